Context: an optimization exercise on an open-source flow, tuned for small area and a short achievable clock period. The choices shown serve that exercise and are no tape-out recipe.
Where RTL was checked, it was by simulation tests only, not by an equivalence proof against the original.
The runs stand in the order in which they began. Some may have run side by side, so a run need not build on the results above it, and the first need not be the original design.
Not every run is shown, and edits may drop behaviour that the tests do not exercise.
Function not checked in runs 4 to 11, 18, 24 and 26 to 29: the RTL went through the layout flow alone.
No activity file was given, so power comes from the tool's default toggle rates.

===== design/flow/run.sh =====
#!/bin/bash
# synth_recipe.tcl (not shown) runs the flow's synth.tcl, then flattens the netlist and writes it again
# the make line also repeats each setting of config.mk as NAME=value (left out here)
make -C /OpenROAD-flow-scripts/flow DESIGN_CONFIG=/design/flow/config.mk WORK_HOME=/design/flow/orfs CLKGATE_MAP_FILE= SYNTH_SCRIPT=/design/flow/synth_recipe.tcl finish

===== design/flow/design.v =====
module alu #(
    parameter DATA_WIDTH = 32,
    parameter INST_WIDTH = 4
)(
    input                   i_clk,
    input                   i_rst_n,
    input  [DATA_WIDTH-1:0] i_data_a,
    input  [DATA_WIDTH-1:0] i_data_b,
    input  [INST_WIDTH-1:0] i_inst,
    input                   i_valid,
    output [DATA_WIDTH-1:0] o_data,
    output                  o_overflow,
    output                  o_valid
);
reg [DATA_WIDTH-1:0] o_data_w, o_data_r;
reg                  o_overflow_w, o_overflow_r;
reg                  o_valid_w, o_valid_r;
integer i;
wire signed [DATA_WIDTH-1:0] signed_data_a_w, signed_data_a_r;
wire signed [DATA_WIDTH-1:0] signed_data_b_w, signed_data_b_r;
reg signed [DATA_WIDTH-1:0] data_ext;
assign o_data = o_data_r;
assign o_overflow = o_overflow_r;
assign o_valid = o_valid_r;
assign signed_data_a_w = i_data_a;
assign signed_data_b_w = i_data_b;
always @(*) begin
    data_ext = 0;
    i = 0;
    if (i_valid) begin
        case(i_inst) 
            4'd0: begin
                o_data_w = signed_data_a_w + signed_data_b_w;
                if (signed_data_a_w[DATA_WIDTH-1] == 0 && signed_data_b_w[DATA_WIDTH-1] == 0 && o_data_w[DATA_WIDTH-1] == 1)
                    o_overflow_w = 1;
                else if(signed_data_a_w[DATA_WIDTH-1] == 1 && signed_data_b_w[DATA_WIDTH-1] == 1 && o_data_w[DATA_WIDTH-1] == 0)
                    o_overflow_w = 1;
                else
                    o_overflow_w = 0;
                o_valid_w = 1;
            end
            4'd1: begin
                o_data_w = signed_data_a_w - signed_data_b_w;
                if (signed_data_a_w[DATA_WIDTH-1] == 0 && signed_data_b_w[DATA_WIDTH-1] == 1 && o_data_w[DATA_WIDTH-1] == 1)
                    o_overflow_w = 1;
                else if(signed_data_a_w[DATA_WIDTH-1] == 1 && signed_data_b_w[DATA_WIDTH-1] == 0 && o_data_w[DATA_WIDTH-1] == 0)
                    o_overflow_w = 1;
                else
                    o_overflow_w = 0;
                o_valid_w = 1;
            end
            4'd2: begin
                {data_ext, o_data_w} = signed_data_a_w * signed_data_b_w;
                o_overflow_w = {data_ext, o_data_w[DATA_WIDTH-1]} == 0? 0: data_ext == -1? 0:1;
                o_valid_w = 1;
            end
            4'd3: begin
                o_overflow_w = 0;
                o_data_w = signed_data_a_w > signed_data_b_w? signed_data_a_w : signed_data_b_w;
                o_valid_w = 1;
            end
            4'd4: begin
                o_overflow_w = 0;
                o_data_w = signed_data_a_w < signed_data_b_w? signed_data_a_w : signed_data_b_w;
                o_valid_w = 1;
            end
            4'd5: begin 
                {o_overflow_w, o_data_w} = i_data_a + i_data_b;
                o_valid_w = 1;
            end
            4'd6: begin
                {o_overflow_w, o_data_w} = i_data_a - i_data_b;
                o_valid_w = 1;
            end
            4'd7: begin
                {data_ext, o_data_w} = i_data_a * i_data_b;
                o_overflow_w = data_ext == 0? 0 : 1;
                o_valid_w = 1;
            end
            4'd8: begin
                o_overflow_w = 0;
                o_data_w = i_data_a > i_data_b? i_data_a:i_data_b;
                o_valid_w = 1;
            end
            4'd9: begin
                o_overflow_w = 0;
                o_data_w = i_data_a < i_data_b? i_data_a:i_data_b;
                o_valid_w = 1;
            end
            4'd10: begin
                o_overflow_w = 0;
                o_data_w = i_data_a & i_data_b;
                o_valid_w = 1;
            end
            4'd11: begin
                o_overflow_w = 0;
                o_data_w = i_data_a | i_data_b;
                o_valid_w = 1;
            end
            4'd12: begin
                o_overflow_w = 0;
                o_data_w = i_data_a ^ i_data_b;
                o_valid_w = 1;
            end
            4'd13: begin
                o_overflow_w = 0;
                o_data_w = ~i_data_a;
                o_valid_w = 1;
            end
            4'd14: begin
                o_overflow_w = 0;
                for(i = 0; i < DATA_WIDTH; i = i + 1) begin
                    o_data_w[i] = i_data_a[DATA_WIDTH-1-i];
                end
                o_valid_w = 1;
            end
        default: begin
            o_valid_w = 1;
            o_data_w = 0;
            o_overflow_w = 0;
        end
    endcase
    end else begin
        o_valid_w = 0;
        o_data_w = 0;
        o_overflow_w = 0;
    end
end
always @(posedge i_clk or negedge i_rst_n) begin
    if (~i_rst_n) begin
        o_data_r <= 0;
        o_overflow_r <= 0;
        o_valid_r <= 0;
    end else begin
        o_data_r <= o_data_w;
        o_overflow_r <= o_overflow_w;
        o_valid_r <= o_valid_w;
    end
end
endmodule

===== design/flow/constraint.sdc =====
create_clock -name core_clock -period 13.0 [get_ports {i_clk}]
set_input_delay 2.6000 -clock core_clock [delete_from_list [all_inputs] [get_ports {i_clk}]]
set_output_delay 2.6000 -clock core_clock [all_outputs]
set_load 0.01 [all_outputs]

===== design/flow/config.mk =====
export PLATFORM = sky130hd
export DESIGN_NAME = alu
export DESIGN_NICKNAME = alu
export VERILOG_FILES = /design/flow/design.v
export SDC_FILE = /design/flow/constraint.sdc
export NUM_CORES = 4
export LEC_CHECK = 0
export CAP_MARGIN = 20
export CORE_MARGIN = 2
export CORE_UTILIZATION = 45
export PLACE_DENSITY = 0.6
export SLEW_MARGIN = 20

==> flow_metrics.tcl, run 1 <==
set metrics [dict create \
    status "complete, no violations" \
    rsz0062_at_grt "no" \
    htree_levels 2 \
    synth_area_per_cell_um2 8.73 \
    async_flop_share_pct 100 \
    nets 8679 \
    grt_usage_pct 36.8 \
    fin_crit_sh_pct 97.9 \
    drt-vias-per-instance 5.81 \
    critPathRequiredTime_ps 13210 \
    cts_made_buffers 5 \
    slowest_stage "a2111oi_4" \
    row_count 131 \
    synthDistinctLibCells 88 \
    gr-total-overflow 0 \
    synth_seq_area_share_pct 1.47 \
    wl_met2_um 105000 \
    post-route-cell-area_um2 61700 \
    first_pass_iters 6 \
    grt_pass1_vias 52100 \
    startpoint_type "input pin" \
    wl_met3_um 19100 \
    yosysMostFrequentCell "inv_1" \
    dpl_cell_area_um2 61400 \
    antenna_found_initial 5 \
    tightest_slew_ps 1210 \
    portBuffers 104 \
    synthesis.instances 6613 \
    drt-initial-drc-count 4860 \
    cts.hold.buffers_added 0 \
    crit_path_end_kind "flip-flop" \
    wl_met1_um 85000 \
    setup_viol 0 \
    yosysWarnings 1 \
    hold_ws_ps 2420 \
    dr_total_vias 48300 \
    fin_crit_ps 12730 \
    syn_nets 8642 \
    max_cap_violations 0 \
    yosysTopAreaCell "fa_1" \
    cts-root-buf "clkbuf_16" \
    die_w_um 362 \
    slew_headroom_pct 18.3 \
    cts_buffer_depth 2 \
    path_clk_slew_ps 80 \
    synth_seq_cells 34 \
    crit_type "input pin to flip-flop" \
    synth_area_um2 57700 \
    crit_arrival_ps 12940 \
    ant_nets 0 \
    cp_max_fo 18 \
    instances_no_fill 8316 \
    hold_viol_final 0 \
    placed_cells 8302 \
    synthFlopType "dfrtp_1" \
    wl_per_cell_um 28.2 \
    drc 0 \
    fp.dieArea_um2 131000 \
    max_freq_ghz 0.0786 \
    finalMaxSlewViolations 0 \
    ioPinCount 105 \
    critical_path_cell_count 33 \
    yosys-top-cells-area "fa_1 (51%), ha_1 (10%), inv_1 (10%)" \
    post-synth-top-area-fraction_pct 51.1 \
    gp_congestion 1.10 \
    start_util_pct 45.3 \
    clock_sinks 34 \
    drive_gt1_share_pct 4.63 \
    routed.top_layer "met5" \
    synth_common_cells "inv_1 (1611), fa_1 (1474), nand2_1 (739)" \
    grt_max_degree 47 \
    area_growth_syn_to_layout_pct 6.88 \
    synth_edf_count 0 \
    fin_util_pct 48.4 \
    totalWireLength_um 234000 \
    path_delay_family "adder cells" \
    cp_num_buf_inv 11 \
    hold_class "input pin to asynchronous set/reset pin" \
    cts_tree "yes" \
    cpPeakStageDelay_ps 740 \
    dieHeight_um 362 \
    dpl.hpwl_um 198000 \
    core_area_um2 127000 \
    grt_pass1_wl_um 348000 \
]
==> cells by family after synthesis <==
family	count (synthesis)	share of synthesized area, %
XOR/XNOR	132	2.00
AO/OA/AOI/OAI	862	9.98
multiplexers	14	0.247
AND/OR/NAND/NOR	1669	12.0
flip-flops	34	1.47
buffers and inverters	1944	12.7
adder cells (fa/ha/maj)	1958	61.6
==> through the flow <==
stage	setup TNS [ps]	setup WS, ps
after global placement	-111	-111
after detailed placement	-170	-170
after global routing	0	58.6
after CTS	0	141
final	0	270
after floorplan	0	1850
==> layout make-up <==
cell class              count  area [um^2]
flip-flops and latches     34          851
multi-input cells        4635        49600
clock inverters             3         68.8
clock buffers               5          125
diodes                      3         7.51
repair buffers            340         2860
fillers                 12500        65700
well taps                1662         2080
inverters                1634         6140
==> worst paths after layout <==
check	from	endpoint	slack (ps)
hold / removal	i_rst_n	o_data_r[23]	2420
max in group asynchronous	i_rst_n	o_data_r[20]	9960
min in group core_clock	i_valid	o_valid_r	2810
setup / recovery	i_data_a[8]	o_overflow_r	270
==> layout by cell type, fill, tap and decap left out, types with 22 or more instances in the layout <==
master,n
a221oi_1,27
xnor2_1,79
nand4_1,43
nand2_1,738
o21ai_0,158
nand3_1,45
o211ai_1,27
xor2_1,53
o21bai_1,30
a221o_1,51
a31oi_1,22
nor2_1,653
inv_1,1610
a21oi_1,259
nor3_1,42
clkdlybuf4s50_1,99
nor2b_1,25
nand2b_1,23
buf_4,230
ha_1,484
a211oi_1,22
fa_1,1474
o31ai_1,22
dfrtp_1,34
a21o_1,57
o22ai_1,38
==> repair_timing <==
item	4_1_cts	5_1_grt
setup endpoints to repair	0	1
resized for setup	0	2
setup buffers	0	3
hold endpoints to repair	0	0
==> metal layers <==
layer	vias to the layer above	GRT usage (%)
li1	20100	-
met1	24900	44.5
met2	2575	58.2
met3	742	6.00
met4	6	30.4
met5	-	0
==> flip-flops by register name, indices dropped and copies added (netlist names) <==
| signal | flops |
|---|---|
| o_overflow_r | 1 |
| o_valid_r | 1 |
| o_data_r | 32 |
Power of run 1 is left out: the tool's default activity adds up to more than one toggle a clock period on the data nets, which glitch-free logic cannot reach.
==> run 2, diff against run 1 <==
==> design/flow/design.v (replaced) <==
module alu #(
    parameter DATA_WIDTH = 32,
    parameter INST_WIDTH = 4
)(
    input                   i_clk,
    input                   i_rst_n,
    input  [DATA_WIDTH-1:0] i_data_a,
    input  [DATA_WIDTH-1:0] i_data_b,
    input  [INST_WIDTH-1:0] i_inst,
    input                   i_valid,
    output [DATA_WIDTH-1:0] o_data,
    output                  o_overflow,
    output                  o_valid
);
reg [31:0] o_data_r;
reg        o_overflow_r;
reg        o_valid_r;
assign o_data     = o_data_r;
assign o_overflow = o_overflow_r;
assign o_valid    = o_valid_r;
wire [31:0] a = i_data_a;
wire [31:0] b = i_data_b;
wire [3:0]  op = i_inst;
wire sub = (op == 4'd1) | (op == 4'd3) | (op == 4'd4) | (op == 4'd6) |
           (op == 4'd8) | (op == 4'd9);
wire [31:0] bx = b ^ {32{sub}};
wire [32:0] s = {1'b0, a} + {1'b0, bx} + {32'd0, sub};
wire c32 = s[32];
wire c31 = a[31] ^ bx[31] ^ s[31];
wire v_add = c31 ^ c32;
wire lt_u = ~c32;
wire lt_s = a[31] ^ b[31] ^ lt_u;
wire [32:0] p = {1'b0, a} * {1'b0, b};
wire sgn = ~op[2];                        
wire [31:0] xa = a ^ {32{sgn & a[31]}};
wire [31:0] xb = b ^ {32{sgn & b[31]}};
reg  [31:0] ta, tb;                       
integer i;
always @(*) begin
    ta[31] = xa[31];
    tb[31] = xb[31];
    for (i = 30; i >= 0; i = i - 1) begin
        ta[i] = ta[i+1] | xa[i];
        tb[i] = tb[i+1] | xb[i];
    end
end
reg ge32, ge31;                           
always @(*) begin
    ge32 = 1'b0;
    ge31 = 1'b0;
    for (i = 1; i <= 31; i = i + 1) begin
        ge32 = ge32 | (ta[i] & tb[32-i]);
        ge31 = ge31 | (ta[i] & tb[31-i]);
    end
    ge31 = ge31 | (ta[0] & tb[31]);
end
wire ps32 = p[32] ^ (a[31] & b[0]) ^ (b[31] & a[0]);
wire e31 = ge31 & ~ge32;
wire sneg = a[31] ^ b[31];
wire ov_smul = ge32 | (~sneg & (e31 | p[31] | ps32)) | (sneg & e31 & ~ps32);
wire ov_umul = ge32 | p[32];
reg [31:0] d_w;
reg        ov_w;
always @(*) begin
    d_w = 32'd0;
    ov_w = 1'b0;
    case (op)
        4'd0: begin d_w = s[31:0]; ov_w = v_add; end
        4'd1: begin d_w = s[31:0]; ov_w = v_add; end
        4'd2: begin d_w = p[31:0]; ov_w = ov_smul; end
        4'd3: d_w = lt_s ? b : a;
        4'd4: d_w = lt_s ? a : b;
        4'd5: begin d_w = s[31:0]; ov_w = c32; end
        4'd6: begin d_w = s[31:0]; ov_w = lt_u; end
        4'd7: begin d_w = p[31:0]; ov_w = ov_umul; end
        4'd8: d_w = lt_u ? b : a;
        4'd9: d_w = lt_u ? a : b;
        4'd10: d_w = a & b;
        4'd11: d_w = a | b;
        4'd12: d_w = a ^ b;
        4'd13: d_w = ~a;
        4'd14: for (i = 0; i < 32; i = i + 1) d_w[i] = a[31-i];
        default: ;
    endcase
    if (!i_valid) begin
        d_w = 32'd0;
        ov_w = 1'b0;
    end
end
always @(posedge i_clk or negedge i_rst_n) begin
    if (~i_rst_n) begin
        o_data_r     <= 32'd0;
        o_overflow_r <= 1'b0;
        o_valid_r    <= 1'b0;
    end else begin
        o_data_r     <= d_w;
        o_overflow_r <= ov_w;
        o_valid_r    <= i_valid;
    end
end
endmodule
==> run 2 against run 1 <==
Compared with the run above:
- still clean on timing, DRC and antenna
- die area is 58% lower
- worst hold slack worse by 120 ps
- design area down 58%
- critical path depth decreased by 5
==> flow_metrics.tcl, run 2 <==
set metrics [dict create \
    cts_tree "yes" \
    cts.hold.buffers_added 0 \
    synth_area_per_cell_um2 7.92 \
    synth_common_cells "inv_1 (619), nand2_1 (489), fa_1 (439)" \
    fin_crit_sh_pct 86.3 \
    reg_top3 "o_data_r x32, o_overflow_r x1, o_valid_r x1" \
    synthDistinctLibCells 79 \
    slew_headroom_pct 23.5 \
    status "complete, no violations" \
    grtUsageMet3_pct 8.66 \
    first_pass_iters 5 \
    cp_max_fo 17 \
    drive_gt1_share_pct 4.66 \
    final_common_cell "inv_1" \
    synthesis.instances 3017 \
    dpl.hpwl_um 81600 \
    yosysTopAreaCell "fa_1" \
    yosysMostFrequentCell "inv_1" \
    grt_usage_pct 38.4 \
    htree_levels 2 \
    dr_total_vias 22500 \
    synth_area_um2 23900 \
    path_clk_slew_ps 70 \
    max_cap_violations 0 \
    setup_viol 0 \
    antenna_found_initial 3 \
    max_freq_ghz 0.0891 \
    drt-vias-per-instance 6.03 \
    drc 0 \
    startpoint_type "input pin" \
    synth_seq_area_share_pct 3.56 \
    final_cell_mix "inv_1 (619), nand2_1 (489), fa_1 (439), nor2_1 (230), ha_1 (219)" \
    synthFlopType "dfrtp_1" \
    yosysWarnings 1 \
    crit_arrival_ps 11390 \
    grt_pass1_wl_um 152000 \
    cts_setup_buffers 0 \
    grt_busiest_layer "met2" \
    async_flop_share_pct 100 \
    use_met1_pct 51.6 \
    start_util_pct 45.5 \
    crit_type "input pin to flip-flop" \
    hold_viol_final 0 \
    post-synth-top-area-fraction_pct 36.8 \
    yosys-top-cells-area "fa_1 (37%), ha_1 (11%), inv_1 (9.7%)" \
    nets 3777 \
    critPathRequiredTime_ps 13170 \
    crit_path_end_kind "flip-flop" \
    clock_sinks 34 \
    die_w_um 234 \
    dieHeight_um 234 \
    core_area_um2 52600 \
    grt_max_degree 35 \
    ioPinCount 105 \
    gp_congestion 1.03 \
    ant_nets 0 \
    cts.repair.resized 0 \
    fp.dieArea_um2 55000 \
    finalMaxSlewViolations 0 \
    regMostFlops "o_data_r" \
    fin_crit_ps 11220 \
    portBuffers 104 \
    hold_class "input pin to asynchronous set/reset pin" \
    cts_buffer_depth 2 \
    largest_reg_flops 32 \
    synth_edf_count 0 \
    row_count 84 \
    met2_usage_pct 57.4 \
    tns_ps 0 \
    wl_per_cell_um 27.8 \
    tightest_slew_ps 1140 \
    totalWireLength_um 104000 \
    cts-root-buf "clkbuf_16" \
    cts_made_buffers 5 \
    drt-initial-drc-count 2655 \
    syn_nets 3746 \
    rsz0062_at_grt "no" \
    grt_pass1_vias 22600 \
    synth_seq_cells 34 \
    gr-total-overflow 0 \
    area_growth_syn_to_layout_pct 8.83 \
]
## run 2: cell types whose count changed in the layout (fill, tap and decap cells not counted), moves of 29 or more
cell	previous run	this run
fa_1	1474	439
nand2_1	738	489
nand4_1	43	6
inv_1	1610	619
nor2_1	653	230
a221o_1	51	6
ha_1	484	219
a22oi_1	7	36
xnor2_1	79	130
o21ai_0	158	72
a21oi_1	259	90
buf_4	230	96
## run 2: metrics by stage
step | hold WS [ps] | setup WS (ps) | instance area [um^2] | utilization (%) | instances
after floorplan | 2300 | 2900 | 23900 | - | 3017
after global placement | 2820 | 1550 | 25900 | 49.2 | 3728
after detailed placement | 2820 | 1540 | 25800 | 49.2 | 3728
after CTS | 2490 | 1870 | 26000 | 49.5 | 3736
after global routing | 2330 | 1510 | 26000 | 49.5 | 3737
final | 2310 | 1780 | 26000 | 49.5 | 3739
## run 2: metal layers
layer	vias up	part of all wire (%)
li1	9472	-
met1	11300	40
met2	1455	42
met3	338	11
met4	2	7.1
met5	-	0.0067
## run 2: critical path, stage by stage
cell	delay (ps)
clkdlybuf4s50_1	1220
buf_4	370
nand2_1	110
fa_1	580
inv_1	50
fa_1	390
fa_1	460
fa_1	500
inv_1	50
fa_1	490
inv_1	50
fa_1	450
fa_1	510
inv_1	50
fa_1	480
inv_1	40
ha_1	360
a21oi_1	300
o21ai_0	160
o211ai_1	210
o211ai_1	110
a31oi_1	760
nand2b_1	250
o21ai_0	130
xnor2_1	280
o21ai_0	160
nor2_1	150
a31oi_1	90
## run 2: worst paths after layout
| path | end | slack, ps | depth (start not counted) | start |
|---|---|---|---|---|
| setup / recovery | o_data_r[31] | 1780 | 28 | i_data_a[9] |
| hold / removal | o_overflow_r | 2310 | 1 | i_rst_n |
| max in group asynchronous | o_data_r[17] | 10270 | 1 | i_rst_n |
| min in group core_clock | o_valid_r | 2900 | 1 | i_valid |
## run 2: final cells by class
class                      instances  area, um^2
tap                              688         861
clock inverter                     2        12.5
inverter                         632        2370
antenna                            2        5.00
sequential                        34         851
multi-input combinational       2175       20000
fill                            5274       26500
clock buffer                       6         139
timing repair buffer             200        1750
## run 2: cells by family after synthesis
group                    count (synthesis)  synth area share [%]
AO/OA/AOI/OAI                          444                  12.8
XOR/XNOR                               162                  5.94
adder cells (fa/ha/maj)                658                  48.2
buffers and inverters                  808                  12.8
flip-flops                              34                  3.56
multiplexers                            20                 0.906
AND/OR/NAND/NOR                        891                  15.8
Power of run 2 is left out for the same reason.
==> run 3, diff against run 2 <==
==> design/flow/design.v (replaced) <==
module alu #(
    parameter DATA_WIDTH = 32,
    parameter INST_WIDTH = 4
)(
    input                   i_clk,
    input                   i_rst_n,
    input  [DATA_WIDTH-1:0] i_data_a,
    input  [DATA_WIDTH-1:0] i_data_b,
    input  [INST_WIDTH-1:0] i_inst,
    input                   i_valid,
    output [DATA_WIDTH-1:0] o_data,
    output                  o_overflow,
    output                  o_valid
);
reg [31:0] o_data_r;
reg        o_overflow_r;
reg        o_valid_r;
assign o_data     = o_data_r;
assign o_overflow = o_overflow_r;
assign o_valid    = o_valid_r;
wire [31:0] a  = i_data_a;
wire [31:0] b  = i_data_b;
wire [3:0]  op = i_inst;
wire is_mul = i_valid & ((op == 4'd2) | (op == 4'd7));
wire addop  = i_valid & ((op == 4'd0) | (op == 4'd1) | (op == 4'd5) | (op == 4'd6));
wire sub    = i_valid & ((op == 4'd1) | (op == 4'd6));
wire [31:0] bm = b & {32{is_mul}};
wire [32:0] bx = {bm, 1'b0};
wire [15:0] bt_one, bt_two, bt_neg;
genvar gi;
generate
    for (gi = 0; gi < 16; gi = gi + 1) begin : g_enc
        assign bt_one[gi] = bx[2*gi+1] ^ bx[2*gi];
        assign bt_two[gi] = (bx[2*gi+2] & ~bx[2*gi+1] & ~bx[2*gi]) |
                            (~bx[2*gi+2] & bx[2*gi+1] & bx[2*gi]);
        assign bt_neg[gi] = bx[2*gi+2] & ~(bx[2*gi+1] & bx[2*gi]);
    end
endgenerate
wire pp0_0 = ((bt_one[0] & a[0])) ^ bt_neg[0];
wire pp0_1 = ((bt_one[0] & a[1]) | (bt_two[0] & a[0])) ^ bt_neg[0];
wire pp0_2 = ((bt_one[0] & a[2]) | (bt_two[0] & a[1])) ^ bt_neg[0];
wire pp0_3 = ((bt_one[0] & a[3]) | (bt_two[0] & a[2])) ^ bt_neg[0];
wire pp0_4 = ((bt_one[0] & a[4]) | (bt_two[0] & a[3])) ^ bt_neg[0];
wire pp0_5 = ((bt_one[0] & a[5]) | (bt_two[0] & a[4])) ^ bt_neg[0];
wire pp0_6 = ((bt_one[0] & a[6]) | (bt_two[0] & a[5])) ^ bt_neg[0];
wire pp0_7 = ((bt_one[0] & a[7]) | (bt_two[0] & a[6])) ^ bt_neg[0];
wire pp0_8 = ((bt_one[0] & a[8]) | (bt_two[0] & a[7])) ^ bt_neg[0];
wire pp0_9 = ((bt_one[0] & a[9]) | (bt_two[0] & a[8])) ^ bt_neg[0];
wire pp0_10 = ((bt_one[0] & a[10]) | (bt_two[0] & a[9])) ^ bt_neg[0];
wire pp0_11 = ((bt_one[0] & a[11]) | (bt_two[0] & a[10])) ^ bt_neg[0];
wire pp0_12 = ((bt_one[0] & a[12]) | (bt_two[0] & a[11])) ^ bt_neg[0];
wire pp0_13 = ((bt_one[0] & a[13]) | (bt_two[0] & a[12])) ^ bt_neg[0];
wire pp0_14 = ((bt_one[0] & a[14]) | (bt_two[0] & a[13])) ^ bt_neg[0];
wire pp0_15 = ((bt_one[0] & a[15]) | (bt_two[0] & a[14])) ^ bt_neg[0];
wire pp0_16 = ((bt_one[0] & a[16]) | (bt_two[0] & a[15])) ^ bt_neg[0];
wire pp0_17 = ((bt_one[0] & a[17]) | (bt_two[0] & a[16])) ^ bt_neg[0];
wire pp0_18 = ((bt_one[0] & a[18]) | (bt_two[0] & a[17])) ^ bt_neg[0];
wire pp0_19 = ((bt_one[0] & a[19]) | (bt_two[0] & a[18])) ^ bt_neg[0];
wire pp0_20 = ((bt_one[0] & a[20]) | (bt_two[0] & a[19])) ^ bt_neg[0];
wire pp0_21 = ((bt_one[0] & a[21]) | (bt_two[0] & a[20])) ^ bt_neg[0];
wire pp0_22 = ((bt_one[0] & a[22]) | (bt_two[0] & a[21])) ^ bt_neg[0];
wire pp0_23 = ((bt_one[0] & a[23]) | (bt_two[0] & a[22])) ^ bt_neg[0];
wire pp0_24 = ((bt_one[0] & a[24]) | (bt_two[0] & a[23])) ^ bt_neg[0];
wire pp0_25 = ((bt_one[0] & a[25]) | (bt_two[0] & a[24])) ^ bt_neg[0];
wire pp0_26 = ((bt_one[0] & a[26]) | (bt_two[0] & a[25])) ^ bt_neg[0];
wire pp0_27 = ((bt_one[0] & a[27]) | (bt_two[0] & a[26])) ^ bt_neg[0];
wire pp0_28 = ((bt_one[0] & a[28]) | (bt_two[0] & a[27])) ^ bt_neg[0];
wire pp0_29 = ((bt_one[0] & a[29]) | (bt_two[0] & a[28])) ^ bt_neg[0];
wire pp0_30 = ((bt_one[0] & a[30]) | (bt_two[0] & a[29])) ^ bt_neg[0];
wire pp0_31 = ((bt_one[0] & a[31]) | (bt_two[0] & a[30])) ^ bt_neg[0];
wire pp0_32 = ((bt_two[0] & a[31])) ^ bt_neg[0];
wire pp1_0 = ((bt_one[1] & a[0])) ^ bt_neg[1];
wire pp1_1 = ((bt_one[1] & a[1]) | (bt_two[1] & a[0])) ^ bt_neg[1];
wire pp1_2 = ((bt_one[1] & a[2]) | (bt_two[1] & a[1])) ^ bt_neg[1];
wire pp1_3 = ((bt_one[1] & a[3]) | (bt_two[1] & a[2])) ^ bt_neg[1];
wire pp1_4 = ((bt_one[1] & a[4]) | (bt_two[1] & a[3])) ^ bt_neg[1];
wire pp1_5 = ((bt_one[1] & a[5]) | (bt_two[1] & a[4])) ^ bt_neg[1];
wire pp1_6 = ((bt_one[1] & a[6]) | (bt_two[1] & a[5])) ^ bt_neg[1];
wire pp1_7 = ((bt_one[1] & a[7]) | (bt_two[1] & a[6])) ^ bt_neg[1];
wire pp1_8 = ((bt_one[1] & a[8]) | (bt_two[1] & a[7])) ^ bt_neg[1];
wire pp1_9 = ((bt_one[1] & a[9]) | (bt_two[1] & a[8])) ^ bt_neg[1];
wire pp1_10 = ((bt_one[1] & a[10]) | (bt_two[1] & a[9])) ^ bt_neg[1];
wire pp1_11 = ((bt_one[1] & a[11]) | (bt_two[1] & a[10])) ^ bt_neg[1];
wire pp1_12 = ((bt_one[1] & a[12]) | (bt_two[1] & a[11])) ^ bt_neg[1];
wire pp1_13 = ((bt_one[1] & a[13]) | (bt_two[1] & a[12])) ^ bt_neg[1];
wire pp1_14 = ((bt_one[1] & a[14]) | (bt_two[1] & a[13])) ^ bt_neg[1];
wire pp1_15 = ((bt_one[1] & a[15]) | (bt_two[1] & a[14])) ^ bt_neg[1];
wire pp1_16 = ((bt_one[1] & a[16]) | (bt_two[1] & a[15])) ^ bt_neg[1];
wire pp1_17 = ((bt_one[1] & a[17]) | (bt_two[1] & a[16])) ^ bt_neg[1];
wire pp1_18 = ((bt_one[1] & a[18]) | (bt_two[1] & a[17])) ^ bt_neg[1];
wire pp1_19 = ((bt_one[1] & a[19]) | (bt_two[1] & a[18])) ^ bt_neg[1];
wire pp1_20 = ((bt_one[1] & a[20]) | (bt_two[1] & a[19])) ^ bt_neg[1];
wire pp1_21 = ((bt_one[1] & a[21]) | (bt_two[1] & a[20])) ^ bt_neg[1];
wire pp1_22 = ((bt_one[1] & a[22]) | (bt_two[1] & a[21])) ^ bt_neg[1];
wire pp1_23 = ((bt_one[1] & a[23]) | (bt_two[1] & a[22])) ^ bt_neg[1];
wire pp1_24 = ((bt_one[1] & a[24]) | (bt_two[1] & a[23])) ^ bt_neg[1];
wire pp1_25 = ((bt_one[1] & a[25]) | (bt_two[1] & a[24])) ^ bt_neg[1];
wire pp1_26 = ((bt_one[1] & a[26]) | (bt_two[1] & a[25])) ^ bt_neg[1];
wire pp1_27 = ((bt_one[1] & a[27]) | (bt_two[1] & a[26])) ^ bt_neg[1];
wire pp1_28 = ((bt_one[1] & a[28]) | (bt_two[1] & a[27])) ^ bt_neg[1];
wire pp1_29 = ((bt_one[1] & a[29]) | (bt_two[1] & a[28])) ^ bt_neg[1];
wire pp1_30 = ((bt_one[1] & a[30]) | (bt_two[1] & a[29])) ^ bt_neg[1];
wire pp2_0 = ((bt_one[2] & a[0])) ^ bt_neg[2];
wire pp2_1 = ((bt_one[2] & a[1]) | (bt_two[2] & a[0])) ^ bt_neg[2];
wire pp2_2 = ((bt_one[2] & a[2]) | (bt_two[2] & a[1])) ^ bt_neg[2];
wire pp2_3 = ((bt_one[2] & a[3]) | (bt_two[2] & a[2])) ^ bt_neg[2];
wire pp2_4 = ((bt_one[2] & a[4]) | (bt_two[2] & a[3])) ^ bt_neg[2];
wire pp2_5 = ((bt_one[2] & a[5]) | (bt_two[2] & a[4])) ^ bt_neg[2];
wire pp2_6 = ((bt_one[2] & a[6]) | (bt_two[2] & a[5])) ^ bt_neg[2];
wire pp2_7 = ((bt_one[2] & a[7]) | (bt_two[2] & a[6])) ^ bt_neg[2];
wire pp2_8 = ((bt_one[2] & a[8]) | (bt_two[2] & a[7])) ^ bt_neg[2];
wire pp2_9 = ((bt_one[2] & a[9]) | (bt_two[2] & a[8])) ^ bt_neg[2];
wire pp2_10 = ((bt_one[2] & a[10]) | (bt_two[2] & a[9])) ^ bt_neg[2];
wire pp2_11 = ((bt_one[2] & a[11]) | (bt_two[2] & a[10])) ^ bt_neg[2];
wire pp2_12 = ((bt_one[2] & a[12]) | (bt_two[2] & a[11])) ^ bt_neg[2];
wire pp2_13 = ((bt_one[2] & a[13]) | (bt_two[2] & a[12])) ^ bt_neg[2];
wire pp2_14 = ((bt_one[2] & a[14]) | (bt_two[2] & a[13])) ^ bt_neg[2];
wire pp2_15 = ((bt_one[2] & a[15]) | (bt_two[2] & a[14])) ^ bt_neg[2];
wire pp2_16 = ((bt_one[2] & a[16]) | (bt_two[2] & a[15])) ^ bt_neg[2];
wire pp2_17 = ((bt_one[2] & a[17]) | (bt_two[2] & a[16])) ^ bt_neg[2];
wire pp2_18 = ((bt_one[2] & a[18]) | (bt_two[2] & a[17])) ^ bt_neg[2];
wire pp2_19 = ((bt_one[2] & a[19]) | (bt_two[2] & a[18])) ^ bt_neg[2];
wire pp2_20 = ((bt_one[2] & a[20]) | (bt_two[2] & a[19])) ^ bt_neg[2];
wire pp2_21 = ((bt_one[2] & a[21]) | (bt_two[2] & a[20])) ^ bt_neg[2];
wire pp2_22 = ((bt_one[2] & a[22]) | (bt_two[2] & a[21])) ^ bt_neg[2];
wire pp2_23 = ((bt_one[2] & a[23]) | (bt_two[2] & a[22])) ^ bt_neg[2];
wire pp2_24 = ((bt_one[2] & a[24]) | (bt_two[2] & a[23])) ^ bt_neg[2];
wire pp2_25 = ((bt_one[2] & a[25]) | (bt_two[2] & a[24])) ^ bt_neg[2];
wire pp2_26 = ((bt_one[2] & a[26]) | (bt_two[2] & a[25])) ^ bt_neg[2];
wire pp2_27 = ((bt_one[2] & a[27]) | (bt_two[2] & a[26])) ^ bt_neg[2];
wire pp2_28 = ((bt_one[2] & a[28]) | (bt_two[2] & a[27])) ^ bt_neg[2];
wire pp3_0 = ((bt_one[3] & a[0])) ^ bt_neg[3];
wire pp3_1 = ((bt_one[3] & a[1]) | (bt_two[3] & a[0])) ^ bt_neg[3];
wire pp3_2 = ((bt_one[3] & a[2]) | (bt_two[3] & a[1])) ^ bt_neg[3];
wire pp3_3 = ((bt_one[3] & a[3]) | (bt_two[3] & a[2])) ^ bt_neg[3];
wire pp3_4 = ((bt_one[3] & a[4]) | (bt_two[3] & a[3])) ^ bt_neg[3];
wire pp3_5 = ((bt_one[3] & a[5]) | (bt_two[3] & a[4])) ^ bt_neg[3];
wire pp3_6 = ((bt_one[3] & a[6]) | (bt_two[3] & a[5])) ^ bt_neg[3];
wire pp3_7 = ((bt_one[3] & a[7]) | (bt_two[3] & a[6])) ^ bt_neg[3];
wire pp3_8 = ((bt_one[3] & a[8]) | (bt_two[3] & a[7])) ^ bt_neg[3];
wire pp3_9 = ((bt_one[3] & a[9]) | (bt_two[3] & a[8])) ^ bt_neg[3];
wire pp3_10 = ((bt_one[3] & a[10]) | (bt_two[3] & a[9])) ^ bt_neg[3];
wire pp3_11 = ((bt_one[3] & a[11]) | (bt_two[3] & a[10])) ^ bt_neg[3];
wire pp3_12 = ((bt_one[3] & a[12]) | (bt_two[3] & a[11])) ^ bt_neg[3];
wire pp3_13 = ((bt_one[3] & a[13]) | (bt_two[3] & a[12])) ^ bt_neg[3];
wire pp3_14 = ((bt_one[3] & a[14]) | (bt_two[3] & a[13])) ^ bt_neg[3];
wire pp3_15 = ((bt_one[3] & a[15]) | (bt_two[3] & a[14])) ^ bt_neg[3];
wire pp3_16 = ((bt_one[3] & a[16]) | (bt_two[3] & a[15])) ^ bt_neg[3];
wire pp3_17 = ((bt_one[3] & a[17]) | (bt_two[3] & a[16])) ^ bt_neg[3];
wire pp3_18 = ((bt_one[3] & a[18]) | (bt_two[3] & a[17])) ^ bt_neg[3];
wire pp3_19 = ((bt_one[3] & a[19]) | (bt_two[3] & a[18])) ^ bt_neg[3];
wire pp3_20 = ((bt_one[3] & a[20]) | (bt_two[3] & a[19])) ^ bt_neg[3];
wire pp3_21 = ((bt_one[3] & a[21]) | (bt_two[3] & a[20])) ^ bt_neg[3];
wire pp3_22 = ((bt_one[3] & a[22]) | (bt_two[3] & a[21])) ^ bt_neg[3];
wire pp3_23 = ((bt_one[3] & a[23]) | (bt_two[3] & a[22])) ^ bt_neg[3];
wire pp3_24 = ((bt_one[3] & a[24]) | (bt_two[3] & a[23])) ^ bt_neg[3];
wire pp3_25 = ((bt_one[3] & a[25]) | (bt_two[3] & a[24])) ^ bt_neg[3];
wire pp3_26 = ((bt_one[3] & a[26]) | (bt_two[3] & a[25])) ^ bt_neg[3];
wire pp4_0 = ((bt_one[4] & a[0])) ^ bt_neg[4];
wire pp4_1 = ((bt_one[4] & a[1]) | (bt_two[4] & a[0])) ^ bt_neg[4];
wire pp4_2 = ((bt_one[4] & a[2]) | (bt_two[4] & a[1])) ^ bt_neg[4];
wire pp4_3 = ((bt_one[4] & a[3]) | (bt_two[4] & a[2])) ^ bt_neg[4];
wire pp4_4 = ((bt_one[4] & a[4]) | (bt_two[4] & a[3])) ^ bt_neg[4];
wire pp4_5 = ((bt_one[4] & a[5]) | (bt_two[4] & a[4])) ^ bt_neg[4];
wire pp4_6 = ((bt_one[4] & a[6]) | (bt_two[4] & a[5])) ^ bt_neg[4];
wire pp4_7 = ((bt_one[4] & a[7]) | (bt_two[4] & a[6])) ^ bt_neg[4];
wire pp4_8 = ((bt_one[4] & a[8]) | (bt_two[4] & a[7])) ^ bt_neg[4];
wire pp4_9 = ((bt_one[4] & a[9]) | (bt_two[4] & a[8])) ^ bt_neg[4];
wire pp4_10 = ((bt_one[4] & a[10]) | (bt_two[4] & a[9])) ^ bt_neg[4];
wire pp4_11 = ((bt_one[4] & a[11]) | (bt_two[4] & a[10])) ^ bt_neg[4];
wire pp4_12 = ((bt_one[4] & a[12]) | (bt_two[4] & a[11])) ^ bt_neg[4];
wire pp4_13 = ((bt_one[4] & a[13]) | (bt_two[4] & a[12])) ^ bt_neg[4];
wire pp4_14 = ((bt_one[4] & a[14]) | (bt_two[4] & a[13])) ^ bt_neg[4];
wire pp4_15 = ((bt_one[4] & a[15]) | (bt_two[4] & a[14])) ^ bt_neg[4];
wire pp4_16 = ((bt_one[4] & a[16]) | (bt_two[4] & a[15])) ^ bt_neg[4];
wire pp4_17 = ((bt_one[4] & a[17]) | (bt_two[4] & a[16])) ^ bt_neg[4];
wire pp4_18 = ((bt_one[4] & a[18]) | (bt_two[4] & a[17])) ^ bt_neg[4];
wire pp4_19 = ((bt_one[4] & a[19]) | (bt_two[4] & a[18])) ^ bt_neg[4];
wire pp4_20 = ((bt_one[4] & a[20]) | (bt_two[4] & a[19])) ^ bt_neg[4];
wire pp4_21 = ((bt_one[4] & a[21]) | (bt_two[4] & a[20])) ^ bt_neg[4];
wire pp4_22 = ((bt_one[4] & a[22]) | (bt_two[4] & a[21])) ^ bt_neg[4];
wire pp4_23 = ((bt_one[4] & a[23]) | (bt_two[4] & a[22])) ^ bt_neg[4];
wire pp4_24 = ((bt_one[4] & a[24]) | (bt_two[4] & a[23])) ^ bt_neg[4];
wire pp5_0 = ((bt_one[5] & a[0])) ^ bt_neg[5];
wire pp5_1 = ((bt_one[5] & a[1]) | (bt_two[5] & a[0])) ^ bt_neg[5];
wire pp5_2 = ((bt_one[5] & a[2]) | (bt_two[5] & a[1])) ^ bt_neg[5];
wire pp5_3 = ((bt_one[5] & a[3]) | (bt_two[5] & a[2])) ^ bt_neg[5];
wire pp5_4 = ((bt_one[5] & a[4]) | (bt_two[5] & a[3])) ^ bt_neg[5];
wire pp5_5 = ((bt_one[5] & a[5]) | (bt_two[5] & a[4])) ^ bt_neg[5];
wire pp5_6 = ((bt_one[5] & a[6]) | (bt_two[5] & a[5])) ^ bt_neg[5];
wire pp5_7 = ((bt_one[5] & a[7]) | (bt_two[5] & a[6])) ^ bt_neg[5];
wire pp5_8 = ((bt_one[5] & a[8]) | (bt_two[5] & a[7])) ^ bt_neg[5];
wire pp5_9 = ((bt_one[5] & a[9]) | (bt_two[5] & a[8])) ^ bt_neg[5];
wire pp5_10 = ((bt_one[5] & a[10]) | (bt_two[5] & a[9])) ^ bt_neg[5];
wire pp5_11 = ((bt_one[5] & a[11]) | (bt_two[5] & a[10])) ^ bt_neg[5];
wire pp5_12 = ((bt_one[5] & a[12]) | (bt_two[5] & a[11])) ^ bt_neg[5];
wire pp5_13 = ((bt_one[5] & a[13]) | (bt_two[5] & a[12])) ^ bt_neg[5];
wire pp5_14 = ((bt_one[5] & a[14]) | (bt_two[5] & a[13])) ^ bt_neg[5];
wire pp5_15 = ((bt_one[5] & a[15]) | (bt_two[5] & a[14])) ^ bt_neg[5];
wire pp5_16 = ((bt_one[5] & a[16]) | (bt_two[5] & a[15])) ^ bt_neg[5];
wire pp5_17 = ((bt_one[5] & a[17]) | (bt_two[5] & a[16])) ^ bt_neg[5];
wire pp5_18 = ((bt_one[5] & a[18]) | (bt_two[5] & a[17])) ^ bt_neg[5];
wire pp5_19 = ((bt_one[5] & a[19]) | (bt_two[5] & a[18])) ^ bt_neg[5];
wire pp5_20 = ((bt_one[5] & a[20]) | (bt_two[5] & a[19])) ^ bt_neg[5];
wire pp5_21 = ((bt_one[5] & a[21]) | (bt_two[5] & a[20])) ^ bt_neg[5];
wire pp5_22 = ((bt_one[5] & a[22]) | (bt_two[5] & a[21])) ^ bt_neg[5];
wire pp6_0 = ((bt_one[6] & a[0])) ^ bt_neg[6];
wire pp6_1 = ((bt_one[6] & a[1]) | (bt_two[6] & a[0])) ^ bt_neg[6];
wire pp6_2 = ((bt_one[6] & a[2]) | (bt_two[6] & a[1])) ^ bt_neg[6];
wire pp6_3 = ((bt_one[6] & a[3]) | (bt_two[6] & a[2])) ^ bt_neg[6];
wire pp6_4 = ((bt_one[6] & a[4]) | (bt_two[6] & a[3])) ^ bt_neg[6];
wire pp6_5 = ((bt_one[6] & a[5]) | (bt_two[6] & a[4])) ^ bt_neg[6];
wire pp6_6 = ((bt_one[6] & a[6]) | (bt_two[6] & a[5])) ^ bt_neg[6];
wire pp6_7 = ((bt_one[6] & a[7]) | (bt_two[6] & a[6])) ^ bt_neg[6];
wire pp6_8 = ((bt_one[6] & a[8]) | (bt_two[6] & a[7])) ^ bt_neg[6];
wire pp6_9 = ((bt_one[6] & a[9]) | (bt_two[6] & a[8])) ^ bt_neg[6];
wire pp6_10 = ((bt_one[6] & a[10]) | (bt_two[6] & a[9])) ^ bt_neg[6];
wire pp6_11 = ((bt_one[6] & a[11]) | (bt_two[6] & a[10])) ^ bt_neg[6];
wire pp6_12 = ((bt_one[6] & a[12]) | (bt_two[6] & a[11])) ^ bt_neg[6];
wire pp6_13 = ((bt_one[6] & a[13]) | (bt_two[6] & a[12])) ^ bt_neg[6];
wire pp6_14 = ((bt_one[6] & a[14]) | (bt_two[6] & a[13])) ^ bt_neg[6];
wire pp6_15 = ((bt_one[6] & a[15]) | (bt_two[6] & a[14])) ^ bt_neg[6];
wire pp6_16 = ((bt_one[6] & a[16]) | (bt_two[6] & a[15])) ^ bt_neg[6];
wire pp6_17 = ((bt_one[6] & a[17]) | (bt_two[6] & a[16])) ^ bt_neg[6];
wire pp6_18 = ((bt_one[6] & a[18]) | (bt_two[6] & a[17])) ^ bt_neg[6];
wire pp6_19 = ((bt_one[6] & a[19]) | (bt_two[6] & a[18])) ^ bt_neg[6];
wire pp6_20 = ((bt_one[6] & a[20]) | (bt_two[6] & a[19])) ^ bt_neg[6];
wire pp7_0 = ((bt_one[7] & a[0])) ^ bt_neg[7];
wire pp7_1 = ((bt_one[7] & a[1]) | (bt_two[7] & a[0])) ^ bt_neg[7];
wire pp7_2 = ((bt_one[7] & a[2]) | (bt_two[7] & a[1])) ^ bt_neg[7];
wire pp7_3 = ((bt_one[7] & a[3]) | (bt_two[7] & a[2])) ^ bt_neg[7];
wire pp7_4 = ((bt_one[7] & a[4]) | (bt_two[7] & a[3])) ^ bt_neg[7];
wire pp7_5 = ((bt_one[7] & a[5]) | (bt_two[7] & a[4])) ^ bt_neg[7];
wire pp7_6 = ((bt_one[7] & a[6]) | (bt_two[7] & a[5])) ^ bt_neg[7];
wire pp7_7 = ((bt_one[7] & a[7]) | (bt_two[7] & a[6])) ^ bt_neg[7];
wire pp7_8 = ((bt_one[7] & a[8]) | (bt_two[7] & a[7])) ^ bt_neg[7];
wire pp7_9 = ((bt_one[7] & a[9]) | (bt_two[7] & a[8])) ^ bt_neg[7];
wire pp7_10 = ((bt_one[7] & a[10]) | (bt_two[7] & a[9])) ^ bt_neg[7];
wire pp7_11 = ((bt_one[7] & a[11]) | (bt_two[7] & a[10])) ^ bt_neg[7];
wire pp7_12 = ((bt_one[7] & a[12]) | (bt_two[7] & a[11])) ^ bt_neg[7];
wire pp7_13 = ((bt_one[7] & a[13]) | (bt_two[7] & a[12])) ^ bt_neg[7];
wire pp7_14 = ((bt_one[7] & a[14]) | (bt_two[7] & a[13])) ^ bt_neg[7];
wire pp7_15 = ((bt_one[7] & a[15]) | (bt_two[7] & a[14])) ^ bt_neg[7];
wire pp7_16 = ((bt_one[7] & a[16]) | (bt_two[7] & a[15])) ^ bt_neg[7];
wire pp7_17 = ((bt_one[7] & a[17]) | (bt_two[7] & a[16])) ^ bt_neg[7];
wire pp7_18 = ((bt_one[7] & a[18]) | (bt_two[7] & a[17])) ^ bt_neg[7];
wire pp8_0 = ((bt_one[8] & a[0])) ^ bt_neg[8];
wire pp8_1 = ((bt_one[8] & a[1]) | (bt_two[8] & a[0])) ^ bt_neg[8];
wire pp8_2 = ((bt_one[8] & a[2]) | (bt_two[8] & a[1])) ^ bt_neg[8];
wire pp8_3 = ((bt_one[8] & a[3]) | (bt_two[8] & a[2])) ^ bt_neg[8];
wire pp8_4 = ((bt_one[8] & a[4]) | (bt_two[8] & a[3])) ^ bt_neg[8];
wire pp8_5 = ((bt_one[8] & a[5]) | (bt_two[8] & a[4])) ^ bt_neg[8];
wire pp8_6 = ((bt_one[8] & a[6]) | (bt_two[8] & a[5])) ^ bt_neg[8];
wire pp8_7 = ((bt_one[8] & a[7]) | (bt_two[8] & a[6])) ^ bt_neg[8];
wire pp8_8 = ((bt_one[8] & a[8]) | (bt_two[8] & a[7])) ^ bt_neg[8];
wire pp8_9 = ((bt_one[8] & a[9]) | (bt_two[8] & a[8])) ^ bt_neg[8];
wire pp8_10 = ((bt_one[8] & a[10]) | (bt_two[8] & a[9])) ^ bt_neg[8];
wire pp8_11 = ((bt_one[8] & a[11]) | (bt_two[8] & a[10])) ^ bt_neg[8];
wire pp8_12 = ((bt_one[8] & a[12]) | (bt_two[8] & a[11])) ^ bt_neg[8];
wire pp8_13 = ((bt_one[8] & a[13]) | (bt_two[8] & a[12])) ^ bt_neg[8];
wire pp8_14 = ((bt_one[8] & a[14]) | (bt_two[8] & a[13])) ^ bt_neg[8];
wire pp8_15 = ((bt_one[8] & a[15]) | (bt_two[8] & a[14])) ^ bt_neg[8];
wire pp8_16 = ((bt_one[8] & a[16]) | (bt_two[8] & a[15])) ^ bt_neg[8];
wire pp9_0 = ((bt_one[9] & a[0])) ^ bt_neg[9];
wire pp9_1 = ((bt_one[9] & a[1]) | (bt_two[9] & a[0])) ^ bt_neg[9];
wire pp9_2 = ((bt_one[9] & a[2]) | (bt_two[9] & a[1])) ^ bt_neg[9];
wire pp9_3 = ((bt_one[9] & a[3]) | (bt_two[9] & a[2])) ^ bt_neg[9];
wire pp9_4 = ((bt_one[9] & a[4]) | (bt_two[9] & a[3])) ^ bt_neg[9];
wire pp9_5 = ((bt_one[9] & a[5]) | (bt_two[9] & a[4])) ^ bt_neg[9];
wire pp9_6 = ((bt_one[9] & a[6]) | (bt_two[9] & a[5])) ^ bt_neg[9];
wire pp9_7 = ((bt_one[9] & a[7]) | (bt_two[9] & a[6])) ^ bt_neg[9];
wire pp9_8 = ((bt_one[9] & a[8]) | (bt_two[9] & a[7])) ^ bt_neg[9];
wire pp9_9 = ((bt_one[9] & a[9]) | (bt_two[9] & a[8])) ^ bt_neg[9];
wire pp9_10 = ((bt_one[9] & a[10]) | (bt_two[9] & a[9])) ^ bt_neg[9];
wire pp9_11 = ((bt_one[9] & a[11]) | (bt_two[9] & a[10])) ^ bt_neg[9];
wire pp9_12 = ((bt_one[9] & a[12]) | (bt_two[9] & a[11])) ^ bt_neg[9];
wire pp9_13 = ((bt_one[9] & a[13]) | (bt_two[9] & a[12])) ^ bt_neg[9];
wire pp9_14 = ((bt_one[9] & a[14]) | (bt_two[9] & a[13])) ^ bt_neg[9];
wire pp10_0 = ((bt_one[10] & a[0])) ^ bt_neg[10];
wire pp10_1 = ((bt_one[10] & a[1]) | (bt_two[10] & a[0])) ^ bt_neg[10];
wire pp10_2 = ((bt_one[10] & a[2]) | (bt_two[10] & a[1])) ^ bt_neg[10];
wire pp10_3 = ((bt_one[10] & a[3]) | (bt_two[10] & a[2])) ^ bt_neg[10];
wire pp10_4 = ((bt_one[10] & a[4]) | (bt_two[10] & a[3])) ^ bt_neg[10];
wire pp10_5 = ((bt_one[10] & a[5]) | (bt_two[10] & a[4])) ^ bt_neg[10];
wire pp10_6 = ((bt_one[10] & a[6]) | (bt_two[10] & a[5])) ^ bt_neg[10];
wire pp10_7 = ((bt_one[10] & a[7]) | (bt_two[10] & a[6])) ^ bt_neg[10];
wire pp10_8 = ((bt_one[10] & a[8]) | (bt_two[10] & a[7])) ^ bt_neg[10];
wire pp10_9 = ((bt_one[10] & a[9]) | (bt_two[10] & a[8])) ^ bt_neg[10];
wire pp10_10 = ((bt_one[10] & a[10]) | (bt_two[10] & a[9])) ^ bt_neg[10];
wire pp10_11 = ((bt_one[10] & a[11]) | (bt_two[10] & a[10])) ^ bt_neg[10];
wire pp10_12 = ((bt_one[10] & a[12]) | (bt_two[10] & a[11])) ^ bt_neg[10];
wire pp11_0 = ((bt_one[11] & a[0])) ^ bt_neg[11];
wire pp11_1 = ((bt_one[11] & a[1]) | (bt_two[11] & a[0])) ^ bt_neg[11];
wire pp11_2 = ((bt_one[11] & a[2]) | (bt_two[11] & a[1])) ^ bt_neg[11];
wire pp11_3 = ((bt_one[11] & a[3]) | (bt_two[11] & a[2])) ^ bt_neg[11];
wire pp11_4 = ((bt_one[11] & a[4]) | (bt_two[11] & a[3])) ^ bt_neg[11];
wire pp11_5 = ((bt_one[11] & a[5]) | (bt_two[11] & a[4])) ^ bt_neg[11];
wire pp11_6 = ((bt_one[11] & a[6]) | (bt_two[11] & a[5])) ^ bt_neg[11];
wire pp11_7 = ((bt_one[11] & a[7]) | (bt_two[11] & a[6])) ^ bt_neg[11];
wire pp11_8 = ((bt_one[11] & a[8]) | (bt_two[11] & a[7])) ^ bt_neg[11];
wire pp11_9 = ((bt_one[11] & a[9]) | (bt_two[11] & a[8])) ^ bt_neg[11];
wire pp11_10 = ((bt_one[11] & a[10]) | (bt_two[11] & a[9])) ^ bt_neg[11];
wire pp12_0 = ((bt_one[12] & a[0])) ^ bt_neg[12];
wire pp12_1 = ((bt_one[12] & a[1]) | (bt_two[12] & a[0])) ^ bt_neg[12];
wire pp12_2 = ((bt_one[12] & a[2]) | (bt_two[12] & a[1])) ^ bt_neg[12];
wire pp12_3 = ((bt_one[12] & a[3]) | (bt_two[12] & a[2])) ^ bt_neg[12];
wire pp12_4 = ((bt_one[12] & a[4]) | (bt_two[12] & a[3])) ^ bt_neg[12];
wire pp12_5 = ((bt_one[12] & a[5]) | (bt_two[12] & a[4])) ^ bt_neg[12];
wire pp12_6 = ((bt_one[12] & a[6]) | (bt_two[12] & a[5])) ^ bt_neg[12];
wire pp12_7 = ((bt_one[12] & a[7]) | (bt_two[12] & a[6])) ^ bt_neg[12];
wire pp12_8 = ((bt_one[12] & a[8]) | (bt_two[12] & a[7])) ^ bt_neg[12];
wire pp13_0 = ((bt_one[13] & a[0])) ^ bt_neg[13];
wire pp13_1 = ((bt_one[13] & a[1]) | (bt_two[13] & a[0])) ^ bt_neg[13];
wire pp13_2 = ((bt_one[13] & a[2]) | (bt_two[13] & a[1])) ^ bt_neg[13];
wire pp13_3 = ((bt_one[13] & a[3]) | (bt_two[13] & a[2])) ^ bt_neg[13];
wire pp13_4 = ((bt_one[13] & a[4]) | (bt_two[13] & a[3])) ^ bt_neg[13];
wire pp13_5 = ((bt_one[13] & a[5]) | (bt_two[13] & a[4])) ^ bt_neg[13];
wire pp13_6 = ((bt_one[13] & a[6]) | (bt_two[13] & a[5])) ^ bt_neg[13];
wire pp14_0 = ((bt_one[14] & a[0])) ^ bt_neg[14];
wire pp14_1 = ((bt_one[14] & a[1]) | (bt_two[14] & a[0])) ^ bt_neg[14];
wire pp14_2 = ((bt_one[14] & a[2]) | (bt_two[14] & a[1])) ^ bt_neg[14];
wire pp14_3 = ((bt_one[14] & a[3]) | (bt_two[14] & a[2])) ^ bt_neg[14];
wire pp14_4 = ((bt_one[14] & a[4]) | (bt_two[14] & a[3])) ^ bt_neg[14];
wire pp15_0 = ((bt_one[15] & a[0])) ^ bt_neg[15];
wire pp15_1 = ((bt_one[15] & a[1]) | (bt_two[15] & a[0])) ^ bt_neg[15];
wire pp15_2 = ((bt_one[15] & a[2]) | (bt_two[15] & a[1])) ^ bt_neg[15];
wire pp16_0 = bm[31] & a[0];
wire fs1, fc1;
ha u_ha1 (.x(bt_neg[1]), .y(pp0_2), .s(fs1), .c(fc1));
wire fs2, fc2;
ha u_ha2 (.x(pp0_3), .y(pp1_1), .s(fs2), .c(fc2));
wire fs3, fc3;
fa u_fa3 (.x(bt_neg[2]), .y(pp0_4), .z(pp1_2), .s(fs3), .c(fc3));
wire fs4, fc4;
ha u_ha4 (.x(pp2_0), .y(fc2), .s(fs4), .c(fc4));
wire fs5, fc5;
fa u_fa5 (.x(pp0_5), .y(pp1_3), .z(pp2_1), .s(fs5), .c(fc5));
wire fs6, fc6;
ha u_ha6 (.x(fc3), .y(fs5), .s(fs6), .c(fc6));
wire fs7, fc7;
fa u_fa7 (.x(bt_neg[3]), .y(pp0_6), .z(pp1_4), .s(fs7), .c(fc7));
wire fs8, fc8;
fa u_fa8 (.x(pp2_2), .y(pp3_0), .z(fc5), .s(fs8), .c(fc8));
wire fs9, fc9;
ha u_ha9 (.x(fs7), .y(fc6), .s(fs9), .c(fc9));
wire fs10, fc10;
fa u_fa10 (.x(pp0_7), .y(pp1_5), .z(pp2_3), .s(fs10), .c(fc10));
wire fs11, fc11;
fa u_fa11 (.x(pp3_1), .y(fc7), .z(fs10), .s(fs11), .c(fc11));
wire fs12, fc12;
ha u_ha12 (.x(fc8), .y(fs11), .s(fs12), .c(fc12));
wire fs13, fc13;
fa u_fa13 (.x(bt_neg[4]), .y(pp0_8), .z(pp1_6), .s(fs13), .c(fc13));
wire fs14, fc14;
fa u_fa14 (.x(pp2_4), .y(pp3_2), .z(pp4_0), .s(fs14), .c(fc14));
wire fs15, fc15;
fa u_fa15 (.x(fc10), .y(fs13), .z(fs14), .s(fs15), .c(fc15));
wire fs16, fc16;
ha u_ha16 (.x(fc11), .y(fs15), .s(fs16), .c(fc16));
wire fs17, fc17;
fa u_fa17 (.x(pp0_9), .y(pp1_7), .z(pp2_5), .s(fs17), .c(fc17));
wire fs18, fc18;
fa u_fa18 (.x(pp3_3), .y(pp4_1), .z(fc13), .s(fs18), .c(fc18));
wire fs19, fc19;
fa u_fa19 (.x(fc14), .y(fs17), .z(fc15), .s(fs19), .c(fc19));
wire fs20, fc20;
ha u_ha20 (.x(fs18), .y(fc16), .s(fs20), .c(fc20));
wire fs21, fc21;
fa u_fa21 (.x(bt_neg[5]), .y(pp0_10), .z(pp1_8), .s(fs21), .c(fc21));
wire fs22, fc22;
fa u_fa22 (.x(pp2_6), .y(pp3_4), .z(pp4_2), .s(fs22), .c(fc22));
wire fs23, fc23;
fa u_fa23 (.x(pp5_0), .y(fc17), .z(fs21), .s(fs23), .c(fc23));
wire fs24, fc24;
fa u_fa24 (.x(fs22), .y(fc18), .z(fs23), .s(fs24), .c(fc24));
wire fs25, fc25;
ha u_ha25 (.x(fc19), .y(fs24), .s(fs25), .c(fc25));
wire fs26, fc26;
fa u_fa26 (.x(pp0_11), .y(pp1_9), .z(pp2_7), .s(fs26), .c(fc26));
wire fs27, fc27;
fa u_fa27 (.x(pp3_5), .y(pp4_3), .z(pp5_1), .s(fs27), .c(fc27));
wire fs28, fc28;
fa u_fa28 (.x(fc21), .y(fc22), .z(fs26), .s(fs28), .c(fc28));
wire fs29, fc29;
fa u_fa29 (.x(fs27), .y(fc23), .z(fs28), .s(fs29), .c(fc29));
wire fs30, fc30;
ha u_ha30 (.x(fc24), .y(fs29), .s(fs30), .c(fc30));
wire fs31, fc31;
fa u_fa31 (.x(bt_neg[6]), .y(pp0_12), .z(pp1_10), .s(fs31), .c(fc31));
wire fs32, fc32;
fa u_fa32 (.x(pp2_8), .y(pp3_6), .z(pp4_4), .s(fs32), .c(fc32));
wire fs33, fc33;
fa u_fa33 (.x(pp5_2), .y(pp6_0), .z(fc26), .s(fs33), .c(fc33));
wire fs34, fc34;
fa u_fa34 (.x(fc27), .y(fs31), .z(fs32), .s(fs34), .c(fc34));
wire fs35, fc35;
fa u_fa35 (.x(fc28), .y(fs33), .z(fs34), .s(fs35), .c(fc35));
wire fs36, fc36;
ha u_ha36 (.x(fc29), .y(fs35), .s(fs36), .c(fc36));
wire fs37, fc37;
fa u_fa37 (.x(pp0_13), .y(pp1_11), .z(pp2_9), .s(fs37), .c(fc37));
wire fs38, fc38;
fa u_fa38 (.x(pp3_7), .y(pp4_5), .z(pp5_3), .s(fs38), .c(fc38));
wire fs39, fc39;
fa u_fa39 (.x(pp6_1), .y(fc31), .z(fc32), .s(fs39), .c(fc39));
wire fs40, fc40;
fa u_fa40 (.x(fs37), .y(fs38), .z(fc33), .s(fs40), .c(fc40));
wire fs41, fc41;
fa u_fa41 (.x(fc34), .y(fs39), .z(fs40), .s(fs41), .c(fc41));
wire fs42, fc42;
ha u_ha42 (.x(fc35), .y(fc36), .s(fs42), .c(fc42));
wire fs43, fc43;
fa u_fa43 (.x(bt_neg[7]), .y(pp0_14), .z(pp1_12), .s(fs43), .c(fc43));
wire fs44, fc44;
fa u_fa44 (.x(pp2_10), .y(pp3_8), .z(pp4_6), .s(fs44), .c(fc44));
wire fs45, fc45;
fa u_fa45 (.x(pp5_4), .y(pp6_2), .z(pp7_0), .s(fs45), .c(fc45));
wire fs46, fc46;
fa u_fa46 (.x(fc37), .y(fc38), .z(fs43), .s(fs46), .c(fc46));
wire fs47, fc47;
fa u_fa47 (.x(fs44), .y(fs45), .z(fc39), .s(fs47), .c(fc47));
wire fs48, fc48;
fa u_fa48 (.x(fs46), .y(fc40), .z(fs47), .s(fs48), .c(fc48));
wire fs49, fc49;
ha u_ha49 (.x(fc41), .y(fs48), .s(fs49), .c(fc49));
wire fs50, fc50;
fa u_fa50 (.x(pp0_15), .y(pp1_13), .z(pp2_11), .s(fs50), .c(fc50));
wire fs51, fc51;
fa u_fa51 (.x(pp3_9), .y(pp4_7), .z(pp5_5), .s(fs51), .c(fc51));
wire fs52, fc52;
fa u_fa52 (.x(pp6_3), .y(pp7_1), .z(fc43), .s(fs52), .c(fc52));
wire fs53, fc53;
fa u_fa53 (.x(fc44), .y(fc45), .z(fs50), .s(fs53), .c(fc53));
wire fs54, fc54;
fa u_fa54 (.x(fs51), .y(fc46), .z(fs52), .s(fs54), .c(fc54));
wire fs55, fc55;
fa u_fa55 (.x(fs53), .y(fc47), .z(fs54), .s(fs55), .c(fc55));
wire fs56, fc56;
ha u_ha56 (.x(fc48), .y(fs55), .s(fs56), .c(fc56));
wire fs57, fc57;
fa u_fa57 (.x(bt_neg[8]), .y(pp0_16), .z(pp1_14), .s(fs57), .c(fc57));
wire fs58, fc58;
fa u_fa58 (.x(pp2_12), .y(pp3_10), .z(pp4_8), .s(fs58), .c(fc58));
wire fs59, fc59;
fa u_fa59 (.x(pp5_6), .y(pp6_4), .z(pp7_2), .s(fs59), .c(fc59));
wire fs60, fc60;
fa u_fa60 (.x(pp8_0), .y(fc50), .z(fc51), .s(fs60), .c(fc60));
wire fs61, fc61;
fa u_fa61 (.x(fs57), .y(fs58), .z(fs59), .s(fs61), .c(fc61));
wire fs62, fc62;
fa u_fa62 (.x(fc52), .y(fc53), .z(fs60), .s(fs62), .c(fc62));
wire fs63, fc63;
fa u_fa63 (.x(fs61), .y(fc54), .z(fs62), .s(fs63), .c(fc63));
wire fs64, fc64;
ha u_ha64 (.x(fc55), .y(fs63), .s(fs64), .c(fc64));
wire fs65, fc65;
fa u_fa65 (.x(pp0_17), .y(pp1_15), .z(pp2_13), .s(fs65), .c(fc65));
wire fs66, fc66;
fa u_fa66 (.x(pp3_11), .y(pp4_9), .z(pp5_7), .s(fs66), .c(fc66));
wire fs67, fc67;
fa u_fa67 (.x(pp6_5), .y(pp7_3), .z(pp8_1), .s(fs67), .c(fc67));
wire fs68, fc68;
fa u_fa68 (.x(fc57), .y(fc58), .z(fc59), .s(fs68), .c(fc68));
wire fs69, fc69;
fa u_fa69 (.x(fs65), .y(fs66), .z(fs67), .s(fs69), .c(fc69));
wire fs70, fc70;
fa u_fa70 (.x(fc60), .y(fc61), .z(fs68), .s(fs70), .c(fc70));
wire fs71, fc71;
fa u_fa71 (.x(fs69), .y(fc62), .z(fs70), .s(fs71), .c(fc71));
wire fs72, fc72;
ha u_ha72 (.x(fc63), .y(fs71), .s(fs72), .c(fc72));
wire fs73, fc73;
fa u_fa73 (.x(bt_neg[9]), .y(pp0_18), .z(pp1_16), .s(fs73), .c(fc73));
wire fs74, fc74;
fa u_fa74 (.x(pp2_14), .y(pp3_12), .z(pp4_10), .s(fs74), .c(fc74));
wire fs75, fc75;
fa u_fa75 (.x(pp5_8), .y(pp6_6), .z(pp7_4), .s(fs75), .c(fc75));
wire fs76, fc76;
fa u_fa76 (.x(pp8_2), .y(pp9_0), .z(fc65), .s(fs76), .c(fc76));
wire fs77, fc77;
fa u_fa77 (.x(fc66), .y(fc67), .z(fs73), .s(fs77), .c(fc77));
wire fs78, fc78;
fa u_fa78 (.x(fs74), .y(fs75), .z(fc68), .s(fs78), .c(fc78));
wire fs79, fc79;
fa u_fa79 (.x(fc69), .y(fs76), .z(fs77), .s(fs79), .c(fc79));
wire fs80, fc80;
fa u_fa80 (.x(fc70), .y(fs78), .z(fs79), .s(fs80), .c(fc80));
wire fs81, fc81;
ha u_ha81 (.x(fc71), .y(fs80), .s(fs81), .c(fc81));
wire fs82, fc82;
fa u_fa82 (.x(pp0_19), .y(pp1_17), .z(pp2_15), .s(fs82), .c(fc82));
wire fs83, fc83;
fa u_fa83 (.x(pp3_13), .y(pp4_11), .z(pp5_9), .s(fs83), .c(fc83));
wire fs84, fc84;
fa u_fa84 (.x(pp6_7), .y(pp7_5), .z(pp8_3), .s(fs84), .c(fc84));
wire fs85, fc85;
fa u_fa85 (.x(pp9_1), .y(fc73), .z(fc74), .s(fs85), .c(fc85));
wire fs86, fc86;
fa u_fa86 (.x(fc75), .y(fs82), .z(fs83), .s(fs86), .c(fc86));
wire fs87, fc87;
fa u_fa87 (.x(fs84), .y(fc76), .z(fc77), .s(fs87), .c(fc87));
wire fs88, fc88;
fa u_fa88 (.x(fs85), .y(fs86), .z(fc78), .s(fs88), .c(fc88));
wire fs89, fc89;
fa u_fa89 (.x(fc79), .y(fs87), .z(fs88), .s(fs89), .c(fc89));
wire fs90, fc90;
ha u_ha90 (.x(fc80), .y(fc81), .s(fs90), .c(fc90));
wire fs91, fc91;
fa u_fa91 (.x(bt_neg[10]), .y(pp0_20), .z(pp1_18), .s(fs91), .c(fc91));
wire fs92, fc92;
fa u_fa92 (.x(pp2_16), .y(pp3_14), .z(pp4_12), .s(fs92), .c(fc92));
wire fs93, fc93;
fa u_fa93 (.x(pp5_10), .y(pp6_8), .z(pp7_6), .s(fs93), .c(fc93));
wire fs94, fc94;
fa u_fa94 (.x(pp8_4), .y(pp9_2), .z(pp10_0), .s(fs94), .c(fc94));
wire fs95, fc95;
fa u_fa95 (.x(fc82), .y(fc83), .z(fc84), .s(fs95), .c(fc95));
wire fs96, fc96;
fa u_fa96 (.x(fs91), .y(fs92), .z(fs93), .s(fs96), .c(fc96));
wire fs97, fc97;
fa u_fa97 (.x(fs94), .y(fc85), .z(fc86), .s(fs97), .c(fc97));
wire fs98, fc98;
fa u_fa98 (.x(fs95), .y(fs96), .z(fc87), .s(fs98), .c(fc98));
wire fs99, fc99;
fa u_fa99 (.x(fs97), .y(fc88), .z(fs98), .s(fs99), .c(fc99));
wire fs100, fc100;
ha u_ha100 (.x(fc89), .y(fs99), .s(fs100), .c(fc100));
wire fs101, fc101;
fa u_fa101 (.x(pp0_21), .y(pp1_19), .z(pp2_17), .s(fs101), .c(fc101));
wire fs102, fc102;
fa u_fa102 (.x(pp3_15), .y(pp4_13), .z(pp5_11), .s(fs102), .c(fc102));
wire fs103, fc103;
fa u_fa103 (.x(pp6_9), .y(pp7_7), .z(pp8_5), .s(fs103), .c(fc103));
wire fs104, fc104;
fa u_fa104 (.x(pp9_3), .y(pp10_1), .z(fc91), .s(fs104), .c(fc104));
wire fs105, fc105;
fa u_fa105 (.x(fc92), .y(fc93), .z(fc94), .s(fs105), .c(fc105));
wire fs106, fc106;
fa u_fa106 (.x(fs101), .y(fs102), .z(fs103), .s(fs106), .c(fc106));
wire fs107, fc107;
fa u_fa107 (.x(fc95), .y(fc96), .z(fs104), .s(fs107), .c(fc107));
wire fs108, fc108;
fa u_fa108 (.x(fs105), .y(fs106), .z(fc97), .s(fs108), .c(fc108));
wire fs109, fc109;
fa u_fa109 (.x(fs107), .y(fc98), .z(fs108), .s(fs109), .c(fc109));
wire fs110, fc110;
ha u_ha110 (.x(fc99), .y(fs109), .s(fs110), .c(fc110));
wire fs111, fc111;
fa u_fa111 (.x(bt_neg[11]), .y(pp0_22), .z(pp1_20), .s(fs111), .c(fc111));
wire fs112, fc112;
fa u_fa112 (.x(pp2_18), .y(pp3_16), .z(pp4_14), .s(fs112), .c(fc112));
wire fs113, fc113;
fa u_fa113 (.x(pp5_12), .y(pp6_10), .z(pp7_8), .s(fs113), .c(fc113));
wire fs114, fc114;
fa u_fa114 (.x(pp8_6), .y(pp9_4), .z(pp10_2), .s(fs114), .c(fc114));
wire fs115, fc115;
fa u_fa115 (.x(pp11_0), .y(fc101), .z(fc102), .s(fs115), .c(fc115));
wire fs116, fc116;
fa u_fa116 (.x(fc103), .y(fs111), .z(fs112), .s(fs116), .c(fc116));
wire fs117, fc117;
fa u_fa117 (.x(fs113), .y(fs114), .z(fc104), .s(fs117), .c(fc117));
wire fs118, fc118;
fa u_fa118 (.x(fc105), .y(fc106), .z(fs115), .s(fs118), .c(fc118));
wire fs119, fc119;
fa u_fa119 (.x(fs116), .y(fc107), .z(fs117), .s(fs119), .c(fc119));
wire fs120, fc120;
fa u_fa120 (.x(fs118), .y(fc108), .z(fs119), .s(fs120), .c(fc120));
wire fs121, fc121;
ha u_ha121 (.x(fc109), .y(fs120), .s(fs121), .c(fc121));
wire fs122, fc122;
fa u_fa122 (.x(pp0_23), .y(pp1_21), .z(pp2_19), .s(fs122), .c(fc122));
wire fs123, fc123;
fa u_fa123 (.x(pp3_17), .y(pp4_15), .z(pp5_13), .s(fs123), .c(fc123));
wire fs124, fc124;
fa u_fa124 (.x(pp6_11), .y(pp7_9), .z(pp8_7), .s(fs124), .c(fc124));
wire fs125, fc125;
fa u_fa125 (.x(pp9_5), .y(pp10_3), .z(pp11_1), .s(fs125), .c(fc125));
wire fs126, fc126;
fa u_fa126 (.x(fc111), .y(fc112), .z(fc113), .s(fs126), .c(fc126));
wire fs127, fc127;
fa u_fa127 (.x(fc114), .y(fs122), .z(fs123), .s(fs127), .c(fc127));
wire fs128, fc128;
fa u_fa128 (.x(fs124), .y(fs125), .z(fc115), .s(fs128), .c(fc128));
wire fs129, fc129;
fa u_fa129 (.x(fc116), .y(fs126), .z(fs127), .s(fs129), .c(fc129));
wire fs130, fc130;
fa u_fa130 (.x(fc117), .y(fc118), .z(fs128), .s(fs130), .c(fc130));
wire fs131, fc131;
fa u_fa131 (.x(fs129), .y(fc119), .z(fs130), .s(fs131), .c(fc131));
wire fs132, fc132;
ha u_ha132 (.x(fc120), .y(fs131), .s(fs132), .c(fc132));
wire fs133, fc133;
fa u_fa133 (.x(bt_neg[12]), .y(pp0_24), .z(pp1_22), .s(fs133), .c(fc133));
wire fs134, fc134;
fa u_fa134 (.x(pp2_20), .y(pp3_18), .z(pp4_16), .s(fs134), .c(fc134));
wire fs135, fc135;
fa u_fa135 (.x(pp5_14), .y(pp6_12), .z(pp7_10), .s(fs135), .c(fc135));
wire fs136, fc136;
fa u_fa136 (.x(pp8_8), .y(pp9_6), .z(pp10_4), .s(fs136), .c(fc136));
wire fs137, fc137;
fa u_fa137 (.x(pp11_2), .y(pp12_0), .z(fc122), .s(fs137), .c(fc137));
wire fs138, fc138;
fa u_fa138 (.x(fc123), .y(fc124), .z(fc125), .s(fs138), .c(fc138));
wire fs139, fc139;
fa u_fa139 (.x(fs133), .y(fs134), .z(fs135), .s(fs139), .c(fc139));
wire fs140, fc140;
fa u_fa140 (.x(fs136), .y(fc126), .z(fc127), .s(fs140), .c(fc140));
wire fs141, fc141;
fa u_fa141 (.x(fs137), .y(fs138), .z(fs139), .s(fs141), .c(fc141));
wire fs142, fc142;
fa u_fa142 (.x(fc128), .y(fc129), .z(fs140), .s(fs142), .c(fc142));
wire fs143, fc143;
fa u_fa143 (.x(fs141), .y(fc130), .z(fs142), .s(fs143), .c(fc143));
wire fs144, fc144;
ha u_ha144 (.x(fc131), .y(fs143), .s(fs144), .c(fc144));
wire fs145, fc145;
fa u_fa145 (.x(pp0_25), .y(pp1_23), .z(pp2_21), .s(fs145), .c(fc145));
wire fs146, fc146;
fa u_fa146 (.x(pp3_19), .y(pp4_17), .z(pp5_15), .s(fs146), .c(fc146));
wire fs147, fc147;
fa u_fa147 (.x(pp6_13), .y(pp7_11), .z(pp8_9), .s(fs147), .c(fc147));
wire fs148, fc148;
fa u_fa148 (.x(pp9_7), .y(pp10_5), .z(pp11_3), .s(fs148), .c(fc148));
wire fs149, fc149;
fa u_fa149 (.x(pp12_1), .y(fc133), .z(fc134), .s(fs149), .c(fc149));
wire fs150, fc150;
fa u_fa150 (.x(fc135), .y(fc136), .z(fs145), .s(fs150), .c(fc150));
wire fs151, fc151;
fa u_fa151 (.x(fs146), .y(fs147), .z(fs148), .s(fs151), .c(fc151));
wire fs152, fc152;
fa u_fa152 (.x(fc137), .y(fc138), .z(fc139), .s(fs152), .c(fc152));
wire fs153, fc153;
fa u_fa153 (.x(fs149), .y(fs150), .z(fs151), .s(fs153), .c(fc153));
wire fs154, fc154;
fa u_fa154 (.x(fc140), .y(fc141), .z(fs152), .s(fs154), .c(fc154));
wire fs155, fc155;
fa u_fa155 (.x(fs153), .y(fc142), .z(fs154), .s(fs155), .c(fc155));
wire fs156, fc156;
ha u_ha156 (.x(fc143), .y(fs155), .s(fs156), .c(fc156));
wire fs157, fc157;
fa u_fa157 (.x(bt_neg[13]), .y(pp0_26), .z(pp1_24), .s(fs157), .c(fc157));
wire fs158, fc158;
fa u_fa158 (.x(pp2_22), .y(pp3_20), .z(pp4_18), .s(fs158), .c(fc158));
wire fs159, fc159;
fa u_fa159 (.x(pp5_16), .y(pp6_14), .z(pp7_12), .s(fs159), .c(fc159));
wire fs160, fc160;
fa u_fa160 (.x(pp8_10), .y(pp9_8), .z(pp10_6), .s(fs160), .c(fc160));
wire fs161, fc161;
fa u_fa161 (.x(pp11_4), .y(pp12_2), .z(pp13_0), .s(fs161), .c(fc161));
wire fs162, fc162;
fa u_fa162 (.x(fc145), .y(fc146), .z(fc147), .s(fs162), .c(fc162));
wire fs163, fc163;
fa u_fa163 (.x(fc148), .y(fs157), .z(fs158), .s(fs163), .c(fc163));
wire fs164, fc164;
fa u_fa164 (.x(fs159), .y(fs160), .z(fs161), .s(fs164), .c(fc164));
wire fs165, fc165;
fa u_fa165 (.x(fc149), .y(fc150), .z(fc151), .s(fs165), .c(fc165));
wire fs166, fc166;
fa u_fa166 (.x(fs162), .y(fs163), .z(fs164), .s(fs166), .c(fc166));
wire fs167, fc167;
fa u_fa167 (.x(fc152), .y(fc153), .z(fs165), .s(fs167), .c(fc167));
wire fs168, fc168;
fa u_fa168 (.x(fs166), .y(fc154), .z(fs167), .s(fs168), .c(fc168));
wire fs169, fc169;
ha u_ha169 (.x(fc155), .y(fs168), .s(fs169), .c(fc169));
wire fs170, fc170;
fa u_fa170 (.x(pp0_27), .y(pp1_25), .z(pp2_23), .s(fs170), .c(fc170));
wire fs171, fc171;
fa u_fa171 (.x(pp3_21), .y(pp4_19), .z(pp5_17), .s(fs171), .c(fc171));
wire fs172, fc172;
fa u_fa172 (.x(pp6_15), .y(pp7_13), .z(pp8_11), .s(fs172), .c(fc172));
wire fs173, fc173;
fa u_fa173 (.x(pp9_9), .y(pp10_7), .z(pp11_5), .s(fs173), .c(fc173));
wire fs174, fc174;
fa u_fa174 (.x(pp12_3), .y(pp13_1), .z(fc157), .s(fs174), .c(fc174));
wire fs175, fc175;
fa u_fa175 (.x(fc158), .y(fc159), .z(fc160), .s(fs175), .c(fc175));
wire fs176, fc176;
fa u_fa176 (.x(fc161), .y(fs170), .z(fs171), .s(fs176), .c(fc176));
wire fs177, fc177;
fa u_fa177 (.x(fs172), .y(fs173), .z(fc162), .s(fs177), .c(fc177));
wire fs178, fc178;
fa u_fa178 (.x(fc163), .y(fc164), .z(fs174), .s(fs178), .c(fc178));
wire fs179, fc179;
fa u_fa179 (.x(fs175), .y(fs176), .z(fc165), .s(fs179), .c(fc179));
wire fs180, fc180;
fa u_fa180 (.x(fs177), .y(fc166), .z(fs178), .s(fs180), .c(fc180));
wire fs181, fc181;
fa u_fa181 (.x(fs179), .y(fc167), .z(fs180), .s(fs181), .c(fc181));
wire fs182, fc182;
ha u_ha182 (.x(fc168), .y(fs181), .s(fs182), .c(fc182));
wire fs183, fc183;
fa u_fa183 (.x(bt_neg[14]), .y(pp0_28), .z(pp1_26), .s(fs183), .c(fc183));
wire fs184, fc184;
fa u_fa184 (.x(pp2_24), .y(pp3_22), .z(pp4_20), .s(fs184), .c(fc184));
wire fs185, fc185;
fa u_fa185 (.x(pp5_18), .y(pp6_16), .z(pp7_14), .s(fs185), .c(fc185));
wire fs186, fc186;
fa u_fa186 (.x(pp8_12), .y(pp9_10), .z(pp10_8), .s(fs186), .c(fc186));
wire fs187, fc187;
fa u_fa187 (.x(pp11_6), .y(pp12_4), .z(pp13_2), .s(fs187), .c(fc187));
wire fs188, fc188;
fa u_fa188 (.x(pp14_0), .y(fc170), .z(fc171), .s(fs188), .c(fc188));
wire fs189, fc189;
fa u_fa189 (.x(fc172), .y(fc173), .z(fs183), .s(fs189), .c(fc189));
wire fs190, fc190;
fa u_fa190 (.x(fs184), .y(fs185), .z(fs186), .s(fs190), .c(fc190));
wire fs191, fc191;
fa u_fa191 (.x(fs187), .y(fc174), .z(fc175), .s(fs191), .c(fc191));
wire fs192, fc192;
fa u_fa192 (.x(fc176), .y(fs188), .z(fs189), .s(fs192), .c(fc192));
wire fs193, fc193;
fa u_fa193 (.x(fs190), .y(fc177), .z(fc178), .s(fs193), .c(fc193));
wire fs194, fc194;
fa u_fa194 (.x(fs191), .y(fs192), .z(fc179), .s(fs194), .c(fc194));
wire fs195, fc195;
fa u_fa195 (.x(fs193), .y(fc180), .z(fs194), .s(fs195), .c(fc195));
wire fs196, fc196;
ha u_ha196 (.x(fc181), .y(fc182), .s(fs196), .c(fc196));
wire fs197, fc197;
fa u_fa197 (.x(pp0_29), .y(pp1_27), .z(pp2_25), .s(fs197), .c(fc197));
wire fs198, fc198;
fa u_fa198 (.x(pp3_23), .y(pp4_21), .z(pp5_19), .s(fs198), .c(fc198));
wire fs199, fc199;
fa u_fa199 (.x(pp6_17), .y(pp7_15), .z(pp8_13), .s(fs199), .c(fc199));
wire fs200, fc200;
fa u_fa200 (.x(pp9_11), .y(pp10_9), .z(pp11_7), .s(fs200), .c(fc200));
wire fs201, fc201;
fa u_fa201 (.x(pp12_5), .y(pp13_3), .z(pp14_1), .s(fs201), .c(fc201));
wire fs202, fc202;
fa u_fa202 (.x(fc183), .y(fc184), .z(fc185), .s(fs202), .c(fc202));
wire fs203, fc203;
fa u_fa203 (.x(fc186), .y(fc187), .z(fs197), .s(fs203), .c(fc203));
wire fs204, fc204;
fa u_fa204 (.x(fs198), .y(fs199), .z(fs200), .s(fs204), .c(fc204));
wire fs205, fc205;
fa u_fa205 (.x(fs201), .y(fc188), .z(fc189), .s(fs205), .c(fc205));
wire fs206, fc206;
fa u_fa206 (.x(fc190), .y(fs202), .z(fs203), .s(fs206), .c(fc206));
wire fs207, fc207;
fa u_fa207 (.x(fs204), .y(fc191), .z(fc192), .s(fs207), .c(fc207));
wire fs208, fc208;
fa u_fa208 (.x(fs205), .y(fs206), .z(fc193), .s(fs208), .c(fc208));
wire fs209, fc209;
fa u_fa209 (.x(fs207), .y(fc194), .z(fs208), .s(fs209), .c(fc209));
wire fs210, fc210;
ha u_ha210 (.x(fc195), .y(fs209), .s(fs210), .c(fc210));
wire fs211, fc211;
fa u_fa211 (.x(bt_neg[15]), .y(pp0_30), .z(pp1_28), .s(fs211), .c(fc211));
wire fs212, fc212;
fa u_fa212 (.x(pp2_26), .y(pp3_24), .z(pp4_22), .s(fs212), .c(fc212));
wire fs213, fc213;
fa u_fa213 (.x(pp5_20), .y(pp6_18), .z(pp7_16), .s(fs213), .c(fc213));
wire fs214, fc214;
fa u_fa214 (.x(pp8_14), .y(pp9_12), .z(pp10_10), .s(fs214), .c(fc214));
wire fs215, fc215;
fa u_fa215 (.x(pp11_8), .y(pp12_6), .z(pp13_4), .s(fs215), .c(fc215));
wire fs216, fc216;
fa u_fa216 (.x(pp14_2), .y(pp15_0), .z(fc197), .s(fs216), .c(fc216));
wire fs217, fc217;
fa u_fa217 (.x(fc198), .y(fc199), .z(fc200), .s(fs217), .c(fc217));
wire fs218, fc218;
fa u_fa218 (.x(fc201), .y(fs211), .z(fs212), .s(fs218), .c(fc218));
wire fs219, fc219;
fa u_fa219 (.x(fs213), .y(fs214), .z(fs215), .s(fs219), .c(fc219));
wire fs220, fc220;
fa u_fa220 (.x(fc202), .y(fc203), .z(fc204), .s(fs220), .c(fc220));
wire fs221, fc221;
fa u_fa221 (.x(fs216), .y(fs217), .z(fs218), .s(fs221), .c(fc221));
wire fs222, fc222;
fa u_fa222 (.x(fs219), .y(fc205), .z(fc206), .s(fs222), .c(fc222));
wire fs223, fc223;
fa u_fa223 (.x(fs220), .y(fs221), .z(fc207), .s(fs223), .c(fc223));
wire fs224, fc224;
fa u_fa224 (.x(fs222), .y(fc208), .z(fs223), .s(fs224), .c(fc224));
wire fs225, fc225;
ha u_ha225 (.x(fc209), .y(fs224), .s(fs225), .c(fc225));
wire fs226, fc226;
fa u_fa226 (.x(pp0_31), .y(pp1_29), .z(pp2_27), .s(fs226), .c(fc226));
wire fs227, fc227;
fa u_fa227 (.x(pp3_25), .y(pp4_23), .z(pp5_21), .s(fs227), .c(fc227));
wire fs228, fc228;
fa u_fa228 (.x(pp6_19), .y(pp7_17), .z(pp8_15), .s(fs228), .c(fc228));
wire fs229, fc229;
fa u_fa229 (.x(pp9_13), .y(pp10_11), .z(pp11_9), .s(fs229), .c(fc229));
wire fs230, fc230;
fa u_fa230 (.x(pp12_7), .y(pp13_5), .z(pp14_3), .s(fs230), .c(fc230));
wire fs231, fc231;
fa u_fa231 (.x(pp15_1), .y(fc211), .z(fc212), .s(fs231), .c(fc231));
wire fs232, fc232;
fa u_fa232 (.x(fc213), .y(fc214), .z(fc215), .s(fs232), .c(fc232));
wire fs233, fc233;
fa u_fa233 (.x(fs226), .y(fs227), .z(fs228), .s(fs233), .c(fc233));
wire fs234, fc234;
fa u_fa234 (.x(fs229), .y(fs230), .z(fc216), .s(fs234), .c(fc234));
wire fs235, fc235;
fa u_fa235 (.x(fc217), .y(fc218), .z(fc219), .s(fs235), .c(fc235));
wire fs236, fc236;
fa u_fa236 (.x(fs231), .y(fs232), .z(fs233), .s(fs236), .c(fc236));
wire fs237, fc237;
fa u_fa237 (.x(fc220), .y(fs234), .z(fc221), .s(fs237), .c(fc237));
wire fs238, fc238;
fa u_fa238 (.x(fs235), .y(fs236), .z(fc222), .s(fs238), .c(fc238));
wire fs239, fc239;
fa u_fa239 (.x(fs237), .y(fc223), .z(fs238), .s(fs239), .c(fc239));
wire fs240, fc240;
ha u_ha240 (.x(fc224), .y(fs239), .s(fs240), .c(fc240));
wire fs241, fc241;
fa u_fa241 (.x(pp16_0), .y(pp0_32), .z(pp1_30), .s(fs241), .c(fc241));
wire fs242, fc242;
fa u_fa242 (.x(pp2_28), .y(pp3_26), .z(pp4_24), .s(fs242), .c(fc242));
wire fs243, fc243;
fa u_fa243 (.x(pp5_22), .y(pp6_20), .z(pp7_18), .s(fs243), .c(fc243));
wire fs244, fc244;
fa u_fa244 (.x(pp8_16), .y(pp9_14), .z(pp10_12), .s(fs244), .c(fc244));
wire fs245, fc245;
fa u_fa245 (.x(pp11_10), .y(pp12_8), .z(pp13_6), .s(fs245), .c(fc245));
wire fs246, fc246;
fa u_fa246 (.x(pp14_4), .y(pp15_2), .z(fc226), .s(fs246), .c(fc246));
wire fs247, fc247;
fa u_fa247 (.x(fc227), .y(fc228), .z(fc229), .s(fs247), .c(fc247));
wire fs248, fc248;
fa u_fa248 (.x(fc230), .y(fs241), .z(fs242), .s(fs248), .c(fc248));
wire fs249, fc249;
fa u_fa249 (.x(fs243), .y(fs244), .z(fs245), .s(fs249), .c(fc249));
wire fs250, fc250;
fa u_fa250 (.x(fc231), .y(fc232), .z(fc233), .s(fs250), .c(fc250));
wire fs251, fc251;
fa u_fa251 (.x(fs246), .y(fs247), .z(fs248), .s(fs251), .c(fc251));
wire fs252, fc252;
fa u_fa252 (.x(fs249), .y(fc234), .z(fc235), .s(fs252), .c(fc252));
wire fs253, fc253;
fa u_fa253 (.x(fc236), .y(fs250), .z(fs251), .s(fs253), .c(fc253));
wire fs254, fc254;
fa u_fa254 (.x(fs252), .y(fc237), .z(fs253), .s(fs254), .c(fc254));
wire fs255, fc255;
fa u_fa255 (.x(fc238), .y(fs254), .z(fc239), .s(fs255), .c(fc255));
wire [32:0] tr0 = {fc240, fc225, fc210, fc196, fs195, fc169, fc156, fc144, fc132, fc121, fc110, fc100, fc90, fs89, fc72, fc64, fc56, fc49, fc42, fs41, fc30, fc25, fc20, fs19, fc12, fc9, fs8, fc4, fs3, fc1, pp1_0, pp0_1, bt_neg[0]};
wire [32:0] tr1 = {fs255, fs240, fs225, fs210, fs196, fs182, fs169, fs156, fs144, fs132, fs121, fs110, fs100, fs90, fs81, fs72, fs64, fs56, fs49, fs42, fs36, fs30, fs25, fs20, fs16, fs12, fs9, fs6, fs4, fs2, fs1, 1'b0, pp0_0};
wire [31:0] aa = a & {32{addop}};
wire [31:0] bb = (b ^ {32{sub}}) & {32{addop}};
wire [32:0] ax = tr0 | {1'b0, aa};
wire [32:0] bxx = tr1 | {1'b0, bb};
wire [33:0] s2 = {ax, 1'b1} + {bxx, sub};
wire [32:0] s = s2[33:1];
wire c32 = s[32];
wire c31 = ax[31] ^ bxx[31] ^ s[31];
wire v_add = c31 ^ c32;
wire lt_u = a < b;
wire lt_s = a[31] ^ b[31] ^ lt_u;
wire sgn = ~op[2];                        
wire [31:0] xa = a ^ {32{sgn & a[31]}};
wire [31:0] xb = b ^ {32{sgn & b[31]}};
reg  [31:0] tb;                           
reg ge32, ge31;                           
integer i;
always @(*) begin
    tb[31] = xb[31];
    for (i = 30; i >= 0; i = i - 1)
        tb[i] = tb[i+1] | xb[i];
    ge32 = 1'b0;
    ge31 = xa[0] & tb[31];
    for (i = 1; i <= 31; i = i + 1) begin
        ge32 = ge32 | (xa[i] & tb[32-i]);
        ge31 = ge31 | (xa[i] & tb[31-i]);
    end
end
wire ps32 = s[32] ^ (a[31] & b[0]) ^ (b[31] & a[0]);
wire e31 = ge31 & ~ge32;
wire sneg = a[31] ^ b[31];
wire ov_smul = ge32 | (~sneg & (e31 | s[31] | ps32)) | (sneg & e31 & ~ps32);
wire ov_umul = ge32 | s[32];
wire lt = op[3] ? lt_u : lt_s;           
wire mx = (op == 4'd3) | (op == 4'd8);
wire mn = (op == 4'd4) | (op == 4'd9);
wire sel_a = (mx & ~lt) | (mn & lt);
wire sel_b = (mx & lt) | (mn & ~lt);
wire e11 = i_valid & (sel_a | sel_b | (op == 4'd10) | (op == 4'd11));
wire e10 = i_valid & (sel_a | (op == 4'd11) | (op == 4'd12));
wire e01 = i_valid & (sel_b | (op == 4'd11) | (op == 4'd12) | (op == 4'd13));
wire e00 = i_valid & (op == 4'd13);
wire erev = i_valid & (op == 4'd14);
wire [31:0] d_w;
genvar gk;
generate
    for (gk = 0; gk < 32; gk = gk + 1) begin : g_out
        wire f = (a[gk] & b[gk] & e11) | (a[gk] & ~b[gk] & e10) |
                 (~a[gk] & b[gk] & e01) | (~a[gk] & ~b[gk] & e00);
        assign d_w[gk] = s[gk] | f | (a[31-gk] & erev);
    end
endgenerate
wire ov_w = i_valid & ((((op == 4'd0) | (op == 4'd1)) & v_add) |
                       ((op == 4'd2) & ov_smul) | ((op == 4'd5) & c32) |
                       ((op == 4'd6) & ~c32) | ((op == 4'd7) & ov_umul));
always @(posedge i_clk or negedge i_rst_n) begin
    if (~i_rst_n) begin
        o_data_r     <= 32'd0;
        o_overflow_r <= 1'b0;
        o_valid_r    <= 1'b0;
    end else begin
        o_data_r     <= d_w;
        o_overflow_r <= ov_w;
        o_valid_r    <= i_valid;
    end
end
endmodule
module fa (input x, input y, input z, output s, output c);
assign s = x ^ y ^ z;
assign c = (x & y) | (x & z) | (y & z);
endmodule
module ha (input x, input y, output s, output c);
assign s = x ^ y;
assign c = x & y;
endmodule
--- a/design/flow/config.mk
+++ b/design/flow/config.mk
@@ -11,2 +11,4 @@
 export PLACE_DENSITY = 0.6
 export SLEW_MARGIN = 20
+export SYNTH_HIERARCHICAL = 1
+export SYNTH_MINIMUM_KEEP_SIZE = 0
==> run 3 against run 2 <==
Compared with the run above:
- critical path type unchanged
- core utilization rose by 0.28 points
- synthesized cell count fell by 21%
- sequential cell count did not move
- still clean
==> flow_metrics.tcl, run 3 <==
set metrics [dict create \
    status "complete, no violations" \
    die_w_um 216 \
    dpl_cell_area_um2 21900 \
    cts_tree "yes" \
    max_freq_ghz 0.0853 \
    insertedDiodeCount 0 \
    totalWireLength_um 90500 \
    synth_top_family_by_area "adder cells" \
    cts_setup_buffers 0 \
    path_delay_family "adder cells" \
    post-synth-top-area-fraction_pct 22.3 \
    cp_max_fo 92 \
    startpoint_type "input pin" \
    fin_total_pwr_mw 2.13 \
    fin_crit_ps 11720 \
    drive_gt1_share_pct 7.05 \
    first_pass_iters 9 \
    max_cap_violations 0 \
    drt-initial-drc-count 3198 \
    row_count 77 \
    gr-total-overflow 0 \
    async_flop_share_pct 100 \
    crit_type "input pin to flip-flop" \
    final_common_cell "xnor2_1" \
    fp.dieArea_um2 46700 \
    htree_levels 2 \
    slowest_stage "ha_1" \
    max-vdd-ir-drop_mv 0.0715 \
    instances_no_fill 2946 \
    slew_headroom_pct 22.3 \
    ant_nets 0 \
    area_growth_syn_to_layout_pct 8.91 \
    fillers 4328 \
    critPathRequiredTime_ps 13180 \
    syn_nets 2894 \
    tns_ps 0 \
    regMostFlops "o_data_r" \
    drt-vias-per-instance 6.93 \
    power_density_nw_per_um2 96.5 \
    dr_total_vias 20400 \
    cp_num_buf_inv 2 \
    cts.hold.buffers_added 0 \
    largest_reg_flops 32 \
    cts_made_buffers 5 \
    yosysWarnings 7 \
    synth_area_per_cell_um2 8.45 \
    antenna_found_initial 5 \
    synth_mux_area_share_pct 0.772 \
    synth_seq_cells 34 \
    synthFlopType "dfrtp_1" \
    synth_seq_area_share_pct 4.20 \
    cts-root-buf "clkbuf_16" \
    synth-compound-area-share_pct 27.1 \
    reg_top3 "o_data_r x32, o_overflow_r x1, o_valid_r x1" \
    hold_class "input pin to asynchronous set/reset pin" \
    post-route-cell-area_um2 22100 \
    synth_edf_count 0 \
    hold_ws_ps 2420 \
    yosys-top-cells-area "fa_1 (22%), xnor2_1 (14%), ha_1 (12%)" \
    dpl.hpwl_um 66100 \
    grt_usage_pct 37.9 \
    portBuffers 104 \
    grt_pass1_wl_um 134000 \
    hold_viol_final 0 \
    synth_area_um2 20300 \
    synth_simple_gate_area_share_pct 12.3 \
    synth_common_cells "xnor2_1 (317), a22oi_1 (249), fa_1 (226)" \
    crit_arrival_ps 11900 \
    setup_viol 0 \
    ioPinCount 105 \
    synthDistinctLibCells 78 \
    cts_buffer_depth 2 \
    rsz0062_at_grt "no" \
    yosysMostFrequentCell "xnor2_1" \
    start_util_pct 45.7 \
    finalMaxSlewViolations 0 \
    final_cell_mix "xnor2_1 (317), a22oi_1 (249), fa_1 (226), ha_1 (201), nor2_1 (138)" \
    dieHeight_um 216 \
    core_area_um2 44300 \
    synthAdderAreaFrac_pct 34.8 \
    crit_path_end_kind "flip-flop" \
    leakage_nw 9.62 \
    cpMostUsedCell "fa_1" \
    nets 2853 \
    grt_pass1_vias 19900 \
    clock_sinks 34 \
    placed_cells 2939 \
    path_clk_slew_ps 70 \
    cpPeakStageDelay_ps 1030 \
    grt_max_degree 93 \
    cts.repair.resized 0 \
    synthesis.instances 2396 \
    yosysTopAreaCell "fa_1" \
    fin_crit_sh_pct 90.2 \
    drc 0 \
    synth_xor_xnor_area_share_pct 14.4 \
    tightest_slew_ps 1160 \
    wl_per_cell_um 30.7 \
    gp_congestion 1.00 \
]
[run 3: cell count changes in the layout (fill, tap and decap cells not counted), sizes merged, moves of 22 or more]
cell / previous run / this run
a21o: 38 / 74
fa: 439 / 226
o211a: 0 / 31
a222oi: 3 / 28
nor2: 231 / 142
xnor2: 130 / 317
nand2: 489 / 131
a22oi: 36 / 249
a221o: 6 / 32
nand3: 28 / 59
o21ai: 76 / 54
a221oi: 44 / 13
inv: 621 / 75
[run 3: report_power, final]
| part | total, mW | leakage (nW) | switching, mW | internal (mW) |
|---|---|---|---|---|
| registers | 0.169 | 0.397 | 0.0145 | 0.155 |
| clock network | 0.128 | 0.0688 | 0.0534 | 0.0743 |
| logic | 1.83 | 9.15 | 1.10 | 0.732 |
| total | 2.13 | 9.62 | 1.17 | 0.961 |
[run 3: metrics by stage]
stage	setup WS, ps	utilization, %
after floorplan	1780	-
after global placement	1150	49.4
after detailed placement	1100	49.4
after CTS	1390	49.7
after global routing	895	49.8
final	1280	49.8
[run 3: area by class of cell]
class | count | area [um^2] | share of cell area, %
clock buffers | 6 | 139 | 0.630
inverters | 88 | 330 | 1.50
multi-input cells | 2022 | 18200 | 82.6
flip-flops and latches | 34 | 851 | 3.86
well taps | 592 | 741 | 3.36
repair buffers | 204 | 1780 | 8.09
[run 3: final timing paths]
| path | to | start | cells past startpoint | slack (ps) |
|---|---|---|---|---|
| min in group core_clock | o_overflow_r | i_inst[2] | 5 | 2980 |
| max | o_overflow_r | i_inst[0] | 26 | 1280 |
| min | o_data_r[1] | i_rst_n | 1 | 2420 |
| max in group asynchronous | o_data_r[14] | i_rst_n | 1 | 9970 |
[run 3: modules after synthesis (local to each module, per instance)]
module  times used  flops+latches  area, um^2  cells
alu              1             34       15400   2141
fa             225              0        20.0      1
ha              30              0        12.5      1
[run 3: kinds of logic after synthesis]
kind of cell,after synthesis
flip-flops,34
AO/OA/AOI/OAI,736
XOR/XNOR,331
AND/OR/NAND/NOR,513
multiplexers,15
adder cells (fa/ha/maj),427
buffers and inverters,340
[run 3: metal layers]
layer | track usage, % | part of all wire [%] | vias to the layer above
li1 | - | - | 8576
met1 | 52.3 | 40 | 10200
met2 | 58.6 | 44 | 1412
met3 | 6.68 | 11 | 258
met4 | 15.7 | 4.5 | 8
met5 | 0 | 0.055 | -
## Run 4: large edit since run 3, in outline
design/flow/design.v: 914 -> 1074 lines; modules unchanged: 2
  alu: edited, 906 -> 873 lines, shown in part
  cpa: new, 131 lines
  ltu: new, 3 lines
  ovf: new, 42 lines
  omux: new, 3 lines
  outsel: new, 14 lines
==> module alu, changes in run 4, first 42 of 812 lines <==
@@ -25,6 +25,5 @@
 wire addop  = i_valid & ((op == 4'd0) | (op == 4'd1) | (op == 4'd5) | (op == 4'd6));
 wire sub    = i_valid & ((op == 4'd1) | (op == 4'd6));
-wire [31:0] bm = b & {32{is_mul}};
-wire [32:0] bx = {bm, 1'b0};
+wire [32:0] bx = {b, 1'b0};
 wire [15:0] bt_one, bt_two, bt_neg;
 genvar gi;
@@ -325,5 +324,5 @@
 wire pp15_1 = ((bt_one[15] & a[1]) | (bt_two[15] & a[0])) ^ bt_neg[15];
 wire pp15_2 = ((bt_one[15] & a[2]) | (bt_two[15] & a[1])) ^ bt_neg[15];
-wire pp16_0 = bm[31] & a[0];
+wire pp16_0 = b[31] & a[0];
 wire fs1, fc1;
 ha u_ha1 (.x(bt_neg[1]), .y(pp0_2), .s(fs1), .c(fc1));
@@ -331,544 +330,521 @@
 ha u_ha2 (.x(pp0_3), .y(pp1_1), .s(fs2), .c(fc2));
 wire fs3, fc3;
-fa u_fa3 (.x(bt_neg[2]), .y(pp0_4), .z(pp1_2), .s(fs3), .c(fc3));
+fa u_fa3 (.x(pp1_2), .y(bt_neg[2]), .z(pp0_4), .s(fs3), .c(fc3));
 wire fs4, fc4;
 ha u_ha4 (.x(pp2_0), .y(fc2), .s(fs4), .c(fc4));
 wire fs5, fc5;
-fa u_fa5 (.x(pp0_5), .y(pp1_3), .z(pp2_1), .s(fs5), .c(fc5));
+fa u_fa5 (.x(pp2_1), .y(pp0_5), .z(pp1_3), .s(fs5), .c(fc5));
 wire fs6, fc6;
 ha u_ha6 (.x(fc3), .y(fs5), .s(fs6), .c(fc6));
 wire fs7, fc7;
-fa u_fa7 (.x(bt_neg[3]), .y(pp0_6), .z(pp1_4), .s(fs7), .c(fc7));
+fa u_fa7 (.x(pp1_4), .y(bt_neg[3]), .z(pp0_6), .s(fs7), .c(fc7));
 wire fs8, fc8;
-fa u_fa8 (.x(pp2_2), .y(pp3_0), .z(fc5), .s(fs8), .c(fc8));
+fa u_fa8 (.x(fc5), .y(pp2_2), .z(pp3_0), .s(fs8), .c(fc8));
 wire fs9, fc9;
 ha u_ha9 (.x(fs7), .y(fc6), .s(fs9), .c(fc9));
 wire fs10, fc10;
-fa u_fa10 (.x(pp0_7), .y(pp1_5), .z(pp2_3), .s(fs10), .c(fc10));
+fa u_fa10 (.x(pp2_3), .y(pp0_7), .z(pp1_5), .s(fs10), .c(fc10));
 wire fs11, fc11;
-fa u_fa11 (.x(pp3_1), .y(fc7), .z(fs10), .s(fs11), .c(fc11));
+fa u_fa11 (.x(fs10), .y(pp3_1), .z(fc7), .s(fs11), .c(fc11));
 wire fs12, fc12;
==> module cpa as of run 4 <==
module cpa (
    input  [32:0] t0, t1,
    input  [31:0] a, b,
    input         mul, addop, sub,
    output [32:0] s
);
wire [32:0] x = (t0 & {33{mul}}) | {1'b0, a & {32{addop}}};
wire [32:0] y = (t1 & {33{mul}}) | {1'b0, (b ^ {32{sub}}) & {32{addop}}};
wire [32:0] p0 = x ^ y;
wire [32:0] g0 = x & y;
wire gg1 = g0[32] | (p0[32] & g0[31]);
wire pp1 = p0[32] & p0[31];
wire gg2 = g0[30] | (p0[30] & g0[29]);
wire pp2 = p0[30] & p0[29];
wire gg3 = g0[28] | (p0[28] & g0[27]);
wire pp3 = p0[28] & p0[27];
wire gg4 = g0[26] | (p0[26] & g0[25]);
wire pp4 = p0[26] & p0[25];
wire gg5 = g0[24] | (p0[24] & g0[23]);
wire pp5 = p0[24] & p0[23];
wire gg6 = g0[22] | (p0[22] & g0[21]);
wire pp6 = p0[22] & p0[21];
wire gg7 = g0[20] | (p0[20] & g0[19]);
wire pp7 = p0[20] & p0[19];
wire gg8 = g0[18] | (p0[18] & g0[17]);
wire pp8 = p0[18] & p0[17];
wire gg9 = g0[16] | (p0[16] & g0[15]);
wire pp9 = p0[16] & p0[15];
wire gg10 = g0[14] | (p0[14] & g0[13]);
wire pp10 = p0[14] & p0[13];
wire gg11 = g0[12] | (p0[12] & g0[11]);
wire pp11 = p0[12] & p0[11];
wire gg12 = g0[10] | (p0[10] & g0[9]);
wire pp12 = p0[10] & p0[9];
wire gg13 = g0[8] | (p0[8] & g0[7]);
wire pp13 = p0[8] & p0[7];
wire gg14 = g0[6] | (p0[6] & g0[5]);
wire pp14 = p0[6] & p0[5];
wire gg15 = g0[4] | (p0[4] & g0[3]);
wire pp15 = p0[4] & p0[3];
wire gg16 = g0[2] | (p0[2] & g0[1]);
wire pp16 = p0[2] & p0[1];
wire gg17 = g0[0] | (p0[0] & sub);
wire gg18 = gg2 | (pp2 & gg3);
wire pp18 = pp2 & pp3;
wire gg19 = gg4 | (pp4 & gg5);
wire pp19 = pp4 & pp5;
wire gg20 = gg6 | (pp6 & gg7);
wire pp20 = pp6 & pp7;
wire gg21 = gg8 | (pp8 & gg9);
wire pp21 = pp8 & pp9;
wire gg22 = gg10 | (pp10 & gg11);
wire pp22 = pp10 & pp11;
wire gg23 = gg12 | (pp12 & gg13);
wire pp23 = pp12 & pp13;
wire gg24 = gg14 | (pp14 & gg15);
wire pp24 = pp14 & pp15;
wire gg25 = gg16 | (pp16 & gg17);
wire gg26 = gg18 | (pp18 & gg19);
wire pp26 = pp18 & pp19;
wire gg27 = gg20 | (pp20 & gg21);
wire pp27 = pp20 & pp21;
wire gg28 = gg22 | (pp22 & gg23);
wire pp28 = pp22 & pp23;
wire gg29 = gg24 | (pp24 & gg25);
wire gg30 = gg26 | (pp26 & gg27);
wire pp30 = pp26 & pp27;
wire gg31 = gg28 | (pp28 & gg29);
wire gg32 = gg30 | (pp30 & gg31);
wire gg33 = gg27 | (pp27 & gg31);
wire gg34 = gg19 | (pp19 & gg33);
wire gg35 = gg21 | (pp21 & gg31);
wire gg36 = gg23 | (pp23 & gg29);
wire gg37 = gg1 | (pp1 & gg32);
wire gg38 = gg3 | (pp3 & gg34);
wire gg39 = gg5 | (pp5 & gg33);
wire gg40 = gg7 | (pp7 & gg35);
wire gg41 = gg9 | (pp9 & gg31);
wire gg42 = gg11 | (pp11 & gg36);
wire gg43 = gg13 | (pp13 & gg29);
wire gg44 = gg15 | (pp15 & gg25);
wire gg45 = g0[31] | (p0[31] & gg32);
wire gg46 = g0[29] | (p0[29] & gg38);
wire gg47 = g0[27] | (p0[27] & gg34);
wire gg48 = g0[25] | (p0[25] & gg39);
wire gg49 = g0[23] | (p0[23] & gg33);
wire gg50 = g0[21] | (p0[21] & gg40);
wire gg51 = g0[19] | (p0[19] & gg35);
wire gg52 = g0[17] | (p0[17] & gg41);
wire gg53 = g0[15] | (p0[15] & gg31);
wire gg54 = g0[13] | (p0[13] & gg42);
wire gg55 = g0[11] | (p0[11] & gg36);
wire gg56 = g0[9] | (p0[9] & gg43);
wire gg57 = g0[7] | (p0[7] & gg29);
wire gg58 = g0[5] | (p0[5] & gg44);
wire gg59 = g0[3] | (p0[3] & gg25);
wire gg60 = g0[1] | (p0[1] & gg17);
assign s[0] = p0[0] ^ sub;
assign s[1] = p0[1] ^ gg17;
assign s[2] = p0[2] ^ gg60;
assign s[3] = p0[3] ^ gg25;
assign s[4] = p0[4] ^ gg59;
assign s[5] = p0[5] ^ gg44;
assign s[6] = p0[6] ^ gg58;
assign s[7] = p0[7] ^ gg29;
assign s[8] = p0[8] ^ gg57;
assign s[9] = p0[9] ^ gg43;
assign s[10] = p0[10] ^ gg56;
assign s[11] = p0[11] ^ gg36;
assign s[12] = p0[12] ^ gg55;
assign s[13] = p0[13] ^ gg42;
assign s[14] = p0[14] ^ gg54;
assign s[15] = p0[15] ^ gg31;
assign s[16] = p0[16] ^ gg53;
assign s[17] = p0[17] ^ gg41;
assign s[18] = p0[18] ^ gg52;
assign s[19] = p0[19] ^ gg35;
assign s[20] = p0[20] ^ gg51;
assign s[21] = p0[21] ^ gg40;
assign s[22] = p0[22] ^ gg50;
assign s[23] = p0[23] ^ gg33;
assign s[24] = p0[24] ^ gg49;
assign s[25] = p0[25] ^ gg39;
assign s[26] = p0[26] ^ gg48;
assign s[27] = p0[27] ^ gg34;
assign s[28] = p0[28] ^ gg47;
assign s[29] = p0[29] ^ gg38;
assign s[30] = p0[30] ^ gg46;
assign s[31] = p0[31] ^ gg32;
assign s[32] = p0[32] ^ gg45;
endmodule
==> module ltu as of run 4 <==
module ltu (input [31:0] a, input [31:0] b, output lt);
assign lt = a < b;
endmodule
==> module ovf as of run 4 <==
module ovf (
    input  [31:0] a, b,
    input  [3:0]  op,
    input         valid, sub,
    output reg [3:0] ovt
);
wire sgn = ~op[2];                        
wire [31:0] xa = a ^ {32{sgn & a[31]}};
wire [31:0] xb = b ^ {32{sgn & b[31]}};
reg  [31:0] tb;                           
reg ge32, ge31;
integer i;
always @(*) begin
    tb[31] = xb[31];
    for (i = 30; i >= 0; i = i - 1)
        tb[i] = tb[i+1] | xb[i];
    ge32 = 1'b0;
    ge31 = xa[0] & tb[31];
    for (i = 1; i <= 31; i = i + 1) begin
        ge32 = ge32 | (xa[i] & tb[32-i]);
        ge31 = ge31 | (xa[i] & tb[31-i]);
    end
end
wire e31 = ge31 & ~ge32;
wire sneg = a[31] ^ b[31];
wire k32 = (a[31] & b[0]) ^ (b[31] & a[0]);    
wire x31 = a[31] ^ b[31] ^ sub;                
always @(*) begin
    case (op)
        4'd0, 4'd1: ovt = {x31, ~x31, ~x31, x31};            
        4'd2: ovt = {ge32 | ~sneg | (sneg & e31 & k32),
                     ge32 | ~sneg | (sneg & e31 & ~k32),
                     ge32 | (~sneg & (e31 | ~k32)) | (sneg & e31 & k32),
                     ge32 | (~sneg & (e31 | k32)) | (sneg & e31 & ~k32)};
        4'd5: ovt = 4'b1010;                                 
        4'd6: ovt = 4'b0101;                                 
        4'd7: ovt = {1'b1, ge32, 1'b1, ge32};
        default: ovt = 4'b0000;
    endcase
    if (!valid) ovt = 4'b0000;
end
endmodule
==> module omux as of run 4 <==
module omux (input [3:0] t, input s31, input s32, output y);
assign y = t[{s31, s32}];
endmodule
==> module outsel as of run 4 <==
module outsel (
    input  [31:0] a, b, s,
    input         e11, e10, e01, e00, erev,
    output [31:0] d
);
genvar k;
generate
    for (k = 0; k < 32; k = k + 1) begin : g
        wire f = (a[k] & b[k] & e11) | (a[k] & ~b[k] & e10) |
                 (~a[k] & b[k] & e01) | (~a[k] & ~b[k] & e00);
        assign d[k] = s[k] | f | (a[31-k] & erev);
    end
endgenerate
endmodule
--- a/design/flow/config.mk
+++ b/design/flow/config.mk
@@ -10,4 +10,5 @@
 export CORE_UTILIZATION = 45
 export PLACE_DENSITY = 0.6
+export SETUP_SLACK_MARGIN = 4
 export SLEW_MARGIN = 20
 export SYNTH_HIERARCHICAL = 1
==> run 4 against run 3 <==
Compared with the run above:
- highest routed layer is now met4
- largest power group unchanged
- sequential cell count is the same
- still clean on timing, DRC and antenna
- clock-buffer cell count fell by 1
- global-route usage decreased by 1.2 points
- area after synthesis fell by 7.0%
- critical path type unchanged
- sequential share of layout area about the same
- die area fell by 6.9%
- setup slack improved by 2600 ps
- first-iteration DRC count down 21%
- clock power grew 27%
==> flow_metrics.tcl, run 4 <==
set metrics [dict create \
    status "complete, no violations" \
    max-vdd-ir-drop_mv 0.655 \
    synth-compound-area-share_pct 24.4 \
    dieHeight_um 209 \
    synthFlopType "dfrtp_1" \
    synth_seq_cells 34 \
    drc 0 \
    tightest_slew_ps 1140 \
    wl_per_cell_um 30.4 \
    synth_mux_area_share_pct 4.40 \
    ioPinCount 105 \
    cts.hold.buffers_added 0 \
    slew_headroom_pct 24.0 \
    fin_ws_ps 3930 \
    synthDistinctLibCells 102 \
    synth_common_cells "xnor2_1 (269), a22oi_1 (243), fa_1 (242)" \
    synth_area_per_cell_um2 9.09 \
    crit_arrival_ps 9240 \
    synth_xor_xnor_area_share_pct 15.6 \
    fillers 3746 \
    die_w_um 209 \
    final_common_cell "xnor2_1" \
    leakage_nw 8.79 \
    drt-vias-per-instance 6.98 \
    grt_pass1_wl_um 120000 \
    fin_crit_sh_pct 69.8 \
    gr-total-overflow 0 \
    cts_buffer_depth 2 \
    setup_viol 0 \
    post-synth-top-area-fraction_pct 25.7 \
    ant_nets 0 \
    synthAdderAreaFrac_pct 32.8 \
    dpl.hpwl_um 53900 \
    instances_no_fill 2664 \
    yosysTopAreaCell "fa_1" \
    post-route-cell-area_um2 22000 \
    yosysWarnings 8 \
    finalMaxSlewViolations 0 \
    max_cap_violations 0 \
    htree_levels 2 \
    start_util_pct 45.8 \
    totalWireLength_um 81000 \
    critPathRequiredTime_ps 13160 \
    rsz0062_at_grt "yes" \
    drive_gt1_share_pct 16.8 \
    regArea_um2 851 \
    synth_simple_gate_area_share_pct 11.2 \
    crit_path_end_kind "flip-flop" \
    multi_input_area_um2 17200 \
    largest_reg_flops 32 \
    synth_edf_count 0 \
    core_area_um2 41100 \
    reg_top3 "o_data_r x32, o_overflow_r x1, o_valid_r x1" \
    hold_viol_final 0 \
    max_freq_ghz 0.110 \
    fp.dieArea_um2 43500 \
    grt_pass1_vias 18600 \
    power_density_nw_per_um2 187 \
    synthesis.instances 2071 \
    yosysMostFrequentCell "xnor2_1" \
    synth_area_um2 18800 \
    startpoint_type "input pin" \
    synth_top_family_by_area "adder cells" \
    yosys-top-cells-area "fa_1 (26%), xnor2_1 (13%), a22oi_1 (9.7%)" \
    pre_cts_ws_ps 1860 \
    dr_total_vias 18600 \
    regMostFlops "o_data_r" \
    grt_max_degree 75 \
    hold_ws_ps 2400 \
    drt-initial-drc-count 2523 \
    final_cell_mix "xnor2_1 (263), a22oi_1 (235), fa_1 (206), nand2_1 (133), buf_4 (108)" \
    hold_class "input pin to asynchronous set/reset pin" \
    row_count 74 \
    nets 2550 \
    cts_made_buffers 5 \
    portBuffers 104 \
    insertedDiodeCount 0 \
    first_pass_iters 7 \
    tns_ps 0 \
    syn_nets 2490 \
    dpl_cell_area_um2 20100 \
    cp_max_fo 17 \
    placed_cells 2574 \
    synth_seq_area_share_pct 4.52 \
    async_flop_share_pct 100 \
    fin_crit_ps 9070 \
    antenna_found_initial 1 \
    cts-root-buf "clkbuf_16" \
    gp_congestion 0.946 \
    area_growth_syn_to_layout_pct 16.7 \
    path_clk_slew_ps 60 \
    crit_type "input pin to flip-flop" \
    cts_tree "yes" \
    grt_usage_pct 36.7 \
    clock_sinks 34 \
]
-- run 4: per-module statistics from Yosys, one instance, submodules excluded --
| module | times used | cells | flops+latches | cell area, um^2 |
|---|---|---|---|---|
| ovf | 1 | 427 | 0 | 2730 |
| cpa | 1 | 275 | 0 | 2310 |
| fa | 225 | 1 | 0 | 20.0 |
| ha | 30 | 1 | 0 | 12.5 |
| ltu | 1 | 108 | 0 | 777 |
| outsel | 1 | 79 | 0 | 1150 |
| omux | 1 | 1 | 0 | 22.5 |
| alu | 1 | 926 | 34 | 6960 |
-- run 4: metrics by stage --
stage / utilization, % / power [mW]
after CTS: 52.7 / 4.05
after global placement: 48.9 / 3.70
after detailed placement: 48.9 / 3.73
final: 53.5 / 4.10
after global routing: 53.5 / 4.49
after floorplan: - / 2.57
-- run 4: layout make-up --
type                       count  area share [%]
inverter                      87            1.88
sequential                    34            3.87
timing repair inverter         3           0.114
multi-input combinational   1740            78.3
tap                          532            3.03
clock inverter                 3           0.313
clock buffer                   5           0.569
timing repair buffer         260            11.9
-- run 4: worst max-delay path by stage --
stage | startpoint | to | slack, ps | cells past startpoint
after global routing | i_data_b[15] | o_overflow_r | 3740 | 25
final | i_data_a[17] | o_overflow_r | 3930 | 21
after global placement | i_data_b[2] | o_overflow_r | 2000 | 22
after detailed placement | i_data_b[2] | o_overflow_r | 1860 | 22
after floorplan | i_data_b[5] | o_overflow_r | 4090 | 22
after CTS | i_data_b[5] | o_overflow_r | 4000 | 25
-- run 4: logic make-up after synthesis --
kind of cell | Yosys count
and+or+nand+nor | 404
buffers and inverters | 298
DFF | 34
AOI/OAI and AO/OA | 616
adders and majority gates | 348
xor gates and xnor gates | 333
other | 1
muxes | 37
-- run 4: per-layer routing --
layer,vias to the layer above,share of wire [%],global-route usage (%)
met2,1309,45,57.3
met1,9323,37,47.2
met4,0,6.3,18.7
met3,334,12,9.30
met5,-,0,0
li1,7622,-,-
-- run 4: timing repair --
item | in CTS | in global routing
setup endpoints to repair | 22 | 10
pin swaps | 52 | 31
buffers inserted | 54 | 17
resized for setup | 206 | 51
gates cloned | 10 | 1
-- run 4: report_power, final --
group | internal [mW] | switching [mW]
combinational | 1.73 | 2.05
sequential | 0.145 | 0.0133
clock | 0.110 | 0.0523
total | 1.99 | 2.11
-- run 4: critical path: stages --
cell and delay [ps]:
dlygate4sd2_1 950, a22oi_2 240, xnor2_2 220, fa_1 600, fa_2 460, fa_2 350
fa_1 520, fa_1 410, ha_1 310, a22o_1 270, ha_4 260, a21o_1 170
a21o_1 190, a21oi_2 130, o21ai_1 90, a21oi_2 120, buf_6 140, o21ai_1 90
fa_2 360, xnor2_2 210, mux4_2 520
==> run 5, diff against run 4 <==
--- a/design/flow/config.mk
+++ b/design/flow/config.mk
@@ -10,5 +10,5 @@
 export CORE_UTILIZATION = 45
 export PLACE_DENSITY = 0.6
-export SETUP_SLACK_MARGIN = 4
+export SETUP_SLACK_MARGIN = 0
 export SLEW_MARGIN = 20
 export SYNTH_HIERARCHICAL = 1
==> run 5 against run 4 <==
Compared with the run above:
- cell count shrank 3.0%
- core utilization fell by 4.0 points
- clock-buffer cell count is the same
- maximum frequency is 17% lower
- global-route usage down 1.8 points
- largest cell class unchanged
==> flow_metrics.tcl, run 5 <==
set metrics [dict create \
    fin_util_pct 49.4 \
    power_frac_comb_pct 91.8 \
    ant_nets 0 \
    post-synth-top-area-fraction_pct 25.7 \
    max_cap_violations 0 \
    crit_type "input pin to flip-flop" \
    fin_crit_sh_pct 84.6 \
    cts_made_buffers 5 \
    finalMaxSlewViolations 0 \
    wl_met1_um 29800 \
    critPathRequiredTime_ps 13170 \
    yosysWarnings 8 \
    hold_viol_final 0 \
    synthAdderAreaFrac_pct 32.8 \
    cpMostUsedCell "fa_1" \
    grt_usage_pct 34.9 \
    totalWireLength_um 76500 \
    p_switching_mw 2.05 \
    synth_area_per_cell_um2 9.09 \
    nets 2468 \
    synth-compound-area-share_pct 24.4 \
    cts_setup_buffers 0 \
    p_int_mw 1.87 \
    slowest_stage "clkdlybuf4s50_1" \
    yosysTopAreaCell "fa_1" \
    grt_max_degree 75 \
    synth_xor_xnor_area_share_pct 15.6 \
    startpoint_type "input pin" \
    cts_tree "yes" \
    antenna_found_initial 1 \
    rsz0062_at_grt "no" \
    tns_ps 0 \
    slew_headroom_pct 15.9 \
    drt-initial-drc-count 2238 \
    synth_seq_area_share_pct 4.52 \
    cts_buffer_depth 2 \
    crit_arrival_ps 11160 \
    die_w_um 209 \
    dpl_cell_area_um2 20100 \
    cts.hold.buffers_added 0 \
    wl_per_cell_um 29.6 \
    fin_crit_ps 10990 \
    cp_max_fo 19 \
    drc 0 \
    synth_simple_gate_area_share_pct 11.2 \
    gp_congestion 0.946 \
    tightest_slew_ps 1260 \
    synth_edf_count 0 \
    swShare_pct 52.3 \
    post-route-cell-area_um2 20300 \
    largest_reg_flops 32 \
    path_clk_slew_ps 70 \
    cts-root-buf "clkbuf_16" \
    cp_cell_sequence "clkdlybuf4s50_1 > ha_1 > nand2b_1 > clkinv_1 > buf_4 > xnor2_1 > fa_1 > fa_1 > fa_1 > fa_1 > ha_1 > a22o_1 > ha_1 > a21oi_1 > o21ai_0 > a221oi_1 > o21ai_0 > a21oi_2 > o21ai_1 > fa_1 > xnor2_1 > mux4_2" \
    fin_total_pwr_mw 3.93 \
    async_flop_share_pct 100 \
    wl_met2_um 34300 \
    hold_class "input pin to asynchronous set/reset pin" \
    path_delay_family "adder cells" \
    synth_top_family_by_area "adder cells" \
    dieHeight_um 209 \
    wl_met3_um 8300 \
    routed.top_layer "met4" \
    synthFlopType "dfrtp_1" \
    synth_mux_area_share_pct 4.40 \
    cpPeakStageDelay_ps 960 \
    reg_top3 "o_data_r x32, o_overflow_r x1, o_valid_r x1" \
    synth_common_cells "xnor2_1 (269), a22oi_1 (243), fa_1 (242)" \
    drt-vias-per-instance 6.94 \
    power_density_nw_per_um2 193 \
    yosys-top-cells-area "fa_1 (26%), xnor2_1 (13%), a22oi_1 (9.7%)" \
    fp.dieArea_um2 43500 \
    synthDistinctLibCells 102 \
    setup_viol 0 \
    cts.repair.resized 0 \
    max_freq_ghz 0.0910 \
    crit_path_end_kind "flip-flop" \
    max-vdd-ir-drop_mv 0.650 \
    first_pass_iters 8 \
    leakage_nw 8.13 \
    gr-total-overflow 0 \
    yosysMostFrequentCell "xnor2_1" \
    cp_num_buf_inv 3 \
    regMostFlops "o_data_r" \
    dr_total_vias 17900 \
    grt_pass1_wl_um 114000 \
    final_common_cell "xnor2_1" \
    status "complete, no violations" \
    ioPinCount 105 \
    start_util_pct 45.8 \
    syn_nets 2490 \
    synth_seq_cells 34 \
    drive_gt1_share_pct 8.59 \
    pwr-share-seq_pct 4.0 \
    grt_pass1_vias 17900 \
    dpl.hpwl_um 53900 \
    synthesis.instances 2071 \
    synth_area_um2 18800 \
    row_count 74 \
    core_area_um2 41100 \
    area_growth_syn_to_layout_pct 7.91 \
    clkPwrFrac_pct 4.2 \
    htree_levels 2 \
    portBuffers 104 \
    final_cell_mix "xnor2_1 (269), a22oi_1 (243), fa_1 (242), nand2_1 (133), ha_1 (106)" \
    clock_sinks 34 \
]
==> run 5: changes by cell type in the layout (fill, tap and decap cells not counted), moves of 13 or more <==
cell,previous run,this run
buf_6,14,0
buf_12,22,0
ha_1,91,106
clkdlybuf4s50_1,72,95
buf_4,108,78
ha_4,13,0
fa_2,36,0
fa_1,206,242
==> run 5: logic make-up (layout without fill, tap and decap cells) <==
kind of cell | after synthesis | after routing
AO/OA/AOI/OAI | 616 | 616
AND/OR/NAND/NOR | 404 | 404
adder cells (fa/ha/maj) | 348 | 348
XOR/XNOR | 333 | 333
buffers and inverters | 298 | 277
multiplexers | 37 | 37
flip-flops | 34 | 34
other | 1 | 2
==> run 5: power by group through the flow <==
stage                     registers, mW  clock network, mW  logic, mW
after floorplan                   0.176                  0       2.40
after detailed placement          0.161                  0       3.57
after global placement            0.159                  0       3.54
after global routing              0.161              0.168       3.99
after CTS                         0.159              0.163       3.60
final                             0.159              0.163       3.60
==> run 5: through the flow <==
stage          hold WS (ps)  instances  setup slack (ps)
3_5_place_dp           2730       2574              1860
3_3_place_gp           2710       2574              2000
2_1_floorplan          2300       2071              4090
4_1_cts                2420       2582              2140
5_1_grt                2470       2582              1750
6_report               2400       2583              2010
==> run 5: layout make-up <==
type                            count  area, um^2
Fill cell                        3906       20800
Multi-Input combinational cell   1739       16700
Timing Repair Buffer              182        1580
Sequential cell                    34         851
Tap cell                          532         666
Inverter                           87         327
Clock buffer                        5         125
Clock inverter                      3        68.8
Antenna cell                        1        2.50
==> run 5: layer usage <==
metal | GRT usage, % | vias to the layer above
li1 | - | 7444
met1 | 46.4 | 9010
met2 | 55.1 | 1228
met3 | 6.94 | 256
met4 | 15.5 | 0
met5 | 0 | -
==> run 5: worst max path at each step <==
stage / startpoint / endpoint / cells past startpoint
after floorplan: i_data_b[5] / o_overflow_r / 22
after global placement: i_data_b[2] / o_overflow_r / 22
after detailed placement: i_data_b[2] / o_overflow_r / 22
after CTS: i_data_b[2] / o_overflow_r / 22
after global routing: i_data_b[2] / o_overflow_r / 22
final: i_data_b[2] / o_overflow_r / 22
==> run 5: modules after synthesis (local to each module, per instance), excerpt <==
module	copies in the design	flops+latches	cell area (um^2)
fa	225	0	20.0
ltu	1	0	777
outsel	1	0	1150
ovf	1	0	2730
omux	1	0	22.5
cpa	1	0	2310
alu	1	34	6960
==> run 6, diff against run 5 <==
--- a/design/flow/design.v
+++ b/design/flow/design.v
@@ -1015,18 +1015,33 @@
 wire [31:0] xa = a ^ {32{sgn & a[31]}};
 wire [31:0] xb = b ^ {32{sgn & b[31]}};
-reg  [31:0] tb;                           
-reg ge32, ge31;
-integer i;
-always @(*) begin
-    tb[31] = xb[31];
-    for (i = 30; i >= 0; i = i - 1)
-        tb[i] = tb[i+1] | xb[i];
-    ge32 = 1'b0;
-    ge31 = xa[0] & tb[31];
-    for (i = 1; i <= 31; i = i + 1) begin
-        ge32 = ge32 | (xa[i] & tb[32-i]);
-        ge31 = ge31 | (xa[i] & tb[31-i]);
+wire [32:0] tb;                           
+wire [31:0] lb;                           
+wire [8:0]  hb;                           
+assign tb[32] = 1'b0;
+assign hb[8] = 1'b0;
+genvar g;
+generate
+    for (g = 0; g < 8; g = g + 1) begin : g_sfx
+        sfx4 u (.x(xb[4*g+3:4*g]), .t(lb[4*g+3:4*g]));
+        assign hb[g] = hb[g+1] | lb[4*g];
+        assign tb[4*g+3:4*g] = lb[4*g+3:4*g] | {4{hb[g+1]}};
     end
-end
+endgenerate
+wire [31:0] q32, q31;
+generate
+    for (g = 0; g < 32; g = g + 1) begin : g_q
+        assign q32[g] = (g == 0) ? 1'b0 : tb[32-g];
+        assign q31[g] = tb[31-g];
+    end
+endgenerate
+wire [3:0] h32, h31;
+generate
+    for (g = 0; g < 4; g = g + 1) begin : g_h
+        ao8 u32 (.p(xa[8*g+7:8*g]), .q(q32[8*g+7:8*g]), .y(h32[g]));
+        ao8 u31 (.p(xa[8*g+7:8*g]), .q(q31[8*g+7:8*g]), .y(h31[g]));
+    end
+endgenerate
+wire ge32 = |h32;
+wire ge31 = |h31;
 wire e31 = ge31 & ~ge32;
 wire sneg = a[31] ^ b[31];
@@ -1048,4 +1063,13 @@
 end
 endmodule
+module sfx4 (input [3:0] x, output [3:0] t);
+assign t[3] = x[3];
+assign t[2] = t[3] | x[2];
+assign t[1] = t[2] | x[1];
+assign t[0] = t[1] | x[0];
+endmodule
+module ao8 (input [7:0] p, input [7:0] q, output y);
+assign y = |(p & q);
+endmodule
 module omux (input [3:0] t, input s31, input s32, output y);
 assign y = t[{s31, s32}];
--- a/design/flow/config.mk
+++ b/design/flow/config.mk
@@ -10,5 +10,5 @@
 export CORE_UTILIZATION = 45
 export PLACE_DENSITY = 0.6
-export SETUP_SLACK_MARGIN = 0
+export SETUP_SLACK_MARGIN = 4
 export SLEW_MARGIN = 20
 export SYNTH_HIERARCHICAL = 1
==> run 6 against run 5 <==
Compared with the run above:
- still clean
- die area shrank 5.9%
- clock-buffer cell count grew 1
- synthesized cell count shrank 9.9%
- cell count shrank 5.2%
- global-route usage shrank 2.8 points
- setup slack gained 2000 ps
- combinational power grew 7.2%
- sequential power shrank 3%
- design area grew 2.9%
- critical path depth grew 1
- area after synthesis shrank 6.0%
- critical endpoint unchanged
- highest routed layer unchanged
==> flow_metrics.tcl, run 6 <==
set metrics [dict create \
    synthDistinctLibCells 70 \
    regMostFlops "o_data_r" \
    grt_pass1_wl_um 99900 \
    setup_viol 0 \
    yosys-top-cells-area "fa_1 (27%), xnor2_1 (16%), a22oi_1 (12%)" \
    largest_reg_flops 32 \
    startpoint_type "input pin" \
    clock_sinks 34 \
    rsz0062_at_grt "no" \
    synth_area_um2 17700 \
    max_freq_ghz 0.112 \
    gp_congestion 0.936 \
    nets 2349 \
    dr_total_vias 16400 \
    max-vdd-ir-drop_mv 0.433 \
    drc 0 \
    synth_seq_cells 34 \
    drive_gt1_share_pct 17.8 \
    cp_num_buf_inv 3 \
    synth_common_cells "xnor2_1 (314), a22oi_1 (273), fa_1 (242)" \
    fin_crit_ps 8950 \
    core_area_um2 38700 \
    slew_headroom_pct 34.1 \
    async_flop_share_pct 100 \
    totalWireLength_um 69100 \
    cts_buffer_depth 2 \
    die_w_um 202 \
    critical_path_cell_count 23 \
    grt_pass1_vias 15800 \
    crit_arrival_ps 9120 \
    drt-initial-drc-count 2012 \
    cts.hold.buffers_added 0 \
    cts-root-buf "clkbuf_16" \
    power_density_nw_per_um2 198 \
    area_growth_syn_to_layout_pct 18.1 \
    synth_area_per_cell_um2 9.49 \
    row_count 72 \
    synth_seq_area_share_pct 4.81 \
    fin_crit_sh_pct 68.8 \
    path_clk_slew_ps 60 \
    cp-endpoint "o_overflow_r" \
    dieHeight_um 202 \
    htree_levels 2 \
    leakage_nw 8.38 \
    cts_tree "yes" \
    status "complete, no violations" \
    insertedDiodeCount 0 \
    slowest_stage "fa_1" \
    antenna_found_initial 1 \
    finalMaxSlewViolations 0 \
    crit_path_start "i_data_b[12]" \
    hold_viol_final 0 \
    reg_top3 "o_data_r x32, o_overflow_r x1, o_valid_r x1" \
    final_cell_mix "xnor2_1 (307), a22oi_1 (264), fa_1 (208), nand2_1 (99), ha_1 (87)" \
    yosysTopAreaCell "fa_1" \
    synthesis.instances 1865 \
    tns_ps 0 \
    grt_max_degree 66 \
    fin_util_pct 54.0 \
    crit_path_end_kind "flip-flop" \
    cts_made_buffers 5 \
    critPathRequiredTime_ps 13170 \
    final_common_cell "xnor2_1" \
    first_pass_iters 8 \
    max_cap_violations 0 \
    yosysMostFrequentCell "xnor2_1" \
    yosysWarnings 8 \
    post-synth-top-area-fraction_pct 27.4 \
    syn_nets 2284 \
    gr-total-overflow 0 \
    portBuffers 104 \
    crit_type "input pin to flip-flop" \
    grt_usage_pct 32.1 \
    tightest_slew_ps 989 \
    ioPinCount 105 \
    cpMostUsedCell "fa_2" \
    synth_edf_count 0 \
    drt-vias-per-instance 6.68 \
    cp_max_fo 10 \
    path_delay_family "adder cells" \
    start_util_pct 45.7 \
    cpPeakStageDelay_ps 530 \
    hold_class "input pin to asynchronous set/reset pin" \
    cp_cell_sequence "clkbuf_2 > nand2b_4 > o21ai_4 > buf_2 > a22oi_1 > xnor2_1 > fa_2 > fa_2 > fa_2 > fa_1 > fa_1 > ha_1 > a22o_1 > ha_1 > a21o_1 > a21oi_2 > o21ai_1 > a21oi_2 > buf_6 > o21ai_2 > fa_2 > xnor2_2 > mux4_2" \
    wl_per_cell_um 28.2 \
    dpl.hpwl_um 45200 \
    fp.dieArea_um2 40900 \
    ant_nets 0 \
    synthFlopType "dfrtp_1" \
]
==> run 6: power breakdown <==
group          switching (mW)  internal [mW]
Sequential            0.00937          0.145
Clock                  0.0532         0.0760
Combinational            2.07           1.79
Total                    2.13           2.01
==> run 6: final cells by class <==
class | count | area, um^2
clock buffer | 6 | 139
clock inverter | 2 | 12.5
fill | 3500 | 17800
inverter | 82 | 409
multi-input combinational | 1565 | 16300
sequential | 34 | 851
tap | 518 | 648
timing repair buffer | 239 | 2480
timing repair inverter | 3 | 26.3
==> run 6: how the worst min path moves through the flow <==
stage	from	to	slack, ps	depth (start not counted)
floorplan	i_rst_n	o_data_r[0]	2300	0
global placement	i_rst_n	o_valid_r	2740	1
detailed placement	i_rst_n	o_valid_r	2740	1
CTS	i_rst_n	o_valid_r	2420	1
global route	i_rst_n	o_valid_r	2460	1
finish	i_rst_n	o_valid_r	2390	1
==> run 6: what timing repair did <==
action	in CTS	in global routing
setup buffers	29	41
pin swaps	23	44
cloned	1	10
endpoints found under the hold margin	0	0
setup endpoints to repair	16	9
gates resized for setup	176	190
==> run 6: modules after synthesis, one instance, submodules excluded, a selection <==
module / flip-flops and latches / area [um^2]
ovf: 0 / 1090
outsel: 0 / 1150
sfx4: 0 / 27.5
ltu: 0 / 777
ha: 0 / 12.5
ao8: 0 / 36.3
fa: 0 / 20.0
cpa: 0 / 2310
==> run 6: layer usage <==
| layer | global-route usage [%] | vias up | share of wire (%) |
|---|---|---|---|
| met1 | 43.1 | 8301 | 39 |
| li1 | - | 6760 | - |
| met4 | 11.8 | 0 | 3.7 |
| met5 | 0 | - | 0 |
| met3 | 6.47 | 196 | 12 |
| met2 | 51.3 | 1100 | 46 |
==> run 6: logic make-up after synthesis <==
group / after synthesis / share of synthesized area (%)
AND/OR/NAND/NOR: 298 / 8.99
multiplexers: 35 / 4.57
AO/OA/AOI/OAI: 510 / 21.5
adder cells (fa/ha/maj): 348 / 34.9
flip-flops: 34 / 4.81
buffers and inverters: 266 / 6.57
other: 2 / 0.0424
XOR/XNOR: 372 / 18.6
==> run 6: metrics by stage <==
step,setup slack (ps),power [mW],instances,area (um^2),hold slack [ps]
after floorplan,4090,2.56,1865,17700,2300
after global placement,2230,3.68,2360,19000,2740
after detailed placement,2170,3.75,2360,19000,2740
after CTS,4000,4.01,2398,19900,2420
after global routing,3980,4.56,2449,20900,2460
final,4050,4.14,2449,20900,2390
==> run 7, diff against run 6 <==
--- a/design/flow/config.mk
+++ b/design/flow/config.mk
@@ -10,5 +10,5 @@
 export CORE_UTILIZATION = 45
 export PLACE_DENSITY = 0.6
-export SETUP_SLACK_MARGIN = 4
+export SETUP_SLACK_MARGIN = 5
 export SLEW_MARGIN = 20
 export SYNTH_HIERARCHICAL = 1
==> run 7 against run 6 <==
Compared with the run above:
- still clean
- clock-buffer cell count up 1
- total power up 18%
- maximum frequency up 1.5%
- critical path type unchanged
- highest routed layer is now met5
==> flow_metrics.tcl, run 7 <==
set metrics [dict create \
    drt-initial-drc-count 2770 \
    grt_pass1_wl_um 122000 \
    max-vdd-ir-drop_mv 0.291 \
    drt-vias-per-instance 7.03 \
    synth_area_um2 17700 \
    totalWireLength_um 87100 \
    final_common_cell "xnor2_1" \
    cts-root-buf "clkbuf_16" \
    cp_max_fo 9 \
    fin_crit_sh_pct 67.8 \
    synth_edf_count 0 \
    row_count 72 \
    swShare_pct 50.8 \
    antenna_found_initial 2 \
    cts_tree "yes" \
    max_cap_violations 0 \
    die_w_um 202 \
    status "complete, no violations" \
    start_util_pct 45.7 \
    portBuffers 104 \
    reg_top3 "o_data_r x32, o_overflow_r x1, o_valid_r x1" \
    yosysWarnings 8 \
    synth_common_cells "xnor2_1 (314), a22oi_1 (273), fa_1 (242)" \
    ant_nets 0 \
    crit_path_end_kind "flip-flop" \
    insertedDiodeCount 0 \
    synth_area_per_cell_um2 9.49 \
    ioPinCount 105 \
    cts_made_buffers 5 \
    syn_nets 2284 \
    final_cell_mix "xnor2_1 (288), a22oi_1 (217), buf_4 (196), fa_1 (154), nand2_1 (96)" \
    setup_viol 0 \
    yosysMostFrequentCell "xnor2_1" \
    cts.hold.buffers_added 0 \
    synth_seq_area_share_pct 4.81 \
    tns_ps 0 \
    wl_per_cell_um 32.9 \
    grt_usage_pct 40.3 \
    area_growth_syn_to_layout_pct 39.4 \
    hold_class "input pin to asynchronous set/reset pin" \
    regMostFlops "o_data_r" \
    power_frac_comb_pct 94.2 \
    fin_crit_ps 8820 \
    drive_gt1_share_pct 33.2 \
    core_area_um2 38700 \
    drc 0 \
    fin_util_pct 63.7 \
    crit_arrival_ps 8990 \
    rsz0062_at_grt "yes" \
    fp.dieArea_um2 40900 \
    synthesis.instances 1865 \
    tightest_slew_ps 975 \
    hold_viol_final 0 \
    pwr-share-seq_pct 3.2 \
    post-route-cell-area_um2 24700 \
    crit_type "input pin to flip-flop" \
    fin_ws_ps 4180 \
    first_pass_iters 7 \
    dr_total_vias 18600 \
    cts_buffer_depth 2 \
    clock_sinks 34 \
    clkPwrFrac_pct 2.6 \
    slew_headroom_pct 35.0 \
    gr-total-overflow 0 \
    yosys-top-cells-area "fa_1 (27%), xnor2_1 (16%), a22oi_1 (12%)" \
    dpl_cell_area_um2 19300 \
    largest_reg_flops 32 \
    dieHeight_um 202 \
    nets 2551 \
    max_freq_ghz 0.113 \
    grt_pass1_vias 18600 \
    synth_seq_cells 34 \
    async_flop_share_pct 100 \
    finalMaxSlewViolations 0 \
    synthFlopType "dfrtp_1" \
    power_density_nw_per_um2 199 \
    p_int_mw 2.41 \
    post-synth-top-area-fraction_pct 27.4 \
    gp_congestion 0.900 \
    pre_cts_ws_ps 2610 \
    grt_max_degree 66 \
    path_clk_slew_ps 60 \
    critPathRequiredTime_ps 13170 \
    hold_ws_ps 2400 \
    dpl.hpwl_um 44800 \
    p_switching_mw 2.49 \
    leakage_nw 10.1 \
    htree_levels 2 \
    synthDistinctLibCells 70 \
    startpoint_type "input pin" \
    yosysTopAreaCell "fa_1" \
]
-- run 7: cell counts after synthesis --
Identical to the previous run, type by type.
-- run 7: cell families after synthesis --
kind of cell	count (synthesis)	share of synthesized area [%]
compound gates	510	21.5
buf+inv	266	6.57
mux	35	4.57
xor+xnor	372	18.6
fa+ha+maj	348	34.9
simple gates	298	8.99
other cells	2	0.0424
flops	34	4.81
-- run 7: path summary, 6_finish.rpt --
path	to	startpoint	depth (start not counted)
worst max-delay path	o_overflow_r	i_data_b[5]	24
max in group asynchronous	o_data_r[20]	i_rst_n	1
min in group core_clock	o_data_r[31]	i_data_a[0]	2
worst min-delay path	o_data_r[0]	i_rst_n	1
-- run 7: Yosys stat by module (local to each module, per instance) --
module,area [um^2],cells,times used,flops+latches
ha,12.5,1,30,0
omux,22.5,1,1,0
outsel,1150,79,1,0
alu,6960,926,1,34
cpa,2310,275,1,0
ovf,1090,149,1,0
ltu,777,108,1,0
fa,20.0,1,225,0
ao8,36.3,5,8,0
sfx4,27.5,4,8,0
-- run 7: final cells by class --
class / instances / area (um^2)
multi-input combinational: 1568 / 17300
fill: 2904 / 14100
timing repair buffer: 439 / 5240
sequential: 34 / 851
tap: 518 / 648
inverter: 82 / 420
clock buffer: 7 / 143
timing repair inverter: 2 / 17.5
clock inverter: 1 / 5.00
-- run 7: worst max-delay path, stage by stage --
cell and delay, ps:
buf_12 120, buf_8 130, ha_4 280, buf_12 160, a22oi_2 340, xnor2_1 170, fa_2 420, fa_2 370
fa_1 510, fa_1 580, fa_1 450, ha_1 310, a22o_1 290, ha_2 210, a21o_1 170, a21o_1 170
a21oi_2 220, o21ai_2 100, a21oi_2 130, buf_6 150, o21ai_4 60, fa_2 350, xnor2_2 170, mux4_2 520
-- run 7: power groups by stage --
stage                     combinational (mW)  clock [mW]  sequential [mW]
after floorplan                         2.46           0            0.176
after global placement                  3.54           0            0.157
after detailed placement                3.62           0            0.157
after CTS                               4.03       0.130            0.155
after global routing                    4.84       0.133            0.158
final                                   4.62       0.127            0.155
-- run 7: per-layer routing --
metal / track usage, % / vias up / share of wire [%]
li1: - / 7189 / -
met4: 24.2 / 4 / 8.2
met2: 57.8 / 1856 / 41
met1: 50.2 / 9007 / 34
met3: 16.8 / 575 / 17
met5: 0 / - / 0.057
-- run 7: through the flow --
stage	power, mW	cells
2_1_floorplan	2.64	1865
3_3_place_gp	3.69	2354
4_1_cts	4.31	2576
5_1_grt	5.13	2651
6_report	4.90	2651
3_5_place_dp	3.78	2354
-- run 7: timing repair --
action	CTS	global route
gates cloned	31	3
pin swaps	153	152
gates resized for setup	507	136
buffers inserted	183	72
setup endpoints to repair	24	20
==> run 8, diff against run 7 <==
==> design/flow/flow/run.sh (new file) <==
#!/bin/bash
# The standard ORFS layout (standard synthesis included), except that the
# port buffers are plain buffers (buf_4) rather than the delay cell that
# buffer_ports picks on its own; every port still gets its buffer.
set -uo pipefail
export BUFFER_PORTS_ARGS="-buffer_cell sky130_fd_sc_hd__buf_4"
bash standard.sh finish > flow_make.log 2>&1
status=$?
cp -r orfs/logs flow_logs 2>/dev/null || true
exit $status
==> design/flow/standard.sh (new file) <==
#!/bin/bash
# synth_recipe.tcl (not shown) runs the flow's synth.tcl, then flattens the netlist and writes it again
# the make line also repeats each setting of config.mk as NAME=value (left out here)
make -C /OpenROAD-flow-scripts/flow DESIGN_CONFIG=/design/flow/config.mk WORK_HOME=/design/flow/orfs CLKGATE_MAP_FILE= SYNTH_SCRIPT=/design/flow/synth_recipe.tcl "${@:-finish}"
--- a/design/flow/config.mk
+++ b/design/flow/config.mk
@@ -10,5 +10,5 @@
 export CORE_UTILIZATION = 45
 export PLACE_DENSITY = 0.6
-export SETUP_SLACK_MARGIN = 5
+export SETUP_SLACK_MARGIN = 4
 export SLEW_MARGIN = 20
 export SYNTH_HIERARCHICAL = 1
removed: design/flow/run.sh
==> run 8 against run 7 <==
Compared with the run above:
- sequential share of layout area grew 0.87 points
- critical path depth shrank 1
- combinational power shrank 21%
- clock-buffer cell count is the same
- die area is the same
- worst hold slack lost 140 ps
- design area shrank 20%
- setup slack lost 130 ps
- core utilization shrank 13 points
- sequential cell count is the same
- via count shrank 14%
- critical endpoint unchanged
- largest cell class unchanged
- highest routed layer is now met4
==> flow_metrics.tcl, run 8 <==
set metrics [dict create \
    path_delay_family "adder cells" \
    power_density_nw_per_um2 201 \
    cpPeakStageDelay_ps 540 \
    synth_area_um2 17700 \
    crit_type "input pin to flip-flop" \
    hold_viol_final 0 \
    critPathRequiredTime_ps 13160 \
    placed_cells 2328 \
    yosysMostFrequentCell "xnor2_1" \
    synth_seq_area_share_pct 4.81 \
    synth_common_cells "xnor2_1 (314), a22oi_1 (273), fa_1 (242)" \
    grt_max_degree 66 \
    grt_pass1_wl_um 101000 \
    portBuffers 104 \
    synthesis.instances 1865 \
    max-vdd-ir-drop_mv 0.337 \
    slew_headroom_pct 30.3 \
    yosysWarnings 8 \
    finalMaxSlewViolations 0 \
    drc 0 \
    fp.dieArea_um2 40900 \
    crit_arrival_ps 9110 \
    fin_crit_sh_pct 68.8 \
    tightest_slew_ps 1050 \
    rsz0062_at_grt "no" \
    die_w_um 202 \
    fin_crit_ps 8950 \
    final_cell_mix "xnor2_1 (307), a22oi_1 (269), fa_1 (236), buf_4 (144), nand2_1 (99)" \
    synth_area_per_cell_um2 9.49 \
    async_flop_share_pct 100 \
    first_pass_iters 6 \
    antenna_found_initial 0 \
    slowest_stage "fa_1" \
    start_util_pct 45.7 \
    startpoint_type "input pin" \
    totalWireLength_um 68000 \
    max_cap_violations 0 \
    drt-initial-drc-count 1812 \
    wl_per_cell_um 28.5 \
    post-synth-top-area-fraction_pct 27.4 \
    regMostFlops "o_data_r" \
    synthFlopType "dfrtp_1" \
    setup_viol 0 \
    cts-root-buf "clkbuf_16" \
    clock_sinks 34 \
    status "complete, no violations" \
    synth_seq_cells 34 \
    syn_nets 2284 \
    nets 2283 \
    gp_congestion 0.932 \
    htree_levels 2 \
    synth_edf_count 0 \
    dr_total_vias 15900 \
    cts_made_buffers 5 \
    cpMostUsedCell "fa_1" \
    drt-vias-per-instance 6.69 \
    ioPinCount 105 \
    final_common_cell "xnor2_1" \
    grt_pass1_vias 16000 \
    reg_top3 "o_data_r x32, o_overflow_r x1, o_valid_r x1" \
    ant_nets 0 \
    instances_no_fill 2383 \
    synthDistinctLibCells 70 \
    core_area_um2 38700 \
    hold_class "input pin to asynchronous set/reset pin" \
    dpl.hpwl_um 45100 \
    insertedDiodeCount 0 \
    max_freq_ghz 0.112 \
    grt_usage_pct 32.5 \
    cp_num_buf_inv 3 \
    dieHeight_um 202 \
    gr-total-overflow 0 \
    area_growth_syn_to_layout_pct 11.4 \
    crit_path_end_kind "flip-flop" \
    yosysTopAreaCell "fa_1" \
    cts_buffer_depth 2 \
    path_clk_slew_ps 60 \
    cp_cell_sequence "buf_4 > nand2b_1 > o21ai_4 > buf_4 > buf_4 > a22oi_1 > xnor2_1 > fa_1 > fa_1 > fa_1 > fa_1 > ha_1 > a22o_1 > ha_1 > a21oi_1 > o21ai_0 > a221oi_2 > o21ai_1 > a21oi_2 > o21ai_1 > fa_2 > xnor2_2 > mux4_2" \
    leakage_nw 8.01 \
    yosys-top-cells-area "fa_1 (27%), xnor2_1 (16%), a22oi_1 (12%)" \
    largest_reg_flops 32 \
    drive_gt1_share_pct 15.7 \
    cp_max_fo 11 \
    tns_ps 0 \
    row_count 72 \
    cts.hold.buffers_added 0 \
    cts_tree "yes" \
]
==> run 8: per-module statistics from Yosys, one instance, submodules excluded, excerpt <==
module / area [um^2] / times used / cells inside
ao8: 36.3 / 8 / 5
sfx4: 27.5 / 8 / 4
outsel: 1150 / 1 / 79
omux: 22.5 / 1 / 1
alu: 6960 / 1 / 926
ha: 12.5 / 30 / 1
ltu: 777 / 1 / 108
==> run 8: routing by layer <==
metal	up-vias	global-route usage, %	share of wire [%]
met5	-	0	0
met4	0	13.5	4.2
met3	196	6.26	11
met2	1101	51.8	46
met1	8004	43.3	39
li1	6632	-	-
==> run 8: power breakdown <==
| part | total (mW) | internal (mW) | switching (mW) | leakage [nW] |
|---|---|---|---|---|
| Sequential | 0.155 | 0.145 | 0.0101 | 0.433 |
| Combinational | 3.67 | 1.67 | 2.00 | 7.50 |
| Clock | 0.126 | 0.0761 | 0.0499 | 0.0739 |
==> run 8: area by class of cell <==
type / count / area [um^2]
inverters: 82 / 368
flip-flops and latches: 34 / 851
fillers: 3628 / 19000
clock inverters: 1 / 5.00
repair buffers: 175 / 1620
well taps: 518 / 648
clock buffers: 7 / 143
multi-input cells: 1566 / 16100
==> run 8: path summary, 6_finish.rpt <==
kind	start	endpoint	cells after the start
max in group asynchronous	i_rst_n	o_data_r[11]	1
setup / recovery	i_data_b[10]	o_overflow_r	23
min in group core_clock	i_valid	o_valid_r	1
hold / removal	i_rst_n	o_valid_r	1
==> run 8: kinds of logic after synthesis <==
| kind of cell | after synthesis | share of synthesized area, % |
|---|---|---|
| other | 2 | 0.0424 |
| adder cells (fa/ha/maj) | 348 | 34.9 |
| AO/OA/AOI/OAI | 510 | 21.5 |
| flip-flops | 34 | 4.81 |
| multiplexers | 35 | 4.57 |
| AND/OR/NAND/NOR | 298 | 8.99 |
| buffers and inverters | 266 | 6.57 |
| XOR/XNOR | 372 | 18.6 |
==> run 8: through the flow <==
stage / hold WS (ps) / worst slack, ps / area, um^2 / power (mW) / util [%]
after floorplan: 2300 / 4090 / 17700 / 2.56 / -
after global placement: 2580 / 2760 / 18500 / 3.64 / 47.8
after detailed placement: 2590 / 2740 / 18500 / 3.70 / 47.8
after CTS: 2280 / 4010 / 19300 / 3.90 / 49.7
after global routing: 2300 / 3930 / 19700 / 4.39 / 50.9
final: 2260 / 4050 / 19700 / 3.95 / 50.9
==> run 8: timing repair <==
action | in CTS | in global routing
pin swaps | 8 | 18
gates resized for setup | 68 | 57
cloned | 2 | 3
endpoints found under the setup margin | 16 | 4
setup buffers | 26 | 16
==> run 9, diff against run 8 <==
==> design/flow/run.sh (new file) <==
#!/bin/bash
# synth_recipe.tcl (not shown) runs the flow's synth.tcl, then flattens the netlist and writes it again
# the make line also repeats each setting of config.mk as NAME=value (left out here)
make -C /OpenROAD-flow-scripts/flow DESIGN_CONFIG=/design/flow/config.mk WORK_HOME=/design/flow/orfs CLKGATE_MAP_FILE= SYNTH_SCRIPT=/design/flow/synth_recipe.tcl finish
--- a/design/flow/config.mk
+++ b/design/flow/config.mk
@@ -10,5 +10,5 @@
 export CORE_UTILIZATION = 45
 export PLACE_DENSITY = 0.6
-export SETUP_SLACK_MARGIN = 4
+export SETUP_SLACK_MARGIN = 3
 export SLEW_MARGIN = 20
 export SYNTH_HIERARCHICAL = 1
removed: design/flow/flow/run.sh
removed: design/flow/standard.sh
==> run 9 against run 8 <==
Compared with the run above:
- maximum frequency down 9.0%
- highest routed layer unchanged
- worst hold slack better by 130 ps
- combinational power about the same
- sequential power about the same
- area after synthesis unchanged
- routed wire length down 4.7%
- total power about the same
- cell count down 0.25%
- clock power about the same
- still clean
- synthesized cell count unchanged
==> flow_metrics.tcl, run 9 <==
set metrics [dict create \
    status "complete, no violations" \
    fillers 3632 \
    final_common_cell "xnor2_1" \
    synth_seq_area_share_pct 4.81 \
    synthDistinctLibCells 70 \
    yosys-top-cells-area "fa_1 (27%), xnor2_1 (16%), a22oi_1 (12%)" \
    fin_total_pwr_mw 3.96 \
    fp.dieArea_um2 40900 \
    syn_nets 2284 \
    wl_per_cell_um 27.3 \
    grt_pass1_vias 15600 \
    yosysWarnings 8 \
    placed_cells 2360 \
    yosysMostFrequentCell "xnor2_1" \
    ant_nets 0 \
    regMostFlops "o_data_r" \
    synth_area_per_cell_um2 9.49 \
    fin_crit_ps 9830 \
    hold_ws_ps 2390 \
    multi_input_area_um2 15800 \
    totalWireLength_um 64800 \
    regArea_um2 851 \
    cts_made_buffers 5 \
    instances_no_fill 2377 \
    grt_pass1_wl_um 98400 \
    setup_viol 0 \
    ioPinCount 105 \
    largest_reg_flops 32 \
    dpl.hpwl_um 45200 \
    final_cell_mix "xnor2_1 (313), a22oi_1 (273), fa_1 (242), nand2_1 (99), ha_1 (99)" \
    gr-total-overflow 0 \
    portBuffers 104 \
    reg_top3 "o_data_r x32, o_overflow_r x1, o_valid_r x1" \
    fin_crit_sh_pct 75.6 \
    gp_congestion 0.936 \
    grt_usage_pct 31.5 \
    insertedDiodeCount 0 \
    async_flop_share_pct 100 \
    die_w_um 202 \
    drive_gt1_share_pct 8.55 \
    dr_total_vias 15700 \
    start_util_pct 45.7 \
    leakage_nw 7.82 \
    crit_path_end_kind "flip-flop" \
    critPathRequiredTime_ps 13170 \
    cts_tree "yes" \
    row_count 72 \
    tns_ps 0 \
    max_cap_violations 0 \
    pre_cts_ws_ps 2170 \
    synthFlopType "dfrtp_1" \
    post-synth-top-area-fraction_pct 27.4 \
    cts.hold.buffers_added 0 \
    fin_ws_ps 3170 \
    synth_seq_cells 34 \
    path_clk_slew_ps 60 \
    first_pass_iters 7 \
    drc 0 \
    synth_edf_count 0 \
    crit_type "input pin to flip-flop" \
    drt-vias-per-instance 6.58 \
    synthesis.instances 1865 \
    slew_headroom_pct 29.0 \
    synth_common_cells "xnor2_1 (314), a22oi_1 (273), fa_1 (242)" \
    finalMaxSlewViolations 0 \
    core_area_um2 38700 \
    htree_levels 2 \
    tightest_slew_ps 1060 \
    yosysTopAreaCell "fa_1" \
    clock_sinks 34 \
    cp_max_fo 17 \
    cts_buffer_depth 2 \
    max-vdd-ir-drop_mv 0.443 \
    area_growth_syn_to_layout_pct 9.77 \
    power_density_nw_per_um2 204 \
    hold_class "input pin to asynchronous set/reset pin" \
    hold_viol_final 0 \
    startpoint_type "input pin" \
    drt-initial-drc-count 1712 \
    dieHeight_um 202 \
    antenna_found_initial 2 \
    synth_area_um2 17700 \
    crit_arrival_ps 10000 \
    nets 2277 \
    rsz0062_at_grt "no" \
    cts-root-buf "clkbuf_16" \
    max_freq_ghz 0.102 \
    grt_max_degree 66 \
]
==> run 9: report_power, final <==
part / internal, mW / switching, mW
sequential: 0.145 / 0.00931
clock: 0.0760 / 0.0523
combinational: 1.67 / 2.01
total: 1.89 / 2.07
==> run 9: per-layer routing <==
layer  up-vias  share of wire, %  track usage [%]
met5         -                 0                0
met4         0               3.1             10.6
met3       158                10             6.29
met2       990                47             50.7
met1      7896                40             42.5
li1       6606                 -                -
==> run 9: kinds of logic (layout without fill, tap and decap cells) <==
kind of cell / Yosys count / in the layout / share of synthesized area (%)
compound gates: 510 / 510 / 21.5
xor+xnor: 372 / 372 / 18.6
fa+ha+maj: 348 / 348 / 34.9
simple gates: 298 / 298 / 8.99
buf+inv: 266 / 260 / 6.57
mux: 35 / 35 / 4.57
flops: 34 / 34 / 4.81
other cells: 2 / 2 / 0.0424
==> run 9: modules after synthesis (local to each module, per instance), excerpt <==
module | copies in the design | cells
omux | 1 | 1
cpa | 1 | 275
ovf | 1 | 149
outsel | 1 | 79
ha | 30 | 1
sfx4 | 8 | 4
ao8 | 8 | 5
fa | 225 | 1
==> run 9: path summary, 6_finish.rpt <==
check                      slack (ps)          from      endpoint
worst max-delay path             3170  i_data_a[11]  o_overflow_r
max in group asynchronous       10080       i_rst_n  o_data_r[18]
worst min-delay path             2390       i_rst_n     o_valid_r
min in group core_clock          2950   i_data_b[1]   o_data_r[1]
==> run 9: final cells by class <==
| cell class | instances | area share (%) |
|---|---|---|
| sequential | 34 | 4.38 |
| tap | 518 | 3.34 |
| timing repair buffer | 170 | 8.19 |
| multi-input combinational | 1565 | 81.6 |
| clock inverter | 2 | 0.0644 |
| clock buffer | 6 | 0.715 |
| inverter | 82 | 1.75 |
==> run 9: stage by stage <==
stage          area [um^2]  utilization [%]
2_1_floorplan        17700                -
3_3_place_gp         19000             49.0
3_5_place_dp         19000             49.0
4_1_cts              19300             49.9
5_1_grt              19400             50.2
6_report             19400             50.2
==> run 9: worst max-delay path: stages <==
cell and delay, ps:
clkdlybuf4s50_1 950, buf_4 380, a22oi_1 120, xnor2_1 170, fa_1 540, fa_1 500, fa_1 430, fa_1 530
fa_1 410, ha_1 310, a22o_1 230, ha_1 350, a21o_1 180, a21o_1 170, a21oi_1 250, o21ai_0 160
a21oi_2 290, o21ai_1 150, fa_1 470, xnor2_2 240, mux4_2 530
==> run 9: repair_timing <==
action                                  4_1_cts  5_1_grt
setup buffers                                 9        0
resized for setup                            31       26
cloned                                        0        0
pin swaps                                     2        0
endpoints found under the setup margin        6        1
==> run 10, diff against run 9 <==
--- a/design/flow/design.v
+++ b/design/flow/design.v
@@ -837,7 +837,8 @@
 wire [32:0] tr0 = {fc240, fc225, fc210, fc196, fs195, fc169, fc156, fc144, fc132, fc121, fc110, fc100, fc90, fs89, fc72, fc64, fc56, fc49, fc42, fs41, fc30, fc25, fc20, fs19, fc12, fc9, fs8, fc4, fs3, fc1, pp1_0, pp0_1, bt_neg[0]};
 wire [32:0] tr1 = {fs255, fs240, fs225, fs210, fs196, fs182, fs169, fs156, fs144, fs132, fs121, fs110, fs100, fs90, fs81, fs72, fs64, fs56, fs49, fs42, fs36, fs30, fs25, fs20, fs16, fs12, fs9, fs6, fs4, fs2, fs1, 1'b0, pp0_0};
-wire [32:0] s;
+wire [31:0] s;
+wire c31, p31, g31, q32;
 cpa u_cpa (.t0(tr0), .t1(tr1), .a(a), .b(b), .mul(is_mul), .addop(addop),
-           .sub(sub), .s(s));
+           .sub(sub), .s(s), .c31(c31), .p31(p31), .g31(g31), .q32(q32));
 wire lt_u;
 ltu u_ltu (.a(a), .b(b), .lt(lt_u));
@@ -846,5 +847,5 @@
 ovf u_ovf (.a(a), .b(b), .op(op), .valid(i_valid), .sub(sub), .ovt(ovt));
 wire ov_w;
-omux u_omux (.t(ovt), .s31(s[31]), .s32(s[32]), .y(ov_w));
+ovsel u_ovsel (.t(ovt), .p31(p31), .g31(g31), .q32(q32), .c31(c31), .y(ov_w));
 wire lt = op[3] ? lt_u : lt_s;           
 wire mx = (op == 4'd3) | (op == 4'd8);
@@ -858,5 +859,5 @@
 wire erev = i_valid & (op == 4'd14);
 wire [31:0] d_w;
-outsel u_out (.a(a), .b(b), .s(s[31:0]), .e11(e11), .e10(e10), .e01(e01),
+outsel u_out (.a(a), .b(b), .s(s), .e11(e11), .e10(e10), .e01(e01),
               .e00(e00), .erev(erev), .d(d_w));
 always @(posedge i_clk or negedge i_rst_n) begin
@@ -876,10 +877,17 @@
     input  [31:0] a, b,
     input         mul, addop, sub,
-    output [32:0] s
-);
+    output [31:0] s,
+    output        c31, p31, g31, q32    
+);                                      
+wire addp = addop & ~sub;
 wire [32:0] x = (t0 & {33{mul}}) | {1'b0, a & {32{addop}}};
-wire [32:0] y = (t1 & {33{mul}}) | {1'b0, (b ^ {32{sub}}) & {32{addop}}};
-wire [32:0] p0 = x ^ y;
-wire [32:0] g0 = x & y;
+wire [32:0] y = (t1 & {33{mul}}) | {1'b0, (b & {32{addp}}) | (~b & {32{sub}})};
+wire [32:0] p0, g0;
+genvar k;
+generate
+    for (k = 0; k < 33; k = k + 1) begin : g_pg
+        ha u_pg (.x(x[k]), .y(y[k]), .s(p0[k]), .c(g0[k]));
+    end
+endgenerate
 wire gg1 = g0[32] | (p0[32] & g0[31]);
 wire pp1 = p0[32] & p0[31];
@@ -1001,5 +1009,8 @@
 assign s[30] = p0[30] ^ gg46;
 assign s[31] = p0[31] ^ gg32;
-assign s[32] = p0[32] ^ gg45;
+assign c31 = gg32;
+assign p31 = p0[31];
+assign g31 = g0[31];
+assign q32 = p0[32];
 endmodule
 module ltu (input [31:0] a, input [31:0] b, output lt);
@@ -1072,4 +1083,13 @@
 assign y = |(p & q);
 endmodule
+module ovsel (input [3:0] t, input p31, input g31, input q32, input c31, output y);
+wire y0, y1;
+omux u0 (.t(t), .s31(p31), .s32(q32 ^ g31), .y(y0));
+omux u1 (.t(t), .s31(~p31), .s32(q32 ^ (g31 | p31)), .y(y1));
+mx2 u2 (.a(y0), .b(y1), .s(c31), .y(y));
+endmodule
+module mx2 (input a, input b, input s, output y);
+assign y = s ? b : a;
+endmodule
 module omux (input [3:0] t, input s31, input s32, output y);
 assign y = t[{s31, s32}];
==> design/flow/flow/run.sh (new file) <==
#!/bin/bash
# The standard ORFS layout (standard synthesis included), except that the
# port buffers are plain buffers (buf_4) rather than the delay cell that
# buffer_ports picks on its own; every port still gets its buffer.
set -uo pipefail
export BUFFER_PORTS_ARGS="-buffer_cell sky130_fd_sc_hd__buf_4"
bash standard.sh finish > flow_make.log 2>&1
status=$?
cp -r orfs/logs flow_logs 2>/dev/null || true
exit $status
==> design/flow/standard.sh (new file) <==
#!/bin/bash
# synth_recipe.tcl (not shown) runs the flow's synth.tcl, then flattens the netlist and writes it again
# the make line also repeats each setting of config.mk as NAME=value (left out here)
make -C /OpenROAD-flow-scripts/flow DESIGN_CONFIG=/design/flow/config.mk WORK_HOME=/design/flow/orfs CLKGATE_MAP_FILE= SYNTH_SCRIPT=/design/flow/synth_recipe.tcl "${@:-finish}"
--- a/design/flow/config.mk
+++ b/design/flow/config.mk
@@ -10,5 +10,5 @@
 export CORE_UTILIZATION = 45
 export PLACE_DENSITY = 0.6
-export SETUP_SLACK_MARGIN = 3
+export SETUP_SLACK_MARGIN = 4.5
 export SLEW_MARGIN = 20
 export SYNTH_HIERARCHICAL = 1
removed: design/flow/run.sh
==> run 10 against run 9 <==
Compared with the run above:
- sequential cell count is the same
- global-route usage grew 1.5 points
- routed wire length grew 11%
- first-iteration DRC count grew 17%
- clock-buffer cell count grew 1
- design area grew 5.0%
- critical path type unchanged
- largest power group unchanged
==> flow_metrics.tcl, run 10 <==
set metrics [dict create \
    status "complete, no violations" \
    synth_seq_cells 34 \
    dieHeight_um 202 \
    gr-total-overflow 0 \
    instances_no_fill 2410 \
    core_area_um2 38600 \
    tightest_slew_ps 986 \
    critPathRequiredTime_ps 13190 \
    yosysTopAreaCell "fa_1" \
    start_util_pct 45.6 \
    slew_headroom_pct 34.2 \
    grt_pass1_wl_um 102000 \
    power_frac_comb_pct 93.1 \
    drive_gt1_share_pct 19.8 \
    synthDistinctLibCells 79 \
    max_cap_violations 0 \
    fin_crit_sh_pct 64.8 \
    rsz0062_at_grt "yes" \
    yosysMostFrequentCell "xnor2_1" \
    swShare_pct 50.7 \
    cp_max_fo 14 \
    finalMaxSlewViolations 0 \
    synth_area_per_cell_um2 9.43 \
    final_cell_mix "xnor2_1 (310), a22oi_1 (261), fa_1 (194), buf_4 (148), ha_1 (103)" \
    synth_edf_count 0 \
    p_switching_mw 2.16 \
    drc 0 \
    p_int_mw 2.10 \
    crit_path_start "i_data_b[4]" \
    dpl_cell_area_um2 18500 \
    pwr-share-seq_pct 3.9 \
    regMostFlops "o_data_r" \
    hold_viol_final 0 \
    fp.dieArea_um2 40800 \
    final_common_cell "xnor2_1" \
    htree_levels 2 \
    post-synth-top-area-fraction_pct 25.5 \
    antenna_found_initial 0 \
    cts-root-buf "clkbuf_16" \
    clock_sinks 34 \
    dr_total_vias 16500 \
    pre_cts_ws_ps 3620 \
    grt_usage_pct 33.0 \
    cts_made_buffers 5 \
    dpl.hpwl_um 44800 \
    synthesis.instances 1871 \
    synth_area_um2 17600 \
    yosysWarnings 8 \
    crit_arrival_ps 8600 \
    max_freq_ghz 0.119 \
    crit_path_end_kind "flip-flop" \
    clkPwrFrac_pct 3.1 \
    synth_common_cells "xnor2_1 (320), a22oi_1 (273), fa_1 (225)" \
    cts_buffer_depth 2 \
    path_clk_slew_ps 60 \
    synthFlopType "dfrtp_1" \
    fin_util_pct 52.8 \
    setup_viol 0 \
    grt_max_degree 67 \
    wl_per_cell_um 29.9 \
    synth_seq_area_share_pct 4.82 \
    async_flop_share_pct 100 \
    yosys-top-cells-area "fa_1 (26%), xnor2_1 (16%), a22oi_1 (12%)" \
    power_density_nw_per_um2 209 \
    crit_type "input pin to flip-flop" \
    nets 2312 \
    hold_class "input pin to asynchronous set/reset pin" \
    max-vdd-ir-drop_mv 0.233 \
    post-route-cell-area_um2 20400 \
    insertedDiodeCount 0 \
    grt_pass1_vias 16300 \
    portBuffers 104 \
    drt-initial-drc-count 2000 \
    cts_tree "yes" \
    reg_top3 "o_data_r x32, o_overflow_r x1, o_valid_r x1" \
    drt-vias-per-instance 6.85 \
    totalWireLength_um 72100 \
    fin_ws_ps 4580 \
    ioPinCount 105 \
    largest_reg_flops 32 \
    fin_crit_ps 8420 \
    die_w_um 202 \
    cts.hold.buffers_added 0 \
    startpoint_type "input pin" \
    gp_congestion 0.897 \
    first_pass_iters 6 \
    placed_cells 2338 \
    ant_nets 0 \
    area_growth_syn_to_layout_pct 15.6 \
    row_count 72 \
    tns_ps 0 \
    leakage_nw 8.07 \
    syn_nets 2292 \
]
[run 10: cell count changes after synthesis, moves of 3 or more]
cell,before,now
clkbuf_1,87,96
a22o_1,65,33
fa_1,242,225
nor2b_1,6,39
xor2_1,55,17
buf_2,50,47
xnor2_1,314,320
buf_1,26,20
a221o_1,0,33
ha_1,106,125
nand3_1,34,37
nor2_1,16,36
inv_1,70,44
[run 10: area by class of cell]
type	instances	area, um^2
clock buffers	7	143
clock inverters	1	5.00
fillers	3478	18300
inverters	56	294
multi-input cells	1597	16400
flip-flops and latches	34	851
well taps	518	648
repair buffers	195	2050
repair inverters	2	17.5
[run 10: timing repair]
item / CTS / global route
gates cloned: 1 / 15
endpoints found under the setup margin: 16 / 15
buffers inserted: 11 / 37
gates resized for setup: 68 / 146
pin swaps: 2 / 63
[run 10: worst max-delay path: stages]
cell,delay [ps]
buf_4,160
nand2b_1,200
o21ai_4,220
buf_4,170
clkbuf_16,190
a22oi_1,100
xnor2_1,290
fa_1,490
fa_1,460
fa_1,430
fa_2,580
fa_1,430
ha_1,310
a221o_1,360
ha_2,360
nand2_1,130
nor2_2,200
o21ai_4,90
a21oi_1,210
ha_1,190
nor2_1,50
xnor2_1,110
a211o_1,260
[run 10: metrics by stage]
stage	hold WS (ps)	power (mW)
4_1_cts	2290	3.91
6_report	2260	4.26
3_5_place_dp	2600	3.71
2_1_floorplan	2300	2.53
5_1_grt	2300	4.66
3_3_place_gp	2590	3.68
[run 10: power by group through the flow]
stage          sequential (mW)  clock [mW]  combinational, mW
5_1_grt                  0.166       0.134               4.35
3_5_place_dp             0.166           0               3.55
6_report                 0.164       0.130               3.97
4_1_cts                  0.164       0.131               3.61
3_3_place_gp             0.165           0               3.51
2_1_floorplan            0.177           0               2.35
[run 10: cells by family (layout without fill, tap and decap cells)]
family                     after synthesis  count (layout)  share of synthesized area, %
AOI/OAI and AO/OA                      509             509                          21.8
adders and majority gates              350             350                          34.4
muxes                                   38              38                          4.85
and+or+nand+nor                        358             358                          10.9
other                                    2               2                        0.0426
xor gates and xnor gates               340             340                          17.1
buffers and inverters                  240             261                          6.02
DFF                                     34              34                          4.82
[run 10: routing by layer]
layer,global-route usage [%],wire length (um),up-vias
met4,11.9,3170,0
li1,-,-,6778
met1,44.6,27700,8264
met3,6.92,9100,238
met5,0,0,-
met2,52.3,32200,1237
[run 10: path summary, 6_finish.rpt]
kind,to,slack [ps]
setup / recovery,o_data_r[30],4580
hold / removal,o_data_r[0],2260
max in group asynchronous,o_data_r[15],10370
min in group core_clock,o_valid_r,2470
[run 10: Yosys stat by module (local to each module, per instance), a selection]
| module | flip-flops and latches | cells inside | times used | cell area [um^2] |
|---|---|---|---|---|
| fa | 0 | 1 | 225 | 20.0 |
| mx2 | 0 | 1 | 1 | 15.0 |
| outsel | 0 | 79 | 1 | 1150 |
| cpa | 0 | 242 | 1 | 1770 |
| alu | 34 | 926 | 1 | 6960 |
| sfx4 | 0 | 4 | 8 | 27.5 |
| ovf | 0 | 149 | 1 | 1090 |
| omux | 0 | 1 | 2 | 22.5 |
| ao8 | 0 | 5 | 8 | 36.3 |
| ltu | 0 | 108 | 1 | 777 |
==> run 11, diff against run 10 <==
--- a/design/flow/config.mk
+++ b/design/flow/config.mk
@@ -10,5 +10,5 @@
 export CORE_UTILIZATION = 45
 export PLACE_DENSITY = 0.6
-export SETUP_SLACK_MARGIN = 4.5
+export SETUP_SLACK_MARGIN = 4
 export SLEW_MARGIN = 20
 export SYNTH_HIERARCHICAL = 1
==> run 11 against run 10 <==
Compared with the run above:
- cell count is 2.5% lower
- synthesized cell count stayed put
- routed wire length is 5.8% lower
- global-route usage hardly changed
- die area stayed put
- setup slack worse by 390 ps
- sequential share of layout area is 0.35 points higher
- largest cell class unchanged
- area after synthesis stayed put
- worst hold slack better by 23 ps
- clock power hardly changed
- highest routed layer unchanged
- non-clock buffer count is 62 lower
==> flow_metrics.tcl, run 11 <==
set metrics [dict create \
    status "complete, no violations" \
    finalMaxSlewViolations 0 \
    gp_congestion 0.857 \
    first_pass_iters 7 \
    yosysWarnings 8 \
    crit_arrival_ps 9000 \
    synth_common_cells "xnor2_1 (320), a22oi_1 (273), fa_1 (225)" \
    drt-vias-per-instance 6.79 \
    synthesis.instances 1871 \
    cp_max_fo 13 \
    crit_path_end_kind "flip-flop" \
    max_freq_ghz 0.114 \
    cpPeakStageDelay_ps 520 \
    synth_area_per_cell_um2 9.43 \
    synthFlopType "dfrtp_1" \
    htree_levels 2 \
    grt_usage_pct 33.0 \
    antenna_found_initial 0 \
    die_w_um 202 \
    cp_cell_sequence "buf_4 > ha_1 > nand2b_1 > clkinvlp_4 > xnor2_1 > fa_1 > fa_1 > fa_1 > fa_1 > fa_1 > fa_1 > ha_1 > a221o_1 > ha_1 > nor2_2 > xnor2_1 > mux4_2 > mux2_4" \
    cpMostUsedCell "fa_1" \
    core_area_um2 38600 \
    leakage_nw 7.51 \
    tns_ps 0 \
    synthDistinctLibCells 79 \
    path_delay_family "adder cells" \
    wl_per_cell_um 28.9 \
    syn_nets 2292 \
    dieHeight_um 202 \
    largest_reg_flops 32 \
    startpoint_type "input pin" \
    yosys-top-cells-area "fa_1 (26%), xnor2_1 (16%), a22oi_1 (12%)" \
    max-vdd-ir-drop_mv 0.285 \
    synth_seq_area_share_pct 4.82 \
    final_cell_mix "xnor2_1 (320), a22oi_1 (273), fa_1 (225), buf_4 (126), ha_1 (120)" \
    max_cap_violations 0 \
    tightest_slew_ps 1060 \
    clock_sinks 34 \
    grt_pass1_vias 16000 \
    grt_max_degree 74 \
    fin_crit_ps 8810 \
    cts.hold.buffers_added 0 \
    slowest_stage "mux4_2" \
    yosysTopAreaCell "fa_1" \
    yosysMostFrequentCell "xnor2_1" \
    setup_viol 0 \
    crit_type "input pin to flip-flop" \
    critPathRequiredTime_ps 13190 \
    totalWireLength_um 67900 \
    ioPinCount 105 \
    portBuffers 104 \
    ant_nets 0 \
    drt-initial-drc-count 1800 \
    regArea_um2 851 \
    fillers 3609 \
    fp.dieArea_um2 40800 \
    start_util_pct 45.6 \
    cp_num_buf_inv 2 \
    area_growth_syn_to_layout_pct 6.62 \
    gr-total-overflow 0 \
    dpl_cell_area_um2 18400 \
    async_flop_share_pct 100 \
    nets 2250 \
    slew_headroom_pct 29.3 \
    cts_buffer_depth 2 \
    fin_crit_sh_pct 67.8 \
    regMostFlops "o_data_r" \
    post-route-cell-area_um2 18800 \
    hold_viol_final 0 \
    drc 0 \
    synth_edf_count 0 \
    synth_seq_cells 34 \
    dr_total_vias 15900 \
    multi_input_area_um2 15900 \
    synth_area_um2 17600 \
    drive_gt1_share_pct 12.2 \
    cts_made_buffers 5 \
    cts-root-buf "clkbuf_16" \
    cts_tree "yes" \
    final_common_cell "xnor2_1" \
    rsz0062_at_grt "no" \
    reg_top3 "o_data_r x32, o_overflow_r x1, o_valid_r x1" \
    row_count 72 \
    post-synth-top-area-fraction_pct 25.5 \
    dpl.hpwl_um 45100 \
    power_density_nw_per_um2 208 \
    hold_class "input pin to asynchronous set/reset pin" \
    path_clk_slew_ps 60 \
    grt_pass1_wl_um 102000 \
]
run 11: power breakdown:
| part | leakage [nW] | switching (mW) | internal, mW |
|---|---|---|---|
| sequential | 0.431 | 0.0211 | 0.145 |
| combinational | 7.00 | 1.96 | 1.66 |
| clock | 0.0739 | 0.0534 | 0.0762 |
| total | 7.51 | 2.03 | 1.89 |
run 11: stage by stage:
step	worst slack (ps)	total power, mW	hold slack (ps)	utilization, %	instances
5_1_grt	4000	4.33	2310	48.7	2348
6_report	4190	3.92	2290	48.7	2349
4_1_cts	4040	3.90	2290	48.2	2343
3_3_place_gp	3320	3.68	2600	47.7	2332
2_1_floorplan	4480	2.53	2300	-	1871
3_5_place_dp	3180	3.72	2610	47.7	2332
run 11: path summary, 6_finish.rpt:
path	from	endpoint	slack, ps	depth (start not counted)
max	i_data_b[19]	o_overflow_r	4190	18
min	i_rst_n	o_valid_r	2290	1
max in group asynchronous	i_rst_n	o_data_r[13]	10320	1
min in group core_clock	i_valid	o_valid_r	2470	1
run 11: kinds of logic (layout without fill, tap and decap cells):
| kind of cell | count (synthesis) | after routing | synth area share [%] |
|---|---|---|---|
| buffers and inverters | 240 | 197 | 6.02 |
| other | 2 | 3 | 0.0426 |
| adders and majority gates | 350 | 350 | 34.4 |
| xor gates and xnor gates | 340 | 340 | 17.1 |
| muxes | 38 | 38 | 4.85 |
| AOI/OAI and AO/OA | 509 | 511 | 21.8 |
| DFF | 34 | 34 | 4.82 |
| and+or+nand+nor | 358 | 358 | 10.9 |
run 11: layer usage:
metal / track usage [%] / vias to the layer above / wire length, um
met2: 51.1 / 1060 / 30400
met3: 7.97 / 183 / 8030
li1: - / 6649 / -
met5: 0 / - / 0
met1: 44.0 / 8055 / 26700
met4: 14.3 / 0 / 2800
run 11: repair_timing:
item	4_1_cts	5_1_grt
cloned	2	0
setup buffers	1	5
endpoints found under the setup margin	10	13
pin swaps	2	2
gates resized for setup	8	22
run 11: layout make-up:
class / instances / share of cell area [%]
Antenna cell: 1 / 0.0133
Clock buffer: 7 / 0.759
Clock inverter: 1 / 0.0266
Inverter: 56 / 1.21
Multi-Input combinational cell: 1599 / 84.4
Sequential cell: 34 / 4.52
Tap cell: 518 / 3.45
Timing Repair Buffer: 133 / 5.63
run 11: Yosys stat by module (local to each module, per instance), a selection:
module,cells,area (um^2),times used
alu,926,6960,1
ovf,149,1090,1
ltu,108,777,1
ao8,5,36.3,8
ovsel,4,27.5,1
sfx4,4,27.5,8
omux,1,22.5,2
fa,1,20.0,225
ha,1,12.5,63
==> run 12, diff against run 11 <==
--- a/design/flow/design.v
+++ b/design/flow/design.v
@@ -326,515 +326,515 @@
 wire pp16_0 = b[31] & a[0];
 wire fs1, fc1;
-ha u_ha1 (.x(bt_neg[1]), .y(pp0_2), .s(fs1), .c(fc1));
+ha u_ha1 (.x(bt_neg[12]), .y(pp0_24), .s(fs1), .c(fc1));
 wire fs2, fc2;
-ha u_ha2 (.x(pp0_3), .y(pp1_1), .s(fs2), .c(fc2));
+ha u_ha2 (.x(pp0_25), .y(pp1_23), .s(fs2), .c(fc2));
 wire fs3, fc3;
-fa u_fa3 (.x(pp1_2), .y(bt_neg[2]), .z(pp0_4), .s(fs3), .c(fc3));
+fa u_fa3 (.x(pp1_24), .y(bt_neg[13]), .z(pp0_26), .s(fs3), .c(fc3));
 wire fs4, fc4;
-ha u_ha4 (.x(pp2_0), .y(fc2), .s(fs4), .c(fc4));
+ha u_ha4 (.x(pp2_22), .y(pp3_20), .s(fs4), .c(fc4));
 wire fs5, fc5;
-fa u_fa5 (.x(pp2_1), .y(pp0_5), .z(pp1_3), .s(fs5), .c(fc5));
+fa u_fa5 (.x(pp2_23), .y(pp0_27), .z(pp1_25), .s(fs5), .c(fc5));
 wire fs6, fc6;
-ha u_ha6 (.x(fc3), .y(fs5), .s(fs6), .c(fc6));
+ha u_ha6 (.x(pp3_21), .y(pp4_19), .s(fs6), .c(fc6));
 wire fs7, fc7;
-fa u_fa7 (.x(pp1_4), .y(bt_neg[3]), .z(pp0_6), .s(fs7), .c(fc7));
+fa u_fa7 (.x(pp1_26), .y(bt_neg[14]), .z(pp0_28), .s(fs7), .c(fc7));
 wire fs8, fc8;
-fa u_fa8 (.x(fc5), .y(pp2_2), .z(pp3_0), .s(fs8), .c(fc8));
+fa u_fa8 (.x(pp4_20), .y(pp2_24), .z(pp3_22), .s(fs8), .c(fc8));
 wire fs9, fc9;
-ha u_ha9 (.x(fs7), .y(fc6), .s(fs9), .c(fc9));
+ha u_ha9 (.x(pp5_18), .y(pp6_16), .s(fs9), .c(fc9));
 wire fs10, fc10;
-fa u_fa10 (.x(pp2_3), .y(pp0_7), .z(pp1_5), .s(fs10), .c(fc10));
+fa u_fa10 (.x(pp2_25), .y(pp0_29), .z(pp1_27), .s(fs10), .c(fc10));
 wire fs11, fc11;
-fa u_fa11 (.x(fs10), .y(pp3_1), .z(fc7), .s(fs11), .c(fc11));
+fa u_fa11 (.x(pp5_19), .y(pp3_23), .z(pp4_21), .s(fs11), .c(fc11));
 wire fs12, fc12;
-ha u_ha12 (.x(fc8), .y(fs11), .s(fs12), .c(fc12));
+ha u_ha12 (.x(pp6_17), .y(pp7_15), .s(fs12), .c(fc12));
 wire fs13, fc13;
-fa u_fa13 (.x(pp1_6), .y(bt_neg[4]), .z(pp0_8), .s(fs13), .c(fc13));
+fa u_fa13 (.x(pp1_28), .y(bt_neg[15]), .z(pp0_30), .s(fs13), .c(fc13));
 wire fs14, fc14;
-fa u_fa14 (.x(pp4_0), .y(pp2_4), .z(pp3_2), .s(fs14), .c(fc14));
+fa u_fa14 (.x(pp4_22), .y(pp2_26), .z(pp3_24), .s(fs14), .c(fc14));
 wire fs15, fc15;
-fa u_fa15 (.x(fs14), .y(fc10), .z(fs13), .s(fs15), .c(fc15));
+fa u_fa15 (.x(pp7_16), .y(pp5_20), .z(pp6_18), .s(fs15), .c(fc15));
 wire fs16, fc16;
-ha u_ha16 (.x(fc11), .y(fs15), .s(fs16), .c(fc16));
+ha u_ha16 (.x(pp8_14), .y(pp9_12), .s(fs16), .c(fc16));
 wire fs17, fc17;
-fa u_fa17 (.x(pp2_5), .y(pp0_9), .z(pp1_7), .s(fs17), .c(fc17));
+fa u_fa17 (.x(pp2_27), .y(pp0_31), .z(pp1_29), .s(fs17), .c(fc17));
 wire fs18, fc18;
-fa u_fa18 (.x(fc13), .y(pp3_3), .z(pp4_1), .s(fs18), .c(fc18));
+fa u_fa18 (.x(pp5_21), .y(pp3_25), .z(pp4_23), .s(fs18), .c(fc18));
 wire fs19, fc19;
-fa u_fa19 (.x(fc15), .y(fc14), .z(fs17), .s(fs19), .c(fc19));
+fa u_fa19 (.x(pp8_15), .y(pp6_19), .z(pp7_17), .s(fs19), .c(fc19));
 wire fs20, fc20;
-ha u_ha20 (.x(fs18), .y(fc16), .s(fs20), .c(fc20));
+ha u_ha20 (.x(pp9_13), .y(pp10_11), .s(fs20), .c(fc20));
 wire fs21, fc21;
-fa u_fa21 (.x(pp1_8), .y(bt_neg[5]), .z(pp0_10), .s(fs21), .c(fc21));
+fa u_fa21 (.x(pp1_30), .y(pp16_0), .z(pp0_32), .s(fs21), .c(fc21));
 wire fs22, fc22;
-fa u_fa22 (.x(pp4_2), .y(pp2_6), .z(pp3_4), .s(fs22), .c(fc22));
+fa u_fa22 (.x(pp4_24), .y(pp2_28), .z(pp3_26), .s(fs22), .c(fc22));
 wire fs23, fc23;
-fa u_fa23 (.x(fs21), .y(pp5_0), .z(fc17), .s(fs23), .c(fc23));
+fa u_fa23 (.x(pp7_18), .y(pp5_22), .z(pp6_20), .s(fs23), .c(fc23));
 wire fs24, fc24;
-fa u_fa24 (.x(fs23), .y(fs22), .z(fc18), .s(fs24), .c(fc24));
+fa u_fa24 (.x(pp10_12), .y(pp8_16), .z(pp9_14), .s(fs24), .c(fc24));
 wire fs25, fc25;
-ha u_ha25 (.x(fc19), .y(fs24), .s(fs25), .c(fc25));
+ha u_ha25 (.x(bt_neg[8]), .y(pp0_16), .s(fs25), .c(fc25));
 wire fs26, fc26;
-fa u_fa26 (.x(pp2_7), .y(pp0_11), .z(pp1_9), .s(fs26), .c(fc26));
+ha u_ha26 (.x(pp0_17), .y(pp1_15), .s(fs26), .c(fc26));
 wire fs27, fc27;
-fa u_fa27 (.x(pp5_1), .y(pp3_5), .z(pp4_3), .s(fs27), .c(fc27));
+fa u_fa27 (.x(pp1_16), .y(bt_neg[9]), .z(pp0_18), .s(fs27), .c(fc27));
 wire fs28, fc28;
-fa u_fa28 (.x(fs26), .y(fc21), .z(fc22), .s(fs28), .c(fc28));
+ha u_ha28 (.x(pp2_14), .y(pp3_12), .s(fs28), .c(fc28));
 wire fs29, fc29;
-fa u_fa29 (.x(fs28), .y(fs27), .z(fc23), .s(fs29), .c(fc29));
+fa u_fa29 (.x(pp2_15), .y(pp0_19), .z(pp1_17), .s(fs29), .c(fc29));
 wire fs30, fc30;
-ha u_ha30 (.x(fc24), .y(fs29), .s(fs30), .c(fc30));
+ha u_ha30 (.x(pp3_13), .y(pp4_11), .s(fs30), .c(fc30));
 wire fs31, fc31;
-fa u_fa31 (.x(pp1_10), .y(bt_neg[6]), .z(pp0_12), .s(fs31), .c(fc31));
+fa u_fa31 (.x(pp1_18), .y(bt_neg[10]), .z(pp0_20), .s(fs31), .c(fc31));
 wire fs32, fc32;
-fa u_fa32 (.x(pp4_4), .y(pp2_8), .z(pp3_6), .s(fs32), .c(fc32));
+fa u_fa32 (.x(pp4_12), .y(pp2_16), .z(pp3_14), .s(fs32), .c(fc32));
 wire fs33, fc33;
-fa u_fa33 (.x(fc26), .y(pp5_2), .z(pp6_0), .s(fs33), .c(fc33));
+ha u_ha33 (.x(pp5_10), .y(pp6_8), .s(fs33), .c(fc33));
 wire fs34, fc34;
-fa u_fa34 (.x(fs32), .y(fc27), .z(fs31), .s(fs34), .c(fc34));
+fa u_fa34 (.x(pp2_17), .y(pp0_21), .z(pp1_19), .s(fs34), .c(fc34));
 wire fs35, fc35;
-fa u_fa35 (.x(fs34), .y(fc28), .z(fs33), .s(fs35), .c(fc35));
+fa u_fa35 (.x(pp5_11), .y(pp3_15), .z(pp4_13), .s(fs35), .c(fc35));
 wire fs36, fc36;
-ha u_ha36 (.x(fc29), .y(fs35), .s(fs36), .c(fc36));
+ha u_ha36 (.x(pp6_9), .y(pp7_7), .s(fs36), .c(fc36));
 wire fs37, fc37;
-fa u_fa37 (.x(pp2_9), .y(pp0_13), .z(pp1_11), .s(fs37), .c(fc37));
+fa u_fa37 (.x(pp1_20), .y(bt_neg[11]), .z(pp0_22), .s(fs37), .c(fc37));
 wire fs38, fc38;
-fa u_fa38 (.x(pp5_3), .y(pp3_7), .z(pp4_5), .s(fs38), .c(fc38));
+fa u_fa38 (.x(pp4_14), .y(pp2_18), .z(pp3_16), .s(fs38), .c(fc38));
 wire fs39, fc39;
-fa u_fa39 (.x(fc32), .y(pp6_1), .z(fc31), .s(fs39), .c(fc39));
+fa u_fa39 (.x(pp7_8), .y(pp5_12), .z(pp6_10), .s(fs39), .c(fc39));
 wire fs40, fc40;
-fa u_fa40 (.x(fc33), .y(fs37), .z(fs38), .s(fs40), .c(fc40));
+ha u_ha40 (.x(pp8_6), .y(pp9_4), .s(fs40), .c(fc40));
 wire fs41, fc41;
-fa u_fa41 (.x(fs40), .y(fc34), .z(fs39), .s(fs41), .c(fc41));
+fa u_fa41 (.x(pp2_19), .y(pp0_23), .z(pp1_21), .s(fs41), .c(fc41));
 wire fs42, fc42;
-ha u_ha42 (.x(fc35), .y(fc36), .s(fs42), .c(fc42));
+fa u_fa42 (.x(pp5_13), .y(pp3_17), .z(pp4_15), .s(fs42), .c(fc42));
 wire fs43, fc43;
-fa u_fa43 (.x(pp1_12), .y(bt_neg[7]), .z(pp0_14), .s(fs43), .c(fc43));
+fa u_fa43 (.x(pp8_7), .y(pp6_11), .z(pp7_9), .s(fs43), .c(fc43));
 wire fs44, fc44;
-fa u_fa44 (.x(pp4_6), .y(pp2_10), .z(pp3_8), .s(fs44), .c(fc44));
+ha u_ha44 (.x(pp9_5), .y(pp10_3), .s(fs44), .c(fc44));
 wire fs45, fc45;
-fa u_fa45 (.x(pp7_0), .y(pp5_4), .z(pp6_2), .s(fs45), .c(fc45));
+fa u_fa45 (.x(pp3_18), .y(pp1_22), .z(pp2_20), .s(fs45), .c(fc45));
 wire fs46, fc46;
-fa u_fa46 (.x(fs43), .y(fc37), .z(fc38), .s(fs46), .c(fc46));
+fa u_fa46 (.x(pp6_12), .y(pp4_16), .z(pp5_14), .s(fs46), .c(fc46));
 wire fs47, fc47;
-fa u_fa47 (.x(fc39), .y(fs44), .z(fs45), .s(fs47), .c(fc47));
+fa u_fa47 (.x(pp9_6), .y(pp7_10), .z(pp8_8), .s(fs47), .c(fc47));
 wire fs48, fc48;
-fa u_fa48 (.x(fs47), .y(fs46), .z(fc40), .s(fs48), .c(fc48));
+fa u_fa48 (.x(pp12_0), .y(pp10_4), .z(pp11_2), .s(fs48), .c(fc48));
 wire fs49, fc49;
-ha u_ha49 (.x(fc41), .y(fs48), .s(fs49), .c(fc49));
+fa u_fa49 (.x(pp4_17), .y(pp2_21), .z(pp3_19), .s(fs49), .c(fc49));
 wire fs50, fc50;
-fa u_fa50 (.x(pp2_11), .y(pp0_15), .z(pp1_13), .s(fs50), .c(fc50));
+fa u_fa50 (.x(pp7_11), .y(pp5_15), .z(pp6_13), .s(fs50), .c(fc50));
 wire fs51, fc51;
-fa u_fa51 (.x(pp5_5), .y(pp3_9), .z(pp4_7), .s(fs51), .c(fc51));
+fa u_fa51 (.x(pp10_5), .y(pp8_9), .z(pp9_7), .s(fs51), .c(fc51));
 wire fs52, fc52;
-fa u_fa52 (.x(fc43), .y(pp6_3), .z(pp7_1), .s(fs52), .c(fc52));
+fa u_fa52 (.x(fc1), .y(pp11_3), .z(pp12_1), .s(fs52), .c(fc52));
 wire fs53, fc53;
-fa u_fa53 (.x(fs50), .y(fc44), .z(fc45), .s(fs53), .c(fc53));
+fa u_fa53 (.x(pp6_14), .y(pp4_18), .z(pp5_16), .s(fs53), .c(fc53));
 wire fs54, fc54;
-fa u_fa54 (.x(fs52), .y(fs51), .z(fc46), .s(fs54), .c(fc54));
+fa u_fa54 (.x(pp9_8), .y(pp7_12), .z(pp8_10), .s(fs54), .c(fc54));
 wire fs55, fc55;
-fa u_fa55 (.x(fs54), .y(fs53), .z(fc47), .s(fs55), .c(fc55));
+fa u_fa55 (.x(pp12_2), .y(pp10_6), .z(pp11_4), .s(fs55), .c(fc55));
 wire fs56, fc56;
-ha u_ha56 (.x(fc48), .y(fs55), .s(fs56), .c(fc56));
+fa u_fa56 (.x(fs4), .y(pp13_0), .z(fc2), .s(fs56), .c(fc56));
 wire fs57, fc57;
-fa u_fa57 (.x(pp1_14), .y(bt_neg[8]), .z(pp0_16), .s(fs57), .c(fc57));
+fa u_fa57 (.x(pp7_13), .y(pp5_17), .z(pp6_15), .s(fs57), .c(fc57));
 wire fs58, fc58;
-fa u_fa58 (.x(pp4_8), .y(pp2_12), .z(pp3_10), .s(fs58), .c(fc58));
+fa u_fa58 (.x(pp10_7), .y(pp8_11), .z(pp9_9), .s(fs58), .c(fc58));
 wire fs59, fc59;
-fa u_fa59 (.x(pp7_2), .y(pp5_6), .z(pp6_4), .s(fs59), .c(fc59));
+fa u_fa59 (.x(pp13_1), .y(pp11_5), .z(pp12_3), .s(fs59), .c(fc59));
 wire fs60, fc60;
-fa u_fa60 (.x(fc51), .y(pp8_0), .z(fc50), .s(fs60), .c(fc60));
+fa u_fa60 (.x(fc3), .y(fc4), .z(fs6), .s(fs60), .c(fc60));
 wire fs61, fc61;
-fa u_fa61 (.x(fs59), .y(fs57), .z(fs58), .s(fs61), .c(fc61));
+fa u_fa61 (.x(pp9_10), .y(pp7_14), .z(pp8_12), .s(fs61), .c(fc61));
 wire fs62, fc62;
-fa u_fa62 (.x(fs60), .y(fc52), .z(fc53), .s(fs62), .c(fc62));
+fa u_fa62 (.x(pp12_4), .y(pp10_8), .z(pp11_6), .s(fs62), .c(fc62));
 wire fs63, fc63;
-fa u_fa63 (.x(fs62), .y(fs61), .z(fc54), .s(fs63), .c(fc63));
+fa u_fa63 (.x(fc6), .y(pp13_2), .z(pp14_0), .s(fs63), .c(fc63));
 wire fs64, fc64;
-ha u_ha64 (.x(fc55), .y(fs63), .s(fs64), .c(fc64));
+fa u_fa64 (.x(fs7), .y(fs9), .z(fc5), .s(fs64), .c(fc64));
 wire fs65, fc65;
-fa u_fa65 (.x(pp2_13), .y(pp0_17), .z(pp1_15), .s(fs65), .c(fc65));
+fa u_fa65 (.x(pp10_9), .y(pp8_13), .z(pp9_11), .s(fs65), .c(fc65));
 wire fs66, fc66;
-fa u_fa66 (.x(pp5_7), .y(pp3_11), .z(pp4_9), .s(fs66), .c(fc66));
+fa u_fa66 (.x(pp13_3), .y(pp11_7), .z(pp12_5), .s(fs66), .c(fc66));
 wire fs67, fc67;
-fa u_fa67 (.x(pp8_1), .y(pp6_5), .z(pp7_3), .s(fs67), .c(fc67));
+fa u_fa67 (.x(fs12), .y(pp14_1), .z(fc9), .s(fs67), .c(fc67));
 wire fs68, fc68;
-fa u_fa68 (.x(fc59), .y(fc57), .z(fc58), .s(fs68), .c(fc68));
+fa u_fa68 (.x(fs10), .y(fc7), .z(fc8), .s(fs68), .c(fc68));
 wire fs69, fc69;
-fa u_fa69 (.x(fs67), .y(fs65), .z(fs66), .s(fs69), .c(fc69));
+fa u_fa69 (.x(pp12_6), .y(pp10_10), .z(pp11_8), .s(fs69), .c(fc69));
 wire fs70, fc70;
-fa u_fa70 (.x(fs68), .y(fc60), .z(fc61), .s(fs70), .c(fc70));
+fa u_fa70 (.x(pp15_0), .y(pp13_4), .z(pp14_2), .s(fs70), .c(fc70));
 wire fs71, fc71;
-fa u_fa71 (.x(fs70), .y(fs69), .z(fc62), .s(fs71), .c(fc71));
+fa u_fa71 (.x(fc10), .y(fc12), .z(fs16), .s(fs71), .c(fc71));
 wire fs72, fc72;
-ha u_ha72 (.x(fc63), .y(fs71), .s(fs72), .c(fc72));
+fa u_fa72 (.x(fs14), .y(fc11), .z(fs13), .s(fs72), .c(fc72));
 wire fs73, fc73;
-fa u_fa73 (.x(pp1_16), .y(bt_neg[9]), .z(pp0_18), .s(fs73), .c(fc73));
+fa u_fa73 (.x(pp13_5), .y(pp11_9), .z(pp12_7), .s(fs73), .c(fc73));
 wire fs74, fc74;
-fa u_fa74 (.x(pp4_10), .y(pp2_14), .z(pp3_12), .s(fs74), .c(fc74));
+fa u_fa74 (.x(fc16), .y(pp14_3), .z(pp15_1), .s(fs74), .c(fc74));
 wire fs75, fc75;
-fa u_fa75 (.x(pp7_4), .y(pp5_8), .z(pp6_6), .s(fs75), .c(fc75));
+fa u_fa75 (.x(fc14), .y(fs20), .z(fc13), .s(fs75), .c(fc75));
 wire fs76, fc76;
-fa u_fa76 (.x(fc65), .y(pp8_2), .z(pp9_0), .s(fs76), .c(fc76));
+fa u_fa76 (.x(fs18), .y(fc15), .z(fs17), .s(fs76), .c(fc76));
 wire fs77, fc77;
-fa u_fa77 (.x(fs73), .y(fc66), .z(fc67), .s(fs77), .c(fc77));
+fa u_fa77 (.x(pp13_6), .y(pp11_10), .z(pp12_8), .s(fs77), .c(fc77));
 wire fs78, fc78;
-fa u_fa78 (.x(fc68), .y(fs74), .z(fs75), .s(fs78), .c(fc78));
+fa u_fa78 (.x(fc20), .y(pp14_4), .z(pp15_2), .s(fs78), .c(fc78));
 wire fs79, fc79;
-fa u_fa79 (.x(fs77), .y(fc69), .z(fs76), .s(fs79), .c(fc79));
+fa u_fa79 (.x(fc19), .y(fc17), .z(fc18), .s(fs79), .c(fc79));
 wire fs80, fc80;
-fa u_fa80 (.x(fs79), .y(fc70), .z(fs78), .s(fs80), .c(fc80));
+fa u_fa80 (.x(fs23), .y(fs21), .z(fs22), .s(fs80), .c(fc80));
 wire fs81, fc81;
-ha u_ha81 (.x(fc71), .y(fs80), .s(fs81), .c(fc81));
+ha u_ha81 (.x(bt_neg[5]), .y(pp0_10), .s(fs81), .c(fc81));
 wire fs82, fc82;
-fa u_fa82 (.x(pp2_15), .y(pp0_19), .z(pp1_17), .s(fs82), .c(fc82));
+ha u_ha82 (.x(pp0_11), .y(pp1_9), .s(fs82), .c(fc82));
 wire fs83, fc83;
-fa u_fa83 (.x(pp5_9), .y(pp3_13), .z(pp4_11), .s(fs83), .c(fc83));
+fa u_fa83 (.x(pp1_10), .y(bt_neg[6]), .z(pp0_12), .s(fs83), .c(fc83));
 wire fs84, fc84;
-fa u_fa84 (.x(pp8_3), .y(pp6_7), .z(pp7_5), .s(fs84), .c(fc84));
+ha u_ha84 (.x(pp2_8), .y(pp3_6), .s(fs84), .c(fc84));
 wire fs85, fc85;
-fa u_fa85 (.x(fc74), .y(pp9_1), .z(fc73), .s(fs85), .c(fc85));
+fa u_fa85 (.x(pp2_9), .y(pp0_13), .z(pp1_11), .s(fs85), .c(fc85));
 wire fs86, fc86;
-fa u_fa86 (.x(fs83), .y(fc75), .z(fs82), .s(fs86), .c(fc86));
+ha u_ha86 (.x(pp3_7), .y(pp4_5), .s(fs86), .c(fc86));
 wire fs87, fc87;
-fa u_fa87 (.x(fc77), .y(fs84), .z(fc76), .s(fs87), .c(fc87));
+fa u_fa87 (.x(pp1_12), .y(bt_neg[7]), .z(pp0_14), .s(fs87), .c(fc87));
 wire fs88, fc88;
-fa u_fa88 (.x(fc78), .y(fs85), .z(fs86), .s(fs88), .c(fc88));
+fa u_fa88 (.x(pp4_6), .y(pp2_10), .z(pp3_8), .s(fs88), .c(fc88));
 wire fs89, fc89;
-fa u_fa89 (.x(fs88), .y(fc79), .z(fs87), .s(fs89), .c(fc89));
+ha u_ha89 (.x(pp5_4), .y(pp6_2), .s(fs89), .c(fc89));
 wire fs90, fc90;
-ha u_ha90 (.x(fc80), .y(fc81), .s(fs90), .c(fc90));
+fa u_fa90 (.x(pp2_11), .y(pp0_15), .z(pp1_13), .s(fs90), .c(fc90));
 wire fs91, fc91;
-fa u_fa91 (.x(pp1_18), .y(bt_neg[10]), .z(pp0_20), .s(fs91), .c(fc91));
+fa u_fa91 (.x(pp5_5), .y(pp3_9), .z(pp4_7), .s(fs91), .c(fc91));
 wire fs92, fc92;
-fa u_fa92 (.x(pp4_12), .y(pp2_16), .z(pp3_14), .s(fs92), .c(fc92));
+ha u_ha92 (.x(pp6_3), .y(pp7_1), .s(fs92), .c(fc92));
 wire fs93, fc93;
-fa u_fa93 (.x(pp7_6), .y(pp5_10), .z(pp6_8), .s(fs93), .c(fc93));
+fa u_fa93 (.x(pp3_10), .y(pp1_14), .z(pp2_12), .s(fs93), .c(fc93));
 wire fs94, fc94;
-fa u_fa94 (.x(pp10_0), .y(pp8_4), .z(pp9_2), .s(fs94), .c(fc94));
+fa u_fa94 (.x(pp6_4), .y(pp4_8), .z(pp5_6), .s(fs94), .c(fc94));
 wire fs95, fc95;
-fa u_fa95 (.x(fc84), .y(fc82), .z(fc83), .s(fs95), .c(fc95));
+fa u_fa95 (.x(fs25), .y(pp7_2), .z(pp8_0), .s(fs95), .c(fc95));
 wire fs96, fc96;
-fa u_fa96 (.x(fs93), .y(fs91), .z(fs92), .s(fs96), .c(fc96));
+fa u_fa96 (.x(pp4_9), .y(pp2_13), .z(pp3_11), .s(fs96), .c(fc96));
 wire fs97, fc97;
-fa u_fa97 (.x(fc86), .y(fs94), .z(fc85), .s(fs97), .c(fc97));
+fa u_fa97 (.x(pp7_3), .y(pp5_7), .z(pp6_5), .s(fs97), .c(fc97));
 wire fs98, fc98;
-fa u_fa98 (.x(fc87), .y(fs95), .z(fs96), .s(fs98), .c(fc98));
+fa u_fa98 (.x(fs26), .y(pp8_1), .z(fc25), .s(fs98), .c(fc98));
 wire fs99, fc99;
-fa u_fa99 (.x(fs98), .y(fs97), .z(fc88), .s(fs99), .c(fc99));
+fa u_fa99 (.x(pp6_6), .y(pp4_10), .z(pp5_8), .s(fs99), .c(fc99));
 wire fs100, fc100;
-ha u_ha100 (.x(fc89), .y(fs99), .s(fs100), .c(fc100));
+fa u_fa100 (.x(pp9_0), .y(pp7_4), .z(pp8_2), .s(fs100), .c(fc100));
 wire fs101, fc101;
-fa u_fa101 (.x(pp2_17), .y(pp0_21), .z(pp1_19), .s(fs101), .c(fc101));
+fa u_fa101 (.x(fs27), .y(fc26), .z(fs28), .s(fs101), .c(fc101));
 wire fs102, fc102;
-fa u_fa102 (.x(pp5_11), .y(pp3_15), .z(pp4_13), .s(fs102), .c(fc102));
+fa u_fa102 (.x(pp7_5), .y(pp5_9), .z(pp6_7), .s(fs102), .c(fc102));
 wire fs103, fc103;
-fa u_fa103 (.x(pp8_5), .y(pp6_9), .z(pp7_7), .s(fs103), .c(fc103));
+fa u_fa103 (.x(fc28), .y(pp8_3), .z(pp9_1), .s(fs103), .c(fc103));
 wire fs104, fc104;
-fa u_fa104 (.x(fc91), .y(pp9_3), .z(pp10_1), .s(fs104), .c(fc104));
+fa u_fa104 (.x(fs29), .y(fs30), .z(fc27), .s(fs104), .c(fc104));
 wire fs105, fc105;
-fa u_fa105 (.x(fc94), .y(fc92), .z(fc93), .s(fs105), .c(fc105));
+fa u_fa105 (.x(pp9_2), .y(pp7_6), .z(pp8_4), .s(fs105), .c(fc105));
 wire fs106, fc106;
-fa u_fa106 (.x(fs103), .y(fs101), .z(fs102), .s(fs106), .c(fc106));
+fa u_fa106 (.x(fs33), .y(pp10_0), .z(fc30), .s(fs106), .c(fc106));
 wire fs107, fc107;
-fa u_fa107 (.x(fs104), .y(fc95), .z(fc96), .s(fs107), .c(fc107));
+fa u_fa107 (.x(fs32), .y(fc29), .z(fs31), .s(fs107), .c(fc107));
 wire fs108, fc108;
-fa u_fa108 (.x(fc97), .y(fs105), .z(fs106), .s(fs108), .c(fc108));
+fa u_fa108 (.x(pp10_1), .y(pp8_5), .z(pp9_3), .s(fs108), .c(fc108));
 wire fs109, fc109;
-fa u_fa109 (.x(fs108), .y(fs107), .z(fc98), .s(fs109), .c(fc109));
+fa u_fa109 (.x(fc31), .y(fc33), .z(fs36), .s(fs109), .c(fc109));
 wire fs110, fc110;
-ha u_ha110 (.x(fc99), .y(fs109), .s(fs110), .c(fc110));
+fa u_fa110 (.x(fs35), .y(fc32), .z(fs34), .s(fs110), .c(fc110));
 wire fs111, fc111;
-fa u_fa111 (.x(pp1_20), .y(bt_neg[11]), .z(pp0_22), .s(fs111), .c(fc111));
+fa u_fa111 (.x(fc36), .y(pp10_2), .z(pp11_0), .s(fs111), .c(fc111));
 wire fs112, fc112;
-fa u_fa112 (.x(pp4_14), .y(pp2_18), .z(pp3_16), .s(fs112), .c(fc112));
+fa u_fa112 (.x(fc35), .y(fs40), .z(fc34), .s(fs112), .c(fc112));
 wire fs113, fc113;
-fa u_fa113 (.x(pp7_8), .y(pp5_12), .z(pp6_10), .s(fs113), .c(fc113));
+fa u_fa113 (.x(fs39), .y(fs37), .z(fs38), .s(fs113), .c(fc113));
 wire fs114, fc114;
-fa u_fa114 (.x(pp10_2), .y(pp8_6), .z(pp9_4), .s(fs114), .c(fc114));
+fa u_fa114 (.x(fs44), .y(pp11_1), .z(fc40), .s(fs114), .c(fc114));
 wire fs115, fc115;
-fa u_fa115 (.x(fc102), .y(pp11_0), .z(fc101), .s(fs115), .c(fc115));
+fa u_fa115 (.x(fc39), .y(fc37), .z(fc38), .s(fs115), .c(fc115));
 wire fs116, fc116;
-fa u_fa116 (.x(fs112), .y(fc103), .z(fs111), .s(fs116), .c(fc116));
+fa u_fa116 (.x(fs43), .y(fs41), .z(fs42), .s(fs116), .c(fc116));
 wire fs117, fc117;
-fa u_fa117 (.x(fc104), .y(fs113), .z(fs114), .s(fs117), .c(fc117));
+fa u_fa117 (.x(fc41), .y(fc44), .z(fs1), .s(fs117), .c(fc117));
 wire fs118, fc118;
-fa u_fa118 (.x(fs115), .y(fc105), .z(fc106), .s(fs118), .c(fc118));
+fa u_fa118 (.x(fs45), .y(fc42), .z(fc43), .s(fs118), .c(fc118));
 wire fs119, fc119;
-fa u_fa119 (.x(fs117), .y(fs116), .z(fc107), .s(fs119), .c(fc119));
+fa u_fa119 (.x(fs48), .y(fs46), .z(fs47), .s(fs119), .c(fc119));
 wire fs120, fc120;
-fa u_fa120 (.x(fs119), .y(fs118), .z(fc108), .s(fs120), .c(fc120));
+fa u_fa120 (.x(fc46), .y(fs2), .z(fc45), .s(fs120), .c(fc120));
 wire fs121, fc121;
-ha u_ha121 (.x(fc109), .y(fs120), .s(fs121), .c(fc121));
+fa u_fa121 (.x(fs49), .y(fc47), .z(fc48), .s(fs121), .c(fc121));
 wire fs122, fc122;
-fa u_fa122 (.x(pp2_19), .y(pp0_23), .z(pp1_21), .s(fs122), .c(fc122));
+fa u_fa122 (.x(fs52), .y(fs50), .z(fs51), .s(fs122), .c(fc122));
 wire fs123, fc123;
-fa u_fa123 (.x(pp5_13), .y(pp3_17), .z(pp4_15), .s(fs123), .c(fc123));
+fa u_fa123 (.x(fc51), .y(fc49), .z(fc50), .s(fs123), .c(fc123));
 wire fs124, fc124;
-fa u_fa124 (.x(pp8_7), .y(pp6_11), .z(pp7_9), .s(fs124), .c(fc124));
+fa u_fa124 (.x(fs55), .y(fs53), .z(fs54), .s(fs124), .c(fc124));
 wire fs125, fc125;
-fa u_fa125 (.x(pp11_1), .y(pp9_5), .z(pp10_3), .s(fs125), .c(fc125));
+fa u_fa125 (.x(fs56), .y(fs3), .z(fc52), .s(fs125), .c(fc125));
 wire fs126, fc126;
-fa u_fa126 (.x(fc113), .y(fc111), .z(fc112), .s(fs126), .c(fc126));
+fa u_fa126 (.x(fc55), .y(fc53), .z(fc54), .s(fs126), .c(fc126));
 wire fs127, fc127;
-fa u_fa127 (.x(fs123), .y(fc114), .z(fs122), .s(fs127), .c(fc127));
+fa u_fa127 (.x(fs59), .y(fs57), .z(fs58), .s(fs127), .c(fc127));
 wire fs128, fc128;
-fa u_fa128 (.x(fc115), .y(fs124), .z(fs125), .s(fs128), .c(fc128));
+fa u_fa128 (.x(fs60), .y(fs5), .z(fc56), .s(fs128), .c(fc128));
 wire fs129, fc129;
-fa u_fa129 (.x(fs127), .y(fc116), .z(fs126), .s(fs129), .c(fc129));
+fa u_fa129 (.x(fc59), .y(fc57), .z(fc58), .s(fs129), .c(fc129));
 wire fs130, fc130;
-fa u_fa130 (.x(fs128), .y(fc117), .z(fc118), .s(fs130), .c(fc130));
+fa u_fa130 (.x(fs8), .y(fs61), .z(fs62), .s(fs130), .c(fc130));
 wire fs131, fc131;
-fa u_fa131 (.x(fs130), .y(fs129), .z(fc119), .s(fs131), .c(fc131));
+fa u_fa131 (.x(fs64), .y(fs63), .z(fc60), .s(fs131), .c(fc131));
 wire fs132, fc132;
-ha u_ha132 (.x(fc120), .y(fs131), .s(fs132), .c(fc132));
+fa u_fa132 (.x(fs65), .y(fc61), .z(fc62), .s(fs132), .c(fc132));
 wire fs133, fc133;
-fa u_fa133 (.x(pp1_22), .y(bt_neg[12]), .z(pp0_24), .s(fs133), .c(fc133));
+fa u_fa133 (.x(fc63), .y(fs66), .z(fs11), .s(fs133), .c(fc133));
 wire fs134, fc134;
-fa u_fa134 (.x(pp4_16), .y(pp2_20), .z(pp3_18), .s(fs134), .c(fc134));
+fa u_fa134 (.x(fs68), .y(fs67), .z(fc64), .s(fs134), .c(fc134));
 wire fs135, fc135;
-fa u_fa135 (.x(pp7_10), .y(pp5_14), .z(pp6_12), .s(fs135), .c(fc135));
+fa u_fa135 (.x(fs69), .y(fc65), .z(fc66), .s(fs135), .c(fc135));
 wire fs136, fc136;
-fa u_fa136 (.x(pp10_4), .y(pp8_8), .z(pp9_6), .s(fs136), .c(fc136));
+fa u_fa136 (.x(fc67), .y(fs70), .z(fs15), .s(fs136), .c(fc136));
 wire fs137, fc137;
-fa u_fa137 (.x(fc122), .y(pp11_2), .z(pp12_0), .s(fs137), .c(fc137));
+fa u_fa137 (.x(fs72), .y(fc68), .z(fs71), .s(fs137), .c(fc137));
 wire fs138, fc138;
-fa u_fa138 (.x(fc125), .y(fc123), .z(fc124), .s(fs138), .c(fc138));
+fa u_fa138 (.x(fs73), .y(fc69), .z(fc70), .s(fs138), .c(fc138));
 wire fs139, fc139;
-fa u_fa139 (.x(fs135), .y(fs133), .z(fs134), .s(fs139), .c(fc139));
+fa u_fa139 (.x(fc71), .y(fs19), .z(fs74), .s(fs139), .c(fc139));
 wire fs140, fc140;
-fa u_fa140 (.x(fc127), .y(fs136), .z(fc126), .s(fs140), .c(fc140));
+fa u_fa140 (.x(fs76), .y(fc72), .z(fs75), .s(fs140), .c(fc140));
 wire fs141, fc141;
-fa u_fa141 (.x(fs139), .y(fs137), .z(fs138), .s(fs141), .c(fc141));
+fa u_fa141 (.x(fs24), .y(fc73), .z(fs77), .s(fs141), .c(fc141));
 wire fs142, fc142;
-fa u_fa142 (.x(fs140), .y(fc128), .z(fc129), .s(fs142), .c(fc142));
+fa u_fa142 (.x(fc75), .y(fc74), .z(fs78), .s(fs142), .c(fc142));
 wire fs143, fc143;
-fa u_fa143 (.x(fs142), .y(fs141), .z(fc130), .s(fs143), .c(fc143));
+fa u_fa143 (.x(fs80), .y(fc76), .z(fs79), .s(fs143), .c(fc143));
 wire fs144, fc144;
-ha u_ha144 (.x(fc131), .y(fs143), .s(fs144), .c(fc144));
+ha u_ha144 (.x(bt_neg[3]), .y(pp0_6), .s(fs144), .c(fc144));
 wire fs145, fc145;
-fa u_fa145 (.x(pp2_21), .y(pp0_25), .z(pp1_23), .s(fs145), .c(fc145));
+ha u_ha145 (.x(pp0_7), .y(pp1_5), .s(fs145), .c(fc145));
 wire fs146, fc146;
-fa u_fa146 (.x(pp5_15), .y(pp3_19), .z(pp4_17), .s(fs146), .c(fc146));
+fa u_fa146 (.x(pp1_6), .y(bt_neg[4]), .z(pp0_8), .s(fs146), .c(fc146));
 wire fs147, fc147;
-fa u_fa147 (.x(pp8_9), .y(pp6_13), .z(pp7_11), .s(fs147), .c(fc147));
+ha u_ha147 (.x(pp2_4), .y(pp3_2), .s(fs147), .c(fc147));
 wire fs148, fc148;
-fa u_fa148 (.x(pp11_3), .y(pp9_7), .z(pp10_5), .s(fs148), .c(fc148));
+fa u_fa148 (.x(pp2_5), .y(pp0_9), .z(pp1_7), .s(fs148), .c(fc148));
 wire fs149, fc149;
-fa u_fa149 (.x(fc134), .y(pp12_1), .z(fc133), .s(fs149), .c(fc149));
+ha u_ha149 (.x(pp3_3), .y(pp4_1), .s(fs149), .c(fc149));
 wire fs150, fc150;
-fa u_fa150 (.x(fs145), .y(fc135), .z(fc136), .s(fs150), .c(fc150));
+fa u_fa150 (.x(pp3_4), .y(pp1_8), .z(pp2_6), .s(fs150), .c(fc150));
 wire fs151, fc151;
-fa u_fa151 (.x(fs148), .y(fs146), .z(fs147), .s(fs151), .c(fc151));
+fa u_fa151 (.x(fs81), .y(pp4_2), .z(pp5_0), .s(fs151), .c(fc151));
 wire fs152, fc152;
-fa u_fa152 (.x(fc139), .y(fc137), .z(fc138), .s(fs152), .c(fc152));
+fa u_fa152 (.x(pp4_3), .y(pp2_7), .z(pp3_5), .s(fs152), .c(fc152));
 wire fs153, fc153;
-fa u_fa153 (.x(fs151), .y(fs149), .z(fs150), .s(fs153), .c(fc153));
+fa u_fa153 (.x(fs82), .y(pp5_1), .z(fc81), .s(fs153), .c(fc153));
 wire fs154, fc154;
-fa u_fa154 (.x(fs152), .y(fc140), .z(fc141), .s(fs154), .c(fc154));
+fa u_fa154 (.x(pp6_0), .y(pp4_4), .z(pp5_2), .s(fs154), .c(fc154));
 wire fs155, fc155;
-fa u_fa155 (.x(fs154), .y(fs153), .z(fc142), .s(fs155), .c(fc155));
+fa u_fa155 (.x(fs83), .y(fc82), .z(fs84), .s(fs155), .c(fc155));
 wire fs156, fc156;
-ha u_ha156 (.x(fc143), .y(fs155), .s(fs156), .c(fc156));
+fa u_fa156 (.x(fc84), .y(pp5_3), .z(pp6_1), .s(fs156), .c(fc156));
 wire fs157, fc157;
-fa u_fa157 (.x(pp1_24), .y(bt_neg[13]), .z(pp0_26), .s(fs157), .c(fc157));
+fa u_fa157 (.x(fs85), .y(fs86), .z(fc83), .s(fs157), .c(fc157));
 wire fs158, fc158;
-fa u_fa158 (.x(pp4_18), .y(pp2_22), .z(pp3_20), .s(fs158), .c(fc158));
+fa u_fa158 (.x(fs89), .y(pp7_0), .z(fc86), .s(fs158), .c(fc158));
 wire fs159, fc159;
-fa u_fa159 (.x(pp7_12), .y(pp5_16), .z(pp6_14), .s(fs159), .c(fc159));
+fa u_fa159 (.x(fs88), .y(fc85), .z(fs87), .s(fs159), .c(fc159));
 wire fs160, fc160;
-fa u_fa160 (.x(pp10_6), .y(pp8_10), .z(pp9_8), .s(fs160), .c(fc160));
+fa u_fa160 (.x(fc87), .y(fc89), .z(fs92), .s(fs160), .c(fc160));
 wire fs161, fc161;
-fa u_fa161 (.x(pp13_0), .y(pp11_4), .z(pp12_2), .s(fs161), .c(fc161));
+fa u_fa161 (.x(fs91), .y(fc88), .z(fs90), .s(fs161), .c(fc161));
 wire fs162, fc162;
-fa u_fa162 (.x(fc147), .y(fc145), .z(fc146), .s(fs162), .c(fc162));
+fa u_fa162 (.x(fc91), .y(fc92), .z(fc90), .s(fs162), .c(fc162));
 wire fs163, fc163;
-fa u_fa163 (.x(fs158), .y(fc148), .z(fs157), .s(fs163), .c(fc163));
+fa u_fa163 (.x(fs95), .y(fs93), .z(fs94), .s(fs163), .c(fc163));
 wire fs164, fc164;
-fa u_fa164 (.x(fs161), .y(fs159), .z(fs160), .s(fs164), .c(fc164));
+fa u_fa164 (.x(fs96), .y(fc93), .z(fc94), .s(fs164), .c(fc164));
 wire fs165, fc165;
-fa u_fa165 (.x(fc151), .y(fc149), .z(fc150), .s(fs165), .c(fc165));
+fa u_fa165 (.x(fs98), .y(fs97), .z(fc95), .s(fs165), .c(fc165));
 wire fs166, fc166;
-fa u_fa166 (.x(fs164), .y(fs162), .z(fs163), .s(fs166), .c(fc166));
+fa u_fa166 (.x(fs99), .y(fc96), .z(fc97), .s(fs166), .c(fc166));
 wire fs167, fc167;
-fa u_fa167 (.x(fs165), .y(fc152), .z(fc153), .s(fs167), .c(fc167));
+fa u_fa167 (.x(fs101), .y(fs100), .z(fc98), .s(fs167), .c(fc167));
 wire fs168, fc168;
-fa u_fa168 (.x(fs167), .y(fs166), .z(fc154), .s(fs168), .c(fc168));
+fa u_fa168 (.x(fs102), .y(fc99), .z(fc100), .s(fs168), .c(fc168));
 wire fs169, fc169;
-ha u_ha169 (.x(fc155), .y(fs168), .s(fs169), .c(fc169));
+fa u_fa169 (.x(fs104), .y(fs103), .z(fc101), .s(fs169), .c(fc169));
 wire fs170, fc170;
-fa u_fa170 (.x(pp2_23), .y(pp0_27), .z(pp1_25), .s(fs170), .c(fc170));
+fa u_fa170 (.x(fc103), .y(fc102), .z(fs105), .s(fs170), .c(fc170));
 wire fs171, fc171;
-fa u_fa171 (.x(pp5_17), .y(pp3_21), .z(pp4_19), .s(fs171), .c(fc171));
+fa u_fa171 (.x(fs107), .y(fs106), .z(fc104), .s(fs171), .c(fc171));
 wire fs172, fc172;
-fa u_fa172 (.x(pp8_11), .y(pp6_15), .z(pp7_13), .s(fs172), .c(fc172));
+fa u_fa172 (.x(fc106), .y(fc105), .z(fs108), .s(fs172), .c(fc172));
 wire fs173, fc173;
-fa u_fa173 (.x(pp11_5), .y(pp9_9), .z(pp10_7), .s(fs173), .c(fc173));
+fa u_fa173 (.x(fs110), .y(fc107), .z(fs109), .s(fs173), .c(fc173));
 wire fs174, fc174;
-fa u_fa174 (.x(fc157), .y(pp12_3), .z(pp13_1), .s(fs174), .c(fc174));
+fa u_fa174 (.x(fc109), .y(fc108), .z(fs111), .s(fs174), .c(fc174));
 wire fs175, fc175;
-fa u_fa175 (.x(fc160), .y(fc158), .z(fc159), .s(fs175), .c(fc175));
+fa u_fa175 (.x(fs113), .y(fc110), .z(fs112), .s(fs175), .c(fc175));
 wire fs176, fc176;
-fa u_fa176 (.x(fs171), .y(fc161), .z(fs170), .s(fs176), .c(fc176));
+fa u_fa176 (.x(fc112), .y(fc111), .z(fs114), .s(fs176), .c(fc176));
 wire fs177, fc177;
-fa u_fa177 (.x(fc162), .y(fs172), .z(fs173), .s(fs177), .c(fc177));
+fa u_fa177 (.x(fs116), .y(fc113), .z(fs115), .s(fs177), .c(fc177));
 wire fs178, fc178;
-fa u_fa178 (.x(fs174), .y(fc163), .z(fc164), .s(fs178), .c(fc178));
+fa u_fa178 (.x(fc116), .y(fc114), .z(fc115), .s(fs178), .c(fc178));
 wire fs179, fc179;
-fa u_fa179 (.x(fc165), .y(fs175), .z(fs176), .s(fs179), .c(fc179));
+fa u_fa179 (.x(fs119), .y(fs117), .z(fs118), .s(fs179), .c(fc179));
 wire fs180, fc180;
-fa u_fa180 (.x(fs178), .y(fs177), .z(fc166), .s(fs180), .c(fc180));
+fa u_fa180 (.x(fc119), .y(fc117), .z(fc118), .s(fs180), .c(fc180));
 wire fs181, fc181;
-fa u_fa181 (.x(fs180), .y(fs179), .z(fc167), .s(fs181), .c(fc181));
+fa u_fa181 (.x(fs122), .y(fs120), .z(fs121), .s(fs181), .c(fc181));
 wire fs182, fc182;
-ha u_ha182 (.x(fc168), .y(fs181), .s(fs182), .c(fc182));
+fa u_fa182 (.x(fs123), .y(fc120), .z(fc121), .s(fs182), .c(fc182));
 wire fs183, fc183;
-fa u_fa183 (.x(pp1_26), .y(bt_neg[14]), .z(pp0_28), .s(fs183), .c(fc183));
+fa u_fa183 (.x(fs125), .y(fs124), .z(fc122), .s(fs183), .c(fc183));
 wire fs184, fc184;
-fa u_fa184 (.x(pp4_20), .y(pp2_24), .z(pp3_22), .s(fs184), .c(fc184));
+fa u_fa184 (.x(fs126), .y(fc123), .z(fc124), .s(fs184), .c(fc184));
 wire fs185, fc185;
-fa u_fa185 (.x(pp7_14), .y(pp5_18), .z(pp6_16), .s(fs185), .c(fc185));
+fa u_fa185 (.x(fs128), .y(fs127), .z(fc125), .s(fs185), .c(fc185));
 wire fs186, fc186;
-fa u_fa186 (.x(pp10_8), .y(pp8_12), .z(pp9_10), .s(fs186), .c(fc186));
+fa u_fa186 (.x(fs129), .y(fc126), .z(fc127), .s(fs186), .c(fc186));
 wire fs187, fc187;
-fa u_fa187 (.x(pp13_2), .y(pp11_6), .z(pp12_4), .s(fs187), .c(fc187));
+fa u_fa187 (.x(fs131), .y(fs130), .z(fc128), .s(fs187), .c(fc187));
 wire fs188, fc188;
-fa u_fa188 (.x(fc171), .y(pp14_0), .z(fc170), .s(fs188), .c(fc188));
+fa u_fa188 (.x(fs132), .y(fc129), .z(fc130), .s(fs188), .c(fc188));
 wire fs189, fc189;
-fa u_fa189 (.x(fs183), .y(fc172), .z(fc173), .s(fs189), .c(fc189));
+fa u_fa189 (.x(fs134), .y(fs133), .z(fc131), .s(fs189), .c(fc189));
 wire fs190, fc190;
-fa u_fa190 (.x(fs186), .y(fs184), .z(fs185), .s(fs190), .c(fc190));
+fa u_fa190 (.x(fc133), .y(fc132), .z(fs135), .s(fs190), .c(fc190));
 wire fs191, fc191;
-fa u_fa191 (.x(fc175), .y(fs187), .z(fc174), .s(fs191), .c(fc191));
+fa u_fa191 (.x(fs137), .y(fs136), .z(fc134), .s(fs191), .c(fc191));
 wire fs192, fc192;
-fa u_fa192 (.x(fs189), .y(fc176), .z(fs188), .s(fs192), .c(fc192));
+fa u_fa192 (.x(fc136), .y(fc135), .z(fs138), .s(fs192), .c(fc192));
 wire fs193, fc193;
-fa u_fa193 (.x(fc178), .y(fs190), .z(fc177), .s(fs193), .c(fc193));
+fa u_fa193 (.x(fs140), .y(fs139), .z(fc137), .s(fs193), .c(fc193));
 wire fs194, fc194;
-fa u_fa194 (.x(fc179), .y(fs191), .z(fs192), .s(fs194), .c(fc194));
+fa u_fa194 (.x(fc139), .y(fc138), .z(fs141), .s(fs194), .c(fc194));
 wire fs195, fc195;
-fa u_fa195 (.x(fs194), .y(fs193), .z(fc180), .s(fs195), .c(fc195));
+fa u_fa195 (.x(fs143), .y(fs142), .z(fc140), .s(fs195), .c(fc195));
 wire fs196, fc196;
-ha u_ha196 (.x(fc181), .y(fc182), .s(fs196), .c(fc196));
+ha u_ha196 (.x(bt_neg[2]), .y(pp0_4), .s(fs196), .c(fc196));
 wire fs197, fc197;
-fa u_fa197 (.x(pp2_25), .y(pp0_29), .z(pp1_27), .s(fs197), .c(fc197));
+ha u_ha197 (.x(pp0_5), .y(pp1_3), .s(fs197), .c(fc197));
 wire fs198, fc198;
-fa u_fa198 (.x(pp5_19), .y(pp3_23), .z(pp4_21), .s(fs198), .c(fc198));
+fa u_fa198 (.x(pp3_0), .y(pp1_4), .z(pp2_2), .s(fs198), .c(fc198));
 wire fs199, fc199;
-fa u_fa199 (.x(pp8_13), .y(pp6_17), .z(pp7_15), .s(fs199), .c(fc199));
+fa u_fa199 (.x(fc144), .y(pp2_3), .z(pp3_1), .s(fs199), .c(fc199));
 wire fs200, fc200;
-fa u_fa200 (.x(pp11_7), .y(pp9_11), .z(pp10_9), .s(fs200), .c(fc200));
+fa u_fa200 (.x(fs147), .y(pp4_0), .z(fc145), .s(fs200), .c(fc200));
 wire fs201, fc201;
-fa u_fa201 (.x(pp14_1), .y(pp12_5), .z(pp13_3), .s(fs201), .c(fc201));
+fa u_fa201 (.x(fc146), .y(fc147), .z(fs149), .s(fs201), .c(fc201));
 wire fs202, fc202;
-fa u_fa202 (.x(fc185), .y(fc183), .z(fc184), .s(fs202), .c(fc202));
+fa u_fa202 (.x(fs150), .y(fc149), .z(fc148), .s(fs202), .c(fc202));
 wire fs203, fc203;
-fa u_fa203 (.x(fs197), .y(fc186), .z(fc187), .s(fs203), .c(fc203));
+fa u_fa203 (.x(fc151), .y(fc150), .z(fs152), .s(fs203), .c(fc203));
 wire fs204, fc204;
-fa u_fa204 (.x(fs200), .y(fs198), .z(fs199), .s(fs204), .c(fc204));
+fa u_fa204 (.x(fc153), .y(fc152), .z(fs154), .s(fs204), .c(fc204));
 wire fs205, fc205;
-fa u_fa205 (.x(fc189), .y(fs201), .z(fc188), .s(fs205), .c(fc205));
+fa u_fa205 (.x(fc155), .y(fc154), .z(fs156), .s(fs205), .c(fc205));
 wire fs206, fc206;
-fa u_fa206 (.x(fs203), .y(fc190), .z(fs202), .s(fs206), .c(fc206));
+fa u_fa206 (.x(fc157), .y(fc156), .z(fs158), .s(fs206), .c(fc206));
 wire fs207, fc207;
-fa u_fa207 (.x(fc192), .y(fs204), .z(fc191), .s(fs207), .c(fc207));
+fa u_fa207 (.x(fs160), .y(fc158), .z(fc159), .s(fs207), .c(fc207));
 wire fs208, fc208;
-fa u_fa208 (.x(fc193), .y(fs205), .z(fs206), .s(fs208), .c(fc208));
+fa u_fa208 (.x(fs162), .y(fc160), .z(fc161), .s(fs208), .c(fc208));
 wire fs209, fc209;
-fa u_fa209 (.x(fs208), .y(fs207), .z(fc194), .s(fs209), .c(fc209));
+fa u_fa209 (.x(fc163), .y(fc162), .z(fs164), .s(fs209), .c(fc209));
 wire fs210, fc210;
-ha u_ha210 (.x(fc195), .y(fs209), .s(fs210), .c(fc210));
+fa u_fa210 (.x(fc165), .y(fc164), .z(fs166), .s(fs210), .c(fc210));
 wire fs211, fc211;
-fa u_fa211 (.x(pp1_28), .y(bt_neg[15]), .z(pp0_30), .s(fs211), .c(fc211));
+fa u_fa211 (.x(fc167), .y(fc166), .z(fs168), .s(fs211), .c(fc211));
 wire fs212, fc212;
-fa u_fa212 (.x(pp4_22), .y(pp2_26), .z(pp3_24), .s(fs212), .c(fc212));
+fa u_fa212 (.x(fc169), .y(fc168), .z(fs170), .s(fs212), .c(fc212));
 wire fs213, fc213;
-fa u_fa213 (.x(pp7_16), .y(pp5_20), .z(pp6_18), .s(fs213), .c(fc213));
+fa u_fa213 (.x(fc171), .y(fc170), .z(fs172), .s(fs213), .c(fc213));
 wire fs214, fc214;
-fa u_fa214 (.x(pp10_10), .y(pp8_14), .z(pp9_12), .s(fs214), .c(fc214));
+fa u_fa214 (.x(fc173), .y(fc172), .z(fs174), .s(fs214), .c(fc214));
 wire fs215, fc215;
-fa u_fa215 (.x(pp13_4), .y(pp11_8), .z(pp12_6), .s(fs215), .c(fc215));
+fa u_fa215 (.x(fc175), .y(fc174), .z(fs176), .s(fs215), .c(fc215));
 wire fs216, fc216;
-fa u_fa216 (.x(fc197), .y(pp14_2), .z(pp15_0), .s(fs216), .c(fc216));
+fa u_fa216 (.x(fs178), .y(fc176), .z(fc177), .s(fs216), .c(fc216));
 wire fs217, fc217;
-fa u_fa217 (.x(fc200), .y(fc198), .z(fc199), .s(fs217), .c(fc217));
+fa u_fa217 (.x(fs180), .y(fc178), .z(fc179), .s(fs217), .c(fc217));
 wire fs218, fc218;
-fa u_fa218 (.x(fs212), .y(fc201), .z(fs211), .s(fs218), .c(fc218));
+fa u_fa218 (.x(fc181), .y(fc180), .z(fs182), .s(fs218), .c(fc218));
 wire fs219, fc219;
-fa u_fa219 (.x(fs215), .y(fs213), .z(fs214), .s(fs219), .c(fc219));
+fa u_fa219 (.x(fc183), .y(fc182), .z(fs184), .s(fs219), .c(fc219));
 wire fs220, fc220;
-fa u_fa220 (.x(fc204), .y(fc202), .z(fc203), .s(fs220), .c(fc220));
+fa u_fa220 (.x(fc185), .y(fc184), .z(fs186), .s(fs220), .c(fc220));
 wire fs221, fc221;
-fa u_fa221 (.x(fs218), .y(fs216), .z(fs217), .s(fs221), .c(fc221));
+fa u_fa221 (.x(fc187), .y(fc186), .z(fs188), .s(fs221), .c(fc221));
 wire fs222, fc222;
-fa u_fa222 (.x(fc206), .y(fs219), .z(fc205), .s(fs222), .c(fc222));
+fa u_fa222 (.x(fc189), .y(fc188), .z(fs190), .s(fs222), .c(fc222));
 wire fs223, fc223;
-fa u_fa223 (.x(fc207), .y(fs220), .z(fs221), .s(fs223), .c(fc223));
+fa u_fa223 (.x(fc191), .y(fc190), .z(fs192), .s(fs223), .c(fc223));
 wire fs224, fc224;
-fa u_fa224 (.x(fs223), .y(fs222), .z(fc208), .s(fs224), .c(fc224));
+fa u_fa224 (.x(fc193), .y(fc192), .z(fs194), .s(fs224), .c(fc224));
 wire fs225, fc225;
-ha u_ha225 (.x(fc209), .y(fs224), .s(fs225), .c(fc225));
+ha u_ha225 (.x(bt_neg[1]), .y(pp0_2), .s(fs225), .c(fc225));
 wire fs226, fc226;
-fa u_fa226 (.x(pp2_27), .y(pp0_31), .z(pp1_29), .s(fs226), .c(fc226));
+ha u_ha226 (.x(pp0_3), .y(pp1_1), .s(fs226), .c(fc226));
 wire fs227, fc227;
-fa u_fa227 (.x(pp5_21), .y(pp3_25), .z(pp4_23), .s(fs227), .c(fc227));
+fa u_fa227 (.x(fs196), .y(pp1_2), .z(pp2_0), .s(fs227), .c(fc227));
 wire fs228, fc228;
-fa u_fa228 (.x(pp8_15), .y(pp6_19), .z(pp7_17), .s(fs228), .c(fc228));
+fa u_fa228 (.x(fs197), .y(pp2_1), .z(fc196), .s(fs228), .c(fc228));
 wire fs229, fc229;
-fa u_fa229 (.x(pp11_9), .y(pp9_13), .z(pp10_11), .s(fs229), .c(fc229));
+fa u_fa229 (.x(fs198), .y(fc197), .z(fs144), .s(fs229), .c(fc229));
 wire fs230, fc230;
-fa u_fa230 (.x(pp14_3), .y(pp12_7), .z(pp13_5), .s(fs230), .c(fc230));
+fa u_fa230 (.x(fs199), .y(fs145), .z(fc198), .s(fs230), .c(fc230));
 wire fs231, fc231;
-fa u_fa231 (.x(fc212), .y(pp15_1), .z(fc211), .s(fs231), .c(fc231));
+fa u_fa231 (.x(fs200), .y(fs146), .z(fc199), .s(fs231), .c(fc231));
 wire fs232, fc232;
-fa u_fa232 (.x(fc215), .y(fc213), .z(fc214), .s(fs232), .c(fc232));
+fa u_fa232 (.x(fs201), .y(fs148), .z(fc200), .s(fs232), .c(fc232));
 wire fs233, fc233;
-fa u_fa233 (.x(fs228), .y(fs226), .z(fs227), .s(fs233), .c(fc233));
+fa u_fa233 (.x(fs202), .y(fs151), .z(fc201), .s(fs233), .c(fc233));
 wire fs234, fc234;
-fa u_fa234 (.x(fc216), .y(fs229), .z(fs230), .s(fs234), .c(fc234));
+fa u_fa234 (.x(fs203), .y(fs153), .z(fc202), .s(fs234), .c(fc234));
 wire fs235, fc235;
-fa u_fa235 (.x(fc219), .y(fc217), .z(fc218), .s(fs235), .c(fc235));
+fa u_fa235 (.x(fs204), .y(fs155), .z(fc203), .s(fs235), .c(fc235));
 wire fs236, fc236;
-fa u_fa236 (.x(fs233), .y(fs231), .z(fs232), .s(fs236), .c(fc236));
+fa u_fa236 (.x(fs205), .y(fs157), .z(fc204), .s(fs236), .c(fc236));
 wire fs237, fc237;
-fa u_fa237 (.x(fc221), .y(fc220), .z(fs234), .s(fs237), .c(fc237));
+fa u_fa237 (.x(fs206), .y(fs159), .z(fc205), .s(fs237), .c(fc237));
 wire fs238, fc238;
-fa u_fa238 (.x(fc222), .y(fs235), .z(fs236), .s(fs238), .c(fc238));
+fa u_fa238 (.x(fs207), .y(fs161), .z(fc206), .s(fs238), .c(fc238));
 wire fs239, fc239;
-fa u_fa239 (.x(fs238), .y(fs237), .z(fc223), .s(fs239), .c(fc239));
+fa u_fa239 (.x(fs208), .y(fs163), .z(fc207), .s(fs239), .c(fc239));
 wire fs240, fc240;
-ha u_ha240 (.x(fc224), .y(fs239), .s(fs240), .c(fc240));
+fa u_fa240 (.x(fs209), .y(fs165), .z(fc208), .s(fs240), .c(fc240));
 wire fs241, fc241;
-fa u_fa241 (.x(pp1_30), .y(pp16_0), .z(pp0_32), .s(fs241), .c(fc241));
+fa u_fa241 (.x(fs210), .y(fs167), .z(fc209), .s(fs241), .c(fc241));
 wire fs242, fc242;
-fa u_fa242 (.x(pp4_24), .y(pp2_28), .z(pp3_26), .s(fs242), .c(fc242));
+fa u_fa242 (.x(fs211), .y(fs169), .z(fc210), .s(fs242), .c(fc242));
 wire fs243, fc243;
-fa u_fa243 (.x(pp7_18), .y(pp5_22), .z(pp6_20), .s(fs243), .c(fc243));
+fa u_fa243 (.x(fs212), .y(fs171), .z(fc211), .s(fs243), .c(fc243));
 wire fs244, fc244;
-fa u_fa244 (.x(pp10_12), .y(pp8_16), .z(pp9_14), .s(fs244), .c(fc244));
+fa u_fa244 (.x(fs213), .y(fs173), .z(fc212), .s(fs244), .c(fc244));
 wire fs245, fc245;
-fa u_fa245 (.x(pp13_6), .y(pp11_10), .z(pp12_8), .s(fs245), .c(fc245));
+fa u_fa245 (.x(fs214), .y(fs175), .z(fc213), .s(fs245), .c(fc245));
 wire fs246, fc246;
-fa u_fa246 (.x(fc226), .y(pp14_4), .z(pp15_2), .s(fs246), .c(fc246));
+fa u_fa246 (.x(fs215), .y(fs177), .z(fc214), .s(fs246), .c(fc246));
 wire fs247, fc247;
-fa u_fa247 (.x(fc229), .y(fc227), .z(fc228), .s(fs247), .c(fc247));
+fa u_fa247 (.x(fs216), .y(fs179), .z(fc215), .s(fs247), .c(fc247));
 wire fs248, fc248;
-fa u_fa248 (.x(fs242), .y(fc230), .z(fs241), .s(fs248), .c(fc248));
+fa u_fa248 (.x(fs217), .y(fs181), .z(fc216), .s(fs248), .c(fc248));
 wire fs249, fc249;
-fa u_fa249 (.x(fs245), .y(fs243), .z(fs244), .s(fs249), .c(fc249));
+fa u_fa249 (.x(fs218), .y(fs183), .z(fc217), .s(fs249), .c(fc249));
 wire fs250, fc250;
-fa u_fa250 (.x(fc233), .y(fc231), .z(fc232), .s(fs250), .c(fc250));
+fa u_fa250 (.x(fs219), .y(fs185), .z(fc218), .s(fs250), .c(fc250));
 wire fs251, fc251;
-fa u_fa251 (.x(fs248), .y(fs246), .z(fs247), .s(fs251), .c(fc251));
+fa u_fa251 (.x(fs220), .y(fs187), .z(fc219), .s(fs251), .c(fc251));
 wire fs252, fc252;
-fa u_fa252 (.x(fc235), .y(fs249), .z(fc234), .s(fs252), .c(fc252));
+fa u_fa252 (.x(fs221), .y(fs189), .z(fc220), .s(fs252), .c(fc252));
 wire fs253, fc253;
-fa u_fa253 (.x(fs251), .y(fc236), .z(fs250), .s(fs253), .c(fc253));
+fa u_fa253 (.x(fs222), .y(fs191), .z(fc221), .s(fs253), .c(fc253));
 wire fs254, fc254;
-fa u_fa254 (.x(fs253), .y(fs252), .z(fc237), .s(fs254), .c(fc254));
+fa u_fa254 (.x(fs223), .y(fs193), .z(fc222), .s(fs254), .c(fc254));
 wire fs255, fc255;
-fa u_fa255 (.x(fc239), .y(fc238), .z(fs254), .s(fs255), .c(fc255));
-wire [32:0] tr0 = {fc240, fc225, fc210, fc196, fs195, fc169, fc156, fc144, fc132, fc121, fc110, fc100, fc90, fs89, fc72, fc64, fc56, fc49, fc42, fs41, fc30, fc25, fc20, fs19, fc12, fc9, fs8, fc4, fs3, fc1, pp1_0, pp0_1, bt_neg[0]};
-wire [32:0] tr1 = {fs255, fs240, fs225, fs210, fs196, fs182, fs169, fs156, fs144, fs132, fs121, fs110, fs100, fs90, fs81, fs72, fs64, fs56, fs49, fs42, fs36, fs30, fs25, fs20, fs16, fs12, fs9, fs6, fs4, fs2, fs1, 1'b0, pp0_0};
+fa u_fa255 (.x(fs224), .y(fs195), .z(fc223), .s(fs255), .c(fc255));
+wire [32:0] tr0 = {fc254, fc253, fc252, fc251, fc250, fc249, fc248, fc247, fc246, fc245, fc244, fc243, fc242, fc241, fc240, fc239, fc238, fc237, fc236, fc235, fc234, fc233, fc232, fc231, fc230, fc229, fc228, fc227, fc226, fc225, pp1_0, pp0_1, bt_neg[0]};
+wire [32:0] tr1 = {fs255, fs254, fs253, fs252, fs251, fs250, fs249, fs248, fs247, fs246, fs245, fs244, fs243, fs242, fs241, fs240, fs239, fs238, fs237, fs236, fs235, fs234, fs233, fs232, fs231, fs230, fs229, fs228, fs227, fs226, fs225, 1'b0, pp0_0};
 wire [31:0] s;
 wire c31, p31, g31, q32;
==> run 12 against run 11 <==
Compared with the run above:
- design area down 1.0%
- synthesized cell count unchanged
- combinational power down 14%
- sequential share of layout area about the same
- worst hold slack worse by 11 ps
- total power down 13%
- via count down 1.6%
- clock power about the same
- setup slack better by 45 ps
- routed wire length down 2.5%
- critical endpoint is now o_data_r[31]
- die area unchanged
==> flow_metrics.tcl, run 12 <==
set metrics [dict create \
    tightest_slew_ps 1220 \
    tns_ps 0 \
    cts_tree "yes" \
    core_area_um2 38600 \
    yosysTopAreaCell "fa_1" \
    synth_area_um2 17600 \
    clock_sinks 34 \
    post-route-cell-area_um2 18600 \
    cts-root-buf "clkbuf_16" \
    wl_per_cell_um 28.3 \
    synthFlopType "dfrtp_1" \
    synth_seq_area_share_pct 4.82 \
    hold_viol_final 0 \
    crit_path_end_kind "flip-flop" \
    final_common_cell "xnor2_1" \
    drive_gt1_share_pct 11.7 \
    drt-initial-drc-count 1770 \
    hold_ws_ps 2270 \
    rsz0062_at_grt "no" \
    dr_total_vias 15700 \
    fin_crit_ps 8760 \
    totalWireLength_um 66200 \
    fin_util_pct 48.2 \
    reg_top3 "o_data_r x32, o_overflow_r x1, o_valid_r x1" \
    grt_pass1_vias 16000 \
    fp.dieArea_um2 40800 \
    slowest_stage "o21ai_1" \
    yosysWarnings 8 \
    cts.hold.buffers_added 0 \
    gr-total-overflow 0 \
    synthesis.instances 1871 \
    startpoint_type "input pin" \
    largest_reg_flops 32 \
    dpl_cell_area_um2 18400 \
    cp_max_fo 12 \
    synth_common_cells "xnor2_1 (320), a22oi_1 (273), fa_1 (225)" \
    portBuffers 104 \
    placed_cells 2333 \
    post-synth-top-area-fraction_pct 25.5 \
    synthDistinctLibCells 79 \
    die_w_um 202 \
    cp_cell_sequence "buf_4 > nand2b_1 > o21ai_1 > a22oi_1 > xnor2_1 > fa_1 > fa_1 > fa_1 > fa_1 > fa_1 > a221o_1 > ha_1 > o21ai_0 > o21a_1 > o31ai_2 > mux2i_1 > o311ai_0 > a311oi_1 > a211o_1" \
    cts_buffer_depth 2 \
    max_freq_ghz 0.114 \
    fin_crit_sh_pct 67.4 \
    hold_class "input pin to asynchronous set/reset pin" \
    syn_nets 2292 \
    nets 2243 \
    first_pass_iters 6 \
    antenna_found_initial 0 \
    cpPeakStageDelay_ps 910 \
    synth_area_per_cell_um2 9.43 \
    grt_usage_pct 32.2 \
    cts_made_buffers 5 \
    dpl.hpwl_um 44600 \
    async_flop_share_pct 100 \
    synth_seq_cells 34 \
    crit_arrival_ps 8990 \
    finalMaxSlewViolations 0 \
    cpMostUsedCell "fa_1" \
    htree_levels 2 \
    yosysMostFrequentCell "xnor2_1" \
    row_count 72 \
    fin_total_pwr_mw 3.41 \
    area_growth_syn_to_layout_pct 5.53 \
    fillers 3674 \
    pre_cts_ws_ps 3450 \
    yosys-top-cells-area "fa_1 (26%), xnor2_1 (16%), a22oi_1 (12%)" \
    start_util_pct 45.6 \
    gp_congestion 0.921 \
    crit_type "input pin to flip-flop" \
    drt-vias-per-instance 6.70 \
    slew_headroom_pct 18.4 \
    path_clk_slew_ps 50 \
    insertedDiodeCount 0 \
    regMostFlops "o_data_r" \
    final_cell_mix "xnor2_1 (320), a22oi_1 (273), fa_1 (225), buf_4 (127), ha_1 (123)" \
    fin_ws_ps 4240 \
    drc 0 \
    ant_nets 0 \
    cts_setup_buffers 0 \
    instances_no_fill 2341 \
    path_delay_family "compound AO/OA/AOI/OAI gates" \
    status "complete, no violations" \
    power_density_nw_per_um2 183 \
    grt_pass1_wl_um 100000 \
    grt_max_degree 74 \
    dieHeight_um 202 \
    max-vdd-ir-drop_mv 0.180 \
    ioPinCount 105 \
    cp_num_buf_inv 1 \
    leakage_nw 7.49 \
    synth_edf_count 0 \
    setup_viol 0 \
    max_cap_violations 0 \
    critPathRequiredTime_ps 13230 \
]
run 12: cell count changes in the layout (fill, tap and decap cells not counted), moves of 3 or more:
cell,before,now
o21ai_4,6,0
buf_6,4,0
ha_1,120,123
inv_4,4,1
o21ai_2,3,6
run 12: timing repair:
item	CTS	global route
setup endpoints to repair	10	5
gates resized for setup	2	8
hold endpoints to repair	0	0
run 12: final timing paths:
check	endpoint	startpoint	slack, ps	cells after the start
worst max-delay path	o_data_r[31]	i_data_b[20]	4240	19
worst min-delay path	o_overflow_r	i_rst_n	2270	1
max in group asynchronous	o_data_r[18]	i_rst_n	10350	1
min in group core_clock	o_valid_r	i_valid	2480	1
run 12: area by class of cell:
cell class | count | area [um^2] | area share, %
multi-input cells | 1597 | 15800 | 84.8
repair buffers | 128 | 973 | 5.23
flip-flops and latches | 34 | 851 | 4.57
well taps | 518 | 648 | 3.48
inverters | 56 | 214 | 1.15
clock buffers | 7 | 143 | 0.766
clock inverters | 1 | 5.00 | 0.0269
run 12: power by group:
| group | internal (mW) | switching [mW] | total, mW |
|---|---|---|---|
| Sequential | 0.144 | 0.0179 | 0.162 |
| Clock | 0.0762 | 0.0522 | 0.128 |
| Combinational | 1.41 | 1.71 | 3.12 |
| Total | 1.63 | 1.78 | 3.41 |
run 12: cells by family after synthesis:
family	share of synthesized area, %
AOI/OAI and AO/OA	21.8
xor gates and xnor gates	17.1
adders and majority gates	34.4
buffers and inverters	6.02
DFF	4.82
muxes	4.85
other	0.0426
and+or+nand+nor	10.9
run 12: per-module statistics from Yosys, one instance, submodules excluded:
module,flops+latches,copies in the design
alu,34,1
cpa,0,1
outsel,0,1
ovf,0,1
ltu,0,1
fa,0,225
ao8,0,8
mx2,0,1
sfx4,0,8
ovsel,0,1
omux,0,2
ha,0,63
run 12: per-layer routing:
metal	global-route usage, %	routed length (um)
met5	0	0
met4	13.6	2580
met3	5.51	6750
met2	50.7	30000
met1	43.8	26800
==> run 13, diff against run 12 <==
--- a/design/flow/config.mk
+++ b/design/flow/config.mk
@@ -10,5 +10,5 @@
 export CORE_UTILIZATION = 45
 export PLACE_DENSITY = 0.6
-export SETUP_SLACK_MARGIN = 4
+export SETUP_SLACK_MARGIN = 4.5
 export SLEW_MARGIN = 20
 export SYNTH_HIERARCHICAL = 1
==> run 13 against run 12 <==
Compared with the run above:
- still clean on timing, DRC and antenna
- combinational power hardly changed
- setup slack better by 450 ps
- core utilization is 1.0 points higher
==> flow_metrics.tcl, run 13 <==
set metrics [dict create \
    p_int_mw 1.65 \
    portBuffers 104 \
    cts_made_buffers 5 \
    pre_cts_ws_ps 3450 \
    cp_max_fo 19 \
    synthesis.instances 1871 \
    regArea_um2 851 \
    yosysWarnings 8 \
    crit_type "input pin to flip-flop" \
    final_cell_mix "xnor2_1 (318), a22oi_1 (273), fa_1 (225), buf_4 (119), ha_1 (117)" \
    final_common_cell "xnor2_1" \
    status "complete, no violations" \
    drc 0 \
    dpl.hpwl_um 44600 \
    dpl_cell_area_um2 18400 \
    fin_ws_ps 4680 \
    wl_per_cell_um 28.3 \
    synth_common_cells "xnor2_1 (320), a22oi_1 (273), fa_1 (225)" \
    power_density_nw_per_um2 180 \
    drt-vias-per-instance 6.72 \
    synthDistinctLibCells 79 \
    gr-total-overflow 0 \
    dr_total_vias 15800 \
    slowest_stage "fa_1" \
    grt_pass1_vias 16000 \
    area_growth_syn_to_layout_pct 7.78 \
    nets 2253 \
    gp_congestion 0.921 \
    die_w_um 202 \
    first_pass_iters 6 \
    htree_levels 2 \
    dieHeight_um 202 \
    ioPinCount 105 \
    crit_path_end_kind "flip-flop" \
    post-synth-top-area-fraction_pct 25.5 \
    post-route-cell-area_um2 19000 \
    cts_buffer_depth 2 \
    startpoint_type "input pin" \
    insertedDiodeCount 0 \
    swShare_pct 52.0 \
    regMostFlops "o_data_r" \
    hold_class "input pin to asynchronous set/reset pin" \
    path_clk_slew_ps 60 \
    synth_seq_cells 34 \
    core_area_um2 38600 \
    cts-root-buf "clkbuf_16" \
    instances_no_fill 2351 \
    synth_area_per_cell_um2 9.43 \
    row_count 72 \
    fin_util_pct 49.2 \
    grt_pass1_wl_um 100000 \
    drt-initial-drc-count 1810 \
    antenna_found_initial 0 \
    max_freq_ghz 0.120 \
    syn_nets 2292 \
    placed_cells 2333 \
    crit_arrival_ps 8500 \
    clock_sinks 34 \
    max_cap_violations 0 \
    yosysMostFrequentCell "xnor2_1" \
    leakage_nw 7.61 \
    fin_crit_sh_pct 64.0 \
    clkPwrFrac_pct 3.8 \
    grt_max_degree 74 \
    yosys-top-cells-area "fa_1 (26%), xnor2_1 (16%), a22oi_1 (12%)" \
    drive_gt1_share_pct 13.0 \
    hold_viol_final 0 \
    multi_input_area_um2 15900 \
    max-vdd-ir-drop_mv 0.183 \
    finalMaxSlewViolations 0 \
    cpMostUsedCell "fa_1" \
    fillers 3644 \
    synth_seq_area_share_pct 4.82 \
    pwr-share-seq_pct 4.7 \
    start_util_pct 45.6 \
    reg_top3 "o_data_r x32, o_overflow_r x1, o_valid_r x1" \
    cpPeakStageDelay_ps 510 \
    synth_area_um2 17600 \
    cts_tree "yes" \
    synth_edf_count 0 \
    rsz0062_at_grt "yes" \
    largest_reg_flops 32 \
    tns_ps 0 \
    cp_cell_sequence "buf_4 > ha_4 > buf_6 > a22oi_1 > xnor2_1 > fa_1 > fa_1 > fa_1 > fa_1 > fa_1 > a221o_1 > ha_1 > a21o_1 > a21o_1 > a221o_1 > o21ai_2 > a21oi_1 > ha_1 > nor2_1 > xnor2_1 > a211o_1" \
    setup_viol 0 \
    power_frac_comb_pct 91.5 \
    fin_crit_ps 8320 \
    grt_usage_pct 32.2 \
    ant_nets 0 \
    fp.dieArea_um2 40800 \
    critPathRequiredTime_ps 13180 \
    synthFlopType "dfrtp_1" \
    totalWireLength_um 66600 \
    tightest_slew_ps 1220 \
    p_switching_mw 1.78 \
    yosysTopAreaCell "fa_1" \
    async_flop_share_pct 100 \
    slew_headroom_pct 18.9 \
]
-- run 13: cell counts after synthesis --
No cell type changed its count.
-- run 13: final cells by class --
class / count / area share [%]
multi-input cells: 1597 / 83.6
inverters: 56 / 1.51
clock inverters: 1 / 0.0263
clock buffers: 7 / 0.750
flip-flops and latches: 34 / 4.48
repair buffers: 138 / 6.17
well taps: 518 / 3.41
-- run 13: path summary, 6_finish.rpt --
kind,startpoint,endpoint
hold / removal,i_rst_n,o_data_r[6]
max in group asynchronous,i_rst_n,o_data_r[16]
setup / recovery,i_data_b[3],o_data_r[30]
min in group core_clock,i_valid,o_valid_r
-- run 13: per-layer routing --
layer | global-route usage [%] | part of all wire, %
met2 | 50.9 | 46
met1 | 43.6 | 41
met4 | 13.6 | 3.5
met3 | 5.45 | 9.9
met5 | 0 | 0
-- run 13: power by group through the flow --
| stage | clock network (mW) | registers [mW] | logic, mW |
|---|---|---|---|
| after floorplan | 0 | 0.175 | 1.99 |
| after global placement | 0 | 0.164 | 2.99 |
| after detailed placement | 0 | 0.164 | 3.06 |
| after CTS | 0.130 | 0.162 | 3.07 |
| after global routing | 0.133 | 0.165 | 3.43 |
| final | 0.130 | 0.162 | 3.14 |
-- run 13: critical path: cells and delay by family --
family | cells | cell delay, ps
buffers and inverters | 2 | 420
and+or+nand+nor | 1 | 110
adders and majority gates | 8 | 3180
AOI/OAI and AO/OA | 8 | 1890
xor gates and xnor gates | 2 | 270
-- run 13: kinds of logic after synthesis --
| logic type | after synthesis | synth area share [%] |
|---|---|---|
| mux | 38 | 4.85 |
| fa+ha+maj | 350 | 34.4 |
| buf+inv | 240 | 6.02 |
| compound gates | 509 | 21.8 |
| other cells | 2 | 0.0426 |
| simple gates | 358 | 10.9 |
| flops | 34 | 4.82 |
| xor+xnor | 340 | 17.1 |
-- run 13: what timing repair did --
item / in CTS / in global routing
setup buffers: 0 / 8
gates resized for setup: 19 / 58
gates cloned: 0 / 2
hold buffers: 0 / 0
endpoints found under the setup margin: 16 / 10
pin swaps: 0 / 1
-- run 13: per-stage QoR --
| stage | hold WS, ps | total power [mW] |
|---|---|---|
| floorplan | 2300 | 2.16 |
| global route | 2320 | 3.73 |
| detailed placement | 2620 | 3.22 |
| finish | 2280 | 3.43 |
| CTS | 2300 | 3.36 |
| global placement | 2610 | 3.15 |
-- run 13: modules after synthesis, one instance, submodules excluded, excerpt --
module	flops+latches	cell area (um^2)	times used
alu	34	6960	1
ovf	0	1090	1
ltu	0	777	1
sfx4	0	27.5	8
ovsel	0	27.5	1
omux	0	22.5	2
mx2	0	15.0	1
==> run 14, diff against run 13 <==
--- a/design/flow/config.mk
+++ b/design/flow/config.mk
@@ -10,5 +10,5 @@
 export CORE_UTILIZATION = 45
 export PLACE_DENSITY = 0.6
-export SETUP_SLACK_MARGIN = 4.5
+export SETUP_SLACK_MARGIN = 5
 export SLEW_MARGIN = 20
 export SYNTH_HIERARCHICAL = 1
==> run 14 against run 13 <==
Compared with the run above:
- total power is 5.5% higher
- via count increased by 4.8%
- routed wire length up 7.1%
- sequential power barely moved
- critical endpoint is now o_data_r[31]
==> flow_metrics.tcl, run 14 <==
set metrics [dict create \
    fin_total_pwr_mw 3.62 \
    max_freq_ghz 0.123 \
    critPathRequiredTime_ps 13230 \
    core_area_um2 38600 \
    crit_arrival_ps 8340 \
    slew_headroom_pct 33.5 \
    cts_buffer_depth 2 \
    cpPeakStageDelay_ps 600 \
    start_util_pct 45.6 \
    synth_common_cells "xnor2_1 (320), a22oi_1 (273), fa_1 (225)" \
    fin_crit_sh_pct 62.4 \
    synthAdderAreaFrac_pct 34.4 \
    drt-initial-drc-count 1887 \
    yosysMostFrequentCell "xnor2_1" \
    wl_met3_um 7860 \
    max_cap_violations 0 \
    rsz0062_at_grt "yes" \
    final_common_cell "xnor2_1" \
    reg_top3 "o_data_r x32, o_overflow_r x1, o_valid_r x1" \
    row_count 72 \
    htree_levels 2 \
    synthesis.instances 1871 \
    synth_area_um2 17600 \
    cts_tree "yes" \
    crit_path_end_kind "flip-flop" \
    drc 0 \
    finalMaxSlewViolations 0 \
    synth-compound-area-share_pct 21.8 \
    totalWireLength_um 71300 \
    portBuffers 104 \
    wl_met2_um 32300 \
    synth_area_per_cell_um2 9.43 \
    regArea_um2 851 \
    cts-root-buf "clkbuf_16" \
    synth_top_family_by_area "adder cells" \
    post-synth-top-area-fraction_pct 25.5 \
    routed.top_layer "met5" \
    tns_ps 0 \
    path_delay_family "adder cells" \
    hold_class "input pin to asynchronous set/reset pin" \
    synth_simple_gate_area_share_pct 10.9 \
    synth_xor_xnor_area_share_pct 17.1 \
    grt_max_degree 67 \
    tightest_slew_ps 998 \
    cts_made_buffers 5 \
    cp_num_buf_inv 2 \
    synthFlopType "dfrtp_1" \
    yosys-top-cells-area "fa_1 (26%), xnor2_1 (16%), a22oi_1 (12%)" \
    largest_reg_flops 32 \
    insertedDiodeCount 0 \
    yosysWarnings 8 \
    async_flop_share_pct 100 \
    wl_met1_um 27800 \
    status "complete, no violations" \
    setup_viol 0 \
    grt_usage_pct 33.6 \
    multi_input_area_um2 16600 \
    path_clk_slew_ps 50 \
    grt_pass1_vias 16700 \
    fp.dieArea_um2 40800 \
    leakage_nw 8.30 \
    regMostFlops "o_data_r" \
    fin_util_pct 53.9 \
    area_growth_syn_to_layout_pct 18.1 \
    drt-vias-per-instance 6.78 \
    syn_nets 2292 \
    final_cell_mix "xnor2_1 (310), a22oi_1 (260), fa_1 (197), buf_4 (176), nand2_1 (98)" \
    first_pass_iters 6 \
    dieHeight_um 202 \
    clock_sinks 34 \
    gr-total-overflow 0 \
    ant_nets 0 \
    max-vdd-ir-drop_mv 0.191 \
    synth_mux_area_share_pct 4.85 \
    slowest_stage "fa_1" \
    nets 2346 \
    dr_total_vias 16600 \
    cts.hold.buffers_added 0 \
    fillers 3418 \
    cp_cell_sequence "buf_4 > nand2b_1 > o21ai_2 > buf_6 > a22oi_1 > xnor2_1 > fa_1 > fa_1 > fa_1 > fa_1 > fa_1 > a221o_1 > ha_1 > o21ai_1 > o21a_2 > o31ai_4 > mux2i_1 > o311ai_2 > a311oi_2 > a211o_1" \
    power_density_nw_per_um2 174 \
    fin_crit_ps 8120 \
    wl_per_cell_um 29.2 \
    synthDistinctLibCells 79 \
    dpl.hpwl_um 44800 \
    startpoint_type "input pin" \
    gp_congestion 0.959 \
    cp_max_fo 18 \
    synth_seq_area_share_pct 4.82 \
    antenna_found_initial 1 \
    synth_edf_count 0 \
    crit_type "input pin to flip-flop" \
    ioPinCount 105 \
    die_w_um 202 \
    synth_seq_cells 34 \
    grt_pass1_wl_um 105000 \
    drive_gt1_share_pct 22.3 \
    cpMostUsedCell "fa_1" \
    hold_viol_final 0 \
    yosysTopAreaCell "fa_1" \
]
-- run 14: worst paths after layout --
| check | endpoint | from | slack, ps | cells past startpoint |
|---|---|---|---|---|
| setup / recovery | o_data_r[31] | i_data_b[15] | 4880 | 20 |
| hold / removal | o_data_r[1] | i_rst_n | 2290 | 1 |
| max in group asynchronous | o_data_r[10] | i_rst_n | 10350 | 1 |
| min in group core_clock | o_valid_r | i_valid | 2490 | 1 |
-- run 14: power breakdown --
group          total (mW)  switching (mW)  internal (mW)  leakage [nW]
sequential          0.162          0.0177          0.144         0.429
clock               0.119          0.0483         0.0702        0.0640
combinational        3.34            1.76           1.58          7.81
-- run 14: cell type report --
| cell class | count | area share, % |
|---|---|---|
| repair buffers | 228 | 11.3 |
| well taps | 518 | 3.11 |
| multi-input cells | 1598 | 79.5 |
| inverters | 56 | 1.29 |
| flip-flops and latches | 34 | 4.08 |
| repair inverters | 2 | 0.0841 |
| clock buffers | 7 | 0.637 |
-- run 14: modules after synthesis, one instance, submodules excluded --
module | copies in the design | cells
cpa | 1 | 242
ltu | 1 | 108
mx2 | 1 | 1
fa | 225 | 1
alu | 1 | 926
ha | 63 | 1
sfx4 | 8 | 4
ovsel | 1 | 4
ovf | 1 | 149
omux | 2 | 1
outsel | 1 | 79
ao8 | 8 | 5
-- run 14: cells by family (layout without fill, tap and decap cells) --
logic type               count (synthesis)  count (layout)
AO/OA/AOI/OAI                          509             509
adder cells (fa/ha/maj)                350             350
buffers and inverters                  240             293
other                                    2               2
multiplexers                            38              38
AND/OR/NAND/NOR                        358             359
XOR/XNOR                               340             340
flip-flops                              34              34
-- run 14: what timing repair did --
item / CTS / global route
endpoints found under the setup margin: 18 / 15
setup buffers: 35 / 51
gates cloned: 9 / 8
pin swaps: 48 / 121
hold endpoints to repair: 0 / 0
resized for setup: 133 / 112
-- run 14: stage by stage --
stage                     worst slack, ps  instances  area [um^2]  hold WS [ps]
final                                4880       2443        20800          2290
after floorplan                      5000       1871        17700          2300
after CTS                            4960       2384        19800          2300
after detailed placement             3710       2333        18400          2600
after global routing                 4750       2443        20800          2320
after global placement               3950       2333        18400          2600
-- run 14: per-layer routing --
| layer | global-route usage (%) | vias to the layer above |
|---|---|---|
| met5 | 0 | - |
| met4 | 14.6 | 2 |
| met3 | 5.42 | 229 |
| met2 | 53.3 | 1172 |
| met1 | 45.5 | 8322 |
| li1 | - | 6838 |
==> run 15, diff against run 14 <==
==> design/flow/flow/run.sh (replaced) <==
#!/bin/bash
# The standard ORFS layout (standard synthesis included), except that the
# port buffers are plain buffers (buf_2) rather than the delay cell that
# buffer_ports picks on its own; every port still gets its buffer.
set -uo pipefail
export BUFFER_PORTS_ARGS="-buffer_cell sky130_fd_sc_hd__buf_2"
bash standard.sh finish > flow_make.log 2>&1
status=$?
cp -r orfs/logs flow_logs 2>/dev/null || true
exit $status
--- a/design/flow/config.mk
+++ b/design/flow/config.mk
@@ -10,5 +10,5 @@
 export CORE_UTILIZATION = 45
 export PLACE_DENSITY = 0.6
-export SETUP_SLACK_MARGIN = 5
+export SETUP_SLACK_MARGIN = 4.5
 export SLEW_MARGIN = 20
 export SYNTH_HIERARCHICAL = 1
==> run 15 against run 14 <==
Compared with the run above:
- die area unchanged
- total power is 5.1% lower
- sequential cell count unchanged
- still clean on timing, DRC and antenna
==> flow_metrics.tcl, run 15 <==
set metrics [dict create \
    status "complete, no violations" \
    synthDistinctLibCells 79 \
    yosysWarnings 8 \
    hold_viol_final 0 \
    hold_class "input pin to asynchronous set/reset pin" \
    drive_gt1_share_pct 15.1 \
    synth_area_per_cell_um2 9.43 \
    regArea_um2 851 \
    swShare_pct 51.8 \
    dieHeight_um 202 \
    largest_reg_flops 32 \
    fp.dieArea_um2 40800 \
    rsz0062_at_grt "yes" \
    p_int_mw 1.66 \
    hold_ws_ps 2420 \
    leakage_nw 7.60 \
    grt_usage_pct 31.5 \
    synthAdderAreaFrac_pct 34.4 \
    synth_simple_gate_area_share_pct 10.9 \
    cts.hold.buffers_added 0 \
    crit_path_end_kind "flip-flop" \
    synth-compound-area-share_pct 21.8 \
    synthesis.instances 1871 \
    synth_seq_cells 34 \
    yosysTopAreaCell "fa_1" \
    cts_tree "yes" \
    synth_area_um2 17600 \
    setup_viol 0 \
    yosys-top-cells-area "fa_1 (26%), xnor2_1 (16%), a22oi_1 (12%)" \
    ant_nets 0 \
    clkPwrFrac_pct 3.6 \
    totalWireLength_um 64900 \
    nets 2272 \
    core_area_um2 38600 \
    cts_buffer_depth 2 \
    synth_top_family_by_area "adder cells" \
    slew_headroom_pct 33.0 \
    drt-initial-drc-count 1502 \
    fillers 3626 \
    fin_util_pct 49.2 \
    crit_arrival_ps 8610 \
    first_pass_iters 6 \
    power_density_nw_per_um2 181 \
    multi_input_area_um2 16000 \
    final_cell_mix "xnor2_1 (319), a22oi_1 (273), fa_1 (219), ha_1 (110), buf_2 (102)" \
    startpoint_type "input pin" \
    finalMaxSlewViolations 0 \
    grt_pass1_vias 16000 \
    dr_total_vias 15700 \
    synth_seq_area_share_pct 4.82 \
    gr-total-overflow 0 \
    cp_max_fo 25 \
    path_clk_slew_ps 60 \
    die_w_um 202 \
    tightest_slew_ps 1010 \
    reg_top3 "o_data_r x32, o_overflow_r x1, o_valid_r x1" \
    area_growth_syn_to_layout_pct 7.77 \
    drc 0 \
    cts-root-buf "clkbuf_16" \
    fin_crit_ps 8430 \
    clock_sinks 34 \
    crit_path_start "i_data_b[7]" \
    drt-vias-per-instance 6.61 \
    max-vdd-ir-drop_mv 0.157 \
    max_freq_ghz 0.119 \
    async_flop_share_pct 100 \
    gp_congestion 0.933 \
    row_count 72 \
    synth_mux_area_share_pct 4.85 \
    crit_type "input pin to flip-flop" \
    grt_max_degree 67 \
    ioPinCount 105 \
    post-synth-top-area-fraction_pct 25.5 \
    wl_per_cell_um 27.4 \
    htree_levels 2 \
    antenna_found_initial 0 \
    max_cap_violations 0 \
    syn_nets 2292 \
    synth_common_cells "xnor2_1 (320), a22oi_1 (273), fa_1 (225)" \
    synthFlopType "dfrtp_1" \
    cts_made_buffers 5 \
    insertedDiodeCount 0 \
    synth_edf_count 0 \
    portBuffers 104 \
    critPathRequiredTime_ps 13180 \
    tns_ps 0 \
    power_frac_comb_pct 91.8 \
    p_switching_mw 1.78 \
    yosysMostFrequentCell "xnor2_1" \
    pwr-share-seq_pct 4.6 \
    grt_pass1_wl_um 98800 \
    start_util_pct 45.6 \
    final_common_cell "xnor2_1" \
    dpl.hpwl_um 44300 \
    synth_xor_xnor_area_share_pct 17.1 \
    regMostFlops "o_data_r" \
    fin_crit_sh_pct 64.8 \
]
## run 15: cell count changes in the layout (fill, tap and decap cells not counted), sizes merged, moves of 3 or more
cell | before | now
clkinv | 2 | 6
clkbuf | 12 | 9
inv | 54 | 50
bufbuf | 6 | 2
buf | 217 | 151
## run 15: power by group through the flow
stage	combinational, mW	clock, mW	sequential [mW]
after floorplan	1.99	0	0.175
after global placement	2.95	0	0.161
after detailed placement	3.02	0	0.160
after CTS	3.04	0.126	0.158
after global routing	3.45	0.129	0.161
final	3.15	0.123	0.158
## run 15: cell families (layout without fill, tap and decap cells)
logic type,count (synthesis),after routing
and+or+nand+nor,358,358
buffers and inverters,240,221
other,2,2
xor gates and xnor gates,340,340
muxes,38,38
DFF,34,34
AOI/OAI and AO/OA,509,509
adders and majority gates,350,350
## run 15: cell type report
type | count | share of cell area [%]
clock inverter | 3 | 0.112
multi-input combinational | 1597 | 84.3
tap | 518 | 3.41
clock buffer | 5 | 0.658
inverter | 56 | 1.31
sequential | 34 | 4.48
timing repair buffer | 157 | 5.73
## run 15: repair_timing
item | CTS | global route
pin swaps | 3 | 33
hold endpoints to repair | 0 | 0
setup buffers | 6 | 8
resized for setup | 29 | 56
endpoints found under the setup margin | 13 | 13
gates cloned | 2 | 2
## run 15: Yosys stat by module (local to each module, per instance)
module  cells inside  area, um^2
ao8                5        36.3
fa                 1        20.0
ovf              149        1090
ltu              108         777
omux               1        22.5
sfx4               4        27.5
cpa              242        1770
ovsel              4        27.5
alu              926        6960
mx2                1        15.0
outsel            79        1150
ha                 1        12.5
## run 15: worst max path at each step
stage | endpoint | slack [ps] | cells past startpoint
after global placement | o_data_r[30] | 3890 | 22
after CTS | o_data_r[31] | 4470 | 21
final | o_data_r[31] | 4570 | 21
after floorplan | o_data_r[30] | 4870 | 20
after global routing | o_data_r[31] | 4430 | 20
after detailed placement | o_data_r[30] | 3730 | 22
## run 15: worst max-delay path, stage by stage
cell	delay (ps)
buf_2	210
ha_1	330
buf_4	360
a22oi_1	170
xnor2_1	180
ha_1	330
fa_1	530
fa_1	440
fa_1	410
fa_1	520
fa_1	450
a221o_1	370
ha_1	360
o21a_1	130
nor2_1	200
o31ai_4	110
buf_4	150
buf_4	130
nor4_2	260
a311oi_2	100
a211o_1	260
## run 15: metrics by stage
stage	area, um^2	cells	worst slack (ps)	power (mW)
after floorplan	17600	1871	4870	2.16
after global placement	18300	2344	3890	3.11
after detailed placement	18300	2344	3730	3.18
after CTS	18600	2360	4470	3.32
after global routing	19000	2370	4430	3.74
final	19000	2370	4570	3.43
## run 15: routing by layer
metal	vias to the layer above	global-route usage [%]	wire [um]	share of wire, %
met1	7912	42.1	26700	41
met2	903	51.6	30200	47
met4	0	11.6	2260	3.5
li1	6691	-	-	-
met5	-	0	0	0
met3	150	4.72	5770	8.9
==> run 16, diff against run 15 <==
==> design/flow/flow/run.sh (replaced) <==
#!/bin/bash
# The standard ORFS layout (standard synthesis included), except that the
# port buffers are plain buffers (buf_4) rather than the delay cell that
# buffer_ports picks on its own; every port still gets its buffer.
set -uo pipefail
export BUFFER_PORTS_ARGS="-buffer_cell sky130_fd_sc_hd__buf_4"
bash standard.sh finish > flow_make.log 2>&1
status=$?
cp -r orfs/logs flow_logs 2>/dev/null || true
exit $status
--- a/design/flow/config.mk
+++ b/design/flow/config.mk
@@ -14,2 +14,3 @@
 export SYNTH_HIERARCHICAL = 1
 export SYNTH_MINIMUM_KEEP_SIZE = 0
+export TNS_END_PERCENT = 10
==> run 16 against run 15 <==
Compared with the run above:
- routed wire length is 2.5% higher
- cell count is 0.80% lower
- total power is 0.43% lower
- critical path type unchanged
- highest routed layer unchanged
==> flow_metrics.tcl, run 16 <==
set metrics [dict create \
    hold_viol_final 0 \
    yosys-top-cells-area "fa_1 (26%), xnor2_1 (16%), a22oi_1 (12%)" \
    crit_arrival_ps 8500 \
    yosysWarnings 8 \
    critPathRequiredTime_ps 13180 \
    crit_path_start "i_data_b[3]" \
    gp_congestion 0.921 \
    cts-root-buf "clkbuf_16" \
    cts_tree "yes" \
    synth_area_per_cell_um2 9.43 \
    first_pass_iters 6 \
    power_density_nw_per_um2 180 \
    yosysTopAreaCell "fa_1" \
    synth_seq_area_share_pct 4.82 \
    fin_crit_ps 8320 \
    dr_total_vias 15800 \
    rsz0062_at_grt "yes" \
    insertedDiodeCount 0 \
    grt_pass1_vias 16000 \
    regArea_um2 851 \
    wl_per_cell_um 28.3 \
    leakage_nw 7.61 \
    reg_top3 "o_data_r x32, o_overflow_r x1, o_valid_r x1" \
    gr-total-overflow 0 \
    fp.dieArea_um2 40800 \
    htree_levels 2 \
    finalMaxSlewViolations 0 \
    tns_ps 0 \
    crit_path_end_kind "flip-flop" \
    totalWireLength_um 66500 \
    synth_edf_count 0 \
    ant_nets 0 \
    synth_area_um2 17600 \
    drive_gt1_share_pct 12.9 \
    area_growth_syn_to_layout_pct 7.68 \
    row_count 72 \
    drt-vias-per-instance 6.73 \
    synth_seq_cells 34 \
    startpoint_type "input pin" \
    cp_max_fo 19 \
    final_cell_mix "xnor2_1 (318), a22oi_1 (273), fa_1 (225), buf_4 (119), ha_1 (117)" \
    fin_total_pwr_mw 3.42 \
    path_clk_slew_ps 60 \
    synthesis.instances 1871 \
    start_util_pct 45.6 \
    largest_reg_flops 32 \
    antenna_found_initial 0 \
    die_w_um 202 \
    grt_max_degree 74 \
    grt_usage_pct 32.2 \
    cp-endpoint "o_data_r[30]" \
    final_common_cell "xnor2_1" \
    ioPinCount 105 \
    core_area_um2 38600 \
    yosysMostFrequentCell "xnor2_1" \
    setup_viol 0 \
    post-synth-top-area-fraction_pct 25.5 \
    nets 2253 \
    post-route-cell-area_um2 19000 \
    drt-initial-drc-count 1742 \
    cts_buffer_depth 2 \
    hold_class "input pin to asynchronous set/reset pin" \
    multi_input_area_um2 15900 \
    drc 0 \
    max_freq_ghz 0.120 \
    dieHeight_um 202 \
    synthDistinctLibCells 79 \
    status "complete, no violations" \
    portBuffers 104 \
    dpl.hpwl_um 44600 \
    slew_headroom_pct 19.6 \
    crit_type "input pin to flip-flop" \
    tightest_slew_ps 1210 \
    clock_sinks 34 \
    syn_nets 2292 \
    max-vdd-ir-drop_mv 0.181 \
    fillers 3649 \
    grt_pass1_wl_um 100000 \
    cts_made_buffers 5 \
    synth_common_cells "xnor2_1 (320), a22oi_1 (273), fa_1 (225)" \
    max_cap_violations 0 \
    async_flop_share_pct 100 \
    dpl_cell_area_um2 18400 \
    synthFlopType "dfrtp_1" \
    fin_crit_sh_pct 64.0 \
    regMostFlops "o_data_r" \
]
==> run 16: worst min-delay path by stage <==
| stage | slack, ps | startpoint | to |
|---|---|---|---|
| after CTS | 2300 | i_rst_n | o_overflow_r |
| after detailed placement | 2620 | i_rst_n | o_data_r[0] |
| after global routing | 2320 | i_rst_n | o_data_r[25] |
| final | 2280 | i_rst_n | o_data_r[6] |
| after floorplan | 2300 | i_rst_n | o_data_r[0] |
| after global placement | 2610 | i_rst_n | o_overflow_r |
==> run 16: logic make-up after synthesis <==
family                   count (synthesis)  synth area share (%)
other                                    2                0.0426
multiplexers                            38                  4.85
flip-flops                              34                  4.82
AND/OR/NAND/NOR                        358                  10.9
buffers and inverters                  240                  6.02
AO/OA/AOI/OAI                          509                  21.8
XOR/XNOR                               340                  17.1
adder cells (fa/ha/maj)                350                  34.4
==> run 16: metal layers <==
metal	wire (um)	part of all wire (%)	vias up	track usage (%)
met5	0	0	-	0
met4	2330	3.5	0	13.6
met3	6970	10	151	5.45
met2	30400	46	972	50.9
met1	26800	40	8045	43.6
li1	-	-	6660	-
==> run 16: per-module statistics from Yosys (local to each module, per instance), a selection <==
module,flops+latches,cell area [um^2]
alu,34,6960
ovf,0,1090
fa,0,20.0
cpa,0,1770
ao8,0,36.3
mx2,0,15.0
outsel,0,1150
ovsel,0,27.5
==> run 16: metrics by stage <==
stage                     hold slack [ps]  setup slack (ps)  std cells  utilization, %
after floorplan                      2300              4870       1871               -
after global placement               2610              3610       2333            47.7
after detailed placement             2620              3450       2333            47.7
after CTS                            2300              4480       2341            48.2
after global routing                 2320              4470       2351            49.1
final                                2280              4680       2351            49.1
==> run 16: timing repair <==
item / in CTS / in global routing
hold buffers: 0 / 0
gates cloned: 0 / 2
setup endpoints to repair: 16 / 10
setup buffers: 0 / 8
pin swaps: 0 / 1
resized for setup: 18 / 55
==> run 16: worst max-delay path, stage by stage <==
cell and delay [ps]:
buf_4 180, ha_4 380, buf_6 250, a22oi_1 140, xnor2_1 190, fa_1 470
fa_1 470, fa_1 390, fa_1 500, fa_1 420, a221o_1 360, ha_1 360
a21o_1 220, a21o_1 180, a221o_1 420, o21ai_2 220, a21oi_1 90, ha_1 190
nor2_1 110, xnor2_1 80, a211o_1 270
==> run 16: cell type report <==
type                            count  area share, %
Clock buffer                        7          0.751
Inverter                           56           1.50
Clock inverter                      1         0.0264
Sequential cell                    34           4.48
Timing Repair Buffer              138           6.11
Multi-Input combinational cell   1597           83.7
Tap cell                          518           3.41
==> run 16: power breakdown <==
| group | switching, mW | internal [mW] | total (mW) |
|---|---|---|---|
| sequential | 0.0180 | 0.144 | 0.162 |
| clock | 0.0526 | 0.0762 | 0.129 |
| combinational | 1.70 | 1.42 | 3.13 |
| total | 1.78 | 1.64 | 3.42 |
==> run 17, diff against run 16 <==
--- a/design/flow/config.mk
+++ b/design/flow/config.mk
@@ -8,9 +8,8 @@
 export CAP_MARGIN = 20
 export CORE_MARGIN = 2
-export CORE_UTILIZATION = 45
-export PLACE_DENSITY = 0.6
+export CORE_UTILIZATION = 60
+export PLACE_DENSITY = 0.75
 export SETUP_SLACK_MARGIN = 4.5
 export SLEW_MARGIN = 20
 export SYNTH_HIERARCHICAL = 1
 export SYNTH_MINIMUM_KEEP_SIZE = 0
-export TNS_END_PERCENT = 10
==> run 17 against run 16 <==
Compared with the run above:
- critical path depth is 3 lower
- total power shrank 4.0%
- global-route usage is 7.8 points higher
- worst hold slack worse by 9.0 ps
- non-clock buffer count rose by 7
- combinational power fell by 4%
- routed wire length is 5.7% lower
- cell count shrank 5.4%
- largest cell class unchanged
- largest power group unchanged
- highest routed layer unchanged
==> flow_metrics.tcl, run 17 <==
set metrics [dict create \
    cpMostUsedCell "fa_1" \
    yosysMostFrequentCell "xnor2_1" \
    synthDistinctLibCells 79 \
    hold_class "input pin to asynchronous set/reset pin" \
    die_w_um 175 \
    grt_pass1_vias 16000 \
    slowest_stage "ha_2" \
    yosysTopAreaCell "fa_1" \
    insertedDiodeCount 0 \
    yosys-top-cells-area "fa_1 (26%), xnor2_1 (16%), a22oi_1 (12%)" \
    yosysWarnings 8 \
    final_common_cell "xnor2_1" \
    synthFlopType "dfrtp_1" \
    p_switching_mw 1.69 \
    cts_tree "yes" \
    cp_max_fo 17 \
    finalMaxSlewViolations 0 \
    htree_levels 2 \
    synth_edf_count 0 \
    crit_type "input pin to flip-flop" \
    max-vdd-ir-drop_mv 0.146 \
    power_density_nw_per_um2 174 \
    cts_made_buffers 5 \
    dieHeight_um 175 \
    fin_crit_ps 8360 \
    drt-initial-drc-count 2252 \
    synth_seq_area_share_pct 4.82 \
    p_int_mw 1.59 \
    largest_reg_flops 32 \
    grt_pass1_wl_um 94200 \
    synth_common_cells "xnor2_1 (320), a22oi_1 (273), fa_1 (225)" \
    synth_area_per_cell_um2 9.43 \
    fin_crit_sh_pct 64.3 \
    tns_ps 0 \
    slew_headroom_pct 34.1 \
    rsz0062_at_grt "yes" \
    crit_path_start "i_data_b[15]" \
    setup_viol 0 \
    startpoint_type "input pin" \
    antenna_found_initial 0 \
    drt-vias-per-instance 7.28 \
    instances_no_fill 2223 \
    clkPwrFrac_pct 3.6 \
    synth_seq_cells 34 \
    path_clk_slew_ps 60 \
    portBuffers 104 \
    drive_gt1_share_pct 13.2 \
    max_cap_violations 0 \
    gr-total-overflow 0 \
    start_util_pct 61.1 \
    post-synth-top-area-fraction_pct 25.5 \
    wl_per_cell_um 28.2 \
    syn_nets 2292 \
    nets 2260 \
    fp.dieArea_um2 30800 \
    synth_area_um2 17600 \
    crit_arrival_ps 8590 \
    regMostFlops "o_data_r" \
    ioPinCount 105 \
    placed_cells 2197 \
    swShare_pct 51.5 \
    cts_buffer_depth 2 \
    grt_max_degree 67 \
    hold_viol_final 0 \
    final_cell_mix "xnor2_1 (319), a22oi_1 (272), fa_1 (225), buf_4 (128), ha_1 (120)" \
    crit_path_end_kind "flip-flop" \
    first_pass_iters 7 \
    fin_util_pct 65.3 \
    status "complete, no violations" \
    leakage_nw 7.61 \
    dpl.hpwl_um 41800 \
    tightest_slew_ps 988 \
    critPathRequiredTime_ps 13230 \
    power_frac_comb_pct 91.4 \
    dr_total_vias 16200 \
    ant_nets 0 \
    max_freq_ghz 0.120 \
    cpPeakStageDelay_ps 640 \
    cp_cell_sequence "buf_4 > ha_2 > a22oi_1 > xnor2_1 > fa_1 > fa_1 > fa_1 > fa_1 > fa_1 > a221o_1 > ha_1 > a211oi_1 > o21a_1 > o31ai_4 > mux2i_1 > o311ai_0 > a311oi_1 > a211o_1" \
    async_flop_share_pct 100 \
    hold_ws_ps 2280 \
    reg_top3 "o_data_r x32, o_overflow_r x1, o_valid_r x1" \
    area_growth_syn_to_layout_pct 6.77 \
    clock_sinks 34 \
    cts-root-buf "clkbuf_16" \
    grt_usage_pct 40.0 \
    synthesis.instances 1871 \
    row_count 62 \
    drc 0 \
    pwr-share-seq_pct 5.0 \
    core_area_um2 28900 \
    gp_congestion 1.01 \
    totalWireLength_um 62700 \
]
==> run 17: cell counts after synthesis <==
No cell type changed its count.
==> run 17: worst max-delay path by stage <==
| stage | endpoint | slack, ps | cells past startpoint |
|---|---|---|---|
| floorplan | o_data_r[30] | 4870 | 20 |
| global placement | o_data_r[30] | 4070 | 21 |
| detailed placement | o_data_r[31] | 3940 | 19 |
| CTS | o_data_r[31] | 4420 | 19 |
| global route | o_data_r[31] | 4450 | 19 |
| finish | o_data_r[31] | 4640 | 18 |
==> run 17: critical path, delay by kind of cell <==
family | cells | cell delay [ps]
xor gates and xnor gates | 1 | 240
adders and majority gates | 7 | 3370
buffers and inverters | 1 | 180
muxes | 1 | 160
AOI/OAI and AO/OA | 8 | 2020
==> run 17: per-layer routing <==
metal / routed length (um) / vias to the layer above / share of wire, % / track usage, %
met5: 0 / - / 0 / 0
met4: 2750 / 0 / 4.4 / 17.3
met3: 8440 / 250 / 13 / 9.39
met2: 28300 / 1325 / 45 / 62.4
met1: 23300 / 7946 / 37 / 53.3
li1: - / 6670 / - / -
==> run 17: what timing repair did <==
item,CTS,global route
endpoints found under the setup margin,10,9
resized for setup,15,44
buffers inserted,4,15
pin swaps,0,4
gates cloned,0,0
hold buffers,0,0
==> run 17: per-stage QoR <==
stage | setup slack, ps | cell area [um^2] | total power [mW]
CTS | 4420 | 18500 | 3.20
finish | 4640 | 18800 | 3.28
floorplan | 4870 | 17600 | 2.16
global route | 4450 | 18800 | 3.57
global placement | 4070 | 18200 | 3.00
detailed placement | 3940 | 18200 | 3.07
==> run 17: cell type report <==
class                   count  area [um^2]
well taps                 384          480
fillers                  2384        10000
clock buffers               5          125
inverters                  56          264
clock inverters             2         10.0
multi-input cells        1597        15900
flip-flops and latches     34          851
repair buffers            145         1230
==> run 17: modules after synthesis (local to each module, per instance) <==
module  area, um^2  cells inside  times used  flip-flops and latches
ha            12.5             1          63                       0
fa            20.0             1         225                       0
outsel        1150            79           1                       0
cpa           1770           242           1                       0
omux          22.5             1           2                       0
mx2           15.0             1           1                       0
sfx4          27.5             4           8                       0
ovf           1090           149           1                       0
ovsel         27.5             4           1                       0
ltu            777           108           1                       0
ao8           36.3             5           8                       0
alu           6960           926           1                      34
==> run 17: power by group through the flow <==
stage               Clock [mW]  Sequential (mW)  Combinational, mW
detailed placement           0            0.163               2.91
global placement             0            0.164               2.83
CTS                      0.119            0.161               2.92
finish                   0.119            0.163               3.00
global route             0.123            0.164               3.29
floorplan                    0            0.175               1.99
==> run 17: kinds of logic (layout without fill, tap and decap cells) <==
| logic type | Yosys count | after routing | synth area share, % |
|---|---|---|---|
| AO/OA/AOI/OAI | 509 | 509 | 21.8 |
| AND/OR/NAND/NOR | 358 | 358 | 10.9 |
| adder cells (fa/ha/maj) | 350 | 350 | 34.4 |
| XOR/XNOR | 340 | 340 | 17.1 |
| buffers and inverters | 240 | 208 | 6.02 |
| multiplexers | 38 | 38 | 4.85 |
| flip-flops | 34 | 34 | 4.82 |
| other | 2 | 2 | 0.0426 |
==> run 18, diff against run 17 <==
--- a/design/flow/design.v
+++ b/design/flow/design.v
@@ -13,10 +13,4 @@
     output                  o_valid
 );
-reg [31:0] o_data_r;
-reg        o_overflow_r;
-reg        o_valid_r;
-assign o_data     = o_data_r;
-assign o_overflow = o_overflow_r;
-assign o_valid    = o_valid_r;
 wire [31:0] a  = i_data_a;
 wire [31:0] b  = i_data_b;
@@ -25,4 +19,5 @@
 wire addop  = i_valid & ((op == 4'd0) | (op == 4'd1) | (op == 4'd5) | (op == 4'd6));
 wire sub    = i_valid & ((op == 4'd1) | (op == 4'd6));
+wire addp   = addop & ~sub;
 wire [32:0] bx = {b, 1'b0};
 wire [15:0] bt_one, bt_two, bt_neg;
@@ -837,15 +832,7 @@
 wire [32:0] tr0 = {fc254, fc253, fc252, fc251, fc250, fc249, fc248, fc247, fc246, fc245, fc244, fc243, fc242, fc241, fc240, fc239, fc238, fc237, fc236, fc235, fc234, fc233, fc232, fc231, fc230, fc229, fc228, fc227, fc226, fc225, pp1_0, pp0_1, bt_neg[0]};
 wire [32:0] tr1 = {fs255, fs254, fs253, fs252, fs251, fs250, fs249, fs248, fs247, fs246, fs245, fs244, fs243, fs242, fs241, fs240, fs239, fs238, fs237, fs236, fs235, fs234, fs233, fs232, fs231, fs230, fs229, fs228, fs227, fs226, fs225, 1'b0, pp0_0};
-wire [31:0] s;
-wire c31, p31, g31, q32;
-cpa u_cpa (.t0(tr0), .t1(tr1), .a(a), .b(b), .mul(is_mul), .addop(addop),
-           .sub(sub), .s(s), .c31(c31), .p31(p31), .g31(g31), .q32(q32));
 wire lt_u;
 ltu u_ltu (.a(a), .b(b), .lt(lt_u));
 wire lt_s = a[31] ^ b[31] ^ lt_u;
-wire [3:0] ovt;
-ovf u_ovf (.a(a), .b(b), .op(op), .valid(i_valid), .sub(sub), .ovt(ovt));
-wire ov_w;
-ovsel u_ovsel (.t(ovt), .p31(p31), .g31(g31), .q32(q32), .c31(c31), .y(ov_w));
 wire lt = op[3] ? lt_u : lt_s;           
 wire mx = (op == 4'd3) | (op == 4'd8);
@@ -858,29 +845,48 @@
 wire e00 = i_valid & (op == 4'd13);
 wire erev = i_valid & (op == 4'd14);
-wire [31:0] d_w;
-outsel u_out (.a(a), .b(b), .s(s), .e11(e11), .e10(e10), .e01(e01),
-              .e00(e00), .erev(erev), .d(d_w));
+wire [31:0] lg;
+logic_unit u_lg (.a(a), .b(b), .e11(e11), .e10(e10), .e01(e01), .e00(e00),
+                 .erev(erev), .d(lg));
+wire [31:0] ax = (a & {32{addop}}) | lg;
+wire [31:0] by = (b & {32{addp}}) | (~b & {32{sub}});
+wire [32:0] x_w = (tr0 & {33{is_mul}}) | {1'b0, ax};
+wire [32:0] y_w = (tr1 & {33{is_mul}}) | {1'b0, by};
+wire [3:0] ovt;
+ovf u_ovf (.a(a), .b(b), .op(op), .valid(i_valid), .sub(sub), .ovt(ovt));
+reg [32:0] x_r, y_r;
+reg        sub_r;
+reg [3:0]  ovt_r;
+reg        valid_r;
 always @(posedge i_clk or negedge i_rst_n) begin
     if (~i_rst_n) begin
-        o_data_r     <= 32'd0;
-        o_overflow_r <= 1'b0;
-        o_valid_r    <= 1'b0;
+        x_r     <= 33'd0;
+        y_r     <= 33'd0;
+        sub_r   <= 1'b0;
+        ovt_r   <= 4'd0;
+        valid_r <= 1'b0;
     end else begin
-        o_data_r     <= d_w;
-        o_overflow_r <= ov_w;
-        o_valid_r    <= i_valid;
+        x_r     <= x_w;
+        y_r     <= y_w;
+        sub_r   <= sub;
+        ovt_r   <= ovt;
+        valid_r <= i_valid;
     end
 end
+wire [31:0] s;
+wire c31, p31, g31, q32;
+cpa u_cpa (.x(x_r), .y(y_r), .sub(sub_r), .s(s), .c31(c31), .p31(p31),
+           .g31(g31), .q32(q32));
+wire ov;
+ovsel u_ovsel (.t(ovt_r), .p31(p31), .g31(g31), .q32(q32), .c31(c31), .y(ov));
+assign o_data     = s;
+assign o_overflow = ov;
+assign o_valid    = valid_r;
 endmodule
 module cpa (
-    input  [32:0] t0, t1,
-    input  [31:0] a, b,
-    input         mul, addop, sub,
+    input  [32:0] x, y,
+    input         sub,
     output [31:0] s,
     output        c31, p31, g31, q32    
 );                                      
-wire addp = addop & ~sub;
-wire [32:0] x = (t0 & {33{mul}}) | {1'b0, a & {32{addop}}};
-wire [32:0] y = (t1 & {33{mul}}) | {1'b0, (b & {32{addp}}) | (~b & {32{sub}})};
 wire [32:0] p0, g0;
 genvar k;
@@ -1095,6 +1101,6 @@
 assign y = t[{s31, s32}];
 endmodule
-module outsel (
-    input  [31:0] a, b, s,
+module logic_unit (
+    input  [31:0] a, b,
     input         e11, e10, e01, e00, erev,
     output [31:0] d
@@ -1105,5 +1111,5 @@
         wire f = (a[k] & b[k] & e11) | (a[k] & ~b[k] & e10) |
                  (~a[k] & b[k] & e01) | (~a[k] & ~b[k] & e00);
-        assign d[k] = s[k] | f | (a[31-k] & erev);
+        assign d[k] = f | (a[31-k] & erev);
     end
 endgenerate
--- a/design/flow/config.mk
+++ b/design/flow/config.mk
@@ -8,7 +8,7 @@
 export CAP_MARGIN = 20
 export CORE_MARGIN = 2
-export CORE_UTILIZATION = 60
-export PLACE_DENSITY = 0.75
-export SETUP_SLACK_MARGIN = 4.5
+export CORE_UTILIZATION = 45
+export PLACE_DENSITY = 0.6
+export SETUP_SLACK_MARGIN = 5
 export SLEW_MARGIN = 20
 export SYNTH_HIERARCHICAL = 1
==> run 18 against run 17 <==
Compared with the run above:
- still clean on timing, DRC and antenna
- clock power grew 120%
- global-route usage shrank 8.4 points
- cell count grew 8.5%
- critical endpoint is now y_r[28]
- synthesized cell count grew 2.5%
- clock-buffer cell count grew 7
- non-clock buffer count shrank 11
- sequential power grew 79%
- routed wire length grew 5.2%
- sequential share of layout area grew 4.7 points
==> flow_metrics.tcl, run 18 <==
set metrics [dict create \
    status "complete, no violations" \
    ant_nets 0 \
    post-synth-top-area-fraction_pct 24.5 \
    totalWireLength_um 66000 \
    startpoint_type "input pin" \
    synth_edf_count 0 \
    finalMaxSlewViolations 0 \
    dr_total_vias 15900 \
    max-vdd-ir-drop_mv 0.172 \
    power_frac_comb_pct 83.6 \
    drc 0 \
    synthFlopType "dfrtp_1" \
    final_cell_mix "xnor2_1 (320), a22oi_1 (304), fa_1 (225), buf_4 (134), ha_1 (125)" \
    area_growth_syn_to_layout_pct 6.33 \
    path_clk_slew_ps 60 \
    fillers 3783 \
    synth_seq_area_share_pct 9.80 \
    pwr-share-seq_pct 8.6 \
    final_common_cell "xnor2_1" \
    grt_usage_pct 31.6 \
    synthesis.instances 1918 \
    syn_nets 2339 \
    wl_per_cell_um 27.3 \
    slew_headroom_pct 27.7 \
    hold_viol_final 0 \
    cp_num_buf_inv 3 \
    yosys-top-cells-area "fa_1 (24%), xnor2_1 (15%), a22oi_1 (12%)" \
    critPathRequiredTime_ps 13220 \
    insertedDiodeCount 0 \
    grt_pass1_wl_um 99500 \
    row_count 74 \
    pre_cts_ws_ps 4920 \
    yosysMostFrequentCell "xnor2_1" \
    antenna_found_initial 1 \
    start_util_pct 45.3 \
    crit_type "input pin to flip-flop" \
    cp_max_fo 73 \
    first_pass_iters 8 \
    cts-root-buf "clkbuf_16" \
    power_density_nw_per_um2 172 \
    yosysWarnings 8 \
    crit_path_start "i_data_b[1]" \
    max_freq_ghz 0.130 \
    reg_top3 "x_r x33, y_r x33, ovt_r x4" \
    htree_levels 3 \
    cp_cell_sequence "buf_4 > ha_1 > nand2b_1 > clkinv_1 > buf_4 > xnor2_1 > fa_1 > fa_1 > fa_1 > fa_1 > fa_1 > fa_1 > a22oi_1 > o21ai_0" \
    ioPinCount 105 \
    cpMostUsedCell "fa_1" \
    drive_gt1_share_pct 12.1 \
    cts_buffer_depth 2 \
    synth_area_um2 18400 \
    cts.hold.buffers_added 0 \
    clock_sinks 72 \
    tns_ps 0 \
    synthDistinctLibCells 74 \
    fin_ws_ps 5340 \
    synth_area_per_cell_um2 9.59 \
    leakage_nw 7.96 \
    setup_viol 0 \
    gr-total-overflow 0 \
    dpl.hpwl_um 45000 \
    cts_made_buffers 9 \
    crit_arrival_ps 7890 \
    drt-vias-per-instance 6.58 \
    p_switching_mw 1.66 \
    swShare_pct 49.4 \
    grt_pass1_vias 16300 \
    dieHeight_um 206 \
    fin_crit_sh_pct 59.0 \
    core_area_um2 40600 \
    cts.repair.resized 0 \
    path_delay_family "adder cells" \
    portBuffers 104 \
    async_flop_share_pct 100 \
    drt-initial-drc-count 1871 \
    fp.dieArea_um2 42500 \
    nets 2297 \
    grt_max_degree 74 \
    synth_common_cells "xnor2_1 (320), a22oi_1 (304), fa_1 (225)" \
    die_w_um 206 \
    cts_tree "yes" \
    max_cap_violations 0 \
    rsz0062_at_grt "no" \
    p_int_mw 1.70 \
    yosysTopAreaCell "fa_1" \
    hold_class "input pin to asynchronous set/reset pin" \
    fin_crit_ps 7660 \
    clkPwrFrac_pct 7.7 \
    tightest_slew_ps 1080 \
    gp_congestion 0.960 \
    cts_setup_buffers 0 \
    synth_seq_cells 72 \
    slowest_stage "clkinv_1" \
    cpPeakStageDelay_ps 710 \
    crit_path_end_kind "flip-flop" \
]
run 18: cell count changes after synthesis, moves of 11 or more:
cell / delta
a211o_1: -32
a21o_1: +32
a22o_1: -33
a22oi_1: +31
clkbuf_1: +11
dfrtp_1: +38
mux4_1: -12
mux4_2: +12
nand2_1: +13
nand3b_1: -11
nor2b_1: -34
o21ai_0: +15
o21ai_1: +11
run 18: area by class of cell:
cell class	instances	area, um^2	area share [%]
sequential	72	1800	9.21
inverter	57	214	1.09
clock inverter	4	45.0	0.230
timing repair buffer	134	1010	5.14
clock buffer	12	236	1.21
tap	532	666	3.40
multi-input combinational	1602	15600	79.7
run 18: Yosys stat by module (local to each module, per instance), a selection:
module | flops+latches | times used | cells | area (um^2)
alu | 72 | 1 | 1088 | 8670
ao8 | 0 | 8 | 5 | 36.3
cpa | 0 | 1 | 127 | 913
fa | 0 | 225 | 1 | 20.0
ha | 0 | 63 | 1 | 12.5
ltu | 0 | 1 | 108 | 777
mx2 | 0 | 1 | 1 | 15.0
omux | 0 | 2 | 1 | 22.5
ovf | 0 | 1 | 149 | 1090
ovsel | 0 | 1 | 4 | 27.5
sfx4 | 0 | 8 | 4 | 27.5
run 18: stage by stage:
step                      utilization [%]  total power [mW]  cells  hold slack (ps)  instance area, um^2
after floorplan                         -              2.22   1918             2300                18400
after global placement               47.5              3.08   2397             2530                19300
after detailed placement             47.5              3.12   2397             2530                19300
after CTS                            48.2              3.39   2413             2130                19600
after global routing                 48.2              3.70   2413             2150                19600
final                                48.2              3.37   2413             2130                19600
run 18: worst paths after layout:
| path | to | cells past startpoint |
|---|---|---|
| setup / recovery | y_r[28] | 14 |
| hold / removal | y_r[11] | 1 |
| max in group asynchronous | x_r[24] | 2 |
| min in group core_clock | valid_r | 1 |
run 18: per-layer routing:
| metal | track usage (%) | up-vias | share of wire (%) |
|---|---|---|---|
| met3 | 6.78 | 154 | 9.5 |
| met5 | 1.19 | - | 0.10 |
| li1 | - | 6777 | - |
| met1 | 41.5 | 8057 | 40 |
| met2 | 49.3 | 883 | 45 |
| met4 | 15.6 | 2 | 4.7 |
run 18: cell families after synthesis:
kind of cell    after synthesis  share of synthesized area (%)
other cells                   1                         0.0204
fa+ha+maj                   350                           33.0
buf+inv                     244                           5.67
flops                        72                           9.80
simple gates                333                           9.44
mux                          36                           4.30
xor+xnor                    340                           16.3
compound gates              542                           21.4
run 18: power by group through the flow:
stage	Clock, mW	Combinational, mW	Sequential [mW]
6_report	0.261	2.82	0.291
5_1_grt	0.272	3.14	0.294
4_1_cts	0.265	2.83	0.292
3_5_place_dp	0	2.83	0.295
3_3_place_gp	0	2.78	0.296
2_1_floorplan	0	1.94	0.284
==> run 19, diff against run 18 <==
--- a/design/flow/design.v
+++ b/design/flow/design.v
@@ -31,4 +31,23 @@
     end
 endgenerate
+wire lt_u;
+ltu u_ltu (.a(a), .b(b), .lt(lt_u));
+wire lt_s = a[31] ^ b[31] ^ lt_u;
+wire lt = op[3] ? lt_u : lt_s;           
+wire mx = (op == 4'd3) | (op == 4'd8);
+wire mn = (op == 4'd4) | (op == 4'd9);
+wire sel_a = (mx & ~lt) | (mn & lt);
+wire sel_b = (mx & lt) | (mn & ~lt);
+wire e11 = i_valid & (sel_a | sel_b | (op == 4'd10) | (op == 4'd11));
+wire e10 = i_valid & (sel_a | (op == 4'd11) | (op == 4'd12));
+wire e01 = i_valid & (sel_b | (op == 4'd11) | (op == 4'd12) | (op == 4'd13));
+wire e00 = i_valid & (op == 4'd13);
+wire erev = i_valid & (op == 4'd14);
+wire [31:0] lg;
+logic_unit u_lg (.a(a), .b(b), .e11(e11), .e10(e10), .e01(e01), .e00(e00),
+                 .erev(erev), .d(lg));
+wire [31:0] ax = (a & {32{addop}}) | lg;
+wire [31:0] by = (b & {32{addp}}) | (~b & {32{sub}});
+wire [95:0] cs_w;
 wire pp0_0 = ((bt_one[0] & a[0])) ^ bt_neg[0];
 wire pp0_1 = ((bt_one[0] & a[1]) | (bt_two[0] & a[0])) ^ bt_neg[0];
@@ -768,117 +787,200 @@
 wire fs224, fc224;
 fa u_fa224 (.x(fc193), .y(fc192), .z(fs194), .s(fs224), .c(fc224));
+assign cs_w[0] = (bt_neg[0] & is_mul) | ax[0];
+assign cs_w[1] = (pp0_0 & is_mul) | by[0];
+assign cs_w[2] = (pp0_1 & is_mul) | ax[1];
+assign cs_w[3] = by[1];
+assign cs_w[4] = (bt_neg[1] & is_mul) | ax[2];
+assign cs_w[5] = (pp0_2 & is_mul) | by[2];
+assign cs_w[6] = (pp1_0 & is_mul);
+assign cs_w[7] = (pp0_3 & is_mul) | ax[3];
+assign cs_w[8] = (pp1_1 & is_mul) | by[3];
+assign cs_w[9] = (pp1_2 & is_mul) | ax[4];
+assign cs_w[10] = (pp2_0 & is_mul) | by[4];
+assign cs_w[11] = (fs196 & is_mul);
+assign cs_w[12] = (pp2_1 & is_mul) | ax[5];
+assign cs_w[13] = (fc196 & is_mul) | by[5];
+assign cs_w[14] = (fs197 & is_mul);
+assign cs_w[15] = (fc197 & is_mul) | ax[6];
+assign cs_w[16] = (fs144 & is_mul) | by[6];
+assign cs_w[17] = (fs198 & is_mul);
+assign cs_w[18] = (fs145 & is_mul) | ax[7];
+assign cs_w[19] = (fc198 & is_mul) | by[7];
+assign cs_w[20] = (fs199 & is_mul);
+assign cs_w[21] = (fs146 & is_mul) | ax[8];
+assign cs_w[22] = (fc199 & is_mul) | by[8];
+assign cs_w[23] = (fs200 & is_mul);
+assign cs_w[24] = (fs148 & is_mul) | ax[9];
+assign cs_w[25] = (fc200 & is_mul) | by[9];
+assign cs_w[26] = (fs201 & is_mul);
+assign cs_w[27] = (fs151 & is_mul) | ax[10];
+assign cs_w[28] = (fc201 & is_mul) | by[10];
+assign cs_w[29] = (fs202 & is_mul);
+assign cs_w[30] = (fs153 & is_mul) | ax[11];
+assign cs_w[31] = (fc202 & is_mul) | by[11];
+assign cs_w[32] = (fs203 & is_mul);
+assign cs_w[33] = (fs155 & is_mul) | ax[12];
+assign cs_w[34] = (fc203 & is_mul) | by[12];
+assign cs_w[35] = (fs204 & is_mul);
+assign cs_w[36] = (fs157 & is_mul) | ax[13];
+assign cs_w[37] = (fc204 & is_mul) | by[13];
+assign cs_w[38] = (fs205 & is_mul);
+assign cs_w[39] = (fs159 & is_mul) | ax[14];
+assign cs_w[40] = (fc205 & is_mul) | by[14];
+assign cs_w[41] = (fs206 & is_mul);
+assign cs_w[42] = (fs161 & is_mul) | ax[15];
+assign cs_w[43] = (fc206 & is_mul) | by[15];
+assign cs_w[44] = (fs207 & is_mul);
+assign cs_w[45] = (fs163 & is_mul) | ax[16];
+assign cs_w[46] = (fc207 & is_mul) | by[16];
+assign cs_w[47] = (fs208 & is_mul);
+assign cs_w[48] = (fs165 & is_mul) | ax[17];
+assign cs_w[49] = (fc208 & is_mul) | by[17];
+assign cs_w[50] = (fs209 & is_mul);
+assign cs_w[51] = (fs167 & is_mul) | ax[18];
+assign cs_w[52] = (fc209 & is_mul) | by[18];
+assign cs_w[53] = (fs210 & is_mul);
+assign cs_w[54] = (fs169 & is_mul) | ax[19];
+assign cs_w[55] = (fc210 & is_mul) | by[19];
+assign cs_w[56] = (fs211 & is_mul);
+assign cs_w[57] = (fs171 & is_mul) | ax[20];
+assign cs_w[58] = (fc211 & is_mul) | by[20];
+assign cs_w[59] = (fs212 & is_mul);
+assign cs_w[60] = (fs173 & is_mul) | ax[21];
+assign cs_w[61] = (fc212 & is_mul) | by[21];
+assign cs_w[62] = (fs213 & is_mul);
+assign cs_w[63] = (fs175 & is_mul) | ax[22];
+assign cs_w[64] = (fc213 & is_mul) | by[22];
+assign cs_w[65] = (fs214 & is_mul);
+assign cs_w[66] = (fs177 & is_mul) | ax[23];
+assign cs_w[67] = (fc214 & is_mul) | by[23];
+assign cs_w[68] = (fs215 & is_mul);
+assign cs_w[69] = (fs179 & is_mul) | ax[24];
+assign cs_w[70] = (fc215 & is_mul) | by[24];
+assign cs_w[71] = (fs216 & is_mul);
+assign cs_w[72] = (fs181 & is_mul) | ax[25];
+assign cs_w[73] = (fc216 & is_mul) | by[25];
+assign cs_w[74] = (fs217 & is_mul);
+assign cs_w[75] = (fs183 & is_mul) | ax[26];
+assign cs_w[76] = (fc217 & is_mul) | by[26];
+assign cs_w[77] = (fs218 & is_mul);
+assign cs_w[78] = (fs185 & is_mul) | ax[27];
+assign cs_w[79] = (fc218 & is_mul) | by[27];
+assign cs_w[80] = (fs219 & is_mul);
+assign cs_w[81] = (fs187 & is_mul) | ax[28];
+assign cs_w[82] = (fc219 & is_mul) | by[28];
+assign cs_w[83] = (fs220 & is_mul);
+assign cs_w[84] = (fs189 & is_mul) | ax[29];
+assign cs_w[85] = (fc220 & is_mul) | by[29];
+assign cs_w[86] = (fs221 & is_mul);
+assign cs_w[87] = (fs191 & is_mul) | ax[30];
+assign cs_w[88] = (fc221 & is_mul) | by[30];
+assign cs_w[89] = (fs222 & is_mul);
+assign cs_w[90] = (fs193 & is_mul) | ax[31];
+assign cs_w[91] = (fc222 & is_mul) | by[31];
+assign cs_w[92] = (fs223 & is_mul);
+assign cs_w[93] = (fs195 & is_mul);
+assign cs_w[94] = (fc223 & is_mul);
+assign cs_w[95] = (fs224 & is_mul);
+wire ge32, ge31;
+mulov u_mulov (.a(a), .b(b), .sgn(~op[2]), .ge32(ge32), .ge31(ge31));
+wire [9:0] ovi = {i_valid & (op == 4'd2), i_valid & (op == 4'd7),
+                  i_valid & ((op == 4'd0) | (op == 4'd1)),
+                  i_valid & (op == 4'd5), i_valid & (op == 4'd6),
+                  ge32, ge31,
+                  a[31] ^ b[31],                             
+                  (a[31] & b[0]) ^ (b[31] & a[0]),           
+                  a[31] ^ b[31] ^ sub};                      
+reg [95:0] cs_r;
+reg        sub_r;
+reg [9:0]  ovi_r;
+reg        valid_r;
+always @(posedge i_clk) begin
+    cs_r  <= cs_w;
+    sub_r <= sub;
+    ovi_r <= ovi;
+end
+always @(posedge i_clk or negedge i_rst_n) begin
+    if (~i_rst_n)
+        valid_r <= 1'b0;
+    else
+        valid_r <= i_valid;
+end
 wire fs225, fc225;
-ha u_ha225 (.x(bt_neg[1]), .y(pp0_2), .s(fs225), .c(fc225));
+ha u_ha225 (.x(cs_r[4]), .y(cs_r[5]), .s(fs225), .c(fc225));
 wire fs226, fc226;
-ha u_ha226 (.x(pp0_3), .y(pp1_1), .s(fs226), .c(fc226));
+ha u_ha226 (.x(cs_r[7]), .y(cs_r[8]), .s(fs226), .c(fc226));
 wire fs227, fc227;
-fa u_fa227 (.x(fs196), .y(pp1_2), .z(pp2_0), .s(fs227), .c(fc227));
+fa u_fa227 (.x(cs_r[11]), .y(cs_r[9]), .z(cs_r[10]), .s(fs227), .c(fc227));
 wire fs228, fc228;
-fa u_fa228 (.x(fs197), .y(pp2_1), .z(fc196), .s(fs228), .c(fc228));
+fa u_fa228 (.x(cs_r[14]), .y(cs_r[12]), .z(cs_r[13]), .s(fs228), .c(fc228));
 wire fs229, fc229;
-fa u_fa229 (.x(fs198), .y(fc197), .z(fs144), .s(fs229), .c(fc229));
+fa u_fa229 (.x(cs_r[17]), .y(cs_r[15]), .z(cs_r[16]), .s(fs229), .c(fc229));
 wire fs230, fc230;
-fa u_fa230 (.x(fs199), .y(fs145), .z(fc198), .s(fs230), .c(fc230));
+fa u_fa230 (.x(cs_r[20]), .y(cs_r[18]), .z(cs_r[19]), .s(fs230), .c(fc230));
 wire fs231, fc231;
-fa u_fa231 (.x(fs200), .y(fs146), .z(fc199), .s(fs231), .c(fc231));
+fa u_fa231 (.x(cs_r[23]), .y(cs_r[21]), .z(cs_r[22]), .s(fs231), .c(fc231));
 wire fs232, fc232;
-fa u_fa232 (.x(fs201), .y(fs148), .z(fc200), .s(fs232), .c(fc232));
+fa u_fa232 (.x(cs_r[26]), .y(cs_r[24]), .z(cs_r[25]), .s(fs232), .c(fc232));
 wire fs233, fc233;
-fa u_fa233 (.x(fs202), .y(fs151), .z(fc201), .s(fs233), .c(fc233));
+fa u_fa233 (.x(cs_r[29]), .y(cs_r[27]), .z(cs_r[28]), .s(fs233), .c(fc233));
 wire fs234, fc234;
-fa u_fa234 (.x(fs203), .y(fs153), .z(fc202), .s(fs234), .c(fc234));
+fa u_fa234 (.x(cs_r[32]), .y(cs_r[30]), .z(cs_r[31]), .s(fs234), .c(fc234));
 wire fs235, fc235;
-fa u_fa235 (.x(fs204), .y(fs155), .z(fc203), .s(fs235), .c(fc235));
+fa u_fa235 (.x(cs_r[35]), .y(cs_r[33]), .z(cs_r[34]), .s(fs235), .c(fc235));
 wire fs236, fc236;
-fa u_fa236 (.x(fs205), .y(fs157), .z(fc204), .s(fs236), .c(fc236));
+fa u_fa236 (.x(cs_r[38]), .y(cs_r[36]), .z(cs_r[37]), .s(fs236), .c(fc236));
 wire fs237, fc237;
-fa u_fa237 (.x(fs206), .y(fs159), .z(fc205), .s(fs237), .c(fc237));
+fa u_fa237 (.x(cs_r[41]), .y(cs_r[39]), .z(cs_r[40]), .s(fs237), .c(fc237));
 wire fs238, fc238;
-fa u_fa238 (.x(fs207), .y(fs161), .z(fc206), .s(fs238), .c(fc238));
+fa u_fa238 (.x(cs_r[44]), .y(cs_r[42]), .z(cs_r[43]), .s(fs238), .c(fc238));
 wire fs239, fc239;
-fa u_fa239 (.x(fs208), .y(fs163), .z(fc207), .s(fs239), .c(fc239));
+fa u_fa239 (.x(cs_r[47]), .y(cs_r[45]), .z(cs_r[46]), .s(fs239), .c(fc239));
 wire fs240, fc240;
-fa u_fa240 (.x(fs209), .y(fs165), .z(fc208), .s(fs240), .c(fc240));
+fa u_fa240 (.x(cs_r[50]), .y(cs_r[48]), .z(cs_r[49]), .s(fs240), .c(fc240));
 wire fs241, fc241;
-fa u_fa241 (.x(fs210), .y(fs167), .z(fc209), .s(fs241), .c(fc241));
+fa u_fa241 (.x(cs_r[53]), .y(cs_r[51]), .z(cs_r[52]), .s(fs241), .c(fc241));
 wire fs242, fc242;
-fa u_fa242 (.x(fs211), .y(fs169), .z(fc210), .s(fs242), .c(fc242));
+fa u_fa242 (.x(cs_r[56]), .y(cs_r[54]), .z(cs_r[55]), .s(fs242), .c(fc242));
 wire fs243, fc243;
-fa u_fa243 (.x(fs212), .y(fs171), .z(fc211), .s(fs243), .c(fc243));
+fa u_fa243 (.x(cs_r[59]), .y(cs_r[57]), .z(cs_r[58]), .s(fs243), .c(fc243));
 wire fs244, fc244;
-fa u_fa244 (.x(fs213), .y(fs173), .z(fc212), .s(fs244), .c(fc244));
+fa u_fa244 (.x(cs_r[62]), .y(cs_r[60]), .z(cs_r[61]), .s(fs244), .c(fc244));
 wire fs245, fc245;
-fa u_fa245 (.x(fs214), .y(fs175), .z(fc213), .s(fs245), .c(fc245));
+fa u_fa245 (.x(cs_r[65]), .y(cs_r[63]), .z(cs_r[64]), .s(fs245), .c(fc245));
 wire fs246, fc246;
-fa u_fa246 (.x(fs215), .y(fs177), .z(fc214), .s(fs246), .c(fc246));
+fa u_fa246 (.x(cs_r[68]), .y(cs_r[66]), .z(cs_r[67]), .s(fs246), .c(fc246));
 wire fs247, fc247;
-fa u_fa247 (.x(fs216), .y(fs179), .z(fc215), .s(fs247), .c(fc247));
+fa u_fa247 (.x(cs_r[71]), .y(cs_r[69]), .z(cs_r[70]), .s(fs247), .c(fc247));
 wire fs248, fc248;
-fa u_fa248 (.x(fs217), .y(fs181), .z(fc216), .s(fs248), .c(fc248));
+fa u_fa248 (.x(cs_r[74]), .y(cs_r[72]), .z(cs_r[73]), .s(fs248), .c(fc248));
 wire fs249, fc249;
-fa u_fa249 (.x(fs218), .y(fs183), .z(fc217), .s(fs249), .c(fc249));
+fa u_fa249 (.x(cs_r[77]), .y(cs_r[75]), .z(cs_r[76]), .s(fs249), .c(fc249));
 wire fs250, fc250;
-fa u_fa250 (.x(fs219), .y(fs185), .z(fc218), .s(fs250), .c(fc250));
+fa u_fa250 (.x(cs_r[80]), .y(cs_r[78]), .z(cs_r[79]), .s(fs250), .c(fc250));
 wire fs251, fc251;
-fa u_fa251 (.x(fs220), .y(fs187), .z(fc219), .s(fs251), .c(fc251));
+fa u_fa251 (.x(cs_r[83]), .y(cs_r[81]), .z(cs_r[82]), .s(fs251), .c(fc251));
 wire fs252, fc252;
-fa u_fa252 (.x(fs221), .y(fs189), .z(fc220), .s(fs252), .c(fc252));
+fa u_fa252 (.x(cs_r[86]), .y(cs_r[84]), .z(cs_r[85]), .s(fs252), .c(fc252));
 wire fs253, fc253;
-fa u_fa253 (.x(fs222), .y(fs191), .z(fc221), .s(fs253), .c(fc253));
+fa u_fa253 (.x(cs_r[89]), .y(cs_r[87]), .z(cs_r[88]), .s(fs253), .c(fc253));
 wire fs254, fc254;
-fa u_fa254 (.x(fs223), .y(fs193), .z(fc222), .s(fs254), .c(fc254));
+fa u_fa254 (.x(cs_r[92]), .y(cs_r[90]), .z(cs_r[91]), .s(fs254), .c(fc254));
 wire fs255, fc255;
-fa u_fa255 (.x(fs224), .y(fs195), .z(fc223), .s(fs255), .c(fc255));
-wire [32:0] tr0 = {fc254, fc253, fc252, fc251, fc250, fc249, fc248, fc247, fc246, fc245, fc244, fc243, fc242, fc241, fc240, fc239, fc238, fc237, fc236, fc235, fc234, fc233, fc232, fc231, fc230, fc229, fc228, fc227, fc226, fc225, pp1_0, pp0_1, bt_neg[0]};
-wire [32:0] tr1 = {fs255, fs254, fs253, fs252, fs251, fs250, fs249, fs248, fs247, fs246, fs245, fs244, fs243, fs242, fs241, fs240, fs239, fs238, fs237, fs236, fs235, fs234, fs233, fs232, fs231, fs230, fs229, fs228, fs227, fs226, fs225, 1'b0, pp0_0};
-wire lt_u;
-ltu u_ltu (.a(a), .b(b), .lt(lt_u));
-wire lt_s = a[31] ^ b[31] ^ lt_u;
-wire lt = op[3] ? lt_u : lt_s;           
-wire mx = (op == 4'd3) | (op == 4'd8);
-wire mn = (op == 4'd4) | (op == 4'd9);
-wire sel_a = (mx & ~lt) | (mn & lt);
-wire sel_b = (mx & lt) | (mn & ~lt);
-wire e11 = i_valid & (sel_a | sel_b | (op == 4'd10) | (op == 4'd11));
-wire e10 = i_valid & (sel_a | (op == 4'd11) | (op == 4'd12));
-wire e01 = i_valid & (sel_b | (op == 4'd11) | (op == 4'd12) | (op == 4'd13));
-wire e00 = i_valid & (op == 4'd13);
-wire erev = i_valid & (op == 4'd14);
-wire [31:0] lg;
-logic_unit u_lg (.a(a), .b(b), .e11(e11), .e10(e10), .e01(e01), .e00(e00),
-                 .erev(erev), .d(lg));
-wire [31:0] ax = (a & {32{addop}}) | lg;
-wire [31:0] by = (b & {32{addp}}) | (~b & {32{sub}});
-wire [32:0] x_w = (tr0 & {33{is_mul}}) | {1'b0, ax};
-wire [32:0] y_w = (tr1 & {33{is_mul}}) | {1'b0, by};
-wire [3:0] ovt;
-ovf u_ovf (.a(a), .b(b), .op(op), .valid(i_valid), .sub(sub), .ovt(ovt));
-reg [32:0] x_r, y_r;
-reg        sub_r;
-reg [3:0]  ovt_r;
-reg        valid_r;
-always @(posedge i_clk or negedge i_rst_n) begin
-    if (~i_rst_n) begin
-        x_r     <= 33'd0;
-        y_r     <= 33'd0;
-        sub_r   <= 1'b0;
-        ovt_r   <= 4'd0;
-        valid_r <= 1'b0;
-    end else begin
-        x_r     <= x_w;
-        y_r     <= y_w;
-        sub_r   <= sub;
-        ovt_r   <= ovt;
-        valid_r <= i_valid;
-    end
-end
+fa u_fa255 (.x(cs_r[95]), .y(cs_r[93]), .z(cs_r[94]), .s(fs255), .c(fc255));
+wire [32:0] tr0 = {fc254, fc253, fc252, fc251, fc250, fc249, fc248, fc247, fc246, fc245, fc244, fc243, fc242, fc241, fc240, fc239, fc238, fc237, fc236, fc235, fc234, fc233, fc232, fc231, fc230, fc229, fc228, fc227, fc226, fc225, cs_r[6], cs_r[2], cs_r[0]};
+wire [32:0] tr1 = {fs255, fs254, fs253, fs252, fs251, fs250, fs249, fs248, fs247, fs246, fs245, fs244, fs243, fs242, fs241, fs240, fs239, fs238, fs237, fs236, fs235, fs234, fs233, fs232, fs231, fs230, fs229, fs228, fs227, fs226, fs225, cs_r[3], cs_r[1]};
 wire [31:0] s;
 wire c31, p31, g31, q32;
-cpa u_cpa (.x(x_r), .y(y_r), .sub(sub_r), .s(s), .c31(c31), .p31(p31),
+cpa u_cpa (.x(tr0), .y(tr1), .sub(sub_r), .s(s), .c31(c31), .p31(p31),
            .g31(g31), .q32(q32));
+wire [3:0] ovt;
+ovtab u_ovtab (.mul_s(ovi_r[9]), .mul_u(ovi_r[8]), .add(ovi_r[7]), .cout(ovi_r[6]),
+               .bout(ovi_r[5]), .ge32(ovi_r[4]), .ge31(ovi_r[3]), .sneg(ovi_r[2]),
+               .k32(ovi_r[1]), .x31(ovi_r[0]), .t(ovt));
 wire ov;
-ovsel u_ovsel (.t(ovt_r), .p31(p31), .g31(g31), .q32(q32), .c31(c31), .y(ov));
-assign o_data     = s;
-assign o_overflow = ov;
+ovsel u_ovsel (.t(ovt), .p31(p31), .g31(g31), .q32(q32), .c31(c31), .y(ov));
+assign o_data     = s & {32{valid_r}};
+assign o_overflow = ov & valid_r;
 assign o_valid    = valid_r;
 endmodule
@@ -1023,23 +1125,46 @@
 assign lt = a < b;
 endmodule
-module ovf (
+module mulov (
     input  [31:0] a, b,
-    input  [3:0]  op,
-    input         valid, sub,
-    output reg [3:0] ovt
+    input         sgn,
+    output        ge32, ge31
 );
-wire sgn = ~op[2];                        
 wire [31:0] xa = a ^ {32{sgn & a[31]}};
 wire [31:0] xb = b ^ {32{sgn & b[31]}};
-wire [32:0] tb;                           
 wire [31:0] lb;                           
 wire [8:0]  hb;                           
-assign tb[32] = 1'b0;
-assign hb[8] = 1'b0;
+wire [32:0] tb;                           
 genvar g;
 generate
     for (g = 0; g < 8; g = g + 1) begin : g_sfx
         sfx4 u (.x(xb[4*g+3:4*g]), .t(lb[4*g+3:4*g]));
-        assign hb[g] = hb[g+1] | lb[4*g];
+    end
+endgenerate
+wire [7:0] l1, l2;
+generate
+    for (g = 0; g < 8; g = g + 1) begin : g_hb
+        assign l1[g] = (g % 2 == 0) ? (lb[4*g] | lb[4*g+4]) : lb[4*g];
+    end
+endgenerate
+assign l2[7] = l1[7];
+assign l2[6] = l1[6];
+assign l2[5] = l1[5] | l1[6];
+assign l2[4] = l1[4] | l1[6];
+assign l2[3] = l1[3] | l1[4];
+assign l2[2] = l1[2] | l1[4];
+assign l2[1] = l1[1] | l1[2];
+assign l2[0] = l1[0] | l1[2];
+assign hb[8] = 1'b0;
+assign hb[7] = l2[7];
+assign hb[6] = l2[6];
+assign hb[5] = l2[5];
+assign hb[4] = l2[4];
+assign hb[3] = l2[3] | l2[4];
+assign hb[2] = l2[2] | l2[4];
+assign hb[1] = l2[1] | l2[4];
+assign hb[0] = l2[0] | l2[4];
+assign tb[32] = 1'b0;
+generate
+    for (g = 0; g < 8; g = g + 1) begin : g_tb
         assign tb[4*g+3:4*g] = lb[4*g+3:4*g] | {4{hb[g+1]}};
     end
@@ -1059,23 +1184,23 @@
     end
 endgenerate
-wire ge32 = |h32;
-wire ge31 = |h31;
+assign ge32 = |h32;
+assign ge31 = |h31;
+endmodule
+module ovtab (
+    input            mul_s, mul_u, add, cout, bout,    
+    input            ge32, ge31, sneg, k32, x31,
+    output reg [3:0] t
+);
 wire e31 = ge31 & ~ge32;
-wire sneg = a[31] ^ b[31];
-wire k32 = (a[31] & b[0]) ^ (b[31] & a[0]);    
-wire x31 = a[31] ^ b[31] ^ sub;                
 always @(*) begin
-    case (op)
-        4'd0, 4'd1: ovt = {x31, ~x31, ~x31, x31};            
-        4'd2: ovt = {ge32 | ~sneg | (sneg & e31 & k32),
-                     ge32 | ~sneg | (sneg & e31 & ~k32),
-                     ge32 | (~sneg & (e31 | ~k32)) | (sneg & e31 & k32),
-                     ge32 | (~sneg & (e31 | k32)) | (sneg & e31 & ~k32)};
-        4'd5: ovt = 4'b1010;                                 
-        4'd6: ovt = 4'b0101;                                 
-        4'd7: ovt = {1'b1, ge32, 1'b1, ge32};
-        default: ovt = 4'b0000;
-    endcase
-    if (!valid) ovt = 4'b0000;
+    t = 4'b0000;
+    if (add)   t = {x31, ~x31, ~x31, x31};                
+    if (cout)  t = 4'b1010;                               
+    if (bout)  t = 4'b0101;                               
+    if (mul_u) t = {1'b1, ge32, 1'b1, ge32};
+    if (mul_s) t = {ge32 | ~sneg | (sneg & e31 & k32),
+                    ge32 | ~sneg | (sneg & e31 & ~k32),
+                    ge32 | (~sneg & (e31 | ~k32)) | (sneg & e31 & k32),
+                    ge32 | (~sneg & (e31 | k32)) | (sneg & e31 & ~k32)};
 end
 endmodule
==> design/flow/flow/run.sh (replaced) <==
#!/bin/bash
# The standard ORFS layout (standard synthesis included), with two
# changes to how it is made:
#  - the port buffers are plain buffers (buf_4) rather than the delay cell
#    that buffer_ports picks on its own; every port still gets its buffer;
set -uo pipefail
MARGIN=5
export BUFFER_PORTS_ARGS="-buffer_cell sky130_fd_sc_hd__buf_4"
bash standard.sh SETUP_SLACK_MARGIN=$MARGIN finish > flow_make.log 2>&1
status=$?
cp -r orfs/logs flow_logs 2>/dev/null || true
exit $status
--- a/design/flow/config.mk
+++ b/design/flow/config.mk
@@ -10,5 +10,4 @@
 export CORE_UTILIZATION = 45
 export PLACE_DENSITY = 0.6
-export SETUP_SLACK_MARGIN = 5
 export SLEW_MARGIN = 20
 export SYNTH_HIERARCHICAL = 1
==> run 19 against run 18 <==
Compared with the run above:
- sequential cell count increased by 36
- sequential share of layout area increased by 1.4 points
- routed wire length increased by 5.0%
- clock-buffer cell count decreased by 1
- maximum frequency increased by 12%
- combinational power decreased by 28%
- global-route usage increased by 0.054 points
- core utilization increased by 0.33 points
- sequential power increased by 42%
- via count increased by 4.3%
- highest routed layer unchanged
==> flow_metrics.tcl, run 19 <==
set metrics [dict create \
    status "complete, no violations" \
    drt-vias-per-instance 6.56 \
    max_cap_violations 0 \
    final_cell_mix "xnor2_1 (322), a22oi_1 (271), fa_1 (225), buf_4 (137), ha_1 (125)" \
    leakage_nw 8.27 \
    drc 0 \
    fin_ws_ps 6140 \
    crit_type "flip-flop to output port" \
    totalWireLength_um 69300 \
    synthAdderAreaFrac_pct 31.4 \
    fp.dieArea_um2 44600 \
    synth-compound-area-share_pct 20.0 \
    largest_reg_flops 96 \
    max-vdd-ir-drop_mv 0.0886 \
    critPathRequiredTime_ps 10400 \
    grt_usage_pct 31.7 \
    cts_buffer_depth 2 \
    synthFlopType "dfxtp_1" \
    tns_ps 0 \
    rsz0062_at_grt "no" \
    dpl.hpwl_um 47200 \
    startpoint_type "flip-flop" \
    cpPeakStageDelay_ps 640 \
    grt_pass1_wl_um 105000 \
    synth_mux_area_share_pct 4.15 \
    first_pass_iters 6 \
    crit_path_end_kind "output port" \
    antenna_found_initial 3 \
    drive_gt1_share_pct 12.2 \
    fin_util_pct 48.5 \
    reg_top3 "cs_r x96, ovi_r x10" \
    drt-initial-drc-count 1783 \
    wl_per_cell_um 27.4 \
    grt_busiest_layer "met2" \
    grt_max_degree 75 \
    post-synth-top-area-fraction_pct 23.3 \
    die_w_um 211 \
    yosysTopAreaCell "fa_1" \
    gp_congestion 0.943 \
    finalMaxSlewViolations 0 \
    cts.hold.buffers_added 0 \
    clock_sinks 108 \
    cp_max_fo 7 \
    synth_xor_xnor_area_share_pct 15.3 \
    met2_usage_pct 50.8 \
    syn_nets 2454 \
    synth_area_per_cell_um2 9.50 \
    fin_crit_sh_pct 52.8 \
    fillers 4006 \
    dieHeight_um 211 \
    fin_crit_ps 6860 \
    synth_edf_count 0 \
    cts-root-buf "clkbuf_16" \
    crit_arrival_ps 4260 \
    async_flop_share_pct 0.926 \
    yosysMostFrequentCell "xnor2_1" \
    synthDistinctLibCells 81 \
    pre_cts_ws_ps 6120 \
    row_count 75 \
    final_common_cell "xnor2_1" \
    synth_area_um2 19300 \
    yosysWarnings 8 \
    post-route-cell-area_um2 20500 \
    core_area_um2 42100 \
    multi_input_area_um2 16100 \
    start_util_pct 45.9 \
    hold_viol_final 0 \
    area_growth_syn_to_layout_pct 5.88 \
    synth_top_family_by_area "adder cells" \
    regMostFlops "cs_r" \
    setup_viol 0 \
    hold_class "input pin to asynchronous set/reset pin" \
    cts.repair.resized 0 \
    portBuffers 104 \
    tightest_slew_ps 1030 \
    path_clk_slew_ps 80 \
    synth_seq_area_share_pct 11.2 \
    slowest_stage "o21bai_1" \
    cts_setup_buffers 0 \
    gr-total-overflow 0 \
    synth_seq_cells 108 \
    use_met1_pct 41.4 \
    nets 2404 \
    cts_made_buffers 9 \
    synth_simple_gate_area_share_pct 12.2 \
    synthesis.instances 2033 \
    slew_headroom_pct 31.2 \
    dr_total_vias 16600 \
    power_density_nw_per_um2 134 \
    cts_tree "yes" \
    htree_levels 3 \
    synth_common_cells "xnor2_1 (322), a22oi_1 (271), fa_1 (225)" \
    yosys-top-cells-area "fa_1 (23%), xnor2_1 (15%), dfxtp_1 (11%)" \
    ant_nets 0 \
    grt_pass1_vias 16800 \
    dpl_cell_area_um2 20200 \
    grtUsageMet3_pct 6.47 \
    max_freq_ghz 0.146 \
    regArea_um2 2170 \
    cp_cell_sequence "fa_1 > ha_1 > nand3_1 > a211oi_1 > nor3_2 > o31ai_4 > a31oi_1 > o21bai_1 > mux2_4 > and2_1 > buf_4" \
    ioPinCount 105 \
]
==> run 19: changes by cell type in the layout (fill, tap and decap cells not counted), moves of 29 or more <==
cell     change
nor2_1      +29
dfrtp_1     -71
a221o_1     +30
a22oi_1     -33
and2_1      +59
dfxtp_1    +107
==> run 19: area by class of cell <==
cell class / instances / area share [%]
Antenna cell: 1 / 0.0122
Sequential cell: 108 / 10.6
Tap cell: 539 / 3.30
Clock buffer: 11 / 1.14
Clock inverter: 3 / 0.196
Multi-Input combinational cell: 1673 / 78.7
Timing Repair Buffer: 137 / 5.03
Inverter: 54 / 0.991
==> run 19: critical path: cells and delay by family, from the launching register on <==
| family | cells | cell delay [ps] |
|---|---|---|
| compound gates | 4 | 1810 |
| fa+ha+maj | 2 | 830 |
| buf+inv | 1 | 140 |
| flops | 1 | 320 |
| mux | 1 | 350 |
| simple gates | 3 | 420 |
==> run 19: stage by stage <==
step,hold slack (ps),total power [mW],cells
2_1_floorplan,2300,1.85,2033
3_5_place_dp,2400,2.47,2511
4_1_cts,1980,2.76,2525
3_3_place_gp,2400,2.43,2511
6_report,2000,2.74,2526
5_1_grt,1980,3.02,2525
==> run 19: worst max path at each step <==
stage / from / end / slack, ps / depth (start not counted)
CTS: cs_r[21] / o_overflow / 6160 / 11
global route: cs_r[15] / o_overflow / 5990 / 11
floorplan: i_data_b[1] / cs_r[91] / 6820 / 11
detailed placement: i_inst[2] / ovi_r[3] / 6120 / 10
finish: cs_r[15] / o_overflow / 6140 / 11
global placement: i_inst[2] / ovi_r[3] / 6120 / 10
==> run 19: per-layer routing <==
| metal | routed length [um] | vias to the layer above |
|---|---|---|
| met3 | 6400 | 180 |
| met5 | 24 | - |
| met2 | 32200 | 966 |
| met4 | 2780 | 4 |
| li1 | - | 7124 |
| met1 | 27900 | 8285 |
==> run 19: cell families after synthesis <==
group                      count (synthesis)
xor gates and xnor gates                 336
AOI/OAI and AO/OA                        513
DFF                                      108
other                                      1
adders and majority gates                350
muxes                                     37
and+or+nand+nor                          436
buffers and inverters                    252
==> run 19: power by group <==
group          leakage (nW)  switching (mW)  internal (mW)  total [mW]
logic                  7.24            1.12          0.925        2.04
clock network         0.135           0.130          0.147       0.277
registers             0.889          0.0298          0.385       0.414
total                  8.27            1.28           1.46        2.74
==> run 19: Yosys stat by module (local to each module, per instance), a selection <==
module | times used | flops+latches
logic_unit | 1 | 0
mulov | 1 | 0
ovtab | 1 | 0
alu | 1 | 108
mx2 | 1 | 0
ovsel | 1 | 0
==> run 20, diff against run 19 <==
--- a/design/flow/design.v
+++ b/design/flow/design.v
@@ -896,14 +896,16 @@
 reg [9:0]  ovi_r;
 reg        valid_r;
-always @(posedge i_clk) begin
-    cs_r  <= cs_w;
-    sub_r <= sub;
-    ovi_r <= ovi;
-end
 always @(posedge i_clk or negedge i_rst_n) begin
-    if (~i_rst_n)
+    if (~i_rst_n) begin
+        cs_r    <= 96'd0;
+        sub_r   <= 1'b0;
+        ovi_r   <= 10'd0;
         valid_r <= 1'b0;
-    else
+    end else begin
+        cs_r    <= cs_w;
+        sub_r   <= sub;
+        ovi_r   <= ovi;
         valid_r <= i_valid;
+    end
 end
 wire fs225, fc225;
@@ -981,6 +983,6 @@
 wire ov;
 ovsel u_ovsel (.t(ovt), .p31(p31), .g31(g31), .q32(q32), .c31(c31), .y(ov));
-assign o_data     = s & {32{valid_r}};
-assign o_overflow = ov & valid_r;
+assign o_data     = s;
+assign o_overflow = ov;
 assign o_valid    = valid_r;
 endmodule
==> design/flow/flow/run.sh (replaced) <==
#!/bin/bash
# The standard ORFS layout (standard synthesis included), except that the
# port buffers are plain buffers (buf_4) rather than the delay cell that
# buffer_ports picks on its own; every port still gets its buffer.
set -uo pipefail
export BUFFER_PORTS_ARGS="-buffer_cell sky130_fd_sc_hd__buf_4"
bash standard.sh finish > flow_make.log 2>&1
status=$?
cp -r orfs/logs flow_logs 2>/dev/null || true
exit $status
--- a/design/flow/config.mk
+++ b/design/flow/config.mk
@@ -10,4 +10,5 @@
 export CORE_UTILIZATION = 45
 export PLACE_DENSITY = 0.6
+export SETUP_SLACK_MARGIN = 5
 export SLEW_MARGIN = 20
 export SYNTH_HIERARCHICAL = 1
==> run 20 against run 19 <==
Compared with the run above:
- still clean
- cell count grew 0.28%
- core utilization shrank 0.30 points
- setup slack gained 330 ps
- total power grew 8.0%
- synthesized cell count shrank 2.0%
- sequential power is essentially flat
- worst hold slack gained 240 ps
- non-clock buffer count shrank 5
- critical path type unchanged
- critical endpoint unchanged
- largest power group unchanged
- highest routed layer unchanged
==> flow_metrics.tcl, run 20 <==
set metrics [dict create \
    status "complete, no violations" \
    power_density_nw_per_um2 142 \
    fp.dieArea_um2 45100 \
    cts_made_buffers 9 \
    placed_cells 2516 \
    fin_ws_ps 6470 \
    area_growth_syn_to_layout_pct 6.16 \
    instances_no_fill 2533 \
    post-synth-top-area-fraction_pct 23.1 \
    portBuffers 104 \
    grt_pass1_vias 17200 \
    grt_pass1_wl_um 107000 \
    cpMostUsedCell "buf_4" \
    gp_congestion 0.890 \
    max_cap_violations 0 \
    synthesis.instances 1993 \
    rsz0062_at_grt "no" \
    cp_cell_sequence "fa_1 > ha_1 > a21o_1 > nor3b_1 > nor3_2 > o31ai_4 > buf_4 > a31oi_1 > o21bai_1 > mux2_4 > buf_4" \
    crit_path_end_kind "output port" \
    cpPeakStageDelay_ps 480 \
    synth-compound-area-share_pct 20.0 \
    max_freq_ghz 0.153 \
    tightest_slew_ps 1130 \
    clock_sinks 108 \
    syn_nets 2414 \
    regMostFlops "cs_r" \
    yosysWarnings 8 \
    synth_area_per_cell_um2 9.80 \
    grt_max_degree 96 \
    dpl.hpwl_um 47000 \
    hold_class "input pin to asynchronous set/reset pin" \
    drt-initial-drc-count 1786 \
    dieHeight_um 212 \
    nets 2363 \
    cts_buffer_depth 2 \
    synth_xor_xnor_area_share_pct 15.2 \
    cts_tree "yes" \
    synth_area_um2 19500 \
    synth_simple_gate_area_share_pct 10.2 \
    totalWireLength_um 70500 \
    pre_cts_ws_ps 6120 \
    ioPinCount 105 \
    hold_viol_final 0 \
    cp_max_fo 7 \
    path_clk_slew_ps 70 \
    gr-total-overflow 0 \
    crit_type "flip-flop to output port" \
    final_common_cell "xnor2_1" \
    finalMaxSlewViolations 0 \
    ant_nets 0 \
    wl_per_cell_um 27.8 \
    cp_num_buf_inv 2 \
    fin_crit_sh_pct 50.3 \
    synth_seq_area_share_pct 13.8 \
    yosysMostFrequentCell "xnor2_1" \
    hold_ws_ps 2240 \
    yosysTopAreaCell "fa_1" \
    dr_total_vias 16700 \
    first_pass_iters 9 \
    synthFlopType "dfrtp_1" \
    synth_top_family_by_area "adder cells" \
    drt-vias-per-instance 6.60 \
    synth_edf_count 0 \
    reg_top3 "cs_r x96, ovi_r x10" \
    fin_crit_ps 6530 \
    drive_gt1_share_pct 12.3 \
    startpoint_type "flip-flop" \
    grt_usage_pct 32.2 \
    core_area_um2 43000 \
    path_delay_family "compound AO/OA/AOI/OAI gates" \
    start_util_pct 45.4 \
    synth_mux_area_share_pct 4.16 \
    critPathRequiredTime_ps 10400 \
    slowest_stage "fa_1" \
    tns_ps 0 \
    cts_setup_buffers 0 \
    synthAdderAreaFrac_pct 31.1 \
    synthDistinctLibCells 77 \
    crit_arrival_ps 3930 \
    yosys-top-cells-area "fa_1 (23%), xnor2_1 (14%), dfrtp_1 (14%)" \
    async_flop_share_pct 100 \
    antenna_found_initial 1 \
    max-vdd-ir-drop_mv 0.0934 \
    final_cell_mix "xnor2_1 (322), a22oi_1 (299), fa_1 (225), buf_4 (132), ha_1 (125)" \
    slew_headroom_pct 24.5 \
    largest_reg_flops 96 \
    synth_seq_cells 108 \
    synth_common_cells "xnor2_1 (322), a22oi_1 (299), fa_1 (225)" \
    row_count 76 \
    fin_total_pwr_mw 2.95 \
    cts.repair.resized 0 \
    htree_levels 3 \
    die_w_um 212 \
    drc 0 \
    leakage_nw 8.63 \
    cts-root-buf "clkbuf_16" \
    cts.hold.buffers_added 0 \
    setup_viol 0 \
]
[run 20: cell families after synthesis]
group	after synthesis
compound gates	536
simple gates	372
fa+ha+maj	350
xor+xnor	339
buf+inv	249
flops	108
mux	38
other cells	1
[run 20: power breakdown]
part | total (mW) | leakage, nW | internal (mW) | switching, mW
clock network | 0.296 | 0.143 | 0.143 | 0.153
logic | 2.24 | 7.05 | 0.998 | 1.24
registers | 0.417 | 1.45 | 0.383 | 0.0341
total | 2.95 | 8.63 | 1.52 | 1.43
[run 20: layout make-up]
type	count	area [um^2]
well taps	585	732
flip-flops and latches	108	2700
diodes	1	2.50
multi-input cells	1636	15800
repair buffers	132	991
clock buffers	11	253
clock inverters	5	42.5
fillers	4090	22200
inverters	55	206
[run 20: path summary, 6_finish.rpt]
kind / startpoint / end / cells after the start
worst max-delay path: cs_r[9] / o_overflow / 11
worst min-delay path: i_rst_n / valid_r / 1
max in group asynchronous: i_rst_n / cs_r[52] / 2
min in group core_clock: i_valid / valid_r / 1
[run 20: per-layer routing]
metal | track usage (%) | part of all wire, % | routed length, um
met1 | 41.9 | 39 | 27400
met2 | 50.2 | 45 | 32000
met3 | 6.03 | 9.6 | 6730
met4 | 18.8 | 6.2 | 4370
met5 | 0 | 0.023 | 16
[run 20: per-stage QoR]
step / instance area (um^2) / util [%]
floorplan: 19500 / -
global placement: 20400 / 47.5
detailed placement: 20400 / 47.5
CTS: 20700 / 48.2
global route: 20700 / 48.2
finish: 20700 / 48.2
[run 20: modules after synthesis (local to each module, per instance), a selection]
module | cells inside | times used
alu | 1184 | 1
ao8 | 5 | 8
cpa | 127 | 1
fa | 1 | 225
ha | 1 | 63
logic_unit | 79 | 1
ltu | 108 | 1
mulov | 107 | 1
omux | 1 | 2
ovsel | 4 | 1
ovtab | 21 | 1
sfx4 | 4 | 8
==> run 21, diff against run 20 <==
--- a/design/flow/design.v
+++ b/design/flow/design.v
@@ -896,16 +896,14 @@
 reg [9:0]  ovi_r;
 reg        valid_r;
+always @(posedge i_clk) begin
+    cs_r  <= cs_w;
+    sub_r <= sub;
+    ovi_r <= ovi;
+end
 always @(posedge i_clk or negedge i_rst_n) begin
-    if (~i_rst_n) begin
-        cs_r    <= 96'd0;
-        sub_r   <= 1'b0;
-        ovi_r   <= 10'd0;
+    if (~i_rst_n)
         valid_r <= 1'b0;
-    end else begin
-        cs_r    <= cs_w;
-        sub_r   <= sub;
-        ovi_r   <= ovi;
+    else
         valid_r <= i_valid;
-    end
 end
 wire fs225, fc225;
@@ -983,6 +981,6 @@
 wire ov;
 ovsel u_ovsel (.t(ovt), .p31(p31), .g31(g31), .q32(q32), .c31(c31), .y(ov));
-assign o_data     = s;
-assign o_overflow = ov;
+assign o_data     = s & {32{valid_r}};
+assign o_overflow = ov & valid_r;
 assign o_valid    = valid_r;
 endmodule
==> design/flow/flow/run.sh (replaced) <==
#!/bin/bash
# The standard ORFS layout (standard synthesis included), with two
# changes to how it is made:
#  - the port buffers are plain buffers (buf_4) rather than the delay cell
#    that buffer_ports picks on its own; every port still gets its buffer;
set -uo pipefail
MARGIN=7.5
export BUFFER_PORTS_ARGS="-buffer_cell sky130_fd_sc_hd__buf_4"
bash standard.sh SETUP_SLACK_MARGIN=$MARGIN finish > flow_make.log 2>&1
status=$?
cp -r orfs/logs flow_logs 2>/dev/null || true
exit $status
--- a/design/flow/config.mk
+++ b/design/flow/config.mk
@@ -10,5 +10,4 @@
 export CORE_UTILIZATION = 45
 export PLACE_DENSITY = 0.6
-export SETUP_SLACK_MARGIN = 5
 export SLEW_MARGIN = 20
 export SYNTH_HIERARCHICAL = 1
==> run 21 against run 20 <==
Compared with the run above:
- via count rose by 5.2%
- synthesized cell count up 2.0%
- maximum frequency grew 5.2%
- core utilization rose by 9.1 points
- cell count grew 4.9%
- setup slack improved by 320 ps
- sequential share of layout area shrank 4.0 points
- worst hold slack worse by 250 ps
- non-clock buffer count up 130
- sequential power is essentially flat
- die area decreased by 1.1%
- critical path type unchanged
- critical endpoint unchanged
- largest cell class unchanged
- largest power group unchanged
- highest routed layer is now met4
==> flow_metrics.tcl, run 21 <==
set metrics [dict create \
    status "complete, no violations" \
    crit_type "flip-flop to output port" \
    yosysMostFrequentCell "xnor2_1" \
    drc 0 \
    multi_input_area_um2 17600 \
    htree_levels 3 \
    fin_ws_ps 6790 \
    synth_seq_area_share_pct 11.2 \
    crit_path_start "cs_r[17]" \
    leakage_nw 9.59 \
    regArea_um2 2170 \
    slew_headroom_pct 30.6 \
    p_int_mw 1.68 \
    use_met1_pct 42.5 \
    setup_viol 0 \
    syn_nets 2454 \
    synthesis.instances 2033 \
    drt-vias-per-instance 6.62 \
    synthFlopType "dfxtp_1" \
    swShare_pct 45.4 \
    synth_edf_count 0 \
    portBuffers 104 \
    grtUsageMet3_pct 7.52 \
    rsz0062_at_grt "yes" \
    power_density_nw_per_um2 127 \
    final_common_cell "xnor2_1" \
    max_cap_violations 0 \
    dr_total_vias 17600 \
    start_util_pct 45.9 \
    synth_seq_cells 108 \
    gp_congestion 0.915 \
    tns_ps 0 \
    max-vdd-ir-drop_mv 0.0722 \
    clock_sinks 108 \
    synth_common_cells "xnor2_1 (322), a22oi_1 (271), fa_1 (225)" \
    fin_crit_sh_pct 47.8 \
    fp.dieArea_um2 44600 \
    reg_top3 "cs_r x96, ovi_r x10" \
    grt_max_degree 49 \
    yosysTopAreaCell "fa_1" \
    ioPinCount 105 \
    yosys-top-cells-area "fa_1 (23%), xnor2_1 (15%), dfxtp_1 (11%)" \
    crit_arrival_ps 3610 \
    nets 2534 \
    final_cell_mix "xnor2_1 (294), a22oi_1 (219), fa_1 (165), buf_4 (150), dfxtp_1 (103)" \
    first_pass_iters 8 \
    dieHeight_um 211 \
    cts-root-buf "clkbuf_16" \
    ant_nets 0 \
    synthDistinctLibCells 81 \
    post-synth-top-area-fraction_pct 23.3 \
    async_flop_share_pct 0.926 \
    insertedDiodeCount 0 \
    cp-endpoint "o_overflow" \
    gr-total-overflow 0 \
    cts_tree "yes" \
    die_w_um 211 \
    grt_busiest_layer "met2" \
    clkPwrFrac_pct 9.7 \
    fin_crit_ps 6210 \
    row_count 75 \
    drt-initial-drc-count 1957 \
    regMostFlops "cs_r" \
    wl_per_cell_um 28.2 \
    met2_usage_pct 53.8 \
    pwr-share-seq_pct 13.5 \
    crit_path_end_kind "output port" \
    power_frac_comb_pct 76.8 \
    totalWireLength_um 74900 \
    pre_cts_ws_ps 6060 \
    yosysWarnings 8 \
    max_freq_ghz 0.161 \
    path_clk_slew_ps 80 \
    area_growth_syn_to_layout_pct 25.1 \
    grt_pass1_wl_um 111000 \
    finalMaxSlewViolations 0 \
    p_switching_mw 1.40 \
    fillers 3531 \
    drive_gt1_share_pct 30.0 \
    startpoint_type "flip-flop" \
    hold_class "input pin to asynchronous set/reset pin" \
    grt_usage_pct 33.5 \
    tightest_slew_ps 1040 \
    cp_max_fo 4 \
    antenna_found_initial 0 \
    grt_pass1_vias 17700 \
    hold_viol_final 0 \
    largest_reg_flops 96 \
    cts_buffer_depth 2 \
    synth_area_um2 19300 \
    synth_area_per_cell_um2 9.50 \
    dpl.hpwl_um 47400 \
    cts_made_buffers 9 \
    core_area_um2 42100 \
    critPathRequiredTime_ps 10400 \
]
run 21: cell types whose count changed in the layout (fill, tap and decap cells not counted), sizes merged, moves of 11 or more:
cell,before,now
a221o,34,63
nor2,42,62
o21ai,86,60
dfrtp,108,1
a22oi,299,271
buf,132,250
bufbuf,0,11
and2,35,69
dfxtp,0,107
run 21: Yosys stat by module, one instance, submodules excluded:
module | cells | copies in the design
cpa | 127 | 1
mx2 | 1 | 1
logic_unit | 79 | 1
ha | 1 | 63
sfx4 | 4 | 8
alu | 1224 | 1
mulov | 107 | 1
ltu | 108 | 1
ovsel | 4 | 1
fa | 1 | 225
ovtab | 21 | 1
omux | 1 | 2
ao8 | 5 | 8
run 21: worst max-delay path, cell delays in order (launching register included):
cell	delay [ps]
dfxtp_2	330
fa_1	520
ha_4	320
nand3_4	100
a211oi_2	210
nor3_2	70
buf_4	160
o31ai_4	230
buf_6	170
buf_12	110
a31oi_4	120
o21bai_4	270
mux2_4	330
and2_1	160
buf_4	140
run 21: layout make-up:
class                   instances  area share [%]
repair inverters                3           0.109
clock buffers                   9           0.932
clock inverters                 7           0.326
repair buffers                262            12.5
multi-input cells            1675            73.0
well taps                     539            2.79
inverters                      54            1.40
flip-flops and latches        108            8.98
run 21: worst min-delay path by stage:
stage                     slack (ps)  startpoint  depth (start not counted)  endpoint
after global placement          2370     i_rst_n                          1   valid_r
final                           1980     i_rst_n                          1   valid_r
after global routing            1980     i_rst_n                          1   valid_r
after CTS                       1970     i_rst_n                          1   valid_r
after floorplan                 2300     i_rst_n                          0   valid_r
after detailed placement        2380     i_rst_n                          1   valid_r
run 21: layer usage:
| metal | wire [um] | share of wire [%] |
|---|---|---|
| met4 | 4040 | 5.4 |
| met3 | 7830 | 10 |
| met5 | 0 | 0 |
| met1 | 28300 | 38 |
| met2 | 34700 | 46 |
run 21: stage by stage:
stage | instances | util (%) | cell area, um^2 | power, mW | hold slack, ps
final | 2657 | 57.4 | 24200 | 3.08 | 1980
after global routing | 2657 | 57.4 | 24200 | 3.35 | 1980
after CTS | 2632 | 55.4 | 23400 | 3.00 | 1970
after detailed placement | 2507 | 48.7 | 20500 | 2.53 | 2380
after global placement | 2507 | 48.7 | 20500 | 2.48 | 2370
after floorplan | 2033 | - | 19900 | 1.92 | 2300
run 21: cells by family after synthesis:
logic type / share of synthesized area (%)
adders and majority gates: 31.4
other: 0.0194
AOI/OAI and AO/OA: 20.0
muxes: 4.15
DFF: 11.2
and+or+nand+nor: 12.2
buffers and inverters: 5.69
xor gates and xnor gates: 15.3
run 21: what timing repair did:
item / in CTS / in global routing
resized for setup: 278 / 121
pin swaps: 115 / 107
setup endpoints to repair: 99 / 92
setup buffers: 92 / 24
gates cloned: 17 / 1
hold buffers: 0 / 0
run 21: power by group through the flow:
| stage | registers (mW) | logic [mW] | clock network (mW) |
|---|---|---|---|
| CTS | 0.418 | 2.28 | 0.305 |
| global route | 0.423 | 2.61 | 0.313 |
| detailed placement | 0.425 | 2.10 | 0 |
| floorplan | 0.416 | 1.51 | 0 |
| global placement | 0.424 | 2.06 | 0 |
| finish | 0.417 | 2.37 | 0.298 |
==> run 22, diff against run 21 <==
--- a/design/flow/flow/run.sh
+++ b/design/flow/flow/run.sh
@@ -5,5 +5,5 @@
 #    that buffer_ports picks on its own; every port still gets its buffer;
 set -uo pipefail
-MARGIN=7.5
+MARGIN=7
 export BUFFER_PORTS_ARGS="-buffer_cell sky130_fd_sc_hd__buf_4"
 bash standard.sh SETUP_SLACK_MARGIN=$MARGIN finish > flow_make.log 2>&1
==> run 22 against run 21 <==
Compared with the run above:
- first-iteration DRC count is 8.6% lower
- via count is 4.1% lower
- clock-buffer cell count is 1 higher
- critical path type unchanged
- still clean on timing, DRC and antenna
==> flow_metrics.tcl, run 22 <==
set metrics [dict create \
    status "complete, no violations" \
    regArea_um2 2170 \
    antenna_found_initial 0 \
    core_area_um2 42100 \
    cp_max_fo 4 \
    path_delay_family "adder cells" \
    tns_ps 0 \
    final_cell_mix "xnor2_1 (318), a22oi_1 (265), fa_1 (220), buf_4 (126), dfxtp_1 (105)" \
    swShare_pct 46.4 \
    hold_viol_final 0 \
    dpl.hpwl_um 45800 \
    cts-root-buf "clkbuf_16" \
    row_count 75 \
    synthFlopType "dfxtp_1" \
    tightest_slew_ps 1070 \
    cpMostUsedCell "ha_4" \
    gp_congestion 0.911 \
    synth_area_per_cell_um2 9.50 \
    placed_cells 2507 \
    crit_type "flip-flop to output port" \
    p_switching_mw 1.32 \
    area_growth_syn_to_layout_pct 11.6 \
    synth_seq_area_share_pct 11.2 \
    dr_total_vias 16900 \
    cts_tree "yes" \
    slowest_stage "fa_1" \
    path_clk_slew_ps 80 \
    yosysTopAreaCell "fa_1" \
    synthesis.instances 2033 \
    gr-total-overflow 0 \
    fin_crit_ps 6190 \
    largest_reg_flops 96 \
    fp.dieArea_um2 44600 \
    drt-vias-per-instance 6.59 \
    yosys-top-cells-area "fa_1 (23%), xnor2_1 (15%), dfxtp_1 (11%)" \
    totalWireLength_um 70200 \
    dieHeight_um 211 \
    clock_sinks 108 \
    ant_nets 0 \
    max_freq_ghz 0.162 \
    wl_per_cell_um 27.5 \
    pwr-share-seq_pct 14.6 \
    rsz0062_at_grt "yes" \
    power_frac_comb_pct 74.8 \
    finalMaxSlewViolations 0 \
    reg_top3 "cs_r x96, ovi_r x10" \
    drive_gt1_share_pct 16.9 \
    synth_edf_count 0 \
    cp_num_buf_inv 3 \
    fin_util_pct 51.2 \
    insertedDiodeCount 0 \
    critPathRequiredTime_ps 10400 \
    leakage_nw 8.57 \
    p_int_mw 1.53 \
    crit_path_end_kind "output port" \
    grt_pass1_wl_um 106000 \
    ioPinCount 105 \
    dpl_cell_area_um2 20200 \
    yosysMostFrequentCell "xnor2_1" \
    max_cap_violations 0 \
    synth_common_cells "xnor2_1 (322), a22oi_1 (271), fa_1 (225)" \
    max-vdd-ir-drop_mv 0.0879 \
    fin_crit_sh_pct 47.6 \
    power_density_nw_per_um2 132 \
    final_common_cell "xnor2_1" \
    start_util_pct 45.9 \
    cts_buffer_depth 2 \
    instances_no_fill 2555 \
    yosysWarnings 8 \
    fillers 3868 \
    post-route-cell-area_um2 21600 \
    synth_area_um2 19300 \
    drc 0 \
    slew_headroom_pct 28.4 \
    htree_levels 3 \
    hold_class "input pin to asynchronous set/reset pin" \
    multi_input_area_um2 16600 \
    async_flop_share_pct 0.926 \
    grt_pass1_vias 17200 \
    cts_made_buffers 9 \
    cp_cell_sequence "fa_1 > ha_4 > a21o_1 > nor3b_4 > nor3_2 > buf_4 > o31ai_4 > buf_12 > nand4_1 > a31oi_4 > ha_4 > nor2_1 > xnor2_1 > and2_4 > buf_6" \
    post-synth-top-area-fraction_pct 23.3 \
    first_pass_iters 6 \
    drt-initial-drc-count 1788 \
    cpPeakStageDelay_ps 510 \
    setup_viol 0 \
    die_w_um 211 \
    regMostFlops "cs_r" \
    nets 2432 \
    syn_nets 2454 \
    grt_usage_pct 31.8 \
    clkPwrFrac_pct 10.6 \
    startpoint_type "flip-flop" \
    grt_max_degree 96 \
    synth_seq_cells 108 \
    portBuffers 104 \
    synthDistinctLibCells 81 \
    hold_ws_ps 1970 \
    cts.hold.buffers_added 0 \
    crit_arrival_ps 3590 \
]
## run 22: changes by cell type in the layout (fill, tap and decap cells not counted), moves of 24 or more
cell,before,now
fa_1,165,220
fa_2,60,5
a22oi_1,219,265
a22oi_2,52,6
buf_6,54,17
buf_4,150,126
xnor2_1,294,318
## run 22: kinds of logic (layout without fill, tap and decap cells)
kind of cell / after synthesis / in the layout / share of synthesized area (%)
compound gates: 513 / 513 / 20.0
xor+xnor: 336 / 336 / 15.3
fa+ha+maj: 350 / 350 / 31.4
buf+inv: 252 / 234 / 5.69
flops: 108 / 108 / 11.2
mux: 37 / 37 / 4.15
other cells: 1 / 1 / 0.0194
simple gates: 436 / 437 / 12.2
## run 22: worst paths after layout
| kind | start | to | slack [ps] | cells after the start |
|---|---|---|---|---|
| worst max-delay path | cs_r[11] | o_data[30] | 6810 | 15 |
| max in group asynchronous | i_rst_n | valid_r | 10940 | 1 |
| worst min-delay path | i_rst_n | valid_r | 1970 | 1 |
| min in group core_clock | i_valid | valid_r | 2380 | 1 |
## run 22: routing by layer
metal	global-route usage, %	part of all wire [%]	vias to the layer above
li1	-	-	7195
met5	0	0	-
met4	16.5	4.9	0
met1	41.8	40	8503
met3	5.46	8.7	213
met2	50.3	46	939
## run 22: cell type report
| type | instances | area share [%] |
|---|---|---|
| multi-input combinational | 1674 | 77.0 |
| clock inverter | 6 | 0.325 |
| sequential | 108 | 10.1 |
| timing repair buffer | 164 | 7.12 |
| tap | 539 | 3.13 |
| inverter | 54 | 1.26 |
| clock buffer | 10 | 1.11 |
## run 22: power by group through the flow
stage / sequential [mW] / clock, mW / combinational, mW
6_report: 0.416 / 0.303 / 2.14
5_1_grt: 0.423 / 0.318 / 2.38
3_3_place_gp: 0.424 / 0 / 2.01
3_5_place_dp: 0.425 / 0 / 2.04
4_1_cts: 0.417 / 0.306 / 2.10
2_1_floorplan: 0.416 / 0 / 1.44
## run 22: modules after synthesis (local to each module, per instance), excerpt
module,flip-flops and latches,times used,cells inside,area [um^2]
sfx4,0,8,4,27.5
mx2,0,1,1,15.0
ha,0,63,1,12.5
logic_unit,0,1,79,1050
ao8,0,8,5,36.3
fa,0,225,1,20.0
## run 22: per-stage QoR
step | setup slack (ps) | total power [mW]
2_1_floorplan | 6980 | 1.85
3_3_place_gp | 6040 | 2.43
3_5_place_dp | 5980 | 2.46
4_1_cts | 6830 | 2.83
5_1_grt | 6660 | 3.13
6_report | 6810 | 2.86
## run 22: timing repair
item	in CTS	in global routing
resized for setup	91	58
setup endpoints to repair	82	58
pin swaps	29	18
cloned	0	4
buffers inserted	21	7
==> run 23, diff against run 22 <==
--- a/design/flow/flow/run.sh
+++ b/design/flow/flow/run.sh
@@ -5,5 +5,5 @@
 #    that buffer_ports picks on its own; every port still gets its buffer;
 set -uo pipefail
-MARGIN=7
+MARGIN=6.5
 export BUFFER_PORTS_ARGS="-buffer_cell sky130_fd_sc_hd__buf_4"
 bash standard.sh SETUP_SLACK_MARGIN=$MARGIN finish > flow_make.log 2>&1
==> run 23 against run 22 <==
Compared with the run above:
- cell count fell by 1.0%
- global-route usage fell by 0.078 points
- critical path type is now input pin to flip-flop
- still clean on timing, DRC and antenna
- setup slack got worse by 180 ps
- worst hold slack improved by 31 ps
- via count fell by 1.9%
- combinational power fell by 4%
- die area did not move
==> flow_metrics.tcl, run 23 <==
set metrics [dict create \
    hold_class "input pin to asynchronous set/reset pin" \
    crit_type "input pin to flip-flop" \
    setup_viol 0 \
    power_density_nw_per_um2 133 \
    largest_reg_flops 96 \
    tightest_slew_ps 1030 \
    status "complete, no violations" \
    yosysTopAreaCell "fa_1" \
    grt_usage_pct 31.7 \
    fin_crit_ps 6370 \
    ioPinCount 105 \
    dpl_cell_area_um2 20200 \
    cts_tree "yes" \
    hold_ws_ps 2000 \
    synth_area_um2 19300 \
    hold_viol_final 0 \
    critPathRequiredTime_ps 13280 \
    synth_edf_count 0 \
    first_pass_iters 6 \
    rsz0062_at_grt "yes" \
    cts-root-buf "clkbuf_16" \
    max-vdd-ir-drop_mv 0.0887 \
    cts_made_buffers 9 \
    reg_top3 "cs_r x96, ovi_r x10" \
    gr-total-overflow 0 \
    synthesis.instances 2033 \
    max_cap_violations 0 \
    synth_seq_cells 108 \
    slew_headroom_pct 31.3 \
    yosys-top-cells-area "fa_1 (23%), xnor2_1 (15%), dfxtp_1 (11%)" \
    async_flop_share_pct 0.926 \
    yosysWarnings 8 \
    final_common_cell "xnor2_1" \
    drc 0 \
    totalWireLength_um 69400 \
    max_freq_ghz 0.157 \
    met2_usage_pct 50.9 \
    clock_sinks 108 \
    fp.dieArea_um2 44600 \
    tns_ps 0 \
    crit_arrival_ps 6650 \
    cp_cell_sequence "buf_4 > ha_1 > nand2b_1 > inv_2 > xnor2_1 > fa_1 > fa_1 > fa_1 > fa_1 > fa_1 > and2_1" \
    final_cell_mix "xnor2_1 (322), a22oi_1 (271), fa_1 (225), buf_4 (135), ha_1 (125)" \
    dr_total_vias 16500 \
    finalMaxSlewViolations 0 \
    leakage_nw 8.31 \
    synth_common_cells "xnor2_1 (322), a22oi_1 (271), fa_1 (225)" \
    nets 2407 \
    die_w_um 211 \
    yosysMostFrequentCell "xnor2_1" \
    grt_max_degree 75 \
    htree_levels 3 \
    portBuffers 104 \
    post-route-cell-area_um2 20600 \
    crit_path_end_kind "flip-flop" \
    grtUsageMet3_pct 6.47 \
    regMostFlops "cs_r" \
    startpoint_type "input pin" \
    fillers 3993 \
    antenna_found_initial 3 \
    synth_area_per_cell_um2 9.50 \
    core_area_um2 42100 \
    dpl.hpwl_um 47200 \
    row_count 75 \
    grt_pass1_vias 16800 \
    grt_busiest_layer "met2" \
    cpPeakStageDelay_ps 640 \
    path_clk_slew_ps 80 \
    ant_nets 0 \
    synthDistinctLibCells 81 \
    post-synth-top-area-fraction_pct 23.3 \
    start_util_pct 45.9 \
    syn_nets 2454 \
    grt_pass1_wl_um 105000 \
    drive_gt1_share_pct 12.6 \
    cpMostUsedCell "fa_1" \
    dieHeight_um 211 \
    cts_buffer_depth 2 \
    cp_max_fo 27 \
    drt-initial-drc-count 1732 \
    drt-vias-per-instance 6.54 \
    gp_congestion 0.943 \
    wl_per_cell_um 27.5 \
    slowest_stage "inv_2" \
    synthFlopType "dfxtp_1" \
    use_met1_pct 41.5 \
    area_growth_syn_to_layout_pct 6.44 \
    fin_crit_sh_pct 49.0 \
    synth_seq_area_share_pct 11.2 \
]
run 23: stage by stage:
step                      utilization (%)  setup slack, ps  total power [mW]  std cells
after floorplan                         -             6820              1.85       2033
after global routing                 48.8             6440              3.03       2528
final                                48.8             6630              2.74       2529
after global placement               47.9             6120              2.43       2511
after CTS                            48.6             6450              2.76       2526
after detailed placement             47.9             6120              2.47       2511
run 23: where the power goes:
| part | switching [mW] | internal [mW] |
|---|---|---|
| Combinational | 1.12 | 0.927 |
| Sequential | 0.0299 | 0.385 |
| Clock | 0.129 | 0.147 |
run 23: final cells by class:
class,instances,area [um^2],area share (%)
inverters,54,203,0.986
multi-input cells,1673,16200,78.6
clock inverters,3,40.0,0.195
clock buffers,11,233,1.13
diodes,1,2.50,0.0122
well taps,539,674,3.28
repair buffers,140,1090,5.29
flip-flops and latches,108,2170,10.5
run 23: critical path: cells and delay by family:
| family | cells | cell delay (ps) |
|---|---|---|
| adder cells (fa/ha/maj) | 6 | 2650 |
| buffers and inverters | 2 | 810 |
| AND/OR/NAND/NOR | 2 | 310 |
| XOR/XNOR | 1 | 220 |
run 23: per-layer routing:
| metal | share of wire (%) | vias to the layer above | wire, um |
|---|---|---|---|
| met4 | 4.1 | 4 | 2820 |
| met2 | 46 | 926 | 32200 |
| met1 | 40 | 8281 | 28100 |
| met5 | 0.035 | - | 24 |
| li1 | - | 7136 | - |
| met3 | 9.0 | 186 | 6280 |
run 23: per-module statistics from Yosys, one instance, submodules excluded, excerpt:
| module | cells inside | times used | cell area, um^2 |
|---|---|---|---|
| fa | 1 | 225 | 20.0 |
| logic_unit | 79 | 1 | 1050 |
| omux | 1 | 2 | 22.5 |
| ovtab | 21 | 1 | 136 |
| ha | 1 | 63 | 12.5 |
| alu | 1224 | 1 | 9730 |
| mulov | 107 | 1 | 825 |
| cpa | 127 | 1 | 913 |
| ovsel | 4 | 1 | 27.5 |
| ao8 | 5 | 8 | 36.3 |
| sfx4 | 4 | 8 | 27.5 |
| ltu | 108 | 1 | 777 |
run 23: what timing repair did:
| item | 4_1_cts | 5_1_grt |
|---|---|---|
| hold buffers | 0 | 0 |
| pin swaps | 2 | 2 |
| setup endpoints to repair | 5 | 49 |
| gates resized for setup | 5 | 8 |
| buffers inserted | 1 | 2 |
run 23: worst paths after layout:
check | endpoint | slack (ps) | startpoint
setup / recovery | cs_r[95] | 6630 | i_data_b[5]
hold / removal | valid_r | 2000 | i_rst_n
max in group asynchronous | valid_r | 10890 | i_rst_n
min in group core_clock | valid_r | 2400 | i_valid
run 23: kinds of logic (layout without fill, tap and decap cells):
group           count (synthesis)  after routing  share of synthesized area, %
compound gates                513            513                          20.0
xor+xnor                      336            336                          15.3
fa+ha+maj                     350            350                          31.4
buf+inv                       252            208                          5.69
flops                         108            108                          11.2
mux                            37             37                          4.15
other cells                     1              2                        0.0194
simple gates                  436            436                          12.2
==> run 24, diff against run 23 <==
--- a/design/flow/design.v
+++ b/design/flow/design.v
@@ -39,6 +39,6 @@
 wire sel_a = (mx & ~lt) | (mn & lt);
 wire sel_b = (mx & lt) | (mn & ~lt);
-wire e11 = i_valid & (sel_a | sel_b | (op == 4'd10) | (op == 4'd11));
-wire e10 = i_valid & (sel_a | (op == 4'd11) | (op == 4'd12));
+wire e11 = i_valid & (sel_a | sel_b | (op == 4'd10) | (op == 4'd11)) | addop;
+wire e10 = i_valid & (sel_a | (op == 4'd11) | (op == 4'd12)) | addop;
 wire e01 = i_valid & (sel_b | (op == 4'd11) | (op == 4'd12) | (op == 4'd13));
 wire e00 = i_valid & (op == 4'd13);
@@ -47,5 +47,5 @@
 logic_unit u_lg (.a(a), .b(b), .e11(e11), .e10(e10), .e01(e01), .e00(e00),
                  .erev(erev), .d(lg));
-wire [31:0] ax = (a & {32{addop}}) | lg;
+wire [31:0] ax = lg;
 wire [31:0] by = (b & {32{addp}}) | (~b & {32{sub}});
 wire [95:0] cs_w;
--- a/design/flow/flow/run.sh
+++ b/design/flow/flow/run.sh
@@ -5,5 +5,5 @@
 #    that buffer_ports picks on its own; every port still gets its buffer;
 set -uo pipefail
-MARGIN=6.5
+MARGIN=7
 export BUFFER_PORTS_ARGS="-buffer_cell sky130_fd_sc_hd__buf_4"
 bash standard.sh SETUP_SLACK_MARGIN=$MARGIN finish > flow_make.log 2>&1
==> run 24 against run 23 <==
Compared with the run above:
- routed wire length rose by 1.8%
- still clean on timing, DRC and antenna
- maximum frequency is 5.0% higher
- core utilization rose by 1.7 points
==> flow_metrics.tcl, run 24 <==
set metrics [dict create \
    status "complete, no violations" \
    synth_edf_count 0 \
    drive_gt1_share_pct 16.8 \
    final_cell_mix "xnor2_1 (318), a22oi_1 (295), fa_1 (215), buf_4 (136), ha_1 (107)" \
    first_pass_iters 8 \
    core_area_um2 42000 \
    insertedDiodeCount 0 \
    fin_crit_sh_pct 46.7 \
    fin_crit_ps 6070 \
    path_clk_slew_ps 80 \
    yosysWarnings 8 \
    nets 2440 \
    power_frac_comb_pct 75.8 \
    gr-total-overflow 0 \
    clkPwrFrac_pct 10.0 \
    synth_area_um2 19200 \
    dpl_cell_area_um2 20200 \
    cp_max_fo 5 \
    yosysTopAreaCell "fa_1" \
    max_freq_ghz 0.165 \
    syn_nets 2455 \
    finalMaxSlewViolations 0 \
    ant_nets 0 \
    synth_seq_area_share_pct 11.3 \
    setup_viol 0 \
    pwr-share-seq_pct 14.2 \
    fin_util_pct 50.5 \
    rsz0062_at_grt "yes" \
    synthesis.instances 2034 \
    cts.hold.buffers_added 0 \
    max-vdd-ir-drop_mv 0.0799 \
    clock_sinks 108 \
    synthFlopType "dfxtp_1" \
    largest_reg_flops 96 \
    synthDistinctLibCells 84 \
    grt_pass1_vias 17000 \
    power_density_nw_per_um2 136 \
    regMostFlops "cs_r" \
    tns_ps 0 \
    tightest_slew_ps 1150 \
    row_count 75 \
    hold_class "input pin to asynchronous set/reset pin" \
    grt_usage_pct 32.1 \
    wl_per_cell_um 27.6 \
    totalWireLength_um 70700 \
    swShare_pct 47.4 \
    slew_headroom_pct 23.3 \
    async_flop_share_pct 0.926 \
    synth_common_cells "xnor2_1 (319), a22oi_1 (297), fa_1 (225)" \
    cts_tree "yes" \
    grt_pass1_wl_um 107000 \
    cts_buffer_depth 2 \
    dpl.hpwl_um 47500 \
    p_int_mw 1.52 \
    p_switching_mw 1.37 \
    synth_area_per_cell_um2 9.44 \
    fp.dieArea_um2 44300 \
    crit_path_end_kind "output port" \
    area_growth_syn_to_layout_pct 10.6 \
    ioPinCount 105 \
    startpoint_type "flip-flop" \
    critPathRequiredTime_ps 10400 \
    htree_levels 3 \
    yosys-top-cells-area "fa_1 (23%), xnor2_1 (15%), a22oi_1 (12%)" \
    crit_type "flip-flop to output port" \
    reg_top3 "cs_r x96, ovi_r x10" \
    hold_viol_final 0 \
    yosysMostFrequentCell "xnor2_1" \
    synth_seq_cells 108 \
    drt-vias-per-instance 6.51 \
    cts-root-buf "clkbuf_16" \
    post-synth-top-area-fraction_pct 23.5 \
    gp_congestion 0.981 \
    hold_ws_ps 1970 \
    die_w_um 211 \
    portBuffers 104 \
    dr_total_vias 16700 \
    crit_arrival_ps 3470 \
    cts_made_buffers 9 \
    drt-initial-drc-count 1688 \
    grt_max_degree 76 \
    antenna_found_initial 1 \
    post-route-cell-area_um2 21200 \
    start_util_pct 45.7 \
    max_cap_violations 0 \
    fillers 3884 \
    leakage_nw 8.71 \
    dieHeight_um 211 \
    drc 0 \
    final_common_cell "xnor2_1" \
]
[run 24: layer usage]
| metal | share of wire (%) | track usage, % | vias up |
|---|---|---|---|
| met5 | 0.023 | 0 | - |
| met4 | 4.2 | 13.3 | 2 |
| met3 | 9.0 | 6.11 | 166 |
| met2 | 47 | 52.0 | 941 |
| met1 | 40 | 42.2 | 8400 |
| li1 | - | - | 7172 |
[run 24: per-module statistics from Yosys (local to each module, per instance), a selection]
module / flops+latches / copies in the design / area [um^2] / cells
logic_unit: 0 / 1 / 1050 / 79
ao8: 0 / 8 / 36.3 / 5
fa: 0 / 225 / 20.0 / 1
mulov: 0 / 1 / 825 / 107
cpa: 0 / 1 / 913 / 127
sfx4: 0 / 8 / 27.5 / 4
mx2: 0 / 1 / 15.0 / 1
[run 24: area by class of cell]
class                      count  area (um^2)  area share, %
multi-input combinational   1677        16400           77.1
sequential                   108         2170           10.2
timing repair buffer         167         1510           7.11
tap                          539          674           3.18
clock buffer                  10          239           1.13
inverter                      56          228           1.07
clock inverter                 6         46.3          0.218
[run 24: worst paths after layout]
path	startpoint	to	slack, ps	cells after the start
setup / recovery	cs_r[12]	o_data[22]	6930	15
hold / removal	i_rst_n	valid_r	1970	1
max in group asynchronous	i_rst_n	valid_r	10950	1
min in group core_clock	i_valid	valid_r	2410	1
[run 24: per-stage QoR]
stage                     setup WS [ps]  total power, mW  std cells
after floorplan                    6880             1.84       2034
after global placement             6290             2.50       2523
after detailed placement           6190             2.53       2523
after CTS                          6910             2.87       2557
after global routing               6770             3.15       2563
final                              6930             2.89       2563
[run 24: cell families after synthesis]
logic type	after synthesis	share of synthesized area, %
compound gates	537	20.0
simple gates	415	11.8
fa+ha+maj	350	31.6
xor+xnor	337	15.5
buf+inv	249	5.68
flops	108	11.3
mux	37	4.18
other cells	1	0.0195
[run 24: power groups by stage]
stage | Sequential, mW | Combinational (mW) | Clock [mW]
after floorplan | 0.410 | 1.43 | 0
after global placement | 0.418 | 2.09 | 0
after detailed placement | 0.419 | 2.11 | 0
after CTS | 0.411 | 2.17 | 0.292
after global routing | 0.416 | 2.43 | 0.304
final | 0.410 | 2.19 | 0.289
[run 24: worst max-delay path, stage by stage, from the launching register on]
cell	delay [ps]
dfxtp_2	330
fa_1	520
ha_4	310
nand3_2	60
a211oi_2	230
nor3_2	70
buf_4	160
o31ai_4	180
buf_6	220
a31o_1	200
a31o_1	180
ha_4	130
nor2_2	40
xnor2_1	170
and2_4	170
buf_6	90
[run 24: repair_timing]
item,in CTS,in global routing
endpoints found under the setup margin,76,53
cloned,1,1
resized for setup,56,61
pin swaps,27,13
setup buffers,17,5
==> run 25, diff against run 24 <==
--- a/design/flow/design.v
+++ b/design/flow/design.v
@@ -896,14 +896,16 @@
 reg [9:0]  ovi_r;
 reg        valid_r;
-always @(posedge i_clk) begin
-    cs_r  <= cs_w;
-    sub_r <= sub;
-    ovi_r <= ovi;
-end
 always @(posedge i_clk or negedge i_rst_n) begin
-    if (~i_rst_n)
+    if (~i_rst_n) begin
+        cs_r    <= 96'd0;
+        sub_r   <= 1'b0;
+        ovi_r   <= 10'd0;
         valid_r <= 1'b0;
-    else
+    end else begin
+        cs_r    <= cs_w;
+        sub_r   <= sub;
+        ovi_r   <= ovi;
         valid_r <= i_valid;
+    end
 end
 wire fs225, fc225;
@@ -981,6 +983,6 @@
 wire ov;
 ovsel u_ovsel (.t(ovt), .p31(p31), .g31(g31), .q32(q32), .c31(c31), .y(ov));
-assign o_data     = s & {32{valid_r}};
-assign o_overflow = ov & valid_r;
+assign o_data     = s;
+assign o_overflow = ov;
 assign o_valid    = valid_r;
 endmodule
==> run 25 against run 24 <==
Compared with the run above:
- clock-buffer cell count shrank 1
- global-route usage down 0.72 points
- sequential power is essentially flat
- cell count shrank 1.5%
- design area rose by 1.1%
- sequential cell count did not move
- area after synthesis up 1.1%
- synthesized cell count is 2.5% lower
- clock power decreased by 2%
- largest power group unchanged
- die area up 1.1%
==> flow_metrics.tcl, run 25 <==
set metrics [dict create \
    nets 2395 \
    tns_ps 0 \
    totalWireLength_um 69400 \
    synth_common_cells "a22oi_1 (298), xnor2_1 (294), fa_1 (225)" \
    dieHeight_um 212 \
    cts_tree "yes" \
    grt_usage_pct 31.4 \
    fin_crit_sh_pct 46.1 \
    cts-root-buf "clkbuf_16" \
    drt-vias-per-instance 6.59 \
    rsz0062_at_grt "yes" \
    max_cap_violations 0 \
    max_freq_ghz 0.167 \
    cpPeakStageDelay_ps 580 \
    synthesis.instances 1983 \
    antenna_found_initial 2 \
    critPathRequiredTime_ps 10400 \
    area_growth_syn_to_layout_pct 10.6 \
    slowest_stage "fa_1" \
    synthFlopType "dfrtp_1" \
    fillers 3939 \
    regArea_um2 2700 \
    synth_seq_cells 108 \
    leakage_nw 9.03 \
    drt-initial-drc-count 1836 \
    pre_cts_ws_ps 6130 \
    dr_total_vias 16600 \
    synth_area_per_cell_um2 9.79 \
    cts_made_buffers 9 \
    gp_congestion 0.910 \
    synth_seq_area_share_pct 13.9 \
    yosysTopAreaCell "fa_1" \
    cp_max_fo 5 \
    multi_input_area_um2 16200 \
    post-route-cell-area_um2 21500 \
    insertedDiodeCount 0 \
    wl_per_cell_um 27.5 \
    path_clk_slew_ps 80 \
    hold_ws_ps 2260 \
    fp.dieArea_um2 44800 \
    setup_viol 0 \
    fin_ws_ps 7010 \
    crit_arrival_ps 3390 \
    hold_class "input pin to asynchronous set/reset pin" \
    drc 0 \
    dpl.hpwl_um 46000 \
    fin_crit_ps 5990 \
    largest_reg_flops 96 \
    dpl_cell_area_um2 20400 \
    synth_area_um2 19400 \
    async_flop_share_pct 100 \
    core_area_um2 42800 \
    reg_top3 "cs_r x96, ovi_r x10" \
    crit_path_end_kind "output port" \
    cp_num_buf_inv 3 \
    syn_nets 2404 \
    clock_sinks 108 \
    post-synth-top-area-fraction_pct 23.2 \
    finalMaxSlewViolations 0 \
    max-vdd-ir-drop_mv 0.101 \
    synth_edf_count 0 \
    status "complete, no violations" \
    ioPinCount 105 \
    final_common_cell "a22oi_1" \
    slew_headroom_pct 37.6 \
    hold_viol_final 0 \
    synthDistinctLibCells 83 \
    power_density_nw_per_um2 138 \
    grt_pass1_vias 16700 \
    gr-total-overflow 0 \
    grt_max_degree 76 \
    grt_pass1_wl_um 104000 \
    cp_cell_sequence "fa_1 > ha_4 > a21o_1 > nor3b_2 > nor3_2 > buf_4 > o31ai_4 > buf_6 > a31o_1 > a31o_1 > ha_2 > nor2_2 > xnor2_1 > buf_4" \
    startpoint_type "flip-flop" \
    crit_type "flip-flop to output port" \
    tightest_slew_ps 933 \
    portBuffers 104 \
    yosysMostFrequentCell "a22oi_1" \
    final_cell_mix "a22oi_1 (297), xnor2_1 (294), fa_1 (217), buf_4 (139), dfrtp_1 (108)" \
    path_delay_family "adder cells" \
    regMostFlops "cs_r" \
    first_pass_iters 8 \
    yosys-top-cells-area "fa_1 (23%), dfrtp_1 (14%), xnor2_1 (13%)" \
    ant_nets 0 \
    htree_levels 3 \
    cts_buffer_depth 2 \
    drive_gt1_share_pct 16.7 \
    die_w_um 212 \
    yosysWarnings 8 \
    start_util_pct 45.4 \
    row_count 76 \
]
-- run 25: power by group --
group | internal (mW) | leakage, nW | switching (mW)
clock network | 0.131 | 0.136 | 0.152
registers | 0.383 | 1.44 | 0.0295
logic | 1.03 | 7.45 | 1.23
-- run 25: path summary, 6_finish.rpt --
check	end	slack (ps)	start	cells past startpoint
max	o_data[22]	7010	cs_r[11]	14
min	cs_r[28]	2260	i_rst_n	1
max in group asynchronous	cs_r[73]	9490	i_rst_n	2
min in group core_clock	valid_r	2370	i_valid	1
-- run 25: cells by family (layout without fill, tap and decap cells) --
group	Yosys count	after routing	synth area share [%]
compound gates	535	536	19.6
xor+xnor	336	336	15.2
fa+ha+maj	350	350	31.2
buf+inv	238	232	5.26
flops	108	108	13.9
mux	37	37	4.13
other cells	1	1	0.0193
simple gates	378	379	10.7
-- run 25: stage by stage --
stage                     cells  util, %  total power, mW
after floorplan            1983        -             1.84
after global placement     2478     47.6             2.59
after detailed placement   2478     47.6             2.62
after CTS                  2513     49.2             2.95
after global routing       2525     50.2             3.22
final                      2525     50.2             2.96
-- run 25: Yosys stat by module (local to each module, per instance), a selection --
module / cells inside / flip-flops and latches
ao8: 5 / 0
cpa: 127 / 0
logic_unit: 79 / 0
ltu: 108 / 0
mx2: 1 / 0
ovsel: 4 / 0
ovtab: 21 / 0
sfx4: 4 / 0
-- run 25: final cells by class --
class	count	area share [%]
Inverter	55	1.10
Tap cell	546	3.18
Clock inverter	7	0.227
Timing Repair inverter	1	0.0233
Clock buffer	9	1.05
Sequential cell	108	12.6
Timing Repair Buffer	160	6.44
Multi-Input combinational cell	1639	75.4
-- run 25: per-layer routing --
layer | vias to the layer above | global-route usage [%] | part of all wire [%]
li1 | 7005 | - | -
met1 | 8460 | 40.6 | 39
met2 | 978 | 50.8 | 47
met3 | 201 | 5.83 | 8.9
met4 | 4 | 15.0 | 5.0
met5 | - | 0 | 0.039
-- run 25: what timing repair did --
item,in CTS,in global routing
pin swaps,32,29
hold endpoints to repair,0,0
gates cloned,2,3
setup buffers,17,9
resized for setup,49,55
hold buffers,0,0
endpoints found under the setup margin,72,60
==> run 26, diff against run 25 <==
--- a/design/flow/design.v
+++ b/design/flow/design.v
@@ -31,15 +31,13 @@
     end
 endgenerate
-wire lt_u;
-ltu u_ltu (.a(a), .b(b), .lt(lt_u));
-wire lt_s = a[31] ^ b[31] ^ lt_u;
-wire lt = op[3] ? lt_u : lt_s;           
+wire lt;
+ltcmp u_lt (.a(a), .b(b), .sgn(~op[3]), .lt(lt));
 wire mx = (op == 4'd3) | (op == 4'd8);
 wire mn = (op == 4'd4) | (op == 4'd9);
-wire sel_a = (mx & ~lt) | (mn & lt);
-wire sel_b = (mx & lt) | (mn & ~lt);
-wire e11 = i_valid & (sel_a | sel_b | (op == 4'd10) | (op == 4'd11)) | addop;
-wire e10 = i_valid & (sel_a | (op == 4'd11) | (op == 4'd12)) | addop;
-wire e01 = i_valid & (sel_b | (op == 4'd11) | (op == 4'd12) | (op == 4'd13));
+wire e11 = i_valid & (mx | mn | (op == 4'd10) | (op == 4'd11)) | addop;
+wire k10 = i_valid & ((op == 4'd11) | (op == 4'd12)) | addop;
+wire k01 = i_valid & ((op == 4'd11) | (op == 4'd12) | (op == 4'd13));
+wire e10 = k10 | (i_valid & (lt ? mn : mx));
+wire e01 = k01 | (i_valid & (lt ? mx : mn));
 wire e00 = i_valid & (op == 4'd13);
 wire erev = i_valid & (op == 4'd14);
@@ -1124,6 +1122,34 @@
 assign q32 = p0[32];
 endmodule
-module ltu (input [31:0] a, input [31:0] b, output lt);
-assign lt = a < b;
+module ltcmp (input [31:0] a, input [31:0] b, input sgn, output lt);
+wire [31:0] g0, e0;
+assign g0[30:0] = ~a[30:0] & b[30:0];
+assign e0[30:0] = ~(a[30:0] ^ b[30:0]);
+assign g0[31] = sgn ? (a[31] & ~b[31]) : (~a[31] & b[31]);
+assign e0[31] = ~(a[31] ^ b[31]);
+wire [15:0] g1, e1;
+wire [7:0]  g2, e2;
+wire [3:0]  g3, e3;
+wire [1:0]  g4, e4;
+genvar i;
+generate
+    for (i = 0; i < 16; i = i + 1) begin : l1
+        assign g1[i] = g0[2*i+1] | (e0[2*i+1] & g0[2*i]);
+        assign e1[i] = e0[2*i+1] & e0[2*i];
+    end
+    for (i = 0; i < 8; i = i + 1) begin : l2
+        assign g2[i] = g1[2*i+1] | (e1[2*i+1] & g1[2*i]);
+        assign e2[i] = e1[2*i+1] & e1[2*i];
+    end
+    for (i = 0; i < 4; i = i + 1) begin : l3
+        assign g3[i] = g2[2*i+1] | (e2[2*i+1] & g2[2*i]);
+        assign e3[i] = e2[2*i+1] & e2[2*i];
+    end
+    for (i = 0; i < 2; i = i + 1) begin : l4
+        assign g4[i] = g3[2*i+1] | (e3[2*i+1] & g3[2*i]);
+        assign e4[i] = e3[2*i+1] & e3[2*i];
+    end
+endgenerate
+assign lt = g4[1] | (e4[1] & g4[0]);
 endmodule
 module mulov (
==> run 26 against run 25 <==
Compared with the run above:
- critical endpoint is now o_data[26]
- worst hold slack got worse by 21 ps
- routed wire length increased by 1.7%
- design area increased by 0.55%
- critical path depth grew 2
==> flow_metrics.tcl, run 26 <==
set metrics [dict create \
    gr-total-overflow 0 \
    syn_nets 2403 \
    status "complete, no violations" \
    tns_ps 0 \
    antenna_found_initial 0 \
    synth_common_cells "xnor2_1 (320), a22oi_1 (297), fa_1 (225)" \
    async_flop_share_pct 100 \
    pwr-share-seq_pct 13.8 \
    tightest_slew_ps 920 \
    drt-vias-per-instance 6.43 \
    totalWireLength_um 70600 \
    crit_type "flip-flop to output port" \
    hold_viol_final 0 \
    clkPwrFrac_pct 10.4 \
    synth_xor_xnor_area_share_pct 15.2 \
    cts_made_buffers 9 \
    path_clk_slew_ps 80 \
    slew_headroom_pct 38.5 \
    final_common_cell "xnor2_1" \
    wl_per_cell_um 27.7 \
    p_int_mw 1.58 \
    gp_congestion 0.937 \
    synth_mux_area_share_pct 4.33 \
    first_pass_iters 6 \
    finalMaxSlewViolations 0 \
    placed_cells 2510 \
    fin_crit_sh_pct 47.3 \
    fp.dieArea_um2 44900 \
    dpl.hpwl_um 47800 \
    cp_cell_sequence "fa_1 > ha_4 > buf_6 > nand3_2 > a211oi_2 > nor3_2 > buf_4 > o31ai_4 > buf_12 > buf_4 > a31oi_4 > o21ai_2 > ha_1 > nor2_1 > xnor2_1 > buf_4" \
    fin_util_pct 50.4 \
    fin_ws_ps 6850 \
    synthDistinctLibCells 75 \
    yosysWarnings 8 \
    synthAdderAreaFrac_pct 31.3 \
    dr_total_vias 16400 \
    synthFlopType "dfrtp_1" \
    max_freq_ghz 0.163 \
    cpPeakStageDelay_ps 520 \
    grt_usage_pct 32.0 \
    row_count 76 \
    max_cap_violations 0 \
    dpl_cell_area_um2 20400 \
    leakage_nw 9.16 \
    insertedDiodeCount 0 \
    pre_cts_ws_ps 6150 \
    grt_max_degree 76 \
    fin_total_pwr_mw 3.01 \
    max-vdd-ir-drop_mv 0.0932 \
    power_frac_comb_pct 75.8 \
    drt-initial-drc-count 1656 \
    clock_sinks 108 \
    ioPinCount 105 \
    yosysTopAreaCell "fa_1" \
    cp_max_fo 4 \
    synth_top_family_by_area "adder cells" \
    cts_buffer_depth 2 \
    power_density_nw_per_um2 139 \
    grt_pass1_vias 16900 \
    crit_path_end_kind "output port" \
    htree_levels 3 \
    nets 2387 \
    post-route-cell-area_um2 21600 \
    area_growth_syn_to_layout_pct 11.0 \
    final_cell_mix "xnor2_1 (317), a22oi_1 (293), fa_1 (223), buf_4 (131), dfrtp_1 (108)" \
    reg_top3 "cs_r x96, ovi_r x10" \
    crit_arrival_ps 3550 \
    die_w_um 212 \
    portBuffers 104 \
    post-synth-top-area-fraction_pct 23.2 \
    core_area_um2 42900 \
    setup_viol 0 \
    critPathRequiredTime_ps 10400 \
    p_switching_mw 1.43 \
    ant_nets 0 \
    synth_edf_count 0 \
    hold_ws_ps 2240 \
    grt_pass1_wl_um 106000 \
    synthesis.instances 1981 \
    start_util_pct 45.4 \
    swShare_pct 47.4 \
    dieHeight_um 212 \
    synth_area_um2 19500 \
    regMostFlops "cs_r" \
    synth_seq_cells 108 \
    rsz0062_at_grt "yes" \
    drive_gt1_share_pct 16.7 \
    yosys-top-cells-area "fa_1 (23%), xnor2_1 (14%), dfrtp_1 (14%)" \
    slowest_stage "fa_1" \
    synth_seq_area_share_pct 13.9 \
    cts-root-buf "clkbuf_16" \
    synth_simple_gate_area_share_pct 10.2 \
    drc 0 \
    cpMostUsedCell "buf_4" \
    fin_crit_ps 6150 \
    cts_tree "yes" \
    hold_class "input pin to asynchronous set/reset pin" \
    largest_reg_flops 96 \
    synth_area_per_cell_um2 9.82 \
    startpoint_type "flip-flop" \
    yosysMostFrequentCell "xnor2_1" \
    synth-compound-area-share_pct 19.5 \
    instances_no_fill 2554 \
]
## run 26: cell types whose count changed after synthesis, moves of 3 or more
cell and change:
nor2_1 +3, buf_4 +3, and2_1 -33, a21o_1 -3, o21ai_0 -33, xor2_1 -26
and3_1 +28, buf_2 +5, inv_1 +4, o21ai_2 +5, o21ai_1 +24, xnor2_1 +26
mux2i_1 +4
## run 26: final cells by class
cell class,count,area [um^2]
multi-input combinational,1625,16100
fill,3906,21300
inverter,59,268
clock inverter,4,75.1
tap,585,732
sequential,108,2700
clock buffer,11,233
timing repair buffer,162,1490
## run 26: worst max-delay path by stage
stage | start | cells past startpoint | end
floorplan | i_data_b[6] | 12 | cs_r[91]
global placement | i_data_b[1] | 12 | cs_r[85]
detailed placement | i_data_b[1] | 12 | cs_r[88]
CTS | cs_r[11] | 15 | o_data[22]
global route | cs_r[10] | 15 | o_data[22]
finish | cs_r[10] | 16 | o_data[26]
## run 26: kinds of logic after synthesis
kind of cell	Yosys count
AOI/OAI and AO/OA	527
buffers and inverters	248
adders and majority gates	351
other	1
DFF	108
xor gates and xnor gates	337
and+or+nand+nor	368
muxes	41
## run 26: layer usage
layer / GRT usage (%) / up-vias / wire (um)
met5: 0 / - / 0
met4: 16.0 / 0 / 3640
met3: 7.31 / 174 / 6550
met2: 50.8 / 929 / 32500
met1: 41.1 / 8320 / 27900
li1: - / 6997 / -
## run 26: power by group through the flow
stage          registers, mW  clock network, mW  logic, mW
3_3_place_gp           0.424                  0       2.17
3_5_place_dp           0.424                  0       2.20
4_1_cts                0.418              0.317       2.24
2_1_floorplan          0.411                  0       1.41
5_1_grt                0.422              0.333       2.51
6_report               0.416              0.314       2.28
## run 26: worst max-delay path, delay by kind of cell, from the launching register on
| kind | cells | cell delay (ps) |
|---|---|---|
| adders and majority gates | 3 | 980 |
| xor gates and xnor gates | 1 | 170 |
| and+or+nand+nor | 3 | 190 |
| buffers and inverters | 5 | 700 |
| DFF | 1 | 390 |
| AOI/OAI and AO/OA | 4 | 730 |
## run 26: Yosys stat by module, one instance, submodules excluded, a selection
module	cells inside	copies in the design
fa	1	225
sfx4	4	8
cpa	127	1
ovsel	4	1
omux	1	2
ltcmp	110	1
## run 26: timing repair
action | in CTS | in global routing
setup buffers | 18 | 9
gates resized for setup | 50 | 73
setup endpoints to repair | 48 | 34
endpoints found under the hold margin | 0 | 0
hold buffers | 0 | 0
cloned | 0 | 2
pin swaps | 23 | 20
==> run 27, diff against run 26 <==
--- a/design/flow/design.v
+++ b/design/flow/design.v
@@ -31,13 +31,15 @@
     end
 endgenerate
-wire lt;
-ltcmp u_lt (.a(a), .b(b), .sgn(~op[3]), .lt(lt));
+wire lt_u;
+ltu u_ltu (.a(a), .b(b), .lt(lt_u));
+wire lt_s = a[31] ^ b[31] ^ lt_u;
+wire lt = op[3] ? lt_u : lt_s;           
 wire mx = (op == 4'd3) | (op == 4'd8);
 wire mn = (op == 4'd4) | (op == 4'd9);
-wire e11 = i_valid & (mx | mn | (op == 4'd10) | (op == 4'd11)) | addop;
-wire k10 = i_valid & ((op == 4'd11) | (op == 4'd12)) | addop;
-wire k01 = i_valid & ((op == 4'd11) | (op == 4'd12) | (op == 4'd13));
-wire e10 = k10 | (i_valid & (lt ? mn : mx));
-wire e01 = k01 | (i_valid & (lt ? mx : mn));
+wire sel_a = (mx & ~lt) | (mn & lt);
+wire sel_b = (mx & lt) | (mn & ~lt);
+wire e11 = i_valid & (sel_a | sel_b | (op == 4'd10) | (op == 4'd11)) | addop;
+wire e10 = i_valid & (sel_a | (op == 4'd11) | (op == 4'd12)) | addop;
+wire e01 = i_valid & (sel_b | (op == 4'd11) | (op == 4'd12) | (op == 4'd13));
 wire e00 = i_valid & (op == 4'd13);
 wire erev = i_valid & (op == 4'd14);
@@ -47,5 +49,5 @@
 wire [31:0] ax = lg;
 wire [31:0] by = (b & {32{addp}}) | (~b & {32{sub}});
-wire [95:0] cs_w;
+wire [73:0] cs_w;
 wire pp0_0 = ((bt_one[0] & a[0])) ^ bt_neg[0];
 wire pp0_1 = ((bt_one[0] & a[1]) | (bt_two[0] & a[0])) ^ bt_neg[0];
@@ -785,100 +787,126 @@
 wire fs224, fc224;
 fa u_fa224 (.x(fc193), .y(fc192), .z(fs194), .s(fs224), .c(fc224));
+wire fs225, fc225;
+ha u_ha225 (.x((bt_neg[1] & is_mul) | ax[2]), .y((pp0_2 & is_mul) | by[2]), .s(fs225), .c(fc225));
+wire fs226, fc226;
+ha u_ha226 (.x((pp0_3 & is_mul) | ax[3]), .y((pp1_1 & is_mul) | by[3]), .s(fs226), .c(fc226));
+wire fs227, fc227;
+fa u_fa227 (.x((fs196 & is_mul)), .y((pp1_2 & is_mul) | ax[4]), .z((pp2_0 & is_mul) | by[4]), .s(fs227), .c(fc227));
+wire fs228, fc228;
+fa u_fa228 (.x((fs197 & is_mul)), .y((pp2_1 & is_mul) | ax[5]), .z((fc196 & is_mul) | by[5]), .s(fs228), .c(fc228));
+wire fs229, fc229;
+fa u_fa229 (.x((fs198 & is_mul)), .y((fc197 & is_mul) | ax[6]), .z((fs144 & is_mul) | by[6]), .s(fs229), .c(fc229));
+wire fs230, fc230;
+fa u_fa230 (.x((fs199 & is_mul)), .y((fs145 & is_mul) | ax[7]), .z((fc198 & is_mul) | by[7]), .s(fs230), .c(fc230));
+wire fs231, fc231;
+fa u_fa231 (.x((fs200 & is_mul)), .y((fs146 & is_mul) | ax[8]), .z((fc199 & is_mul) | by[8]), .s(fs231), .c(fc231));
+wire fs232, fc232;
+fa u_fa232 (.x((fs201 & is_mul)), .y((fs148 & is_mul) | ax[9]), .z((fc200 & is_mul) | by[9]), .s(fs232), .c(fc232));
+wire fs233, fc233;
+fa u_fa233 (.x((fs202 & is_mul)), .y((fs151 & is_mul) | ax[10]), .z((fc201 & is_mul) | by[10]), .s(fs233), .c(fc233));
+wire fs234, fc234;
+fa u_fa234 (.x((fs203 & is_mul)), .y((fs153 & is_mul) | ax[11]), .z((fc202 & is_mul) | by[11]), .s(fs234), .c(fc234));
+wire fs235, fc235;
+fa u_fa235 (.x((fs204 & is_mul)), .y((fs155 & is_mul) | ax[12]), .z((fc203 & is_mul) | by[12]), .s(fs235), .c(fc235));
+wire fs236, fc236;
+fa u_fa236 (.x((fs205 & is_mul)), .y((fs157 & is_mul) | ax[13]), .z((fc204 & is_mul) | by[13]), .s(fs236), .c(fc236));
+wire fs237, fc237;
+fa u_fa237 (.x((fs206 & is_mul)), .y((fs159 & is_mul) | ax[14]), .z((fc205 & is_mul) | by[14]), .s(fs237), .c(fc237));
+wire fs238, fc238;
+fa u_fa238 (.x((fs207 & is_mul)), .y((fs161 & is_mul) | ax[15]), .z((fc206 & is_mul) | by[15]), .s(fs238), .c(fc238));
+wire fs239, fc239;
+fa u_fa239 (.x((fs208 & is_mul)), .y((fs163 & is_mul) | ax[16]), .z((fc207 & is_mul) | by[16]), .s(fs239), .c(fc239));
+wire fs240, fc240;
+fa u_fa240 (.x((fs209 & is_mul)), .y((fs165 & is_mul) | ax[17]), .z((fc208 & is_mul) | by[17]), .s(fs240), .c(fc240));
+wire fs241, fc241;
+fa u_fa241 (.x((fs210 & is_mul)), .y((fs167 & is_mul) | ax[18]), .z((fc209 & is_mul) | by[18]), .s(fs241), .c(fc241));
+wire fs242, fc242;
+fa u_fa242 (.x((fs211 & is_mul)), .y((fs169 & is_mul) | ax[19]), .z((fc210 & is_mul) | by[19]), .s(fs242), .c(fc242));
+wire fs243, fc243;
+fa u_fa243 (.x((fs212 & is_mul)), .y((fs171 & is_mul) | ax[20]), .z((fc211 & is_mul) | by[20]), .s(fs243), .c(fc243));
+wire fs244, fc244;
+fa u_fa244 (.x((fs213 & is_mul)), .y((fs173 & is_mul) | ax[21]), .z((fc212 & is_mul) | by[21]), .s(fs244), .c(fc244));
+wire fs245, fc245;
+fa u_fa245 (.x((fs214 & is_mul)), .y((fs175 & is_mul) | ax[22]), .z((fc213 & is_mul) | by[22]), .s(fs245), .c(fc245));
+wire fs246, fc246;
+fa u_fa246 (.x((fs215 & is_mul)), .y((fs177 & is_mul) | ax[23]), .z((fc214 & is_mul) | by[23]), .s(fs246), .c(fc246));
+wire fs247, fc247;
+fa u_fa247 (.x((fs216 & is_mul)), .y((fs179 & is_mul) | ax[24]), .z((fc215 & is_mul) | by[24]), .s(fs247), .c(fc247));
+wire fs248, fc248;
+fa u_fa248 (.x((fs217 & is_mul)), .y((fs181 & is_mul) | ax[25]), .z((fc216 & is_mul) | by[25]), .s(fs248), .c(fc248));
 assign cs_w[0] = (bt_neg[0] & is_mul) | ax[0];
 assign cs_w[1] = (pp0_0 & is_mul) | by[0];
 assign cs_w[2] = (pp0_1 & is_mul) | ax[1];
 assign cs_w[3] = by[1];
-assign cs_w[4] = (bt_neg[1] & is_mul) | ax[2];
-assign cs_w[5] = (pp0_2 & is_mul) | by[2];
-assign cs_w[6] = (pp1_0 & is_mul);
-assign cs_w[7] = (pp0_3 & is_mul) | ax[3];
-assign cs_w[8] = (pp1_1 & is_mul) | by[3];
-assign cs_w[9] = (pp1_2 & is_mul) | ax[4];
-assign cs_w[10] = (pp2_0 & is_mul) | by[4];
-assign cs_w[11] = (fs196 & is_mul);
-assign cs_w[12] = (pp2_1 & is_mul) | ax[5];
-assign cs_w[13] = (fc196 & is_mul) | by[5];
-assign cs_w[14] = (fs197 & is_mul);
-assign cs_w[15] = (fc197 & is_mul) | ax[6];
-assign cs_w[16] = (fs144 & is_mul) | by[6];
-assign cs_w[17] = (fs198 & is_mul);
-assign cs_w[18] = (fs145 & is_mul) | ax[7];
-assign cs_w[19] = (fc198 & is_mul) | by[7];
-assign cs_w[20] = (fs199 & is_mul);
-assign cs_w[21] = (fs146 & is_mul) | ax[8];
-assign cs_w[22] = (fc199 & is_mul) | by[8];
-assign cs_w[23] = (fs200 & is_mul);
-assign cs_w[24] = (fs148 & is_mul) | ax[9];
-assign cs_w[25] = (fc200 & is_mul) | by[9];
-assign cs_w[26] = (fs201 & is_mul);
-assign cs_w[27] = (fs151 & is_mul) | ax[10];
-assign cs_w[28] = (fc201 & is_mul) | by[10];
-assign cs_w[29] = (fs202 & is_mul);
-assign cs_w[30] = (fs153 & is_mul) | ax[11];
-assign cs_w[31] = (fc202 & is_mul) | by[11];
-assign cs_w[32] = (fs203 & is_mul);
-assign cs_w[33] = (fs155 & is_mul) | ax[12];
-assign cs_w[34] = (fc203 & is_mul) | by[12];
-assign cs_w[35] = (fs204 & is_mul);
-assign cs_w[36] = (fs157 & is_mul) | ax[13];
-assign cs_w[37] = (fc204 & is_mul) | by[13];
-assign cs_w[38] = (fs205 & is_mul);
-assign cs_w[39] = (fs159 & is_mul) | ax[14];
-assign cs_w[40] = (fc205 & is_mul) | by[14];
-assign cs_w[41] = (fs206 & is_mul);
-assign cs_w[42] = (fs161 & is_mul) | ax[15];
-assign cs_w[43] = (fc206 & is_mul) | by[15];
-assign cs_w[44] = (fs207 & is_mul);
-assign cs_w[45] = (fs163 & is_mul) | ax[16];
-assign cs_w[46] = (fc207 & is_mul) | by[16];
-assign cs_w[47] = (fs208 & is_mul);
-assign cs_w[48] = (fs165 & is_mul) | ax[17];
-assign cs_w[49] = (fc208 & is_mul) | by[17];
-assign cs_w[50] = (fs209 & is_mul);
-assign cs_w[51] = (fs167 & is_mul) | ax[18];
-assign cs_w[52] = (fc209 & is_mul) | by[18];
-assign cs_w[53] = (fs210 & is_mul);
-assign cs_w[54] = (fs169 & is_mul) | ax[19];
-assign cs_w[55] = (fc210 & is_mul) | by[19];
-assign cs_w[56] = (fs211 & is_mul);
-assign cs_w[57] = (fs171 & is_mul) | ax[20];
-assign cs_w[58] = (fc211 & is_mul) | by[20];
-assign cs_w[59] = (fs212 & is_mul);
-assign cs_w[60] = (fs173 & is_mul) | ax[21];
-assign cs_w[61] = (fc212 & is_mul) | by[21];
-assign cs_w[62] = (fs213 & is_mul);
-assign cs_w[63] = (fs175 & is_mul) | ax[22];
-assign cs_w[64] = (fc213 & is_mul) | by[22];
-assign cs_w[65] = (fs214 & is_mul);
-assign cs_w[66] = (fs177 & is_mul) | ax[23];
-assign cs_w[67] = (fc214 & is_mul) | by[23];
-assign cs_w[68] = (fs215 & is_mul);
-assign cs_w[69] = (fs179 & is_mul) | ax[24];
-assign cs_w[70] = (fc215 & is_mul) | by[24];
-assign cs_w[71] = (fs216 & is_mul);
-assign cs_w[72] = (fs181 & is_mul) | ax[25];
-assign cs_w[73] = (fc216 & is_mul) | by[25];
-assign cs_w[74] = (fs217 & is_mul);
-assign cs_w[75] = (fs183 & is_mul) | ax[26];
-assign cs_w[76] = (fc217 & is_mul) | by[26];
-assign cs_w[77] = (fs218 & is_mul);
-assign cs_w[78] = (fs185 & is_mul) | ax[27];
-assign cs_w[79] = (fc218 & is_mul) | by[27];
-assign cs_w[80] = (fs219 & is_mul);
-assign cs_w[81] = (fs187 & is_mul) | ax[28];
-assign cs_w[82] = (fc219 & is_mul) | by[28];
-assign cs_w[83] = (fs220 & is_mul);
-assign cs_w[84] = (fs189 & is_mul) | ax[29];
-assign cs_w[85] = (fc220 & is_mul) | by[29];
-assign cs_w[86] = (fs221 & is_mul);
-assign cs_w[87] = (fs191 & is_mul) | ax[30];
-assign cs_w[88] = (fc221 & is_mul) | by[30];
-assign cs_w[89] = (fs222 & is_mul);
-assign cs_w[90] = (fs193 & is_mul) | ax[31];
-assign cs_w[91] = (fc222 & is_mul) | by[31];
-assign cs_w[92] = (fs223 & is_mul);
-assign cs_w[93] = (fs195 & is_mul);
-assign cs_w[94] = (fc223 & is_mul);
-assign cs_w[95] = (fs224 & is_mul);
+assign cs_w[4] = fs225;
+assign cs_w[5] = (pp1_0 & is_mul);
+assign cs_w[6] = fc225;
+assign cs_w[7] = fs226;
+assign cs_w[8] = fc226;
+assign cs_w[9] = fs227;
+assign cs_w[10] = fc227;
+assign cs_w[11] = fs228;
+assign cs_w[12] = fc228;
+assign cs_w[13] = fs229;
+assign cs_w[14] = fc229;
+assign cs_w[15] = fs230;
+assign cs_w[16] = fc230;
+assign cs_w[17] = fs231;
+assign cs_w[18] = fc231;
+assign cs_w[19] = fs232;
+assign cs_w[20] = fc232;
+assign cs_w[21] = fs233;
+assign cs_w[22] = fc233;
+assign cs_w[23] = fs234;
+assign cs_w[24] = fc234;
+assign cs_w[25] = fs235;
+assign cs_w[26] = fc235;
+assign cs_w[27] = fs236;
+assign cs_w[28] = fc236;
+assign cs_w[29] = fs237;
+assign cs_w[30] = fc237;
+assign cs_w[31] = fs238;
+assign cs_w[32] = fc238;
+assign cs_w[33] = fs239;
+assign cs_w[34] = fc239;
+assign cs_w[35] = fs240;
+assign cs_w[36] = fc240;
+assign cs_w[37] = fs241;
+assign cs_w[38] = fc241;
+assign cs_w[39] = fs242;
+assign cs_w[40] = fc242;
+assign cs_w[41] = fs243;
+assign cs_w[42] = fc243;
+assign cs_w[43] = fs244;
+assign cs_w[44] = fc244;
+assign cs_w[45] = fs245;
+assign cs_w[46] = fc245;
+assign cs_w[47] = fs246;
+assign cs_w[48] = fc246;
+assign cs_w[49] = fs247;
+assign cs_w[50] = fc247;
+assign cs_w[51] = fs248;
+assign cs_w[52] = (fs183 & is_mul) | ax[26];
+assign cs_w[53] = (fc217 & is_mul) | by[26];
+assign cs_w[54] = (fs218 & is_mul);
+assign cs_w[55] = fc248;
+assign cs_w[56] = (fs185 & is_mul) | ax[27];
+assign cs_w[57] = (fc218 & is_mul) | by[27];
+assign cs_w[58] = (fs219 & is_mul);
+assign cs_w[59] = (fs187 & is_mul) | ax[28];
+assign cs_w[60] = (fc219 & is_mul) | by[28];
+assign cs_w[61] = (fs220 & is_mul);
+assign cs_w[62] = (fs189 & is_mul) | ax[29];
+assign cs_w[63] = (fc220 & is_mul) | by[29];
+assign cs_w[64] = (fs221 & is_mul);
+assign cs_w[65] = (fs191 & is_mul) | ax[30];
+assign cs_w[66] = (fc221 & is_mul) | by[30];
+assign cs_w[67] = (fs222 & is_mul);
+assign cs_w[68] = (fs193 & is_mul) | ax[31];
+assign cs_w[69] = (fc222 & is_mul) | by[31];
+assign cs_w[70] = (fs223 & is_mul);
+assign cs_w[71] = (fs195 & is_mul);
+assign cs_w[72] = (fc223 & is_mul);
+assign cs_w[73] = (fs224 & is_mul);
 wire ge32, ge31;
 mulov u_mulov (.a(a), .b(b), .sgn(~op[2]), .ge32(ge32), .ge31(ge31));
@@ -890,5 +918,5 @@
                   (a[31] & b[0]) ^ (b[31] & a[0]),           
                   a[31] ^ b[31] ^ sub};                      
-reg [95:0] cs_r;
+reg [73:0] cs_r;
 reg        sub_r;
 reg [9:0]  ovi_r;
@@ -896,5 +924,5 @@
 always @(posedge i_clk or negedge i_rst_n) begin
     if (~i_rst_n) begin
-        cs_r    <= 96'd0;
+        cs_r    <= 74'd0;
         sub_r   <= 1'b0;
         ovi_r   <= 10'd0;
@@ -907,68 +935,20 @@
     end
 end
-wire fs225, fc225;
-ha u_ha225 (.x(cs_r[4]), .y(cs_r[5]), .s(fs225), .c(fc225));
-wire fs226, fc226;
-ha u_ha226 (.x(cs_r[7]), .y(cs_r[8]), .s(fs226), .c(fc226));
-wire fs227, fc227;
-fa u_fa227 (.x(cs_r[11]), .y(cs_r[9]), .z(cs_r[10]), .s(fs227), .c(fc227));
-wire fs228, fc228;
-fa u_fa228 (.x(cs_r[14]), .y(cs_r[12]), .z(cs_r[13]), .s(fs228), .c(fc228));
-wire fs229, fc229;
-fa u_fa229 (.x(cs_r[17]), .y(cs_r[15]), .z(cs_r[16]), .s(fs229), .c(fc229));
-wire fs230, fc230;
-fa u_fa230 (.x(cs_r[20]), .y(cs_r[18]), .z(cs_r[19]), .s(fs230), .c(fc230));
-wire fs231, fc231;
-fa u_fa231 (.x(cs_r[23]), .y(cs_r[21]), .z(cs_r[22]), .s(fs231), .c(fc231));
-wire fs232, fc232;
-fa u_fa232 (.x(cs_r[26]), .y(cs_r[24]), .z(cs_r[25]), .s(fs232), .c(fc232));
-wire fs233, fc233;
-fa u_fa233 (.x(cs_r[29]), .y(cs_r[27]), .z(cs_r[28]), .s(fs233), .c(fc233));
-wire fs234, fc234;
-fa u_fa234 (.x(cs_r[32]), .y(cs_r[30]), .z(cs_r[31]), .s(fs234), .c(fc234));
-wire fs235, fc235;
-fa u_fa235 (.x(cs_r[35]), .y(cs_r[33]), .z(cs_r[34]), .s(fs235), .c(fc235));
-wire fs236, fc236;
-fa u_fa236 (.x(cs_r[38]), .y(cs_r[36]), .z(cs_r[37]), .s(fs236), .c(fc236));
-wire fs237, fc237;
-fa u_fa237 (.x(cs_r[41]), .y(cs_r[39]), .z(cs_r[40]), .s(fs237), .c(fc237));
-wire fs238, fc238;
-fa u_fa238 (.x(cs_r[44]), .y(cs_r[42]), .z(cs_r[43]), .s(fs238), .c(fc238));
-wire fs239, fc239;
-fa u_fa239 (.x(cs_r[47]), .y(cs_r[45]), .z(cs_r[46]), .s(fs239), .c(fc239));
-wire fs240, fc240;
-fa u_fa240 (.x(cs_r[50]), .y(cs_r[48]), .z(cs_r[49]), .s(fs240), .c(fc240));
-wire fs241, fc241;
-fa u_fa241 (.x(cs_r[53]), .y(cs_r[51]), .z(cs_r[52]), .s(fs241), .c(fc241));
-wire fs242, fc242;
-fa u_fa242 (.x(cs_r[56]), .y(cs_r[54]), .z(cs_r[55]), .s(fs242), .c(fc242));
-wire fs243, fc243;
-fa u_fa243 (.x(cs_r[59]), .y(cs_r[57]), .z(cs_r[58]), .s(fs243), .c(fc243));
-wire fs244, fc244;
-fa u_fa244 (.x(cs_r[62]), .y(cs_r[60]), .z(cs_r[61]), .s(fs244), .c(fc244));
-wire fs245, fc245;
-fa u_fa245 (.x(cs_r[65]), .y(cs_r[63]), .z(cs_r[64]), .s(fs245), .c(fc245));
-wire fs246, fc246;
-fa u_fa246 (.x(cs_r[68]), .y(cs_r[66]), .z(cs_r[67]), .s(fs246), .c(fc246));
-wire fs247, fc247;
-fa u_fa247 (.x(cs_r[71]), .y(cs_r[69]), .z(cs_r[70]), .s(fs247), .c(fc247));
-wire fs248, fc248;
-fa u_fa248 (.x(cs_r[74]), .y(cs_r[72]), .z(cs_r[73]), .s(fs248), .c(fc248));
 wire fs249, fc249;
-fa u_fa249 (.x(cs_r[77]), .y(cs_r[75]), .z(cs_r[76]), .s(fs249), .c(fc249));
+fa u_fa249 (.x(cs_r[54]), .y(cs_r[52]), .z(cs_r[53]), .s(fs249), .c(fc249));
 wire fs250, fc250;
-fa u_fa250 (.x(cs_r[80]), .y(cs_r[78]), .z(cs_r[79]), .s(fs250), .c(fc250));
+fa u_fa250 (.x(cs_r[58]), .y(cs_r[56]), .z(cs_r[57]), .s(fs250), .c(fc250));
 wire fs251, fc251;
-fa u_fa251 (.x(cs_r[83]), .y(cs_r[81]), .z(cs_r[82]), .s(fs251), .c(fc251));
+fa u_fa251 (.x(cs_r[61]), .y(cs_r[59]), .z(cs_r[60]), .s(fs251), .c(fc251));
 wire fs252, fc252;
-fa u_fa252 (.x(cs_r[86]), .y(cs_r[84]), .z(cs_r[85]), .s(fs252), .c(fc252));
+fa u_fa252 (.x(cs_r[64]), .y(cs_r[62]), .z(cs_r[63]), .s(fs252), .c(fc252));
 wire fs253, fc253;
-fa u_fa253 (.x(cs_r[89]), .y(cs_r[87]), .z(cs_r[88]), .s(fs253), .c(fc253));
+fa u_fa253 (.x(cs_r[67]), .y(cs_r[65]), .z(cs_r[66]), .s(fs253), .c(fc253));
 wire fs254, fc254;
-fa u_fa254 (.x(cs_r[92]), .y(cs_r[90]), .z(cs_r[91]), .s(fs254), .c(fc254));
+fa u_fa254 (.x(cs_r[70]), .y(cs_r[68]), .z(cs_r[69]), .s(fs254), .c(fc254));
 wire fs255, fc255;
-fa u_fa255 (.x(cs_r[95]), .y(cs_r[93]), .z(cs_r[94]), .s(fs255), .c(fc255));
-wire [32:0] tr0 = {fc254, fc253, fc252, fc251, fc250, fc249, fc248, fc247, fc246, fc245, fc244, fc243, fc242, fc241, fc240, fc239, fc238, fc237, fc236, fc235, fc234, fc233, fc232, fc231, fc230, fc229, fc228, fc227, fc226, fc225, cs_r[6], cs_r[2], cs_r[0]};
-wire [32:0] tr1 = {fs255, fs254, fs253, fs252, fs251, fs250, fs249, fs248, fs247, fs246, fs245, fs244, fs243, fs242, fs241, fs240, fs239, fs238, fs237, fs236, fs235, fs234, fs233, fs232, fs231, fs230, fs229, fs228, fs227, fs226, fs225, cs_r[3], cs_r[1]};
+fa u_fa255 (.x(cs_r[73]), .y(cs_r[71]), .z(cs_r[72]), .s(fs255), .c(fc255));
+wire [32:0] tr0 = {fc254, fc253, fc252, fc251, fc250, fc249, cs_r[55], cs_r[50], cs_r[48], cs_r[46], cs_r[44], cs_r[42], cs_r[40], cs_r[38], cs_r[36], cs_r[34], cs_r[32], cs_r[30], cs_r[28], cs_r[26], cs_r[24], cs_r[22], cs_r[20], cs_r[18], cs_r[16], cs_r[14], cs_r[12], cs_r[10], cs_r[8], cs_r[6], cs_r[4], cs_r[2], cs_r[0]};
+wire [32:0] tr1 = {fs255, fs254, fs253, fs252, fs251, fs250, fs249, cs_r[51], cs_r[49], cs_r[47], cs_r[45], cs_r[43], cs_r[41], cs_r[39], cs_r[37], cs_r[35], cs_r[33], cs_r[31], cs_r[29], cs_r[27], cs_r[25], cs_r[23], cs_r[21], cs_r[19], cs_r[17], cs_r[15], cs_r[13], cs_r[11], cs_r[9], cs_r[7], cs_r[5], cs_r[3], cs_r[1]};
 wire [31:0] s;
 wire c31, p31, g31, q32;
@@ -1122,34 +1102,6 @@
 assign q32 = p0[32];
 endmodule
-module ltcmp (input [31:0] a, input [31:0] b, input sgn, output lt);
-wire [31:0] g0, e0;
-assign g0[30:0] = ~a[30:0] & b[30:0];
-assign e0[30:0] = ~(a[30:0] ^ b[30:0]);
-assign g0[31] = sgn ? (a[31] & ~b[31]) : (~a[31] & b[31]);
-assign e0[31] = ~(a[31] ^ b[31]);
-wire [15:0] g1, e1;
-wire [7:0]  g2, e2;
-wire [3:0]  g3, e3;
-wire [1:0]  g4, e4;
-genvar i;
-generate
-    for (i = 0; i < 16; i = i + 1) begin : l1
-        assign g1[i] = g0[2*i+1] | (e0[2*i+1] & g0[2*i]);
-        assign e1[i] = e0[2*i+1] & e0[2*i];
-    end
-    for (i = 0; i < 8; i = i + 1) begin : l2
-        assign g2[i] = g1[2*i+1] | (e1[2*i+1] & g1[2*i]);
-        assign e2[i] = e1[2*i+1] & e1[2*i];
-    end
-    for (i = 0; i < 4; i = i + 1) begin : l3
-        assign g3[i] = g2[2*i+1] | (e2[2*i+1] & g2[2*i]);
-        assign e3[i] = e2[2*i+1] & e2[2*i];
-    end
-    for (i = 0; i < 2; i = i + 1) begin : l4
-        assign g4[i] = g3[2*i+1] | (e3[2*i+1] & g3[2*i]);
-        assign e4[i] = e3[2*i+1] & e3[2*i];
-    end
-endgenerate
-assign lt = g4[1] | (e4[1] & g4[0]);
+module ltu (input [31:0] a, input [31:0] b, output lt);
+assign lt = a < b;
 endmodule
 module mulov (
==> run 27 against run 26 <==
Compared with the run above:
- still clean
- global-route usage up 1.0 points
- area after synthesis down 2.7%
- die area down 2.6%
- sequential power down 17%
- clock power down about 10%
- synthesized cell count down 0.35%
- largest power group unchanged
- clock-buffer cell count down 2
- total power down 2.1%
- core utilization up 2.9 points
- setup slack better by 170 ps
==> flow_metrics.tcl, run 27 <==
set metrics [dict create \
    status "complete, no violations" \
    crit_path_end_kind "flip-flop" \
    cts-root-buf "clkbuf_16" \
    cp_max_fo 21 \
    row_count 75 \
    regMostFlops "cs_r" \
    area_growth_syn_to_layout_pct 17.6 \
    die_w_um 209 \
    portBuffers 104 \
    crit_arrival_ps 6230 \
    synth_common_cells "xnor2_1 (322), a22oi_1 (299), fa_1 (225)" \
    cts_made_buffers 9 \
    yosysMostFrequentCell "xnor2_1" \
    hold_viol_final 0 \
    crit_type "input pin to flip-flop" \
    critPathRequiredTime_ps 13260 \
    synth_area_um2 18900 \
    slew_headroom_pct 46.6 \
    multi_input_area_um2 16500 \
    cpMostUsedCell "fa_1" \
    synthDistinctLibCells 78 \
    dieHeight_um 209 \
    final_cell_mix "xnor2_1 (315), a22oi_1 (284), fa_1 (206), buf_4 (127), ha_1 (109)" \
    max-vdd-ir-drop_mv 0.0789 \
    first_pass_iters 6 \
    cp_cell_sequence "buf_6 > ha_1 > buf_12 > a22oi_2 > xnor2_2 > fa_1 > fa_1 > fa_2 > fa_2 > and3_1 > fa_1" \
    yosys-top-cells-area "fa_1 (24%), xnor2_1 (15%), a22oi_1 (12%)" \
    cts_buffer_depth 2 \
    drt-vias-per-instance 6.75 \
    largest_reg_flops 74 \
    path_clk_slew_ps 70 \
    grt_max_degree 61 \
    grt_pass1_vias 17400 \
    setup_viol 0 \
    nets 2424 \
    antenna_found_initial 1 \
    synth_seq_area_share_pct 11.4 \
    synthesis.instances 1974 \
    fin_util_pct 53.3 \
    slowest_stage "fa_1" \
    rsz0062_at_grt "yes" \
    yosysTopAreaCell "fa_1" \
    cts.hold.buffers_added 0 \
    post-synth-top-area-fraction_pct 23.8 \
    yosysWarnings 8 \
    cpPeakStageDelay_ps 610 \
    grt_usage_pct 33.0 \
    start_util_pct 45.3 \
    finalMaxSlewViolations 0 \
    ant_nets 0 \
    synth_edf_count 0 \
    drive_gt1_share_pct 21.0 \
    synth_seq_cells 86 \
    core_area_um2 41800 \
    grt_pass1_wl_um 108000 \
    final_common_cell "xnor2_1" \
    drt-initial-drc-count 2163 \
    synth_area_per_cell_um2 9.59 \
    fin_crit_sh_pct 45.9 \
    leakage_nw 9.38 \
    totalWireLength_um 75600 \
    syn_nets 2395 \
    fp.dieArea_um2 43700 \
    max_cap_violations 0 \
    drc 0 \
    startpoint_type "input pin" \
    clock_sinks 86 \
    htree_levels 3 \
    dpl.hpwl_um 47100 \
    ioPinCount 105 \
    fillers 3722 \
    hold_class "input pin to asynchronous set/reset pin" \
    tns_ps 0 \
    reg_top3 "cs_r x74, ovi_r x10" \
    gp_congestion 0.968 \
    tightest_slew_ps 801 \
    synthFlopType "dfrtp_1" \
    gr-total-overflow 0 \
    cts_tree "yes" \
    async_flop_share_pct 100 \
    power_density_nw_per_um2 132 \
    dr_total_vias 17200 \
    regArea_um2 2150 \
    wl_per_cell_um 29.6 \
    fin_crit_ps 5970 \
    max_freq_ghz 0.167 \
]
==> run 27: changes by cell type after synthesis, moves of 3 or more <==
cell	delta
o21ai_0	+38
buf_1	-3
dfrtp_1	-22
o211ai_1	+3
o21ai_1	-27
and3_1	+3
buf_6	-3
nor2b_1	+3
buf_4	+3
mux2i_1	-3
clkbuf_1	+5
o21ai_2	-4
nand2_1	+4
==> run 27: what timing repair did <==
| action | in CTS | in global routing |
|---|---|---|
| setup endpoints to repair | 83 | 65 |
| pin swaps | 10 | 69 |
| buffers inserted | 14 | 36 |
| gates resized for setup | 91 | 179 |
| gates cloned | 4 | 17 |
==> run 27: through the flow <==
stage	area (um^2)	total power [mW]	cells	hold WS, ps	setup slack, ps
global placement	19900	2.46	2459	2660	5900
global route	22300	3.18	2547	2270	6940
CTS	20800	2.84	2494	2240	6960
detailed placement	19900	2.50	2460	2660	5770
finish	22300	2.95	2550	2230	7030
floorplan	19000	1.76	1974	2300	6900
==> run 27: modules after synthesis (local to each module, per instance) <==
module      flip-flops and latches  cell area [um^2]  cells  times used
ovsel                            0              27.5      4           1
cpa                              0               913    127           1
ltu                              0               777    108           1
alu                             86              9340   1165           1
omux                             0              22.5      1           2
mulov                            0               825    107           1
ovtab                            0               136     21           1
ao8                              0              36.3      5           8
logic_unit                       0              1050     79           1
mx2                              0              15.0      1           1
fa                               0              20.0      1         225
sfx4                             0              27.5      4           8
ha                               0              12.5      1          63
==> run 27: routing by layer <==
metal | vias up | wire length [um] | global-route usage [%]
met4 | 0 | 4450 | 18.4
met5 | - | 0 | 0
met1 | 8764 | 29500 | 42.4
met2 | 1114 | 34200 | 52.3
met3 | 256 | 7430 | 6.73
li1 | 7091 | - | -
==> run 27: kinds of logic (layout without fill, tap and decap cells) <==
kind of cell / Yosys count / after routing / share of synthesized area [%]
buffers and inverters: 246 / 277 / 5.60
other: 1 / 4 / 0.0198
multiplexers: 38 / 38 / 4.29
XOR/XNOR: 337 / 337 / 15.6
flip-flops: 86 / 86 / 11.4
AND/OR/NAND/NOR: 381 / 381 / 10.9
AO/OA/AOI/OAI: 535 / 538 / 20.1
adder cells (fa/ha/maj): 350 / 350 / 32.1
==> run 27: layout make-up <==
class | instances | share of cell area, %
clock buffer | 9 | 1.01
timing repair inverter | 2 | 0.0787
tap | 539 | 3.03
clock inverter | 7 | 0.326
timing repair buffer | 202 | 10.3
antenna | 3 | 0.0337
inverter | 57 | 1.38
sequential | 86 | 9.67
multi-input combinational | 1645 | 74.2
==> run 27: worst max path at each step <==
| stage | start | slack, ps | cells after the start | end |
|---|---|---|---|---|
| floorplan | i_data_b[15] | 6900 | 11 | cs_r[51] |
| global placement | i_data_b[1] | 5900 | 15 | cs_r[11] |
| detailed placement | i_data_b[1] | 5770 | 15 | cs_r[11] |
| CTS | i_data_b[5] | 6960 | 15 | cs_r[11] |
| global route | i_data_b[11] | 6940 | 11 | cs_r[47] |
| finish | i_data_b[11] | 7030 | 11 | cs_r[47] |
==> run 27: report_power, final <==
| group | internal [mW] | leakage (nW) | total [mW] | switching [mW] |
|---|---|---|---|---|
| sequential | 0.317 | 1.14 | 0.347 | 0.0302 |
| clock | 0.150 | 0.142 | 0.282 | 0.133 |
| combinational | 1.07 | 8.09 | 2.32 | 1.25 |
| total | 1.54 | 9.38 | 2.95 | 1.41 |
==> run 27: critical path: cells and delay by family <==
kind / cells / cell delay, ps
fa+ha+maj: 6 / 2780
compound gates: 1 / 230
simple gates: 1 / 160
xor+xnor: 1 / 120
buf+inv: 2 / 330
==> run 28, diff against run 27 <==
--- a/design/flow/design.v
+++ b/design/flow/design.v
@@ -49,5 +49,5 @@
 wire [31:0] ax = lg;
 wire [31:0] by = (b & {32{addp}}) | (~b & {32{sub}});
-wire [73:0] cs_w;
+wire [82:0] cs_w;
 wire pp0_0 = ((bt_one[0] & a[0])) ^ bt_neg[0];
 wire pp0_1 = ((bt_one[0] & a[1]) | (bt_two[0] & a[0])) ^ bt_neg[0];
@@ -817,22 +817,4 @@
 wire fs239, fc239;
 fa u_fa239 (.x((fs208 & is_mul)), .y((fs163 & is_mul) | ax[16]), .z((fc207 & is_mul) | by[16]), .s(fs239), .c(fc239));
-wire fs240, fc240;
-fa u_fa240 (.x((fs209 & is_mul)), .y((fs165 & is_mul) | ax[17]), .z((fc208 & is_mul) | by[17]), .s(fs240), .c(fc240));
-wire fs241, fc241;
-fa u_fa241 (.x((fs210 & is_mul)), .y((fs167 & is_mul) | ax[18]), .z((fc209 & is_mul) | by[18]), .s(fs241), .c(fc241));
-wire fs242, fc242;
-fa u_fa242 (.x((fs211 & is_mul)), .y((fs169 & is_mul) | ax[19]), .z((fc210 & is_mul) | by[19]), .s(fs242), .c(fc242));
-wire fs243, fc243;
-fa u_fa243 (.x((fs212 & is_mul)), .y((fs171 & is_mul) | ax[20]), .z((fc211 & is_mul) | by[20]), .s(fs243), .c(fc243));
-wire fs244, fc244;
-fa u_fa244 (.x((fs213 & is_mul)), .y((fs173 & is_mul) | ax[21]), .z((fc212 & is_mul) | by[21]), .s(fs244), .c(fc244));
-wire fs245, fc245;
-fa u_fa245 (.x((fs214 & is_mul)), .y((fs175 & is_mul) | ax[22]), .z((fc213 & is_mul) | by[22]), .s(fs245), .c(fc245));
-wire fs246, fc246;
-fa u_fa246 (.x((fs215 & is_mul)), .y((fs177 & is_mul) | ax[23]), .z((fc214 & is_mul) | by[23]), .s(fs246), .c(fc246));
-wire fs247, fc247;
-fa u_fa247 (.x((fs216 & is_mul)), .y((fs179 & is_mul) | ax[24]), .z((fc215 & is_mul) | by[24]), .s(fs247), .c(fc247));
-wire fs248, fc248;
-fa u_fa248 (.x((fs217 & is_mul)), .y((fs181 & is_mul) | ax[25]), .z((fc216 & is_mul) | by[25]), .s(fs248), .c(fc248));
 assign cs_w[0] = (bt_neg[0] & is_mul) | ax[0];
 assign cs_w[1] = (pp0_0 & is_mul) | by[0];
@@ -869,44 +851,53 @@
 assign cs_w[32] = fc238;
 assign cs_w[33] = fs239;
-assign cs_w[34] = fc239;
-assign cs_w[35] = fs240;
-assign cs_w[36] = fc240;
-assign cs_w[37] = fs241;
-assign cs_w[38] = fc241;
-assign cs_w[39] = fs242;
-assign cs_w[40] = fc242;
-assign cs_w[41] = fs243;
-assign cs_w[42] = fc243;
-assign cs_w[43] = fs244;
-assign cs_w[44] = fc244;
-assign cs_w[45] = fs245;
-assign cs_w[46] = fc245;
-assign cs_w[47] = fs246;
-assign cs_w[48] = fc246;
-assign cs_w[49] = fs247;
-assign cs_w[50] = fc247;
-assign cs_w[51] = fs248;
-assign cs_w[52] = (fs183 & is_mul) | ax[26];
-assign cs_w[53] = (fc217 & is_mul) | by[26];
-assign cs_w[54] = (fs218 & is_mul);
-assign cs_w[55] = fc248;
-assign cs_w[56] = (fs185 & is_mul) | ax[27];
-assign cs_w[57] = (fc218 & is_mul) | by[27];
-assign cs_w[58] = (fs219 & is_mul);
-assign cs_w[59] = (fs187 & is_mul) | ax[28];
-assign cs_w[60] = (fc219 & is_mul) | by[28];
-assign cs_w[61] = (fs220 & is_mul);
-assign cs_w[62] = (fs189 & is_mul) | ax[29];
-assign cs_w[63] = (fc220 & is_mul) | by[29];
-assign cs_w[64] = (fs221 & is_mul);
-assign cs_w[65] = (fs191 & is_mul) | ax[30];
-assign cs_w[66] = (fc221 & is_mul) | by[30];
-assign cs_w[67] = (fs222 & is_mul);
-assign cs_w[68] = (fs193 & is_mul) | ax[31];
-assign cs_w[69] = (fc222 & is_mul) | by[31];
-assign cs_w[70] = (fs223 & is_mul);
-assign cs_w[71] = (fs195 & is_mul);
-assign cs_w[72] = (fc223 & is_mul);
-assign cs_w[73] = (fs224 & is_mul);
+assign cs_w[34] = (fs165 & is_mul) | ax[17];
+assign cs_w[35] = (fc208 & is_mul) | by[17];
+assign cs_w[36] = (fs209 & is_mul);
+assign cs_w[37] = fc239;
+assign cs_w[38] = (fs167 & is_mul) | ax[18];
+assign cs_w[39] = (fc209 & is_mul) | by[18];
+assign cs_w[40] = (fs210 & is_mul);
+assign cs_w[41] = (fs169 & is_mul) | ax[19];
+assign cs_w[42] = (fc210 & is_mul) | by[19];
+assign cs_w[43] = (fs211 & is_mul);
+assign cs_w[44] = (fs171 & is_mul) | ax[20];
+assign cs_w[45] = (fc211 & is_mul) | by[20];
+assign cs_w[46] = (fs212 & is_mul);
+assign cs_w[47] = (fs173 & is_mul) | ax[21];
+assign cs_w[48] = (fc212 & is_mul) | by[21];
+assign cs_w[49] = (fs213 & is_mul);
+assign cs_w[50] = (fs175 & is_mul) | ax[22];
+assign cs_w[51] = (fc213 & is_mul) | by[22];
+assign cs_w[52] = (fs214 & is_mul);
+assign cs_w[53] = (fs177 & is_mul) | ax[23];
+assign cs_w[54] = (fc214 & is_mul) | by[23];
+assign cs_w[55] = (fs215 & is_mul);
+assign cs_w[56] = (fs179 & is_mul) | ax[24];
+assign cs_w[57] = (fc215 & is_mul) | by[24];
+assign cs_w[58] = (fs216 & is_mul);
+assign cs_w[59] = (fs181 & is_mul) | ax[25];
+assign cs_w[60] = (fc216 & is_mul) | by[25];
+assign cs_w[61] = (fs217 & is_mul);
+assign cs_w[62] = (fs183 & is_mul) | ax[26];
+assign cs_w[63] = (fc217 & is_mul) | by[26];
+assign cs_w[64] = (fs218 & is_mul);
+assign cs_w[65] = (fs185 & is_mul) | ax[27];
+assign cs_w[66] = (fc218 & is_mul) | by[27];
+assign cs_w[67] = (fs219 & is_mul);
+assign cs_w[68] = (fs187 & is_mul) | ax[28];
+assign cs_w[69] = (fc219 & is_mul) | by[28];
+assign cs_w[70] = (fs220 & is_mul);
+assign cs_w[71] = (fs189 & is_mul) | ax[29];
+assign cs_w[72] = (fc220 & is_mul) | by[29];
+assign cs_w[73] = (fs221 & is_mul);
+assign cs_w[74] = (fs191 & is_mul) | ax[30];
+assign cs_w[75] = (fc221 & is_mul) | by[30];
+assign cs_w[76] = (fs222 & is_mul);
+assign cs_w[77] = (fs193 & is_mul) | ax[31];
+assign cs_w[78] = (fc222 & is_mul) | by[31];
+assign cs_w[79] = (fs223 & is_mul);
+assign cs_w[80] = (fs195 & is_mul);
+assign cs_w[81] = (fc223 & is_mul);
+assign cs_w[82] = (fs224 & is_mul);
 wire ge32, ge31;
 mulov u_mulov (.a(a), .b(b), .sgn(~op[2]), .ge32(ge32), .ge31(ge31));
@@ -918,5 +909,5 @@
                   (a[31] & b[0]) ^ (b[31] & a[0]),           
                   a[31] ^ b[31] ^ sub};                      
-reg [73:0] cs_r;
+reg [82:0] cs_r;
 reg        sub_r;
 reg [9:0]  ovi_r;
@@ -924,5 +915,5 @@
 always @(posedge i_clk or negedge i_rst_n) begin
     if (~i_rst_n) begin
-        cs_r    <= 74'd0;
+        cs_r    <= 83'd0;
         sub_r   <= 1'b0;
         ovi_r   <= 10'd0;
@@ -935,20 +926,38 @@
     end
 end
+wire fs240, fc240;
+fa u_fa240 (.x(cs_r[36]), .y(cs_r[34]), .z(cs_r[35]), .s(fs240), .c(fc240));
+wire fs241, fc241;
+fa u_fa241 (.x(cs_r[40]), .y(cs_r[38]), .z(cs_r[39]), .s(fs241), .c(fc241));
+wire fs242, fc242;
+fa u_fa242 (.x(cs_r[43]), .y(cs_r[41]), .z(cs_r[42]), .s(fs242), .c(fc242));
+wire fs243, fc243;
+fa u_fa243 (.x(cs_r[46]), .y(cs_r[44]), .z(cs_r[45]), .s(fs243), .c(fc243));
+wire fs244, fc244;
+fa u_fa244 (.x(cs_r[49]), .y(cs_r[47]), .z(cs_r[48]), .s(fs244), .c(fc244));
+wire fs245, fc245;
+fa u_fa245 (.x(cs_r[52]), .y(cs_r[50]), .z(cs_r[51]), .s(fs245), .c(fc245));
+wire fs246, fc246;
+fa u_fa246 (.x(cs_r[55]), .y(cs_r[53]), .z(cs_r[54]), .s(fs246), .c(fc246));
+wire fs247, fc247;
+fa u_fa247 (.x(cs_r[58]), .y(cs_r[56]), .z(cs_r[57]), .s(fs247), .c(fc247));
+wire fs248, fc248;
+fa u_fa248 (.x(cs_r[61]), .y(cs_r[59]), .z(cs_r[60]), .s(fs248), .c(fc248));
 wire fs249, fc249;
-fa u_fa249 (.x(cs_r[54]), .y(cs_r[52]), .z(cs_r[53]), .s(fs249), .c(fc249));
+fa u_fa249 (.x(cs_r[64]), .y(cs_r[62]), .z(cs_r[63]), .s(fs249), .c(fc249));
 wire fs250, fc250;
-fa u_fa250 (.x(cs_r[58]), .y(cs_r[56]), .z(cs_r[57]), .s(fs250), .c(fc250));
+fa u_fa250 (.x(cs_r[67]), .y(cs_r[65]), .z(cs_r[66]), .s(fs250), .c(fc250));
 wire fs251, fc251;
-fa u_fa251 (.x(cs_r[61]), .y(cs_r[59]), .z(cs_r[60]), .s(fs251), .c(fc251));
+fa u_fa251 (.x(cs_r[70]), .y(cs_r[68]), .z(cs_r[69]), .s(fs251), .c(fc251));
 wire fs252, fc252;
-fa u_fa252 (.x(cs_r[64]), .y(cs_r[62]), .z(cs_r[63]), .s(fs252), .c(fc252));
+fa u_fa252 (.x(cs_r[73]), .y(cs_r[71]), .z(cs_r[72]), .s(fs252), .c(fc252));
 wire fs253, fc253;
-fa u_fa253 (.x(cs_r[67]), .y(cs_r[65]), .z(cs_r[66]), .s(fs253), .c(fc253));
+fa u_fa253 (.x(cs_r[76]), .y(cs_r[74]), .z(cs_r[75]), .s(fs253), .c(fc253));
 wire fs254, fc254;
-fa u_fa254 (.x(cs_r[70]), .y(cs_r[68]), .z(cs_r[69]), .s(fs254), .c(fc254));
+fa u_fa254 (.x(cs_r[79]), .y(cs_r[77]), .z(cs_r[78]), .s(fs254), .c(fc254));
 wire fs255, fc255;
-fa u_fa255 (.x(cs_r[73]), .y(cs_r[71]), .z(cs_r[72]), .s(fs255), .c(fc255));
-wire [32:0] tr0 = {fc254, fc253, fc252, fc251, fc250, fc249, cs_r[55], cs_r[50], cs_r[48], cs_r[46], cs_r[44], cs_r[42], cs_r[40], cs_r[38], cs_r[36], cs_r[34], cs_r[32], cs_r[30], cs_r[28], cs_r[26], cs_r[24], cs_r[22], cs_r[20], cs_r[18], cs_r[16], cs_r[14], cs_r[12], cs_r[10], cs_r[8], cs_r[6], cs_r[4], cs_r[2], cs_r[0]};
-wire [32:0] tr1 = {fs255, fs254, fs253, fs252, fs251, fs250, fs249, cs_r[51], cs_r[49], cs_r[47], cs_r[45], cs_r[43], cs_r[41], cs_r[39], cs_r[37], cs_r[35], cs_r[33], cs_r[31], cs_r[29], cs_r[27], cs_r[25], cs_r[23], cs_r[21], cs_r[19], cs_r[17], cs_r[15], cs_r[13], cs_r[11], cs_r[9], cs_r[7], cs_r[5], cs_r[3], cs_r[1]};
+fa u_fa255 (.x(cs_r[82]), .y(cs_r[80]), .z(cs_r[81]), .s(fs255), .c(fc255));
+wire [32:0] tr0 = {fc254, fc253, fc252, fc251, fc250, fc249, fc248, fc247, fc246, fc245, fc244, fc243, fc242, fc241, fc240, cs_r[37], cs_r[32], cs_r[30], cs_r[28], cs_r[26], cs_r[24], cs_r[22], cs_r[20], cs_r[18], cs_r[16], cs_r[14], cs_r[12], cs_r[10], cs_r[8], cs_r[6], cs_r[4], cs_r[2], cs_r[0]};
+wire [32:0] tr1 = {fs255, fs254, fs253, fs252, fs251, fs250, fs249, fs248, fs247, fs246, fs245, fs244, fs243, fs242, fs241, fs240, cs_r[33], cs_r[31], cs_r[29], cs_r[27], cs_r[25], cs_r[23], cs_r[21], cs_r[19], cs_r[17], cs_r[15], cs_r[13], cs_r[11], cs_r[9], cs_r[7], cs_r[5], cs_r[3], cs_r[1]};
 wire [31:0] s;
 wire c31, p31, g31, q32;
==> run 28 against run 27 <==
Compared with the run above:
- die area up 0.64%
- critical path depth is 6 higher
- clock-buffer cell count increased by 2
- critical path type unchanged
- critical endpoint is now cs_r[11]
- largest cell class unchanged
- highest routed layer is now met5
==> flow_metrics.tcl, run 28 <==
set metrics [dict create \
    hold_class "input pin to asynchronous set/reset pin" \
    tightest_slew_ps 1000 \
    dpl_cell_area_um2 20000 \
    drt-initial-drc-count 1770 \
    final_common_cell "a22oi_1" \
    cpPeakStageDelay_ps 450 \
    final_cell_mix "a22oi_1 (297), xnor2_1 (294), fa_1 (217), buf_4 (147)" \
    leakage_nw 9.18 \
    hold_viol_final 0 \
    synth_seq_area_share_pct 12.5 \
    cts_tree "yes" \
    ant_nets 0 \
    yosys-top-cells-area "fa_1 (24%), xnor2_1 (14%), dfrtp_1 (12%)" \
    multi_input_area_um2 16300 \
    dpl.hpwl_um 45400 \
    row_count 75 \
    cp_max_fo 8 \
    yosysMostFrequentCell "a22oi_1" \
    synthesis.instances 1971 \
    path_delay_family "compound AO/OA/AOI/OAI gates" \
    cts-root-buf "clkbuf_16" \
    fp.dieArea_um2 44000 \
    power_density_nw_per_um2 132 \
    htree_levels 3 \
    status "complete, no violations" \
    fin_ws_ps 6940 \
    yosysWarnings 8 \
    pre_cts_ws_ps 5700 \
    rsz0062_at_grt "yes" \
    synth_area_per_cell_um2 9.67 \
    synth_edf_count 0 \
    portBuffers 104 \
    synthDistinctLibCells 77 \
    regMostFlops "cs_r" \
    async_flop_share_pct 100 \
    nets 2416 \
    dr_total_vias 16800 \
    max_cap_violations 0 \
    yosysTopAreaCell "fa_1" \
    drive_gt1_share_pct 18.6 \
    drc 0 \
    fin_crit_ps 6060 \
    grt_max_degree 56 \
    post-route-cell-area_um2 21900 \
    grt_usage_pct 32.7 \
    dieHeight_um 210 \
    crit_type "input pin to flip-flop" \
    antenna_found_initial 1 \
    post-synth-top-area-fraction_pct 23.6 \
    start_util_pct 45.5 \
    crit_arrival_ps 6340 \
    grt_pass1_vias 16900 \
    syn_nets 2392 \
    grt_pass1_wl_um 107000 \
    ioPinCount 105 \
    critPathRequiredTime_ps 13290 \
    cp_num_buf_inv 4 \
    totalWireLength_um 71500 \
    synth_common_cells "a22oi_1 (298), xnor2_1 (294), fa_1 (225)" \
    gr-total-overflow 0 \
    drt-vias-per-instance 6.61 \
    synthFlopType "dfrtp_1" \
    synth_area_um2 19100 \
    core_area_um2 41900 \
    die_w_um 210 \
    first_pass_iters 9 \
    setup_viol 0 \
    path_clk_slew_ps 70 \
    largest_reg_flops 83 \
    gp_congestion 0.900 \
    insertedDiodeCount 0 \
    cp_cell_sequence "buf_12 > clkinv_8 > ha_4 > a211o_1 > a31oi_4 > o31ai_4 > a211o_4 > a21oi_4 > a31oi_1 > o211ai_1 > a221oi_4 > buf_4 > buf_12 > mux4_2 > a21o_1 > a211o_1 > fa_1" \
    fillers 3766 \
    regArea_um2 2380 \
    tns_ps 0 \
    crit_path_end_kind "flip-flop" \
    cts_buffer_depth 2 \
    fin_crit_sh_pct 46.6 \
    clock_sinks 95 \
    max_freq_ghz 0.165 \
    max-vdd-ir-drop_mv 0.0841 \
    reg_top3 "cs_r x83, ovi_r x10" \
    slowest_stage "mux4_2" \
    cts_made_buffers 9 \
    area_growth_syn_to_layout_pct 14.9 \
    slew_headroom_pct 32.8 \
    synth_seq_cells 95 \
    finalMaxSlewViolations 0 \
    startpoint_type "input pin" \
    wl_per_cell_um 28.2 \
]
[run 28: Yosys stat by module, one instance, submodules excluded, a selection]
module / cell area [um^2] / times used
mulov: 825 / 1
ltu: 777 / 1
ovsel: 27.5 / 1
ovtab: 136 / 1
mx2: 15.0 / 1
ao8: 36.3 / 8
omux: 22.5 / 2
alu: 9460 / 1
ha: 12.5 / 63
fa: 20.0 / 225
cpa: 913 / 1
sfx4: 27.5 / 8
[run 28: metrics by stage]
step                hold WS [ps]  cells  util (%)  power [mW]
floorplan                   2300   1971         -        1.80
global placement            2620   2457      47.9        2.50
detailed placement          2630   2457      47.9        2.52
CTS                         2180   2507      50.9        2.90
global route                2210   2539      52.3        3.16
finish                      2170   2539      52.3        2.90
[run 28: worst paths after layout]
check                             from        to  slack [ps]  cells past startpoint
worst max-delay path       i_data_b[2]  cs_r[11]        6940                     17
worst min-delay path           i_rst_n  cs_r[56]        2170                      1
max in group asynchronous      i_rst_n  cs_r[18]        9640                      2
min in group core_clock        i_valid   valid_r        2360                      1
[run 28: layer usage]
metal  vias to the layer above  track usage (%)  share of wire, %
met5                         -                0             0.017
met4                         2             18.1               6.1
met3                       222             6.93               9.2
met2                       999             50.4                45
met1                      8522             43.2                40
li1                       7038                -                 -
[run 28: cells by family (layout without fill, tap and decap cells)]
group | Yosys count | in the layout | synth area share, %
multiplexers | 37 | 37 | 4.21
other | 1 | 1 | 0.0197
AND/OR/NAND/NOR | 373 | 375 | 10.6
flip-flops | 95 | 95 | 12.5
adder cells (fa/ha/maj) | 350 | 350 | 31.8
buffers and inverters | 241 | 266 | 5.28
AO/OA/AOI/OAI | 536 | 538 | 20.0
XOR/XNOR | 338 | 338 | 15.5
[run 28: repair_timing]
| action | 4_1_cts | 5_1_grt |
|---|---|---|
| hold buffers | 0 | 0 |
| pin swaps | 21 | 55 |
| buffers inserted | 25 | 29 |
| cloned | 9 | 3 |
| setup endpoints to repair | 93 | 74 |
| gates resized for setup | 94 | 66 |
[run 28: layout make-up]
cell class | count | share of cell area (%)
clock buffer | 11 | 1.06
clock inverter | 5 | 0.372
inverter | 56 | 1.13
multi-input combinational | 1639 | 74.4
sequential | 95 | 10.9
tap | 539 | 3.08
timing repair buffer | 194 | 9.08
[run 28: power by group]
group,internal [mW],switching [mW]
Clock,0.169,0.134
Combinational,1.02,1.20
Sequential,0.344,0.0262
Total,1.54,1.36
==> run 29, diff against run 28 <==
==> design/flow/design.v: back to that of run 27 <==
--- a/design/flow/flow/run.sh
+++ b/design/flow/flow/run.sh
@@ -5,5 +5,5 @@
 #    that buffer_ports picks on its own; every port still gets its buffer;
 set -uo pipefail
-MARGIN=7
+MARGIN=6.5
 export BUFFER_PORTS_ARGS="-buffer_cell sky130_fd_sc_hd__buf_4"
 bash standard.sh SETUP_SLACK_MARGIN=$MARGIN finish > flow_make.log 2>&1
==> run 29 against run 28 <==
Compared with the run above:
- sequential cell count decreased by 9
- clock power decreased by 11%
- die area decreased by 0.63%
- routed wire length decreased by 5.6%
- synthesized cell count increased by 0.15%
- sequential share of layout area decreased by 0.25 points
- total power decreased by 5.1%
- non-clock buffer count decreased by 52
- cell count decreased by 2.2%
- critical path type unchanged
==> flow_metrics.tcl, run 29 <==
set metrics [dict create \
    gp_congestion 0.936 \
    final_cell_mix "xnor2_1 (321), a22oi_1 (299), fa_1 (225), buf_4 (134), ha_1 (125)" \
    crit_arrival_ps 6650 \
    regArea_um2 2150 \
    fillers 3856 \
    synthFlopType "dfrtp_1" \
    fin_crit_sh_pct 49.2 \
    async_flop_share_pct 100 \
    nets 2359 \
    drt-vias-per-instance 6.61 \
    clock_sinks 86 \
    status "complete, no violations" \
    synth_edf_count 0 \
    htree_levels 3 \
    syn_nets 2395 \
    drc 0 \
    grt_pass1_vias 17000 \
    start_util_pct 45.3 \
    synth_common_cells "xnor2_1 (322), a22oi_1 (299), fa_1 (225)" \
    setup_viol 0 \
    hold_viol_final 0 \
    cts_made_buffers 9 \
    core_area_um2 41800 \
    fin_crit_ps 6400 \
    placed_cells 2462 \
    path_clk_slew_ps 70 \
    max_cap_violations 0 \
    pwr-share-seq_pct 12.6 \
    cp_max_fo 41 \
    cts_buffer_depth 2 \
    multi_input_area_um2 15800 \
    die_w_um 209 \
    slowest_stage "fa_1" \
    swShare_pct 48.1 \
    instances_no_fill 2482 \
    synth_area_per_cell_um2 9.59 \
    synthDistinctLibCells 78 \
    portBuffers 104 \
    first_pass_iters 6 \
    hold_class "input pin to asynchronous set/reset pin" \
    max_freq_ghz 0.156 \
    rsz0062_at_grt "yes" \
    tightest_slew_ps 1040 \
    crit_path_end_kind "flip-flop" \
    regMostFlops "cs_r" \
    dpl.hpwl_um 46300 \
    cts-root-buf "clkbuf_16" \
    synth_seq_cells 86 \
    synth_seq_area_share_pct 11.4 \
    cts.hold.buffers_added 0 \
    ioPinCount 105 \
    fp.dieArea_um2 43700 \
    antenna_found_initial 0 \
    p_int_mw 1.43 \
    drive_gt1_share_pct 13.3 \
    leakage_nw 8.67 \
    finalMaxSlewViolations 0 \
    startpoint_type "input pin" \
    row_count 75 \
    synthesis.instances 1974 \
    yosysTopAreaCell "fa_1" \
    ant_nets 0 \
    wl_per_cell_um 27.2 \
    crit_type "input pin to flip-flop" \
    yosysWarnings 8 \
    post-synth-top-area-fraction_pct 23.8 \
    synth_area_um2 18900 \
    cpPeakStageDelay_ps 530 \
    yosys-top-cells-area "fa_1 (24%), xnor2_1 (15%), a22oi_1 (12%)" \
    cpMostUsedCell "fa_1" \
    power_density_nw_per_um2 136 \
    dieHeight_um 209 \
    final_common_cell "xnor2_1" \
    grt_usage_pct 31.3 \
    grt_pass1_wl_um 103000 \
    dr_total_vias 16400 \
    tns_ps 0 \
    cts_tree "yes" \
    clkPwrFrac_pct 9.7 \
    max-vdd-ir-drop_mv 0.0710 \
    p_switching_mw 1.32 \
    yosysMostFrequentCell "xnor2_1" \
    largest_reg_flops 74 \
    drt-initial-drc-count 1608 \
    insertedDiodeCount 0 \
    reg_top3 "cs_r x74, ovi_r x10" \
    cp_cell_sequence "buf_4 > clkinvlp_4 > buf_4 > buf_4 > nand2_1 > nand3_1 > o21ai_0 > fa_1 > fa_1 > fa_1 > fa_1 > a22oi_1 > o21ai_0 > fa_1" \
    totalWireLength_um 67400 \
    power_frac_comb_pct 77.7 \
    area_growth_syn_to_layout_pct 7.08 \
    gr-total-overflow 0 \
    critPathRequiredTime_ps 13250 \
    hold_ws_ps 2210 \
    slew_headroom_pct 30.6 \
    grt_max_degree 76 \
]
## run 29: cell types whose count changed in the layout (fill, tap and decap cells not counted), sizes merged, moves of 9 or more
cell | previous run | this run
buf | 186 | 141
and3 | 2 | 36
and2 | 36 | 4
xor2 | 44 | 15
xnor2 | 294 | 322
dfrtp | 95 | 86
## run 29: per-module statistics from Yosys, one instance, submodules excluded
module      area (um^2)  cells  times used  flops+latches
alu                9340   1165           1             86
ao8                36.3      5           8              0
cpa                 913    127           1              0
fa                 20.0      1         225              0
ha                 12.5      1          63              0
logic_unit         1050     79           1              0
ltu                 777    108           1              0
mulov               825    107           1              0
mx2                15.0      1           1              0
omux               22.5      1           2              0
ovsel              27.5      4           1              0
ovtab               136     21           1              0
sfx4               27.5      4           8              0
## run 29: cells by family (layout without fill, tap and decap cells)
logic type / after synthesis / after routing / share of synthesized area [%]
mux: 38 / 38 / 4.29
compound gates: 535 / 535 / 20.1
buf+inv: 246 / 215 / 5.60
flops: 86 / 86 / 11.4
fa+ha+maj: 350 / 350 / 32.1
xor+xnor: 337 / 337 / 15.6
other cells: 1 / 1 / 0.0198
simple gates: 381 / 381 / 10.9
## run 29: layer usage
metal | up-vias | wire length (um) | global-route usage (%)
li1 | 6932 | - | -
met1 | 8293 | 27000 | 40.8
met2 | 971 | 31200 | 50.3
met3 | 202 | 6050 | 5.91
met4 | 0 | 3240 | 14.7
met5 | - | 0 | 0
## run 29: layout make-up
type / instances / area share (%)
clock buffers: 12 / 1.31
well taps: 539 / 3.33
repair buffers: 142 / 5.48
flip-flops and latches: 86 / 10.6
multi-input cells: 1642 / 78.0
clock inverters: 4 / 0.142
inverters: 57 / 1.12
## run 29: critical path, delay by kind of cell
| kind | cells | cell delay (ps) |
|---|---|---|
| AOI/OAI and AO/OA | 3 | 500 |
| adders and majority gates | 5 | 2310 |
| buffers and inverters | 4 | 1060 |
| and+or+nand+nor | 2 | 150 |
## run 29: power groups by stage
stage / Combinational [mW] / Sequential, mW / Clock (mW)
after floorplan: 1.41 / 0.339 / 0
after CTS: 2.15 / 0.346 / 0.275
after detailed placement: 2.13 / 0.351 / 0
after global placement: 2.09 / 0.351 / 0
final: 2.14 / 0.346 / 0.268
after global routing: 2.34 / 0.351 / 0.283
## run 29: how the worst max path moves through the flow
stage	to	slack [ps]	start	cells past startpoint
after global placement	cs_r[51]	6030	i_data_b[1]	12
after CTS	cs_r[11]	6540	i_data_a[2]	15
after detailed placement	cs_r[51]	6000	i_data_b[1]	12
after global routing	cs_r[47]	6460	i_data_b[0]	14
final	cs_r[47]	6600	i_data_b[0]	14
after floorplan	cs_r[51]	6690	i_data_b[5]	12
## run 29: per-stage QoR
step                      worst slack, ps  power (mW)  area (um^2)  utilization (%)
after floorplan                      6690        1.75        18900                -
after global placement               6030        2.44        19900             47.6
after detailed placement             6000        2.48        19900             47.6
after CTS                            6540        2.77        20200             48.3
after global routing                 6460        2.98        20300             48.5
final                                6600        2.75        20300             48.5
## run 29: what timing repair did
action | in CTS | in global routing
pin swaps | 0 | 0
gates resized for setup | 1 | 24
setup buffers | 0 | 4
endpoints found under the setup margin | 11 | 49
==> run 30, diff against run 29 <==
==> design/flow/design.v: back to that of run 25 <==
==> run 30 against run 29 <==
Compared with the run above:
- clock power grew 5%
- highest routed layer unchanged
- sequential share of layout area grew 2.5 points
- total power grew 3.2%
- largest power group unchanged
- clock-buffer cell count stayed put
- design area is 1.9% higher
- maximum frequency rose by 0.72%
- global-route usage decreased by 0.30 points
- largest cell class unchanged
- still clean
==> flow_metrics.tcl, run 30 <==
set metrics [dict create \
    synth_area_um2 19400 \
    synth_common_cells "a22oi_1 (298), xnor2_1 (294), fa_1 (225)" \
    nets 2367 \
    clock_sinks 108 \
    status "complete, no violations" \
    drt-vias-per-instance 6.45 \
    portBuffers 104 \
    rsz0062_at_grt "no" \
    max-vdd-ir-drop_mv 0.0826 \
    antenna_found_initial 0 \
    startpoint_type "input pin" \
    dr_total_vias 16100 \
    dpl.hpwl_um 45200 \
    fin_crit_ps 6350 \
    synth_seq_cells 108 \
    synthDistinctLibCells 83 \
    grt_usage_pct 31.0 \
    core_area_um2 42800 \
    drive_gt1_share_pct 12.6 \
    pwr-share-seq_pct 14.5 \
    synth_seq_area_share_pct 13.9 \
    post-route-cell-area_um2 20700 \
    p_switching_mw 1.35 \
    drt-initial-drc-count 1565 \
    grt_pass1_wl_um 103000 \
    swShare_pct 47.7 \
    grt_pass1_vias 17100 \
    crit_path_end_kind "flip-flop" \
    hold_viol_final 0 \
    yosysTopAreaCell "fa_1" \
    crit_path_start "i_data_b[1]" \
    largest_reg_flops 96 \
    setup_viol 0 \
    final_common_cell "a22oi_1" \
    gp_congestion 0.903 \
    max_cap_violations 0 \
    drc 0 \
    totalWireLength_um 66900 \
    fin_total_pwr_mw 2.84 \
    yosysWarnings 8 \
    final_cell_mix "a22oi_1 (298), xnor2_1 (294), fa_1 (225), buf_4 (134), ha_1 (125)" \
    synth_edf_count 0 \
    crit_type "input pin to flip-flop" \
    hold_class "input pin to asynchronous set/reset pin" \
    reg_top3 "cs_r x96, ovi_r x10" \
    area_growth_syn_to_layout_pct 6.38 \
    cp_max_fo 75 \
    cts_tree "yes" \
    tns_ps 0 \
    clkPwrFrac_pct 9.9 \
    gr-total-overflow 0 \
    start_util_pct 45.4 \
    die_w_um 212 \
    ant_nets 0 \
    fin_util_pct 48.3 \
    syn_nets 2404 \
    dieHeight_um 212 \
    row_count 76 \
    critPathRequiredTime_ps 13270 \
    cts-root-buf "clkbuf_16" \
    slew_headroom_pct 22.4 \
    dpl_cell_area_um2 20300 \
    power_frac_comb_pct 75.6 \
    fp.dieArea_um2 44800 \
    first_pass_iters 6 \
    cts_made_buffers 9 \
    synthesis.instances 1983 \
    leakage_nw 8.85 \
    wl_per_cell_um 26.8 \
    finalMaxSlewViolations 0 \
    regMostFlops "cs_r" \
    max_freq_ghz 0.157 \
    synth_area_per_cell_um2 9.79 \
    path_clk_slew_ps 80 \
    grt_max_degree 91 \
    yosys-top-cells-area "fa_1 (23%), dfrtp_1 (14%), xnor2_1 (13%)" \
    synthFlopType "dfrtp_1" \
    insertedDiodeCount 0 \
    p_int_mw 1.49 \
    ioPinCount 105 \
    fin_crit_sh_pct 48.9 \
    power_density_nw_per_um2 137 \
    cts_buffer_depth 2 \
    yosysMostFrequentCell "a22oi_1" \
    async_flop_share_pct 100 \
    crit_arrival_ps 6620 \
    post-synth-top-area-fraction_pct 23.2 \
    htree_levels 3 \
    tightest_slew_ps 1160 \
]
==> run 30: cell types whose count changed after synthesis, sizes merged, moves of 4 or more <==
cell   change
dfrtp     +22
buf        -4
and2      +33
and3      -31
xnor2     -28
xor2      +27
==> run 30: metal layers <==
layer	share of wire, %	vias up	GRT usage [%]
met3	8.1	205	5.53
met2	47	845	50.5
li1	-	6945	-
met4	5.3	0	16.7
met5	0	-	0
met1	40	8114	39.3
==> run 30: Yosys stat by module (local to each module, per instance), a selection <==
module | flip-flops and latches | times used | cells
ltu | 0 | 1 | 108
sfx4 | 0 | 8 | 4
ovtab | 0 | 1 | 21
fa | 0 | 225 | 1
ovsel | 0 | 1 | 4
alu | 108 | 1 | 1174
mx2 | 0 | 1 | 1
mulov | 0 | 1 | 107
cpa | 0 | 1 | 127
omux | 0 | 2 | 1
==> run 30: metrics by stage <==
stage | hold slack [ps] | setup slack (ps) | instances
3_3_place_gp | 2660 | 6030 | 2479
5_1_grt | 2290 | 6530 | 2497
3_5_place_dp | 2670 | 5960 | 2479
4_1_cts | 2260 | 6530 | 2497
2_1_floorplan | 2300 | 6650 | 1983
6_report | 2240 | 6650 | 2497
==> run 30: what timing repair did <==
| item | CTS | global route |
|---|---|---|
| hold buffers | 0 | 0 |
| setup buffers | 2 | 0 |
| hold endpoints to repair | 0 | 0 |
| resized for setup | 2 | 6 |
| cloned | 0 | 0 |
| pin swaps | 1 | 1 |
| endpoints found under the setup margin | 10 | 16 |
==> run 30: layout make-up <==
class | count | area, um^2
inverters | 55 | 210
repair buffers | 135 | 1020
clock buffers | 12 | 246
well taps | 546 | 683
flip-flops and latches | 108 | 2700
fillers | 4000 | 22100
clock inverters | 4 | 33.8
multi-input cells | 1637 | 15800
==> run 30: worst max path at each step <==
stage | endpoint | cells past startpoint
after global routing | cs_r[91] | 12
after global placement | cs_r[91] | 12
after floorplan | ovi_r[3] | 12
after CTS | o_overflow | 12
after detailed placement | cs_r[91] | 12
final | cs_r[91] | 12
==> run 30: critical path: stages <==
cell	delay, ps
buf_6	220
or3b_2	580
nand2_4	310
a22oi_1	130
xor2_1	180
fa_1	500
fa_1	520
fa_1	430
fa_1	400
fa_1	380
a22oi_1	170
o21ai_0	120
==> run 30: cell families after synthesis <==
kind of cell | Yosys count | synth area share, %
mux | 37 | 4.13
other cells | 1 | 0.0193
flops | 108 | 13.9
fa+ha+maj | 350 | 31.2
buf+inv | 238 | 5.26
simple gates | 378 | 10.7
xor+xnor | 336 | 15.2
compound gates | 535 | 19.6
==> run 30: power by group through the flow <==
stage | clock [mW] | sequential (mW) | combinational (mW)
after global routing | 0.300 | 0.418 | 2.39
final | 0.282 | 0.412 | 2.15
after floorplan | 0 | 0.412 | 1.41
after global placement | 0 | 0.419 | 2.12
after detailed placement | 0 | 0.419 | 2.15
after CTS | 0.288 | 0.413 | 2.17
==> run 31, diff against run 30 <==
--- a/design/flow/flow/run.sh
+++ b/design/flow/flow/run.sh
@@ -5,5 +5,5 @@
 #    that buffer_ports picks on its own; every port still gets its buffer;
 set -uo pipefail
-MARGIN=6.5
+MARGIN=6.75
 export BUFFER_PORTS_ARGS="-buffer_cell sky130_fd_sc_hd__buf_4"
 bash standard.sh SETUP_SLACK_MARGIN=$MARGIN finish > flow_make.log 2>&1
==> run 31 against run 30 <==
Compared with the run above:
- core utilization increased by 0.58 points
- clock-buffer cell count unchanged
- sequential cell count unchanged
- worst hold slack improved by 31 ps
- sequential power hardly changed
- via count rose by 2.6%
- sequential share of layout area down 0.16 points
- design area rose by 1.2%
- area after synthesis unchanged
- largest cell class unchanged
- largest power group unchanged
==> flow_metrics.tcl, run 31 <==
set metrics [dict create \
    fin_util_pct 48.9 \
    final_common_cell "a22oi_1" \
    yosys-top-cells-area "fa_1 (23%), dfrtp_1 (14%), xnor2_1 (13%)" \
    nets 2382 \
    yosysTopAreaCell "fa_1" \
    first_pass_iters 7 \
    grt_max_degree 76 \
    placed_cells 2481 \
    cts_tree "yes" \
    startpoint_type "input pin" \
    critical_path_cell_count 12 \
    ioPinCount 105 \
    grt_pass1_wl_um 104000 \
    cp_max_fo 14 \
    drt-vias-per-instance 6.58 \
    tightest_slew_ps 962 \
    cpMostUsedCell "fa_1" \
    hold_viol_final 0 \
    fin_crit_sh_pct 47.6 \
    max_cap_violations 0 \
    crit_type "input pin to flip-flop" \
    start_util_pct 45.4 \
    fillers 3975 \
    totalWireLength_um 69000 \
    synth_xor_xnor_area_share_pct 15.2 \
    wl_per_cell_um 27.5 \
    yosysMostFrequentCell "a22oi_1" \
    synth_top_family_by_area "adder cells" \
    fp.dieArea_um2 44800 \
    dr_total_vias 16500 \
    reg_top3 "cs_r x96, ovi_r x10" \
    die_w_um 212 \
    cp_num_buf_inv 1 \
    synthFlopType "dfrtp_1" \
    antenna_found_initial 0 \
    cts_buffer_depth 2 \
    cts.hold.buffers_added 0 \
    cts-root-buf "clkbuf_16" \
    path_clk_slew_ps 80 \
    async_flop_share_pct 100 \
    synth_simple_gate_area_share_pct 10.7 \
    row_count 76 \
    dieHeight_um 212 \
    slew_headroom_pct 35.7 \
    synthesis.instances 1983 \
    tns_ps 0 \
    fin_total_pwr_mw 2.90 \
    synthAdderAreaFrac_pct 31.2 \
    critPathRequiredTime_ps 13250 \
    crit_arrival_ps 6440 \
    synth_area_per_cell_um2 9.79 \
    portBuffers 104 \
    synthDistinctLibCells 83 \
    max_freq_ghz 0.162 \
    syn_nets 2404 \
    hold_class "input pin to asynchronous set/reset pin" \
    power_density_nw_per_um2 139 \
    slowest_stage "o21ai_2" \
    largest_reg_flops 96 \
    gr-total-overflow 0 \
    cp_cell_sequence "buf_4 > nand2b_1 > o21ai_2 > a22oi_1 > xnor2_1 > fa_1 > fa_1 > fa_1 > fa_1 > fa_1 > a22oi_1 > o21ai_0" \
    synth_area_um2 19400 \
    htree_levels 3 \
    setup_viol 0 \
    path_delay_family "adder cells" \
    drive_gt1_share_pct 13.8 \
    gp_congestion 0.922 \
    regMostFlops "cs_r" \
    leakage_nw 8.91 \
    max-vdd-ir-drop_mv 0.0973 \
    fin_crit_ps 6190 \
    finalMaxSlewViolations 0 \
    synth-compound-area-share_pct 19.6 \
    synth_mux_area_share_pct 4.13 \
    drc 0 \
    drt-initial-drc-count 1735 \
    dpl.hpwl_um 46400 \
    grt_usage_pct 31.3 \
    insertedDiodeCount 0 \
    synth_seq_area_share_pct 13.9 \
    status "complete, no violations" \
    synth_common_cells "a22oi_1 (298), xnor2_1 (294), fa_1 (225)" \
    grt_pass1_vias 16900 \
    instances_no_fill 2511 \
    ant_nets 0 \
    cpPeakStageDelay_ps 580 \
    rsz0062_at_grt "yes" \
    synth_seq_cells 108 \
    area_growth_syn_to_layout_pct 7.65 \
    hold_ws_ps 2270 \
    yosysWarnings 8 \
    final_cell_mix "a22oi_1 (298), xnor2_1 (294), fa_1 (225), buf_4 (145), ha_1 (119)" \
    synth_edf_count 0 \
    cts_made_buffers 9 \
    clock_sinks 108 \
    core_area_um2 42800 \
    crit_path_end_kind "flip-flop" \
    post-synth-top-area-fraction_pct 23.2 \
]
## run 31: area by class of cell
class	instances	area (um^2)	area share (%)
Timing Repair Buffer	149	1140	5.46
Clock inverter	3	23.8	0.114
Inverter	55	223	1.07
Sequential cell	108	2700	12.9
Tap cell	546	683	3.27
Multi-Input combinational cell	1638	15900	76.0
Clock buffer	12	246	1.18
## run 31: worst paths after layout
| kind | start | to | slack, ps |
|---|---|---|---|
| worst max-delay path | i_data_b[6] | cs_r[91] | 6810 |
| worst min-delay path | i_rst_n | cs_r[26] | 2270 |
| max in group asynchronous | i_rst_n | cs_r[71] | 9450 |
| min in group core_clock | i_valid | valid_r | 2370 |
## run 31: repair_timing
action / 4_1_cts / 5_1_grt
gates cloned: 0 / 1
resized for setup: 8 / 27
setup endpoints to repair: 20 / 52
setup buffers: 2 / 12
pin swaps: 2 / 9
## run 31: routing by layer
layer | track usage (%) | routed length (um)
met1 | 41.0 | 27700
met2 | 49.6 | 31800
met3 | 5.77 | 5940
met4 | 16.4 | 3640
met5 | 0 | 0
## run 31: cell families after synthesis
kind of cell | after synthesis
compound gates | 535
xor+xnor | 336
fa+ha+maj | 350
buf+inv | 238
flops | 108
mux | 37
other cells | 1
simple gates | 378
## run 31: where the power goes
part | switching, mW | internal [mW]
sequential | 0.0300 | 0.383
clock | 0.145 | 0.135
combinational | 1.22 | 0.992
## run 31: modules after synthesis, one instance, submodules excluded, excerpt
module,flip-flops and latches,times used,cell area (um^2)
omux,0,2,22.5
fa,0,225,20.0
alu,108,1,9830
ltu,0,1,777
sfx4,0,8,27.5
ovsel,0,1,27.5
mulov,0,1,825
## run 31: stage by stage
stage | cell area (um^2) | setup slack, ps
2_1_floorplan | 19400 | 6760
3_3_place_gp | 20300 | 6260
3_5_place_dp | 20300 | 6200
4_1_cts | 20700 | 6760
5_1_grt | 20900 | 6730
6_report | 20900 | 6810
==> run 32, diff against run 31 <==
==> design/flow/flow/run.sh (replaced) <==
#!/bin/bash
# The standard ORFS layout (standard synthesis included), with two
# changes to how it is made:
#  - the port buffers are plain buffers (buf_2) rather than the delay cell
#    that buffer_ports picks on its own; every port still gets its buffer;
set -uo pipefail
MARGIN=7
export BUFFER_PORTS_ARGS="-buffer_cell sky130_fd_sc_hd__buf_2"
bash standard.sh SETUP_SLACK_MARGIN=$MARGIN finish > flow_make.log 2>&1
status=$?
cp -r orfs/logs flow_logs 2>/dev/null || true
exit $status
==> run 32 against run 31 <==
Compared with the run above:
- global-route usage increased by 1.1 points
- sequential power about the same
- routed wire length increased by 3.8%
- critical endpoint is now o_data[20]
- largest cell class unchanged
- highest routed layer unchanged
==> flow_metrics.tcl, run 32 <==
set metrics [dict create \
    core_area_um2 42800 \
    synthesis.instances 1983 \
    synth_edf_count 0 \
    grt_pass1_wl_um 108000 \
    area_growth_syn_to_layout_pct 11.4 \
    die_w_um 212 \
    fp.dieArea_um2 44800 \
    synthDistinctLibCells 83 \
    async_flop_share_pct 100 \
    drc 0 \
    path_clk_slew_ps 70 \
    cp_num_buf_inv 5 \
    yosys-top-cells-area "fa_1 (23%), dfrtp_1 (14%), xnor2_1 (13%)" \
    cts_tree "yes" \
    cts_made_buffers 9 \
    dieHeight_um 212 \
    cp-endpoint "o_data[20]" \
    path_delay_family "adder cells" \
    max-vdd-ir-drop_mv 0.0777 \
    cp_cell_sequence "fa_1 > ha_4 > a21o_1 > nor3b_2 > nor3_2 > buf_4 > o31ai_4 > buf_6 > a31o_1 > buf_4 > buf_6 > ha_4 > nor2_4 > xnor2_1 > buf_2" \
    dr_total_vias 16900 \
    hold_class "input pin to asynchronous set/reset pin" \
    leakage_nw 9.17 \
    fin_total_pwr_mw 2.98 \
    htree_levels 3 \
    synth_seq_area_share_pct 13.9 \
    yosysTopAreaCell "fa_1" \
    tightest_slew_ps 926 \
    syn_nets 2404 \
    final_cell_mix "a22oi_1 (296), xnor2_1 (292), fa_1 (214), dfrtp_1 (108), nand2_1 (103)" \
    gp_congestion 0.970 \
    critPathRequiredTime_ps 10400 \
    cpPeakStageDelay_ps 600 \
    max_freq_ghz 0.165 \
    max_cap_violations 0 \
    final_common_cell "a22oi_1" \
    slowest_stage "fa_1" \
    totalWireLength_um 71700 \
    synth_area_um2 19400 \
    start_util_pct 45.4 \
    grt_max_degree 61 \
    power_frac_comb_pct 75.0 \
    clock_sinks 108 \
    antenna_found_initial 1 \
    fin_util_pct 50.5 \
    synth_area_per_cell_um2 9.79 \
    yosysWarnings 8 \
    reg_top3 "cs_r x96, ovi_r x10" \
    critical_path_cell_count 15 \
    fin_crit_ps 6060 \
    gr-total-overflow 0 \
    tns_ps 0 \
    status "complete, no violations" \
    swShare_pct 47.0 \
    insertedDiodeCount 0 \
    synthFlopType "dfrtp_1" \
    grt_usage_pct 32.4 \
    ant_nets 0 \
    row_count 76 \
    dpl.hpwl_um 46500 \
    wl_per_cell_um 28.1 \
    yosysMostFrequentCell "a22oi_1" \
    ioPinCount 105 \
    post-synth-top-area-fraction_pct 23.2 \
    pwr-share-seq_pct 13.9 \
    clkPwrFrac_pct 11.1 \
    cts.hold.buffers_added 0 \
    p_int_mw 1.58 \
    crit_arrival_ps 3460 \
    drt-vias-per-instance 6.62 \
    grt_pass1_vias 17400 \
    synth_common_cells "a22oi_1 (298), xnor2_1 (294), fa_1 (225)" \
    power_density_nw_per_um2 138 \
    portBuffers 104 \
    hold_viol_final 0 \
    fin_crit_sh_pct 46.6 \
    drive_gt1_share_pct 18.2 \
    cp_max_fo 7 \
    regMostFlops "cs_r" \
    finalMaxSlewViolations 0 \
    p_switching_mw 1.40 \
    synth_seq_cells 108 \
    crit_path_start "cs_r[11]" \
    cts_buffer_depth 2 \
    startpoint_type "flip-flop" \
    largest_reg_flops 96 \
    nets 2422 \
    crit_type "flip-flop to output port" \
    rsz0062_at_grt "yes" \
    setup_viol 0 \
    drt-initial-drc-count 1898 \
    slew_headroom_pct 38.1 \
    crit_path_end_kind "output port" \
    first_pass_iters 6 \
    cts-root-buf "clkbuf_16" \
]
run 32: cell count changes in the layout (fill, tap and decap cells not counted), sizes merged:
| cell | delta |
|---|---|
| bufbuf | +2 |
| nand2 | +2 |
| clkbuf | +5 |
| buf | +28 |
| inv | -1 |
| bufinv | +3 |
run 32: layer usage:
metal / global-route usage, % / up-vias / routed length (um)
li1: - / 7062 / -
met5: 0 / - / 0
met3: 5.83 / 228 / 6920
met1: 42.2 / 8573 / 27900
met4: 16.2 / 0 / 3910
met2: 51.9 / 1025 / 33000
run 32: per-module statistics from Yosys (local to each module, per instance):
module	cell area, um^2	copies in the design	flip-flops and latches
mulov	825	1	0
ltu	777	1	0
cpa	913	1	0
mx2	15.0	1	0
omux	22.5	2	0
ha	12.5	63	0
alu	9830	1	108
logic_unit	1050	1	0
ovsel	27.5	1	0
ovtab	136	1	0
ao8	36.3	8	0
fa	20.0	225	0
sfx4	27.5	8	0
run 32: what timing repair did:
action	CTS	global route
resized for setup	77	51
endpoints found under the setup margin	80	53
gates cloned	4	3
buffers inserted	20	17
pin swaps	30	24
run 32: cells by family after synthesis:
family / after synthesis / synth area share [%]
buffers and inverters: 238 / 5.26
AND/OR/NAND/NOR: 378 / 10.7
multiplexers: 37 / 4.13
other: 1 / 0.0193
adder cells (fa/ha/maj): 350 / 31.2
AO/OA/AOI/OAI: 535 / 19.6
flip-flops: 108 / 13.9
XOR/XNOR: 336 / 15.2
run 32: area by class of cell:
class                   instances  area, um^2
fillers                      3923       21200
multi-input cells            1640       16200
flip-flops and latches        108        2700
repair buffers                187        1480
well taps                     546         683
inverters                      55         231
clock buffers                   9         225
clock inverters                 5         103
run 32: how the worst min path moves through the flow:
stage / start / depth (start not counted) / slack [ps] / endpoint
finish: i_rst_n / 1 / 2240 / cs_r[29]
global route: i_rst_n / 1 / 2290 / cs_r[29]
CTS: i_rst_n / 1 / 2260 / cs_r[23]
detailed placement: i_rst_n / 1 / 2670 / cs_r[26]
global placement: i_rst_n / 1 / 2660 / cs_r[28]
floorplan: i_rst_n / 0 / 2300 / cs_r[0]
run 32: stage by stage:
stage	instances	hold slack (ps)	cell area (um^2)	worst slack (ps)
after floorplan	1983	2300	19500	6920
after global placement	2492	2660	20200	6080
after detailed placement	2492	2670	20200	6030
after CTS	2530	2260	21200	6990
after global routing	2550	2290	21600	6820
final	2550	2240	21600	6940
run 32: power by group through the flow:
| stage | combinational, mW | sequential (mW) | clock (mW) |
|---|---|---|---|
| after floorplan | 1.43 | 0.412 | 0 |
| after global placement | 2.13 | 0.420 | 0 |
| after detailed placement | 2.14 | 0.420 | 0 |
| after CTS | 2.21 | 0.414 | 0.333 |
| after global routing | 2.46 | 0.419 | 0.346 |
| final | 2.23 | 0.413 | 0.331 |

-- afterwards: timing with drivers on the ports --
In the flow no input, the clock included, has a driving cell. The finished layouts below were timed again as built, in two steps.
Step 1: set_driving_cell puts a clkbuf_16 on i_clk and a buf_2 on each other input, an assumption about the parent block.
Step 2 moves the port delays by t, midway between the first and last clock arrival at a register: inputs arrive t later, outputs are due t later. That takes back most of the time a late clock gives input paths.
a / b / c = ideal / step 1 / step 2; a / b = the first two.
run	t, ns	slack for setup (ns)	worst hold slack (ns)	latest minus earliest clock arrival (ns)	worst data-port slew with drivers (ns)
run 1	0.361	0.270 / 0.274 / -0.087	2.424 / 2.405 / 2.766	0.013 / 0.013	0.08
run 2	0.362	1.782 / 1.812 / 1.449	2.306 / 2.276 / 2.638	0.015 / 0.015	0.08
run 3	0.359	1.280 / 1.315 / 0.955	2.423 / 2.389 / 2.748	0.015 / 0.015	0.15
run 4	0.318	3.928 / 3.927 / 3.609	2.399 / 2.388 / 2.706	0.011 / 0.010	0.09
run 5	0.320	2.008 / 2.009 / 1.690	2.397 / 2.387 / 2.706	0.011 / 0.011	0.09
run 6	0.338	4.054 / 4.077 / 3.740	2.392 / 2.370 / 2.708	0.013 / 0.013	0.04
run 7	0.348	4.185 / 4.182 / 3.834	2.399 / 2.375 / 2.722	0.012 / 0.011	0.14
run 8	0.339	4.052 / 4.074 / 3.735	2.262 / 2.241 / 2.580	0.004 / 0.004	0.17
run 9	0.338	3.169 / 3.182 / 2.844	2.391 / 2.368 / 2.706	0.012 / 0.012	0.04
run 10	0.338	4.581 / 4.534 / 4.196	2.263 / 2.246 / 2.583	0.003 / 0.003	0.27
run 11	0.345	4.192 / 4.182 / 3.837	2.286 / 2.264 / 2.609	0.007 / 0.008	0.08
run 12	0.340	4.238 / 4.245 / 3.906	2.275 / 2.255 / 2.595	0.007 / 0.007	0.07
run 13	0.346	4.683 / 4.645 / 4.299	2.279 / 2.255 / 2.601	0.009 / 0.008	0.20
run 14	0.331	4.883 / 4.766 / 4.435	2.287 / 2.269 / 2.599	0.006 / 0.007	0.27
run 15	0.335	4.572 / 4.596 / 4.261	2.422 / 2.408 / 2.743	0.008 / 0.008	0.04
run 16	0.345	4.680 / 4.655 / 4.310	2.285 / 2.261 / 2.605	0.005 / 0.005	0.19
run 17	0.326	4.639 / 4.660 / 4.334	2.276 / 2.258 / 2.584	0.009 / 0.009	0.05
run 18	0.425	5.335 / 5.359 / 4.934	2.129 / 2.107 / 2.532	0.012 / 0.012	0.05
run 19	0.429	6.137 / 6.087 / 6.083	1.998 / 1.977 / 2.406	0.022 / 0.021	0.10
run 20	0.444	6.466 / 6.411 / 6.058	2.239 / 2.216 / 2.660	0.020 / 0.019	0.07
run 21	0.422	6.787 / 6.737 / 6.612	1.984 / 1.963 / 2.385	0.015 / 0.015	0.22
run 22	0.440	6.814 / 6.764 / 6.629	1.970 / 1.964 / 2.403	0.017 / 0.017	0.17
run 23	0.427	6.632 / 6.631 / 6.223	2.001 / 1.982 / 2.409	0.020 / 0.020	0.09
run 24	0.434	6.934 / 6.880 / 6.579	1.974 / 1.944 / 2.378	0.014 / 0.014	0.19
run 25	0.444	7.010 / 6.955 / 6.625	2.261 / 2.228 / 2.672	0.010 / 0.010	0.18
run 26	0.432	6.854 / 6.801 / 6.595	2.240 / 2.212 / 2.644	0.018 / 0.018	0.18
run 27	0.435	7.028 / 6.924 / 6.489	2.226 / 2.201 / 2.637	0.012 / 0.011	0.25
run 28	0.461	6.944 / 6.872 / 6.411	2.167 / 2.138 / 2.599	0.011 / 0.011	0.23
run 29	0.431	6.600 / 6.630 / 6.198	2.211 / 2.187 / 2.618	0.013 / 0.013	0.06
run 30	0.449	6.646 / 6.620 / 6.226	2.240 / 2.202 / 2.650	0.015 / 0.015	0.04
run 31	0.446	6.813 / 6.822 / 6.403	2.271 / 2.233 / 2.679	0.020 / 0.020	0.07
run 32	0.444	6.943 / 6.885 / 6.561	2.239 / 2.203 / 2.647	0.018 / 0.018	0.04
Met with ideal ports but missed after step 2: setup timing in run 1. The setup slack of run 27, which loses most, moves by -0.104 ns with the drivers and by -0.539 ns with both steps.
